Context: an optimization exercise on an open-source flow, tuned for small area and a short achievable clock period. The choices shown serve that exercise and are no tape-out recipe.
Where RTL was checked, it was by simulation tests only, not by an equivalence proof against the original.
Order is by start time. A run may have started before the one above it ended, and the first run may already hold edits.
Some runs may be left out. An edit can pass the tests and still lose a function that they never use.
Only the layout flow was run in runs 3, 4, 8, 13, 14, 17, 19 to 21, 27 and 31; the RTL was not checked for function there.
Power and IR drop assume default switching activity.

### design/flow/run.sh
#!/bin/bash
# synth_recipe.tcl (not shown) runs the flow's synth.tcl, then flattens the netlist and writes it again
# the make line also repeats each setting of config.mk as NAME=value (left out here)
make -C /OpenROAD-flow-scripts/flow DESIGN_CONFIG=/design/flow/config.mk WORK_HOME=/design/flow/orfs CLKGATE_MAP_FILE= SYNTH_SCRIPT=/design/flow/synth_recipe.tcl finish
### design/flow/config.mk
export PLATFORM = sky130hd
export DESIGN_NAME = cpu
export DESIGN_NICKNAME = cpu
export VERILOG_FILES = /design/flow/design.v
export SDC_FILE = /design/flow/constraint.sdc
export NUM_CORES = 4
export LEC_CHECK = 0
export CAP_MARGIN = 20
export CORE_MARGIN = 2
export CORE_UTILIZATION = 40
export PLACE_DENSITY = 0.6
export SLEW_MARGIN = 20
### design/flow/constraint.sdc
create_clock -name core_clock -period 11.0 [get_ports {clk}]
set_input_delay 2.2000 -clock core_clock [delete_from_list [all_inputs] [get_ports {clk}]]
set_output_delay 2.2000 -clock core_clock [all_outputs]
set_load 0.01 [all_outputs]
### design/flow/design.v
parameter
    SYNC  = 6'd0,
    IMM0  = 6'd1,
    PHA0  = 6'd2,
    PLA0  = 6'd3,
    ZPG0  = 6'd4,
    DATA  = 6'd5,
    ABS0  = 6'd6,
    ABS1  = 6'd7,
    BRA0  = 6'd8,
    JSR0  = 6'd9,
    JSR1  = 6'd10,
    JSR2  = 6'd11,
    RTS0  = 6'd12,
    RTS1  = 6'd13,
    RTS2  = 6'd14,
    JMP0  = 6'd15,
    JMP1  = 6'd16,
    IDX0  = 6'd17,
    IDX1  = 6'd18,
    IDX2  = 6'd19,
    BRK0  = 6'd20,
    BRK1  = 6'd21,
    BRK2  = 6'd22,
    BRK3  = 6'd23,
    RTI0  = 6'd24,
    IND0  = 6'd25,
    IND1  = 6'd26,
    ZPW0  = 6'd27,
    ABW0  = 6'd28,
    ABW1  = 6'd29,
    RMW0  = 6'd30,
    RMW1  = 6'd31,
    BRK4  = 6'd32,
    JMPW  = 6'd33,
    INDW  = 6'd34,
    ABSW  = 6'd35,
    ABWW  = 6'd36,
    JSRW  = 6'd37,
    JSRH  = 6'd38,
    JSRL  = 6'd39,
    JSR3  = 6'd40,
    JSR4  = 6'd41,
    RTSW  = 6'd42,
    IMMR  = 6'd43,
    ABSR  = 6'd44,
    ZPGR  = 6'd45,
    IDXR  = 6'd46,
    PHAR  = 6'd47,
    PHAS  = 6'd48,
    PLAR  = 6'd49;
parameter
    NOP   = 2'b00,
    LDA   = 2'b01,
    STA   = 2'b10,
    RMW   = 2'b11;
parameter
    DST__ = 2'b00,
    DST_X = 2'b01,
    DST_Y = 2'b10,
    DST_A = 2'b11;
parameter
    SRC__ = 2'b00,
    SRC_Z = 2'b00,
    SRC_X = 2'b01,
    SRC_Y = 2'b10,
    SRC_A = 2'b11;
parameter
    SEL_Z = 2'b00,
    SEL_X = 2'b01,
    SEL_Y = 2'b10,
    SEL_A = 2'b11;
parameter
    FLAG____ = 2'b00,
    FLAG_ADD = 2'b01,
    FLAG_CMP = 2'b10,
    FLAG_BIT = 2'b11;
parameter
    IZ = SEL_Z,
    IX = SEL_X,
    IY = SEL_Y;
parameter
    IDX___ = 2'b00,      
    IDX_X_ = 2'b01,      
    IDX__Y = 2'b10,      
    IDX_XY = 2'b11;      
parameter  
    ALU_____ = 9'b00_000_00_00,
    ALU_REG  = 9'b00_000_00_00,  
    ALU_INCA = 9'b00_000_00_01,  
    ALU_DECA = 9'b00_000_10_00,  
    ALU_LDA  = 9'b00_001_00_00,  
    ALU_INCM = 9'b00_001_00_01,  
    ALU_DECM = 9'b00_001_10_00,  
    ALU_ADC  = 9'b00_000_01_10,  
    ALU_CMP  = 9'b00_000_11_01,  
    ALU_SBC  = 9'b00_000_11_10,  
    ALU_ORA  = 9'b00_100_00_00,  
    ALU_AND  = 9'b00_101_00_00,  
    ALU_EOR  = 9'b00_110_00_00,  
    ALU_TSX  = 9'b00_111_00_00,  
    ALU_PLA  = 9'b01_000_00_00,  
    ALU_ASLA = 9'b10_000_00_00,  
    ALU_ROLA = 9'b10_000_00_11,  
    ALU_LSRA = 9'b11_000_00_00,  
    ALU_RORA = 9'b11_000_00_11,  
    ALU_ASLM = 9'b10_001_00_00,  
    ALU_ROLM = 9'b10_001_00_11,  
    ALU_LSRM = 9'b11_001_00_00,  
    ALU_RORM = 9'b11_001_00_11;  
parameter
    AB_ZPGX = 11'b00_1_00_100_11_0,   
    AB_ABSX = 11'b10_1_00_010_01_0,   
    AB_PUSH = 11'b01_0_00_000_00_0,   
    AB_PULL = 11'b01_0_00_000_00_1,   
    AB_HOLD = 11'b10_0_00_011_00_0,   
    AB_NEXT = 11'b10_0_00_011_00_1,   
    AB_INCR = 11'b10_1_00_011_00_1,   
    AB_OPER = 11'b00_0_01_001_00_0,   
    AB_FWRD = 11'b10_0_01_001_10_0,   
    AB_JMP1 = 11'b10_0_01_010_00_1,   
    AB_JMP0 = 11'b10_0_01_010_01_0,   
    AB_BACK = 11'b11_0_01_001_10_0,   
    AB_NMIV = 11'b01_0_10_000_00_0,   
    AB_IRQV = 11'b01_0_11_000_00_0;   
parameter
    WE___ = 2'b00,                   
    WE_1_ = 2'b01,                   
    WE_ST = 2'b10;                   
parameter
    DR___ = 1'b0,                    
    DR_DI = 1'b1;                    
parameter
    DO____ = 3'b000,
    DO_ALU = 3'b000,
    DO_PCL = 3'b001,
    DO_PCH = 3'b010,
    DO_PHP = 3'b011,
    DO_PC3 = 3'b100;
parameter
    S____  = 2'b00,
    S_INC  = 2'b01,
    S_DEC  = 2'b10;
parameter
    AB_16  = 2'b00,
    AB_24  = 2'b01,
    AB_32  = 2'b10,
    AB_48  = 2'b11;
parameter
    R_08  = 2'b00,
    R_16  = 2'b01,
    R_24  = 2'b10,
    R_32  = 2'b11;
module alu(
    input [8:0] alu_op,              
    input [23:0] R,
    input [15:0] S,
    input [7:0] DI,
    input [7:0] DR,
    input [7:0] D3,
    input [7:0] D4,
    input C,
    input [1:0] RWDTH,
    output reg [23:0] alu_out,
    output reg alu_C,
    output alu_Z,
    output reg alu_N,
    output reg alu_V );
 parameter
    SYNC  = 6'd0,
    IMM0  = 6'd1,
    PHA0  = 6'd2,
    PLA0  = 6'd3,
    ZPG0  = 6'd4,
    DATA  = 6'd5,
    ABS0  = 6'd6,
    ABS1  = 6'd7,
    BRA0  = 6'd8,
    JSR0  = 6'd9,
    JSR1  = 6'd10,
    JSR2  = 6'd11,
    RTS0  = 6'd12,
    RTS1  = 6'd13,
    RTS2  = 6'd14,
    JMP0  = 6'd15,
    JMP1  = 6'd16,
    IDX0  = 6'd17,
    IDX1  = 6'd18,
    IDX2  = 6'd19,
    BRK0  = 6'd20,
    BRK1  = 6'd21,
    BRK2  = 6'd22,
    BRK3  = 6'd23,
    RTI0  = 6'd24,
    IND0  = 6'd25,
    IND1  = 6'd26,
    ZPW0  = 6'd27,
    ABW0  = 6'd28,
    ABW1  = 6'd29,
    RMW0  = 6'd30,
    RMW1  = 6'd31,
    BRK4  = 6'd32,
    JMPW  = 6'd33,
    INDW  = 6'd34,
    ABSW  = 6'd35,
    ABWW  = 6'd36,
    JSRW  = 6'd37,
    JSRH  = 6'd38,
    JSRL  = 6'd39,
    JSR3  = 6'd40,
    JSR4  = 6'd41,
    RTSW  = 6'd42,
    IMMR  = 6'd43,
    ABSR  = 6'd44,
    ZPGR  = 6'd45,
    IDXR  = 6'd46,
    PHAR  = 6'd47,
    PHAS  = 6'd48,
    PLAR  = 6'd49;
parameter
    NOP   = 2'b00,
    LDA   = 2'b01,
    STA   = 2'b10,
    RMW   = 2'b11;
parameter
    DST__ = 2'b00,
    DST_X = 2'b01,
    DST_Y = 2'b10,
    DST_A = 2'b11;
parameter
    SRC__ = 2'b00,
    SRC_Z = 2'b00,
    SRC_X = 2'b01,
    SRC_Y = 2'b10,
    SRC_A = 2'b11;
parameter
    SEL_Z = 2'b00,
    SEL_X = 2'b01,
    SEL_Y = 2'b10,
    SEL_A = 2'b11;
parameter
    FLAG____ = 2'b00,
    FLAG_ADD = 2'b01,
    FLAG_CMP = 2'b10,
    FLAG_BIT = 2'b11;
parameter
    IZ = SEL_Z,
    IX = SEL_X,
    IY = SEL_Y;
parameter
    IDX___ = 2'b00,      
    IDX_X_ = 2'b01,      
    IDX__Y = 2'b10,      
    IDX_XY = 2'b11;      
parameter  
    ALU_____ = 9'b00_000_00_00,
    ALU_REG  = 9'b00_000_00_00,  
    ALU_INCA = 9'b00_000_00_01,  
    ALU_DECA = 9'b00_000_10_00,  
    ALU_LDA  = 9'b00_001_00_00,  
    ALU_INCM = 9'b00_001_00_01,  
    ALU_DECM = 9'b00_001_10_00,  
    ALU_ADC  = 9'b00_000_01_10,  
    ALU_CMP  = 9'b00_000_11_01,  
    ALU_SBC  = 9'b00_000_11_10,  
    ALU_ORA  = 9'b00_100_00_00,  
    ALU_AND  = 9'b00_101_00_00,  
    ALU_EOR  = 9'b00_110_00_00,  
    ALU_TSX  = 9'b00_111_00_00,  
    ALU_PLA  = 9'b01_000_00_00,  
    ALU_ASLA = 9'b10_000_00_00,  
    ALU_ROLA = 9'b10_000_00_11,  
    ALU_LSRA = 9'b11_000_00_00,  
    ALU_RORA = 9'b11_000_00_11,  
    ALU_ASLM = 9'b10_001_00_00,  
    ALU_ROLM = 9'b10_001_00_11,  
    ALU_LSRM = 9'b11_001_00_00,  
    ALU_RORM = 9'b11_001_00_11;  
parameter
    AB_ZPGX = 11'b00_1_00_100_11_0,   
    AB_ABSX = 11'b10_1_00_010_01_0,   
    AB_PUSH = 11'b01_0_00_000_00_0,   
    AB_PULL = 11'b01_0_00_000_00_1,   
    AB_HOLD = 11'b10_0_00_011_00_0,   
    AB_NEXT = 11'b10_0_00_011_00_1,   
    AB_INCR = 11'b10_1_00_011_00_1,   
    AB_OPER = 11'b00_0_01_001_00_0,   
    AB_FWRD = 11'b10_0_01_001_10_0,   
    AB_JMP1 = 11'b10_0_01_010_00_1,   
    AB_JMP0 = 11'b10_0_01_010_01_0,   
    AB_BACK = 11'b11_0_01_001_10_0,   
    AB_NMIV = 11'b01_0_10_000_00_0,   
    AB_IRQV = 11'b01_0_11_000_00_0;   
parameter
    WE___ = 2'b00,                   
    WE_1_ = 2'b01,                   
    WE_ST = 2'b10;                   
parameter
    DR___ = 1'b0,                    
    DR_DI = 1'b1;                    
parameter
    DO____ = 3'b000,
    DO_ALU = 3'b000,
    DO_PCL = 3'b001,
    DO_PCH = 3'b010,
    DO_PHP = 3'b011,
    DO_PC3 = 3'b100;
parameter
    S____  = 2'b00,
    S_INC  = 2'b01,
    S_DEC  = 2'b10;
parameter
    AB_16  = 2'b00,
    AB_24  = 2'b01,
    AB_32  = 2'b10,
    AB_48  = 2'b11;
parameter
    R_08  = 2'b00,
    R_16  = 2'b01,
    R_24  = 2'b10,
    R_32  = 2'b11;
wire shift = alu_op[8];              
wire right = alu_op[7];              
reg [23:0] alu_ai;
reg [23:0] alu_bi;
reg alu_ci;
reg alu_si;
assign alu_Z = (alu_out == 8'b00);
reg [23:0] MEM;                      
reg [23:0] R_IN;                     
always @* begin
    case( RWDTH )
        R_08: R_IN = { 16'h0000, R[7:0] };
        R_16: R_IN = { 8'h00, R[15:0] };
        default: R_IN = R;
    endcase
    case( RWDTH )
        R_24: MEM = { DR, D3, D4 };
        R_16: MEM = { 8'h00, DR, D3 };
        default: MEM = { 8'h00, 8'h00, DR };
    endcase
    casez( alu_op[6:4] )                 
        3'b0?0: alu_ai = R_IN;           
        3'b0?1: alu_ai = MEM;            
        3'b100: alu_ai = R_IN | MEM;     
        3'b101: alu_ai = R_IN & MEM;     
        3'b110: alu_ai = R_IN ^ MEM;     
        3'b111: alu_ai = S;              
    endcase
    casez( alu_op[3:2] )             
        2'b00: alu_bi = 0;           
        2'b01: alu_bi = MEM;         
        2'b10: alu_bi = ~0;          
        2'b11: alu_bi = ~MEM;        
    endcase
    casez( alu_op[1:0] )             
        2'b00: alu_ci = 0;           
        2'b01: alu_ci = 1;           
        2'b10: alu_ci = C;           
        2'b11: alu_ci = 0;           
    endcase
    {alu_C, alu_out} = alu_ai + alu_bi + alu_ci;
    alu_si = C & alu_op[0];          
    if( shift )
        if( right )
            {alu_out, alu_C} = {alu_si, alu_out};
        else
            {alu_C, alu_out} = {alu_out, alu_si};
    else if( right )
        alu_out = DI;
    alu_N = (RWDTH == R_24) ? alu_out[23] : (RWDTH == R_16) ? alu_out[15] : alu_out[7];
    alu_V = (RWDTH == R_24) ? (alu_ai[23] ^  alu_bi[23] ^ alu_C ^ alu_N) :
             (RWDTH == R_16) ? (alu_ai[15] ^  alu_bi[15] ^ alu_C ^ alu_N) :
              (alu_ai[7] ^  alu_bi[7] ^ alu_C ^ alu_N); 
end
endmodule
module ab(
    input clk,
    input RST,
    input [10:0] ab_op,              
    input [15:0] S,
    input [7:0] DI,
    input [7:0] DR,
    input [7:0] D3,
    input [23:0] XY,
    input ABWDTH,                    
    output [23:0] AB,
    output reg [23:0] PC );
reg [7:0] AB3;
reg [7:0] ABH;
reg [7:0] ABL;
assign AB = { AB3, ABH, ABL };
reg [23:0] ab_hold;
always @(posedge clk)
    if( ab_op[8] )                   
        ab_hold <= AB;
always @(posedge clk)
    if( RST )
        PC <= 24'hfffffa;
    else case( ab_op[7:6] )          
        2'b01: PC <= AB + 1'b1;
        2'b10: PC <= 24'hfffff7;
        2'b11: PC <= 24'hfffffd;
      default:;  
    endcase
reg [23:0] base;
always @* begin
    if (ab_op[5]) base = 16'h0000;
    else case( ab_op[4:3] )          
       2'b00: base = {8'h00, S};
       2'b01: base = PC;
       2'b10: if (ABWDTH == 1'b1) base = { DI, DR, D3 };
              else base = { 8'h00, DI, DR };
       2'b11: base = ab_hold;
    endcase
end
wire abl_ci = ab_op[0];      
reg abl_co;                  
reg abh_co;                  
always @* begin
    case( ab_op[2:1] )               
        2'b00: {abl_co, ABL} = base[7:0] + 00 + abl_ci;
        2'b01: {abl_co, ABL} = base[7:0] + XY + abl_ci;
        2'b10: {abl_co, ABL} = base[7:0] + DI + abl_ci;
        2'b11: {abl_co, ABL} = XY        + DI + abl_ci;
    endcase
end
wire abh_ci = ab_op[10] & abl_co;     
always @* begin
    case( ab_op[10:9] )               
        2'b00: {abh_co, ABH} = base[15:8] + 8'h00 + abh_ci;                 
        2'b01: {abh_co, ABH} = base[15:8] + 8'h01 + abh_ci;    
        2'b10: {abh_co, ABH} = base[15:8] + 8'h00 + abh_ci;    
        2'b11: {abh_co, ABH} = base[15:8] + 8'hff + abh_ci;    
    endcase
end
always @* begin
    case( ab_op[10:9] )               
        2'b11: AB3 = base[23:16] + 8'hff + abh_co;   
        default: AB3 = base[23:16] + abh_co;         
    endcase    
end
endmodule
module regfile(
    input clk,
    input reg_we,
    input [1:0] reg_src,
    input [1:0] reg_dst,
    input [1:0] reg_idx,
    output [23:0] src,
    output [23:0] idx,
    input [23:0] dst,
    output reg [15:0] S,
    input txs,
    input push,
    input pull,
    input variation );
 parameter
    SYNC  = 6'd0,
    IMM0  = 6'd1,
    PHA0  = 6'd2,
    PLA0  = 6'd3,
    ZPG0  = 6'd4,
    DATA  = 6'd5,
    ABS0  = 6'd6,
    ABS1  = 6'd7,
    BRA0  = 6'd8,
    JSR0  = 6'd9,
    JSR1  = 6'd10,
    JSR2  = 6'd11,
    RTS0  = 6'd12,
    RTS1  = 6'd13,
    RTS2  = 6'd14,
    JMP0  = 6'd15,
    JMP1  = 6'd16,
    IDX0  = 6'd17,
    IDX1  = 6'd18,
    IDX2  = 6'd19,
    BRK0  = 6'd20,
    BRK1  = 6'd21,
    BRK2  = 6'd22,
    BRK3  = 6'd23,
    RTI0  = 6'd24,
    IND0  = 6'd25,
    IND1  = 6'd26,
    ZPW0  = 6'd27,
    ABW0  = 6'd28,
    ABW1  = 6'd29,
    RMW0  = 6'd30,
    RMW1  = 6'd31,
    BRK4  = 6'd32,
    JMPW  = 6'd33,
    INDW  = 6'd34,
    ABSW  = 6'd35,
    ABWW  = 6'd36,
    JSRW  = 6'd37,
    JSRH  = 6'd38,
    JSRL  = 6'd39,
    JSR3  = 6'd40,
    JSR4  = 6'd41,
    RTSW  = 6'd42,
    IMMR  = 6'd43,
    ABSR  = 6'd44,
    ZPGR  = 6'd45,
    IDXR  = 6'd46,
    PHAR  = 6'd47,
    PHAS  = 6'd48,
    PLAR  = 6'd49;
parameter
    NOP   = 2'b00,
    LDA   = 2'b01,
    STA   = 2'b10,
    RMW   = 2'b11;
parameter
    DST__ = 2'b00,
    DST_X = 2'b01,
    DST_Y = 2'b10,
    DST_A = 2'b11;
parameter
    SRC__ = 2'b00,
    SRC_Z = 2'b00,
    SRC_X = 2'b01,
    SRC_Y = 2'b10,
    SRC_A = 2'b11;
parameter
    SEL_Z = 2'b00,
    SEL_X = 2'b01,
    SEL_Y = 2'b10,
    SEL_A = 2'b11;
parameter
    FLAG____ = 2'b00,
    FLAG_ADD = 2'b01,
    FLAG_CMP = 2'b10,
    FLAG_BIT = 2'b11;
parameter
    IZ = SEL_Z,
    IX = SEL_X,
    IY = SEL_Y;
parameter
    IDX___ = 2'b00,      
    IDX_X_ = 2'b01,      
    IDX__Y = 2'b10,      
    IDX_XY = 2'b11;      
parameter  
    ALU_____ = 9'b00_000_00_00,
    ALU_REG  = 9'b00_000_00_00,  
    ALU_INCA = 9'b00_000_00_01,  
    ALU_DECA = 9'b00_000_10_00,  
    ALU_LDA  = 9'b00_001_00_00,  
    ALU_INCM = 9'b00_001_00_01,  
    ALU_DECM = 9'b00_001_10_00,  
    ALU_ADC  = 9'b00_000_01_10,  
    ALU_CMP  = 9'b00_000_11_01,  
    ALU_SBC  = 9'b00_000_11_10,  
    ALU_ORA  = 9'b00_100_00_00,  
    ALU_AND  = 9'b00_101_00_00,  
    ALU_EOR  = 9'b00_110_00_00,  
    ALU_TSX  = 9'b00_111_00_00,  
    ALU_PLA  = 9'b01_000_00_00,  
    ALU_ASLA = 9'b10_000_00_00,  
    ALU_ROLA = 9'b10_000_00_11,  
    ALU_LSRA = 9'b11_000_00_00,  
    ALU_RORA = 9'b11_000_00_11,  
    ALU_ASLM = 9'b10_001_00_00,  
    ALU_ROLM = 9'b10_001_00_11,  
    ALU_LSRM = 9'b11_001_00_00,  
    ALU_RORM = 9'b11_001_00_11;  
parameter
    AB_ZPGX = 11'b00_1_00_100_11_0,   
    AB_ABSX = 11'b10_1_00_010_01_0,   
    AB_PUSH = 11'b01_0_00_000_00_0,   
    AB_PULL = 11'b01_0_00_000_00_1,   
    AB_HOLD = 11'b10_0_00_011_00_0,   
    AB_NEXT = 11'b10_0_00_011_00_1,   
    AB_INCR = 11'b10_1_00_011_00_1,   
    AB_OPER = 11'b00_0_01_001_00_0,   
    AB_FWRD = 11'b10_0_01_001_10_0,   
    AB_JMP1 = 11'b10_0_01_010_00_1,   
    AB_JMP0 = 11'b10_0_01_010_01_0,   
    AB_BACK = 11'b11_0_01_001_10_0,   
    AB_NMIV = 11'b01_0_10_000_00_0,   
    AB_IRQV = 11'b01_0_11_000_00_0;   
parameter
    WE___ = 2'b00,                   
    WE_1_ = 2'b01,                   
    WE_ST = 2'b10;                   
parameter
    DR___ = 1'b0,                    
    DR_DI = 1'b1;                    
parameter
    DO____ = 3'b000,
    DO_ALU = 3'b000,
    DO_PCL = 3'b001,
    DO_PCH = 3'b010,
    DO_PHP = 3'b011,
    DO_PC3 = 3'b100;
parameter
    S____  = 2'b00,
    S_INC  = 2'b01,
    S_DEC  = 2'b10;
parameter
    AB_16  = 2'b00,
    AB_24  = 2'b01,
    AB_32  = 2'b10,
    AB_48  = 2'b11;
parameter
    R_08  = 2'b00,
    R_16  = 2'b01,
    R_24  = 2'b10,
    R_32  = 2'b11;
reg [23:0] regs[3:1];                     
assign src = (reg_src == SEL_Z) ? 24'h000000 : regs[reg_src];
assign idx = (reg_idx == SEL_Z) ? 24'h000000 : regs[reg_idx];
always @(posedge clk)
    if( reg_we && reg_dst != SEL_Z )
        regs[reg_dst] <= dst;
    else if( variation )
        regs[SEL_A] <= {16'h6502, R_16, AB_24, 4'h0};     
always @(posedge clk)
    if( txs )       S <= src[15:0];
    else if( push ) S <= S - 1;
    else if( pull ) S <= S + 1;
endmodule
module cpu( 
    input clk,                           
    input RST,                           
    output [23:0] AB,                    
    output sync,                         
    input [7:0] DI,                      
    output reg [7:0] DO,                 
    output WE,                           
    input IRQ,                           
    input NMI,                           
    input RDY,                           
    input debug );                       
 parameter
    SYNC  = 6'd0,
    IMM0  = 6'd1,
    PHA0  = 6'd2,
    PLA0  = 6'd3,
    ZPG0  = 6'd4,
    DATA  = 6'd5,
    ABS0  = 6'd6,
    ABS1  = 6'd7,
    BRA0  = 6'd8,
    JSR0  = 6'd9,
    JSR1  = 6'd10,
    JSR2  = 6'd11,
    RTS0  = 6'd12,
    RTS1  = 6'd13,
    RTS2  = 6'd14,
    JMP0  = 6'd15,
    JMP1  = 6'd16,
    IDX0  = 6'd17,
    IDX1  = 6'd18,
    IDX2  = 6'd19,
    BRK0  = 6'd20,
    BRK1  = 6'd21,
    BRK2  = 6'd22,
    BRK3  = 6'd23,
    RTI0  = 6'd24,
    IND0  = 6'd25,
    IND1  = 6'd26,
    ZPW0  = 6'd27,
    ABW0  = 6'd28,
    ABW1  = 6'd29,
    RMW0  = 6'd30,
    RMW1  = 6'd31,
    BRK4  = 6'd32,
    JMPW  = 6'd33,
    INDW  = 6'd34,
    ABSW  = 6'd35,
    ABWW  = 6'd36,
    JSRW  = 6'd37,
    JSRH  = 6'd38,
    JSRL  = 6'd39,
    JSR3  = 6'd40,
    JSR4  = 6'd41,
    RTSW  = 6'd42,
    IMMR  = 6'd43,
    ABSR  = 6'd44,
    ZPGR  = 6'd45,
    IDXR  = 6'd46,
    PHAR  = 6'd47,
    PHAS  = 6'd48,
    PLAR  = 6'd49;
parameter
    NOP   = 2'b00,
    LDA   = 2'b01,
    STA   = 2'b10,
    RMW   = 2'b11;
parameter
    DST__ = 2'b00,
    DST_X = 2'b01,
    DST_Y = 2'b10,
    DST_A = 2'b11;
parameter
    SRC__ = 2'b00,
    SRC_Z = 2'b00,
    SRC_X = 2'b01,
    SRC_Y = 2'b10,
    SRC_A = 2'b11;
parameter
    SEL_Z = 2'b00,
    SEL_X = 2'b01,
    SEL_Y = 2'b10,
    SEL_A = 2'b11;
parameter
    FLAG____ = 2'b00,
    FLAG_ADD = 2'b01,
    FLAG_CMP = 2'b10,
    FLAG_BIT = 2'b11;
parameter
    IZ = SEL_Z,
    IX = SEL_X,
    IY = SEL_Y;
parameter
    IDX___ = 2'b00,      
    IDX_X_ = 2'b01,      
    IDX__Y = 2'b10,      
    IDX_XY = 2'b11;      
parameter  
    ALU_____ = 9'b00_000_00_00,
    ALU_REG  = 9'b00_000_00_00,  
    ALU_INCA = 9'b00_000_00_01,  
    ALU_DECA = 9'b00_000_10_00,  
    ALU_LDA  = 9'b00_001_00_00,  
    ALU_INCM = 9'b00_001_00_01,  
    ALU_DECM = 9'b00_001_10_00,  
    ALU_ADC  = 9'b00_000_01_10,  
    ALU_CMP  = 9'b00_000_11_01,  
    ALU_SBC  = 9'b00_000_11_10,  
    ALU_ORA  = 9'b00_100_00_00,  
    ALU_AND  = 9'b00_101_00_00,  
    ALU_EOR  = 9'b00_110_00_00,  
    ALU_TSX  = 9'b00_111_00_00,  
    ALU_PLA  = 9'b01_000_00_00,  
    ALU_ASLA = 9'b10_000_00_00,  
    ALU_ROLA = 9'b10_000_00_11,  
    ALU_LSRA = 9'b11_000_00_00,  
    ALU_RORA = 9'b11_000_00_11,  
    ALU_ASLM = 9'b10_001_00_00,  
    ALU_ROLM = 9'b10_001_00_11,  
    ALU_LSRM = 9'b11_001_00_00,  
    ALU_RORM = 9'b11_001_00_11;  
parameter
    AB_ZPGX = 11'b00_1_00_100_11_0,   
    AB_ABSX = 11'b10_1_00_010_01_0,   
    AB_PUSH = 11'b01_0_00_000_00_0,   
    AB_PULL = 11'b01_0_00_000_00_1,   
    AB_HOLD = 11'b10_0_00_011_00_0,   
    AB_NEXT = 11'b10_0_00_011_00_1,   
    AB_INCR = 11'b10_1_00_011_00_1,   
    AB_OPER = 11'b00_0_01_001_00_0,   
    AB_FWRD = 11'b10_0_01_001_10_0,   
    AB_JMP1 = 11'b10_0_01_010_00_1,   
    AB_JMP0 = 11'b10_0_01_010_01_0,   
    AB_BACK = 11'b11_0_01_001_10_0,   
    AB_NMIV = 11'b01_0_10_000_00_0,   
    AB_IRQV = 11'b01_0_11_000_00_0;   
parameter
    WE___ = 2'b00,                   
    WE_1_ = 2'b01,                   
    WE_ST = 2'b10;                   
parameter
    DR___ = 1'b0,                    
    DR_DI = 1'b1;                    
parameter
    DO____ = 3'b000,
    DO_ALU = 3'b000,
    DO_PCL = 3'b001,
    DO_PCH = 3'b010,
    DO_PHP = 3'b011,
    DO_PC3 = 3'b100;
parameter
    S____  = 2'b00,
    S_INC  = 2'b01,
    S_DEC  = 2'b10;
parameter
    AB_16  = 2'b00,
    AB_24  = 2'b01,
    AB_32  = 2'b10,
    AB_48  = 2'b11;
parameter
    R_08  = 2'b00,
    R_16  = 2'b01,
    R_24  = 2'b10,
    R_32  = 2'b11;
wire [23:0] PC;                          
reg [7:0] D4;                            
reg [7:0] D3;                            
reg [7:0] DR;                            
wire [7:0] IR;                           
reg [2:0] PREFIX;                        
reg ABWDTH;                              
reg [1:0] RWDTH;                         
reg [1:0] RBYTES;                        
wire B = 1;
reg N, V, D, I, Z, C;                    
wire [7:0] P = { N, V, 1'b1, B, D, I, Z, C };
wire alu_C, alu_Z, alu_V, alu_N;
wire [23:0] alu_out;
reg [5:0] state;
wire [5:0] init_state;
assign sync = (state == SYNC);
reg [18:0] control;
wire [1:0] ins_type = control[18:17];
wire adc_sbc = (ins_type == FLAG_ADD);
wire cmp     = (ins_type == FLAG_CMP);
wire bit_isn = (ins_type == FLAG_BIT);
reg clc, sec, cld, sed, cli, sei, clv, plp, php, rti, txs, variation;
wire store = control[16];
wire load = control[15];
wire [8:0] alu_op = control[10:2];
wire shift = alu_op[8];
reg [3:0] cond_code;
reg cond;
reg [21:0] bus_op;
wire [10:0] ab_op = bus_op[10:0];
wire [1:0] we_op = bus_op[12:11];
wire dr_di = bus_op[13];
wire [2:0] do_op = bus_op[16:14];
wire pull = bus_op[19];
wire push = bus_op[20];
wire [15:0] S;                         
wire [23:0] R;                         
wire [23:0] XY;                        
regfile regfile( 
    .clk(clk),
    .reg_idx(control[1:0] & bus_op[18:17]),    
    .reg_src(control[14:13]),                  
    .reg_dst(control[12:11]),                  
    .reg_we(load & ~store & sync),             
    .src(R),
    .idx(XY),
    .dst(alu_out),
    .S(S),
    .txs(txs),
    .push(push),
    .pull(pull),
    .variation(variation) );
alu alu(
    .alu_op(alu_op),         
    .R(R),
    .S(S),
    .D4(D4),
    .D3(D3),
    .DR(DR),
    .DI(DI),
    .C(C),
    .RWDTH(RWDTH),
    .alu_out(alu_out),
    .alu_C(alu_C), 
    .alu_Z(alu_Z), 
    .alu_N(alu_N), 
    .alu_V(alu_V) );
ab ab(
    .clk(clk),
    .RST(RST),
    .ab_op(ab_op),           
    .S(S),
    .DI(DI),
    .DR(DR),
    .D3(D3),
    .XY(XY),
    .ABWDTH(ABWDTH),
    .AB(AB),
    .PC(PC) );
assign WE = we_op[0] | (we_op[1] & store);   
always @(posedge clk)
    if( dr_di ) begin
        D4 <= D3;
        D3 <= DR;
        DR <= DI;
    end
always @*
    case( do_op )
        DO_ALU: if (~store || (RWDTH == R_08)) DO = alu_out;
                else if (RWDTH == R_16) begin
                    if (RBYTES == 1) DO = alu_out[7:0];
                    else DO = alu_out[15:8];
                end
                else begin  
                    if (RBYTES == 2) DO = alu_out[7:0];
                    else if (RBYTES == 1) DO = alu_out[15:8];
                    else DO = alu_out[23:16];
                end
        DO_PHP: if (php) DO = P;
                else if (RWDTH == R_08) DO = alu_out[7:0];
                else if (RWDTH == R_16) begin
                    if (RBYTES == 1) DO = alu_out[7:0];
                    else DO = alu_out[15:8];
                end
                else begin  
                    if (RBYTES == 2) DO = alu_out[7:0];
                    else if (RBYTES == 1) DO = alu_out[15:8];
                    else DO = alu_out[23:16];
                end
        DO_PCL: DO = { 8'h00, PC[7:0] };
        DO_PCH: DO = { 8'h00, PC[15:8] };
        DO_PC3: DO = { 8'h00, PC[23:16] };
        default: DO = alu_out[7:0];
    endcase
always @(posedge clk)
    case( state )
        RTS0: if( rti )                         N <= DI[7];
        SYNC: if( plp )                         N <= DI[7];
              else if( bit_isn )                N <= DI[7];
              else if( load | cmp )             N <= alu_N;
     default:;  
    endcase
always @(posedge clk)
    case( state )
        RTS0: if( rti )                         V <= DI[6];
        SYNC: if( plp )                         V <= DI[6];
              else if( clv )                    V <= 0;
              else if( bit_isn )                V <= DI[6];
              else if( adc_sbc )                V <= alu_V;
     default:;  
    endcase
always @(posedge clk)
    case( state )
        RTS0: if( rti )                         D <= DI[3];
        SYNC: if( plp )                         D <= DI[3];
              else if( cld )                    D <= 0;
              else if( sed )                    D <= 1;
     default:;  
    endcase
always @(posedge clk)
    case( state )
        BRK4:                                   I <= 1;
        RTS0: if( rti )                         I <= DI[2];
        SYNC: if( plp )                         I <= DI[2]; 
              else if( cli )                    I <= 0;
              else if( sei )                    I <= 1;
     default:;  
    endcase
always @(posedge clk)
    case( state )
        RTS0: if( rti )                         Z <= DI[1];
        SYNC: if( plp )                         Z <= DI[1]; 
              else if( load | cmp | bit_isn )   Z <= alu_Z;
     default:;  
    endcase
always @(posedge clk) begin
    case( state )
        RTS0: if( rti )                         C <= DI[0];
        SYNC: if( plp )                         C <= DI[0];
              else if( clc )                    C <= 0;
              else if( sec )                    C <= 1;
              else if( cmp | shift | adc_sbc )  C <= alu_C;
     default:;  
    endcase
end
reg [8:0] DIHOLD;
always @(posedge clk)
    case( state )
        PLA0: DIHOLD <= {1'b1, DI[7:0]};
        PHA0: DIHOLD <= {1'b1, DI[7:0]};
        RMW1: DIHOLD <= {1'b1, DI[7:0]};
     default: DIHOLD <= {1'b0, DI[7:0]};
    endcase
assign IR = DIHOLD[8] ? DIHOLD[7:0] : DI[7:0];
always @(posedge clk) 
    cond_code <= IR[7:4];
always @*
    casez( cond_code )
        4'b000?: cond = ~N;
        4'b001?: cond =  N;
        4'b010?: cond = ~V;
        4'b011?: cond =  V;
        4'b1000: cond =  1;
        4'b1001: cond = ~C;
        4'b101?: cond =  C;
        4'b110?: cond = ~Z;
        4'b111?: cond =  Z;
    endcase
always @(posedge clk)
    if( RST ) begin
        ABWDTH <= 1'b1;                
        RWDTH <= R_08;                 
        RBYTES <= R_08;
        PREFIX <= { R_08, 1'b1 };
        state <= BRK4;
    end
    else begin
    if( sync ) begin
        ABWDTH <= PREFIX[0];                 
        RWDTH <= PREFIX[2:1];                
        RBYTES <= PREFIX[2:1];               
        if (IR[3:0] == 4'hF)                 
            PREFIX <= { IR[7:6], IR[4] };    
        else if (IR == 8'h40) begin          
            ABWDTH <= 1'b1;
            RWDTH <= R_08;
            PREFIX <= { R_08, 1'b1 };
        end
        else                                 
            PREFIX <= { R_08, 1'b0 };
    end
    case( state )
        SYNC:  state <= init_state;
        ABSW:  state <= ABS0;
        ABS0:  state <= ABS1;
        ABS1:  if (RBYTES == 0) state <= DATA;
               else begin
                   RBYTES <= RBYTES - 1'b1;
                   state <= ABSR;
               end
        ABSR:  if (RBYTES == 0) state <= DATA;
               else RBYTES <= RBYTES - 1'b1;
        ABWW:  state <= ABWW;
        ABW0:  state <= ABW1;
        ABW1:  state <= RMW0;
        BRA0:  state <= SYNC;
        BRK0:  state <= BRK1;
        BRK1:  state <= BRK2;
        BRK2:  state <= BRK3;
        BRK3:  state <= JMP0;
        BRK4:  state <= BRK3;
        DATA:  state <= SYNC;
        IDX0:  state <= IDX1;
        IDX1:  state <= IDX2;
        IDX2:  if (RBYTES == 0) state <= DATA;
               else begin
                   RBYTES <= RBYTES - 1'b1;
                   state <= IDXR;
               end
        IDXR:  if (RBYTES == 0) state <= DATA;
               else RBYTES <= RBYTES - 1'b1;
        IMM0:  if (RBYTES == 0) state <= SYNC;
               else begin
                   RBYTES <= RBYTES - 1'b1;
                   state <= IMMR;
               end
        IMMR:  if (RBYTES == 0) state <= SYNC;
               else RBYTES <= RBYTES - 1'b1;
        INDW:  state <= IND0;
        IND0:  state <= IND1;
        IND1:  state <= (ABWDTH == 1'b0) ? JMP0 : JMPW;
        JMPW:  state <= JMP0;
        JMP0:  state <= JMP1;
        JMP1:  state <= SYNC;
        JSRW:  state <= JSRH;
        JSRH:  state <= JSR3;
        JSR3:  state <= JSRL;
        JSRL:  state <= JSR4;
        JSR4:  state <= JMP1;
        JSR0:  state <= JSR1;
        JSR1:  state <= JSR2;
        JSR2:  state <= JMP1;
        PHA0:  if (RBYTES == 0) state <= SYNC;
               else begin
                   RBYTES <= RBYTES - 1'b1;
                   state <= PHAR;
               end
        PHAR:  if (RBYTES == 0) state <= PHAS;
               else RBYTES <= RBYTES - 1'b1;
        PHAS:  state <= SYNC;
        PLA0:  if (RBYTES == 0) state <= SYNC;
               else begin
                   RBYTES <= RBYTES - 1'b1;
                   state <= PLAR;
               end
        PLAR:  if (RBYTES == 0) state <= SYNC;
               else RBYTES <= RBYTES - 1'b1;
        RMW0:  state <= RMW1;
        RMW1:  state <= SYNC;
        RTI0:  state <= RTS0;
        RTS0:  state <= (ABWDTH == 1'b0) ? RTS1 : RTSW;
        RTSW:  state <= RTS1;
        RTS1:  state <= RTS2;
        RTS2:  state <= SYNC;
        ZPG0:  if (RBYTES == 0) state <= DATA;
               else begin
                   RBYTES <= RBYTES - 1'b1;
                   state <= ZPGR;
               end
        ZPGR:  if (RBYTES == 0) state <= DATA;
               else RBYTES <= RBYTES - 1'b1;
        ZPW0:  state <= RMW0;
        default:  state <= SYNC;
    endcase
    end
reg [24:0] decode;
assign init_state = decode[5:0];
always @* begin
    case( state )
       ABSW:                    bus_op = { S____, IDX___, DO____, DR_DI, WE___, AB_OPER };          
       ABS0:                    bus_op = { S____, IDX___, DO____, DR_DI, WE___, AB_OPER };          
       ABS1:                    bus_op = { S____, IDX_XY, DO_ALU, DR___, WE_ST, AB_ABSX };      
       ABSR:                    bus_op = { S____, IDX_XY, DO_ALU, DR_DI, WE_ST, AB_INCR };      
       ABWW:                    bus_op = { S____, IDX___, DO____, DR_DI, WE___, AB_OPER };          
       ABW0:                    bus_op = { S____, IDX___, DO____, DR_DI, WE___, AB_OPER };          
       ABW1:                    bus_op = { S____, IDX_XY, DO____, DR___, WE___, AB_ABSX };			
       BRA0: if( cond & DI[7] ) bus_op = { S____, IDX___, DO____, DR___, WE___, AB_BACK };
             else if( cond )    bus_op = { S____, IDX___, DO____, DR___, WE___, AB_FWRD };
             else               bus_op = { S____, IDX___, DO____, DR___, WE___, AB_OPER };
       BRK0:                    bus_op = { S_DEC, IDX___, DO_PCH, DR___, WE_1_, AB_PUSH };			
       BRK1:                    bus_op = { S_DEC, IDX___, DO_PCL, DR___, WE_1_, AB_PUSH };			
       BRK2:                    bus_op = { S_DEC, IDX___, DO_PHP, DR___, WE_1_, AB_IRQV };			
       BRK3:                    bus_op = { S____, IDX___, DO____, DR_DI, WE___, AB_OPER };          
       BRK4:                    bus_op = { S____, IDX___, DO____, DR___, WE___, AB_OPER };          
       DATA:                    bus_op = { S____, IDX___, DO____, DR_DI, WE___, AB_OPER };			
       IDX0:                    bus_op = { S____, IDX_X_, DO____, DR_DI, WE___, AB_ZPGX };			
       IDX1:                    bus_op = { S____, IDX___, DO____, DR_DI, WE___, AB_NEXT };			
       IDX2:                    bus_op = { S____, IDX__Y, DO_ALU, DR___, WE_ST, AB_ABSX };      
       IDXR:                    bus_op = { S____, IDX__Y, DO_ALU, DR_DI, WE_ST, AB_INCR };      
       IMM0:                    bus_op = { S____, IDX___, DO____, DR_DI, WE___, AB_OPER };          
       IMMR:                    bus_op = { S____, IDX___, DO____, DR_DI, WE___, AB_OPER };          
       INDW:                    bus_op = { S____, IDX___, DO____, DR_DI, WE___, AB_OPER };          
       IND0:                    bus_op = { S____, IDX___, DO____, DR_DI, WE___, AB_OPER };          
       IND1:                    bus_op = { S____, IDX_X_, DO____, DR___, WE___, AB_JMP0 };          
       JMPW:                    bus_op = { S____, IDX___, DO____, DR_DI, WE___, AB_OPER };          
       JMP0:                    bus_op = { S____, IDX___, DO____, DR_DI, WE___, AB_OPER };   
       JMP1:                    bus_op = { S____, IDX___, DO____, DR___, WE___, AB_JMP0 };          
       JSRW:                    bus_op = { S_DEC, IDX___, DO_PC3, DR_DI, WE_1_, AB_PUSH };          
       JSRH:                    bus_op = { S_DEC, IDX___, DO_PCH, DR___, WE_1_, AB_PUSH };          
       JSR3:                    bus_op = { S____, IDX___, DO____, DR___, WE___, AB_OPER };          
       JSR4:                    bus_op = { S____, IDX___, DO____, DR___, WE___, AB_OPER };          
       JSRL:                    bus_op = { S_DEC, IDX___, DO_PCL, DR_DI, WE_1_, AB_PUSH };          
       JSR0:                    bus_op = { S_DEC, IDX___, DO_PCH, DR_DI, WE_1_, AB_PUSH };          
       JSR1:                    bus_op = { S_DEC, IDX___, DO_PCL, DR___, WE_1_, AB_PUSH };			
       JSR2:                    bus_op = { S____, IDX___, DO____, DR___, WE___, AB_OPER };          
       PHA0:                    bus_op = { S_DEC, IDX___, DO_PHP, DR___, WE_1_, AB_PUSH };      
       PHAR:                    bus_op = { S_DEC, IDX___, DO_PHP, DR___, WE_1_, AB_PUSH };      
       PHAS:                    bus_op = { S____, IDX___, DO____, DR___, WE___, AB_OPER };  
       PLA0:                    bus_op = { S_INC, IDX___, DO____, DR_DI, WE___, AB_PULL };      
       PLAR:                    bus_op = { S_INC, IDX___, DO____, DR_DI, WE___, AB_PULL };      
       RMW0:                    bus_op = { S____, IDX___, DO____, DR_DI, WE___, AB_OPER };			
       RMW1:                    bus_op = { S____, IDX___, DO_ALU, DR___, WE_1_, AB_HOLD };			
       RTI0:                    bus_op = { S_INC, IDX___, DO____, DR___, WE___, AB_PULL };          
       RTS0:                    bus_op = { S_INC, IDX___, DO____, DR___, WE___, AB_PULL };          
       RTS1:                    bus_op = { S_INC, IDX___, DO____, DR_DI, WE___, AB_PULL };          
       RTSW:                    bus_op = { S_INC, IDX___, DO____, DR_DI, WE___, AB_PULL };          
       RTS2: if( rti )          bus_op = { S____, IDX___, DO____, DR___, WE___, AB_JMP0 };
             else               bus_op = { S____, IDX___, DO____, DR___, WE___, AB_JMP1 };
       SYNC:                    bus_op = { S____, IDX___, DO____, DR___, WE___, AB_OPER };	
       ZPG0:                    bus_op = { S____, IDX_XY, DO_ALU, DR___, WE_ST, AB_ZPGX };      
       ZPGR:                    bus_op = { S____, IDX_XY, DO_ALU, DR_DI, WE_ST, AB_INCR };      
       ZPW0:                    bus_op = { S____, IDX_XY, DO____, DR___, WE___, AB_ZPGX };			
       default:                 bus_op = { S____, IDX___, DO____, DR___, WE___, AB_OPER };           
    endcase
end
always @(posedge clk)
    if( sync ) begin
        control <= decode[24:6];
        clc <= (IR == 8'h18);
        sec <= (IR == 8'h38);
        cld <= (IR == 8'hD8);
        sed <= (IR == 8'hF8);
        cli <= (IR == 8'h58);
        sei <= (IR == 8'h78);
        rti <= (IR == 8'h40);
        clv <= (IR == 8'hB8);
        php <= (IR == 8'h08) || (IR == 8'h00);
        plp <= (IR == 8'h28);
        txs <= (IR == 8'h9A);
        variation <= (IR == 8'h0F);
    end
always @* begin
    case( IR )
         8'h6D: decode = { FLAG_ADD, LDA, SRC_A, DST_A, ALU_ADC , IZ, (PREFIX[0] == 1'b1) ? ABSW : ABS0 };  
         8'h7D: decode = { FLAG_ADD, LDA, SRC_A, DST_A, ALU_ADC , IX, (PREFIX[0] == 1'b1) ? ABSW : ABS0 };  
         8'h79: decode = { FLAG_ADD, LDA, SRC_A, DST_A, ALU_ADC , IY, (PREFIX[0] == 1'b1) ? ABSW : ABS0 };  
         8'h69: decode = { FLAG_ADD, LDA, SRC_A, DST_A, ALU_ADC , IZ, IMM0 };  
         8'h65: decode = { FLAG_ADD, LDA, SRC_A, DST_A, ALU_ADC , IZ, ZPG0 };  
         8'h72: decode = { FLAG_ADD, LDA, SRC_A, DST_A, ALU_ADC , IZ, IDX0 };  
         8'h61: decode = { FLAG_ADD, LDA, SRC_A, DST_A, ALU_ADC , IX, IDX0 };  
         8'h75: decode = { FLAG_ADD, LDA, SRC_A, DST_A, ALU_ADC , IX, ZPG0 };  
         8'h71: decode = { FLAG_ADD, LDA, SRC_A, DST_A, ALU_ADC , IY, IDX0 };  
         8'hED: decode = { FLAG_ADD, LDA, SRC_A, DST_A, ALU_SBC , IZ, (PREFIX[0] == 1'b1) ? ABSW : ABS0 };  
         8'hFD: decode = { FLAG_ADD, LDA, SRC_A, DST_A, ALU_SBC , IX, (PREFIX[0] == 1'b1) ? ABSW : ABS0 };  
         8'hF9: decode = { FLAG_ADD, LDA, SRC_A, DST_A, ALU_SBC , IY, (PREFIX[0] == 1'b1) ? ABSW : ABS0 };  
         8'hE9: decode = { FLAG_ADD, LDA, SRC_A, DST_A, ALU_SBC , IZ, IMM0 };  
         8'hE5: decode = { FLAG_ADD, LDA, SRC_A, DST_A, ALU_SBC , IZ, ZPG0 };  
         8'hF2: decode = { FLAG_ADD, LDA, SRC_A, DST_A, ALU_SBC , IZ, IDX0 };  
         8'hE1: decode = { FLAG_ADD, LDA, SRC_A, DST_A, ALU_SBC , IX, IDX0 };  
         8'hF5: decode = { FLAG_ADD, LDA, SRC_A, DST_A, ALU_SBC , IX, ZPG0 };  
         8'hF1: decode = { FLAG_ADD, LDA, SRC_A, DST_A, ALU_SBC , IY, IDX0 };  
         8'h2D: decode = { FLAG____, LDA, SRC_A, DST_A, ALU_AND , IZ, (PREFIX[0] == 1'b1) ? ABSW : ABS0 };  
         8'h3D: decode = { FLAG____, LDA, SRC_A, DST_A, ALU_AND , IX, (PREFIX[0] == 1'b1) ? ABSW : ABS0 };  
         8'h39: decode = { FLAG____, LDA, SRC_A, DST_A, ALU_AND , IY, (PREFIX[0] == 1'b1) ? ABSW : ABS0 };  
         8'h29: decode = { FLAG____, LDA, SRC_A, DST_A, ALU_AND , IZ, IMM0 };  
         8'h25: decode = { FLAG____, LDA, SRC_A, DST_A, ALU_AND , IZ, ZPG0 };  
         8'h32: decode = { FLAG____, LDA, SRC_A, DST_A, ALU_AND , IZ, IDX0 };  
         8'h21: decode = { FLAG____, LDA, SRC_A, DST_A, ALU_AND , IX, IDX0 };  
         8'h35: decode = { FLAG____, LDA, SRC_A, DST_A, ALU_AND , IX, ZPG0 };  
         8'h31: decode = { FLAG____, LDA, SRC_A, DST_A, ALU_AND , IY, IDX0 };  
         8'h0D: decode = { FLAG____, LDA, SRC_A, DST_A, ALU_ORA , IZ, (PREFIX[0] == 1'b1) ? ABSW : ABS0 };  
         8'h1D: decode = { FLAG____, LDA, SRC_A, DST_A, ALU_ORA , IX, (PREFIX[0] == 1'b1) ? ABSW : ABS0 };  
         8'h19: decode = { FLAG____, LDA, SRC_A, DST_A, ALU_ORA , IY, (PREFIX[0] == 1'b1) ? ABSW : ABS0 };  
         8'h09: decode = { FLAG____, LDA, SRC_A, DST_A, ALU_ORA , IZ, IMM0 };  
         8'h05: decode = { FLAG____, LDA, SRC_A, DST_A, ALU_ORA , IZ, ZPG0 };  
         8'h12: decode = { FLAG____, LDA, SRC_A, DST_A, ALU_ORA , IZ, IDX0 };  
         8'h01: decode = { FLAG____, LDA, SRC_A, DST_A, ALU_ORA , IX, IDX0 };  
         8'h15: decode = { FLAG____, LDA, SRC_A, DST_A, ALU_ORA , IX, ZPG0 };  
         8'h11: decode = { FLAG____, LDA, SRC_A, DST_A, ALU_ORA , IY, IDX0 };  
         8'hAD: decode = { FLAG____, LDA, SRC_A, DST_A, ALU_LDA , IZ, (PREFIX[0] == 1'b1) ? ABSW : ABS0 };  
         8'hBD: decode = { FLAG____, LDA, SRC_A, DST_A, ALU_LDA , IX, (PREFIX[0] == 1'b1) ? ABSW : ABS0 };  
         8'hB9: decode = { FLAG____, LDA, SRC_A, DST_A, ALU_LDA , IY, (PREFIX[0] == 1'b1) ? ABSW : ABS0 };  
         8'hA9: decode = { FLAG____, LDA, SRC_A, DST_A, ALU_LDA , IZ, IMM0 };  
         8'hA5: decode = { FLAG____, LDA, SRC_A, DST_A, ALU_LDA , IZ, ZPG0 };  
         8'hB2: decode = { FLAG____, LDA, SRC_A, DST_A, ALU_LDA , IZ, IDX0 };  
         8'hA1: decode = { FLAG____, LDA, SRC_A, DST_A, ALU_LDA , IX, IDX0 };  
         8'hB5: decode = { FLAG____, LDA, SRC_A, DST_A, ALU_LDA , IX, ZPG0 };  
         8'hB1: decode = { FLAG____, LDA, SRC_A, DST_A, ALU_LDA , IY, IDX0 };  
         8'hCD: decode = { FLAG_CMP, NOP, SRC_A, DST__, ALU_CMP , IZ, (PREFIX[0] == 1'b1) ? ABSW : ABS0 };  
         8'hDD: decode = { FLAG_CMP, NOP, SRC_A, DST__, ALU_CMP , IX, (PREFIX[0] == 1'b1) ? ABSW : ABS0 };  
         8'hD9: decode = { FLAG_CMP, NOP, SRC_A, DST__, ALU_CMP , IY, (PREFIX[0] == 1'b1) ? ABSW : ABS0 };  
         8'hC9: decode = { FLAG_CMP, NOP, SRC_A, DST__, ALU_CMP , IZ, IMM0 };  
         8'hC5: decode = { FLAG_CMP, NOP, SRC_A, DST__, ALU_CMP , IZ, ZPG0 };  
         8'hD2: decode = { FLAG_CMP, NOP, SRC_A, DST__, ALU_CMP , IZ, IDX0 };  
         8'hC1: decode = { FLAG_CMP, NOP, SRC_A, DST__, ALU_CMP , IX, IDX0 };  
         8'hD5: decode = { FLAG_CMP, NOP, SRC_A, DST__, ALU_CMP , IX, ZPG0 };  
         8'hD1: decode = { FLAG_CMP, NOP, SRC_A, DST__, ALU_CMP , IY, IDX0 };  
         8'h4D: decode = { FLAG____, LDA, SRC_A, DST_A, ALU_EOR , IZ, (PREFIX[0] == 1'b1) ? ABSW : ABS0 };  
         8'h5D: decode = { FLAG____, LDA, SRC_A, DST_A, ALU_EOR , IX, (PREFIX[0] == 1'b1) ? ABSW : ABS0 };  
         8'h59: decode = { FLAG____, LDA, SRC_A, DST_A, ALU_EOR , IY, (PREFIX[0] == 1'b1) ? ABSW : ABS0 };  
         8'h49: decode = { FLAG____, LDA, SRC_A, DST_A, ALU_EOR , IZ, IMM0 };  
         8'h45: decode = { FLAG____, LDA, SRC_A, DST_A, ALU_EOR , IZ, ZPG0 };  
         8'h52: decode = { FLAG____, LDA, SRC_A, DST_A, ALU_EOR , IZ, IDX0 };  
         8'h41: decode = { FLAG____, LDA, SRC_A, DST_A, ALU_EOR , IX, IDX0 };  
         8'h55: decode = { FLAG____, LDA, SRC_A, DST_A, ALU_EOR , IX, ZPG0 };  
         8'h51: decode = { FLAG____, LDA, SRC_A, DST_A, ALU_EOR , IY, IDX0 };  
         8'h8D: decode = { FLAG____, STA, SRC_A, DST__, ALU_REG , IZ, (PREFIX[0] == 1'b1) ? ABSW : ABS0 };  
         8'h9D: decode = { FLAG____, STA, SRC_A, DST__, ALU_REG , IX, (PREFIX[0] == 1'b1) ? ABSW : ABS0 };  
         8'h99: decode = { FLAG____, STA, SRC_A, DST__, ALU_REG , IY, (PREFIX[0] == 1'b1) ? ABSW : ABS0 };  
         8'h85: decode = { FLAG____, STA, SRC_A, DST__, ALU_REG , IZ, ZPG0 };  
         8'h92: decode = { FLAG____, STA, SRC_A, DST__, ALU_REG , IZ, IDX0 };  
         8'h81: decode = { FLAG____, STA, SRC_A, DST__, ALU_REG , IX, IDX0 };  
         8'h95: decode = { FLAG____, STA, SRC_A, DST__, ALU_REG , IX, ZPG0 };  
         8'h91: decode = { FLAG____, STA, SRC_A, DST__, ALU_REG , IY, IDX0 };  
         8'h0A: decode = { FLAG____, LDA, SRC_A, DST_A, ALU_ASLA, IZ, SYNC };  
         8'h4A: decode = { FLAG____, LDA, SRC_A, DST_A, ALU_LSRA, IZ, SYNC };  
         8'h2A: decode = { FLAG____, LDA, SRC_A, DST_A, ALU_ROLA, IZ, SYNC };  
         8'h6A: decode = { FLAG____, LDA, SRC_A, DST_A, ALU_RORA, IZ, SYNC };  
         8'h0E: decode = { FLAG____, RMW, SRC__, DST__, ALU_ASLM, IZ, (PREFIX[0] == 1'b1) ? ABWW : ABW0 };  
         8'h1E: decode = { FLAG____, RMW, SRC__, DST__, ALU_ASLM, IX, (PREFIX[0] == 1'b1) ? ABWW : ABW0 };  
         8'h06: decode = { FLAG____, RMW, SRC__, DST__, ALU_ASLM, IZ, ZPW0 };  
         8'h16: decode = { FLAG____, RMW, SRC__, DST__, ALU_ASLM, IX, ZPW0 };  
         8'h4E: decode = { FLAG____, RMW, SRC__, DST__, ALU_LSRM, IZ, (PREFIX[0] == 1'b1) ? ABWW : ABW0 };  
         8'h5E: decode = { FLAG____, RMW, SRC__, DST__, ALU_LSRM, IX, (PREFIX[0] == 1'b1) ? ABWW : ABW0 };  
         8'h46: decode = { FLAG____, RMW, SRC__, DST__, ALU_LSRM, IZ, ZPW0 };  
         8'h56: decode = { FLAG____, RMW, SRC__, DST__, ALU_LSRM, IX, ZPW0 };  
         8'h2E: decode = { FLAG____, RMW, SRC__, DST__, ALU_ROLM, IZ, (PREFIX[0] == 1'b1) ? ABWW : ABW0 };  
         8'h3E: decode = { FLAG____, RMW, SRC__, DST__, ALU_ROLM, IX, (PREFIX[0] == 1'b1) ? ABWW : ABW0 };  
         8'h26: decode = { FLAG____, RMW, SRC__, DST__, ALU_ROLM, IZ, ZPW0 };  
         8'h36: decode = { FLAG____, RMW, SRC__, DST__, ALU_ROLM, IX, ZPW0 };  
         8'h6E: decode = { FLAG____, RMW, SRC__, DST__, ALU_RORM, IZ, (PREFIX[0] == 1'b1) ? ABWW : ABW0 };  
         8'h7E: decode = { FLAG____, RMW, SRC__, DST__, ALU_RORM, IX, (PREFIX[0] == 1'b1) ? ABWW : ABW0 };  
         8'h66: decode = { FLAG____, RMW, SRC__, DST__, ALU_RORM, IZ, ZPW0 };  
         8'h76: decode = { FLAG____, RMW, SRC__, DST__, ALU_RORM, IX, ZPW0 };  
         8'h90: decode = { FLAG____, NOP, SRC__, DST__, ALU_____, IZ, BRA0 };  
         8'hB0: decode = { FLAG____, NOP, SRC__, DST__, ALU_____, IZ, BRA0 };  
         8'hF0: decode = { FLAG____, NOP, SRC__, DST__, ALU_____, IZ, BRA0 };  
         8'h30: decode = { FLAG____, NOP, SRC__, DST__, ALU_____, IZ, BRA0 };  
         8'hD0: decode = { FLAG____, NOP, SRC__, DST__, ALU_____, IZ, BRA0 };  
         8'h10: decode = { FLAG____, NOP, SRC__, DST__, ALU_____, IZ, BRA0 };  
         8'h80: decode = { FLAG____, NOP, SRC__, DST__, ALU_____, IZ, BRA0 };  
         8'h50: decode = { FLAG____, NOP, SRC__, DST__, ALU_____, IZ, BRA0 };  
         8'h70: decode = { FLAG____, NOP, SRC__, DST__, ALU_____, IZ, BRA0 };  
         8'h2C: decode = { FLAG_BIT, NOP, SRC_A, DST__, ALU_AND , IZ, (PREFIX[0] == 1'b1) ? ABSW : ABS0 };  
         8'h3C: decode = { FLAG_BIT, NOP, SRC_A, DST__, ALU_AND , IX, (PREFIX[0] == 1'b1) ? ABSW : ABS0 };  
         8'h89: decode = { FLAG_BIT, NOP, SRC_A, DST__, ALU_AND , IZ, IMM0 };  
         8'h24: decode = { FLAG_BIT, NOP, SRC_A, DST__, ALU_AND , IZ, ZPG0 };  
         8'h34: decode = { FLAG_BIT, NOP, SRC_A, DST__, ALU_AND , IX, ZPG0 };  
         8'h18: decode = { FLAG____, NOP, SRC__, DST__, ALU_____, IZ, SYNC };  
         8'hD8: decode = { FLAG____, NOP, SRC__, DST__, ALU_____, IZ, SYNC };  
         8'h58: decode = { FLAG____, NOP, SRC__, DST__, ALU_____, IZ, SYNC };  
         8'hB8: decode = { FLAG____, NOP, SRC__, DST__, ALU_____, IZ, SYNC };  
         8'h38: decode = { FLAG____, NOP, SRC__, DST__, ALU_____, IZ, SYNC };  
         8'hF8: decode = { FLAG____, NOP, SRC__, DST__, ALU_____, IZ, SYNC };  
         8'h78: decode = { FLAG____, NOP, SRC__, DST__, ALU_____, IZ, SYNC };  
         8'hEA: decode = { FLAG____, NOP, SRC__, DST__, ALU_____, IZ, SYNC };  
         8'hEC: decode = { FLAG_CMP, NOP, SRC_X, DST__, ALU_CMP , IZ, (PREFIX[0] == 1'b1) ? ABSW : ABS0 };  
         8'hE0: decode = { FLAG_CMP, NOP, SRC_X, DST__, ALU_CMP , IZ, IMM0 };  
         8'hE4: decode = { FLAG_CMP, NOP, SRC_X, DST__, ALU_CMP , IZ, ZPG0 };  
         8'hCC: decode = { FLAG_CMP, NOP, SRC_Y, DST__, ALU_CMP , IZ, (PREFIX[0] == 1'b1) ? ABSW : ABS0 };  
         8'hC0: decode = { FLAG_CMP, NOP, SRC_Y, DST__, ALU_CMP , IZ, IMM0 };  
         8'hC4: decode = { FLAG_CMP, NOP, SRC_Y, DST__, ALU_CMP , IZ, ZPG0 };  
         8'hCE: decode = { FLAG____, RMW, SRC__, DST__, ALU_DECM, IZ, (PREFIX[0] == 1'b1) ? ABWW : ABW0 };  
         8'hDE: decode = { FLAG____, RMW, SRC__, DST__, ALU_DECM, IX, (PREFIX[0] == 1'b1) ? ABWW : ABW0 };  
         8'hC6: decode = { FLAG____, RMW, SRC__, DST__, ALU_DECM, IZ, ZPW0 };  
         8'hD6: decode = { FLAG____, RMW, SRC__, DST__, ALU_DECM, IX, ZPW0 };  
         8'hEE: decode = { FLAG____, RMW, SRC__, DST__, ALU_INCM, IZ, (PREFIX[0] == 1'b1) ? ABWW : ABW0 };  
         8'hFE: decode = { FLAG____, RMW, SRC__, DST__, ALU_INCM, IX, (PREFIX[0] == 1'b1) ? ABWW : ABW0 };  
         8'hE6: decode = { FLAG____, RMW, SRC__, DST__, ALU_INCM, IZ, ZPW0 };  
         8'hF6: decode = { FLAG____, RMW, SRC__, DST__, ALU_INCM, IX, ZPW0 };  
         8'h3A: decode = { FLAG____, LDA, SRC_A, DST_A, ALU_DECA, IZ, SYNC };  
         8'hCA: decode = { FLAG____, LDA, SRC_X, DST_X, ALU_DECA, IZ, SYNC };  
         8'h88: decode = { FLAG____, LDA, SRC_Y, DST_Y, ALU_DECA, IZ, SYNC };  
         8'h1A: decode = { FLAG____, LDA, SRC_A, DST_A, ALU_INCA, IZ, SYNC };  
         8'hE8: decode = { FLAG____, LDA, SRC_X, DST_X, ALU_INCA, IZ, SYNC };  
         8'hC8: decode = { FLAG____, LDA, SRC_Y, DST_Y, ALU_INCA, IZ, SYNC };  
         8'hAA: decode = { FLAG____, LDA, SRC_A, DST_X, ALU_REG , IZ, SYNC };  
         8'hA8: decode = { FLAG____, LDA, SRC_A, DST_Y, ALU_REG , IZ, SYNC };  
         8'hBA: decode = { FLAG____, LDA, SRC__, DST_X, ALU_TSX , IZ, SYNC };  
         8'h8A: decode = { FLAG____, LDA, SRC_X, DST_A, ALU_REG , IZ, SYNC };  
         8'h9A: decode = { FLAG____, NOP, SRC_X, DST__, ALU_REG , IZ, SYNC };  
         8'h98: decode = { FLAG____, LDA, SRC_Y, DST_A, ALU_REG , IZ, SYNC };  
         8'h00: decode = { FLAG____, NOP, SRC__, DST__, ALU_____, IZ, BRK0 };  
         8'h4C: decode = { FLAG____, NOP, SRC__, DST__, ALU_____, IZ, (PREFIX[0] == 1'b1) ? JMPW : JMP0 };  
         8'h6C: decode = { FLAG____, NOP, SRC__, DST__, ALU_____, IZ, (PREFIX[0] == 1'b1) ? INDW : IND0 };  
         8'h7C: decode = { FLAG____, NOP, SRC__, DST__, ALU_____, IX, (PREFIX[0] == 1'b1) ? INDW : IND0 };  
         8'h20: decode = { FLAG____, NOP, SRC__, DST__, ALU_____, IZ, (PREFIX[0] == 1'b1) ? JSRW : JSR0 };  
         8'h40: decode = { FLAG____, NOP, SRC__, DST__, ALU_____, IZ, RTI0 };  
         8'h60: decode = { FLAG____, NOP, SRC__, DST__, ALU_____, IZ, RTS0 };  
         8'hAE: decode = { FLAG____, LDA, SRC__, DST_X, ALU_LDA , IZ, (PREFIX[0] == 1'b1) ? ABSW : ABS0 };  
         8'hBE: decode = { FLAG____, LDA, SRC__, DST_X, ALU_LDA , IY, (PREFIX[0] == 1'b1) ? ABSW : ABS0 };  
         8'hA2: decode = { FLAG____, LDA, SRC__, DST_X, ALU_LDA , IZ, IMM0 };  
         8'hA6: decode = { FLAG____, LDA, SRC__, DST_X, ALU_LDA , IZ, ZPG0 };  
         8'hB6: decode = { FLAG____, LDA, SRC__, DST_X, ALU_LDA , IY, ZPG0 };  
         8'hAC: decode = { FLAG____, LDA, SRC__, DST_Y, ALU_LDA , IZ, (PREFIX[0] == 1'b1) ? ABSW : ABS0 };  
         8'hBC: decode = { FLAG____, LDA, SRC__, DST_Y, ALU_LDA , IX, (PREFIX[0] == 1'b1) ? ABSW : ABS0 };  
         8'hA0: decode = { FLAG____, LDA, SRC__, DST_Y, ALU_LDA , IZ, IMM0 };  
         8'hA4: decode = { FLAG____, LDA, SRC__, DST_Y, ALU_LDA , IZ, ZPG0 };  
         8'hB4: decode = { FLAG____, LDA, SRC__, DST_Y, ALU_LDA , IX, ZPG0 };  
         8'h48: decode = { FLAG____, NOP, SRC_A, DST__, ALU_REG , IZ, PHA0 };  
         8'hDA: decode = { FLAG____, NOP, SRC_X, DST__, ALU_REG , IZ, PHA0 };  
         8'h5A: decode = { FLAG____, NOP, SRC_Y, DST__, ALU_REG , IZ, PHA0 };  
         8'h68: decode = { FLAG____, LDA, SRC__, DST_A, ALU_PLA , IZ, PLA0 };  
         8'hFA: decode = { FLAG____, LDA, SRC__, DST_X, ALU_PLA , IZ, PLA0 };  
         8'h7A: decode = { FLAG____, LDA, SRC__, DST_Y, ALU_PLA , IZ, PLA0 };  
         8'h08: decode = { FLAG____, NOP, SRC__, DST__, ALU_REG , IZ, PHA0 };  
         8'h28: decode = { FLAG____, NOP, SRC__, DST__, ALU_____, IZ, PLA0 };  
         8'h8E: decode = { FLAG____, STA, SRC_X, DST__, ALU_REG , IZ, (PREFIX[0] == 1'b1) ? ABSW : ABS0 };  
         8'h86: decode = { FLAG____, STA, SRC_X, DST__, ALU_REG , IZ, ZPG0 };  
         8'h96: decode = { FLAG____, STA, SRC_X, DST__, ALU_REG , IY, ZPG0 };  
         8'h8C: decode = { FLAG____, STA, SRC_Y, DST__, ALU_REG , IZ, (PREFIX[0] == 1'b1) ? ABSW : ABS0 };  
         8'h84: decode = { FLAG____, STA, SRC_Y, DST__, ALU_REG , IZ, ZPG0 };  
         8'h94: decode = { FLAG____, STA, SRC_Y, DST__, ALU_REG , IX, ZPG0 };  
         8'h9C: decode = { FLAG____, STA, SRC_Z, DST__, ALU_REG , IZ, (PREFIX[0] == 1'b1) ? ABSW : ABS0 };  
         8'h9E: decode = { FLAG____, STA, SRC_Z, DST__, ALU_REG , IX, (PREFIX[0] == 1'b1) ? ABSW : ABS0 };  
         8'h64: decode = { FLAG____, STA, SRC_Z, DST__, ALU_REG , IZ, ZPG0 };  
         8'h74: decode = { FLAG____, STA, SRC_Z, DST__, ALU_REG , IX, ZPG0 };  
         8'h0F: decode = { FLAG____, NOP, SRC__, DST__, ALU_____, IZ, SYNC };  
         8'h1F: decode = { FLAG____, NOP, SRC__, DST__, ALU_____, IZ, SYNC };  
         8'h4F: decode = { FLAG____, NOP, SRC__, DST__, ALU_____, IZ, SYNC };  
         8'h8F: decode = { FLAG____, NOP, SRC__, DST__, ALU_____, IZ, SYNC };  
         8'h5F: decode = { FLAG____, NOP, SRC__, DST__, ALU_____, IZ, SYNC };  
         8'h9F: decode = { FLAG____, NOP, SRC__, DST__, ALU_____, IZ, SYNC };  
         8'h1C: decode = { 21'b00_00_00_00_00_000000000_00, (PREFIX[0] == 1'b1) ? ABSW : ABS0 };  
         8'h14: decode = { 21'b00_00_00_00_00_000000000_00, ZPG0 };  
         8'h0C: decode = { 21'b00_00_00_00_00_000000000_00, (PREFIX[0] == 1'b1) ? ABSW : ABS0 };  
         8'h04: decode = { 21'b00_00_00_00_00_000000000_00, ZPG0 };  
       default: decode = { 21'b00_00_00_00_00_000000000_00, SYNC }; 
    endcase
end
endmodule
==> flow_metrics.tcl, run 1 <==
set metrics [dict create \
    vias 21973 \
    dieArea_um2 57100 \
    postSynthCellCount 2704 \
    cts_buffers 28 \
    drt-vias-per-instance 6.40 \
    hold_class "flop to flop" \
    start_util 0.402 \
    cap_violations 0 \
    grt_start_max_net_pins 55 \
    io_pins 48 \
    num_antenna_cells 0 \
    drive_gt1_frac 0.0970 \
    slowest_stage "clkdlybuf4s50_1" \
    worst_pin_slew_ns 1.21 \
    clock_sinks 226 \
    synth-edff-count 173 \
    io_buffer_count 43 \
    hold_depth 2 \
    rr_startpoint "state[5]" \
    syn_nets 2850 \
    fin_crit_sh 0.963 \
    crit_path_start "state[5]" \
    rrSetupSlack_ns 2.38 \
    clk_pin_slew_worst_paths_ns 0.06 \
    syn2layout_area_growth_pct 10.3 \
    fin_skew_ns 0.0403 \
    cpLargestDelayFamily "compound AO/OA/AOI/OAI gates" \
    finalHoldViolCount 0 \
    setup_viol 0 \
    synth_cell_types 120 \
    grt.overflow.total 0 \
    dp.cells 3377 \
    syn_area_per_cell_um2 8.17 \
    drtAntennaViolNets 0 \
    crit_path_start_kind "flop" \
    cpMostUsedCell "ha_1" \
    timing.final.crit_period_ns 10.59 \
    arrival_ns 8.39 \
    die_h_um 239 \
    cts_buffer_depth 3 \
    asyncSetResetFlopFracSynth 0 \
    maxSlewHeadroom 0.181 \
    fmax_ghz 0.0944 \
    rows 86 \
    slew_violations 0 \
    coreArea_um2 54900 \
    cts_tree "yes" \
    path_class "flop to output port" \
    path_depth 32 \
    grt_pass1_vias 20387 \
    synth_area_um2 22100 \
    die_x_um 239 \
    path_max_fanout 28 \
    root_buffer "clkbuf_16" \
    final_cells 3435 \
    cp_num_buf_inv 4 \
    track_usage 0.293 \
    r2r_end "ab.PC[23]" \
    fillCellCount 5493 \
    cts.htree.levels 1 \
    seq_area_frac_synth 0.283 \
    drcViolationCount 0 \
    dp_hpwl_um 64200 \
    grt_pass1_wl_um 128000 \
    drtIter0Drc 2563 \
    critical_path.max_stage_delay_ns 0.61 \
    cts_hold_buf 0 \
    finalWeightedCongestion 0.965 \
    firstDrtPassIters 8 \
    synth.ff_latch_count 226 \
    ys.flop_type "edfxtp_1" \
    r2r_cells 37 \
    grt_antenna_before_repair 1 \
    wl_per_cell_um 25.0 \
    status "complete, no violations" \
    yosys_warnings 4 \
    cp-end-kind "output port" \
    clk_latency_ns 0.60 \
    wirelength_um 85700 \
    cp-endpoint "AB[18]" \
    required_ns 8.80 \
    nNetsFinal 2855 \
]
==> per-stage QoR <==
| stage | util | cell area, µm² | TNS (ns) | setup WS [ns] | hold slack, ns |
|---|---|---|---|---|---|
| 2_1_floorplan | - | 22100 | 0 | 2.03 | 0.446 |
| 3_3_place_gp | 0.425 | 23300 | 0 | 0.568 | 0.461 |
| 3_5_place_dp | 0.425 | 23300 | 0 | 0.536 | 0.474 |
| 4_1_cts | 0.442 | 24300 | 0 | 0.0927 | 0.482 |
| 5_1_grt | 0.444 | 24400 | -0.00456 | -0.00456 | 0.515 |
| 6_report | 0.444 | 24400 | 0 | 0.410 | 0.481 |
==> cell usage after synthesis (all sizes together) (12+ instances only) <==
cell type | n | area share
nand2 | 313 | 0.054
nor2 | 267 | 0.046
a21oi | 216 | 0.050
o21ai | 180 | 0.041
edfxtp | 173 | 0.24
inv | 128 | 0.022
ha | 125 | 0.071
clkbuf | 102 | 0.017
xnor2 | 73 | 0.029
mux2i | 71 | 0.032
nand3 | 68 | 0.015
buf | 67 | 0.019
nor3 | 54 | 0.013
a211oi | 53 | 0.019
dfxtp | 53 | 0.048
xor2 | 46 | 0.019
o22ai | 45 | 0.013
nor2b | 44 | 0.012
a21o | 43 | 0.015
nand2b | 41 | 0.012
and2 | 34 | 0.0096
a22oi | 31 | 0.012
a31oi | 31 | 0.0088
o211ai | 28 | 0.0095
nand4 | 26 | 0.0087
and3 | 25 | 0.0071
nor4 | 22 | 0.0082
mux4 | 21 | 0.021
o21a | 19 | 0.0065
o31ai | 17 | 0.0066
or2 | 17 | 0.0048
o221ai | 15 | 0.0062
mux2 | 13 | 0.0066
nor3b | 13 | 0.0044
a21boi | 12 | 0.0041
a221oi | 12 | 0.0061
==> routing by layer <==
layer  vias up  part of all wire  routed length [µm]  GRT usage
met5         -           0.00058                  50          0
met4         2             0.044                3740      0.114
met3       214             0.082                7010     0.0455
met2      1056              0.45               38500      0.466
met1     10671              0.43               36400      0.400
li1      10030                 -                   -          -
==> sequential cells by signal, summed over array words and instances (netlist names), 4 cells and up, named ones only <==
register / flops
cond_code: 4
state: 6
DR: 8
control: 19
ab.PC: 24
D4: 8
regfile.S: 16
DIHOLD: 9
regfile.regs: 72
ab.ab_hold: 24
D3: 8
==> cells in the final DEF (no fill, tap or decap), drive strengths merged, types with 11 or more instances in the layout <==
cell type and count:
a211oi 53, a21boi 12, a21o 43, a21oi 216
a221oi 12, a22oi 31, a31oi 31, and2 34
and3 25, buf 101, clkbuf 39, clkdlybuf4s50 43
dfxtp 53, edfxtp 173, ha 125, inv 134
mux2 13, mux2i 71, mux4 21, nand2 313
nand2b 41, nand3 68, nand3b 11, nand4 26
nor2 267, nor2b 44, nor3 54, nor3b 13
nor4 22, o2111ai 11, o211ai 28, o21a 19
o21ai 180, o221ai 15, o22ai 45, o31a 11
o31ai 17, or2 17, xnor2 73, xor2 46
==> cell families after synthesis <==
family / share of synthesized area
and+or+nand+nor: 0.217
DFF: 0.283
adders and majority gates: 0.0772
xor gates and xnor gates: 0.0475
muxes: 0.0602
buffers and inverters: 0.0593
AOI/OAI and AO/OA: 0.256
==> worst register-to-register path: cells and delay by family (launching register included) <==
kind,cells,cell delay [ns]
mux,1,0.24
compound gates,15,3.47
buf+inv,3,0.51
simple gates,8,1.40
flops,1,0.47
fa+ha+maj,6,1.64
xor+xnor,4,0.76
==> worst min path at each step <==
stage | start | to
2_1_floorplan | PREFIX[1] | PREFIX[1]
3_3_place_gp | PREFIX[1] | PREFIX[1]
3_5_place_dp | PREFIX[2] | PREFIX[2]
4_1_cts | PREFIX[2] | PREFIX[2]
5_1_grt | PREFIX[1] | PREFIX[1]
6_report | PREFIX[2] | PREFIX[2]
==> layout make-up <==
type,count,area [µm²],share of cell area
Clock inverter,13,105,0.00431
Inverter,132,495,0.0203
Clock buffer,39,826,0.0339
Timing Repair Buffer,144,1190,0.0489
Tap cell,704,881,0.0362
Multi-Input combinational cell,2177,14600,0.599
Sequential cell,226,6270,0.257
==> what timing repair did <==
action | CTS | global route
gates resized for setup | 1 | 10
buffers inserted | 0 | 6
pin swaps | 0 | 2
gates cloned | 0 | 0
setup endpoints to repair | 2 | 8
Power of run 1 is not shown: the default activity estimate is doubtful for this run.
==> inputs of run 2 (changes only) <==
--- a/design/flow/config.mk
+++ b/design/flow/config.mk
@@ -5,8 +5,10 @@
 export SDC_FILE = /design/flow/constraint.sdc
 export NUM_CORES = 4
 export LEC_CHECK = 0
+export ABC_CLOCK_PERIOD_IN_PS = 6000
 export CAP_MARGIN = 20
 export CORE_MARGIN = 2
 export CORE_UTILIZATION = 40
 export PLACE_DENSITY = 0.6
+export SETUP_SLACK_MARGIN = 4
 export SLEW_MARGIN = 20
==> run 2 against run 1 <==
Still clean on timing, DRC and antenna. Flip-flop and latch count stayed put. Synthesized cell count stayed put. Setup slack better by 1.6 ns. Core utilization is 6.8 points higher. First-iteration DRC count is 7.1% higher. Wire length is 7.0% higher. Fmax is 17% higher. Cell area is 15% higher. Clock skew is 0.0090 ns lower. Sequential share of layout area is 3.3 points lower. Die area stayed put. Register-to-register slack better by 1.1 ns. Critical path type unchanged. Critical endpoint is now AB[23]. Largest cell class unchanged.
==> flow_metrics.tcl, run 2 <==
set metrics [dict create \
    drive_gt1_frac 0.251 \
    status "complete, no violations" \
    asyncSetResetFlopFracSynth 0 \
    rr_startpoint "state[3]" \
    io_buffer_count 43 \
    largest_register_ff_count 72 \
    rrSetupSlack_ns 3.52 \
    netlist.area_leader.share 0.235 \
    hold_depth 2 \
    dp_hpwl_um 64000 \
    cpMostUsedCell "a21o_1" \
    grt.overflow.total 0 \
    fin_skew_ns 0.0314 \
    cp_num_buf_inv 4 \
    start_util 0.402 \
    whs_ns 0.481 \
    grt_start_max_net_pins 54 \
    firstDrtPassIters 6 \
    wirelength_um 91800 \
    top_regs "regfile.regs (72), ab.PC (24), ab.ab_hold (24)" \
    setup_viol 0 \
    synth.ff_latch_count 226 \
    postSynthCellCount 2704 \
    ys.flop_type "edfxtp_1" \
    regMostFlops "regfile.regs" \
    r2r_end "ab.PC[23]" \
    final.setup.tns_ns 0 \
    fmax_ghz 0.111 \
    cts_buffer_depth 3 \
    dpl_worst_slack_ns 0.784 \
    drtAntennaViolNets 0 \
    layout_common_cells "298 x nand2_1, 259 x nor2_1, 258 x buf_4, 190 x a21oi_1, 173 x edfxtp_1" \
    coreArea_um2 54900 \
    io_pins 48 \
    cts.htree.levels 1 \
    drcViolationCount 0 \
    die_x_um 239 \
    timing.final.crit_period_ns 9.03 \
    cts_tree "yes" \
    arrival_ns 6.83 \
    cap_violations 0 \
    drt-vias-per-instance 6.35 \
    hold_class "flop to flop" \
    worst_slack_ns 1.97 \
    final_common_cell "nand2_1" \
    finalInstanceArea_um2 28100 \
    min-delay-start "PREFIX[1]" \
    wl_per_cell_um 25.0 \
    synth_common_cells "310 x nand2_1, 266 x nor2_1, 214 x a21oi_1" \
    required_ns 8.80 \
    slew_violations 0 \
    critical_path.max_stage_delay_ns 0.41 \
    synth.largest_area_cell "edfxtp_1" \
    track_usage 0.309 \
    dieArea_um2 57100 \
    fin_crit_sh 0.821 \
    slowest_stage "dfxtp_4" \
    yosysMostFrequentCell "nand2_1" \
    synth_area_um2 22100 \
    num_antenna_cells 0 \
    path_max_fanout 10 \
    fillCellCount 5077 \
    synth.area.top_cells "edfxtp_1 24%, ha_1 7.1%, nand2_1 5.3%" \
    synth_cell_types 120 \
    drtIter0Drc 2745 \
    clk_pin_slew_worst_paths_ns 0.06 \
    vias 23253 \
    yosys_warnings 4 \
    maxSlewHeadroom 0.241 \
    synth-edff-count 173 \
    finalHoldViolCount 0 \
    postPlaceCellArea_um2 23500 \
    grt_pass1_vias 22222 \
    cpLargestDelayFamily "compound AO/OA/AOI/OAI gates" \
    seq_area_frac_synth 0.283 \
    cp-end-kind "output port" \
    finalWeightedCongestion 1.02 \
    holdPathEnd "PREFIX[1]" \
    cts_buffers 28 \
    syn_nets 2850 \
    clock_sinks 226 \
    grt_antenna_before_repair 0 \
    nNetsFinal 3083 \
    r2r_cells 39 \
    crit_path_start "state[3]" \
    rows 86 \
    syn_area_per_cell_um2 8.17 \
    syn2layout_area_growth_pct 27.2 \
    root_buffer "clkbuf_16" \
    die_h_um 239 \
    path_class "flop to output port" \
    crit_path_start_kind "flop" \
    rsz0062_at_grt "true" \
    clk_latency_ns 0.58 \
    worst_pin_slew_ns 1.14 \
    grt_pass1_wl_um 136000 \
]
[run 2: layout make-up]
cell class                      instances  area [µm²]  area share
Multi-Input combinational cell       2177       16100       0.571
Inverter                              132         514      0.0183
Tap cell                              704         881      0.0314
Sequential cell                       226        6290       0.224
Clock buffer                           32         737      0.0262
Clock inverter                         20         211     0.00753
Timing Repair Buffer                  372        3400       0.121
[run 2: logic make-up (layout without fill, tap and decap cells)]
group,Yosys count,count (layout),share of synthesized area
AO/OA/AOI/OAI,840,840,0.256
XOR/XNOR,119,119,0.0475
adder cells (fa/ha/maj),132,132,0.0772
buffers and inverters,301,556,0.0593
flip-flops,226,226,0.283
multiplexers,105,105,0.0602
AND/OR/NAND/NOR,981,981,0.217
[run 2: layer usage]
layer	track usage	share of wire	up-vias
met5	0	0	-
met4	0.150	0.055	0
met3	0.0508	0.086	276
met2	0.494	0.45	1241
met1	0.407	0.41	11259
li1	-	-	10477
[run 2: how the worst max path moves through the flow]
stage,slack (ns),depth (start not counted),end
5_1_grt,1.68,32,AB[23]
2_1_floorplan,2.64,26,AB[22]
4_1_cts,2.08,33,AB[23]
6_report,1.97,32,AB[23]
3_3_place_gp,0.81,26,AB[18]
3_5_place_dp,0.78,27,AB[22]
[run 2: per-stage QoR]
step / cells / util
CTS: 3582 / 0.490
global route: 3663 / 0.512
detailed placement: 3361 / 0.429
floorplan: 2704 / -
finish: 3663 / 0.512
global placement: 3361 / 0.429
[run 2: worst reg2reg max path: cells and delay by family (launching register included)]
| family | cells | cell delay, ns |
|---|---|---|
| buf+inv | 5 | 0.57 |
| fa+ha+maj | 6 | 1.29 |
| mux | 1 | 0.16 |
| xor+xnor | 4 | 0.62 |
| simple gates | 8 | 1.34 |
| compound gates | 15 | 3.01 |
| flops | 1 | 0.41 |
[run 2: what timing repair did]
action,CTS,global route
endpoints found under the setup margin,49,44
endpoints found under the hold margin,0,0
setup buffers,166,79
pin swaps,117,125
gates resized for setup,370,122
gates cloned,3,2
hold buffers,0,0
Power of run 2 is not shown: the default activity estimate is doubtful for this run.
==> inputs of run 3 (changes only) <==
==> design/flow/design.v (replaced) <==
parameter
    SYNC  = 6'd0,
    IMM0  = 6'd1,
    PHA0  = 6'd2,
    PLA0  = 6'd3,
    ZPG0  = 6'd4,
    DATA  = 6'd5,
    ABS0  = 6'd6,
    ABS1  = 6'd7,
    BRA0  = 6'd8,
    JSR0  = 6'd9,
    JSR1  = 6'd10,
    JSR2  = 6'd11,
    RTS0  = 6'd12,
    RTS1  = 6'd13,
    RTS2  = 6'd14,
    JMP0  = 6'd15,
    JMP1  = 6'd16,
    IDX0  = 6'd17,
    IDX1  = 6'd18,
    IDX2  = 6'd19,
    BRK0  = 6'd20,
    BRK1  = 6'd21,
    BRK2  = 6'd22,
    BRK3  = 6'd23,
    RTI0  = 6'd24,
    IND0  = 6'd25,
    IND1  = 6'd26,
    ZPW0  = 6'd27,
    ABW0  = 6'd28,
    ABW1  = 6'd29,
    RMW0  = 6'd30,
    RMW1  = 6'd31,
    BRK4  = 6'd32,
    JMPW  = 6'd33,
    INDW  = 6'd34,
    ABSW  = 6'd35,
    ABWW  = 6'd36,
    JSRW  = 6'd37,
    JSRH  = 6'd38,
    JSRL  = 6'd39,
    JSR3  = 6'd40,
    JSR4  = 6'd41,
    RTSW  = 6'd42,
    IMMR  = 6'd43,
    ABSR  = 6'd44,
    ZPGR  = 6'd45,
    IDXR  = 6'd46,
    PHAR  = 6'd47,
    PHAS  = 6'd48,
    PLAR  = 6'd49;
parameter
    NOP   = 2'b00,
    LDA   = 2'b01,
    STA   = 2'b10,
    RMW   = 2'b11;
parameter
    DST__ = 2'b00,
    DST_X = 2'b01,
    DST_Y = 2'b10,
    DST_A = 2'b11;
parameter
    SRC__ = 2'b00,
    SRC_Z = 2'b00,
    SRC_X = 2'b01,
    SRC_Y = 2'b10,
    SRC_A = 2'b11;
parameter
    SEL_Z = 2'b00,
    SEL_X = 2'b01,
    SEL_Y = 2'b10,
    SEL_A = 2'b11;
parameter
    FLAG____ = 2'b00,
    FLAG_ADD = 2'b01,
    FLAG_CMP = 2'b10,
    FLAG_BIT = 2'b11;
parameter
    IZ = SEL_Z,
    IX = SEL_X,
    IY = SEL_Y;
parameter
    IDX___ = 2'b00,      
    IDX_X_ = 2'b01,      
    IDX__Y = 2'b10,      
    IDX_XY = 2'b11;      
parameter  
    ALU_____ = 9'b00_000_00_00,
    ALU_REG  = 9'b00_000_00_00,  
    ALU_INCA = 9'b00_000_00_01,  
    ALU_DECA = 9'b00_000_10_00,  
    ALU_LDA  = 9'b00_001_00_00,  
    ALU_INCM = 9'b00_001_00_01,  
    ALU_DECM = 9'b00_001_10_00,  
    ALU_ADC  = 9'b00_000_01_10,  
    ALU_CMP  = 9'b00_000_11_01,  
    ALU_SBC  = 9'b00_000_11_10,  
    ALU_ORA  = 9'b00_100_00_00,  
    ALU_AND  = 9'b00_101_00_00,  
    ALU_EOR  = 9'b00_110_00_00,  
    ALU_TSX  = 9'b00_111_00_00,  
    ALU_PLA  = 9'b01_000_00_00,  
    ALU_ASLA = 9'b10_000_00_00,  
    ALU_ROLA = 9'b10_000_00_11,  
    ALU_LSRA = 9'b11_000_00_00,  
    ALU_RORA = 9'b11_000_00_11,  
    ALU_ASLM = 9'b10_001_00_00,  
    ALU_ROLM = 9'b10_001_00_11,  
    ALU_LSRM = 9'b11_001_00_00,  
    ALU_RORM = 9'b11_001_00_11;  
parameter
    AB_ZPGX = 11'b00_1_00_100_11_0,   
    AB_ABSX = 11'b10_1_00_010_01_0,   
    AB_PUSH = 11'b01_0_00_000_00_0,   
    AB_PULL = 11'b01_0_00_000_00_1,   
    AB_HOLD = 11'b10_0_00_011_00_0,   
    AB_NEXT = 11'b10_0_00_011_00_1,   
    AB_INCR = 11'b10_1_00_011_00_1,   
    AB_OPER = 11'b00_0_01_001_00_0,   
    AB_FWRD = 11'b10_0_01_001_10_0,   
    AB_JMP1 = 11'b10_0_01_010_00_1,   
    AB_JMP0 = 11'b10_0_01_010_01_0,   
    AB_BACK = 11'b11_0_01_001_10_0,   
    AB_NMIV = 11'b01_0_10_000_00_0,   
    AB_IRQV = 11'b01_0_11_000_00_0;   
parameter
    WE___ = 2'b00,                   
    WE_1_ = 2'b01,                   
    WE_ST = 2'b10;                   
parameter
    DR___ = 1'b0,                    
    DR_DI = 1'b1;                    
parameter
    DO____ = 3'b000,
    DO_ALU = 3'b000,
    DO_PCL = 3'b001,
    DO_PCH = 3'b010,
    DO_PHP = 3'b011,
    DO_PC3 = 3'b100;
parameter
    S____  = 2'b00,
    S_INC  = 2'b01,
    S_DEC  = 2'b10;
parameter
    AB_16  = 2'b00,
    AB_24  = 2'b01,
    AB_32  = 2'b10,
    AB_48  = 2'b11;
parameter
    R_08  = 2'b00,
    R_16  = 2'b01,
    R_24  = 2'b10,
    R_32  = 2'b11;
module cpu( 
    input clk,                           
    input RST,                           
    output [23:0] AB,                    
    output sync,                         
    input [7:0] DI,                      
    output reg [7:0] DO,                 
    output WE,                           
    input IRQ,                           
    input NMI,                           
    input RDY,                           
    input debug );                       
 parameter
    SYNC  = 6'd0,
    IMM0  = 6'd1,
    PHA0  = 6'd2,
    PLA0  = 6'd3,
    ZPG0  = 6'd4,
    DATA  = 6'd5,
    ABS0  = 6'd6,
    ABS1  = 6'd7,
    BRA0  = 6'd8,
    JSR0  = 6'd9,
    JSR1  = 6'd10,
    JSR2  = 6'd11,
    RTS0  = 6'd12,
    RTS1  = 6'd13,
    RTS2  = 6'd14,
    JMP0  = 6'd15,
    JMP1  = 6'd16,
    IDX0  = 6'd17,
    IDX1  = 6'd18,
    IDX2  = 6'd19,
    BRK0  = 6'd20,
    BRK1  = 6'd21,
    BRK2  = 6'd22,
    BRK3  = 6'd23,
    RTI0  = 6'd24,
    IND0  = 6'd25,
    IND1  = 6'd26,
    ZPW0  = 6'd27,
    ABW0  = 6'd28,
    ABW1  = 6'd29,
    RMW0  = 6'd30,
    RMW1  = 6'd31,
    BRK4  = 6'd32,
    JMPW  = 6'd33,
    INDW  = 6'd34,
    ABSW  = 6'd35,
    ABWW  = 6'd36,
    JSRW  = 6'd37,
    JSRH  = 6'd38,
    JSRL  = 6'd39,
    JSR3  = 6'd40,
    JSR4  = 6'd41,
    RTSW  = 6'd42,
    IMMR  = 6'd43,
    ABSR  = 6'd44,
    ZPGR  = 6'd45,
    IDXR  = 6'd46,
    PHAR  = 6'd47,
    PHAS  = 6'd48,
    PLAR  = 6'd49;
parameter
    NOP   = 2'b00,
    LDA   = 2'b01,
    STA   = 2'b10,
    RMW   = 2'b11;
parameter
    DST__ = 2'b00,
    DST_X = 2'b01,
    DST_Y = 2'b10,
    DST_A = 2'b11;
parameter
    SRC__ = 2'b00,
    SRC_Z = 2'b00,
    SRC_X = 2'b01,
    SRC_Y = 2'b10,
    SRC_A = 2'b11;
parameter
    SEL_Z = 2'b00,
    SEL_X = 2'b01,
    SEL_Y = 2'b10,
    SEL_A = 2'b11;
parameter
    FLAG____ = 2'b00,
    FLAG_ADD = 2'b01,
    FLAG_CMP = 2'b10,
    FLAG_BIT = 2'b11;
parameter
    IZ = SEL_Z,
    IX = SEL_X,
    IY = SEL_Y;
parameter
    IDX___ = 2'b00,      
    IDX_X_ = 2'b01,      
    IDX__Y = 2'b10,      
    IDX_XY = 2'b11;      
parameter  
    ALU_____ = 9'b00_000_00_00,
    ALU_REG  = 9'b00_000_00_00,  
    ALU_INCA = 9'b00_000_00_01,  
    ALU_DECA = 9'b00_000_10_00,  
    ALU_LDA  = 9'b00_001_00_00,  
    ALU_INCM = 9'b00_001_00_01,  
    ALU_DECM = 9'b00_001_10_00,  
    ALU_ADC  = 9'b00_000_01_10,  
    ALU_CMP  = 9'b00_000_11_01,  
    ALU_SBC  = 9'b00_000_11_10,  
    ALU_ORA  = 9'b00_100_00_00,  
    ALU_AND  = 9'b00_101_00_00,  
    ALU_EOR  = 9'b00_110_00_00,  
    ALU_TSX  = 9'b00_111_00_00,  
    ALU_PLA  = 9'b01_000_00_00,  
    ALU_ASLA = 9'b10_000_00_00,  
    ALU_ROLA = 9'b10_000_00_11,  
    ALU_LSRA = 9'b11_000_00_00,  
    ALU_RORA = 9'b11_000_00_11,  
    ALU_ASLM = 9'b10_001_00_00,  
    ALU_ROLM = 9'b10_001_00_11,  
    ALU_LSRM = 9'b11_001_00_00,  
    ALU_RORM = 9'b11_001_00_11;  
parameter
    AB_ZPGX = 11'b00_1_00_100_11_0,   
    AB_ABSX = 11'b10_1_00_010_01_0,   
    AB_PUSH = 11'b01_0_00_000_00_0,   
    AB_PULL = 11'b01_0_00_000_00_1,   
    AB_HOLD = 11'b10_0_00_011_00_0,   
    AB_NEXT = 11'b10_0_00_011_00_1,   
    AB_INCR = 11'b10_1_00_011_00_1,   
    AB_OPER = 11'b00_0_01_001_00_0,   
    AB_FWRD = 11'b10_0_01_001_10_0,   
    AB_JMP1 = 11'b10_0_01_010_00_1,   
    AB_JMP0 = 11'b10_0_01_010_01_0,   
    AB_BACK = 11'b11_0_01_001_10_0,   
    AB_NMIV = 11'b01_0_10_000_00_0,   
    AB_IRQV = 11'b01_0_11_000_00_0;   
parameter
    WE___ = 2'b00,                   
    WE_1_ = 2'b01,                   
    WE_ST = 2'b10;                   
parameter
    DR___ = 1'b0,                    
    DR_DI = 1'b1;                    
parameter
    DO____ = 3'b000,
    DO_ALU = 3'b000,
    DO_PCL = 3'b001,
    DO_PCH = 3'b010,
    DO_PHP = 3'b011,
    DO_PC3 = 3'b100;
parameter
    S____  = 2'b00,
    S_INC  = 2'b01,
    S_DEC  = 2'b10;
parameter
    AB_16  = 2'b00,
    AB_24  = 2'b01,
    AB_32  = 2'b10,
    AB_48  = 2'b11;
parameter
    R_08  = 2'b00,
    R_16  = 2'b01,
    R_24  = 2'b10,
    R_32  = 2'b11;
function [24:0] dec;
    input [7:0] op;
    input p0;
    case( op )
         8'h6D: dec = { FLAG_ADD, LDA, SRC_A, DST_A, ALU_ADC , IZ, (p0) ? ABSW : ABS0 };  
         8'h7D: dec = { FLAG_ADD, LDA, SRC_A, DST_A, ALU_ADC , IX, (p0) ? ABSW : ABS0 };  
         8'h79: dec = { FLAG_ADD, LDA, SRC_A, DST_A, ALU_ADC , IY, (p0) ? ABSW : ABS0 };  
         8'h69: dec = { FLAG_ADD, LDA, SRC_A, DST_A, ALU_ADC , IZ, IMM0 };  
         8'h65: dec = { FLAG_ADD, LDA, SRC_A, DST_A, ALU_ADC , IZ, ZPG0 };  
         8'h72: dec = { FLAG_ADD, LDA, SRC_A, DST_A, ALU_ADC , IZ, IDX0 };  
         8'h61: dec = { FLAG_ADD, LDA, SRC_A, DST_A, ALU_ADC , IX, IDX0 };  
         8'h75: dec = { FLAG_ADD, LDA, SRC_A, DST_A, ALU_ADC , IX, ZPG0 };  
         8'h71: dec = { FLAG_ADD, LDA, SRC_A, DST_A, ALU_ADC , IY, IDX0 };  
         8'hED: dec = { FLAG_ADD, LDA, SRC_A, DST_A, ALU_SBC , IZ, (p0) ? ABSW : ABS0 };  
         8'hFD: dec = { FLAG_ADD, LDA, SRC_A, DST_A, ALU_SBC , IX, (p0) ? ABSW : ABS0 };  
         8'hF9: dec = { FLAG_ADD, LDA, SRC_A, DST_A, ALU_SBC , IY, (p0) ? ABSW : ABS0 };  
         8'hE9: dec = { FLAG_ADD, LDA, SRC_A, DST_A, ALU_SBC , IZ, IMM0 };  
         8'hE5: dec = { FLAG_ADD, LDA, SRC_A, DST_A, ALU_SBC , IZ, ZPG0 };  
         8'hF2: dec = { FLAG_ADD, LDA, SRC_A, DST_A, ALU_SBC , IZ, IDX0 };  
         8'hE1: dec = { FLAG_ADD, LDA, SRC_A, DST_A, ALU_SBC , IX, IDX0 };  
         8'hF5: dec = { FLAG_ADD, LDA, SRC_A, DST_A, ALU_SBC , IX, ZPG0 };  
         8'hF1: dec = { FLAG_ADD, LDA, SRC_A, DST_A, ALU_SBC , IY, IDX0 };  
         8'h2D: dec = { FLAG____, LDA, SRC_A, DST_A, ALU_AND , IZ, (p0) ? ABSW : ABS0 };  
         8'h3D: dec = { FLAG____, LDA, SRC_A, DST_A, ALU_AND , IX, (p0) ? ABSW : ABS0 };  
         8'h39: dec = { FLAG____, LDA, SRC_A, DST_A, ALU_AND , IY, (p0) ? ABSW : ABS0 };  
         8'h29: dec = { FLAG____, LDA, SRC_A, DST_A, ALU_AND , IZ, IMM0 };  
         8'h25: dec = { FLAG____, LDA, SRC_A, DST_A, ALU_AND , IZ, ZPG0 };  
         8'h32: dec = { FLAG____, LDA, SRC_A, DST_A, ALU_AND , IZ, IDX0 };  
         8'h21: dec = { FLAG____, LDA, SRC_A, DST_A, ALU_AND , IX, IDX0 };  
         8'h35: dec = { FLAG____, LDA, SRC_A, DST_A, ALU_AND , IX, ZPG0 };  
         8'h31: dec = { FLAG____, LDA, SRC_A, DST_A, ALU_AND , IY, IDX0 };  
         8'h0D: dec = { FLAG____, LDA, SRC_A, DST_A, ALU_ORA , IZ, (p0) ? ABSW : ABS0 };  
         8'h1D: dec = { FLAG____, LDA, SRC_A, DST_A, ALU_ORA , IX, (p0) ? ABSW : ABS0 };  
         8'h19: dec = { FLAG____, LDA, SRC_A, DST_A, ALU_ORA , IY, (p0) ? ABSW : ABS0 };  
         8'h09: dec = { FLAG____, LDA, SRC_A, DST_A, ALU_ORA , IZ, IMM0 };  
         8'h05: dec = { FLAG____, LDA, SRC_A, DST_A, ALU_ORA , IZ, ZPG0 };  
         8'h12: dec = { FLAG____, LDA, SRC_A, DST_A, ALU_ORA , IZ, IDX0 };  
         8'h01: dec = { FLAG____, LDA, SRC_A, DST_A, ALU_ORA , IX, IDX0 };  
         8'h15: dec = { FLAG____, LDA, SRC_A, DST_A, ALU_ORA , IX, ZPG0 };  
         8'h11: dec = { FLAG____, LDA, SRC_A, DST_A, ALU_ORA , IY, IDX0 };  
         8'hAD: dec = { FLAG____, LDA, SRC_A, DST_A, ALU_LDA , IZ, (p0) ? ABSW : ABS0 };  
         8'hBD: dec = { FLAG____, LDA, SRC_A, DST_A, ALU_LDA , IX, (p0) ? ABSW : ABS0 };  
         8'hB9: dec = { FLAG____, LDA, SRC_A, DST_A, ALU_LDA , IY, (p0) ? ABSW : ABS0 };  
         8'hA9: dec = { FLAG____, LDA, SRC_A, DST_A, ALU_LDA , IZ, IMM0 };  
         8'hA5: dec = { FLAG____, LDA, SRC_A, DST_A, ALU_LDA , IZ, ZPG0 };  
         8'hB2: dec = { FLAG____, LDA, SRC_A, DST_A, ALU_LDA , IZ, IDX0 };  
         8'hA1: dec = { FLAG____, LDA, SRC_A, DST_A, ALU_LDA , IX, IDX0 };  
         8'hB5: dec = { FLAG____, LDA, SRC_A, DST_A, ALU_LDA , IX, ZPG0 };  
         8'hB1: dec = { FLAG____, LDA, SRC_A, DST_A, ALU_LDA , IY, IDX0 };  
         8'hCD: dec = { FLAG_CMP, NOP, SRC_A, DST__, ALU_CMP , IZ, (p0) ? ABSW : ABS0 };  
         8'hDD: dec = { FLAG_CMP, NOP, SRC_A, DST__, ALU_CMP , IX, (p0) ? ABSW : ABS0 };  
         8'hD9: dec = { FLAG_CMP, NOP, SRC_A, DST__, ALU_CMP , IY, (p0) ? ABSW : ABS0 };  
         8'hC9: dec = { FLAG_CMP, NOP, SRC_A, DST__, ALU_CMP , IZ, IMM0 };  
         8'hC5: dec = { FLAG_CMP, NOP, SRC_A, DST__, ALU_CMP , IZ, ZPG0 };  
         8'hD2: dec = { FLAG_CMP, NOP, SRC_A, DST__, ALU_CMP , IZ, IDX0 };  
         8'hC1: dec = { FLAG_CMP, NOP, SRC_A, DST__, ALU_CMP , IX, IDX0 };  
         8'hD5: dec = { FLAG_CMP, NOP, SRC_A, DST__, ALU_CMP , IX, ZPG0 };  
         8'hD1: dec = { FLAG_CMP, NOP, SRC_A, DST__, ALU_CMP , IY, IDX0 };  
         8'h4D: dec = { FLAG____, LDA, SRC_A, DST_A, ALU_EOR , IZ, (p0) ? ABSW : ABS0 };  
         8'h5D: dec = { FLAG____, LDA, SRC_A, DST_A, ALU_EOR , IX, (p0) ? ABSW : ABS0 };  
         8'h59: dec = { FLAG____, LDA, SRC_A, DST_A, ALU_EOR , IY, (p0) ? ABSW : ABS0 };  
         8'h49: dec = { FLAG____, LDA, SRC_A, DST_A, ALU_EOR , IZ, IMM0 };  
         8'h45: dec = { FLAG____, LDA, SRC_A, DST_A, ALU_EOR , IZ, ZPG0 };  
         8'h52: dec = { FLAG____, LDA, SRC_A, DST_A, ALU_EOR , IZ, IDX0 };  
         8'h41: dec = { FLAG____, LDA, SRC_A, DST_A, ALU_EOR , IX, IDX0 };  
         8'h55: dec = { FLAG____, LDA, SRC_A, DST_A, ALU_EOR , IX, ZPG0 };  
         8'h51: dec = { FLAG____, LDA, SRC_A, DST_A, ALU_EOR , IY, IDX0 };  
         8'h8D: dec = { FLAG____, STA, SRC_A, DST__, ALU_REG , IZ, (p0) ? ABSW : ABS0 };  
         8'h9D: dec = { FLAG____, STA, SRC_A, DST__, ALU_REG , IX, (p0) ? ABSW : ABS0 };  
         8'h99: dec = { FLAG____, STA, SRC_A, DST__, ALU_REG , IY, (p0) ? ABSW : ABS0 };  
         8'h85: dec = { FLAG____, STA, SRC_A, DST__, ALU_REG , IZ, ZPG0 };  
         8'h92: dec = { FLAG____, STA, SRC_A, DST__, ALU_REG , IZ, IDX0 };  
         8'h81: dec = { FLAG____, STA, SRC_A, DST__, ALU_REG , IX, IDX0 };  
         8'h95: dec = { FLAG____, STA, SRC_A, DST__, ALU_REG , IX, ZPG0 };  
         8'h91: dec = { FLAG____, STA, SRC_A, DST__, ALU_REG , IY, IDX0 };  
         8'h0A: dec = { FLAG____, LDA, SRC_A, DST_A, ALU_ASLA, IZ, SYNC };  
         8'h4A: dec = { FLAG____, LDA, SRC_A, DST_A, ALU_LSRA, IZ, SYNC };  
         8'h2A: dec = { FLAG____, LDA, SRC_A, DST_A, ALU_ROLA, IZ, SYNC };  
         8'h6A: dec = { FLAG____, LDA, SRC_A, DST_A, ALU_RORA, IZ, SYNC };  
         8'h0E: dec = { FLAG____, RMW, SRC__, DST__, ALU_ASLM, IZ, (p0) ? ABWW : ABW0 };  
         8'h1E: dec = { FLAG____, RMW, SRC__, DST__, ALU_ASLM, IX, (p0) ? ABWW : ABW0 };  
         8'h06: dec = { FLAG____, RMW, SRC__, DST__, ALU_ASLM, IZ, ZPW0 };  
         8'h16: dec = { FLAG____, RMW, SRC__, DST__, ALU_ASLM, IX, ZPW0 };  
         8'h4E: dec = { FLAG____, RMW, SRC__, DST__, ALU_LSRM, IZ, (p0) ? ABWW : ABW0 };  
         8'h5E: dec = { FLAG____, RMW, SRC__, DST__, ALU_LSRM, IX, (p0) ? ABWW : ABW0 };  
         8'h46: dec = { FLAG____, RMW, SRC__, DST__, ALU_LSRM, IZ, ZPW0 };  
         8'h56: dec = { FLAG____, RMW, SRC__, DST__, ALU_LSRM, IX, ZPW0 };  
         8'h2E: dec = { FLAG____, RMW, SRC__, DST__, ALU_ROLM, IZ, (p0) ? ABWW : ABW0 };  
         8'h3E: dec = { FLAG____, RMW, SRC__, DST__, ALU_ROLM, IX, (p0) ? ABWW : ABW0 };  
         8'h26: dec = { FLAG____, RMW, SRC__, DST__, ALU_ROLM, IZ, ZPW0 };  
         8'h36: dec = { FLAG____, RMW, SRC__, DST__, ALU_ROLM, IX, ZPW0 };  
         8'h6E: dec = { FLAG____, RMW, SRC__, DST__, ALU_RORM, IZ, (p0) ? ABWW : ABW0 };  
         8'h7E: dec = { FLAG____, RMW, SRC__, DST__, ALU_RORM, IX, (p0) ? ABWW : ABW0 };  
         8'h66: dec = { FLAG____, RMW, SRC__, DST__, ALU_RORM, IZ, ZPW0 };  
         8'h76: dec = { FLAG____, RMW, SRC__, DST__, ALU_RORM, IX, ZPW0 };  
         8'h90: dec = { FLAG____, NOP, SRC__, DST__, ALU_____, IZ, BRA0 };  
         8'hB0: dec = { FLAG____, NOP, SRC__, DST__, ALU_____, IZ, BRA0 };  
         8'hF0: dec = { FLAG____, NOP, SRC__, DST__, ALU_____, IZ, BRA0 };  
         8'h30: dec = { FLAG____, NOP, SRC__, DST__, ALU_____, IZ, BRA0 };  
         8'hD0: dec = { FLAG____, NOP, SRC__, DST__, ALU_____, IZ, BRA0 };  
         8'h10: dec = { FLAG____, NOP, SRC__, DST__, ALU_____, IZ, BRA0 };  
         8'h80: dec = { FLAG____, NOP, SRC__, DST__, ALU_____, IZ, BRA0 };  
         8'h50: dec = { FLAG____, NOP, SRC__, DST__, ALU_____, IZ, BRA0 };  
         8'h70: dec = { FLAG____, NOP, SRC__, DST__, ALU_____, IZ, BRA0 };  
         8'h2C: dec = { FLAG_BIT, NOP, SRC_A, DST__, ALU_AND , IZ, (p0) ? ABSW : ABS0 };  
         8'h3C: dec = { FLAG_BIT, NOP, SRC_A, DST__, ALU_AND , IX, (p0) ? ABSW : ABS0 };  
         8'h89: dec = { FLAG_BIT, NOP, SRC_A, DST__, ALU_AND , IZ, IMM0 };  
         8'h24: dec = { FLAG_BIT, NOP, SRC_A, DST__, ALU_AND , IZ, ZPG0 };  
         8'h34: dec = { FLAG_BIT, NOP, SRC_A, DST__, ALU_AND , IX, ZPG0 };  
         8'h18: dec = { FLAG____, NOP, SRC__, DST__, ALU_____, IZ, SYNC };  
         8'hD8: dec = { FLAG____, NOP, SRC__, DST__, ALU_____, IZ, SYNC };  
         8'h58: dec = { FLAG____, NOP, SRC__, DST__, ALU_____, IZ, SYNC };  
         8'hB8: dec = { FLAG____, NOP, SRC__, DST__, ALU_____, IZ, SYNC };  
         8'h38: dec = { FLAG____, NOP, SRC__, DST__, ALU_____, IZ, SYNC };  
         8'hF8: dec = { FLAG____, NOP, SRC__, DST__, ALU_____, IZ, SYNC };  
         8'h78: dec = { FLAG____, NOP, SRC__, DST__, ALU_____, IZ, SYNC };  
         8'hEA: dec = { FLAG____, NOP, SRC__, DST__, ALU_____, IZ, SYNC };  
         8'hEC: dec = { FLAG_CMP, NOP, SRC_X, DST__, ALU_CMP , IZ, (p0) ? ABSW : ABS0 };  
         8'hE0: dec = { FLAG_CMP, NOP, SRC_X, DST__, ALU_CMP , IZ, IMM0 };  
         8'hE4: dec = { FLAG_CMP, NOP, SRC_X, DST__, ALU_CMP , IZ, ZPG0 };  
         8'hCC: dec = { FLAG_CMP, NOP, SRC_Y, DST__, ALU_CMP , IZ, (p0) ? ABSW : ABS0 };  
         8'hC0: dec = { FLAG_CMP, NOP, SRC_Y, DST__, ALU_CMP , IZ, IMM0 };  
         8'hC4: dec = { FLAG_CMP, NOP, SRC_Y, DST__, ALU_CMP , IZ, ZPG0 };  
         8'hCE: dec = { FLAG____, RMW, SRC__, DST__, ALU_DECM, IZ, (p0) ? ABWW : ABW0 };  
         8'hDE: dec = { FLAG____, RMW, SRC__, DST__, ALU_DECM, IX, (p0) ? ABWW : ABW0 };  
         8'hC6: dec = { FLAG____, RMW, SRC__, DST__, ALU_DECM, IZ, ZPW0 };  
         8'hD6: dec = { FLAG____, RMW, SRC__, DST__, ALU_DECM, IX, ZPW0 };  
         8'hEE: dec = { FLAG____, RMW, SRC__, DST__, ALU_INCM, IZ, (p0) ? ABWW : ABW0 };  
         8'hFE: dec = { FLAG____, RMW, SRC__, DST__, ALU_INCM, IX, (p0) ? ABWW : ABW0 };  
         8'hE6: dec = { FLAG____, RMW, SRC__, DST__, ALU_INCM, IZ, ZPW0 };  
         8'hF6: dec = { FLAG____, RMW, SRC__, DST__, ALU_INCM, IX, ZPW0 };  
         8'h3A: dec = { FLAG____, LDA, SRC_A, DST_A, ALU_DECA, IZ, SYNC };  
         8'hCA: dec = { FLAG____, LDA, SRC_X, DST_X, ALU_DECA, IZ, SYNC };  
         8'h88: dec = { FLAG____, LDA, SRC_Y, DST_Y, ALU_DECA, IZ, SYNC };  
         8'h1A: dec = { FLAG____, LDA, SRC_A, DST_A, ALU_INCA, IZ, SYNC };  
         8'hE8: dec = { FLAG____, LDA, SRC_X, DST_X, ALU_INCA, IZ, SYNC };  
         8'hC8: dec = { FLAG____, LDA, SRC_Y, DST_Y, ALU_INCA, IZ, SYNC };  
         8'hAA: dec = { FLAG____, LDA, SRC_A, DST_X, ALU_REG , IZ, SYNC };  
         8'hA8: dec = { FLAG____, LDA, SRC_A, DST_Y, ALU_REG , IZ, SYNC };  
         8'hBA: dec = { FLAG____, LDA, SRC__, DST_X, ALU_TSX , IZ, SYNC };  
         8'h8A: dec = { FLAG____, LDA, SRC_X, DST_A, ALU_REG , IZ, SYNC };  
         8'h9A: dec = { FLAG____, NOP, SRC_X, DST__, ALU_REG , IZ, SYNC };  
         8'h98: dec = { FLAG____, LDA, SRC_Y, DST_A, ALU_REG , IZ, SYNC };  
         8'h00: dec = { FLAG____, NOP, SRC__, DST__, ALU_____, IZ, BRK0 };  
         8'h4C: dec = { FLAG____, NOP, SRC__, DST__, ALU_____, IZ, (p0) ? JMPW : JMP0 };  
         8'h6C: dec = { FLAG____, NOP, SRC__, DST__, ALU_____, IZ, (p0) ? INDW : IND0 };  
         8'h7C: dec = { FLAG____, NOP, SRC__, DST__, ALU_____, IX, (p0) ? INDW : IND0 };  
         8'h20: dec = { FLAG____, NOP, SRC__, DST__, ALU_____, IZ, (p0) ? JSRW : JSR0 };  
         8'h40: dec = { FLAG____, NOP, SRC__, DST__, ALU_____, IZ, RTI0 };  
         8'h60: dec = { FLAG____, NOP, SRC__, DST__, ALU_____, IZ, RTS0 };  
         8'hAE: dec = { FLAG____, LDA, SRC__, DST_X, ALU_LDA , IZ, (p0) ? ABSW : ABS0 };  
         8'hBE: dec = { FLAG____, LDA, SRC__, DST_X, ALU_LDA , IY, (p0) ? ABSW : ABS0 };  
         8'hA2: dec = { FLAG____, LDA, SRC__, DST_X, ALU_LDA , IZ, IMM0 };  
         8'hA6: dec = { FLAG____, LDA, SRC__, DST_X, ALU_LDA , IZ, ZPG0 };  
         8'hB6: dec = { FLAG____, LDA, SRC__, DST_X, ALU_LDA , IY, ZPG0 };  
         8'hAC: dec = { FLAG____, LDA, SRC__, DST_Y, ALU_LDA , IZ, (p0) ? ABSW : ABS0 };  
         8'hBC: dec = { FLAG____, LDA, SRC__, DST_Y, ALU_LDA , IX, (p0) ? ABSW : ABS0 };  
         8'hA0: dec = { FLAG____, LDA, SRC__, DST_Y, ALU_LDA , IZ, IMM0 };  
         8'hA4: dec = { FLAG____, LDA, SRC__, DST_Y, ALU_LDA , IZ, ZPG0 };  
         8'hB4: dec = { FLAG____, LDA, SRC__, DST_Y, ALU_LDA , IX, ZPG0 };  
         8'h48: dec = { FLAG____, NOP, SRC_A, DST__, ALU_REG , IZ, PHA0 };  
         8'hDA: dec = { FLAG____, NOP, SRC_X, DST__, ALU_REG , IZ, PHA0 };  
         8'h5A: dec = { FLAG____, NOP, SRC_Y, DST__, ALU_REG , IZ, PHA0 };  
         8'h68: dec = { FLAG____, LDA, SRC__, DST_A, ALU_PLA , IZ, PLA0 };  
         8'hFA: dec = { FLAG____, LDA, SRC__, DST_X, ALU_PLA , IZ, PLA0 };  
         8'h7A: dec = { FLAG____, LDA, SRC__, DST_Y, ALU_PLA , IZ, PLA0 };  
         8'h08: dec = { FLAG____, NOP, SRC__, DST__, ALU_REG , IZ, PHA0 };  
         8'h28: dec = { FLAG____, NOP, SRC__, DST__, ALU_____, IZ, PLA0 };  
         8'h8E: dec = { FLAG____, STA, SRC_X, DST__, ALU_REG , IZ, (p0) ? ABSW : ABS0 };  
         8'h86: dec = { FLAG____, STA, SRC_X, DST__, ALU_REG , IZ, ZPG0 };  
         8'h96: dec = { FLAG____, STA, SRC_X, DST__, ALU_REG , IY, ZPG0 };  
         8'h8C: dec = { FLAG____, STA, SRC_Y, DST__, ALU_REG , IZ, (p0) ? ABSW : ABS0 };  
         8'h84: dec = { FLAG____, STA, SRC_Y, DST__, ALU_REG , IZ, ZPG0 };  
         8'h94: dec = { FLAG____, STA, SRC_Y, DST__, ALU_REG , IX, ZPG0 };  
         8'h9C: dec = { FLAG____, STA, SRC_Z, DST__, ALU_REG , IZ, (p0) ? ABSW : ABS0 };  
         8'h9E: dec = { FLAG____, STA, SRC_Z, DST__, ALU_REG , IX, (p0) ? ABSW : ABS0 };  
         8'h64: dec = { FLAG____, STA, SRC_Z, DST__, ALU_REG , IZ, ZPG0 };  
         8'h74: dec = { FLAG____, STA, SRC_Z, DST__, ALU_REG , IX, ZPG0 };  
         8'h0F: dec = { FLAG____, NOP, SRC__, DST__, ALU_____, IZ, SYNC };  
         8'h1F: dec = { FLAG____, NOP, SRC__, DST__, ALU_____, IZ, SYNC };  
         8'h4F: dec = { FLAG____, NOP, SRC__, DST__, ALU_____, IZ, SYNC };  
         8'h8F: dec = { FLAG____, NOP, SRC__, DST__, ALU_____, IZ, SYNC };  
         8'h5F: dec = { FLAG____, NOP, SRC__, DST__, ALU_____, IZ, SYNC };  
         8'h9F: dec = { FLAG____, NOP, SRC__, DST__, ALU_____, IZ, SYNC };  
         8'h1C: dec = { 21'b00_00_00_00_00_000000000_00, (p0) ? ABSW : ABS0 };  
         8'h14: dec = { 21'b00_00_00_00_00_000000000_00, ZPG0 };  
         8'h0C: dec = { 21'b00_00_00_00_00_000000000_00, (p0) ? ABSW : ABS0 };  
         8'h04: dec = { 21'b00_00_00_00_00_000000000_00, ZPG0 };  
       default: dec = { 19'b0, IZ, SYNC };
    endcase
endfunction
function [24:0] padd24;                  
    input [23:0] a;
    input [23:0] b;
    input c;
    reg [24:0] G, P, Gn, Pn;
    integer i, l;
    begin
        G = { a & b, c };
        P = { a ^ b, 1'b0 };
        for( l = 1; l < 25; l = l * 2 ) begin
            Gn = G;
            Pn = P;
            for( i = l; i < 25; i = i + 1 ) begin
                Gn[i] = G[i] | (P[i] & G[i - l]);
                Pn[i] = P[i] & P[i - l];
            end
            G = Gn;
            P = Pn;
        end
        padd24 = { G[24], (a ^ b) ^ G[23:0] };
    end
endfunction
function [8:0] padd8;                    
    input [7:0] a;
    input [7:0] b;
    input c;
    reg [8:0] G, P, Gn, Pn;
    integer i, l;
    begin
        G = { a & b, c };
        P = { a ^ b, 1'b0 };
        for( l = 1; l < 9; l = l * 2 ) begin
            Gn = G;
            Pn = P;
            for( i = l; i < 9; i = i + 1 ) begin
                Gn[i] = G[i] | (P[i] & G[i - l]);
                Pn[i] = P[i] & P[i - l];
            end
            G = Gn;
            P = Pn;
        end
        padd8 = { G[8], (a ^ b) ^ G[7:0] };
    end
endfunction
function [23:0] allones;                 
    input [23:0] x;
    reg [23:0] P, Pn;
    integer i, l;
    begin
        P = { x[22:0], 1'b1 };
        for( l = 1; l < 24; l = l * 2 ) begin
            Pn = P;
            for( i = l; i < 24; i = i + 1 )
                Pn[i] = P[i] & P[i - l];
            P = Pn;
        end
        allones = P;
    end
endfunction
reg [23:0] PC;                           
reg [23:0] ab_hold;                      
reg [7:0] D4;                            
reg [7:0] D3;                            
reg [7:0] DR;                            
wire [7:0] IR;                           
reg [7:0] OP;                            
reg [2:0] PREFIX;                        
reg ABWDTH;                              
reg [1:0] RWDTH;                         
reg [1:0] RBYTES;                        
reg N, V, D, I, Z, C;                    
wire [7:0] P = { N, V, 1'b1, 1'b1, D, I, Z, C };
reg [23:0] XR, YR, AR;                   
reg [15:0] S;                            
reg [5:0] state;
assign sync = (state == SYNC);
wire [24:0] op_dec = dec( OP, PREFIX[0] );      
wire [18:0] control = op_dec[24:6];
wire [1:0] ins_type = control[18:17];
wire adc_sbc = (ins_type == FLAG_ADD);
wire cmp     = (ins_type == FLAG_CMP);
wire bit_isn = (ins_type == FLAG_BIT);
wire store = control[16];
wire load = control[15];
wire [1:0] reg_src = control[14:13];
wire [1:0] reg_dst = control[12:11];
wire [8:0] alu_op = control[10:2];
wire shift = alu_op[8];
wire clc = (OP == 8'h18);
wire sec = (OP == 8'h38);
wire cld = (OP == 8'hD8);
wire sed = (OP == 8'hF8);
wire cli = (OP == 8'h58);
wire sei = (OP == 8'h78);
wire rti = (OP == 8'h40);
wire clv = (OP == 8'hB8);
wire php = (OP == 8'h08) || (OP == 8'h00);
wire plp = (OP == 8'h28);
wire txs = (OP == 8'h9A);
wire variation = (OP == 8'h0F);
reg [21:0] bus_op;
wire [10:0] ab_op = bus_op[10:0];
wire [1:0] we_op = bus_op[12:11];
wire dr_di = bus_op[13];
wire [2:0] do_op = bus_op[16:14];
wire pull = bus_op[19];
wire push = bus_op[20];
reg [23:0] R;                            
always @*
    case( reg_src )
        SEL_X: R = XR;
        SEL_Y: R = YR;
        SEL_A: R = AR;
        default: R = 24'h000000;
    endcase
wire [1:0] reg_idx = control[1:0] & bus_op[18:17];
wire [23:0] XY = ({24{reg_idx == SEL_X}} & XR) | ({24{reg_idx == SEL_Y}} & YR) | ({24{reg_idx == SEL_A}} & AR);
reg [23:0] R_IN;
reg [23:0] MEM;
reg [23:0] alu_ai;
reg [23:0] alu_bi;
reg alu_ci;
reg alu_si;
reg [23:0] alu_out;
reg alu_C, alu_N, alu_V;
wire alu_Z = (alu_out == 24'h000000);
always @* begin
    case( RWDTH )
        R_08: R_IN = { 16'h0000, R[7:0] };
        R_16: R_IN = { 8'h00, R[15:0] };
        default: R_IN = R;
    endcase
    case( RWDTH )
        R_24: MEM = { DR, D3, D4 };
        R_16: MEM = { 8'h00, DR, D3 };
        default: MEM = { 8'h00, 8'h00, DR };
    endcase
    casez( alu_op[6:4] )
        3'b0?0: alu_ai = R_IN;
        3'b0?1: alu_ai = MEM;
        3'b100: alu_ai = R_IN | MEM;
        3'b101: alu_ai = R_IN & MEM;
        3'b110: alu_ai = R_IN ^ MEM;
        3'b111: alu_ai = { 8'h00, S };
    endcase
    case( alu_op[3:2] )
        2'b00: alu_bi = 24'h000000;
        2'b01: alu_bi = MEM;
        2'b10: alu_bi = 24'hffffff;
        2'b11: alu_bi = ~MEM;
    endcase
    case( alu_op[1:0] )
        2'b01: alu_ci = 1'b1;
        2'b10: alu_ci = C;
        default: alu_ci = 1'b0;
    endcase
    {alu_C, alu_out} = padd24( alu_ai, alu_bi, alu_ci );
    alu_si = C & alu_op[0];
    if( alu_op[8] )
        if( alu_op[7] )
            {alu_out, alu_C} = {alu_si, alu_out};
        else
            {alu_C, alu_out} = {alu_out, alu_si};
    else if( alu_op[7] )
        alu_out = { 16'h0000, DI };
    alu_N = (RWDTH == R_24) ? alu_out[23] : (RWDTH == R_16) ? alu_out[15] : alu_out[7];
    alu_V = (RWDTH == R_24) ? (alu_ai[23] ^ alu_bi[23] ^ alu_C ^ alu_N) :
            (RWDTH == R_16) ? (alu_ai[15] ^ alu_bi[15] ^ alu_C ^ alu_N) :
                              (alu_ai[7]  ^ alu_bi[7]  ^ alu_C ^ alu_N);
end
wire reg_we = load & ~store & sync;
always @(posedge clk)
    if( reg_we && reg_dst == SEL_X )
        XR <= alu_out;
always @(posedge clk)
    if( reg_we && reg_dst == SEL_Y )
        YR <= alu_out;
always @(posedge clk)
    if( reg_we && reg_dst == SEL_A )
        AR <= alu_out;
    else if( variation && !(reg_we && reg_dst != SEL_Z) )
        AR <= {16'h6502, R_16, AB_24, 4'h0};
always @(posedge clk)
    if( txs )       S <= R[15:0];
    else if( push ) S <= S - 1'b1;
    else if( pull ) S <= S + 1'b1;
reg [23:0] base;
always @* begin
    if( ab_op[5] ) base = 24'h000000;
    else case( ab_op[4:3] )
       2'b00: base = { 8'h00, S };
       2'b01: base = PC;
       2'b10: base = ABWDTH ? { DI, DR, D3 } : { 8'h00, DI, DR };
       2'b11: base = ab_hold;
    endcase
end
wire [7:0] abl_a = (ab_op[2:1] == 2'b11) ? XY[7:0] : base[7:0];
wire [7:0] abl_b = ((ab_op[2:1] == 2'b01) ? XY[7:0] : 8'h00) | (ab_op[2] ? DI : 8'h00);
wire [8:0] abl_sum = padd8( abl_a, abl_b, ab_op[0] );
wire abl_co = abl_sum[8] ^ (ab_op[1] & XY[8]);
wire [15:0] abh_base = base[23:8];
wire [23:0] abh_ones = allones( { 8'h00, abh_base } );
wire [23:0] abh_zeros = allones( { 8'h00, ~abh_base } );
wire [15:0] abh_p1 = abh_base ^ abh_ones[15:0];
wire [15:0] abh_m1 = abh_base ^ abh_zeros[15:0];
wire [15:0] abh_c0 = (ab_op[10:9] == 2'b01) ? abh_p1 : (ab_op[10:9] == 2'b11) ? abh_m1 : abh_base;
wire [15:0] abh_c1 = ab_op[10] ^ ab_op[9] ? abh_p1 : abh_base;
wire [15:0] abh = abl_co ? abh_c1 : abh_c0;
assign AB = { abh, abl_sum[7:0] };
always @(posedge clk)
    if( ab_op[8] )
        ab_hold <= AB;
always @(posedge clk)
    if( RST )
        PC <= 24'hfffffa;
    else case( ab_op[7:6] )
        2'b01: PC <= AB ^ allones( AB );
        2'b10: PC <= 24'hfffff7;
        2'b11: PC <= 24'hfffffd;
      default:;
    endcase
assign WE = we_op[0] | (we_op[1] & store);
always @(posedge clk)
    if( dr_di ) begin
        D4 <= D3;
        D3 <= DR;
        DR <= DI;
    end
function [7:0] bytesel;
    input [23:0] x;
    input [1:0] w;
    input [1:0] n;
    if( w == R_08 ) bytesel = x[7:0];
    else if( w == R_16 ) bytesel = (n == 2'd1) ? x[7:0] : x[15:8];
    else bytesel = (n == 2'd2) ? x[7:0] : (n == 2'd1) ? x[15:8] : x[23:16];
endfunction
reg [8:0] rmw_in;
always @*
    case( RWDTH )
        R_16: rmw_in = { DR[0], D3 };
        R_24: rmw_in = { D3[0], D4 };
        default: rmw_in = { 1'b0, DR };
    endcase
wire rmw_si = C & alu_op[0];
wire [7:0] rmw_sum = rmw_in[7:0] + ((alu_op[3:2] == 2'b10) ? 8'hff : 8'h00) + (alu_op[1:0] == 2'b01);
reg [7:0] rmw_lo;                        
reg [7:0] rmw_hi;                        
always @* begin
    if( alu_op[8] ) begin
        rmw_lo = alu_op[7] ? rmw_in[8:1] : { rmw_in[6:0], rmw_si };
        rmw_hi = alu_op[7] ? { rmw_si, 7'h00 } : 8'h00;
    end
    else begin
        rmw_lo = rmw_sum;
        rmw_hi = ((alu_op[3:2] == 2'b10) && (alu_op[1:0] != 2'b01) && (DR == 8'h00)) ? 8'hff : 8'h00;
    end
end
wire [7:0] do_reg = bytesel( R, RWDTH, RBYTES );
wire [7:0] do_rmw = (RWDTH == R_32) ? rmw_hi : rmw_lo;
always @*
    case( do_op )
        DO_PCL: DO = PC[7:0];
        DO_PCH: DO = PC[15:8];
        DO_PC3: DO = PC[23:16];
        DO_PHP: DO = php ? P : do_reg;
        default: DO = (state == RMW1) ? do_rmw : do_reg;
    endcase
always @(posedge clk)
    case( state )
        RTS0: if( rti )                         N <= DI[7];
        SYNC: if( plp )                         N <= DI[7];
              else if( bit_isn )                N <= DI[7];
              else if( load | cmp )             N <= alu_N;
     default:;
    endcase
always @(posedge clk)
    case( state )
        RTS0: if( rti )                         V <= DI[6];
        SYNC: if( plp )                         V <= DI[6];
              else if( clv )                    V <= 0;
              else if( bit_isn )                V <= DI[6];
              else if( adc_sbc )                V <= alu_V;
     default:;
    endcase
always @(posedge clk)
    case( state )
        RTS0: if( rti )                         D <= DI[3];
        SYNC: if( plp )                         D <= DI[3];
              else if( cld )                    D <= 0;
              else if( sed )                    D <= 1;
     default:;
    endcase
always @(posedge clk)
    case( state )
        BRK4:                                   I <= 1;
        RTS0: if( rti )                         I <= DI[2];
        SYNC: if( plp )                         I <= DI[2]; 
              else if( cli )                    I <= 0;
              else if( sei )                    I <= 1;
     default:;
    endcase
always @(posedge clk)
    case( state )
        RTS0: if( rti )                         Z <= DI[1];
        SYNC: if( plp )                         Z <= DI[1]; 
              else if( load | cmp | bit_isn )   Z <= alu_Z;
     default:;
    endcase
always @(posedge clk)
    case( state )
        RTS0: if( rti )                         C <= DI[0];
        SYNC: if( plp )                         C <= DI[0];
              else if( clc )                    C <= 0;
              else if( sec )                    C <= 1;
              else if( cmp | shift | adc_sbc )  C <= alu_C;
     default:;
    endcase
reg [8:0] DIHOLD;
always @(posedge clk)
    case( state )
        PLA0: DIHOLD <= {1'b1, DI[7:0]};
        PHA0: DIHOLD <= {1'b1, DI[7:0]};
        RMW1: DIHOLD <= {1'b1, DI[7:0]};
     default: DIHOLD <= {1'b0, DI[7:0]};
    endcase
assign IR = DIHOLD[8] ? DIHOLD[7:0] : DI[7:0];
reg cond;
always @*
    casez( OP[7:4] )
        4'b000?: cond = ~N;
        4'b001?: cond =  N;
        4'b010?: cond = ~V;
        4'b011?: cond =  V;
        4'b1000: cond =  1;
        4'b1001: cond = ~C;
        4'b101?: cond =  C;
        4'b110?: cond = ~Z;
        4'b111?: cond =  Z;
    endcase
wire [24:0] ir_dec = dec( IR, PREFIX[0] );
wire [5:0] init_state = ir_dec[5:0];
always @(posedge clk)
    if( sync )
        OP <= IR;
always @(posedge clk)
    if( RST ) begin
        ABWDTH <= 1'b1;
        RWDTH <= R_08;
        RBYTES <= R_08;
        PREFIX <= { R_08, 1'b1 };
        state <= BRK4;
    end
    else begin
    if( sync ) begin
        ABWDTH <= PREFIX[0];
        RWDTH <= PREFIX[2:1];
        RBYTES <= PREFIX[2:1];
        if (IR[3:0] == 4'hF)
            PREFIX <= { IR[7:6], IR[4] };
        else if (IR == 8'h40) begin
            ABWDTH <= 1'b1;
            RWDTH <= R_08;
            PREFIX <= { R_08, 1'b1 };
        end
        else
            PREFIX <= { R_08, 1'b0 };
    end
    case( state )
        SYNC:  state <= init_state;
        ABSW:  state <= ABS0;
        ABS0:  state <= ABS1;
        ABS1:  if (RBYTES == 0) state <= DATA;
               else begin
                   RBYTES <= RBYTES - 1'b1;
                   state <= ABSR;
               end
        ABSR:  if (RBYTES == 0) state <= DATA;
               else RBYTES <= RBYTES - 1'b1;
        ABWW:  state <= ABWW;
        ABW0:  state <= ABW1;
        ABW1:  state <= RMW0;
        BRA0:  state <= SYNC;
        BRK0:  state <= BRK1;
        BRK1:  state <= BRK2;
        BRK2:  state <= BRK3;
        BRK3:  state <= JMP0;
        BRK4:  state <= BRK3;
        DATA:  state <= SYNC;
        IDX0:  state <= IDX1;
        IDX1:  state <= IDX2;
        IDX2:  if (RBYTES == 0) state <= DATA;
               else begin
                   RBYTES <= RBYTES - 1'b1;
                   state <= IDXR;
               end
        IDXR:  if (RBYTES == 0) state <= DATA;
               else RBYTES <= RBYTES - 1'b1;
        IMM0:  if (RBYTES == 0) state <= SYNC;
               else begin
                   RBYTES <= RBYTES - 1'b1;
                   state <= IMMR;
               end
        IMMR:  if (RBYTES == 0) state <= SYNC;
               else RBYTES <= RBYTES - 1'b1;
        INDW:  state <= IND0;
        IND0:  state <= IND1;
        IND1:  state <= (ABWDTH == 1'b0) ? JMP0 : JMPW;
        JMPW:  state <= JMP0;
        JMP0:  state <= JMP1;
        JMP1:  state <= SYNC;
        JSRW:  state <= JSRH;
        JSRH:  state <= JSR3;
        JSR3:  state <= JSRL;
        JSRL:  state <= JSR4;
        JSR4:  state <= JMP1;
        JSR0:  state <= JSR1;
        JSR1:  state <= JSR2;
        JSR2:  state <= JMP1;
        PHA0:  if (RBYTES == 0) state <= SYNC;
               else begin
                   RBYTES <= RBYTES - 1'b1;
                   state <= PHAR;
               end
        PHAR:  if (RBYTES == 0) state <= PHAS;
               else RBYTES <= RBYTES - 1'b1;
        PHAS:  state <= SYNC;
        PLA0:  if (RBYTES == 0) state <= SYNC;
               else begin
                   RBYTES <= RBYTES - 1'b1;
                   state <= PLAR;
               end
        PLAR:  if (RBYTES == 0) state <= SYNC;
               else RBYTES <= RBYTES - 1'b1;
        RMW0:  state <= RMW1;
        RMW1:  state <= SYNC;
        RTI0:  state <= RTS0;
        RTS0:  state <= (ABWDTH == 1'b0) ? RTS1 : RTSW;
        RTSW:  state <= RTS1;
        RTS1:  state <= RTS2;
        RTS2:  state <= SYNC;
        ZPG0:  if (RBYTES == 0) state <= DATA;
               else begin
                   RBYTES <= RBYTES - 1'b1;
                   state <= ZPGR;
               end
        ZPGR:  if (RBYTES == 0) state <= DATA;
               else RBYTES <= RBYTES - 1'b1;
        ZPW0:  state <= RMW0;
        default:  state <= SYNC;
    endcase
    end
always @* begin
    case( state )
       ABSW:                    bus_op = { S____, IDX___, DO____, DR_DI, WE___, AB_OPER };          
       ABS0:                    bus_op = { S____, IDX___, DO____, DR_DI, WE___, AB_OPER };          
       ABS1:                    bus_op = { S____, IDX_XY, DO_ALU, DR___, WE_ST, AB_ABSX };      
       ABSR:                    bus_op = { S____, IDX_XY, DO_ALU, DR_DI, WE_ST, AB_INCR };      
       ABWW:                    bus_op = { S____, IDX___, DO____, DR_DI, WE___, AB_OPER };          
       ABW0:                    bus_op = { S____, IDX___, DO____, DR_DI, WE___, AB_OPER };          
       ABW1:                    bus_op = { S____, IDX_XY, DO____, DR___, WE___, AB_ABSX };			
       BRA0: if( cond & DI[7] ) bus_op = { S____, IDX___, DO____, DR___, WE___, AB_BACK };
             else if( cond )    bus_op = { S____, IDX___, DO____, DR___, WE___, AB_FWRD };
             else               bus_op = { S____, IDX___, DO____, DR___, WE___, AB_OPER };
       BRK0:                    bus_op = { S_DEC, IDX___, DO_PCH, DR___, WE_1_, AB_PUSH };			
       BRK1:                    bus_op = { S_DEC, IDX___, DO_PCL, DR___, WE_1_, AB_PUSH };			
       BRK2:                    bus_op = { S_DEC, IDX___, DO_PHP, DR___, WE_1_, AB_IRQV };			
       BRK3:                    bus_op = { S____, IDX___, DO____, DR_DI, WE___, AB_OPER };          
       BRK4:                    bus_op = { S____, IDX___, DO____, DR___, WE___, AB_OPER };          
       DATA:                    bus_op = { S____, IDX___, DO____, DR_DI, WE___, AB_OPER };			
       IDX0:                    bus_op = { S____, IDX_X_, DO____, DR_DI, WE___, AB_ZPGX };			
       IDX1:                    bus_op = { S____, IDX___, DO____, DR_DI, WE___, AB_NEXT };			
       IDX2:                    bus_op = { S____, IDX__Y, DO_ALU, DR___, WE_ST, AB_ABSX };      
       IDXR:                    bus_op = { S____, IDX__Y, DO_ALU, DR_DI, WE_ST, AB_INCR };      
       IMM0:                    bus_op = { S____, IDX___, DO____, DR_DI, WE___, AB_OPER };          
       IMMR:                    bus_op = { S____, IDX___, DO____, DR_DI, WE___, AB_OPER };          
       INDW:                    bus_op = { S____, IDX___, DO____, DR_DI, WE___, AB_OPER };          
       IND0:                    bus_op = { S____, IDX___, DO____, DR_DI, WE___, AB_OPER };          
       IND1:                    bus_op = { S____, IDX_X_, DO____, DR___, WE___, AB_JMP0 };          
       JMPW:                    bus_op = { S____, IDX___, DO____, DR_DI, WE___, AB_OPER };          
       JMP0:                    bus_op = { S____, IDX___, DO____, DR_DI, WE___, AB_OPER };   
       JMP1:                    bus_op = { S____, IDX___, DO____, DR___, WE___, AB_JMP0 };          
       JSRW:                    bus_op = { S_DEC, IDX___, DO_PC3, DR_DI, WE_1_, AB_PUSH };          
       JSRH:                    bus_op = { S_DEC, IDX___, DO_PCH, DR___, WE_1_, AB_PUSH };          
       JSR3:                    bus_op = { S____, IDX___, DO____, DR___, WE___, AB_OPER };          
       JSR4:                    bus_op = { S____, IDX___, DO____, DR___, WE___, AB_OPER };          
       JSRL:                    bus_op = { S_DEC, IDX___, DO_PCL, DR_DI, WE_1_, AB_PUSH };          
       JSR0:                    bus_op = { S_DEC, IDX___, DO_PCH, DR_DI, WE_1_, AB_PUSH };          
       JSR1:                    bus_op = { S_DEC, IDX___, DO_PCL, DR___, WE_1_, AB_PUSH };			
       JSR2:                    bus_op = { S____, IDX___, DO____, DR___, WE___, AB_OPER };          
       PHA0:                    bus_op = { S_DEC, IDX___, DO_PHP, DR___, WE_1_, AB_PUSH };      
       PHAR:                    bus_op = { S_DEC, IDX___, DO_PHP, DR___, WE_1_, AB_PUSH };      
       PHAS:                    bus_op = { S____, IDX___, DO____, DR___, WE___, AB_OPER };  
       PLA0:                    bus_op = { S_INC, IDX___, DO____, DR_DI, WE___, AB_PULL };      
       PLAR:                    bus_op = { S_INC, IDX___, DO____, DR_DI, WE___, AB_PULL };      
       RMW0:                    bus_op = { S____, IDX___, DO____, DR_DI, WE___, AB_OPER };			
       RMW1:                    bus_op = { S____, IDX___, DO_ALU, DR___, WE_1_, AB_HOLD };			
       RTI0:                    bus_op = { S_INC, IDX___, DO____, DR___, WE___, AB_PULL };          
       RTS0:                    bus_op = { S_INC, IDX___, DO____, DR___, WE___, AB_PULL };          
       RTS1:                    bus_op = { S_INC, IDX___, DO____, DR_DI, WE___, AB_PULL };          
       RTSW:                    bus_op = { S_INC, IDX___, DO____, DR_DI, WE___, AB_PULL };          
       RTS2: if( rti )          bus_op = { S____, IDX___, DO____, DR___, WE___, AB_JMP0 };
             else               bus_op = { S____, IDX___, DO____, DR___, WE___, AB_JMP1 };
       SYNC:                    bus_op = { S____, IDX___, DO____, DR___, WE___, AB_OPER };	
       ZPG0:                    bus_op = { S____, IDX_XY, DO_ALU, DR___, WE_ST, AB_ZPGX };      
       ZPGR:                    bus_op = { S____, IDX_XY, DO_ALU, DR_DI, WE_ST, AB_INCR };      
       ZPW0:                    bus_op = { S____, IDX_XY, DO____, DR___, WE___, AB_ZPGX };			
       default:                 bus_op = { S____, IDX___, DO____, DR___, WE___, AB_OPER };           
    endcase
end
endmodule
==> design/flow/config.mk (replaced) <==
export PLATFORM = sky130hd
export DESIGN_NAME = cpu
export DESIGN_NICKNAME = cpu
export VERILOG_FILES = /design/flow/design.v
export SDC_FILE = /design/flow/constraint.sdc
export NUM_CORES = 4
export LEC_CHECK = 0
export CAP_MARGIN = 20
export CORE_MARGIN = 2
export CORE_UTILIZATION = 40
export PLACE_DENSITY = 0.6
export SETUP_SLACK_MARGIN = 3
export SLEW_MARGIN = 20
==> run 3 against run 2 <==
Still clean on timing, DRC and antenna. Synthesized cell count decreased by 7.6%. Clock-buffer cell count decreased by 15. Cell area decreased by 19%. Flip-flop and latch count decreased by 29. Global-route usage increased by 0.059 points. Synthesized area decreased by 10%. Via count decreased by 9.4%. Non-clock buffer count decreased by 174.
==> flow_metrics.tcl, run 3 <==
set metrics [dict create \
    status "complete, no violations" \
    rows 81 \
    worst_pin_slew_ns 1.10 \
    yosys_warnings 1 \
    ys.flop_type "edfxtp_1" \
    wirelength_um 80300 \
    final.setup.tns_ns 0 \
    crit_path_start_kind "flop" \
    grt_start_max_net_pins 63 \
    syn2layout_area_growth_pct 15.3 \
    grt_pass1_wl_um 121000 \
    synth.area.top_cells "edfxtp_1 23%, ha_1 7.0%, nor2_1 5.2%" \
    fin_skew_ns 0.0157 \
    vias 21076 \
    clk_latency_ns 0.48 \
    synth_common_cells "275 x nor2_1, 218 x nand2_1, 186 x a21oi_1" \
    timing.final.crit_period_ns 8.03 \
    cts.htree.levels 4 \
    synth.ff_latch_count 197 \
    maxSlewHeadroom 0.263 \
    hold_class "flop to flop" \
    yosysMostFrequentCell "nor2_1" \
    fin_crit_sh 0.730 \
    finalWeightedCongestion 0.972 \
    layout_common_cells "271 x nor2_1, 216 x nand2_1, 174 x a21oi_1, 151 x o21ai_0, 150 x edfxtp_1" \
    cts_buffers 17 \
    final_common_cell "nor2_1" \
    synth_cell_types 112 \
    synth_area_um2 19800 \
    start_util 0.405 \
    setup_viol 0 \
    grt_pass1_vias 19540 \
    root_buffer "clkbuf_16" \
    synth.largest_area_cell "edfxtp_1" \
    drt-vias-per-instance 6.55 \
    rsz0062_at_grt "true" \
    slew_violations 0 \
    drtIter0Drc 2897 \
    dp_hpwl_um 58100 \
    syn_area_per_cell_um2 7.94 \
    cts_tree "yes" \
    cap_violations 0 \
    drcViolationCount 0 \
    coreArea_um2 49000 \
    firstDrtPassIters 9 \
    drive_gt1_frac 0.140 \
    netlist.area_leader.share 0.227 \
    cp-end-kind "output port" \
    min-delay-start "PREFIX[1]" \
    io_buffer_count 43 \
    rr_startpoint "OP[0]" \
    fmax_ghz 0.125 \
    num_antenna_cells 0 \
    cts_hold_buf 0 \
    cts_buffer_depth 2 \
    path_max_fanout 16 \
    drtAntennaViolNets 0 \
    path_class "flop to output port" \
    syn_nets 2629 \
    finalHoldViolCount 0 \
    rrSetupSlack_ns 3.15 \
    wl_per_cell_um 25.0 \
    r2r_cells 31 \
    clk_pin_slew_worst_paths_ns 0.08 \
    track_usage 0.310 \
    die_h_um 227 \
    dieArea_um2 51400 \
    grt.overflow.total 0 \
    nNetsFinal 2671 \
    holdPathEnd "PREFIX[1]" \
    io_pins 48 \
    clock_sinks 197 \
    asyncSetResetFlopFracSynth 0 \
    synth-edff-count 150 \
    die_x_um 227 \
    r2r_end "Z" \
    seq_area_frac_synth 0.275 \
    postSynthCellCount 2499 \
    hold_depth 2 \
    required_ns 8.80 \
    grt_antenna_before_repair 3 \
    arrival_ns 5.83 \
]
[run 3: cells by family after synthesis]
family	synth area share
flops	0.275
buf+inv	0.0602
xor+xnor	0.0468
simple gates	0.223
compound gates	0.281
fa+ha+maj	0.0756
mux	0.0392
[run 3: per-stage QoR]
stage	util	hold WS [ns]	cells	setup WS (ns)	area, µm²
global placement	0.428	0.474	3104	1.77	20900
global route	0.467	0.508	3218	2.79	22900
detailed placement	0.428	0.473	3104	1.63	20900
floorplan	-	0.446	2499	3.40	19800
finish	0.467	0.488	3218	2.97	22900
CTS	0.459	0.486	3203	3.02	22500
[run 3: cell type report]
cell class	instances	area (µm²)
Clock inverter	15	174
Multi-Input combinational cell	2010	13800
Inverter	117	450
Timing Repair Buffer	198	1730
Fill cell	4850	26100
Tap cell	664	831
Sequential cell	197	5470
Clock buffer	17	425
[run 3: metal layers]
metal / routed length [µm] / share of wire / vias up / global-route usage
li1: - / - / 9461 / -
met5: 10 / 0.00012 / - / 0
met1: 33100 / 0.41 / 10186 / 0.422
met3: 7740 / 0.096 / 231 / 0.0494
met4: 4140 / 0.052 / 2 / 0.140
met2: 35300 / 0.44 / 1196 / 0.482
[run 3: critical path, stage by stage, from the launching register on]
cell and delay [ns]:
edfxtp_1 0.38, buf_4 0.23, nor2b_2 0.41, nand4_1 0.33, o32ai_1 0.36, nand2b_1 0.50, a22o_1 0.26, ha_4 0.22
a21o_1 0.17, a21o_1 0.17, a21o_1 0.18, a21o_1 0.19, a21oi_2 0.18, o21ai_4 0.18, mux2_4 0.36, buf_4 0.16
buf_4 0.14, o41ai_4 0.40, xnor2_1 0.20, inv_1 0.08, clkdlybuf4s15_2 0.23
[run 3: repair_timing]
| item | 4_1_cts | 5_1_grt |
|---|---|---|
| buffers inserted | 65 | 15 |
| cloned | 2 | 0 |
| gates resized for setup | 120 | 77 |
| pin swaps | 17 | 15 |
| endpoints found under the setup margin | 65 | 39 |
[run 3: worst max path at each step]
stage	cells past startpoint	to	start	slack (ns)
floorplan	25	AB[21]	state[5]	3.40
global placement	19	AB[21]	OP[1]	1.77
detailed placement	19	AB[21]	OP[1]	1.63
CTS	22	AB[23]	OP[7]	3.02
global route	31	Z	OP[0]	2.79
finish	20	AB[20]	OP[6]	2.97
Power of run 3 is not shown: the default activity estimate is doubtful for this run.
==> inputs of run 4 (changes only) <==
--- a/design/flow/design.v
+++ b/design/flow/design.v
@@ -507,6 +507,68 @@
        default: dec = { 19'b0, IZ, SYNC };
     endcase
 endfunction
+function [20:0] busop;
+    input [5:0] st;
+    input r;                             
+    input c;                             
+    input d7;                            
+    case( st )
+        ABSW:                    busop = { S____, IDX___, DO____, DR_DI, WE___, AB_OPER };
+        ABS0:                    busop = { S____, IDX___, DO____, DR_DI, WE___, AB_OPER };
+        ABS1:                    busop = { S____, IDX_XY, DO_ALU, DR___, WE_ST, AB_ABSX };
+        ABSR:                    busop = { S____, IDX_XY, DO_ALU, DR_DI, WE_ST, AB_INCR };
+        ABWW:                    busop = { S____, IDX___, DO____, DR_DI, WE___, AB_OPER };
+        ABW0:                    busop = { S____, IDX___, DO____, DR_DI, WE___, AB_OPER };
+        ABW1:                    busop = { S____, IDX_XY, DO____, DR___, WE___, AB_ABSX };
+        BRA0: if( c & d7 ) busop = { S____, IDX___, DO____, DR___, WE___, AB_BACK };
+             else if( c )    busop = { S____, IDX___, DO____, DR___, WE___, AB_FWRD };
+             else               busop = { S____, IDX___, DO____, DR___, WE___, AB_OPER };
+        BRK0:                    busop = { S_DEC, IDX___, DO_PCH, DR___, WE_1_, AB_PUSH };
+        BRK1:                    busop = { S_DEC, IDX___, DO_PCL, DR___, WE_1_, AB_PUSH };
+        BRK2:                    busop = { S_DEC, IDX___, DO_PHP, DR___, WE_1_, AB_IRQV };
+        BRK3:                    busop = { S____, IDX___, DO____, DR_DI, WE___, AB_OPER };
+        BRK4:                    busop = { S____, IDX___, DO____, DR___, WE___, AB_OPER };
+        DATA:                    busop = { S____, IDX___, DO____, DR_DI, WE___, AB_OPER };
+        IDX0:                    busop = { S____, IDX_X_, DO____, DR_DI, WE___, AB_ZPGX };
+        IDX1:                    busop = { S____, IDX___, DO____, DR_DI, WE___, AB_NEXT };
+        IDX2:                    busop = { S____, IDX__Y, DO_ALU, DR___, WE_ST, AB_ABSX };
+        IDXR:                    busop = { S____, IDX__Y, DO_ALU, DR_DI, WE_ST, AB_INCR };
+        IMM0:                    busop = { S____, IDX___, DO____, DR_DI, WE___, AB_OPER };
+        IMMR:                    busop = { S____, IDX___, DO____, DR_DI, WE___, AB_OPER };
+        INDW:                    busop = { S____, IDX___, DO____, DR_DI, WE___, AB_OPER };
+        IND0:                    busop = { S____, IDX___, DO____, DR_DI, WE___, AB_OPER };
+        IND1:                    busop = { S____, IDX_X_, DO____, DR___, WE___, AB_JMP0 };
+        JMPW:                    busop = { S____, IDX___, DO____, DR_DI, WE___, AB_OPER };
+        JMP0:                    busop = { S____, IDX___, DO____, DR_DI, WE___, AB_OPER };
+        JMP1:                    busop = { S____, IDX___, DO____, DR___, WE___, AB_JMP0 };
+        JSRW:                    busop = { S_DEC, IDX___, DO_PC3, DR_DI, WE_1_, AB_PUSH };
+        JSRH:                    busop = { S_DEC, IDX___, DO_PCH, DR___, WE_1_, AB_PUSH };
+        JSR3:                    busop = { S____, IDX___, DO____, DR___, WE___, AB_OPER };
+        JSR4:                    busop = { S____, IDX___, DO____, DR___, WE___, AB_OPER };
+        JSRL:                    busop = { S_DEC, IDX___, DO_PCL, DR_DI, WE_1_, AB_PUSH };
+        JSR0:                    busop = { S_DEC, IDX___, DO_PCH, DR_DI, WE_1_, AB_PUSH };
+        JSR1:                    busop = { S_DEC, IDX___, DO_PCL, DR___, WE_1_, AB_PUSH };
+        JSR2:                    busop = { S____, IDX___, DO____, DR___, WE___, AB_OPER };
+        PHA0:                    busop = { S_DEC, IDX___, DO_PHP, DR___, WE_1_, AB_PUSH };
+        PHAR:                    busop = { S_DEC, IDX___, DO_PHP, DR___, WE_1_, AB_PUSH };
+        PHAS:                    busop = { S____, IDX___, DO____, DR___, WE___, AB_OPER };
+        PLA0:                    busop = { S_INC, IDX___, DO____, DR_DI, WE___, AB_PULL };
+        PLAR:                    busop = { S_INC, IDX___, DO____, DR_DI, WE___, AB_PULL };
+        RMW0:                    busop = { S____, IDX___, DO____, DR_DI, WE___, AB_OPER };
+        RMW1:                    busop = { S____, IDX___, DO_ALU, DR___, WE_1_, AB_HOLD };
+        RTI0:                    busop = { S_INC, IDX___, DO____, DR___, WE___, AB_PULL };
+        RTS0:                    busop = { S_INC, IDX___, DO____, DR___, WE___, AB_PULL };
+        RTS1:                    busop = { S_INC, IDX___, DO____, DR_DI, WE___, AB_PULL };
+        RTSW:                    busop = { S_INC, IDX___, DO____, DR_DI, WE___, AB_PULL };
+        RTS2: if( r )          busop = { S____, IDX___, DO____, DR___, WE___, AB_JMP0 };
+             else               busop = { S____, IDX___, DO____, DR___, WE___, AB_JMP1 };
+        SYNC:                    busop = { S____, IDX___, DO____, DR___, WE___, AB_OPER };
+        ZPG0:                    busop = { S____, IDX_XY, DO_ALU, DR___, WE_ST, AB_ZPGX };
+        ZPGR:                    busop = { S____, IDX_XY, DO_ALU, DR_DI, WE_ST, AB_INCR };
+        ZPW0:                    busop = { S____, IDX_XY, DO____, DR___, WE___, AB_ZPGX };
+       default:                 busop = { S____, IDX___, DO____, DR___, WE___, AB_OPER };           
+    endcase
+endfunction
 function [24:0] padd24;                  
     input [23:0] a;
     input [23:0] b;
@@ -582,7 +644,20 @@
 reg [23:0] XR, YR, AR;                   
 reg [15:0] S;                            
 reg [5:0] state;
+reg [5:0] next_state;
 assign sync = (state == SYNC);
+reg [8:0] DIHOLD;
+always @(posedge clk)
+    case( state )
+        PLA0: DIHOLD <= {1'b1, DI[7:0]};
+        PHA0: DIHOLD <= {1'b1, DI[7:0]};
+        RMW1: DIHOLD <= {1'b1, DI[7:0]};
+     default: DIHOLD <= {1'b0, DI[7:0]};
+    endcase
+assign IR = DIHOLD[8] ? DIHOLD[7:0] : DI[7:0];
+wire [7:0] OP_next = sync ? IR : OP;
+always @(posedge clk)
+    OP <= OP_next;
 wire [24:0] op_dec = dec( OP, PREFIX[0] );      
 wire [18:0] control = op_dec[24:6];
 wire [1:0] ins_type = control[18:17];
@@ -591,7 +666,6 @@
 wire bit_isn = (ins_type == FLAG_BIT);
 wire store = control[16];
 wire load = control[15];
-wire [1:0] reg_src = control[14:13];
 wire [1:0] reg_dst = control[12:11];
 wire [8:0] alu_op = control[10:2];
 wire shift = alu_op[8];
@@ -607,23 +681,156 @@
 wire plp = (OP == 8'h28);
 wire txs = (OP == 8'h9A);
 wire variation = (OP == 8'h0F);
-reg [21:0] bus_op;
+reg cond;
+always @*
+    casez( OP[7:4] )
+        4'b000?: cond = ~N;
+        4'b001?: cond =  N;
+        4'b010?: cond = ~V;
+        4'b011?: cond =  V;
+        4'b1000: cond =  1;
+        4'b1001: cond = ~C;
+        4'b101?: cond =  C;
+        4'b110?: cond = ~Z;
+        4'b111?: cond =  Z;
+    endcase
+wire [20:0] bus_op = busop( state, rti, cond, DI[7] );
 wire [10:0] ab_op = bus_op[10:0];
 wire [1:0] we_op = bus_op[12:11];
 wire dr_di = bus_op[13];
 wire [2:0] do_op = bus_op[16:14];
 wire pull = bus_op[19];
 wire push = bus_op[20];
-reg [23:0] R;                            
+wire [24:0] ir_dec = dec( IR, PREFIX[0] );
+wire [5:0] init_state = ir_dec[5:0];
+always @* begin
+    next_state = state;
+    if( RST )
+        next_state = BRK4;
+    else case( state )
+        SYNC:  next_state = init_state;
+        ABSW:  next_state = ABS0;
+        ABS0:  next_state = ABS1;
+        ABS1:  if (RBYTES == 0) next_state = DATA;
+               else next_state = ABSR;
+        ABSR:  if (RBYTES == 0) next_state = DATA;
+        ABWW:  next_state = ABWW;
+        ABW0:  next_state = ABW1;
+        ABW1:  next_state = RMW0;
+        BRA0:  next_state = SYNC;
+        BRK0:  next_state = BRK1;
+        BRK1:  next_state = BRK2;
+        BRK2:  next_state = BRK3;
+        BRK3:  next_state = JMP0;
+        BRK4:  next_state = BRK3;
+        DATA:  next_state = SYNC;
+        IDX0:  next_state = IDX1;
+        IDX1:  next_state = IDX2;
+        IDX2:  if (RBYTES == 0) next_state = DATA;
+               else next_state = IDXR;
+        IDXR:  if (RBYTES == 0) next_state = DATA;
+        IMM0:  if (RBYTES == 0) next_state = SYNC;
+               else next_state = IMMR;
+        IMMR:  if (RBYTES == 0) next_state = SYNC;
+        INDW:  next_state = IND0;
+        IND0:  next_state = IND1;
+        IND1:  next_state = (ABWDTH == 1'b0) ? JMP0 : JMPW;
+        JMPW:  next_state = JMP0;
+        JMP0:  next_state = JMP1;
+        JMP1:  next_state = SYNC;
+        JSRW:  next_state = JSRH;
+        JSRH:  next_state = JSR3;
+        JSR3:  next_state = JSRL;
+        JSRL:  next_state = JSR4;
+        JSR4:  next_state = JMP1;
+        JSR0:  next_state = JSR1;
+        JSR1:  next_state = JSR2;
+        JSR2:  next_state = JMP1;
+        PHA0:  if (RBYTES == 0) next_state = SYNC;
+               else next_state = PHAR;
+        PHAR:  if (RBYTES == 0) next_state = PHAS;
+        PHAS:  next_state = SYNC;
+        PLA0:  if (RBYTES == 0) next_state = SYNC;
+               else next_state = PLAR;
+        PLAR:  if (RBYTES == 0) next_state = SYNC;
+        RMW0:  next_state = RMW1;
+        RMW1:  next_state = SYNC;
+        RTI0:  next_state = RTS0;
+        RTS0:  next_state = (ABWDTH == 1'b0) ? RTS1 : RTSW;
+        RTSW:  next_state = RTS1;
+        RTS1:  next_state = RTS2;
+        RTS2:  next_state = SYNC;
+        ZPG0:  if (RBYTES == 0) next_state = DATA;
+               else next_state = ZPGR;
+        ZPGR:  if (RBYTES == 0) next_state = DATA;
+        ZPW0:  next_state = RMW0;
+        default:  next_state = SYNC;
+    endcase
+end
+reg count;
 always @*
-    case( reg_src )
-        SEL_X: R = XR;
-        SEL_Y: R = YR;
-        SEL_A: R = AR;
-        default: R = 24'h000000;
+    case( state )
+        ABS1, ABSR, IDX2, IDXR, IMM0, IMMR, PHA0, PHAR, PLA0, PLAR, ZPG0, ZPGR:
+            count = 1'b1;
+        default:
+            count = 1'b0;
     endcase
-wire [1:0] reg_idx = control[1:0] & bus_op[18:17];
-wire [23:0] XY = ({24{reg_idx == SEL_X}} & XR) | ({24{reg_idx == SEL_Y}} & YR) | ({24{reg_idx == SEL_A}} & AR);
+always @(posedge clk)
+    state <= next_state;
+always @(posedge clk)
+    if( RST ) begin
+        ABWDTH <= 1'b1;
+        RWDTH <= R_08;
+        RBYTES <= R_08;
+        PREFIX <= { R_08, 1'b1 };
+    end
+    else begin
+        if( sync ) begin
+            ABWDTH <= PREFIX[0];
+            RWDTH <= PREFIX[2:1];
+            RBYTES <= PREFIX[2:1];
+            if (IR[3:0] == 4'hF)
+                PREFIX <= { IR[7:6], IR[4] };
+            else if (IR == 8'h40) begin
+                ABWDTH <= 1'b1;
+                RWDTH <= R_08;
+                PREFIX <= { R_08, 1'b1 };
+            end
+            else
+                PREFIX <= { R_08, 1'b0 };
+        end
+        if( count && RBYTES != 0 )
+            RBYTES <= RBYTES - 1'b1;
+    end
+wire [24:0] nop_dec = dec( OP_next, PREFIX[0] );
+wire [20:0] nbus_op = busop( next_state, OP_next == 8'h40, 1'b0, 1'b0 );
+wire nABWDTH = RST ? 1'b1 : (sync ? ((IR == 8'h40) ? 1'b1 : PREFIX[0]) : ABWDTH);
+wire [1:0] nidx = nop_dec[7:6] & nbus_op[18:17];
+reg bs_S, bs_PC, bs_D24, bs_D16, bs_H;   
+reg [1:0] ab_x;                          
+reg [1:0] ab_h;                          
+reg ab_ci;
+reg ab_bra;                              
+reg ix_X, ix_Y;                          
+reg src_X, src_Y, src_A;                 
+always @(posedge clk) begin
+    bs_S   <= ~nbus_op[5] & (nbus_op[4:3] == 2'b00);
+    bs_PC  <= ~nbus_op[5] & (nbus_op[4:3] == 2'b01);
+    bs_D24 <= ~nbus_op[5] & (nbus_op[4:3] == 2'b10) & nABWDTH;
+    bs_D16 <= ~nbus_op[5] & (nbus_op[4:3] == 2'b10) & ~nABWDTH;
+    bs_H   <= ~nbus_op[5] & (nbus_op[4:3] == 2'b11);
+    ab_x   <= nbus_op[2:1];
+    ab_h   <= nbus_op[10:9];
+    ab_ci  <= nbus_op[0];
+    ab_bra <= (next_state == BRA0);
+    ix_X   <= (nidx == SEL_X);
+    ix_Y   <= (nidx == SEL_Y);
+    src_X  <= (nop_dec[20:19] == SEL_X);
+    src_Y  <= (nop_dec[20:19] == SEL_Y);
+    src_A  <= (nop_dec[20:19] == SEL_A);
+end
+wire [23:0] R = ({24{src_X}} & XR) | ({24{src_Y}} & YR) | ({24{src_A}} & AR);
+wire [8:0] XY = ({9{ix_X}} & XR[8:0]) | ({9{ix_Y}} & YR[8:0]);
 reg [23:0] R_IN;
 reg [23:0] MEM;
 reg [23:0] alu_ai;
@@ -687,33 +894,30 @@
 always @(posedge clk)
     if( reg_we && reg_dst == SEL_A )
         AR <= alu_out;
-    else if( variation && !(reg_we && reg_dst != SEL_Z) )
+    else if( variation )                 
         AR <= {16'h6502, R_16, AB_24, 4'h0};
 always @(posedge clk)
     if( txs )       S <= R[15:0];
     else if( push ) S <= S - 1'b1;
     else if( pull ) S <= S + 1'b1;
-reg [23:0] base;
-always @* begin
-    if( ab_op[5] ) base = 24'h000000;
-    else case( ab_op[4:3] )
-       2'b00: base = { 8'h00, S };
-       2'b01: base = PC;
-       2'b10: base = ABWDTH ? { DI, DR, D3 } : { 8'h00, DI, DR };
-       2'b11: base = ab_hold;
-    endcase
-end
-wire [7:0] abl_a = (ab_op[2:1] == 2'b11) ? XY[7:0] : base[7:0];
-wire [7:0] abl_b = ((ab_op[2:1] == 2'b01) ? XY[7:0] : 8'h00) | (ab_op[2] ? DI : 8'h00);
-wire [8:0] abl_sum = padd8( abl_a, abl_b, ab_op[0] );
-wire abl_co = abl_sum[8] ^ (ab_op[1] & XY[8]);
+wire [23:0] base = ({24{bs_S}} & { 8'h00, S })
+                 | ({24{bs_PC}} & PC)
+                 | ({24{bs_D24}} & { DI, DR, D3 })
+                 | ({24{bs_D16}} & { 8'h00, DI, DR })
+                 | ({24{bs_H}} & ab_hold);
+wire [1:0] x_op = ab_bra ? { cond, 1'b0 } : ab_x;
+wire [1:0] h_op = ab_bra ? { cond, cond & DI[7] } : ab_h;
+wire [7:0] abl_a = (x_op == 2'b11) ? XY[7:0] : base[7:0];
+wire [7:0] abl_b = ((x_op == 2'b01) ? XY[7:0] : 8'h00) | (x_op[1] ? DI : 8'h00);
+wire [8:0] abl_sum = padd8( abl_a, abl_b, ab_ci );
+wire abl_co = abl_sum[8] ^ (x_op[0] & XY[8]);
 wire [15:0] abh_base = base[23:8];
 wire [23:0] abh_ones = allones( { 8'h00, abh_base } );
 wire [23:0] abh_zeros = allones( { 8'h00, ~abh_base } );
 wire [15:0] abh_p1 = abh_base ^ abh_ones[15:0];
 wire [15:0] abh_m1 = abh_base ^ abh_zeros[15:0];
-wire [15:0] abh_c0 = (ab_op[10:9] == 2'b01) ? abh_p1 : (ab_op[10:9] == 2'b11) ? abh_m1 : abh_base;
-wire [15:0] abh_c1 = ab_op[10] ^ ab_op[9] ? abh_p1 : abh_base;
+wire [15:0] abh_c0 = (h_op == 2'b01) ? abh_p1 : (h_op == 2'b11) ? abh_m1 : abh_base;
+wire [15:0] abh_c1 = (h_op[1] ^ h_op[0]) ? abh_p1 : abh_base;
 wire [15:0] abh = abl_co ? abh_c1 : abh_c0;
 assign AB = { abh, abl_sum[7:0] };
 always @(posedge clk)
@@ -824,196 +1028,4 @@
               else if( cmp | shift | adc_sbc )  C <= alu_C;
      default:;
     endcase
-reg [8:0] DIHOLD;
-always @(posedge clk)
-    case( state )
-        PLA0: DIHOLD <= {1'b1, DI[7:0]};
-        PHA0: DIHOLD <= {1'b1, DI[7:0]};
-        RMW1: DIHOLD <= {1'b1, DI[7:0]};
-     default: DIHOLD <= {1'b0, DI[7:0]};
-    endcase
-assign IR = DIHOLD[8] ? DIHOLD[7:0] : DI[7:0];
-reg cond;
-always @*
-    casez( OP[7:4] )
-        4'b000?: cond = ~N;
-        4'b001?: cond =  N;
-        4'b010?: cond = ~V;
-        4'b011?: cond =  V;
-        4'b1000: cond =  1;
-        4'b1001: cond = ~C;
-        4'b101?: cond =  C;
-        4'b110?: cond = ~Z;
-        4'b111?: cond =  Z;
-    endcase
-wire [24:0] ir_dec = dec( IR, PREFIX[0] );
-wire [5:0] init_state = ir_dec[5:0];
-always @(posedge clk)
-    if( sync )
-        OP <= IR;
-always @(posedge clk)
-    if( RST ) begin
-        ABWDTH <= 1'b1;
-        RWDTH <= R_08;
-        RBYTES <= R_08;
-        PREFIX <= { R_08, 1'b1 };
-        state <= BRK4;
-    end
-    else begin
-    if( sync ) begin
-        ABWDTH <= PREFIX[0];
-        RWDTH <= PREFIX[2:1];
-        RBYTES <= PREFIX[2:1];
-        if (IR[3:0] == 4'hF)
-            PREFIX <= { IR[7:6], IR[4] };
-        else if (IR == 8'h40) begin
-            ABWDTH <= 1'b1;
-            RWDTH <= R_08;
-            PREFIX <= { R_08, 1'b1 };
-        end
-        else
-            PREFIX <= { R_08, 1'b0 };
-    end
-    case( state )
-        SYNC:  state <= init_state;
-        ABSW:  state <= ABS0;
-        ABS0:  state <= ABS1;
-        ABS1:  if (RBYTES == 0) state <= DATA;
-               else begin
-                   RBYTES <= RBYTES - 1'b1;
-                   state <= ABSR;
-               end
-        ABSR:  if (RBYTES == 0) state <= DATA;
-               else RBYTES <= RBYTES - 1'b1;
-        ABWW:  state <= ABWW;
-        ABW0:  state <= ABW1;
-        ABW1:  state <= RMW0;
-        BRA0:  state <= SYNC;
-        BRK0:  state <= BRK1;
-        BRK1:  state <= BRK2;
-        BRK2:  state <= BRK3;
-        BRK3:  state <= JMP0;
-        BRK4:  state <= BRK3;
-        DATA:  state <= SYNC;
-        IDX0:  state <= IDX1;
-        IDX1:  state <= IDX2;
-        IDX2:  if (RBYTES == 0) state <= DATA;
-               else begin
-                   RBYTES <= RBYTES - 1'b1;
-                   state <= IDXR;
-               end
-        IDXR:  if (RBYTES == 0) state <= DATA;
-               else RBYTES <= RBYTES - 1'b1;
-        IMM0:  if (RBYTES == 0) state <= SYNC;
-               else begin
-                   RBYTES <= RBYTES - 1'b1;
-                   state <= IMMR;
-               end
-        IMMR:  if (RBYTES == 0) state <= SYNC;
-               else RBYTES <= RBYTES - 1'b1;
-        INDW:  state <= IND0;
-        IND0:  state <= IND1;
-        IND1:  state <= (ABWDTH == 1'b0) ? JMP0 : JMPW;
-        JMPW:  state <= JMP0;
-        JMP0:  state <= JMP1;
-        JMP1:  state <= SYNC;
-        JSRW:  state <= JSRH;
-        JSRH:  state <= JSR3;
-        JSR3:  state <= JSRL;
-        JSRL:  state <= JSR4;
-        JSR4:  state <= JMP1;
-        JSR0:  state <= JSR1;
-        JSR1:  state <= JSR2;
-        JSR2:  state <= JMP1;
-        PHA0:  if (RBYTES == 0) state <= SYNC;
-               else begin
-                   RBYTES <= RBYTES - 1'b1;
-                   state <= PHAR;
-               end
-        PHAR:  if (RBYTES == 0) state <= PHAS;
-               else RBYTES <= RBYTES - 1'b1;
-        PHAS:  state <= SYNC;
-        PLA0:  if (RBYTES == 0) state <= SYNC;
-               else begin
-                   RBYTES <= RBYTES - 1'b1;
-                   state <= PLAR;
-               end
-        PLAR:  if (RBYTES == 0) state <= SYNC;
-               else RBYTES <= RBYTES - 1'b1;
-        RMW0:  state <= RMW1;
-        RMW1:  state <= SYNC;
-        RTI0:  state <= RTS0;
-        RTS0:  state <= (ABWDTH == 1'b0) ? RTS1 : RTSW;
-        RTSW:  state <= RTS1;
-        RTS1:  state <= RTS2;
-        RTS2:  state <= SYNC;
-        ZPG0:  if (RBYTES == 0) state <= DATA;
-               else begin
-                   RBYTES <= RBYTES - 1'b1;
-                   state <= ZPGR;
-               end
-        ZPGR:  if (RBYTES == 0) state <= DATA;
-               else RBYTES <= RBYTES - 1'b1;
-        ZPW0:  state <= RMW0;
-        default:  state <= SYNC;
-    endcase
-    end
-always @* begin
-    case( state )
-       ABSW:                    bus_op = { S____, IDX___, DO____, DR_DI, WE___, AB_OPER };          
-       ABS0:                    bus_op = { S____, IDX___, DO____, DR_DI, WE___, AB_OPER };          
-       ABS1:                    bus_op = { S____, IDX_XY, DO_ALU, DR___, WE_ST, AB_ABSX };      
-       ABSR:                    bus_op = { S____, IDX_XY, DO_ALU, DR_DI, WE_ST, AB_INCR };      
-       ABWW:                    bus_op = { S____, IDX___, DO____, DR_DI, WE___, AB_OPER };          
-       ABW0:                    bus_op = { S____, IDX___, DO____, DR_DI, WE___, AB_OPER };          
-       ABW1:                    bus_op = { S____, IDX_XY, DO____, DR___, WE___, AB_ABSX };			
-       BRA0: if( cond & DI[7] ) bus_op = { S____, IDX___, DO____, DR___, WE___, AB_BACK };
-             else if( cond )    bus_op = { S____, IDX___, DO____, DR___, WE___, AB_FWRD };
-             else               bus_op = { S____, IDX___, DO____, DR___, WE___, AB_OPER };
-       BRK0:                    bus_op = { S_DEC, IDX___, DO_PCH, DR___, WE_1_, AB_PUSH };			
-       BRK1:                    bus_op = { S_DEC, IDX___, DO_PCL, DR___, WE_1_, AB_PUSH };			
-       BRK2:                    bus_op = { S_DEC, IDX___, DO_PHP, DR___, WE_1_, AB_IRQV };			
-       BRK3:                    bus_op = { S____, IDX___, DO____, DR_DI, WE___, AB_OPER };          
-       BRK4:                    bus_op = { S____, IDX___, DO____, DR___, WE___, AB_OPER };          
-       DATA:                    bus_op = { S____, IDX___, DO____, DR_DI, WE___, AB_OPER };			
-       IDX0:                    bus_op = { S____, IDX_X_, DO____, DR_DI, WE___, AB_ZPGX };			
-       IDX1:                    bus_op = { S____, IDX___, DO____, DR_DI, WE___, AB_NEXT };			
-       IDX2:                    bus_op = { S____, IDX__Y, DO_ALU, DR___, WE_ST, AB_ABSX };      
-       IDXR:                    bus_op = { S____, IDX__Y, DO_ALU, DR_DI, WE_ST, AB_INCR };      
-       IMM0:                    bus_op = { S____, IDX___, DO____, DR_DI, WE___, AB_OPER };          
-       IMMR:                    bus_op = { S____, IDX___, DO____, DR_DI, WE___, AB_OPER };          
-       INDW:                    bus_op = { S____, IDX___, DO____, DR_DI, WE___, AB_OPER };          
-       IND0:                    bus_op = { S____, IDX___, DO____, DR_DI, WE___, AB_OPER };          
-       IND1:                    bus_op = { S____, IDX_X_, DO____, DR___, WE___, AB_JMP0 };          
-       JMPW:                    bus_op = { S____, IDX___, DO____, DR_DI, WE___, AB_OPER };          
-       JMP0:                    bus_op = { S____, IDX___, DO____, DR_DI, WE___, AB_OPER };   
-       JMP1:                    bus_op = { S____, IDX___, DO____, DR___, WE___, AB_JMP0 };          
-       JSRW:                    bus_op = { S_DEC, IDX___, DO_PC3, DR_DI, WE_1_, AB_PUSH };          
-       JSRH:                    bus_op = { S_DEC, IDX___, DO_PCH, DR___, WE_1_, AB_PUSH };          
-       JSR3:                    bus_op = { S____, IDX___, DO____, DR___, WE___, AB_OPER };          
-       JSR4:                    bus_op = { S____, IDX___, DO____, DR___, WE___, AB_OPER };          
-       JSRL:                    bus_op = { S_DEC, IDX___, DO_PCL, DR_DI, WE_1_, AB_PUSH };          
-       JSR0:                    bus_op = { S_DEC, IDX___, DO_PCH, DR_DI, WE_1_, AB_PUSH };          
-       JSR1:                    bus_op = { S_DEC, IDX___, DO_PCL, DR___, WE_1_, AB_PUSH };			
-       JSR2:                    bus_op = { S____, IDX___, DO____, DR___, WE___, AB_OPER };          
-       PHA0:                    bus_op = { S_DEC, IDX___, DO_PHP, DR___, WE_1_, AB_PUSH };      
-       PHAR:                    bus_op = { S_DEC, IDX___, DO_PHP, DR___, WE_1_, AB_PUSH };      
-       PHAS:                    bus_op = { S____, IDX___, DO____, DR___, WE___, AB_OPER };  
-       PLA0:                    bus_op = { S_INC, IDX___, DO____, DR_DI, WE___, AB_PULL };      
-       PLAR:                    bus_op = { S_INC, IDX___, DO____, DR_DI, WE___, AB_PULL };      
-       RMW0:                    bus_op = { S____, IDX___, DO____, DR_DI, WE___, AB_OPER };			
-       RMW1:                    bus_op = { S____, IDX___, DO_ALU, DR___, WE_1_, AB_HOLD };			
-       RTI0:                    bus_op = { S_INC, IDX___, DO____, DR___, WE___, AB_PULL };          
-       RTS0:                    bus_op = { S_INC, IDX___, DO____, DR___, WE___, AB_PULL };          
-       RTS1:                    bus_op = { S_INC, IDX___, DO____, DR_DI, WE___, AB_PULL };          
-       RTSW:                    bus_op = { S_INC, IDX___, DO____, DR_DI, WE___, AB_PULL };          
-       RTS2: if( rti )          bus_op = { S____, IDX___, DO____, DR___, WE___, AB_JMP0 };
-             else               bus_op = { S____, IDX___, DO____, DR___, WE___, AB_JMP1 };
-       SYNC:                    bus_op = { S____, IDX___, DO____, DR___, WE___, AB_OPER };	
-       ZPG0:                    bus_op = { S____, IDX_XY, DO_ALU, DR___, WE_ST, AB_ZPGX };      
-       ZPGR:                    bus_op = { S____, IDX_XY, DO_ALU, DR_DI, WE_ST, AB_INCR };      
-       ZPW0:                    bus_op = { S____, IDX_XY, DO____, DR___, WE___, AB_ZPGX };			
-       default:                 bus_op = { S____, IDX___, DO____, DR___, WE___, AB_OPER };           
-    endcase
-end
 endmodule
--- a/design/flow/config.mk
+++ b/design/flow/config.mk
@@ -9,5 +9,5 @@
 export CORE_MARGIN = 2
 export CORE_UTILIZATION = 40
 export PLACE_DENSITY = 0.6
-export SETUP_SLACK_MARGIN = 3
+export SETUP_SLACK_MARGIN = 4
 export SLEW_MARGIN = 20
==> run 4 against run 3 <==
Still clean on timing, DRC and antenna. Non-clock buffer count up 62. Setup slack better by 0.71 ns. Critical path depth down 4. Flip-flop and latch count up 16. Die area up 4.5%. Cell count up 7.9%. Register-to-register slack better by 0.77 ns.
==> flow_metrics.tcl, run 4 <==
set metrics [dict create \
    status "complete, no violations" \
    coreArea_um2 51300 \
    track_usage 0.305 \
    dpl_worst_slack_ns 2.26 \
    cp-end-kind "output port" \
    timing.final.crit_period_ns 7.31 \
    finalHoldViolCount 0 \
    path_max_fanout 3 \
    grt_pass1_vias 20630 \
    cts_tree "yes" \
    cp_num_buf_inv 6 \
    io_buffer_count 43 \
    cap_violations 0 \
    syn2layout_area_growth_pct 19.8 \
    cpLargestDelayFamily "compound AO/OA/AOI/OAI gates" \
    wirelength_um 86200 \
    seq_area_frac_synth 0.274 \
    clock_sinks 213 \
    dp_hpwl_um 59700 \
    final.setup.tns_ns 0 \
    r2r_cells 40 \
    drive_gt1_frac 0.174 \
    grt_antenna_before_repair 1 \
    path_class "input pin to output port" \
    multiInputGateArea_um2 14600 \
    arrival_ns 5.11 \
    rsz0062_at_grt "true" \
    rows 83 \
    path_depth 16 \
    crit_chain "buf_6, buf_6, nand2_4, o21ai_2, ha_1, and2_4, buf_6, a22oi_2, and3b_2, o31a_1, buf_4, a2111oi_4, a311oi_2, a311oi_2, inv_1, buf_2" \
    postSynthCellCount 2660 \
    dieArea_um2 53700 \
    fillCellCount 4940 \
    drtIter0Drc 3190 \
    grt_pass1_wl_um 127000 \
    worst_slack_ns 3.69 \
    final_cells 3471 \
    dp.cells 3266 \
    layout_common_cells "292 x nand2_1, 258 x nor2_1, 181 x a21oi_1, 148 x buf_4, 142 x edfxtp_1" \
    die_x_um 232 \
    synth-edff-count 142 \
    fin_crit_sh 0.665 \
    cts_hold_buf 0 \
    syn_area_per_cell_um2 7.80 \
    cts.htree.levels 1 \
    drt-vias-per-instance 6.58 \
    cts_buffers 25 \
    setup_viol 0 \
    postPlaceCellArea_um2 21800 \
    synth_area_um2 20700 \
    finalWeightedCongestion 0.996 \
    die_h_um 232 \
    num_antenna_cells 0 \
    io_pins 48 \
    yosys_warnings 1 \
    critical_path.max_stage_delay_ns 0.42 \
    ys.flop_type "edfxtp_1" \
    slowest_stage "a311oi_2" \
    syn_nets 2793 \
    fmax_ghz 0.137 \
    nNetsFinal 2905 \
    clk_pin_slew_worst_paths_ns 0.07 \
    grt_start_max_net_pins 54 \
    wl_per_cell_um 24.8 \
    synth_common_cells "299 x nand2_1, 268 x nor2_1, 188 x a21oi_1" \
    hold_depth 2 \
    final_common_cell "nand2_1" \
    hold_class "flop to flop" \
    start_util 0.404 \
    netlist.area_leader.share 0.206 \
    asyncSetResetFlopFracSynth 0 \
    worst_pin_slew_ns 1.05 \
    drtAntennaViolNets 0 \
    synth.ff_latch_count 213 \
    fin_skew_ns 0.0258 \
    clk_latency_ns 0.56 \
    drcViolationCount 0 \
    slew_violations 0 \
    crit_path_start_kind "input pin" \
    maxSlewHeadroom 0.301 \
    grt.overflow.total 0 \
    yosysMostFrequentCell "nand2_1" \
    synth.area.top_cells "edfxtp_1 21%, ha_1 6.9%, dfxtp_1 6.9%" \
    vias 22828 \
    synth.largest_area_cell "edfxtp_1" \
    cts_buffer_depth 3 \
    synth_cell_types 113 \
    root_buffer "clkbuf_16" \
    required_ns 8.80 \
    seq_area_um2 5710 \
    finalInstanceArea_um2 24900 \
    firstDrtPassIters 7 \
    cpMostUsedCell "buf_6" \
]
==> run 4: through the flow <==
step,utilization,hold slack [ns]
2_1_floorplan,-,0.445
3_3_place_gp,0.424,0.464
3_5_place_dp,0.424,0.476
4_1_cts,0.468,0.486
5_1_grt,0.484,0.502
6_report,0.484,0.489
==> run 4: final timing paths <==
check | slack (ns) | start | to
worst min register to register | 0.49 | PREFIX[2] | PREFIX[2]
worst max-delay path | 3.69 | DI[2] | AB[10]
worst max register to register | 3.92 | OP[5] | PC[20]
worst min-delay path | 0.49 | PREFIX[2] | PREFIX[2]
==> run 4: area by class of cell <==
cell class | instances | area share
Tap cell | 680 | 0.0342
Clock inverter | 11 | 0.00398
Multi-Input combinational cell | 2138 | 0.587
Sequential cell | 213 | 0.230
Inverter | 134 | 0.0204
Clock buffer | 35 | 0.0288
Timing Repair Buffer | 260 | 0.0956
==> run 4: cell families (layout without fill, tap and decap cells) <==
family / Yosys count / count (layout) / share of synthesized area
AND/OR/NAND/NOR: 1025 / 1025 / 0.240
AO/OA/AOI/OAI: 874 / 874 / 0.297
buffers and inverters: 309 / 440 / 0.0607
flip-flops: 213 / 213 / 0.274
adder cells (fa/ha/maj): 119 / 119 / 0.0736
XOR/XNOR: 83 / 83 / 0.0350
multiplexers: 37 / 37 / 0.0199
==> run 4: repair_timing <==
item                                    4_1_cts  5_1_grt
cloned                                        4        0
pin swaps                                    50       51
gates resized for setup                     223      124
endpoints found under the setup margin       45       37
setup buffers                               107       48
==> run 4: worst reg2reg max path, delay by kind of cell (launching register included) <==
| family | cells | cell delay [ns] |
|---|---|---|
| buf+inv | 22 | 2.63 |
| compound gates | 7 | 1.93 |
| simple gates | 8 | 1.33 |
| fa+ha+maj | 1 | 0.36 |
| flops | 1 | 0.29 |
| mux | 1 | 0.23 |
| xor+xnor | 1 | 0.23 |
==> run 4: layer usage <==
metal,vias to the layer above,global-route usage,share of wire
met2,1347,0.491,0.45
met3,209,0.0542,0.10
met1,11001,0.409,0.40
li1,10269,-,-
met5,-,0.00643,0.00052
met4,2,0.112,0.045
Power of run 4 is not shown: the default activity estimate is doubtful for this run.
==> inputs of run 5 (changes only) <==
--- a/design/flow/design.v
+++ b/design/flow/design.v
@@ -569,28 +569,6 @@
        default:                 busop = { S____, IDX___, DO____, DR___, WE___, AB_OPER };           
     endcase
 endfunction
-function [24:0] padd24;                  
-    input [23:0] a;
-    input [23:0] b;
-    input c;
-    reg [24:0] G, P, Gn, Pn;
-    integer i, l;
-    begin
-        G = { a & b, c };
-        P = { a ^ b, 1'b0 };
-        for( l = 1; l < 25; l = l * 2 ) begin
-            Gn = G;
-            Pn = P;
-            for( i = l; i < 25; i = i + 1 ) begin
-                Gn[i] = G[i] | (P[i] & G[i - l]);
-                Pn[i] = P[i] & P[i - l];
-            end
-            G = Gn;
-            P = Pn;
-        end
-        padd24 = { G[24], (a ^ b) ^ G[23:0] };
-    end
-endfunction
 function [8:0] padd8;                    
     input [7:0] a;
     input [7:0] b;
@@ -870,7 +848,7 @@
         2'b10: alu_ci = C;
         default: alu_ci = 1'b0;
     endcase
-    {alu_C, alu_out} = padd24( alu_ai, alu_bi, alu_ci );
+    {alu_C, alu_out} = alu_ai + alu_bi + alu_ci;
     alu_si = C & alu_op[0];
     if( alu_op[8] )
         if( alu_op[7] )
@@ -912,13 +890,10 @@
 wire [8:0] abl_sum = padd8( abl_a, abl_b, ab_ci );
 wire abl_co = abl_sum[8] ^ (x_op[0] & XY[8]);
 wire [15:0] abh_base = base[23:8];
-wire [23:0] abh_ones = allones( { 8'h00, abh_base } );
-wire [23:0] abh_zeros = allones( { 8'h00, ~abh_base } );
-wire [15:0] abh_p1 = abh_base ^ abh_ones[15:0];
-wire [15:0] abh_m1 = abh_base ^ abh_zeros[15:0];
-wire [15:0] abh_c0 = (h_op == 2'b01) ? abh_p1 : (h_op == 2'b11) ? abh_m1 : abh_base;
-wire [15:0] abh_c1 = (h_op[1] ^ h_op[0]) ? abh_p1 : abh_base;
-wire [15:0] abh = abl_co ? abh_c1 : abh_c0;
+wire abh_down = (h_op == 2'b11);
+wire [23:0] abh_run = allones( { 8'h00, abh_base ^ {16{abh_down}} } );
+wire abh_flip = h_op[0] ^ (h_op[1] & abl_co);
+wire [15:0] abh = abh_base ^ ({16{abh_flip}} & abh_run[15:0]);
 assign AB = { abh, abl_sum[7:0] };
 always @(posedge clk)
     if( ab_op[8] )
@@ -927,7 +902,7 @@
     if( RST )
         PC <= 24'hfffffa;
     else case( ab_op[7:6] )
-        2'b01: PC <= AB ^ allones( AB );
+        2'b01: PC <= AB + 1'b1;
         2'b10: PC <= 24'hfffff7;
         2'b11: PC <= 24'hfffffd;
       default:;
--- a/design/flow/config.mk
+++ b/design/flow/config.mk
@@ -9,5 +9,5 @@
 export CORE_MARGIN = 2
 export CORE_UTILIZATION = 40
 export PLACE_DENSITY = 0.6
-export SETUP_SLACK_MARGIN = 4
+export SETUP_SLACK_MARGIN = 2.5
 export SLEW_MARGIN = 20
==> run 5 against run 4 <==
Clock-buffer cell count is 3 lower. Cell count is 9.2% lower. Synthesized area is 4.2% lower. Synthesized cell count is 6.4% lower. Worst hold slack better by 0.026 ns. Fmax is 12% lower. Register-to-register slack worse by 0.66 ns. Highest routed layer is now met4.
==> flow_metrics.tcl, run 5 <==
set metrics [dict create \
    status "complete, no violations" \
    grt_pass1_vias 18860 \
    clk_pin_slew_worst_paths_ns 0.07 \
    postSynthCellCount 2490 \
    cts_buffers 26 \
    syn_nets 2619 \
    grt.overflow.total 0 \
    critical_path.max_stage_delay_ns 0.59 \
    multiInputGateArea_um2 13300 \
    crit_chain "clkdlybuf4s50_1, buf_4, nand2_1, o21ai_0, ha_1, nand2_1, o31a_1, a21oi_1, o211ai_1, buf_4, a211oi_4, nor3_1, buf_4, nand4_1, nor2b_2, clkdlybuf4s50_1" \
    arrival_ns 6.11 \
    required_ns 8.80 \
    drtIter0Drc 2739 \
    path_max_fanout 13 \
    cts.htree.levels 1 \
    rsz0062_at_grt "true" \
    hold_class "flop to flop" \
    drtAntennaViolNets 0 \
    synth.ff_latch_count 213 \
    synth.area.top_cells "edfxtp_1 21%, dfxtp_1 7.2%, ha_1 6.9%" \
    dp_hpwl_um 55500 \
    cp-end-kind "output port" \
    start_util 0.406 \
    syn_area_per_cell_um2 7.98 \
    track_usage 0.288 \
    wl_per_cell_um 24.2 \
    worst_pin_slew_ns 1.27 \
    cpMostUsedCell "buf_4" \
    finalInstanceArea_um2 22100 \
    asyncSetResetFlopFracSynth 0 \
    synth_cell_types 98 \
    fin_crit_sh 0.755 \
    clk_latency_ns 0.56 \
    fin_skew_ns 0.0169 \
    vias 20736 \
    cts_tree "yes" \
    cts_hold_buf 0 \
    crit_path_start_kind "input pin" \
    num_antenna_cells 0 \
    fin_util 0.452 \
    final.setup.tns_ns 0 \
    io_buffer_count 43 \
    nNetsFinal 2599 \
    synth.largest_area_cell "edfxtp_1" \
    yosysMostFrequentCell "nor2_1" \
    dpl_worst_slack_ns 2.27 \
    path_class "input pin to output port" \
    grt_pass1_wl_um 115000 \
    root_buffer "clkbuf_16" \
    fmax_ghz 0.120 \
    syn2layout_area_growth_pct 11.3 \
    synth-edff-count 142 \
    die_x_um 227 \
    rows 81 \
    seq_area_um2 5690 \
    io_pins 48 \
    timing.final.crit_period_ns 8.31 \
    finalHoldViolCount 0 \
    synth_common_cells "267 x nor2_1, 264 x nand2_1, 151 x a21oi_1" \
    finalWeightedCongestion 0.942 \
    firstDrtPassIters 8 \
    grt_start_max_net_pins 49 \
    setup_viol 0 \
    slowest_stage "clkdlybuf4s50_1" \
    postPlaceCellArea_um2 21000 \
    yosys_warnings 1 \
    coreArea_um2 49000 \
    netlist.area_leader.share 0.215 \
    synth_area_um2 19900 \
    maxSlewHeadroom 0.154 \
    fillCellCount 4911 \
    drt-vias-per-instance 6.58 \
    seq_area_frac_synth 0.286 \
    worst_slack_ns 2.69 \
    grt_antenna_before_repair 0 \
    die_h_um 227 \
    cap_violations 0 \
    layout_common_cells "264 x nor2_1, 264 x nand2_1, 149 x a21oi_1, 145 x o21ai_0, 142 x edfxtp_1" \
    drcViolationCount 0 \
    ys.flop_type "edfxtp_1" \
    slew_violations 0 \
    wirelength_um 76300 \
    cts_buffer_depth 3 \
    dieArea_um2 51500 \
    clock_sinks 213 \
    drive_gt1_frac 0.0840 \
]
## run 5: critical path: cells and delay by family
kind	cells	cell delay (ns)
simple gates	5	0.64
buf+inv	5	1.58
fa+ha+maj	1	0.38
compound gates	5	1.28
## run 5: logic make-up after synthesis
kind of cell,after synthesis,share of synthesized area
simple gates,919,0.227
compound gates,813,0.288
buf+inv,287,0.0560
flops,213,0.286
fa+ha+maj,115,0.0747
xor+xnor,102,0.0450
mux,41,0.0239
## run 5: metrics by stage
| stage | cells | hold WS [ns] |
|---|---|---|
| after CTS | 3146 | 0.512 |
| after floorplan | 2490 | 0.469 |
| after global routing | 3153 | 0.537 |
| after global placement | 3095 | 0.491 |
| after detailed placement | 3096 | 0.496 |
| final | 3153 | 0.515 |
## run 5: layer usage
metal / vias to the layer above / wire [µm] / global-route usage
li1: 9382 / - / -
met1: 10033 / 31100 / 0.390
met2: 1114 / 34500 / 0.462
met3: 207 / 6770 / 0.0369
met4: 0 / 3920 / 0.122
met5: - / 0 / 0
## run 5: what timing repair did
action / CTS / global route
gates cloned: 0 / 0
buffers inserted: 3 / 6
endpoints found under the hold margin: 0 / 0
pin swaps: 3 / 6
resized for setup: 4 / 16
endpoints found under the setup margin: 9 / 16
## run 5: layout make-up
| type | instances | share of cell area |
|---|---|---|
| Sequential cell | 213 | 0.257 |
| Multi-Input combinational cell | 1990 | 0.599 |
| Tap cell | 664 | 0.0375 |
| Clock buffer | 32 | 0.0314 |
| Clock inverter | 15 | 0.00990 |
| Timing Repair Buffer | 116 | 0.0444 |
| Inverter | 123 | 0.0209 |
## run 5: worst paths after layout
| check | startpoint | to | slack (ns) | depth (start not counted) |
|---|---|---|---|---|
| max | DI[3] | AB[13] | 2.69 | 16 |
| min | PREFIX[1] | PREFIX[1] | 0.52 | 2 |
| max reg2reg | OP[4] | V | 3.26 | 21 |
| min reg2reg | PREFIX[1] | PREFIX[1] | 0.52 | 2 |
Power of run 5 is not shown: the default activity estimate is doubtful for this run.
==> inputs of run 6 (changes only) <==
--- a/design/flow/config.mk
+++ b/design/flow/config.mk
@@ -9,5 +9,5 @@
 export CORE_MARGIN = 2
 export CORE_UTILIZATION = 40
 export PLACE_DENSITY = 0.6
-export SETUP_SLACK_MARGIN = 2.5
+export SETUP_SLACK_MARGIN = 4
 export SLEW_MARGIN = 20
==> run 6 against run 5 <==
Core utilization grew 2.2 points. Fmax grew 15%. Flip-flop and latch count unchanged. Register-to-register slack better by 0.85 ns. Die area unchanged. Cell count up 2.3%. Synthesized area unchanged. Synthesized cell count unchanged. First-iteration DRC count decreased by 1.2%. Worst hold slack improved by 0.0036 ns. Sequential share of layout area shrank 1.1 points.
==> flow_metrics.tcl, run 6 <==
set metrics [dict create \
    cts_tree "yes" \
    asyncSetResetFlopFracSynth 0 \
    cp-end-kind "output port" \
    io_pins 48 \
    cts_hold_buf 0 \
    clock_sinks 213 \
    finalHoldViolCount 0 \
    rsz0062_at_grt "true" \
    grt_start_max_net_pins 53 \
    worst_pin_slew_ns 1.14 \
    path_class "input pin to output port" \
    cpLargestDelayFamily "buffers and inverters" \
    syn2layout_area_growth_pct 16.8 \
    yosys_warnings 1 \
    critical_path.max_stage_delay_ns 0.38 \
    die_x_um 227 \
    cp_num_buf_inv 5 \
    maxSlewHeadroom 0.228 \
    io_buffer_count 43 \
    drtIter0Drc 2705 \
    grt_antenna_before_repair 0 \
    clk_pin_slew_worst_paths_ns 0.06 \
    root_buffer "clkbuf_16" \
    synth_area_um2 19900 \
    fin_skew_ns 0.0163 \
    dp_hpwl_um 55800 \
    cap_violations 0 \
    crit_path_start_kind "input pin" \
    start_util 0.406 \
    synth-edff-count 142 \
    fmax_ghz 0.139 \
    synth.area.top_cells "edfxtp_1 21%, dfxtp_1 7.2%, ha_1 6.9%" \
    track_usage 0.297 \
    whs_ns 0.519 \
    cts_buffer_depth 3 \
    cts.htree.levels 1 \
    path_max_fanout 10 \
    hold_class "flop to flop" \
    synth_common_cells "267 x nor2_1, 264 x nand2_1, 151 x a21oi_1" \
    vias 21133 \
    coreArea_um2 49000 \
    finalWeightedCongestion 0.953 \
    status "complete, no violations" \
    dieArea_um2 51500 \
    fin_crit_sh 0.655 \
    synth.ff_latch_count 213 \
    nNetsFinal 2669 \
    slowest_stage "clkdlybuf4s15_2" \
    final.setup.tns_ns 0 \
    drt-vias-per-instance 6.55 \
    layout_common_cells "259 x nor2_1, 256 x nand2_1, 145 x a21oi_1, 142 x edfxtp_1, 136 x o21ai_0" \
    required_ns 8.80 \
    arrival_ns 5.01 \
    synth.largest_area_cell "edfxtp_1" \
    crit_chain "clkdlybuf4s15_2, nand2_1, o21ai_0, ha_1, o21a_1, nor2_2, a211o_1, o211ai_1, buf_4, and2_4, nor4_4, buf_4, and2_4, xor2_4, inv_2, buf_6" \
    yosysMostFrequentCell "nor2_1" \
    drive_gt1_frac 0.142 \
    syn_area_per_cell_um2 7.98 \
    die_h_um 227 \
    cts_buffers 27 \
    syn_nets 2619 \
    ys.flop_type "edfxtp_1" \
    grt.overflow.total 0 \
    final_common_cell "nor2_1" \
    setup_viol 0 \
    synth_cell_types 98 \
    rows 81 \
    firstDrtPassIters 7 \
    wirelength_um 79000 \
    clk_latency_ns 0.57 \
    slew_violations 0 \
    drcViolationCount 0 \
    grt_pass1_wl_um 118000 \
    drtAntennaViolNets 0 \
    postSynthCellCount 2490 \
    seq_area_frac_synth 0.286 \
    grt_pass1_vias 19226 \
    wl_per_cell_um 24.5 \
    timing.final.crit_period_ns 7.21 \
    netlist.area_leader.share 0.215 \
]
[run 6: cell counts after synthesis]
No cell type changed its count.
[run 6: cells by family after synthesis]
logic type	Yosys count	share of synthesized area
adders and majority gates	115	0.0747
DFF	213	0.286
and+or+nand+nor	919	0.227
muxes	41	0.0239
buffers and inverters	287	0.0560
xor gates and xnor gates	102	0.0450
AOI/OAI and AO/OA	813	0.288
[run 6: layer usage]
| layer | global-route usage | vias to the layer above | wire (µm) |
|---|---|---|---|
| met5 | 0 | - | 0 |
| met4 | 0.125 | 0 | 3560 |
| met1 | 0.394 | 10206 | 31700 |
| li1 | - | 9546 | - |
| met2 | 0.483 | 1196 | 36600 |
| met3 | 0.0413 | 185 | 7010 |
[run 6: worst min-delay path, cell delays in order, from the launching register on]
cell and delay, ns:
dfxtp_1 0.33, nor2_1 0.10, a31oi_1 0.04
[run 6: path summary, 6_finish.rpt]
kind	startpoint	endpoint	slack, ns	cells past startpoint
worst min register to register	PC[12]	PC[12]	0.52	2
worst min-delay path	PC[12]	PC[12]	0.52	2
worst max-delay path	DI[5]	AB[16]	3.79	16
worst max register to register	OP[7]	V	4.11	24
[run 6: area by class of cell]
class	count	area, µm²
clock inverter	16	148
multi-input combinational	1991	13700
inverter	123	463
antenna	1	2.50
fill	4750	25700
sequential	213	5700
tap	664	831
timing repair buffer	184	1590
clock buffer	34	744
[run 6: metrics by stage]
stage / area [µm²] / setup WS, ns / instances / utilization
floorplan: 19900 / 4.01 / 2490 / -
global placement: 21000 / 2.12 / 3093 / 0.430
detailed placement: 21000 / 2.04 / 3095 / 0.430
CTS: 22800 / 3.75 / 3198 / 0.466
global route: 23200 / 3.74 / 3225 / 0.474
finish: 23200 / 3.79 / 3226 / 0.474
[run 6: what timing repair did]
item,4_1_cts,5_1_grt
pin swaps,32,33
resized for setup,211,53
gates cloned,1,0
buffers inserted,52,25
setup endpoints to repair,34,29
Power of run 6 is not shown: the default activity estimate is doubtful for this run.
==> inputs of run 7 (changes only) <==
==> design/flow/flow/run.sh (new file) <==
#!/bin/bash
# The standard ORFS layout, but with gate resizing free to change a cell's
# footprint (the sky130hd platform default limits it to the same footprint).
set -euo pipefail
bash standard.sh MATCH_CELL_FOOTPRINT=0 finish > make_finish.log 2>&1
==> design/flow/standard.sh (new file) <==
#!/bin/bash
# synth_recipe.tcl (not shown) runs the flow's synth.tcl, then flattens the netlist and writes it again
# the make line also repeats each setting of config.mk as NAME=value (left out here)
make -C /OpenROAD-flow-scripts/flow DESIGN_CONFIG=/design/flow/config.mk WORK_HOME=/design/flow/orfs CLKGATE_MAP_FILE= SYNTH_SCRIPT=/design/flow/synth_recipe.tcl "${@:-finish}"
removed: design/flow/run.sh
==> run 7 against run 6 <==
Cell count is essentially flat. Fmax is essentially flat. Core utilization is essentially flat.
==> flow_metrics.tcl, run 7 <==
set metrics [dict create \
    status "complete, no violations" \
    cts.htree.levels 1 \
    drtIter0Drc 2668 \
    yosys_warnings 1 \
    dpl_worst_slack_ns 2.03 \
    synth-edff-count 142 \
    dieArea_um2 51500 \
    clock_sinks 213 \
    clk_latency_ns 0.56 \
    clk_pin_slew_worst_paths_ns 0.06 \
    final_cells 3225 \
    fin_skew_ns 0.0116 \
    final_common_cell "nor2_1" \
    fillCellCount 4721 \
    seq_area_frac_synth 0.286 \
    vias 21035 \
    grt_pass1_vias 19276 \
    use_met2 0.478 \
    grt_start_max_net_pins 53 \
    min-delay-start "RBYTES[1]" \
    hold_class "flop to flop" \
    finalHoldViolCount 0 \
    syn2layout_area_growth_pct 16.9 \
    firstDrtPassIters 7 \
    cap_violations 0 \
    asyncSetResetFlopFracSynth 0 \
    slew_violations 0 \
    synth.ff_latch_count 213 \
    multiInputGateArea_um2 13700 \
    fmax_ghz 0.139 \
    slowest_stage "ha_1" \
    drcViolationCount 0 \
    layout_common_cells "260 x nor2_1, 258 x nand2_1, 144 x a21oi_1, 142 x edfxtp_1, 139 x o21ai_0" \
    postPlaceCellArea_um2 21000 \
    wl_per_cell_um 24.5 \
    start_util 0.406 \
    rows 81 \
    io_buffer_count 43 \
    cpLargestDelayFamily "buffers and inverters" \
    nNetsFinal 2669 \
    die_h_um 227 \
    path_max_fanout 4 \
    final.setup.tns_ns 0 \
    use_met3 0.0391 \
    grt.overflow.total 0 \
    finalWeightedCongestion 0.953 \
    num_antenna_cells 0 \
    track_usage 0.297 \
    crit_path_start_kind "input pin" \
    wirelength_um 78900 \
    seq_area_um2 5700 \
    cts_buffer_depth 3 \
    yosysMostFrequentCell "nor2_1" \
    hold_depth 2 \
    grt_pass1_wl_um 118000 \
    netlist.area_leader.share 0.215 \
    root_buffer "clkbuf_16" \
    worst_pin_slew_ns 1.30 \
    drt-vias-per-instance 6.52 \
    cts_buffers 27 \
    synth.largest_area_cell "edfxtp_1" \
    busiest_layer "met2" \
    synth_cell_types 98 \
    dp.cells 3095 \
    ys.flop_type "edfxtp_1" \
    setup_viol 0 \
    synth_area_um2 19900 \
    rsz0062_at_grt "true" \
    synth_common_cells "267 x nor2_1, 264 x nand2_1, 151 x a21oi_1" \
    fin_crit_sh 0.655 \
    postSynthCellCount 2490 \
    timing.final.crit_period_ns 7.20 \
    cp_num_buf_inv 8 \
    grt_antenna_before_repair 0 \
    holdPathEnd "RBYTES[1]" \
    cts_tree "yes" \
    syn_area_per_cell_um2 7.98 \
    crit_chain "buf_6, buf_6, nand2_2, o21ai_2, ha_1, a211oi_2, o31a_1, a211o_1, o211ai_1, buf_4, a211oi_4, buf_12, nor3_4, buf_4, buf_6, buf_4, xor2_4, buf_6" \
    dp_hpwl_um 55900 \
    worst_slack_ns 3.80 \
    cp-end-kind "output port" \
    drtAntennaViolNets 0 \
    coreArea_um2 49000 \
    r2r_end "V" \
    syn_nets 2619 \
    io_pins 48 \
    path_class "input pin to output port" \
    arrival_ns 5.00 \
    cpMostUsedCell "buf_6" \
    rrSetupSlack_ns 4.22 \
    critical_path.max_stage_delay_ns 0.34 \
    use_met1 0.399 \
    finalInstanceArea_um2 23200 \
    drive_gt1_frac 0.141 \
    r2r_cells 24 \
    maxSlewHeadroom 0.132 \
    die_x_um 227 \
    rr_startpoint "OP[7]" \
    synth.area.top_cells "edfxtp_1 21%, dfxtp_1 7.2%, ha_1 6.9%" \
    required_ns 8.80 \
]
## run 7: layout make-up
type	instances	area share
multi-input cells	1990	0.590
flip-flops and latches	213	0.246
repair buffers	185	0.0680
well taps	664	0.0358
clock buffers	36	0.0328
inverters	123	0.0200
clock inverters	14	0.00776
## run 7: timing repair
action                                  in CTS  in global routing
cloned                                       0                  0
pin swaps                                   29                 26
hold buffers                                 0                  0
setup buffers                               51                 28
resized for setup                          169                 63
endpoints found under the setup margin      34                 31
## run 7: per-layer routing
| layer | wire length, µm | share of wire |
|---|---|---|
| met5 | 0 | 0 |
| met4 | 3830 | 0.049 |
| met3 | 6670 | 0.084 |
| met2 | 36200 | 0.46 |
| met1 | 32200 | 0.41 |
## run 7: worst max-delay path by stage
stage / slack, ns / start / depth (start not counted) / end
finish: 3.80 / DI[0] / 18 / AB[10]
CTS: 3.79 / DI[2] / 18 / AB[23]
global placement: 2.12 / DI[3] / 13 / AB[13]
global route: 3.71 / DI[0] / 18 / AB[13]
floorplan: 4.01 / DI[0] / 13 / AB[14]
detailed placement: 2.03 / DI[3] / 13 / AB[13]
## run 7: through the flow
| step | utilization | hold slack [ns] |
|---|---|---|
| final | 0.474 | 0.515 |
| after global routing | 0.474 | 0.533 |
| after CTS | 0.465 | 0.508 |
| after detailed placement | 0.430 | 0.500 |
| after global placement | 0.430 | 0.486 |
| after floorplan | - | 0.469 |
## run 7: kinds of logic (layout without fill, tap and decap cells)
kind of cell	after synthesis	in the layout	share of synthesized area
simple gates	919	919	0.227
compound gates	813	813	0.288
fa+ha+maj	115	115	0.0747
xor+xnor	102	102	0.0450
mux	41	41	0.0239
buf+inv	287	358	0.0560
flops	213	213	0.286
## run 7: worst min-delay path, stage by stage (launching register included)
cell and delay [ns]:
dfxtp_1 0.32, nand2_1 0.06, a311oi_1 0.09
Power of run 7 is not shown: the default activity estimate is doubtful for this run.
==> inputs of run 8 (changes only) <==
--- a/design/flow/design.v
+++ b/design/flow/design.v
@@ -151,6 +151,130 @@
     R_16  = 2'b01,
     R_24  = 2'b10,
     R_32  = 2'b11;
+module ab(
+    input bs_S,                      
+    input bs_PC,                     
+    input bs_D24,                    
+    input bs_D16,                    
+    input bs_H,                      
+    input [1:0] ab_x,                
+    input [1:0] ab_h,                
+    input ab_ci,                     
+    input ab_bra,                    
+    input cond,                      
+    input [15:0] S,
+    input [23:0] PC,
+    input [23:0] ab_hold,
+    input [7:0] DI,
+    input [7:0] DR,
+    input [7:0] D3,
+    input [8:0] XY,                  
+    output [23:0] AB,
+    output [23:0] AB_inc );
+function [23:0] allones;                 
+    input [23:0] x;
+    reg [23:0] P, Pn;
+    integer i, l;
+    begin
+        P = { x[22:0], 1'b1 };
+        for( l = 1; l < 24; l = l * 2 ) begin
+            Pn = P;
+            for( i = l; i < 24; i = i + 1 )
+                Pn[i] = P[i] & P[i - l];
+            P = Pn;
+        end
+        allones = P;
+    end
+endfunction
+wire [23:0] rbase = ({24{bs_S}} & { 8'h00, S })
+                  | ({24{bs_PC}} & PC)
+                  | ({24{bs_H}} & ab_hold);
+wire [7:0] base_lo = rbase[7:0] | ({8{bs_D24}} & D3) | ({8{bs_D16}} & DR);
+wire bs_D = bs_D24 | bs_D16;
+wire [1:0] x_op = ab_bra ? { cond, 1'b0 } : ab_x;
+wire [7:0] abl_a = (x_op == 2'b11) ? XY[7:0] : base_lo;
+wire [7:0] abl_b = ((x_op == 2'b01) ? XY[7:0] : 8'h00) | (x_op[1] ? DI : 8'h00);
+wire [7:0] abl_sum;
+wire abl_co;
+ab_add8 ab_add8(
+    .a(abl_a),
+    .b(abl_b),
+    .ci(ab_ci),
+    .x(x_op[0] & XY[8]),
+    .s(abl_sum),
+    .co(abl_co) );
+wire [15:0] abh_base = rbase[23:8];
+wire [23:0] abh_ones = allones( { 8'h00, abh_base } );
+wire [23:0] abh_zeros = allones( { 8'h00, ~abh_base } );
+wire [15:0] abh_p1 = abh_base ^ abh_ones[15:0];
+wire [15:0] abh_m1 = abh_base ^ abh_zeros[15:0];
+reg [15:0] abh_c0, abh_c1;               
+always @*
+    case( ab_h )
+        2'b01: begin abh_c0 = abh_p1; abh_c1 = abh_p1; end
+        2'b10: begin abh_c0 = abh_base; abh_c1 = abh_p1; end
+        2'b11: begin abh_c0 = abh_m1; abh_c1 = abh_base; end
+      default: begin abh_c0 = abh_base; abh_c1 = abh_base; end
+    endcase
+wire [15:0] abh_bc0 = DI[7] ? abh_m1 : abh_base;
+wire [15:0] abh_bc1 = DI[7] ? abh_base : abh_p1;
+wire bra_taken = ab_bra & cond;
+wire [7:0] di_inc = DI ^ allones( { 16'h0000, DI } );
+wire di_ones = (DI == 8'hff);
+wire dr_ones = (DR == 8'hff);
+wire [15:0] abh_d0 = bs_D24 ? { DI, DR } : { 8'h00, DI };
+wire [15:0] abh_d1 = bs_D24 ? (dr_ones ? { di_inc, 8'h00 } : { DI, DR + 8'h01 }) : { 7'h00, di_ones, di_inc };
+wire [15:0] abh_s1 = bs_D ? abh_d1 : bra_taken ? abh_bc1 : abh_c1;
+wire [15:0] abh_s0 = bs_D ? abh_d0 : bra_taken ? abh_bc0 : abh_c0;
+wire [15:0] abh;
+ab_sel16 ab_sel16(
+    .s(abl_co),
+    .a(abh_s1),
+    .b(abh_s0),
+    .y(abh) );
+assign AB = { abh, abl_sum };
+assign AB_inc = AB ^ allones( AB );
+endmodule
+module ab_add8(
+    input [7:0] a,
+    input [7:0] b,
+    input ci,
+    input x,
+    output [7:0] s,
+    output co );
+function [8:0] padd8;                    
+    input [7:0] a;
+    input [7:0] b;
+    input c;
+    reg [8:0] G, P, Gn, Pn;
+    integer i, l;
+    begin
+        G = { a & b, c };
+        P = { a ^ b, 1'b0 };
+        for( l = 1; l < 9; l = l * 2 ) begin
+            Gn = G;
+            Pn = P;
+            for( i = l; i < 9; i = i + 1 ) begin
+                Gn[i] = G[i] | (P[i] & G[i - l]);
+                Pn[i] = P[i] & P[i - l];
+            end
+            G = Gn;
+            P = Pn;
+        end
+        padd8 = { G[8], (a ^ b) ^ G[7:0] };
+    end
+endfunction
+wire [8:0] sum = padd8( a, b, ci );
+assign s = sum[7:0];
+assign co = sum[8] ^ x;
+endmodule
+module ab_sel16(
+    input s,
+    input [15:0] a,
+    input [15:0] b,
+    output [15:0] y );
+assign y = s ? a : b;
+endmodule
 module cpu( 
     input clk,                           
     input RST,                           
@@ -569,43 +693,6 @@
        default:                 busop = { S____, IDX___, DO____, DR___, WE___, AB_OPER };           
     endcase
 endfunction
-function [8:0] padd8;                    
-    input [7:0] a;
-    input [7:0] b;
-    input c;
-    reg [8:0] G, P, Gn, Pn;
-    integer i, l;
-    begin
-        G = { a & b, c };
-        P = { a ^ b, 1'b0 };
-        for( l = 1; l < 9; l = l * 2 ) begin
-            Gn = G;
-            Pn = P;
-            for( i = l; i < 9; i = i + 1 ) begin
-                Gn[i] = G[i] | (P[i] & G[i - l]);
-                Pn[i] = P[i] & P[i - l];
-            end
-            G = Gn;
-            P = Pn;
-        end
-        padd8 = { G[8], (a ^ b) ^ G[7:0] };
-    end
-endfunction
-function [23:0] allones;                 
-    input [23:0] x;
-    reg [23:0] P, Pn;
-    integer i, l;
-    begin
-        P = { x[22:0], 1'b1 };
-        for( l = 1; l < 24; l = l * 2 ) begin
-            Pn = P;
-            for( i = l; i < 24; i = i + 1 )
-                Pn[i] = P[i] & P[i - l];
-            P = Pn;
-        end
-        allones = P;
-    end
-endfunction
 reg [23:0] PC;                           
 reg [23:0] ab_hold;                      
 reg [7:0] D4;                            
@@ -659,19 +746,15 @@
 wire plp = (OP == 8'h28);
 wire txs = (OP == 8'h9A);
 wire variation = (OP == 8'h0F);
-reg cond;
-always @*
-    casez( OP[7:4] )
-        4'b000?: cond = ~N;
-        4'b001?: cond =  N;
-        4'b010?: cond = ~V;
-        4'b011?: cond =  V;
-        4'b1000: cond =  1;
-        4'b1001: cond = ~C;
-        4'b101?: cond =  C;
-        4'b110?: cond = ~Z;
-        4'b111?: cond =  Z;
-    endcase
+reg bc_N, bc_V, bc_C, bc_Z, bc_inv;
+always @(posedge clk) begin
+    bc_N   <= (OP_next[7:6] == 2'b00);
+    bc_V   <= (OP_next[7:6] == 2'b01);
+    bc_C   <= (OP_next[7:5] == 3'b101) | (OP_next[7:4] == 4'b1001);
+    bc_Z   <= (OP_next[7:6] == 2'b11);
+    bc_inv <= ~OP_next[5];
+end
+wire cond = bc_inv ^ ((bc_N & N) | (bc_V & V) | (bc_C & C) | (bc_Z & Z));
 wire [20:0] bus_op = busop( state, rti, cond, DI[7] );
 wire [10:0] ab_op = bus_op[10:0];
 wire [1:0] we_op = bus_op[12:11];
@@ -878,23 +961,27 @@
     if( txs )       S <= R[15:0];
     else if( push ) S <= S - 1'b1;
     else if( pull ) S <= S + 1'b1;
-wire [23:0] base = ({24{bs_S}} & { 8'h00, S })
-                 | ({24{bs_PC}} & PC)
-                 | ({24{bs_D24}} & { DI, DR, D3 })
-                 | ({24{bs_D16}} & { 8'h00, DI, DR })
-                 | ({24{bs_H}} & ab_hold);
-wire [1:0] x_op = ab_bra ? { cond, 1'b0 } : ab_x;
-wire [1:0] h_op = ab_bra ? { cond, cond & DI[7] } : ab_h;
-wire [7:0] abl_a = (x_op == 2'b11) ? XY[7:0] : base[7:0];
-wire [7:0] abl_b = ((x_op == 2'b01) ? XY[7:0] : 8'h00) | (x_op[1] ? DI : 8'h00);
-wire [8:0] abl_sum = padd8( abl_a, abl_b, ab_ci );
-wire abl_co = abl_sum[8] ^ (x_op[0] & XY[8]);
-wire [15:0] abh_base = base[23:8];
-wire abh_down = (h_op == 2'b11);
-wire [23:0] abh_run = allones( { 8'h00, abh_base ^ {16{abh_down}} } );
-wire abh_flip = h_op[0] ^ (h_op[1] & abl_co);
-wire [15:0] abh = abh_base ^ ({16{abh_flip}} & abh_run[15:0]);
-assign AB = { abh, abl_sum[7:0] };
+wire [23:0] AB_inc;                      
+ab ab(
+    .bs_S(bs_S),
+    .bs_PC(bs_PC),
+    .bs_D24(bs_D24),
+    .bs_D16(bs_D16),
+    .bs_H(bs_H),
+    .ab_x(ab_x),
+    .ab_h(ab_h),
+    .ab_ci(ab_ci),
+    .ab_bra(ab_bra),
+    .cond(cond),
+    .S(S),
+    .PC(PC),
+    .ab_hold(ab_hold),
+    .DI(DI),
+    .DR(DR),
+    .D3(D3),
+    .XY(XY),
+    .AB(AB),
+    .AB_inc(AB_inc) );
 always @(posedge clk)
     if( ab_op[8] )
         ab_hold <= AB;
@@ -902,7 +989,7 @@
     if( RST )
         PC <= 24'hfffffa;
     else case( ab_op[7:6] )
-        2'b01: PC <= AB + 1'b1;
+        2'b01: PC <= AB_inc;
         2'b10: PC <= 24'hfffff7;
         2'b11: PC <= 24'hfffffd;
       default:;
==> design/flow/run.sh (new file) <==
#!/bin/bash
# synth_recipe.tcl (not shown) runs the flow's synth.tcl, then flattens the netlist and writes it again
# the make line also repeats each setting of config.mk as NAME=value (left out here)
make -C /OpenROAD-flow-scripts/flow DESIGN_CONFIG=/design/flow/config.mk WORK_HOME=/design/flow/orfs CLKGATE_MAP_FILE= SYNTH_SCRIPT=/design/flow/synth_recipe.tcl finish
--- a/design/flow/config.mk
+++ b/design/flow/config.mk
@@ -11,3 +11,4 @@
 export PLACE_DENSITY = 0.6
 export SETUP_SLACK_MARGIN = 4
 export SLEW_MARGIN = 20
+export SYNTH_HIERARCHICAL = 1
removed: design/flow/flow/run.sh
removed: design/flow/standard.sh
==> run 8 against run 7 <==
Die area increased by 9.6%. Critical endpoint is now AB[14]. Synthesized area increased by 9.8%. Critical path type unchanged. Cell area increased by 7.1%. Via count increased by 9.9%. Flip-flop and latch count increased by 5. Critical path depth decreased by 2. Global-route usage decreased by 0.21 points.
==> flow_metrics.tcl, run 8 <==
set metrics [dict create \
    hold_class "flop to flop" \
    postPlaceCellArea_um2 22800 \
    finalInstanceArea_um2 24900 \
    cts_buffer_depth 3 \
    syn_nets 2872 \
    cp-end-kind "output port" \
    drcViolationCount 0 \
    setup_viol 0 \
    fin_crit_sh 0.647 \
    synth_compound_area_frac 0.294 \
    crit_path_start "DI[0]" \
    r2r_cells 24 \
    required_ns 8.80 \
    path_class "input pin to output port" \
    final_cells 3470 \
    seq_area_frac_synth 0.265 \
    timing.final.crit_period_ns 7.12 \
    drtIter0Drc 3242 \
    cp-endpoint "AB[14]" \
    path_max_fanout 4 \
    finalWeightedCongestion 0.960 \
    ys.flop_type "edfxtp_1" \
    synth_top_family_by_area "compound AO/OA/AOI/OAI gates" \
    rrSetupSlack_ns 4.21 \
    yosysMostFrequentCell "nand2_1" \
    yosys_warnings 9 \
    synthMuxAreaShare 0.0275 \
    final.setup.tns_ns 0 \
    firstDrtPassIters 6 \
    dp_hpwl_um 60600 \
    dieArea_um2 56400 \
    crit_path_start_kind "input pin" \
    netlist.area_leader.share 0.195 \
    worst_pin_slew_ns 1.21 \
    wirelength_um 86500 \
    grt_antenna_before_repair 0 \
    cts_buffers 28 \
    io_pins 48 \
    postSynthCellCount 2737 \
    yosys.area_share.simple 0.225 \
    synth.largest_area_cell "edfxtp_1" \
    yosys.area_share.xor_xnor 0.0514 \
    nNetsFinal 2886 \
    final_common_cell "nand2_1" \
    die_h_um 238 \
    fin_skew_ns 0.0295 \
    cts_tree "yes" \
    slew_violations 0 \
    grt_start_max_net_pins 54 \
    grt_pass1_vias 21337 \
    syn_area_per_cell_um2 7.97 \
    cts_hold_buf 0 \
    synth_area_um2 21800 \
    arrival_ns 4.92 \
    wl_per_cell_um 24.9 \
    die_x_um 238 \
    synth_cell_types 120 \
    r2r_end "V" \
    fmax_ghz 0.140 \
    layout_common_cells "297 x nand2_1, 237 x nor2_1, 146 x a21oi_1, 142 x edfxtp_1, 126 x inv_1" \
    rsz0062_at_grt "true" \
    drtAntennaViolNets 0 \
    status "complete, no violations" \
    vias 23123 \
    drive_gt1_frac 0.132 \
    grt_pass1_wl_um 130000 \
    coreArea_um2 53900 \
    synth.ff_latch_count 218 \
    maxSlewHeadroom 0.187 \
    rows 85 \
    drt-vias-per-instance 6.66 \
    cts.htree.levels 1 \
    synth.area.top_cells "edfxtp_1 20%, dfxtp_1 7.0%, ha_1 6.6%" \
    synth-adder-area-share 0.0714 \
    start_util 0.405 \
    syn2layout_area_growth_pct 14.0 \
    finalHoldViolCount 0 \
    clock_sinks 218 \
    asyncSetResetFlopFracSynth 0 \
    clk_latency_ns 0.62 \
    io_buffer_count 43 \
    dp.cells 3347 \
    root_buffer "clkbuf_16" \
    track_usage 0.295 \
    clk_pin_slew_worst_paths_ns 0.06 \
    synth_common_cells "298 x nand2_1, 237 x nor2_1, 150 x a21oi_1" \
    cap_violations 0 \
    rr_startpoint "OP[4]" \
    synth-edff-count 142 \
    grt.overflow.total 0 \
]
## run 8: how the worst min path moves through the flow
stage / startpoint / to / slack, ns / depth (start not counted)
after global routing: PREFIX[1] / PREFIX[1] / 0.52 / 2
final: PREFIX[1] / PREFIX[1] / 0.49 / 2
after CTS: PREFIX[1] / PREFIX[1] / 0.49 / 2
after global placement: PREFIX[1] / PREFIX[1] / 0.47 / 2
after floorplan: PREFIX[1] / PREFIX[1] / 0.45 / 2
after detailed placement: PREFIX[1] / PREFIX[1] / 0.48 / 2
## run 8: layer usage
layer,up-vias,part of all wire,track usage
met3,213,0.12,0.0622
met1,11063,0.42,0.416
li1,10415,-,-
met2,1432,0.42,0.435
met5,-,0,0
met4,0,0.043,0.124
## run 8: through the flow
step | util | hold WS, ns | setup WS, ns
after floorplan | - | 0.450 | 4.14
after global placement | 0.423 | 0.468 | 2.49
after detailed placement | 0.423 | 0.477 | 2.56
after CTS | 0.455 | 0.487 | 3.90
after global routing | 0.461 | 0.517 | 3.79
final | 0.461 | 0.486 | 3.88
## run 8: cell families (layout without fill, tap and decap cells)
group | Yosys count | count (layout)
other cells | 0 | 1
mux | 53 | 53
simple gates | 990 | 990
compound gates | 890 | 890
buf+inv | 337 | 373
flops | 218 | 218
fa+ha+maj | 121 | 121
xor+xnor | 128 | 128
## run 8: critical path: stages
cell       delay (ns)
buf_6            0.10
buf_12           0.12
a22oi_2          0.16
o21ai_2          0.09
ha_1             0.29
a21o_1           0.22
a2111oi_4        0.42
o21ai_2          0.11
a21oi_2          0.18
xnor2_2          0.13
buf_6            0.13
buf_12           0.10
buf_16           0.11
buf_8            0.11
mux2_4           0.31
buf_6            0.12
## run 8: cell type report
type | count | area [µm²]
diodes | 1 | 2.50
clock buffers | 32 | 747
clock inverters | 20 | 215
fillers | 5263 | 29100
inverters | 135 | 518
multi-input cells | 2182 | 14900
flip-flops and latches | 218 | 5820
well taps | 696 | 871
repair buffers | 186 | 1780
## run 8: what timing repair did
action | 4_1_cts | 5_1_grt
pin swaps | 22 | 14
setup endpoints to repair | 35 | 27
gates resized for setup | 196 | 36
cloned | 5 | 1
setup buffers | 43 | 20
## run 8: per-module statistics from Yosys, one instance, submodules excluded
module	flip-flops and latches	copies in the design	cell area (µm²)
cpu	218	1	17900
ab_add8	0	1	385
ab	0	1	3330
ab_sel16	0	1	249
Power of run 8 is not shown: the default activity estimate is doubtful for this run.
==> inputs of run 9 (changes only) <==
==> design/flow/design.v: back to that of run 5 <==
--- a/design/flow/config.mk
+++ b/design/flow/config.mk
@@ -8,7 +8,7 @@
 export CAP_MARGIN = 20
 export CORE_MARGIN = 2
 export CORE_UTILIZATION = 40
+export CTS_BUF_LIST = sky130_fd_sc_hd__clkbuf_8
 export PLACE_DENSITY = 0.6
 export SETUP_SLACK_MARGIN = 4
 export SLEW_MARGIN = 20
-export SYNTH_HIERARCHICAL = 1
==> run 9 against run 8 <==
Clock-buffer cell count is 11 higher. Synthesized cell count shrank 9.0%. Die area down 8.8%. Critical path depth increased by 1. Setup slack worse by 0.033 ns. Global-route usage is 0.49 points higher. Non-clock buffer count fell by 14. Still clean. Worst hold slack gained 0.032 ns.
==> flow_metrics.tcl, run 9 <==
set metrics [dict create \
    status "complete, no violations" \
    cpMostUsedCell "buf_6" \
    path_max_fanout 5 \
    worst_pin_slew_ns 1.13 \
    rows 81 \
    drtAntennaViolNets 0 \
    slew_violations 0 \
    netlist.area_leader.share 0.215 \
    fillCellCount 4796 \
    track_usage 0.300 \
    crit_path_start_kind "input pin" \
    root_buffer "clkbuf_8" \
    yosysMostFrequentCell "nor2_1" \
    finalWeightedCongestion 0.953 \
    vias 21252 \
    fmax_ghz 0.140 \
    grt_start_max_net_pins 53 \
    hold_class "flop to flop" \
    layout_common_cells "259 x nor2_1, 256 x nand2_1, 145 x a21oi_1, 142 x edfxtp_1, 136 x o21ai_0" \
    min-delay-start "PC[12]" \
    fin_skew_ns 0.0291 \
    clk_latency_ns 0.63 \
    synth_cell_types 98 \
    syn_nets 2619 \
    grt_pass1_vias 19400 \
    asyncSetResetFlopFracSynth 0 \
    syn2layout_area_growth_pct 15.6 \
    arrival_ns 4.95 \
    r2r_end "V" \
    io_buffer_count 43 \
    clock_sinks 213 \
    grt.overflow.total 0 \
    wirelength_um 79600 \
    drcViolationCount 0 \
    die_h_um 227 \
    fin_crit_sh 0.650 \
    synth-edff-count 142 \
    drive_gt1_frac 0.143 \
    required_ns 8.80 \
    io_pins 48 \
    rr_startpoint "OP[2]" \
    syn_area_per_cell_um2 7.98 \
    multiInputGateArea_um2 13700 \
    synth_area_um2 19900 \
    maxSlewHeadroom 0.249 \
    final_common_cell "nor2_1" \
    hold_depth 2 \
    path_class "input pin to output port" \
    grt_pass1_wl_um 118000 \
    cts.htree.levels 2 \
    crit_chain "buf_6, buf_8, nand2_4, o21ai_2, ha_1, a211oi_2, o31a_1, a211o_1, o211ai_1, buf_4, and2_4, nor4_4, buf_6, nand2_8, a21oi_4, xnor2_2, buf_2" \
    finalHoldViolCount 0 \
    final.setup.tns_ns 0 \
    postSynthCellCount 2490 \
    clk_pin_slew_worst_paths_ns 0.06 \
    critical_path.max_stage_delay_ns 0.33 \
    drt-vias-per-instance 6.57 \
    start_util 0.406 \
    drtIter0Drc 2849 \
    yosys_warnings 1 \
    synth.ff_latch_count 213 \
    cp-end-kind "output port" \
    die_x_um 227 \
    synth.largest_area_cell "edfxtp_1" \
    setup_viol 0 \
    timing.final.crit_period_ns 7.15 \
    cts_tree "yes" \
    synth_common_cells "267 x nor2_1, 264 x nand2_1, 151 x a21oi_1" \
    cts_buffer_depth 3 \
    slowest_stage "ha_1" \
    seq_area_frac_synth 0.286 \
    dieArea_um2 51500 \
    seq_area_um2 5700 \
    rsz0062_at_grt "true" \
    coreArea_um2 49000 \
    grt_antenna_before_repair 0 \
    rrSetupSlack_ns 4.23 \
    nNetsFinal 2670 \
    dp_hpwl_um 55800 \
    ys.flop_type "edfxtp_1" \
    cap_violations 0 \
    synth.area.top_cells "edfxtp_1 21%, dfxtp_1 7.2%, ha_1 6.9%" \
    wl_per_cell_um 24.6 \
    holdPathEnd "PC[12]" \
    firstDrtPassIters 7 \
    r2r_cells 23 \
    cts_buffers 40 \
]
run 9: cell types whose count changed after synthesis, moves of 12 or more:
cell / previous run / this run
nand3_1: 99 / 58
o22ai_1: 78 / 38
nand2_1: 298 / 264
nor2_1: 237 / 267
a31oi_1: 65 / 40
o21ai_0: 123 / 148
a222oi_1: 65 / 45
a221oi_1: 11 / 29
xor2_1: 47 / 29
a32oi_1: 9 / 25
a22o_1: 28 / 14
buf_2: 36 / 22
inv_1: 130 / 118
run 9: critical path: cells and delay by family:
kind            cells  cell delay (ns)
xor+xnor            1             0.13
buf+inv             5             0.73
simple gates        4             0.58
fa+ha+maj           1             0.33
compound gates      6             0.94
run 9: metal layers:
| layer | up-vias | track usage | wire [µm] |
|---|---|---|---|
| met3 | 190 | 0.0441 | 6660 |
| li1 | 9554 | - | - |
| met1 | 10362 | 0.395 | 32500 |
| met2 | 1146 | 0.481 | 36600 |
| met5 | - | 0 | 0 |
| met4 | 0 | 0.146 | 3860 |
run 9: stage by stage:
stage,instances,setup WS (ns),utilization,instance area (µm²),hold WS [ns]
finish,3237,3.85,0.469,23000,0.518
detailed placement,3095,2.04,0.430,21000,0.501
global route,3236,3.74,0.469,23000,0.534
floorplan,2490,4.01,-,19900,0.469
CTS,3219,3.79,0.462,22600,0.510
global placement,3093,2.12,0.430,21000,0.486
run 9: kinds of logic (layout without fill, tap and decap cells):
family	after synthesis	after routing	synth area share
buffers and inverters	287	368	0.0560
adder cells (fa/ha/maj)	115	115	0.0747
AND/OR/NAND/NOR	919	920	0.227
AO/OA/AOI/OAI	813	813	0.288
other	0	1	0
multiplexers	41	41	0.0239
XOR/XNOR	102	102	0.0450
flip-flops	213	213	0.286
run 9: what timing repair did:
| item | 4_1_cts | 5_1_grt |
|---|---|---|
| setup buffers | 50 | 15 |
| resized for setup | 209 | 54 |
| hold buffers | 0 | 0 |
| pin swaps | 33 | 31 |
| hold endpoints to repair | 0 | 0 |
| endpoints found under the setup margin | 34 | 30 |
| cloned | 1 | 1 |
run 9: worst max path at each step:
stage,from,end,slack (ns),cells past startpoint
4_1_cts,DI[1],AB[23],3.79,18
5_1_grt,DI[0],AB[23],3.74,17
3_5_place_dp,DI[3],AB[13],2.04,13
3_3_place_gp,DI[3],AB[13],2.12,13
2_1_floorplan,DI[0],AB[14],4.01,13
6_report,DI[0],AB[23],3.85,17
run 9: cell type report:
type / instances / share of cell area
Multi-Input combinational cell: 1991 / 0.596
Clock inverter: 30 / 0.00882
Timing Repair Buffer: 172 / 0.0646
Tap cell: 664 / 0.0361
Clock buffer: 43 / 0.0258
Sequential cell: 213 / 0.248
Inverter: 123 / 0.0201
Antenna cell: 1 / 0.000109
Power of run 9 is not shown: the default activity estimate is doubtful for this run.
==> inputs of run 10 (changes only) <==
--- a/design/flow/config.mk
+++ b/design/flow/config.mk
@@ -7,8 +7,7 @@
 export LEC_CHECK = 0
 export CAP_MARGIN = 20
 export CORE_MARGIN = 2
-export CORE_UTILIZATION = 40
-export CTS_BUF_LIST = sky130_fd_sc_hd__clkbuf_8
-export PLACE_DENSITY = 0.6
+export CORE_UTILIZATION = 65
+export PLACE_DENSITY = 0.75
 export SETUP_SLACK_MARGIN = 4
 export SLEW_MARGIN = 20
==> run 10 against run 9 <==
Still clean. Critical path depth shrank 2. Clock skew is 0.0057 ns lower. Setup slack worse by 0.17 ns.
==> flow_metrics.tcl, run 10 <==
set metrics [dict create \
    status "complete, no violations" \
    rsz0062_at_grt "true" \
    fmax_ghz 0.137 \
    final.setup.tns_ns 0 \
    setup_viol 0 \
    path_depth 15 \
    clock_sinks 213 \
    syn_nets 2619 \
    rr_startpoint "OP[7]" \
    fillCellCount 2137 \
    netlist.area_leader.share 0.215 \
    start_util 0.655 \
    clk_latency_ns 0.55 \
    synth-edff-count 142 \
    multiInputGateArea_um2 13700 \
    slowest_stage "o211ai_1" \
    cts_tree "yes" \
    yosysMostFrequentCell "nor2_1" \
    synth.area.top_cells "edfxtp_1 21%, dfxtp_1 7.2%, ha_1 6.9%" \
    rrSetupSlack_ns 4.24 \
    cap_violations 0 \
    firstDrtPassIters 10 \
    critical_path.max_stage_delay_ns 0.42 \
    path_max_fanout 6 \
    postSynthCellCount 2490 \
    ys.flop_type "edfxtp_1" \
    die_h_um 179 \
    fin_skew_ns 0.0233 \
    arrival_ns 5.12 \
    finalHoldViolCount 0 \
    vias 22340 \
    wirelength_um 78000 \
    required_ns 8.80 \
    seq_area_um2 5710 \
    r2r_end "V" \
    synth.ff_latch_count 213 \
    synth_area_um2 19900 \
    grt_start_max_net_pins 53 \
    nNetsFinal 2671 \
    rows 64 \
    grt_antenna_before_repair 1 \
    cts_buffers 25 \
    worst_pin_slew_ns 1.21 \
    grt_pass1_vias 19824 \
    syn_area_per_cell_um2 7.98 \
    dp_hpwl_um 52300 \
    path_class "input pin to output port" \
    drive_gt1_frac 0.148 \
    drtIter0Drc 4289 \
    clk_pin_slew_worst_paths_ns 0.07 \
    cp_num_buf_inv 3 \
    root_buffer "clkbuf_16" \
    seq_area_frac_synth 0.286 \
    cts.htree.levels 1 \
    whs_ns 0.514 \
    cts_hold_buf 0 \
    wl_per_cell_um 26.4 \
    synth.largest_area_cell "edfxtp_1" \
    drtAntennaViolNets 0 \
    min-delay-start "OP[1]" \
    track_usage 0.456 \
    asyncSetResetFlopFracSynth 0 \
    cp-end-kind "output port" \
    io_buffer_count 43 \
    crit_path_start "DI[0]" \
    yosys_warnings 1 \
    use_met2 0.711 \
    io_pins 48 \
    grt_pass1_wl_um 113000 \
    coreArea_um2 30300 \
    timing.final.crit_period_ns 7.32 \
    fin_crit_sh 0.666 \
    cts_buffer_depth 3 \
    maxSlewHeadroom 0.190 \
    use_met3 0.0939 \
    slew_violations 0 \
    r2r_cells 22 \
    syn2layout_area_growth_pct 15.0 \
    drcViolationCount 0 \
    synth_cell_types 98 \
    crit_chain "buf_12, nand2_4, o21ai_2, ha_1, a211oi_2, o31a_1, a21oi_2, o211ai_1, a211oi_4, nor4_4, buf_6, nand2_8, a21oi_4, xnor2_2, buf_2" \
    hold_class "flop to flop" \
    crit_path_start_kind "input pin" \
    fin_util 0.753 \
    synth_common_cells "267 x nor2_1, 264 x nand2_1, 151 x a21oi_1" \
    use_met1 0.578 \
    busiest_layer "met2" \
    die_x_um 179 \
    finalWeightedCongestion 1.03 \
    grt.overflow.total 0 \
    drt-vias-per-instance 7.55 \
    final_common_cell "nor2_1" \
    dieArea_um2 32000 \
    cpLargestDelayFamily "compound AO/OA/AOI/OAI gates" \
    cp-endpoint "AB[23]" \
    layout_common_cells "261 x nor2_1, 251 x nand2_1, 144 x a21oi_1, 142 x edfxtp_1, 136 x o21ai_0" \
]
-- run 10: metal layers --
metal,up-vias,share of wire
met5,-,0
met4,0,0.088
met1,10387,0.35
li1,9532,-
met2,1912,0.43
met3,509,0.13
-- run 10: how the worst min path moves through the flow --
stage / slack (ns) / endpoint / cells after the start
after floorplan: 0.47 / RBYTES[0] / 2
after global placement: 0.49 / RBYTES[1] / 2
after detailed placement: 0.50 / PREFIX[2] / 2
after CTS: 0.51 / OP[1] / 2
after global routing: 0.54 / OP[1] / 2
final: 0.51 / OP[1] / 2
-- run 10: repair_timing --
item                       4_1_cts  5_1_grt
setup buffers                   54       35
gates resized for setup        201       88
setup endpoints to repair       43       31
cloned                           1        2
pin swaps                       33       32
-- run 10: through the flow --
stage               setup slack [ns]  instance area (µm²)  instances
CTS                             3.86                22200       2919
global route                    3.63                22800       2957
finish                          3.68                22900       2958
detailed placement              2.20                20600       2818
floorplan                       4.01                19900       2490
global placement                2.31                20600       2818
-- run 10: area by class of cell --
class	instances	share of cell area
inverters	123	0.0203
clock inverters	9	0.00367
multi-input cells	1991	0.602
diodes	1	0.000110
repair buffers	188	0.0708
flip-flops and latches	213	0.250
well taps	396	0.0217
clock buffers	37	0.0320
-- run 10: worst min-delay path: stages, from the launching register on --
cell     delay (ns)
dfxtp_2        0.35
nand2_1        0.06
o21ai_0        0.06
-- run 10: logic make-up (layout without fill, tap and decap cells) --
kind of cell               Yosys count  in the layout  synth area share
AOI/OAI and AO/OA                  813            813             0.288
buffers and inverters              287            357            0.0560
muxes                               41             41            0.0239
xor gates and xnor gates           102            102            0.0450
DFF                                213            213             0.286
other                                0              1                 0
adders and majority gates          115            115            0.0747
and+or+nand+nor                    919            920             0.227
Power of run 10 is not shown: the default activity estimate is doubtful for this run.
==> inputs of run 11 (changes only) <==
==> design/flow/flow/run.sh (new file) <==
#!/bin/bash
# The standard ORFS layout, with the data pins placed together on one edge.
set -euo pipefail
bash standard.sh IO_CONSTRAINTS="$PWD/flow/io.tcl" finish > make_finish.log 2>&1
==> design/flow/flow/io.tcl (new file) <==
# keep the data pins together on the bottom edge, next to the address logic
set_io_pin_constraint -region bottom:* -pin_names {AB[0] AB[1] AB[2] AB[3] AB[4] AB[5] AB[6] AB[7] AB[8] AB[9] AB[10] AB[11] AB[12] AB[13] AB[14] AB[15] AB[16] AB[17] AB[18] AB[19] AB[20] AB[21] AB[22] AB[23] DI[0] DI[1] DI[2] DI[3] DI[4] DI[5] DI[6] DI[7] DO[0] DO[1] DO[2] DO[3] DO[4] DO[5] DO[6] DO[7] WE sync}
==> design/flow/standard.sh (new file) <==
#!/bin/bash
# synth_recipe.tcl (not shown) runs the flow's synth.tcl, then flattens the netlist and writes it again
# the make line also repeats each setting of config.mk as NAME=value (left out here)
make -C /OpenROAD-flow-scripts/flow DESIGN_CONFIG=/design/flow/config.mk WORK_HOME=/design/flow/orfs CLKGATE_MAP_FILE= SYNTH_SCRIPT=/design/flow/synth_recipe.tcl "${@:-finish}"
--- a/design/flow/config.mk
+++ b/design/flow/config.mk
@@ -7,7 +7,7 @@
 export LEC_CHECK = 0
 export CAP_MARGIN = 20
 export CORE_MARGIN = 2
-export CORE_UTILIZATION = 65
-export PLACE_DENSITY = 0.75
+export CORE_UTILIZATION = 40
+export PLACE_DENSITY = 0.6
 export SETUP_SLACK_MARGIN = 4
 export SLEW_MARGIN = 20
removed: design/flow/run.sh
==> run 11 against run 10 <==
Synthesized cell count did not move. First-iteration DRC count fell by 36%. Highest routed layer unchanged. Cell area is 2.4% higher. Setup slack better by 0.058 ns. Sequential share of layout area fell by 0.59 points. Register-to-register slack gained 0.03 ns. Flip-flop and latch count did not move. Core utilization down 28 points. Clock skew grew 0.0093 ns.
==> flow_metrics.tcl, run 11 <==
set metrics [dict create \
    rr_startpoint "OP[7]" \
    wl_per_cell_um 24.5 \
    layout_common_cells "261 x nor2_1, 256 x nand2_1, 142 x edfxtp_1, 142 x a21oi_1, 135 x o21ai_0" \
    final_cells 3238 \
    maxSlewHeadroom 0.154 \
    start_util 0.406 \
    drtAntennaViolNets 0 \
    rsz0062_at_grt "true" \
    dieArea_um2 51500 \
    min-delay-start "RBYTES[1]" \
    seq_area_frac_synth 0.286 \
    synth_common_cells "267 x nor2_1, 264 x nand2_1, 151 x a21oi_1" \
    critical_path.max_stage_delay_ns 0.37 \
    rows 81 \
    syn_area_per_cell_um2 7.98 \
    cpLargestDelayFamily "compound AO/OA/AOI/OAI gates" \
    holdPathEnd "RBYTES[1]" \
    coreArea_um2 49000 \
    synth_cell_types 98 \
    rrSetupSlack_ns 4.27 \
    firstDrtPassIters 8 \
    crit_chain "buf_6, buf_6, nand2_4, o21ai_2, ha_1, nand2_1, o31a_1, a211o_1, o211ai_1, buf_4, a211oi_4, buf_6, buf_6, nor4_4, a21boi_4, xnor2_2, buf_2" \
    path_class "input pin to output port" \
    r2r_end "Z" \
    netlist.area_leader.share 0.215 \
    die_x_um 227 \
    r2r_cells 23 \
    vias 21167 \
    dp.cells 3098 \
    clk_latency_ns 0.58 \
    cpMostUsedCell "buf_6" \
    grt_antenna_before_repair 2 \
    cp-end-kind "output port" \
    grt_pass1_wl_um 118000 \
    cap_violations 0 \
    hold_class "flop to flop" \
    clk_pin_slew_worst_paths_ns 0.06 \
    setup_viol 0 \
    wl_met2_um 36000 \
    wl_met3_um 6730 \
    fmax_ghz 0.138 \
    status "complete, no violations" \
    drcViolationCount 0 \
    fin_crit_sh 0.661 \
    timing.final.crit_period_ns 7.27 \
    syn_nets 2619 \
    cts_buffers 26 \
    cts.htree.levels 1 \
    dp_hpwl_um 56400 \
    yosysMostFrequentCell "nor2_1" \
    wl_met1_um 32000 \
    die_h_um 227 \
    crit_path_start_kind "input pin" \
    finalWeightedCongestion 0.993 \
    arrival_ns 5.07 \
    worst_pin_slew_ns 1.27 \
    slowest_stage "nor4_4" \
    finalHoldViolCount 0 \
    drive_gt1_frac 0.151 \
    asyncSetResetFlopFracSynth 0 \
    io_buffer_count 43 \
    postSynthCellCount 2490 \
    cts_tree "yes" \
    cts_buffer_depth 3 \
    wirelength_um 79500 \
    path_max_fanout 5 \
    track_usage 0.299 \
    clock_sinks 213 \
    top_layer "met4" \
    hold_depth 2 \
    yosys_warnings 1 \
    synth.area.top_cells "edfxtp_1 21%, dfxtp_1 7.2%, ha_1 6.9%" \
    num_antenna_cells 0 \
    slew_violations 0 \
    syn2layout_area_growth_pct 17.7 \
    fin_skew_ns 0.0326 \
    synth.ff_latch_count 213 \
    ys.flop_type "edfxtp_1" \
    grt.overflow.total 0 \
    grt_pass1_vias 19285 \
    fillCellCount 4730 \
    final.setup.tns_ns 0 \
    root_buffer "clkbuf_16" \
    synth-edff-count 142 \
    cp_num_buf_inv 6 \
    nNetsFinal 2683 \
    drt-vias-per-instance 6.54 \
    required_ns 8.80 \
    final_common_cell "nor2_1" \
    synth.largest_area_cell "edfxtp_1" \
    grt_start_max_net_pins 53 \
    drtIter0Drc 2739 \
    io_pins 48 \
    synth_area_um2 19900 \
]
-- run 11: cell type report --
type                       instances  area, µm²  area share
clock inverter                    16        236      0.0101
sequential                       213       5700       0.244
tap                              664        831      0.0355
clock buffer                      32        673      0.0288
inverter                         123        464      0.0198
timing repair buffer             200       1740      0.0745
multi-input combinational       1990      13700       0.587
-- run 11: worst max path at each step --
stage | start | endpoint | slack [ns] | cells after the start
global placement | DI[1] | AB[13] | 2.16 | 13
global route | DI[3] | AB[17] | 3.65 | 17
finish | DI[3] | AB[17] | 3.73 | 17
CTS | DI[3] | AB[23] | 3.81 | 18
floorplan | DI[0] | AB[14] | 4.01 | 13
detailed placement | DI[1] | AB[13] | 2.17 | 13
-- run 11: tightest hold or removal path: stages (launching register included) --
cell      delay, ns
dfxtp_1        0.32
nand2_1        0.06
a311oi_1       0.08
-- run 11: logic make-up after synthesis --
family / share of synthesized area
AOI/OAI and AO/OA: 0.288
xor gates and xnor gates: 0.0450
and+or+nand+nor: 0.227
muxes: 0.0239
adders and majority gates: 0.0747
buffers and inverters: 0.0560
DFF: 0.286
-- run 11: repair_timing --
action                                  CTS  global route
endpoints found under the setup margin   37            30
buffers inserted                         57            34
hold buffers                              0             0
gates resized for setup                 201            80
cloned                                    1             0
pin swaps                                33            37
hold endpoints to repair                  0             0
-- run 11: metrics by stage --
stage,hold WS [ns],utilization,instance area [µm²],worst slack [ns]
3_5_place_dp,0.496,0.430,21100,2.17
2_1_floorplan,0.469,-,19900,4.01
6_report,0.512,0.478,23400,3.73
5_1_grt,0.532,0.478,23400,3.65
3_3_place_gp,0.487,0.430,21100,2.16
4_1_cts,0.510,0.466,22800,3.81
-- run 11: metal layers --
| layer | GRT usage | vias to the layer above |
|---|---|---|
| li1 | - | 9559 |
| met1 | 0.392 | 10248 |
| met2 | 0.474 | 1120 |
| met3 | 0.0531 | 240 |
| met4 | 0.152 | 0 |
| met5 | 0 | - |
Power of run 11 is not shown: the default activity estimate is doubtful for this run.
==> inputs of run 12 (changes only) <==
==> design/flow/run.sh (new file) <==
#!/bin/bash
# synth_recipe.tcl (not shown) runs the flow's synth.tcl, then flattens the netlist and writes it again
# the make line also repeats each setting of config.mk as NAME=value (left out here)
make -C /OpenROAD-flow-scripts/flow DESIGN_CONFIG=/design/flow/config.mk WORK_HOME=/design/flow/orfs CLKGATE_MAP_FILE= SYNTH_SCRIPT=/design/flow/synth_recipe.tcl finish
--- a/design/flow/config.mk
+++ b/design/flow/config.mk
@@ -5,9 +5,11 @@
 export SDC_FILE = /design/flow/constraint.sdc
 export NUM_CORES = 4
 export LEC_CHECK = 0
+export ABC_AREA = 1
 export CAP_MARGIN = 20
 export CORE_MARGIN = 2
 export CORE_UTILIZATION = 40
+export CTS_BUF_LIST = sky130_fd_sc_hd__clkbuf_8
 export PLACE_DENSITY = 0.6
 export SETUP_SLACK_MARGIN = 4
 export SLEW_MARGIN = 20
removed: design/flow/flow/run.sh
removed: design/flow/flow/io.tcl
removed: design/flow/standard.sh
==> run 12 against run 11 <==
Still clean on timing, DRC and antenna. Global-route usage grew 1.5 points. Fmax rose by 3.7%. Setup slack improved by 0.26 ns. Flip-flop and latch count unchanged. Core utilization down 1.4 points. Register-to-register slack gained 0.05 ns. Synthesized area up 2.6%. Sequential share of layout area up 0.12 points.
==> flow_metrics.tcl, run 12 <==
set metrics [dict create \
    syn_nets 3291 \
    path_class "input pin to output port" \
    cts.htree.levels 2 \
    postSynthCellCount 3162 \
    status "complete, no violations" \
    dieArea_um2 52800 \
    dp_hpwl_um 65700 \
    finalHoldViolCount 0 \
    cp-end-kind "output port" \
    netlist.area_leader.share 0.209 \
    arrival_ns 4.81 \
    holdPathEnd "PC[8]" \
    yosys_warnings 1 \
    synth_common_cells "868 x nand2_1, 412 x inv_1, 310 x nor2_1" \
    seq_area_um2 5710 \
    critical_path.max_stage_delay_ns 0.32 \
    io_pins 48 \
    r2r_end "Z" \
    die_h_um 230 \
    multiInputGateArea_um2 13200 \
    rr_startpoint "OP[5]" \
    rows 82 \
    syn_area_per_cell_um2 6.45 \
    fin_crit_sh 0.637 \
    ys.flop_type "edfxtp_1" \
    hold_depth 2 \
    vias 23034 \
    nNetsFinal 3370 \
    num_antenna_cells 0 \
    slew_violations 0 \
    synth.ff_latch_count 213 \
    cts_buffers 41 \
    start_util 0.405 \
    io_buffer_count 43 \
    drcViolationCount 0 \
    track_usage 0.314 \
    synth.largest_area_cell "edfxtp_1" \
    clk_latency_ns 0.64 \
    clk_pin_slew_worst_paths_ns 0.06 \
    cp_num_buf_inv 5 \
    required_ns 8.80 \
    grt_pass1_vias 21113 \
    wl_per_cell_um 21.7 \
    drtAntennaViolNets 0 \
    drive_gt1_frac 0.114 \
    cpLargestDelayFamily "simple AND/OR/NAND/NOR gates" \
    clock_sinks 213 \
    synth-edff-count 142 \
    grt_start_max_net_pins 43 \
    asyncSetResetFlopFracSynth 0 \
    hold_class "flop to flop" \
    drtIter0Drc 2680 \
    path_max_fanout 5 \
    yosysMostFrequentCell "nand2_1" \
    wirelength_um 85700 \
    final.setup.tns_ns 0 \
    r2r_cells 31 \
    maxSlewHeadroom 0.296 \
    grt_pass1_wl_um 128000 \
    layout_common_cells "833 x nand2_1, 390 x inv_1, 287 x nor2_1, 236 x o21ai_0, 235 x nand3_1" \
    crit_chain "buf_2, inv_2, o21ai_1, ha_1, inv_2, o21ai_2, a21boi_2, nand3_1, nand2_1, nand2_2, nand3_2, nand2_2, nand2_2, nand2_4, nor2_4, nand3_2, or2_4, xor2_4, inv_2, buf_6" \
    timing.final.crit_period_ns 7.01 \
    finalWeightedCongestion 0.962 \
    synth_cell_types 69 \
    min-delay-start "PC[8]" \
    coreArea_um2 50300 \
    grt.overflow.total 0 \
    drt-vias-per-instance 5.84 \
    firstDrtPassIters 6 \
    root_buffer "clkbuf_8" \
    die_x_um 230 \
    crit_path_start_kind "input pin" \
    final_common_cell "nand2_1" \
    fillCellCount 5328 \
    worst_pin_slew_ns 1.05 \
    slowest_stage "ha_1" \
    synth.area.top_cells "edfxtp_1 21%, nand2_1 16%, inv_1 7.6%" \
    cts_hold_buf 0 \
    syn2layout_area_growth_pct 14.3 \
    rsz0062_at_grt "true" \
    rrSetupSlack_ns 4.32 \
    fin_skew_ns 0.0530 \
    synth_area_um2 20400 \
    cts_tree "yes" \
    fmax_ghz 0.143 \
    grt_antenna_before_repair 2 \
    seq_area_frac_synth 0.279 \
    cap_violations 0 \
    cts_buffer_depth 3 \
    setup_viol 0 \
]
run 12: changes by cell type after synthesis, moves of 43 or more:
| cell | change |
|---|---|
| nand2_1 | +604 |
| inv_1 | +294 |
| nand3_1 | +182 |
| o21ai_0 | +102 |
| a22oi_1 | -60 |
| xnor2_1 | -57 |
| clkbuf_1 | -51 |
| a222oi_1 | -45 |
| nor2_1 | +43 |
run 12: cell families (layout without fill, tap and decap cells):
group / count (synthesis) / after routing / share of synthesized area
xor gates and xnor gates: 53 / 53 / 0.0228
muxes: 3 / 3 / 0.00147
and+or+nand+nor: 1604 / 1604 / 0.334
buffers and inverters: 522 / 633 / 0.101
adders and majority gates: 115 / 115 / 0.0728
DFF: 213 / 213 / 0.279
AOI/OAI and AO/OA: 652 / 652 / 0.189
run 12: how the worst max path moves through the flow:
stage / from / endpoint / slack [ns] / cells after the start
after floorplan: DI[5] / AB[23] / 4.34 / 19
after detailed placement: DI[6] / AB[23] / 2.33 / 20
after global placement: DI[6] / AB[23] / 2.35 / 20
after CTS: DI[7] / AB[23] / 4.00 / 20
final: DI[5] / AB[23] / 3.99 / 20
after global routing: DI[7] / AB[23] / 3.92 / 20
run 12: layout make-up:
type	count	area share
multi-input cells	2427	0.569
clock inverters	32	0.00876
repair buffers	132	0.0455
inverters	426	0.0704
clock buffers	43	0.0254
well taps	672	0.0361
flip-flops and latches	213	0.245
run 12: repair_timing:
| item | CTS | global route |
|---|---|---|
| setup endpoints to repair | 52 | 28 |
| gates cloned | 2 | 0 |
| pin swaps | 29 | 41 |
| setup buffers | 29 | 28 |
| endpoints found under the hold margin | 0 | 0 |
| resized for setup | 192 | 104 |
run 12: per-stage QoR:
stage                     hold WS (ns)  cells  worst slack, ns   util  instance area, µm²
after global routing             0.519   3945             3.92  0.463               23300
after detailed placement         0.477   3811             2.33  0.427               21400
after floorplan                  0.446   3162             4.34      -               20400
after CTS                        0.491   3917             4.00  0.455               22900
final                            0.492   3945             3.99  0.463               23300
after global placement           0.464   3811             2.35  0.427               21400
run 12: per-layer routing:
| layer | track usage | vias to the layer above | part of all wire | wire (µm) |
|---|---|---|---|---|
| li1 | - | 10833 | - | - |
| met5 | 0 | - | 0.00019 | 16 |
| met4 | 0.127 | 4 | 0.040 | 3470 |
| met2 | 0.499 | 1193 | 0.45 | 38400 |
| met3 | 0.0448 | 191 | 0.085 | 7290 |
| met1 | 0.429 | 10813 | 0.43 | 36500 |
run 12: worst register-to-register path, delay by kind of cell, from the launching register on:
family | cells | cell delay (ns)
and+or+nand+nor | 17 | 2.30
buffers and inverters | 5 | 1.11
xor gates and xnor gates | 1 | 0.17
adders and majority gates | 2 | 0.96
DFF | 1 | 0.40
AOI/OAI and AO/OA | 6 | 1.63
Power of run 12 is not shown: the default activity estimate is doubtful for this run.
==> inputs of run 13 (changes only) <==
--- a/design/flow/design.v
+++ b/design/flow/design.v
@@ -151,6 +151,137 @@
     R_16  = 2'b01,
     R_24  = 2'b10,
     R_32  = 2'b11;
+module ab(
+    input bs_S,                      
+    input bs_PC,                     
+    input bs_D24,                    
+    input bs_D16,                    
+    input bs_H,                      
+    input [1:0] ab_x,                
+    input [1:0] ab_h,                
+    input ab_ci,                     
+    input ab_bra,                    
+    input cond,                      
+    input [15:0] S,
+    input [23:0] PC,
+    input [23:0] ab_hold,
+    input [7:0] DI,
+    input [7:0] DR,
+    input [7:0] D3,
+    input [8:0] XY,                  
+    output [23:0] AB,
+    output [23:0] AB_inc );
+function [23:0] allones;                 
+    input [23:0] x;
+    reg [23:0] P;
+    integer i, d;
+    begin
+        P = { x[22:0], 1'b1 };
+        for( d = 1; d < 24; d = d * 2 )
+            for( i = 2 * d - 1; i < 24; i = i + 2 * d )
+                P[i] = P[i] & P[i - d];
+        for( d = 8; d >= 1; d = d / 2 )
+            for( i = 3 * d - 1; i < 24; i = i + 2 * d )
+                P[i] = P[i] & P[i - d];
+        allones = P;
+    end
+endfunction
+wire [23:0] rbase = ({24{bs_S}} & { 8'h00, S })
+                  | ({24{bs_PC}} & PC)
+                  | ({24{bs_H}} & ab_hold);
+wire [7:0] base_lo = rbase[7:0] | ({8{bs_D24}} & D3) | ({8{bs_D16}} & DR);
+wire bs_D = bs_D24 | bs_D16;
+wire [1:0] x_op = ab_bra ? { cond, 1'b0 } : ab_x;
+wire [7:0] abl_a = x_op[0] ? XY[7:0] : base_lo;
+wire [7:0] abl_di;                       
+wire abl_di_co;
+ab_add8 ab_add8(
+    .a(abl_a),
+    .b(DI),
+    .ci(ab_ci),
+    .s(abl_di),
+    .co(abl_di_co) );
+wire [8:0] abl_reg = base_lo + (x_op[0] ? XY[7:0] : 8'h00) + ab_ci;
+wire [7:0] abl_sum = x_op[1] ? abl_di : abl_reg[7:0];
+wire [15:0] abh_base = rbase[23:8];
+wire [23:0] abh_ones = allones( { 8'h00, abh_base } );
+wire [23:0] abh_zeros = allones( { 8'h00, ~abh_base } );
+wire [15:0] abh_p1 = abh_base ^ abh_ones[15:0];
+wire [15:0] abh_m1 = abh_base ^ abh_zeros[15:0];
+reg [15:0] abh_c0, abh_c1;               
+always @*
+    case( ab_h )
+        2'b01: begin abh_c0 = abh_p1; abh_c1 = abh_p1; end
+        2'b10: begin abh_c0 = abh_base; abh_c1 = abh_p1; end
+        2'b11: begin abh_c0 = abh_m1; abh_c1 = abh_base; end
+      default: begin abh_c0 = abh_base; abh_c1 = abh_base; end
+    endcase
+wire [15:0] abh_bc0 = DI[7] ? abh_m1 : abh_base;
+wire [15:0] abh_bc1 = DI[7] ? abh_base : abh_p1;
+wire bra_taken = ab_bra & cond;
+wire [7:0] di_inc = DI ^ allones( { 16'h0000, DI } );
+wire di_ones = (DI == 8'hff);
+wire dr_ones = (DR == 8'hff);
+wire [15:0] abh_d0 = bs_D24 ? { DI, DR } : { 8'h00, DI };
+wire [15:0] abh_d1 = bs_D24 ? (dr_ones ? { di_inc, 8'h00 } : { DI, DR + 8'h01 }) : { 7'h00, di_ones, di_inc };
+wire [15:0] abh_s1 = bra_taken ? abh_bc1 : abh_c1;
+wire [15:0] abh_s0 = bra_taken ? abh_bc0 : abh_c0;
+wire abl_swap = x_op[0] & XY[8];
+wire abl_reg_co = abl_reg[8] ^ abl_swap;
+wire [15:0] abh_t1 = abl_swap ? abh_s0 : abh_s1;
+wire [15:0] abh_t0 = abl_swap ? abh_s1 : abh_s0;
+wire [15:0] abh_r = abl_reg_co ? abh_s1 : abh_s0;
+wire [15:0] abh_d = abl_reg_co ? abh_d1 : abh_d0;
+wire [15:0] abh_u1 = bs_D ? abh_d : x_op[1] ? abh_t1 : abh_r;
+wire [15:0] abh_u0 = bs_D ? abh_d : x_op[1] ? abh_t0 : abh_r;
+wire [15:0] abh;
+ab_sel16 ab_sel16(
+    .s(abl_di_co),
+    .a(abh_u1),
+    .b(abh_u0),
+    .y(abh) );
+assign AB = { abh, abl_sum };
+assign AB_inc = AB ^ allones( AB );
+endmodule
+module ab_add8(
+    input [7:0] a,
+    input [7:0] b,
+    input ci,
+    output [7:0] s,
+    output co );
+function [8:0] padd8;                    
+    input [7:0] a;
+    input [7:0] b;
+    input c;
+    reg [8:0] G, P, Gn, Pn;
+    integer i, l;
+    begin
+        G = { a & b, c };
+        P = { a | b, 1'b0 };
+        for( l = 1; l < 9; l = l * 2 ) begin
+            Gn = G;
+            Pn = P;
+            for( i = l; i < 9; i = i + 1 ) begin
+                Gn[i] = G[i] | (P[i] & G[i - l]);
+                Pn[i] = P[i] & P[i - l];
+            end
+            G = Gn;
+            P = Pn;
+        end
+        padd8 = { G[8], (a ^ b) ^ G[7:0] };
+    end
+endfunction
+wire [8:0] sum = padd8( a, b, ci );
+assign s = sum[7:0];
+assign co = sum[8];
+endmodule
+module ab_sel16(
+    input s,
+    input [15:0] a,
+    input [15:0] b,
+    output [15:0] y );
+assign y = s ? a : b;
+endmodule
 module cpu( 
     input clk,                           
     input RST,                           
@@ -569,43 +700,6 @@
        default:                 busop = { S____, IDX___, DO____, DR___, WE___, AB_OPER };           
     endcase
 endfunction
-function [8:0] padd8;                    
-    input [7:0] a;
-    input [7:0] b;
-    input c;
-    reg [8:0] G, P, Gn, Pn;
-    integer i, l;
-    begin
-        G = { a & b, c };
-        P = { a ^ b, 1'b0 };
-        for( l = 1; l < 9; l = l * 2 ) begin
-            Gn = G;
-            Pn = P;
-            for( i = l; i < 9; i = i + 1 ) begin
-                Gn[i] = G[i] | (P[i] & G[i - l]);
-                Pn[i] = P[i] & P[i - l];
-            end
-            G = Gn;
-            P = Pn;
-        end
-        padd8 = { G[8], (a ^ b) ^ G[7:0] };
-    end
-endfunction
-function [23:0] allones;                 
-    input [23:0] x;
-    reg [23:0] P, Pn;
-    integer i, l;
-    begin
-        P = { x[22:0], 1'b1 };
-        for( l = 1; l < 24; l = l * 2 ) begin
-            Pn = P;
-            for( i = l; i < 24; i = i + 1 )
-                Pn[i] = P[i] & P[i - l];
-            P = Pn;
-        end
-        allones = P;
-    end
-endfunction
 reg [23:0] PC;                           
 reg [23:0] ab_hold;                      
 reg [7:0] D4;                            
@@ -659,19 +753,15 @@
 wire plp = (OP == 8'h28);
 wire txs = (OP == 8'h9A);
 wire variation = (OP == 8'h0F);
-reg cond;
-always @*
-    casez( OP[7:4] )
-        4'b000?: cond = ~N;
-        4'b001?: cond =  N;
-        4'b010?: cond = ~V;
-        4'b011?: cond =  V;
-        4'b1000: cond =  1;
-        4'b1001: cond = ~C;
-        4'b101?: cond =  C;
-        4'b110?: cond = ~Z;
-        4'b111?: cond =  Z;
-    endcase
+reg bc_N, bc_V, bc_C, bc_Z, bc_inv;
+always @(posedge clk) begin
+    bc_N   <= (OP_next[7:6] == 2'b00);
+    bc_V   <= (OP_next[7:6] == 2'b01);
+    bc_C   <= (OP_next[7:5] == 3'b101) | (OP_next[7:4] == 4'b1001);
+    bc_Z   <= (OP_next[7:6] == 2'b11);
+    bc_inv <= ~OP_next[5];
+end
+wire cond = bc_inv ^ ((bc_N & N) | (bc_V & V) | (bc_C & C) | (bc_Z & Z));
 wire [20:0] bus_op = busop( state, rti, cond, DI[7] );
 wire [10:0] ab_op = bus_op[10:0];
 wire [1:0] we_op = bus_op[12:11];
@@ -874,27 +964,37 @@
         AR <= alu_out;
     else if( variation )                 
         AR <= {16'h6502, R_16, AB_24, 4'h0};
+reg [15:0] s_run;
+integer si;
+always @* begin
+    s_run[0] = 1'b1;
+    for( si = 1; si < 16; si = si + 1 )
+        s_run[si] = s_run[si - 1] & (S[si - 1] ^ push);
+end
 always @(posedge clk)
-    if( txs )       S <= R[15:0];
-    else if( push ) S <= S - 1'b1;
-    else if( pull ) S <= S + 1'b1;
-wire [23:0] base = ({24{bs_S}} & { 8'h00, S })
-                 | ({24{bs_PC}} & PC)
-                 | ({24{bs_D24}} & { DI, DR, D3 })
-                 | ({24{bs_D16}} & { 8'h00, DI, DR })
-                 | ({24{bs_H}} & ab_hold);
-wire [1:0] x_op = ab_bra ? { cond, 1'b0 } : ab_x;
-wire [1:0] h_op = ab_bra ? { cond, cond & DI[7] } : ab_h;
-wire [7:0] abl_a = (x_op == 2'b11) ? XY[7:0] : base[7:0];
-wire [7:0] abl_b = ((x_op == 2'b01) ? XY[7:0] : 8'h00) | (x_op[1] ? DI : 8'h00);
-wire [8:0] abl_sum = padd8( abl_a, abl_b, ab_ci );
-wire abl_co = abl_sum[8] ^ (x_op[0] & XY[8]);
-wire [15:0] abh_base = base[23:8];
-wire abh_down = (h_op == 2'b11);
-wire [23:0] abh_run = allones( { 8'h00, abh_base ^ {16{abh_down}} } );
-wire abh_flip = h_op[0] ^ (h_op[1] & abl_co);
-wire [15:0] abh = abh_base ^ ({16{abh_flip}} & abh_run[15:0]);
-assign AB = { abh, abl_sum[7:0] };
+    if( txs )              S <= R[15:0];
+    else if( push | pull ) S <= S ^ s_run;
+wire [23:0] AB_inc;                      
+ab ab(
+    .bs_S(bs_S),
+    .bs_PC(bs_PC),
+    .bs_D24(bs_D24),
+    .bs_D16(bs_D16),
+    .bs_H(bs_H),
+    .ab_x(ab_x),
+    .ab_h(ab_h),
+    .ab_ci(ab_ci),
+    .ab_bra(ab_bra),
+    .cond(cond),
+    .S(S),
+    .PC(PC),
+    .ab_hold(ab_hold),
+    .DI(DI),
+    .DR(DR),
+    .D3(D3),
+    .XY(XY),
+    .AB(AB),
+    .AB_inc(AB_inc) );
 always @(posedge clk)
     if( ab_op[8] )
         ab_hold <= AB;
@@ -902,7 +1002,7 @@
     if( RST )
         PC <= 24'hfffffa;
     else case( ab_op[7:6] )
-        2'b01: PC <= AB + 1'b1;
+        2'b01: PC <= AB_inc;
         2'b10: PC <= 24'hfffff7;
         2'b11: PC <= 24'hfffffd;
       default:;
@@ -929,20 +1029,19 @@
         R_24: rmw_in = { D3[0], D4 };
         default: rmw_in = { 1'b0, DR };
     endcase
-wire rmw_si = C & alu_op[0];
-wire [7:0] rmw_sum = rmw_in[7:0] + ((alu_op[3:2] == 2'b10) ? 8'hff : 8'h00) + (alu_op[1:0] == 2'b01);
+wire [7:0] rmw_inc = rmw_in[7:0] + 8'h01;
+wire [7:0] rmw_dec = rmw_in[7:0] - 8'h01;
 reg [7:0] rmw_lo;                        
 reg [7:0] rmw_hi;                        
-always @* begin
-    if( alu_op[8] ) begin
-        rmw_lo = alu_op[7] ? rmw_in[8:1] : { rmw_in[6:0], rmw_si };
-        rmw_hi = alu_op[7] ? { rmw_si, 7'h00 } : 8'h00;
-    end
-    else begin
-        rmw_lo = rmw_sum;
-        rmw_hi = ((alu_op[3:2] == 2'b10) && (alu_op[1:0] != 2'b01) && (DR == 8'h00)) ? 8'hff : 8'h00;
-    end
-end
+always @*
+    case( OP[7:5] )
+        3'b000:  begin rmw_lo = { rmw_in[6:0], 1'b0 }; rmw_hi = 8'h00; end      
+        3'b001:  begin rmw_lo = { rmw_in[6:0], C };    rmw_hi = 8'h00; end      
+        3'b010:  begin rmw_lo = rmw_in[8:1];           rmw_hi = 8'h00; end      
+        3'b011:  begin rmw_lo = rmw_in[8:1];           rmw_hi = { C, 7'h00 }; end   
+        3'b110:  begin rmw_lo = rmw_dec;               rmw_hi = (DR == 8'h00) ? 8'hff : 8'h00; end   
+        default: begin rmw_lo = rmw_inc;               rmw_hi = 8'h00; end      
+    endcase
 wire [7:0] do_reg = bytesel( R, RWDTH, RBYTES );
 wire [7:0] do_rmw = (RWDTH == R_32) ? rmw_hi : rmw_lo;
 always @*
==> run 13 against run 12 <==
Synthesized area up 11%. Core utilization fell by 0.62 points. Clock skew is 0.013 ns higher. Worst hold slack worse by 0.029 ns. Fmax up 0.55%. Register-to-register slack better by 0.12 ns. Cell area increased by 10%.
==> flow_metrics.tcl, run 13 <==
set metrics [dict create \
    use_met2 0.476 \
    syn_nets 3694 \
    synth_compound_area_frac 0.190 \
    cts_buffer_depth 3 \
    synth.largest_area_cell "edfxtp_1" \
    rrSetupSlack_ns 4.44 \
    vias 25042 \
    path_class "input pin to output port" \
    wirelength_um 89900 \
    final.setup.tns_ns 0 \
    use_met3 0.0352 \
    io_buffer_count 43 \
    crit_path_start "DI[1]" \
    drive_gt1_frac 0.117 \
    maxSlewHeadroom 0.379 \
    synth_cell_types 76 \
    grt_pass1_wl_um 137000 \
    die_x_um 242 \
    required_ns 8.80 \
    setup_viol 0 \
    synth.area.top_cells "edfxtp_1 19%, nand2_1 17%, ha_1 7.8%" \
    hold_class "flop to flop" \
    synth_common_cells "999 x nand2_1, 403 x inv_1, 349 x nor2_1" \
    grt_antenna_before_repair 4 \
    syn_area_per_cell_um2 6.40 \
    min-delay-start "D3[1]" \
    clk_pin_slew_worst_paths_ns 0.05 \
    cap_violations 0 \
    synth.ff_latch_count 218 \
    drcViolationCount 0 \
    final_common_cell "nand2_1" \
    synth_top_family_by_area "simple AND/OR/NAND/NOR gates" \
    timing.final.crit_period_ns 6.97 \
    root_buffer "clkbuf_8" \
    cts.htree.levels 2 \
    syn2layout_area_growth_pct 13.5 \
    busiest_layer "met2" \
    rows 87 \
    layout_common_cells "974 x nand2_1, 395 x inv_1, 343 x nor2_1, 253 x nand3_1, 235 x o21ai_0" \
    seq_area_frac_synth 0.256 \
    clk_latency_ns 0.65 \
    dp_hpwl_um 68300 \
    synth-edff-count 142 \
    drtIter0Drc 2583 \
    status "complete, no violations" \
    rsz0062_at_grt "true" \
    yosysMostFrequentCell "nand2_1" \
    ys.flop_type "edfxtp_1" \
    synth-adder-area-share 0.0833 \
    fmax_ghz 0.144 \
    grt.overflow.total 0 \
    cp-end-kind "output port" \
    yosys.area_share.simple 0.344 \
    coreArea_um2 56200 \
    firstDrtPassIters 6 \
    asyncSetResetFlopFracSynth 0 \
    grt_start_max_net_pins 45 \
    netlist.area_leader.share 0.189 \
    crit_path_start_kind "input pin" \
    postSynthCellCount 3533 \
    fin_skew_ns 0.0665 \
    yosys_warnings 3 \
    io_pins 48 \
    cts_buffers 42 \
    worst_pin_slew_ns 0.922 \
    synth_area_um2 22600 \
    finalWeightedCongestion 0.985 \
    drtAntennaViolNets 0 \
    use_met1 0.399 \
    grt_pass1_vias 22738 \
    cts_tree "yes" \
    rr_startpoint "OP[5]" \
    drt-vias-per-instance 5.69 \
    wl_per_cell_um 20.4 \
    track_usage 0.298 \
    die_h_um 242 \
    path_max_fanout 5 \
    synthMuxAreaShare 0.00398 \
    finalHoldViolCount 0 \
    nNetsFinal 3774 \
    fin_crit_sh 0.633 \
    arrival_ns 4.77 \
    dieArea_um2 58500 \
    slew_violations 0 \
    clock_sinks 218 \
    start_util 0.403 \
    yosys.area_share.xor_xnor 0.0240 \
]
[run 13: cell count changes after synthesis, sizes merged, moves of 12 or more]
cell / before / now
nand2: 880 / 1028
nor2: 335 / 376
inv: 420 / 458
ha: 109 / 141
buf: 22 / 49
nand3: 246 / 263
o211ai: 37 / 54
clkbuf: 73 / 61
o22ai: 35 / 47
xor2: 37 / 49
[run 13: what timing repair did]
action                                  CTS  global route
endpoints found under the setup margin   59            34
resized for setup                       128            79
gates cloned                              1             0
setup buffers                            32            36
pin swaps                                17            22
hold buffers                              0             0
endpoints found under the hold margin     0             0
[run 13: area by class of cell]
class	count	area [µm²]
repair buffers	146	1300
flip-flops and latches	218	5790
multi-input cells	2742	15000
diodes	1	2.50
clock inverters	29	229
clock buffers	47	647
fillers	6038	30500
inverters	463	1790
well taps	756	946
[run 13: worst max-delay path, stage by stage]
cell and delay, ns:
clkdlybuf4s50_1 0.48, buf_6 0.15, clkinvlp_4 0.16, ha_2 0.22
nor2_1 0.15, nand2_1 0.07, nand2_1 0.12, xnor2_1 0.08
mux2i_2 0.48, clkdlybuf4s50_1 0.65
[run 13: cell families (layout without fill, tap and decap cells)]
kind of cell,Yosys count,count (layout)
and+or+nand+nor,1821,1821
AOI/OAI and AO/OA,703,703
buffers and inverters,573,685
DFF,218,218
adders and majority gates,147,147
xor gates and xnor gates,62,62
muxes,9,9
other,0,1
[run 13: final timing paths]
path	to	cells past startpoint
min	D4[1]	0
max reg2reg	Z	33
min reg2reg	D4[1]	0
max	AB[2]	10
[run 13: metal layers]
metal	routed length, µm	vias up
met4	4890	2
met5	13	-
met2	40000	1196
li1	-	12041
met1	37800	11554
met3	7130	249
[run 13: per-stage QoR]
stage	instance area, µm²	setup WS [ns]	hold WS, ns	utilization	instances
CTS	25200	3.93	0.460	0.449	4364
global route	25700	3.94	0.486	0.457	4401
global placement	23800	2.33	0.430	0.423	4255
floorplan	22600	4.27	0.426	-	3533
detailed placement	23800	2.31	0.445	0.423	4255
finish	25700	4.03	0.464	0.457	4402
Power of run 13 is not shown: the default activity estimate is doubtful for this run.
==> inputs of run 14 (changes only) <==
--- a/design/flow/config.mk
+++ b/design/flow/config.mk
@@ -13,3 +13,4 @@
 export PLACE_DENSITY = 0.6
 export SETUP_SLACK_MARGIN = 4
 export SLEW_MARGIN = 20
+export SYNTH_HIERARCHICAL = 1
==> run 14 against run 13 <==
Non-clock buffer count decreased by 50. First-iteration DRC count increased by 5.4%. Synthesized cell count increased by 5.6%. Synthesized area increased by 4.9%. Register-to-register slack got worse by 0.06 ns. Largest cell class unchanged. Highest routed layer is now met4.
==> flow_metrics.tcl, run 14 <==
set metrics [dict create \
    coreArea_um2 58800 \
    postSynthCellCount 3731 \
    grt.overflow.total 0 \
    ys.flop_type "edfxtp_1" \
    dieArea_um2 61300 \
    firstDrtPassIters 6 \
    synth.largest_area_cell "edfxtp_1" \
    maxSlewHeadroom 0.288 \
    grt_antenna_before_repair 1 \
    cp-end-kind "output port" \
    fmax_ghz 0.146 \
    worst_pin_slew_ns 1.07 \
    clk_pin_slew_worst_paths_ns 0.06 \
    cts_buffer_depth 3 \
    cts.htree.levels 2 \
    clock_sinks 218 \
    die_h_um 248 \
    drtIter0Drc 2722 \
    syn_nets 3891 \
    arrival_ns 4.65 \
    synth_area_um2 23700 \
    setup_viol 0 \
    asyncSetResetFlopFracSynth 0 \
    io_pins 48 \
    path_class "input pin to output port" \
    finalWeightedCongestion 0.970 \
    yosys_warnings 9 \
    finalHoldViolCount 0 \
    drive_gt1_frac 0.0970 \
    grt_pass1_vias 23233 \
    io_buffer_count 43 \
    fin_crit_sh 0.623 \
    final_common_cell "nand2_1" \
    seq_area_frac_synth 0.244 \
    required_ns 8.80 \
    grt_pass1_wl_um 138000 \
    status "complete, no violations" \
    netlist.area_leader.share 0.180 \
    path_max_fanout 10 \
    synth-edff-count 142 \
    die_x_um 248 \
    nNetsFinal 3893 \
    yosysMostFrequentCell "nand2_1" \
    cts_tree "yes" \
    cts_buffers 40 \
    rows 89 \
    fin_skew_ns 0.0484 \
    slew_violations 0 \
    synth_common_cells "1040 x nand2_1, 418 x inv_1, 377 x nor2_1" \
    drt-vias-per-instance 5.68 \
    synth.ff_latch_count 218 \
    clk_latency_ns 0.63 \
    final.setup.tns_ns 0 \
    dp_hpwl_um 67800 \
    track_usage 0.292 \
    wl_per_cell_um 20.1 \
    vias 25764 \
    drcViolationCount 0 \
    rsz0062_at_grt "true" \
    syn2layout_area_growth_pct 10.0 \
    synth.area.top_cells "edfxtp_1 18%, nand2_1 16%, ha_1 7.4%" \
    timing.final.crit_period_ns 6.85 \
    syn_area_per_cell_um2 6.36 \
    grt_start_max_net_pins 43 \
    synth_cell_types 85 \
    wirelength_um 91000 \
    start_util 0.404 \
    cap_violations 0 \
    drtAntennaViolNets 0 \
    crit_path_start_kind "input pin" \
    root_buffer "clkbuf_8" \
    layout_common_cells "1021 x nand2_1, 426 x inv_1, 372 x nor2_1, 294 x o21ai_0, 207 x nand3_1" \
    hold_class "flop to flop" \
]
==> run 14: path summary, 6_finish.rpt <==
check	cells after the start	slack, ns	endpoint	from
worst max-delay path	15	4.15	AB[9]	DI[3]
worst min-delay path	2	0.47	PREFIX[1]	PREFIX[1]
worst max register to register	31	4.38	Z	OP[4]
worst min register to register	2	0.47	PREFIX[1]	PREFIX[1]
==> run 14: cell families after synthesis <==
family	synth area share
fa+ha+maj	0.0789
xor+xnor	0.0273
simple gates	0.344
flops	0.244
mux	0.000422
compound gates	0.200
buf+inv	0.105
==> run 14: worst max-delay path: stages <==
cell             delay (ns)
clkdlybuf4s50_1        0.45
buf_4                  0.22
inv_1                  0.06
ha_1                   0.18
inv_2                  0.06
nand2_1                0.04
nand2_1                0.12
inv_1                  0.08
nand2_2                0.08
nand2_1                0.08
nand2_4                0.15
buf_12                 0.15
nand2_1                0.06
nand2_2                0.14
clkdlybuf4s50_1        0.56
==> run 14: timing repair <==
action	CTS	global route
resized for setup	80	61
gates cloned	5	0
setup buffers	8	9
pin swaps	3	5
hold buffers	0	0
endpoints found under the setup margin	34	53
==> run 14: final cells by class <==
type | count | area (µm²)
Fill cell | 6342 | 32700
Multi-Input combinational cell | 2901 | 15700
Sequential cell | 218 | 5810
Inverter | 473 | 1810
Timing Repair Buffer | 96 | 997
Tap cell | 773 | 967
Clock buffer | 48 | 661
Clock inverter | 23 | 154
Timing Repair inverter | 3 | 22.5
Antenna cell | 2 | 5.00
==> run 14: through the flow <==
stage | area, µm² | util | hold WS (ns) | cells | worst slack (ns)
global route | 26100 | 0.444 | 0.496 | 4536 | 3.87
detailed placement | 24700 | 0.420 | 0.464 | 4442 | 2.97
floorplan | 23700 | - | 0.445 | 3731 | 5.14
global placement | 24700 | 0.420 | 0.458 | 4441 | 2.99
CTS | 25900 | 0.440 | 0.474 | 4526 | 3.93
finish | 26100 | 0.444 | 0.473 | 4537 | 4.15
==> run 14: metal layers <==
layer	GRT usage	part of all wire	vias up
met1	0.410	0.44	11872
met3	0.0403	0.088	191
met2	0.449	0.43	1209
met4	0.123	0.043	0
met5	0	0	-
li1	-	-	12492
==> run 14: modules after synthesis (local to each module, per instance) <==
module / area (µm²) / cells
ab: 4930 / 937
ab_add8: 677 / 110
ab_sel16: 244 / 52
cpu: 17900 / 2632
Power of run 14 is not shown: the default activity estimate is doubtful for this run.
==> inputs of run 15 (changes only) <==
==> design/flow/design.v: back to that of run 5 <==
--- a/design/flow/config.mk
+++ b/design/flow/config.mk
@@ -6,11 +6,10 @@
 export NUM_CORES = 4
 export LEC_CHECK = 0
 export ABC_AREA = 1
-export CAP_MARGIN = 20
+export CAP_MARGIN = 5
 export CORE_MARGIN = 2
 export CORE_UTILIZATION = 40
 export CTS_BUF_LIST = sky130_fd_sc_hd__clkbuf_8
 export PLACE_DENSITY = 0.6
 export SETUP_SLACK_MARGIN = 4
-export SLEW_MARGIN = 20
-export SYNTH_HIERARCHICAL = 1
+export SLEW_MARGIN = 5
==> run 15 against run 14 <==
Worst hold slack improved by 0.020 ns. Synthesized cell count fell by 15%. Die area down 14%. First-iteration DRC count decreased by 1.1%. Cell area is 11% lower. Critical path depth is 5 higher. Clock-buffer cell count down 5. Via count shrank 10%. Still clean.
==> flow_metrics.tcl, run 15 <==
set metrics [dict create \
    slew_violations 0 \
    ys.flop_type "edfxtp_1" \
    hold_class "flop to flop" \
    grt_pass1_wl_um 128000 \
    wl_per_cell_um 21.7 \
    postSynthCellCount 3162 \
    rr_startpoint "OP[5]" \
    setup_viol 0 \
    clk_latency_ns 0.64 \
    fmax_ghz 0.143 \
    required_ns 8.80 \
    num_antenna_cells 0 \
    path_max_fanout 5 \
    die_x_um 230 \
    use_met3 0.0448 \
    clock_sinks 213 \
    finalWeightedCongestion 0.962 \
    maxSlewHeadroom 0.252 \
    crit_path_start_kind "input pin" \
    grt_start_max_net_pins 43 \
    synth-edff-count 142 \
    status "complete, no violations" \
    cp-end-kind "output port" \
    finalHoldViolCount 0 \
    cts_buffer_depth 3 \
    cts_tree "yes" \
    synth.ff_latch_count 213 \
    io_pins 48 \
    nNetsFinal 3370 \
    syn2layout_area_growth_pct 14.3 \
    netlist.area_leader.share 0.209 \
    firstDrtPassIters 6 \
    coreArea_um2 50300 \
    layout_common_cells "833 x nand2_1, 390 x inv_1, 287 x nor2_1, 236 x o21ai_0, 235 x nand3_1" \
    r2r_cells 31 \
    synth_cell_types 69 \
    fin_crit_sh 0.637 \
    cts_buffers 41 \
    grt_antenna_before_repair 2 \
    synth.largest_area_cell "edfxtp_1" \
    io_buffer_count 43 \
    dp_hpwl_um 65700 \
    busiest_layer "met2" \
    use_met2 0.499 \
    seq_area_frac_synth 0.279 \
    worst_pin_slew_ns 1.12 \
    drtAntennaViolNets 0 \
    synth_common_cells "868 x nand2_1, 412 x inv_1, 310 x nor2_1" \
    synth_area_um2 20400 \
    grt.overflow.total 0 \
    final_common_cell "nand2_1" \
    hold_depth 2 \
    final.setup.tns_ns 0 \
    drcViolationCount 0 \
    use_met1 0.429 \
    wirelength_um 85700 \
    crit_path_start "DI[5]" \
    cts.htree.levels 2 \
    yosys_warnings 1 \
    synth.area.top_cells "edfxtp_1 21%, nand2_1 16%, inv_1 7.6%" \
    vias 23064 \
    start_util 0.405 \
    rsz0062_at_grt "true" \
    grt_pass1_vias 21113 \
    min-delay-start "PC[8]" \
    rows 82 \
    asyncSetResetFlopFracSynth 0 \
    drt-vias-per-instance 5.85 \
    clk_pin_slew_worst_paths_ns 0.06 \
    drive_gt1_frac 0.114 \
    syn_area_per_cell_um2 6.45 \
    path_class "input pin to output port" \
    timing.final.crit_period_ns 7.00 \
    track_usage 0.314 \
    drtIter0Drc 2691 \
    die_h_um 230 \
    dieArea_um2 52800 \
    yosysMostFrequentCell "nand2_1" \
    fin_skew_ns 0.0506 \
    syn_nets 3291 \
    fillCellCount 5327 \
    arrival_ns 4.80 \
    root_buffer "clkbuf_8" \
    cap_violations 0 \
]
-- run 15: cell types whose count changed in the layout (fill, tap and decap cells not counted), sizes merged, moves of 14 or more --
cell	before	now
nand2	1086	880
o21ai	370	265
nor2	405	335
inv	479	427
buf	53	98
ha	140	109
a21oi	195	176
o211ai	56	37
o22ai	18	35
dlymetal6s2s	16	1
nand3	231	246
nor3	62	48
-- run 15: through the flow --
step / util / cells / cell area (µm²) / setup WS [ns] / hold slack, ns
after CTS: 0.455 / 3917 / 22900 / 4.00 / 0.491
after floorplan: - / 3162 / 20400 / 4.34 / 0.446
after detailed placement: 0.427 / 3811 / 21400 / 2.33 / 0.477
final: 0.463 / 3945 / 23300 / 4.00 / 0.492
after global routing: 0.463 / 3945 / 23300 / 3.92 / 0.519
after global placement: 0.427 / 3811 / 21400 / 2.35 / 0.464
-- run 15: path summary, 6_finish.rpt --
check,endpoint,slack (ns)
worst max-delay path,AB[23],4.00
worst min-delay path,PC[8],0.49
worst min register to register,PC[8],0.49
worst max register to register,Z,4.30
-- run 15: area by class of cell --
cell class                      count  area, µm²  area share
Inverter                          426       1640      0.0704
Sequential cell                   213       5710       0.245
Timing Repair Buffer              132       1060      0.0455
Clock buffer                       43        592      0.0254
Multi-Input combinational cell   2427      13200       0.569
Clock inverter                     32        204     0.00876
Tap cell                          672        841      0.0361
-- run 15: routing by layer --
metal	part of all wire	vias to the layer above
li1	-	10831
met1	0.43	10827
met2	0.45	1215
met3	0.085	187
met4	0.040	4
met5	0.00019	-
-- run 15: cells by family (layout without fill, tap and decap cells) --
group | count (synthesis) | count (layout) | share of synthesized area
AND/OR/NAND/NOR | 1604 | 1604 | 0.334
AO/OA/AOI/OAI | 652 | 652 | 0.189
buffers and inverters | 522 | 633 | 0.101
flip-flops | 213 | 213 | 0.279
adder cells (fa/ha/maj) | 115 | 115 | 0.0728
XOR/XNOR | 53 | 53 | 0.0228
multiplexers | 3 | 3 | 0.00147
-- run 15: worst max-delay path, cell delays in order --
cell and delay (ns):
buf_2 0.18, inv_2 0.08, o21ai_1 0.20, ha_1 0.32
inv_2 0.10, o21ai_2 0.07, a21boi_2 0.14, nand3_1 0.08
nand2_1 0.07, nand2_2 0.09, nand3_2 0.09, nand2_2 0.06
nand2_2 0.11, nand2_4 0.08, nor2_4 0.16, nand3_2 0.10
or2_4 0.27, xor2_4 0.16, inv_2 0.12, buf_6 0.11
-- run 15: timing repair --
item | 4_1_cts | 5_1_grt
hold buffers | 0 | 0
gates cloned | 2 | 0
gates resized for setup | 192 | 104
buffers inserted | 29 | 28
setup endpoints to repair | 52 | 28
pin swaps | 29 | 41
endpoints found under the hold margin | 0 | 0
Power of run 15 is not shown: the default activity estimate is doubtful for this run.
==> inputs of run 16 (changes only) <==
--- a/design/flow/config.mk
+++ b/design/flow/config.mk
@@ -6,10 +6,10 @@
 export NUM_CORES = 4
 export LEC_CHECK = 0
 export ABC_AREA = 1
-export CAP_MARGIN = 5
+export CAP_MARGIN = 20
 export CORE_MARGIN = 2
 export CORE_UTILIZATION = 40
 export CTS_BUF_LIST = sky130_fd_sc_hd__clkbuf_8
 export PLACE_DENSITY = 0.6
-export SETUP_SLACK_MARGIN = 4
-export SLEW_MARGIN = 5
+export SETUP_SLACK_MARGIN = 5
+export SLEW_MARGIN = 20
==> run 16 against run 15 <==
Still clean. Wire length grew 0.99%. Critical path depth is 2 lower. Via count increased by 2.9%. Fmax up 2.6%. Register-to-register slack improved by 0.73 ns. Synthesized area stayed put. Flip-flop and latch count unchanged. Die area stayed put. Non-clock buffer count up 86. Worst hold slack worse by 0.0049 ns.
==> flow_metrics.tcl, run 16 <==
set metrics [dict create \
    path_max_fanout 5 \
    root_buffer "clkbuf_8" \
    vias 23722 \
    synth.largest_area_cell "edfxtp_1" \
    rrSetupSlack_ns 5.03 \
    synth.area.top_cells "edfxtp_1 21%, nand2_1 16%, inv_1 7.6%" \
    firstDrtPassIters 7 \
    synth_cell_types 69 \
    grt.overflow.total 0 \
    nNetsFinal 3458 \
    grt_pass1_wl_um 129000 \
    grt_pass1_vias 21836 \
    required_ns 8.80 \
    cts_tree "yes" \
    path_class "input pin to output port" \
    cts_hold_buf 0 \
    status "complete, no violations" \
    drt-vias-per-instance 5.88 \
    wl_per_cell_um 21.5 \
    cp-end-kind "output port" \
    syn_area_per_cell_um2 6.45 \
    drive_gt1_frac 0.169 \
    yosysMostFrequentCell "nand2_1" \
    fmax_ghz 0.147 \
    synth_area_um2 20400 \
    synth-edff-count 142 \
    hold_class "flop to flop" \
    drtIter0Drc 2592 \
    critical_path.max_stage_delay_ns 0.31 \
    slew_violations 0 \
    fin_crit_sh 0.620 \
    dp_hpwl_um 63500 \
    grt_start_max_net_pins 43 \
    yosys_warnings 1 \
    arrival_ns 4.62 \
    die_h_um 230 \
    track_usage 0.314 \
    final_common_cell "nand2_1" \
    layout_common_cells "812 x nand2_1, 381 x inv_1, 281 x nor2_1, 224 x nand3_1, 214 x o21ai_0" \
    postSynthCellCount 3162 \
    crit_path_start_kind "input pin" \
    crit_chain "clkbuf_4, inv_2, o21ai_4, ha_2, nand2_1, nor2_1, nand3_1, nand4_1, nand2_2, nand3_2, nand2_4, nand2_4, nor2_4, nand3_2, or2_4, xor2_2, inv_2, buf_6" \
    clock_sinks 213 \
    synth.ff_latch_count 213 \
    cts_buffer_depth 3 \
    cts.htree.levels 2 \
    die_x_um 230 \
    synth_common_cells "868 x nand2_1, 412 x inv_1, 310 x nor2_1" \
    coreArea_um2 50300 \
    cts_buffers 42 \
    io_pins 48 \
    timing.final.crit_period_ns 6.82 \
    start_util 0.405 \
    asyncSetResetFlopFracSynth 0 \
    worst_pin_slew_ns 1.10 \
    setup_viol 0 \
    cap_violations 0 \
    wirelength_um 86600 \
    maxSlewHeadroom 0.260 \
    io_buffer_count 43 \
    netlist.area_leader.share 0.209 \
    clk_pin_slew_worst_paths_ns 0.06 \
    syn_nets 3291 \
    clk_latency_ns 0.63 \
    finalWeightedCongestion 0.978 \
    finalHoldViolCount 0 \
    drcViolationCount 0 \
    syn2layout_area_growth_pct 22.3 \
    seq_area_frac_synth 0.279 \
    drtAntennaViolNets 0 \
    ys.flop_type "edfxtp_1" \
    dieArea_um2 52800 \
    rows 82 \
    rsz0062_at_grt "true" \
    slowest_stage "ha_2" \
    final.setup.tns_ns 0 \
    grt_antenna_before_repair 1 \
    fin_skew_ns 0.0383 \
]
run 16: critical path: cells and delay by family:
kind / cells / cell delay [ns]
compound gates: 1 / 0.19
fa+ha+maj: 1 / 0.31
xor+xnor: 1 / 0.16
simple gates: 11 / 1.30
buf+inv: 4 / 0.44
run 16: worst paths after layout:
kind               start     end  cells past startpoint
setup / recovery   DI[0]  AB[23]                     18
hold / removal    PC[12]  PC[12]                      2
setup reg to reg   OP[0]       V                     31
hold reg to reg   PC[12]  PC[12]                      2
run 16: layout make-up:
cell class / instances / area, µm²
Sequential cell: 213 / 5720
Tap cell: 672 / 841
Clock inverter: 26 / 204
Multi-Input combinational cell: 2427 / 13800
Clock buffer: 48 / 661
Antenna cell: 1 / 2.50
Timing Repair inverter: 1 / 5.00
Fill cell: 5139 / 25300
Inverter: 426 / 1740
Timing Repair Buffer: 218 / 1940
run 16: per-stage QoR:
stage,cell area [µm²],hold slack (ns),utilization,cells,worst slack (ns)
2_1_floorplan,20600,0.446,-,3162,4.66
3_3_place_gp,21700,0.464,0.431,3810,2.76
3_5_place_dp,21700,0.476,0.431,3810,2.73
4_1_cts,24000,0.492,0.478,3979,4.18
5_1_grt,24900,0.514,0.496,4031,4.04
6_report,24900,0.487,0.496,4032,4.18
run 16: what timing repair did:
action	4_1_cts	5_1_grt
setup endpoints to repair	100	58
pin swaps	67	83
resized for setup	383	135
gates cloned	3	0
setup buffers	92	52
run 16: cell families (layout without fill, tap and decap cells):
group | Yosys count | after routing | share of synthesized area
AND/OR/NAND/NOR | 1604 | 1604 | 0.334
AO/OA/AOI/OAI | 652 | 652 | 0.189
buffers and inverters | 522 | 719 | 0.101
flip-flops | 213 | 213 | 0.279
adder cells (fa/ha/maj) | 115 | 115 | 0.0728
XOR/XNOR | 53 | 53 | 0.0228
multiplexers | 3 | 3 | 0.00147
other | 0 | 1 | 0
run 16: per-layer routing:
layer	part of all wire	up-vias	wire (µm)	global-route usage
met5	0	-	0	0
met2	0.45	1349	39200	0.508
met1	0.40	11135	34900	0.411
li1	-	10994	-	-
met4	0.050	0	4350	0.138
met3	0.093	244	8060	0.0547
Power of run 16 is not shown: the default activity estimate is doubtful for this run.
==> inputs of run 17 (changes only) <==
--- a/design/flow/design.v
+++ b/design/flow/design.v
@@ -874,10 +874,16 @@
         AR <= alu_out;
     else if( variation )                 
         AR <= {16'h6502, R_16, AB_24, 4'h0};
+reg [15:0] s_run;
+integer si;
+always @* begin
+    s_run[0] = 1'b1;
+    for( si = 1; si < 16; si = si + 1 )
+        s_run[si] = s_run[si - 1] & (S[si - 1] ^ push);
+end
 always @(posedge clk)
-    if( txs )       S <= R[15:0];
-    else if( push ) S <= S - 1'b1;
-    else if( pull ) S <= S + 1'b1;
+    if( txs )              S <= R[15:0];
+    else if( push | pull ) S <= S ^ s_run;
 wire [23:0] base = ({24{bs_S}} & { 8'h00, S })
                  | ({24{bs_PC}} & PC)
                  | ({24{bs_D24}} & { DI, DR, D3 })
@@ -929,20 +935,19 @@
         R_24: rmw_in = { D3[0], D4 };
         default: rmw_in = { 1'b0, DR };
     endcase
-wire rmw_si = C & alu_op[0];
-wire [7:0] rmw_sum = rmw_in[7:0] + ((alu_op[3:2] == 2'b10) ? 8'hff : 8'h00) + (alu_op[1:0] == 2'b01);
+wire [7:0] rmw_inc = rmw_in[7:0] + 8'h01;
+wire [7:0] rmw_dec = rmw_in[7:0] - 8'h01;
 reg [7:0] rmw_lo;                        
 reg [7:0] rmw_hi;                        
-always @* begin
-    if( alu_op[8] ) begin
-        rmw_lo = alu_op[7] ? rmw_in[8:1] : { rmw_in[6:0], rmw_si };
-        rmw_hi = alu_op[7] ? { rmw_si, 7'h00 } : 8'h00;
-    end
-    else begin
-        rmw_lo = rmw_sum;
-        rmw_hi = ((alu_op[3:2] == 2'b10) && (alu_op[1:0] != 2'b01) && (DR == 8'h00)) ? 8'hff : 8'h00;
-    end
-end
+always @*
+    case( OP[7:5] )
+        3'b000:  begin rmw_lo = { rmw_in[6:0], 1'b0 }; rmw_hi = 8'h00; end      
+        3'b001:  begin rmw_lo = { rmw_in[6:0], C };    rmw_hi = 8'h00; end      
+        3'b010:  begin rmw_lo = rmw_in[8:1];           rmw_hi = 8'h00; end      
+        3'b011:  begin rmw_lo = rmw_in[8:1];           rmw_hi = { C, 7'h00 }; end   
+        3'b110:  begin rmw_lo = rmw_dec;               rmw_hi = (DR == 8'h00) ? 8'hff : 8'h00; end   
+        default: begin rmw_lo = rmw_inc;               rmw_hi = 8'h00; end      
+    endcase
 wire [7:0] do_reg = bytesel( R, RWDTH, RBYTES );
 wire [7:0] do_rmw = (RWDTH == R_32) ? rmw_hi : rmw_lo;
 always @*
--- a/design/flow/config.mk
+++ b/design/flow/config.mk
@@ -11,5 +11,5 @@
 export CORE_UTILIZATION = 40
 export CTS_BUF_LIST = sky130_fd_sc_hd__clkbuf_8
 export PLACE_DENSITY = 0.6
-export SETUP_SLACK_MARGIN = 5
+export SETUP_SLACK_MARGIN = 4
 export SLEW_MARGIN = 20
==> run 17 against run 16 <==
Still clean on timing, DRC and antenna. Sequential share of layout area up 1.6 points. Cell count shrank 3.1%. Synthesized area is 1.7% lower. Fmax down 2.7%. Register-to-register slack got worse by 0.93 ns. Via count shrank 5.2%. Setup slack got worse by 0.19 ns. Critical path depth is 26 higher. Wire length fell by 4.4%. Critical path type is now input pin to flop.
==> flow_metrics.tcl, run 17 <==
set metrics [dict create \
    drcViolationCount 0 \
    rows 82 \
    cts_buffers 41 \
    timing.final.crit_period_ns 7.01 \
    synth_common_cells "818 x nand2_1, 397 x inv_1, 320 x nor2_1" \
    maxSlewHeadroom 0.377 \
    track_usage 0.305 \
    arrival_ns 7.51 \
    vias 22482 \
    io_buffer_count 43 \
    crit_path_start_kind "input pin" \
    drt-vias-per-instance 5.76 \
    dp_hpwl_um 62900 \
    grt_pass1_wl_um 124000 \
    required_ns 11.50 \
    wirelength_um 82800 \
    yosys_warnings 1 \
    synth.ff_latch_count 213 \
    syn_nets 3196 \
    clk_pin_slew_worst_paths_ns 0.06 \
    fin_crit_sh 0.637 \
    grt_pass1_vias 20854 \
    io_pins 48 \
    status "complete, no violations" \
    drtAntennaViolNets 0 \
    synth.area.top_cells "edfxtp_1 21%, nand2_1 15%, inv_1 7.4%" \
    path_class "input pin to flop" \
    grt_antenna_before_repair 1 \
    wl_per_cell_um 21.2 \
    cpMostUsedCell "buf_4" \
    die_h_um 228 \
    asyncSetResetFlopFracSynth 0 \
    seq_area_frac_synth 0.284 \
    synth-edff-count 142 \
    cpLargestDelayFamily "buffers and inverters" \
    slowest_stage "ha_4" \
    postSynthCellCount 3083 \
    setup_viol 0 \
    start_util 0.403 \
    synth_cell_types 71 \
    firstDrtPassIters 6 \
    cts_hold_buf 0 \
    fmax_ghz 0.143 \
    final_common_cell "nand2_1" \
    cts_tree "yes" \
    netlist.area_leader.share 0.213 \
    dieArea_um2 51900 \
    final.setup.tns_ns 0 \
    synth_area_um2 20000 \
    coreArea_um2 49800 \
    hold_class "flop to flop" \
    rsz0062_at_grt "true" \
    syn_area_per_cell_um2 6.50 \
    clock_sinks 213 \
    drive_gt1_frac 0.122 \
    synth.largest_area_cell "edfxtp_1" \
    layout_common_cells "799 x nand2_1, 397 x inv_1, 312 x nor2_1, 234 x nand3_1, 194 x o21ai_0" \
    grt.overflow.total 0 \
    grt_start_max_net_pins 39 \
    cp_num_buf_inv 26 \
    path_max_fanout 5 \
    finalHoldViolCount 0 \
    drtIter0Drc 2505 \
    die_x_um 228 \
    fillCellCount 5199 \
    yosysMostFrequentCell "nand2_1" \
    critical_path.max_stage_delay_ns 0.23 \
    ys.flop_type "edfxtp_1" \
    cap_violations 0 \
    clk_latency_ns 0.63 \
    fin_skew_ns 0.0369 \
    root_buffer "clkbuf_8" \
    worst_pin_slew_ns 0.931 \
    syn2layout_area_growth_pct 15.9 \
    cp-end-kind "flop" \
    nNetsFinal 3313 \
    finalWeightedCongestion 0.985 \
    cts.htree.levels 2 \
    cts_buffer_depth 3 \
    slew_violations 0 \
]
[run 17: logic make-up after synthesis]
logic type,synth area share
compound gates,0.178
flops,0.284
xor+xnor,0.0250
mux,0.000999
buf+inv,0.103
fa+ha+maj,0.0633
simple gates,0.345
[run 17: worst paths after layout]
path,from,to,slack [ns],depth (start not counted)
worst min register to register,PC[15],PC[15],0.49,2
worst max register to register,OP[7],PC[23],4.10,51
worst min-delay path,PC[15],PC[15],0.49,2
worst max-delay path,DI[5],PC[23],3.99,44
[run 17: through the flow]
stage	std cells	util	worst slack, ns	hold WS (ns)	instance area (µm²)
final	3906	0.467	3.99	0.486	23200
after global routing	3906	0.467	3.78	0.509	23200
after CTS	3870	0.454	3.95	0.481	22600
after detailed placement	3733	0.424	1.97	0.462	21100
after global placement	3733	0.424	2.01	0.460	21100
after floorplan	3083	-	4.41	0.442	20000
[run 17: repair_timing]
| action | 4_1_cts | 5_1_grt |
|---|---|---|
| cloned | 3 | 1 |
| pin swaps | 20 | 34 |
| setup endpoints to repair | 68 | 35 |
| gates resized for setup | 131 | 104 |
| setup buffers | 58 | 34 |
[run 17: final cells by class]
class	count	area, µm²	share of cell area
diodes	1	2.50	0.000108
repair inverters	1	5.00	0.000216
multi-input cells	2347	12800	0.549
repair buffers	161	1390	0.0597
clock buffers	46	633	0.0273
flip-flops and latches	213	5700	0.246
clock inverters	30	191	0.00824
inverters	435	1700	0.0733
well taps	672	841	0.0362
[run 17: worst min-delay path, cell delays in order, from the launching register on]
cell	delay, ns
dfxtp_1	0.33
nand2_1	0.05
nand3_1	0.07
[run 17: routing by layer]
layer  track usage  vias to the layer above  share of wire
met5             0                        -              0
met1         0.412                    10602           0.43
met4         0.145                        0          0.051
li1              -                    10598              -
met3        0.0515                      214          0.084
met2         0.475                     1068           0.44
Power of run 17 is not shown: the default activity estimate is doubtful for this run.
==> inputs of run 18 (changes only) <==
--- a/design/flow/design.v
+++ b/design/flow/design.v
@@ -645,7 +645,7 @@
 wire store = control[16];
 wire load = control[15];
 wire [1:0] reg_dst = control[12:11];
-wire [8:0] alu_op = control[10:2];
+reg [8:0] alu_op;                        
 wire shift = alu_op[8];
 wire clc = (OP == 8'h18);
 wire sec = (OP == 8'h38);
@@ -806,6 +806,7 @@
     src_X  <= (nop_dec[20:19] == SEL_X);
     src_Y  <= (nop_dec[20:19] == SEL_Y);
     src_A  <= (nop_dec[20:19] == SEL_A);
+    alu_op <= nop_dec[16:8];
 end
 wire [23:0] R = ({24{src_X}} & XR) | ({24{src_Y}} & YR) | ({24{src_A}} & AR);
 wire [8:0] XY = ({9{ix_X}} & XR[8:0]) | ({9{ix_Y}} & YR[8:0]);
==> run 18 against run 17 <==
Setup slack gained 0.14 ns. Sequential share of layout area up 0.70 points. Cell area rose by 0.14%. Clock-buffer cell count did not move. Critical path depth down 21. Die area grew 2.1%.
==> flow_metrics.tcl, run 18 <==
set metrics [dict create \
    maxSlewHeadroom 0.284 \
    cp_num_buf_inv 6 \
    yosys_warnings 1 \
    vias 22671 \
    rows 82 \
    cts_buffer_depth 3 \
    leakage_nw 10.5 \
    final_common_cell "nand2_1" \
    ys.flop_type "edfxtp_1" \
    status "complete, no violations" \
    slew_violations 0 \
    drtIter0Drc 2617 \
    seq_area_frac_synth 0.287 \
    rrSetupSlack_ns 4.61 \
    coreArea_um2 50400 \
    required_ns 8.80 \
    setup_viol 0 \
    cts_buffers 45 \
    grt_start_max_net_pins 34 \
    crit_chain "buf_2, inv_4, o21ai_1, ha_1, nand2_2, inv_1, nand2_1, nand3_2, nand2_2, nand3_1, nand2_1, nand2_2, nand3_2, nand2_4, nand2_8, nand3_4, nor2_8, buf_6, buf_4, nand2_2, nand2_2, nand2_2, buf_6" \
    cts.htree.levels 2 \
    finalHoldViolCount 0 \
    synth_cell_types 79 \
    yosys.area_share.simple 0.342 \
    synth_common_cells "814 x nand2_1, 401 x inv_1, 347 x nor2_1" \
    yosys.area_share.xor_xnor 0.0205 \
    cp-end-kind "output port" \
    cts_hold_buf 0 \
    synth.largest_area_cell "edfxtp_1" \
    critical_path.max_stage_delay_ns 0.30 \
    power_mw 7.31 \
    wl_per_cell_um 21.0 \
    wirelength_um 81900 \
    seqPwrFrac 0.214 \
    syn2layout_area_growth_pct 13.6 \
    seq_area_um2 5870 \
    grt_pass1_vias 20891 \
    finalWeightedCongestion 0.981 \
    fmax_ghz 0.146 \
    synthMuxAreaShare 0.000978 \
    io_pins 48 \
    cpMostUsedCell "nand2_2" \
    path_class "input pin to output port" \
    firstDrtPassIters 6 \
    syn_nets 3212 \
    synth-edff-count 142 \
    fillCellCount 5292 \
    die_x_um 230 \
    track_usage 0.301 \
    synth.area.top_cells "edfxtp_1 21%, nand2_1 15%, dfxtp_1 7.8%" \
    synth.ff_latch_count 222 \
    root_buffer "clkbuf_8" \
    cap_violations 0 \
    cpLargestDelayFamily "simple AND/OR/NAND/NOR gates" \
    final.setup.tns_ns 0 \
    drtAntennaViolNets 0 \
    worst_slack_ns 4.13 \
    switching_power_mw 3.99 \
    fin_skew_ns 0.0453 \
    path_max_fanout 5 \
    io_buffer_count 43 \
    hold_class "flop to flop" \
    synth_area_um2 20500 \
    grt.overflow.total 0 \
    netlist.area_leader.share 0.208 \
    ir_worst_vdd_mv 0.170 \
    die_h_um 230 \
    worst_pin_slew_ns 1.07 \
    slowest_stage "ha_1" \
    yosysMostFrequentCell "nand2_1" \
    dpl_worst_slack_ns 2.66 \
    synth-adder-area-share 0.0620 \
    p_per_area_nw_per_um2 314 \
    rsz0062_at_grt "true" \
    clkPwrFrac 0.137 \
    asyncSetResetFlopFracSynth 0 \
    layout_common_cells "801 x nand2_1, 398 x inv_1, 341 x nor2_1, 225 x nand3_1, 171 x o21ai_0" \
    postSynthCellCount 3099 \
    fin_crit_sh 0.625 \
    p_int_mw 3.32 \
    dieArea_um2 53000 \
    grt_pass1_wl_um 124000 \
    clk_latency_ns 0.65 \
    synth_top_family_by_area "simple AND/OR/NAND/NOR gates" \
    arrival_ns 4.67 \
    syn_area_per_cell_um2 6.60 \
    grt_antenna_before_repair 2 \
    nNetsFinal 3293 \
    synth_compound_area_frac 0.183 \
    timing.final.crit_period_ns 6.87 \
    multiInputGateArea_um2 12800 \
    dp_hpwl_um 62200 \
    crit_path_start_kind "input pin" \
    drcViolationCount 0 \
    drive_gt1_frac 0.111 \
    clk_pin_slew_worst_paths_ns 0.05 \
    start_util 0.406 \
    fin_util 0.462 \
    clock_sinks 222 \
    drt-vias-per-instance 5.83 \
    combPwrFrac 0.649 \
    swShare 0.545 \
    cts_tree "yes" \
]
run 18: worst min-delay path, stage by stage (launching register included):
cell,delay (ns)
dfxtp_1,0.31
nand2_1,0.06
a21oi_1,0.05
run 18: worst paths after layout:
check / start / end / cells past startpoint
setup / recovery: DI[3] / AB[16] / 23
hold / removal: PREFIX[2] / PREFIX[2] / 2
setup reg to reg: RWDTH[1] / Z / 30
hold reg to reg: PREFIX[2] / PREFIX[2] / 2
run 18: metrics by stage:
step	cell area [µm²]	cells	hold WS (ns)
floorplan	20500	3099	0.445
global placement	21500	3752	0.455
detailed placement	21500	3752	0.457
CTS	23100	3881	0.466
global route	23300	3890	0.488
finish	23300	3890	0.463
run 18: repair_timing:
item	4_1_cts	5_1_grt
pin swaps	32	16
setup endpoints to repair	28	22
gates resized for setup	129	30
cloned	2	0
setup buffers	43	8
run 18: kinds of logic (layout without fill, tap and decap cells):
logic type,after synthesis,in the layout
compound gates,596,596
mux,2,2
other cells,0,1
fa+ha+maj,99,99
xor+xnor,48,48
flops,222,222
buf+inv,536,652
simple gates,1596,1598
run 18: per-layer routing:
layer	GRT usage	vias up	routed length, µm
li1	-	10595	-
met1	0.404	10683	34500
met2	0.467	1181	35800
met3	0.0604	212	7700
met4	0.132	0	3870
met5	0	-	0
run 18: power groups by stage:
stage	Clock [mW]	Combinational, mW	Sequential, mW
3_5_place_dp	0	4.45	1.57
5_1_grt	1.05	5.18	1.59
3_3_place_gp	0	4.43	1.57
4_1_cts	1.01	4.61	1.56
2_1_floorplan	0	3.13	1.40
6_report	1.00	4.75	1.57
run 18: layout make-up:
| type | count | share of cell area |
|---|---|---|
| repair buffers | 122 | 0.0443 |
| inverters | 446 | 0.0736 |
| flip-flops and latches | 222 | 0.253 |
| multi-input cells | 2343 | 0.549 |
| clock inverters | 38 | 0.0169 |
| clock buffers | 46 | 0.0272 |
| diodes | 1 | 0.000108 |
| well taps | 672 | 0.0362 |
==> inputs of run 19 (changes only) <==
--- a/design/flow/design.v
+++ b/design/flow/design.v
@@ -577,7 +577,7 @@
     integer i, l;
     begin
         G = { a & b, c };
-        P = { a ^ b, 1'b0 };
+        P = { a | b, 1'b0 };             
         for( l = 1; l < 9; l = l * 2 ) begin
             Gn = G;
             Pn = P;
@@ -895,11 +895,10 @@
 wire [7:0] abl_a = (x_op == 2'b11) ? XY[7:0] : base[7:0];
 wire [7:0] abl_b = ((x_op == 2'b01) ? XY[7:0] : 8'h00) | (x_op[1] ? DI : 8'h00);
 wire [8:0] abl_sum = padd8( abl_a, abl_b, ab_ci );
-wire abl_co = abl_sum[8] ^ (x_op[0] & XY[8]);
 wire [15:0] abh_base = base[23:8];
 wire abh_down = (h_op == 2'b11);
 wire [23:0] abh_run = allones( { 8'h00, abh_base ^ {16{abh_down}} } );
-wire abh_flip = h_op[0] ^ (h_op[1] & abl_co);
+wire abh_flip = (h_op[0] ^ (h_op[1] & x_op[0] & XY[8])) ^ (h_op[1] & abl_sum[8]);    
 wire [15:0] abh = abh_base ^ ({16{abh_flip}} & abh_run[15:0]);
 assign AB = { abh, abl_sum[7:0] };
 always @(posedge clk)
==> run 19 against run 18 <==
Fmax down 2.3%. Power down 6.6%. Critical path type unchanged. Still clean. Non-clock buffer count down 26. Register-to-register slack improved by 0.08 ns. Sequential share of layout area grew 0.21 points. Wire length fell by 0.18%. Clock power down 9.5%. Largest power group unchanged. Flip-flop and latch count unchanged. Via count rose by 0.57%. Worst hold slack lost 0.012 ns. Cell area is 0.79% lower.
==> flow_metrics.tcl, run 19 <==
set metrics [dict create \
    dp_hpwl_um 63100 \
    yosysMostFrequentCell "nand2_1" \
    dp.cells 3805 \
    hold_class "flop to flop" \
    io_buffer_count 43 \
    cap_violations 0 \
    root_buffer "clkbuf_8" \
    final_common_cell "nand2_1" \
    wirelength_um 81700 \
    ys.flop_type "edfxtp_1" \
    clk_latency_ns 0.63 \
    setup_viol 0 \
    synth.ff_latch_count 222 \
    finalWeightedCongestion 1.00 \
    dieArea_um2 53300 \
    firstDrtPassIters 7 \
    p_per_area_nw_per_um2 296 \
    clk_pin_slew_worst_paths_ns 0.06 \
    asyncSetResetFlopFracSynth 0 \
    required_ns 8.80 \
    slew_violations 0 \
    rows 83 \
    track_usage 0.297 \
    finalHoldViolCount 0 \
    path_class "input pin to output port" \
    synth_area_um2 20600 \
    synth-edff-count 142 \
    coreArea_um2 51100 \
    leakage_nw 10.6 \
    synth.area.top_cells "edfxtp_1 21%, nand2_1 14%, inv_1 8.0%" \
    drive_gt1_frac 0.101 \
    nNetsFinal 3323 \
    syn2layout_area_growth_pct 12.1 \
    netlist.area_leader.share 0.207 \
    start_util 0.403 \
    synth_common_cells "779 x nand2_1, 437 x inv_1, 341 x nor2_1" \
    grt_antenna_before_repair 1 \
    drtAntennaViolNets 0 \
    crit_path_start_kind "input pin" \
    drcViolationCount 0 \
    worst_pin_slew_ns 1.09 \
    cts.htree.levels 2 \
    cts_hold_buf 0 \
    drtIter0Drc 2891 \
    fin_skew_ns 0.0292 \
    yosys_warnings 1 \
    arrival_ns 4.83 \
    final_cells 3917 \
    maxSlewHeadroom 0.270 \
    rsz0062_at_grt "true" \
    power_mw 6.83 \
    io_pins 48 \
    postSynthCellCount 3151 \
    synth.largest_area_cell "edfxtp_1" \
    clock_sinks 222 \
    layout_common_cells "771 x nand2_1, 438 x inv_1, 336 x nor2_1, 254 x nand3_1, 206 x o21ai_0" \
    syn_nets 3272 \
    synth_cell_types 66 \
    final.setup.tns_ns 0 \
    fmax_ghz 0.142 \
    die_h_um 231 \
    vias 22801 \
    fin_crit_sh 0.639 \
    cts_tree "yes" \
    status "complete, no violations" \
    drt-vias-per-instance 5.82 \
    grt_pass1_wl_um 123000 \
    seq_area_frac_synth 0.285 \
    grt_start_max_net_pins 35 \
    grt_pass1_vias 20904 \
    cts_buffers 43 \
    syn_area_per_cell_um2 6.53 \
    ir_worst_vdd_mv 0.133 \
    timing.final.crit_period_ns 7.03 \
    path_max_fanout 5 \
    grt.overflow.total 0 \
    wl_per_cell_um 20.9 \
    cts_buffer_depth 3 \
    die_x_um 231 \
    cp-end-kind "output port" \
]
[run 19: changes by cell type after synthesis, sizes merged, moves of 8 or more]
cell    before  now
a21oi      141  125
ha          95  103
nand2      840  811
or2          7   15
inv        428  464
nand3      239  266
o21ai      206  245
clkinv      18    8
[run 19: path summary, 6_finish.rpt]
check / startpoint / end / slack (ns) / cells after the start
setup / recovery: DI[7] / AB[23] / 3.97 / 19
setup reg to reg: RWDTH[1] / Z / 4.69 / 31
hold / removal: D3[7] / D4[7] / 0.45 / 0
hold reg to reg: D3[7] / D4[7] / 0.45 / 0
[run 19: worst max-delay path, cell delays in order]
cell	delay [ns]
buf_6	0.14
clkinvlp_4	0.16
o22ai_4	0.21
inv_1	0.07
ha_1	0.22
nor2_2	0.13
nand2_1	0.08
nor3_2	0.23
nor2_1	0.09
a21oi_2	0.16
nand3_2	0.12
nand2_4	0.11
nor2_8	0.05
nand2_2	0.10
nor2_4	0.05
nand4_1	0.10
xor2_1	0.23
inv_1	0.08
dlygate4sd2_1	0.29
[run 19: cell families (layout without fill, tap and decap cells)]
logic type	Yosys count	count (layout)	synth area share
and+or+nand+nor	1603	1603	0.343
AOI/OAI and AO/OA	612	612	0.181
buffers and inverters	563	647	0.106
DFF	222	222	0.285
adders and majority gates	107	107	0.0665
xor gates and xnor gates	44	44	0.0191
other	0	2	0
[run 19: power breakdown]
group          switching, mW  leakage, nW  internal [mW]
logic                   3.08         8.13           1.32
clock network          0.398        0.528          0.507
registers              0.268         1.95           1.26
[run 19: area by class of cell]
type | count | area (µm²)
fillers | 5427 | 28000
multi-input cells | 2366 | 12800
flip-flops and latches | 222 | 5880
inverters | 472 | 1790
well taps | 680 | 851
repair buffers | 96 | 822
clock buffers | 53 | 729
clock inverters | 25 | 199
repair inverters | 1 | 5.00
diodes | 2 | 5.00
[run 19: through the flow]
| stage | worst slack, ns | utilization | hold WS (ns) | instance area (µm²) |
|---|---|---|---|---|
| finish | 3.97 | 0.452 | 0.451 | 23100 |
| global route | 3.79 | 0.451 | 0.458 | 23100 |
| CTS | 3.77 | 0.446 | 0.450 | 22800 |
| detailed placement | 2.39 | 0.424 | 0.437 | 21700 |
| global placement | 2.43 | 0.424 | 0.430 | 21700 |
| floorplan | 4.54 | - | 0.426 | 20600 |
[run 19: repair_timing]
action / 4_1_cts / 5_1_grt
hold endpoints to repair: 0 / 0
buffers inserted: 8 / 23
endpoints found under the setup margin: 30 / 23
gates cloned: 1 / 0
pin swaps: 4 / 14
gates resized for setup: 95 / 53
[run 19: routing by layer]
layer | routed length (µm) | vias up | share of wire | track usage
met5 | 0 | - | 0 | 0
met4 | 3320 | 0 | 0.041 | 0.114
met3 | 8360 | 180 | 0.10 | 0.0516
met2 | 34700 | 1242 | 0.42 | 0.444
met1 | 35300 | 10700 | 0.43 | 0.424
li1 | - | 10679 | - | -
==> inputs of run 20 (changes only) <==
--- a/design/flow/design.v
+++ b/design/flow/design.v
@@ -577,7 +577,7 @@
     integer i, l;
     begin
         G = { a & b, c };
-        P = { a | b, 1'b0 };             
+        P = { a ^ b, 1'b0 };
         for( l = 1; l < 9; l = l * 2 ) begin
             Gn = G;
             Pn = P;
@@ -895,10 +895,11 @@
 wire [7:0] abl_a = (x_op == 2'b11) ? XY[7:0] : base[7:0];
 wire [7:0] abl_b = ((x_op == 2'b01) ? XY[7:0] : 8'h00) | (x_op[1] ? DI : 8'h00);
 wire [8:0] abl_sum = padd8( abl_a, abl_b, ab_ci );
+wire abl_co = abl_sum[8] ^ (x_op[0] & XY[8]);
 wire [15:0] abh_base = base[23:8];
 wire abh_down = (h_op == 2'b11);
 wire [23:0] abh_run = allones( { 8'h00, abh_base ^ {16{abh_down}} } );
-wire abh_flip = (h_op[0] ^ (h_op[1] & x_op[0] & XY[8])) ^ (h_op[1] & abl_sum[8]);    
+wire abh_flip = h_op[0] ^ (h_op[1] & abl_co);
 wire [15:0] abh = abh_base ^ ({16{abh_flip}} & abh_run[15:0]);
 assign AB = { abh, abl_sum[7:0] };
 always @(posedge clk)
@@ -935,8 +936,10 @@
         R_24: rmw_in = { D3[0], D4 };
         default: rmw_in = { 1'b0, DR };
     endcase
-wire [7:0] rmw_inc = rmw_in[7:0] + 8'h01;
-wire [7:0] rmw_dec = rmw_in[7:0] - 8'h01;
+wire [23:0] rmw_ones = allones( { 16'h0000, rmw_in[7:0] } );
+wire [23:0] rmw_zeros = allones( { 16'h0000, ~rmw_in[7:0] } );
+wire [7:0] rmw_inc = rmw_in[7:0] ^ rmw_ones[7:0];
+wire [7:0] rmw_dec = rmw_in[7:0] ^ rmw_zeros[7:0];
 reg [7:0] rmw_lo;                        
 reg [7:0] rmw_hi;                        
 always @*
==> run 20 against run 19 <==
Still clean. Worst hold slack better by 0.045 ns. Global-route usage is 0.48 points higher. Fmax is 1.6% higher. Flip-flop and latch count stayed put. First-iteration DRC count is 13% lower. Power is 5.7% higher. Clock power is 5.6% higher. Largest cell class unchanged.
==> flow_metrics.tcl, run 20 <==
set metrics [dict create \
    worst_slack_ns 4.08 \
    clk_pin_slew_worst_paths_ns 0.06 \
    drtIter0Drc 2520 \
    synth.largest_area_cell "edfxtp_1" \
    nNetsFinal 3320 \
    clkPwrFrac 0.132 \
    synth.area.top_cells "edfxtp_1 21%, nand2_1 15%, dfxtp_1 7.8%" \
    dp_hpwl_um 62500 \
    rows 82 \
    timing.final.crit_period_ns 6.92 \
    use_met1 0.413 \
    syn_area_per_cell_um2 6.47 \
    postSynthCellCount 3160 \
    fin_crit_sh 0.629 \
    swShare 0.550 \
    rsz0062_at_grt "false" \
    yosys_warnings 1 \
    finalWeightedCongestion 0.974 \
    die_h_um 230 \
    final_cells 3919 \
    dpl_worst_slack_ns 2.64 \
    clock_sinks 222 \
    combPwrFrac 0.654 \
    grt_pass1_vias 20902 \
    worst_pin_slew_ns 1.22 \
    grt_antenna_before_repair 1 \
    use_met2 0.483 \
    status "complete, no violations" \
    cts_tree "yes" \
    cts.htree.levels 2 \
    clk_latency_ns 0.67 \
    use_met3 0.0430 \
    synth_common_cells "793 x nand2_1, 415 x inv_1, 352 x nor2_1" \
    coreArea_um2 50300 \
    synth_cell_types 67 \
    dp.cells 3805 \
    dieArea_um2 52900 \
    drtAntennaViolNets 0 \
    arrival_ns 4.72 \
    cts_buffer_depth 3 \
    seq_area_frac_synth 0.287 \
    final.setup.tns_ns 0 \
    busiest_layer "met2" \
    cp-end-kind "output port" \
    cp-endpoint "AB[18]" \
    slew_violations 0 \
    asyncSetResetFlopFracSynth 0 \
    syn2layout_area_growth_pct 13.1 \
    path_class "input pin to output port" \
    grt_pass1_wl_um 124000 \
    required_ns 8.80 \
    crit_path_start "DI[3]" \
    rrSetupSlack_ns 4.38 \
    fillCellCount 5301 \
    hold_class "flop to flop" \
    die_x_um 230 \
    cap_violations 0 \
    synth-edff-count 142 \
    crit_path_start_kind "input pin" \
    r2r_cells 30 \
    drive_gt1_frac 0.105 \
    wl_per_cell_um 21.1 \
    track_usage 0.302 \
    seqPwrFrac 0.214 \
    fin_skew_ns 0.0751 \
    final_common_cell "nand2_1" \
    netlist.area_leader.share 0.209 \
    cts_buffers 43 \
    ir_worst_vdd_mv 0.170 \
    maxSlewHeadroom 0.177 \
    yosysMostFrequentCell "nand2_1" \
    ys.flop_type "edfxtp_1" \
    leakage_nw 10.5 \
    rr_startpoint "RWDTH[1]" \
    syn_nets 3266 \
    grt.overflow.total 0 \
    setup_viol 0 \
    wirelength_um 82600 \
    fmax_ghz 0.145 \
    root_buffer "clkbuf_8" \
    layout_common_cells "772 x nand2_1, 406 x inv_1, 346 x nor2_1, 264 x nand3_1, 203 x o21ai_0" \
    synth_area_um2 20400 \
    p_per_area_nw_per_um2 312 \
    firstDrtPassIters 8 \
    io_pins 48 \
    r2r_end "V" \
    drt-vias-per-instance 5.86 \
    grt_start_max_net_pins 39 \
    drcViolationCount 0 \
    path_max_fanout 5 \
    vias 22981 \
    start_util 0.407 \
    synth.ff_latch_count 222 \
    p_int_mw 3.25 \
    finalHoldViolCount 0 \
    switching_power_mw 3.97 \
    io_buffer_count 43 \
]
## run 20: layout make-up
type	instances	area, µm²	area share
antenna	1	2.50	0.000108
clock buffer	44	606	0.0262
clock inverter	33	363	0.0157
inverter	455	1740	0.0755
multi-input combinational	2383	12800	0.553
sequential	222	5870	0.254
tap	672	841	0.0364
timing repair buffer	108	895	0.0387
timing repair inverter	1	5.00	0.000217
## run 20: how the worst min path moves through the flow
| stage | startpoint | endpoint | slack (ns) | depth (start not counted) |
|---|---|---|---|---|
| 6_report | PREFIX[1] | PREFIX[1] | 0.50 | 2 |
| 4_1_cts | PREFIX[1] | PREFIX[1] | 0.49 | 2 |
| 3_5_place_dp | PC[9] | PC[9] | 0.47 | 2 |
| 5_1_grt | PREFIX[1] | RWDTH[0] | 0.52 | 2 |
| 2_1_floorplan | PC[9] | PC[9] | 0.45 | 2 |
| 3_3_place_gp | PC[9] | PC[9] | 0.46 | 2 |
## run 20: worst max-delay path, cell delays in order
cell,delay [ns]
clkbuf_2,0.09
buf_6,0.14
clkinvlp_4,0.12
o21ai_4,0.18
ha_4,0.25
a21oi_4,0.15
nand2_2,0.09
nand2_2,0.09
nand4_1,0.09
nand2_2,0.15
nand3_2,0.09
nand2_2,0.09
nand2_4,0.10
nor2_4,0.19
nand3_4,0.12
nor2_4,0.17
nand4_1,0.12
nand2_2,0.11
inv_2,0.05
buf_6,0.11
## run 20: routing by layer
layer  vias up  wire (µm)
li1      10772          -
met1     10901      35300
met2      1151      37200
met3       157       6950
met4         0       3150
met5         -          0
## run 20: what timing repair did
action / in CTS / in global routing
resized for setup: 121 / 59
cloned: 1 / 0
buffers inserted: 26 / 9
pin swaps: 34 / 25
hold buffers: 0 / 0
endpoints found under the setup margin: 27 / 25
## run 20: through the flow
step                      power, mW  area, µm²  utilization  hold WS (ns)
after global routing           7.73      23100        0.460         0.521
after CTS                      7.02      22900        0.456         0.490
after detailed placement       5.92      21500        0.428         0.470
after global placement         5.91      21500        0.428         0.464
after floorplan                4.43      20400            -         0.446
final                          7.22      23100        0.460         0.496
## run 20: logic make-up after synthesis
group / Yosys count / share of synthesized area
simple gates: 1616 / 0.343
compound gates: 626 / 0.186
buf+inv: 555 / 0.105
flops: 222 / 0.287
fa+ha+maj: 92 / 0.0574
xor+xnor: 45 / 0.0193
mux: 4 / 0.00196
## run 20: power by group through the flow
stage | combinational [mW] | sequential [mW] | clock [mW]
after floorplan | 3.03 | 1.40 | 0
after global placement | 4.37 | 1.54 | 0
after detailed placement | 4.38 | 1.55 | 0
after CTS | 4.52 | 1.53 | 0.972
after global routing | 5.16 | 1.56 | 1.01
final | 4.72 | 1.54 | 0.956
==> inputs of run 21 (changes only) <==
--- a/design/flow/design.v
+++ b/design/flow/design.v
@@ -659,19 +659,15 @@
 wire plp = (OP == 8'h28);
 wire txs = (OP == 8'h9A);
 wire variation = (OP == 8'h0F);
-reg cond;
-always @*
-    casez( OP[7:4] )
-        4'b000?: cond = ~N;
-        4'b001?: cond =  N;
-        4'b010?: cond = ~V;
-        4'b011?: cond =  V;
-        4'b1000: cond =  1;
-        4'b1001: cond = ~C;
-        4'b101?: cond =  C;
-        4'b110?: cond = ~Z;
-        4'b111?: cond =  Z;
-    endcase
+reg bc_N, bc_V, bc_C, bc_Z, bc_inv;
+always @(posedge clk) begin
+    bc_N   <= (OP_next[7:6] == 2'b00);
+    bc_V   <= (OP_next[7:6] == 2'b01);
+    bc_C   <= (OP_next[7:5] == 3'b101) | (OP_next[7:4] == 4'b1001);
+    bc_Z   <= (OP_next[7:6] == 2'b11);
+    bc_inv <= ~OP_next[5];
+end
+wire cond = bc_inv ^ ((bc_N & N) | (bc_V & V) | (bc_C & C) | (bc_Z & Z));
 wire [20:0] bus_op = busop( state, rti, cond, DI[7] );
 wire [10:0] ab_op = bus_op[10:0];
 wire [1:0] we_op = bus_op[12:11];
@@ -936,10 +932,8 @@
         R_24: rmw_in = { D3[0], D4 };
         default: rmw_in = { 1'b0, DR };
     endcase
-wire [23:0] rmw_ones = allones( { 16'h0000, rmw_in[7:0] } );
-wire [23:0] rmw_zeros = allones( { 16'h0000, ~rmw_in[7:0] } );
-wire [7:0] rmw_inc = rmw_in[7:0] ^ rmw_ones[7:0];
-wire [7:0] rmw_dec = rmw_in[7:0] ^ rmw_zeros[7:0];
+wire [7:0] rmw_inc = rmw_in[7:0] + 8'h01;
+wire [7:0] rmw_dec = rmw_in[7:0] - 8'h01;
 reg [7:0] rmw_lo;                        
 reg [7:0] rmw_hi;                        
 always @*
==> run 21 against run 20 <==
Sequential share of layout area fell by 0.34 points. First-iteration DRC count is 11% higher. Register-to-register slack gained 0.19 ns. Critical endpoint is now AB[9]. Largest power group unchanged.
==> flow_metrics.tcl, run 21 <==
set metrics [dict create \
    status "complete, no violations" \
    crit_path_start_kind "input pin" \
    nNetsFinal 3396 \
    cts_tree "yes" \
    clock_sinks 227 \
    start_util 0.405 \
    ir_worst_vdd_mv 0.144 \
    syn2layout_area_growth_pct 14.7 \
    synthMuxAreaShare 0 \
    yosys.area_share.simple 0.356 \
    wirelength_um 84300 \
    rrSetupSlack_ns 4.57 \
    hold_class "flop to flop" \
    wl_per_cell_um 21.1 \
    arrival_ns 4.73 \
    cts_buffers 44 \
    postPlaceCellArea_um2 21800 \
    yosys.area_share.xor_xnor 0.0213 \
    synth_common_cells "877 x nand2_1, 422 x inv_1, 354 x nor2_1" \
    io_buffer_count 43 \
    setup_viol 0 \
    vias 23366 \
    die_h_um 232 \
    fin_crit_sh 0.630 \
    asyncSetResetFlopFracSynth 0 \
    grt_start_max_net_pins 39 \
    slew_violations 0 \
    rsz0062_at_grt "true" \
    path_class "input pin to output port" \
    finalHoldViolCount 0 \
    hold_depth 2 \
    grt.overflow.total 0 \
    maxSlewHeadroom 0.210 \
    io_pins 48 \
    rr_startpoint "RWDTH[1]" \
    r2r_cells 26 \
    grt_antenna_before_repair 3 \
    worst_pin_slew_ns 1.18 \
    cp-endpoint "AB[9]" \
    synth.ff_latch_count 227 \
    yosys_warnings 1 \
    crit_path_start "DI[6]" \
    fmax_ghz 0.144 \
    synth_compound_area_frac 0.172 \
    netlist.area_leader.share 0.205 \
    final_common_cell "nand2_1" \
    cp-end-kind "output port" \
    fin_skew_ns 0.0447 \
    clk_latency_ns 0.64 \
    dp_hpwl_um 63200 \
    cts_buffer_depth 3 \
    drive_gt1_frac 0.113 \
    coreArea_um2 51300 \
    drtAntennaViolNets 0 \
    p_per_area_nw_per_um2 311 \
    track_usage 0.305 \
    syn_area_per_cell_um2 6.48 \
    synth_area_um2 20800 \
    r2r_end "Z" \
    ys.flop_type "edfxtp_1" \
    synth.area.top_cells "edfxtp_1 21%, nand2_1 16%, dfxtp_1 8.2%" \
    finalWeightedCongestion 1.01 \
    drcViolationCount 0 \
    grt_pass1_wl_um 126000 \
    finalInstanceArea_um2 23800 \
    drtIter0Drc 2800 \
    leakage_nw 11.2 \
    synth_cell_types 69 \
    required_ns 8.80 \
    seq_area_frac_synth 0.287 \
    root_buffer "clkbuf_8" \
    synth-edff-count 142 \
    firstDrtPassIters 6 \
    die_x_um 232 \
    cts.htree.levels 2 \
    layout_common_cells "854 x nand2_1, 418 x inv_1, 347 x nor2_1, 261 x nand3_1, 184 x o21ai_0" \
    path_max_fanout 4 \
    timing.final.crit_period_ns 6.93 \
    synth.largest_area_cell "edfxtp_1" \
    cap_violations 0 \
    postSynthCellCount 3203 \
    rows 83 \
    syn_nets 3316 \
    final.setup.tns_ns 0 \
    clk_pin_slew_worst_paths_ns 0.05 \
    synth_top_family_by_area "simple AND/OR/NAND/NOR gates" \
    synth-adder-area-share 0.0611 \
    yosysMostFrequentCell "nand2_1" \
    dieArea_um2 53700 \
    grt_pass1_vias 21237 \
    drt-vias-per-instance 5.85 \
]
==> run 21: cell types whose count changed in the layout (fill, tap and decap cells not counted), moves of 8 or more <==
| cell | delta |
|---|---|
| nand3b_1 | +10 |
| clkbuf_8 | +10 |
| a21oi_1 | -35 |
| nand2_1 | +82 |
| nand4_1 | -16 |
| inv_2 | -9 |
| inv_1 | +12 |
| a31oi_1 | +8 |
| a211oi_1 | -8 |
| buf_4 | +15 |
| o21ai_0 | -19 |
==> run 21: timing repair <==
item / in CTS / in global routing
gates cloned: 2 / 0
endpoints found under the setup margin: 30 / 24
setup buffers: 45 / 15
pin swaps: 27 / 34
hold buffers: 0 / 0
gates resized for setup: 122 / 73
==> run 21: per-stage QoR <==
stage	hold WS, ns	util	worst slack [ns]	instances	power, mW
after floorplan	0.446	-	4.55	3203	4.53
after global placement	0.465	0.426	2.53	3855	6.02
after detailed placement	0.470	0.426	2.51	3855	6.06
after CTS	0.479	0.457	4.00	3981	7.15
after global routing	0.502	0.464	3.95	3997	7.89
final	0.482	0.464	4.07	3997	7.40
==> run 21: cell type report <==
cell class              count  area, µm²
diodes                      1       2.50
repair buffers            128       1080
well taps                 680        851
multi-input cells        2427      13200
fillers                  5410      27500
flip-flops and latches    227       5970
clock buffers              54        743
clock inverters            25        205
inverters                 454       1750
repair inverters            1       5.00
==> run 21: kinds of logic after synthesis <==
kind of cell,Yosys count
buffers and inverters,550
adder cells (fa/ha/maj),99
XOR/XNOR,48
flip-flops,227
AO/OA/AOI/OAI,573
AND/OR/NAND/NOR,1706
==> run 21: worst max-delay path, stage by stage <==
cell and delay (ns):
clkdlybuf4s15_1 0.18, buf_8 0.15, inv_8 0.06, o22ai_4 0.07
ha_4 0.32, nand2_4 0.06, nor2_4 0.14, nand3_2 0.12
nand3_2 0.10, nand2_2 0.06, nand2_4 0.07, nand2_2 0.05
nand2_2 0.09, nand2_4 0.09, buf_4 0.16, buf_4 0.16
nor2_2 0.13, xor2_2 0.21, dlygate4sd2_1 0.30
==> run 21: worst min-delay path by stage <==
stage,from,to,slack [ns]
6_report,PREFIX[2],PREFIX[2],0.48
5_1_grt,PC[10],PC[10],0.50
4_1_cts,PREFIX[2],PREFIX[2],0.48
3_5_place_dp,PREFIX[2],PREFIX[2],0.47
3_3_place_gp,PC[10],PC[10],0.47
2_1_floorplan,PC[10],PC[10],0.45
==> run 21: where the power goes <==
part | switching (mW) | internal [mW] | total [mW]
combinational | 3.41 | 1.48 | 4.89
clock | 0.407 | 0.517 | 0.924
sequential | 0.275 | 1.31 | 1.58
==> run 21: metal layers <==
metal | part of all wire | global-route usage | vias up
met1 | 0.44 | 0.431 | 11097
met3 | 0.092 | 0.0500 | 202
li1 | - | - | 10875
met4 | 0.039 | 0.114 | 2
met2 | 0.43 | 0.465 | 1190
met5 | 0.00015 | 0 | -
==> inputs of run 22 (changes only) <==
--- a/design/flow/design.v
+++ b/design/flow/design.v
@@ -659,15 +659,19 @@
 wire plp = (OP == 8'h28);
 wire txs = (OP == 8'h9A);
 wire variation = (OP == 8'h0F);
-reg bc_N, bc_V, bc_C, bc_Z, bc_inv;
-always @(posedge clk) begin
-    bc_N   <= (OP_next[7:6] == 2'b00);
-    bc_V   <= (OP_next[7:6] == 2'b01);
-    bc_C   <= (OP_next[7:5] == 3'b101) | (OP_next[7:4] == 4'b1001);
-    bc_Z   <= (OP_next[7:6] == 2'b11);
-    bc_inv <= ~OP_next[5];
-end
-wire cond = bc_inv ^ ((bc_N & N) | (bc_V & V) | (bc_C & C) | (bc_Z & Z));
+reg cond;
+always @*
+    casez( OP[7:4] )
+        4'b000?: cond = ~N;
+        4'b001?: cond =  N;
+        4'b010?: cond = ~V;
+        4'b011?: cond =  V;
+        4'b1000: cond =  1;
+        4'b1001: cond = ~C;
+        4'b101?: cond =  C;
+        4'b110?: cond = ~Z;
+        4'b111?: cond =  Z;
+    endcase
 wire [20:0] bus_op = busop( state, rti, cond, DI[7] );
 wire [10:0] ab_op = bus_op[10:0];
 wire [1:0] we_op = bus_op[12:11];
--- a/design/flow/config.mk
+++ b/design/flow/config.mk
@@ -5,7 +5,7 @@
 export SDC_FILE = /design/flow/constraint.sdc
 export NUM_CORES = 4
 export LEC_CHECK = 0
-export ABC_AREA = 1
+export ABC_AREA = 0
 export CAP_MARGIN = 20
 export CORE_MARGIN = 2
 export CORE_UTILIZATION = 40
==> run 22 against run 21 <==
Setup slack got worse by 0.18 ns. Flip-flop and latch count decreased by 5. Global-route usage shrank 2.6 points. Critical path type unchanged. Critical endpoint is now AB[23]. Largest cell class unchanged.
==> flow_metrics.tcl, run 22 <==
set metrics [dict create \
    cap_violations 0 \
    grt_pass1_wl_um 114000 \
    p_per_area_nw_per_um2 311 \
    fin_crit_sh 0.647 \
    fmax_ghz 0.141 \
    dieArea_um2 52200 \
    drtAntennaViolNets 0 \
    syn_area_per_cell_um2 8.23 \
    seq_area_frac_synth 0.291 \
    synth_area_um2 20200 \
    yosysMostFrequentCell "nand2_1" \
    firstDrtPassIters 7 \
    leakage_nw 8.77 \
    cts_buffer_depth 3 \
    yosys_warnings 1 \
    dp_hpwl_um 53600 \
    io_buffer_count 43 \
    hold_class "flop to flop" \
    wl_per_cell_um 23.5 \
    ir_worst_vdd_mv 0.166 \
    asyncSetResetFlopFracSynth 0 \
    wirelength_um 75600 \
    vias 20089 \
    status "complete, no violations" \
    clock_sinks 222 \
    clk_latency_ns 0.63 \
    cp-end-kind "output port" \
    cp_num_buf_inv 4 \
    critical_path.max_stage_delay_ns 0.33 \
    path_class "input pin to output port" \
    required_ns 8.80 \
    finalWeightedCongestion 0.922 \
    nNetsFinal 2619 \
    cpMostUsedCell "buf_6" \
    worst_pin_slew_ns 1.11 \
    syn_nets 2565 \
    postSynthCellCount 2452 \
    fin_skew_ns 0.0253 \
    grt_pass1_vias 18895 \
    die_x_um 229 \
    synth-edff-count 142 \
    root_buffer "clkbuf_8" \
    maxSlewHeadroom 0.252 \
    start_util 0.404 \
    netlist.area_leader.share 0.211 \
    crit_chain "buf_4, nand2_4, o21ai_2, ha_1, and2_4, a221oi_4, a21oi_2, a21o_4, o31ai_4, buf_6, nand4b_4, nor2_4, buf_6, o21ai_4, xor2_2, buf_2" \
    io_pins 48 \
    rsz0062_at_grt "true" \
    crit_path_start_kind "input pin" \
    clk_pin_slew_worst_paths_ns 0.06 \
    final.setup.tns_ns 0 \
    slew_violations 0 \
    setup_viol 0 \
    drt-vias-per-instance 6.25 \
    grt_antenna_before_repair 0 \
    path_max_fanout 6 \
    fin_util 0.463 \
    final_common_cell "nand2_1" \
    ys.flop_type "edfxtp_1" \
    drtIter0Drc 2218 \
    synth_common_cells "290 x nand2_1, 202 x nor2_1, 156 x a21oi_1" \
    syn2layout_area_growth_pct 14.6 \
    cts_buffers 43 \
    cts_tree "yes" \
    grt.overflow.total 0 \
    slowest_stage "ha_1" \
    drive_gt1_frac 0.151 \
    die_h_um 229 \
    arrival_ns 4.91 \
    cpLargestDelayFamily "compound AO/OA/AOI/OAI gates" \
    layout_common_cells "284 x nand2_1, 194 x nor2_1, 147 x a21oi_1, 142 x edfxtp_1, 137 x o21ai_0" \
    coreArea_um2 50000 \
    synth_cell_types 115 \
    rows 82 \
    drcViolationCount 0 \
    timing.final.crit_period_ns 7.11 \
    cts.htree.levels 2 \
    synth.largest_area_cell "edfxtp_1" \
    synth.area.top_cells "edfxtp_1 21%, dfxtp_1 7.9%, ha_1 5.9%" \
    finalHoldViolCount 0 \
    track_usage 0.279 \
    grt_start_max_net_pins 56 \
    synth.ff_latch_count 222 \
]
## run 22: cell count changes after synthesis, moves of 32 or more
cell	change
a21oi_1	+41
mux2i_1	+42
clkbuf_1	+39
nor2_1	-152
o21ai_0	-44
nand2b_1	+39
xnor2_1	+86
or3_1	+32
nor2b_1	+48
nand3_1	-213
nand2_1	-587
a222oi_1	+42
inv_1	-305
a22oi_1	+65
## run 22: kinds of logic after synthesis
group                      synth area share
and+or+nand+nor                       0.221
AOI/OAI and AO/OA                     0.255
buffers and inverters                0.0575
DFF                                   0.291
xor gates and xnor gates             0.0540
adders and majority gates            0.0629
muxes                                0.0586
## run 22: area by class of cell
type	count	area, µm²
Fill cell	4898	26800
Multi-Input combinational cell	1948	13700
Timing Repair Buffer	168	1410
Antenna cell	1	2.50
Clock inverter	31	206
Inverter	123	462
Clock buffer	48	661
Tap cell	672	841
Sequential cell	222	5880
## run 22: what timing repair did
action	CTS	global route
endpoints found under the hold margin	0	0
resized for setup	174	38
cloned	0	1
hold buffers	0	0
buffers inserted	50	14
setup endpoints to repair	25	25
pin swaps	40	29
## run 22: tightest hold or removal path, cell delays in order (launching register included)
cell and delay, ns:
dfxtp_1 0.34, nand3_1 0.08, a21oi_1 0.06
## run 22: final timing paths
path	end	slack, ns	cells past startpoint	from
worst max register to register	Z	4.37	20	RWDTH[1]
worst min-delay path	RWDTH[0]	0.52	2	PREFIX[1]
worst max-delay path	AB[23]	3.89	16	DI[6]
worst min register to register	RWDTH[0]	0.52	2	PREFIX[1]
## run 22: power breakdown
part           internal [mW]  leakage (nW)  switching, mW
clock network          0.453         0.507          0.402
registers               1.28          2.01          0.322
logic                   1.82          6.26           2.91
## run 22: per-stage QoR
step	hold WS, ns	power, mW	instances	cell area, µm²	setup WS, ns
after global placement	0.501	5.84	3066	21200	2.38
after floorplan	0.462	4.51	2452	20200	4.05
after detailed placement	0.508	5.89	3066	21200	2.29
after global routing	0.538	7.63	3212	23100	3.82
after CTS	0.518	7.00	3195	22800	3.92
final	0.523	7.19	3213	23100	3.89
## run 22: layer usage
metal,vias to the layer above,GRT usage,share of wire
met2,948,0.451,0.46
met3,177,0.0543,0.084
li1,9267,-,-
met5,-,0,0
met1,9697,0.362,0.41
met4,0,0.118,0.048
==> inputs of run 23 (changes only) <==
==> design/flow/config.mk (replaced) <==
export PLATFORM = sky130hd
export DESIGN_NAME = cpu
export DESIGN_NICKNAME = cpu
export VERILOG_FILES = /design/flow/design.v
export SDC_FILE = /design/flow/constraint.sdc
export NUM_CORES = 4
export LEC_CHECK = 0
export ABC_AREA = 1
export CAP_MARGIN = 20
export CORE_MARGIN = 2
export CORE_UTILIZATION = 40
export CTS_BUF_LIST = sky130_fd_sc_hd__clkbuf_8
export PLACE_DENSITY = 0.7
export SETUP_SLACK_MARGIN = 4
export SLEW_MARGIN = 20
==> run 23 against run 22 <==
Still clean on timing, DRC and antenna. Via count grew 11%. Setup slack better by 0.13 ns. Worst hold slack worse by 0.052 ns. Non-clock buffer count decreased by 72. Wire length is 1.4% higher. Die area increased by 1.4%. Synthesized area is 1.4% higher. Cell count rose by 20%. Register-to-register slack improved by 0.34 ns. Critical path depth increased by 3. Critical path type unchanged. Critical endpoint is now AB[16].
==> flow_metrics.tcl, run 23 <==
set metrics [dict create \
    fmax_ghz 0.143 \
    drive_gt1_frac 0.103 \
    die_h_um 230 \
    cts_buffer_depth 3 \
    slowest_stage "ha_1" \
    wirelength_um 76700 \
    clk_pin_slew_worst_paths_ns 0.06 \
    rsz0062_at_grt "true" \
    synth.area.top_cells "edfxtp_1 21%, nand2_1 15%, dfxtp_1 7.8%" \
    slew_violations 0 \
    coreArea_um2 50400 \
    drt-vias-per-instance 5.80 \
    wl_met1_um 31800 \
    cts_buffers 41 \
    cp-end-kind "output port" \
    root_buffer "clkbuf_8" \
    finalHoldViolCount 0 \
    p_int_mw 3.20 \
    leakage_nw 10.4 \
    wl_per_cell_um 19.9 \
    synth.ff_latch_count 222 \
    dpl_worst_slack_ns 2.68 \
    grt_pass1_vias 19985 \
    grt_pass1_wl_um 116000 \
    ir_worst_vdd_mv 0.149 \
    critical_path.max_stage_delay_ns 0.42 \
    path_max_fanout 7 \
    cap_violations 0 \
    finalWeightedCongestion 1.00 \
    firstDrtPassIters 7 \
    drtAntennaViolNets 0 \
    top_layer "met4" \
    timing.final.crit_period_ns 6.98 \
    fin_skew_ns 0.0543 \
    switching_power_mw 3.93 \
    postSynthCellCount 3099 \
    path_class "input pin to output port" \
    yosys_warnings 1 \
    dieArea_um2 53000 \
    syn_area_per_cell_um2 6.60 \
    synth_common_cells "814 x nand2_1, 401 x inv_1, 347 x nor2_1" \
    netlist.area_leader.share 0.208 \
    rows 82 \
    syn_nets 3212 \
    vias 22364 \
    io_buffer_count 43 \
    wl_met2_um 33800 \
    fin_crit_sh 0.635 \
    grt_start_max_net_pins 34 \
    setup_viol 0 \
    crit_chain "buf_4, inv_2, o21ai_1, ha_1, nand2_1, nor2_2, nand3_2, nand4_1, nand2_2, nand3_2, nand2_4, nand2_8, nand2_4, nor2_4, nand2_4, nor2_4, nand2_1, nand2_2, clkdlybuf4s15_1" \
    worst_pin_slew_ns 1.13 \
    grt.overflow.total 0 \
    hold_class "flop to flop" \
    final.setup.tns_ns 0 \
    io_pins 48 \
    syn2layout_area_growth_pct 11.7 \
    yosysMostFrequentCell "nand2_1" \
    synth_cell_types 79 \
    asyncSetResetFlopFracSynth 0 \
    layout_common_cells "803 x nand2_1, 398 x inv_1, 341 x nor2_1, 222 x nand3_1, 172 x o21ai_0" \
    synth-edff-count 142 \
    synth.largest_area_cell "edfxtp_1" \
    cpMostUsedCell "nand2_4" \
    track_usage 0.280 \
    maxSlewHeadroom 0.244 \
    clkPwrFrac 0.127 \
    cts_hold_buf 0 \
    final_common_cell "nand2_1" \
    synth_area_um2 20500 \
    status "complete, no violations" \
    die_x_um 230 \
    grt_antenna_before_repair 1 \
    seq_area_frac_synth 0.287 \
    clk_latency_ns 0.65 \
    seqPwrFrac 0.219 \
    cts_tree "yes" \
    required_ns 8.80 \
    fillCellCount 5246 \
    arrival_ns 4.78 \
    cts.htree.levels 2 \
    wl_met3_um 7670 \
    ys.flop_type "edfxtp_1" \
    start_util 0.406 \
    combPwrFrac 0.654 \
    clock_sinks 222 \
    nNetsFinal 3263 \
    p_per_area_nw_per_um2 312 \
    drtIter0Drc 2851 \
    drcViolationCount 0 \
    worst_slack_ns 4.02 \
    dp_hpwl_um 58100 \
    crit_path_start_kind "input pin" \
    swShare 0.551 \
]
run 23: cell types whose count changed after synthesis, moves of 31 or more:
cell,before,now
or3_1,32,1
nand2_1,290,814
nor2_1,202,347
clkbuf_1,104,55
a222oi_1,42,0
xnor2_1,93,16
nand4_1,14,45
a22oi_1,71,11
nand3_1,53,228
inv_1,117,401
nand2b_1,39,0
mux2i_1,42,2
nor2b_1,48,0
run 23: worst paths after layout:
check / from / to / slack, ns / cells after the start
hold / removal: PREFIX[1] / PREFIX[1] / 0.47 / 2
hold reg to reg: PREFIX[1] / PREFIX[1] / 0.47 / 2
setup reg to reg: alu_op[3] / Z / 4.71 / 25
setup / recovery: DI[7] / AB[16] / 4.02 / 19
run 23: power groups by stage:
stage / Combinational [mW] / Clock (mW) / Sequential, mW
2_1_floorplan: 3.13 / 0 / 1.40
3_3_place_gp: 4.40 / 0 / 1.56
3_5_place_dp: 4.39 / 0 / 1.56
4_1_cts: 4.46 / 0.919 / 1.55
5_1_grt: 5.08 / 0.951 / 1.58
6_report: 4.67 / 0.907 / 1.56
run 23: routing by layer:
| layer | vias up | track usage |
|---|---|---|
| li1 | 10551 | - |
| met1 | 10388 | 0.381 |
| met2 | 1222 | 0.439 |
| met3 | 203 | 0.0456 |
| met4 | 0 | 0.116 |
| met5 | - | 0 |
run 23: critical path, delay by kind of cell:
family / cells / cell delay [ns]
and+or+nand+nor: 14 / 1.49
buffers and inverters: 3 / 0.54
adders and majority gates: 1 / 0.42
AOI/OAI and AO/OA: 1 / 0.10
run 23: what timing repair did:
item	4_1_cts	5_1_grt
resized for setup	104	64
buffers inserted	15	19
endpoints found under the setup margin	28	22
gates cloned	2	0
pin swaps	12	25
endpoints found under the hold margin	0	0
run 23: kinds of logic after synthesis:
group / count (synthesis) / share of synthesized area
fa+ha+maj: 99 / 0.0620
simple gates: 1596 / 0.342
compound gates: 596 / 0.183
mux: 2 / 0.000978
xor+xnor: 48 / 0.0205
flops: 222 / 0.287
buf+inv: 536 / 0.105
run 23: through the flow:
| stage | utilization | total power [mW] | hold WS (ns) | instance area, µm² | cells |
|---|---|---|---|---|---|
| floorplan | - | 4.53 | 0.445 | 20500 | 3099 |
| global placement | 0.425 | 5.95 | 0.454 | 21400 | 3743 |
| detailed placement | 0.425 | 5.95 | 0.456 | 21400 | 3743 |
| CTS | 0.448 | 6.93 | 0.465 | 22600 | 3834 |
| global route | 0.454 | 7.61 | 0.509 | 22900 | 3854 |
| finish | 0.454 | 7.14 | 0.471 | 22900 | 3854 |
run 23: area by class of cell:
cell class | count | area (µm²) | share of cell area
well taps | 672 | 841 | 0.0368
diodes | 1 | 2.50 | 0.000109
clock inverters | 29 | 282 | 0.0123
flip-flops and latches | 222 | 5870 | 0.257
inverters | 446 | 1710 | 0.0746
clock buffers | 45 | 619 | 0.0271
multi-input cells | 2343 | 12700 | 0.557
repair buffers | 96 | 803 | 0.0351
==> inputs of run 24 (changes only) <==
--- a/design/flow/config.mk
+++ b/design/flow/config.mk
@@ -10,6 +10,8 @@
 export CORE_MARGIN = 2
 export CORE_UTILIZATION = 40
 export CTS_BUF_LIST = sky130_fd_sc_hd__clkbuf_8
-export PLACE_DENSITY = 0.7
+export CTS_CLUSTER_DIAMETER = 70
+export CTS_CLUSTER_SIZE = 16
+export PLACE_DENSITY = 0.6
 export SETUP_SLACK_MARGIN = 4
 export SLEW_MARGIN = 20
==> run 24 against run 23 <==
Sequential power hardly changed. Synthesized cell count did not move. Combinational power grew 2%. Critical path depth increased by 4. Synthesized area stayed put. Cell area about the same. Clock power down 23%. Flip-flop and latch count stayed put. Wire length is 6.7% higher. Clock skew increased by 0.017 ns.
==> flow_metrics.tcl, run 24 <==
set metrics [dict create \
    status "complete, no violations" \
    netlist.area_leader.share 0.208 \
    cpMostUsedCell "nand2_2" \
    grt.overflow.total 0 \
    clock_sinks 222 \
    required_ns 8.80 \
    whs_ns 0.470 \
    clkPwrFrac 0.099 \
    leakage_nw 10.3 \
    die_h_um 230 \
    p_per_area_nw_per_um2 307 \
    grt_pass1_vias 20754 \
    postSynthCellCount 3099 \
    dieArea_um2 53000 \
    wirelength_um 81800 \
    swShare 0.568 \
    worst_pin_slew_ns 1.05 \
    start_util 0.406 \
    crit_path_start_kind "input pin" \
    critical_path.max_stage_delay_ns 0.29 \
    path_class "input pin to output port" \
    cp_num_buf_inv 6 \
    ir_worst_vdd_mv 0.182 \
    fin_crit_sh 0.626 \
    p_int_mw 3.03 \
    cts_buffer_depth 3 \
    cts_buffers 27 \
    final.setup.tns_ns 0 \
    track_usage 0.299 \
    synth_area_um2 20500 \
    slowest_stage "ha_1" \
    wl_per_cell_um 21.2 \
    finalWeightedCongestion 0.981 \
    drtAntennaViolNets 0 \
    nNetsFinal 3275 \
    drt-vias-per-instance 5.86 \
    arrival_ns 4.69 \
    drcViolationCount 0 \
    asyncSetResetFlopFracSynth 0 \
    syn2layout_area_growth_pct 11.7 \
    syn_area_per_cell_um2 6.60 \
    setup_viol 0 \
    io_buffer_count 43 \
    yosysMostFrequentCell "nand2_1" \
    cap_violations 0 \
    dp_hpwl_um 62200 \
    grt_pass1_wl_um 124000 \
    synth-edff-count 142 \
    die_x_um 230 \
    seq_area_frac_synth 0.287 \
    drive_gt1_frac 0.107 \
    coreArea_um2 50400 \
    synth_common_cells "814 x nand2_1, 401 x inv_1, 347 x nor2_1" \
    cp-end-kind "output port" \
    drtIter0Drc 2609 \
    cts_tree "yes" \
    finalHoldViolCount 0 \
    rows 82 \
    switching_power_mw 3.99 \
    yosys_warnings 1 \
    seqPwrFrac 0.223 \
    ys.flop_type "edfxtp_1" \
    hold_class "flop to flop" \
    slew_violations 0 \
    fmax_ghz 0.145 \
    grt_antenna_before_repair 2 \
    layout_common_cells "801 x nand2_1, 394 x inv_1, 341 x nor2_1, 225 x nand3_1, 171 x o21ai_0" \
    clk_pin_slew_worst_paths_ns 0.10 \
    cpLargestDelayFamily "simple AND/OR/NAND/NOR gates" \
    synth.area.top_cells "edfxtp_1 21%, nand2_1 15%, dfxtp_1 7.8%" \
    path_max_fanout 5 \
    final_common_cell "nand2_1" \
    cts.htree.levels 1 \
    synth.largest_area_cell "edfxtp_1" \
    timing.final.crit_period_ns 6.89 \
    crit_chain "buf_2, inv_4, o21ai_1, ha_1, nand2_2, inv_1, nand2_1, nand3_2, nand2_2, nand3_1, nand2_1, nand2_2, nand3_2, nand2_4, nand2_8, nand3_4, nor2_8, buf_6, buf_4, nand2_2, nand2_2, nand2_2, buf_6" \
    rsz0062_at_grt "false" \
    clk_latency_ns 0.66 \
    fin_skew_ns 0.0714 \
    syn_nets 3212 \
    synth_cell_types 79 \
    firstDrtPassIters 7 \
    root_buffer "clkbuf_8" \
    synth.ff_latch_count 222 \
    io_pins 48 \
    combPwrFrac 0.678 \
    vias 22607 \
    maxSlewHeadroom 0.296 \
    grt_start_max_net_pins 34 \
]
[run 24: cell types whose count changed in the layout (fill, tap and decap cells not counted), moves of 5 or more]
| cell | previous run | this run |
|---|---|---|
| buf_6 | 2 | 8 |
| buf_4 | 54 | 70 |
| buf_2 | 1 | 7 |
| clkinv_2 | 12 | 4 |
| clkbuf_2 | 6 | 1 |
| clkbuf_8 | 45 | 27 |
| inv_8 | 0 | 5 |
[run 24: path summary, 6_finish.rpt]
check,startpoint,to,slack (ns),cells past startpoint
worst min register to register,PREFIX[2],PREFIX[2],0.47,2
worst max register to register,RWDTH[1],Z,4.53,30
worst min-delay path,PREFIX[2],PREFIX[2],0.47,2
worst max-delay path,DI[3],AB[16],4.11,23
[run 24: power by group through the flow]
stage	Clock, mW	Sequential [mW]	Combinational, mW
global route	0.734	1.59	5.19
floorplan	0	1.40	3.13
CTS	0.705	1.55	4.61
finish	0.696	1.57	4.76
detailed placement	0	1.57	4.45
global placement	0	1.57	4.43
[run 24: cells by family after synthesis]
| kind of cell | after synthesis | share of synthesized area |
|---|---|---|
| xor gates and xnor gates | 48 | 0.0205 |
| buffers and inverters | 536 | 0.105 |
| and+or+nand+nor | 1596 | 0.342 |
| muxes | 2 | 0.000978 |
| DFF | 222 | 0.287 |
| adders and majority gates | 99 | 0.0620 |
| AOI/OAI and AO/OA | 596 | 0.183 |
[run 24: metal layers]
layer	vias to the layer above	global-route usage	wire length, µm
li1	10537	-	-
met1	10694	0.406	34100
met2	1158	0.468	35900
met3	218	0.0517	7930
met4	0	0.123	3880
met5	-	0	0
[run 24: stage by stage]
stage | utilization | std cells | setup WS [ns] | area, µm² | total power, mW
2_1_floorplan | - | 3099 | 4.53 | 20500 | 4.53
3_3_place_gp | 0.427 | 3752 | 2.68 | 21500 | 5.99
3_5_place_dp | 0.427 | 3752 | 2.66 | 21500 | 6.02
4_1_cts | 0.451 | 3847 | 4.04 | 22700 | 6.87
5_1_grt | 0.454 | 3856 | 3.99 | 22900 | 7.51
6_report | 0.454 | 3856 | 4.11 | 22900 | 7.02
[run 24: tightest hold or removal path: stages, from the launching register on]
cell	delay, ns
dfxtp_1	0.32
nand2_1	0.06
a21oi_1	0.05
[run 24: area by class of cell]
cell class,instances,area (µm²)
antenna,1,2.50
tap,672,841
inverter,446,1710
timing repair buffer,122,1020
multi-input combinational,2343,12800
sequential,222,5880
clock inverter,23,251
fill,5327,27500
clock buffer,27,372
[run 24: what timing repair did]
item | in CTS | in global routing
setup endpoints to repair | 28 | 22
pin swaps | 32 | 15
cloned | 2 | 0
buffers inserted | 43 | 8
hold buffers | 0 | 0
gates resized for setup | 131 | 31
==> inputs of run 25 (changes only) <==
--- a/design/flow/config.mk
+++ b/design/flow/config.mk
@@ -10,8 +10,8 @@
 export CORE_MARGIN = 2
 export CORE_UTILIZATION = 40
 export CTS_BUF_LIST = sky130_fd_sc_hd__clkbuf_8
-export CTS_CLUSTER_DIAMETER = 70
-export CTS_CLUSTER_SIZE = 16
+export CTS_CLUSTER_DIAMETER = 60
+export CTS_CLUSTER_SIZE = 14
 export PLACE_DENSITY = 0.6
-export SETUP_SLACK_MARGIN = 4
+export SETUP_SLACK_MARGIN = 3.8
 export SLEW_MARGIN = 20
==> run 25 against run 24 <==
Still clean on timing, DRC and antenna. Clock skew is 0.014 ns lower. Cell count hardly changed. Global-route usage is 0.51 points lower. Core utilization hardly changed. Synthesized cell count stayed put. Combinational power hardly changed. Via count hardly changed. Fmax is 2.3% lower. Sequential power hardly changed. Critical path type unchanged. Largest power group unchanged. Highest routed layer unchanged.
==> flow_metrics.tcl, run 25 <==
set metrics [dict create \
    status "complete, no violations" \
    switching_power_mw 3.97 \
    path_class "input pin to output port" \
    io_buffer_count 43 \
    clock_sinks 222 \
    coreArea_um2 50400 \
    path_max_fanout 5 \
    grt_pass1_wl_um 122000 \
    timing.final.crit_period_ns 7.05 \
    use_met1 0.403 \
    start_util 0.406 \
    yosysMostFrequentCell "nand2_1" \
    ir_worst_vdd_mv 0.157 \
    fmax_ghz 0.142 \
    fillCellCount 5329 \
    synth.area.top_cells "edfxtp_1 21%, nand2_1 15%, dfxtp_1 7.8%" \
    final.setup.tns_ns 0 \
    slowest_stage "ha_1" \
    die_h_um 230 \
    wirelength_um 81000 \
    synth_area_um2 20500 \
    whs_ns 0.468 \
    p_int_mw 3.06 \
    root_buffer "clkbuf_8" \
    grt_antenna_before_repair 1 \
    dp_hpwl_um 62200 \
    ys.flop_type "edfxtp_1" \
    seq_area_frac_synth 0.287 \
    netlist.area_leader.share 0.208 \
    synth_cell_types 79 \
    dieArea_um2 53000 \
    clk_latency_ns 0.67 \
    drive_gt1_frac 0.104 \
    track_usage 0.294 \
    cpMostUsedCell "nand2_1" \
    power_mw 7.04 \
    nNetsFinal 3275 \
    rr_startpoint "RWDTH[1]" \
    vias 22598 \
    wl_per_cell_um 21.0 \
    cts_buffer_depth 3 \
    crit_chain "buf_2, inv_4, o21ai_0, ha_1, nand2_1, inv_1, nand2_1, nand3_2, nand2_2, nand3_1, nand2_1, nand2_2, nand3_2, nand2_4, nand2_8, nand3_4, nor2_8, buf_4, buf_4, nand3_1, nand2_1, nand2_2, inv_4, buf_6" \
    swShare 0.564 \
    grt.overflow.total 0 \
    firstDrtPassIters 6 \
    layout_common_cells "804 x nand2_1, 394 x inv_1, 342 x nor2_1, 225 x nand3_1, 172 x o21ai_0" \
    fin_skew_ns 0.0579 \
    crit_path_start "DI[3]" \
    drt-vias-per-instance 5.86 \
    busiest_layer "met2" \
    worst_pin_slew_ns 1.06 \
    hold_class "flop to flop" \
    cts_hold_buf 0 \
    cts_tree "yes" \
    final_cells 3859 \
    p_per_area_nw_per_um2 308 \
    setup_viol 0 \
    multiInputGateArea_um2 12800 \
    slew_violations 0 \
    maxSlewHeadroom 0.292 \
    rsz0062_at_grt "false" \
    drtIter0Drc 2556 \
    asyncSetResetFlopFracSynth 0 \
    cp_num_buf_inv 7 \
    cap_violations 0 \
    yosys_warnings 1 \
    postSynthCellCount 3099 \
    clkPwrFrac 0.106 \
    fin_crit_sh 0.641 \
    clk_pin_slew_worst_paths_ns 0.08 \
    io_pins 48 \
    dp.cells 3752 \
    synth_common_cells "814 x nand2_1, 401 x inv_1, 347 x nor2_1" \
    die_x_um 230 \
    rows 82 \
    finalHoldViolCount 0 \
    final_common_cell "nand2_1" \
    required_ns 8.80 \
    finalWeightedCongestion 0.981 \
    cts_buffers 30 \
    syn_area_per_cell_um2 6.60 \
    leakage_nw 10.3 \
    grt_pass1_vias 20527 \
    grt_start_max_net_pins 34 \
    use_met3 0.0413 \
    crit_path_start_kind "input pin" \
    synth.largest_area_cell "edfxtp_1" \
    synth.ff_latch_count 222 \
    synth-edff-count 142 \
    drtAntennaViolNets 0 \
    syn2layout_area_growth_pct 11.8 \
    critical_path.max_stage_delay_ns 0.31 \
    cpLargestDelayFamily "simple AND/OR/NAND/NOR gates" \
    drcViolationCount 0 \
    arrival_ns 4.85 \
    cts.htree.levels 1 \
    min-delay-start "PREFIX[2]" \
    use_met2 0.466 \
    seq_area_um2 5880 \
    combPwrFrac 0.672 \
    syn_nets 3212 \
    seqPwrFrac 0.222 \
    cp-end-kind "output port" \
]
-- run 25: cells by family (layout without fill, tap and decap cells) --
group,count (synthesis),after routing,share of synthesized area
AND/OR/NAND/NOR,1596,1598,0.342
AO/OA/AOI/OAI,596,596,0.183
buffers and inverters,536,621,0.105
flip-flops,222,222,0.287
adder cells (fa/ha/maj),99,99,0.0620
XOR/XNOR,48,48,0.0205
multiplexers,2,2,0.000978
other,0,1,0
-- run 25: layer usage --
layer,up-vias,share of wire
met5,-,0
met4,0,0.043
met3,208,0.087
met2,1102,0.44
met1,10734,0.42
li1,10554,-
-- run 25: what timing repair did --
action / 4_1_cts / 5_1_grt
pin swaps: 16 / 28
setup buffers: 34 / 14
endpoints found under the setup margin: 26 / 24
cloned: 1 / 1
resized for setup: 85 / 53
-- run 25: cell type report --
| cell class | instances | area share |
|---|---|---|
| clock buffers | 30 | 0.0181 |
| diodes | 1 | 0.000109 |
| flip-flops and latches | 222 | 0.257 |
| multi-input cells | 2343 | 0.558 |
| clock inverters | 26 | 0.0123 |
| inverters | 446 | 0.0746 |
| repair buffers | 119 | 0.0437 |
| well taps | 672 | 0.0368 |
-- run 25: power groups by stage --
stage	logic [mW]	clock network (mW)	registers, mW
after floorplan	3.13	0	1.40
after global placement	4.43	0	1.57
after detailed placement	4.45	0	1.57
after CTS	4.55	0.754	1.55
after global routing	5.16	0.780	1.59
final	4.73	0.743	1.56
-- run 25: metrics by stage --
stage	worst slack (ns)	area, µm²	utilization
after floorplan	4.53	20500	-
after global placement	2.68	21500	0.427
after detailed placement	2.66	21500	0.427
after CTS	3.63	22600	0.448
after global routing	3.80	22900	0.454
final	3.95	22900	0.454
-- run 25: worst reg2reg max path, delay by kind of cell, from the launching register on --
| kind | cells | cell delay (ns) |
|---|---|---|
| and+or+nand+nor | 12 | 1.40 |
| buffers and inverters | 5 | 0.81 |
| xor gates and xnor gates | 1 | 0.26 |
| adders and majority gates | 4 | 1.18 |
| AOI/OAI and AO/OA | 8 | 2.25 |
| DFF | 1 | 0.37 |
-- run 25: final timing paths --
kind                    end  slack (ns)  cells after the start
setup / recovery     AB[20]        3.95                     24
hold / removal    PREFIX[2]        0.47                      2
setup reg to reg          Z        4.62                     30
hold reg to reg   PREFIX[2]        0.47                      2
==> inputs of run 26 (changes only) <==
--- a/design/flow/config.mk
+++ b/design/flow/config.mk
@@ -13,5 +13,5 @@
 export CTS_CLUSTER_DIAMETER = 60
 export CTS_CLUSTER_SIZE = 14
 export PLACE_DENSITY = 0.6
-export SETUP_SLACK_MARGIN = 3.8
+export SETUP_SLACK_MARGIN = 4
 export SLEW_MARGIN = 20
==> run 26 against run 25 <==
Fmax increased by 2.6%. Core utilization is 0.13 points higher. Synthesized area is the same. Sequential power about the same. Register-to-register slack gained 0.05 ns. Critical path depth shrank 3.
==> flow_metrics.tcl, run 26 <==
set metrics [dict create \
    status "complete, no violations" \
    slowest_stage "ha_1" \
    yosysMostFrequentCell "nand2_1" \
    dieArea_um2 53000 \
    clock_sinks 222 \
    io_pins 48 \
    syn2layout_area_growth_pct 12.1 \
    asyncSetResetFlopFracSynth 0 \
    synth_common_cells "814 x nand2_1, 401 x inv_1, 347 x nor2_1" \
    final_common_cell "nand2_1" \
    maxSlewHeadroom 0.291 \
    finalHoldViolCount 0 \
    syn_area_per_cell_um2 6.60 \
    synth.area.top_cells "edfxtp_1 21%, nand2_1 15%, dfxtp_1 7.8%" \
    rr_startpoint "RWDTH[1]" \
    rsz0062_at_grt "true" \
    postSynthCellCount 3099 \
    setup_viol 0 \
    rows 82 \
    netlist.area_leader.share 0.208 \
    slew_violations 0 \
    r2r_cells 29 \
    drt-vias-per-instance 5.86 \
    worst_slack_ns 4.13 \
    finalInstanceArea_um2 22900 \
    rrSetupSlack_ns 4.67 \
    cts_tree "yes" \
    synth.largest_area_cell "edfxtp_1" \
    root_buffer "clkbuf_8" \
    synth_area_um2 20500 \
    cts_buffers 30 \
    postPlaceCellArea_um2 21500 \
    drive_gt1_frac 0.108 \
    synth.ff_latch_count 222 \
    cts.htree.levels 1 \
    arrival_ns 4.67 \
    path_max_fanout 5 \
    whs_ns 0.467 \
    cpMostUsedCell "nand2_2" \
    synth-edff-count 142 \
    die_h_um 230 \
    clk_pin_slew_worst_paths_ns 0.08 \
    dpl_worst_slack_ns 2.66 \
    grt_pass1_wl_um 122000 \
    hold_class "flop to flop" \
    fin_skew_ns 0.0614 \
    synth_cell_types 79 \
    fin_crit_sh 0.625 \
    timing.final.crit_period_ns 6.87 \
    coreArea_um2 50400 \
    wirelength_um 81300 \
    cts_hold_buf 0 \
    drcViolationCount 0 \
    r2r_end "Z" \
    worst_pin_slew_ns 1.06 \
    min-delay-start "PREFIX[2]" \
    ir_worst_vdd_mv 0.158 \
    cap_violations 0 \
    firstDrtPassIters 7 \
    grt_start_max_net_pins 34 \
    final.setup.tns_ns 0 \
    fillCellCount 5320 \
    holdPathEnd "PREFIX[2]" \
    grt.overflow.total 0 \
    nNetsFinal 3275 \
    hold_depth 2 \
    drtIter0Drc 2613 \
    yosys_warnings 1 \
    crit_chain "dlygate4sd2_1, buf_8, inv_4, o22ai_2, ha_1, nand2_1, nor2_2, nand3_2, nand4_1, nand2_2, nand3_2, nand2_4, nand2_8, nand3_4, nor2_8, buf_6, buf_4, nand2_2, nand2_2, nand2_2, buf_6" \
    die_x_um 230 \
    critical_path.max_stage_delay_ns 0.30 \
    dp_hpwl_um 62200 \
    finalWeightedCongestion 0.981 \
    crit_path_start_kind "input pin" \
    fmax_ghz 0.146 \
    layout_common_cells "800 x nand2_1, 393 x inv_1, 340 x nor2_1, 225 x nand3_1, 171 x o21ai_0" \
    p_per_area_nw_per_um2 308 \
    required_ns 8.80 \
    cts_buffer_depth 3 \
    io_buffer_count 43 \
    cp-end-kind "output port" \
    ys.flop_type "edfxtp_1" \
    clk_latency_ns 0.67 \
    grt_antenna_before_repair 2 \
    start_util 0.406 \
    path_class "input pin to output port" \
    syn_nets 3212 \
    track_usage 0.296 \
    vias 22604 \
    wl_per_cell_um 21.1 \
    leakage_nw 10.3 \
    drtAntennaViolNets 0 \
    grt_pass1_vias 20711 \
    seq_area_frac_synth 0.287 \
]
==> run 26: metal layers <==
| layer | up-vias | part of all wire | track usage |
|---|---|---|---|
| li1 | 10551 | - | - |
| met1 | 10665 | 0.42 | 0.403 |
| met2 | 1179 | 0.44 | 0.466 |
| met3 | 209 | 0.093 | 0.0465 |
| met4 | 0 | 0.046 | 0.123 |
| met5 | - | 0 | 0 |
==> run 26: final cells by class <==
cell class                 instances  area, µm²  area share
tap                              672        841      0.0367
antenna                            1       2.50    0.000109
inverter                         446       1710      0.0746
timing repair buffer             119       1000      0.0438
sequential                       222       5880       0.256
clock buffer                      30        413      0.0180
clock inverter                    26        280      0.0122
multi-input combinational       2343      12800       0.558
==> run 26: where the power goes <==
group / switching (mW) / internal, mW / total, mW
registers: 0.286 / 1.28 / 1.57
logic: 3.29 / 1.46 / 4.76
clock network: 0.411 / 0.333 / 0.744
total: 3.99 / 3.08 / 7.07
==> run 26: how the worst max path moves through the flow <==
stage | endpoint | slack (ns) | cells past startpoint | from
floorplan | AB[17] | 4.53 | 22 | DI[3]
global placement | AB[17] | 2.68 | 22 | DI[3]
global route | AB[23] | 3.96 | 16 | DI[7]
detailed placement | AB[17] | 2.66 | 23 | DI[3]
finish | AB[16] | 4.13 | 21 | DI[0]
CTS | DO[7] | 4.04 | 22 | RWDTH[1]
==> run 26: stage by stage <==
| step | instances | utilization | total power [mW] |
|---|---|---|---|
| 2_1_floorplan | 3099 | - | 4.53 |
| 3_3_place_gp | 3752 | 0.427 | 5.99 |
| 3_5_place_dp | 3752 | 0.427 | 6.02 |
| 4_1_cts | 3852 | 0.452 | 6.91 |
| 5_1_grt | 3859 | 0.455 | 7.56 |
| 6_report | 3859 | 0.455 | 7.07 |
==> run 26: worst max-delay path: cells and delay by family <==
kind	cells	cell delay (ns)
compound gates	1	0.08
fa+ha+maj	1	0.30
buf+inv	6	0.82
simple gates	13	1.25
==> run 26: what timing repair did <==
action | 4_1_cts | 5_1_grt
cloned | 2 | 0
pin swaps | 30 | 16
endpoints found under the setup margin | 29 | 21
setup buffers | 42 | 6
gates resized for setup | 132 | 39
endpoints found under the hold margin | 0 | 0
==> run 26: cells by family (layout without fill, tap and decap cells) <==
logic type	count (synthesis)	after routing	synth area share
muxes	2	2	0.000978
adders and majority gates	99	99	0.0620
xor gates and xnor gates	48	48	0.0205
AOI/OAI and AO/OA	596	596	0.183
and+or+nand+nor	1596	1598	0.342
buffers and inverters	536	621	0.105
other	0	1	0
DFF	222	222	0.287
==> inputs of run 27 (changes only) <==
--- a/design/flow/design.v
+++ b/design/flow/design.v
@@ -892,9 +892,10 @@
                  | ({24{bs_H}} & ab_hold);
 wire [1:0] x_op = ab_bra ? { cond, 1'b0 } : ab_x;
 wire [1:0] h_op = ab_bra ? { cond, cond & DI[7] } : ab_h;
-wire [7:0] abl_a = (x_op == 2'b11) ? XY[7:0] : base[7:0];
-wire [7:0] abl_b = ((x_op == 2'b01) ? XY[7:0] : 8'h00) | (x_op[1] ? DI : 8'h00);
-wire [8:0] abl_sum = padd8( abl_a, abl_b, ab_ci );
+wire [7:0] abl_a = x_op[0] ? XY[7:0] : base[7:0];
+wire [8:0] abl_di = padd8( abl_a, DI, ab_ci );                              
+wire [8:0] abl_reg = base[7:0] + (x_op[0] ? XY[7:0] : 8'h00) + ab_ci;       
+wire [8:0] abl_sum = x_op[1] ? abl_di : abl_reg;
 wire abl_co = abl_sum[8] ^ (x_op[0] & XY[8]);
 wire [15:0] abh_base = base[23:8];
 wire abh_down = (h_op == 2'b11);
==> run 27 against run 26 <==
First-iteration DRC count is 6.4% higher. Register-to-register slack worse by 0.32 ns. Clock-buffer cell count grew 1. Sequential share of layout area down 0.39 points. Synthesized area up 2.0%. Largest cell class unchanged. Wire length increased by 0.79%. Setup slack got worse by 0.038 ns. Combinational power hardly changed. Critical path type is now flop to output port. Flip-flop and latch count unchanged. Non-clock buffer count is 10 higher.
==> flow_metrics.tcl, run 27 <==
set metrics [dict create \
    status "complete, no violations" \
    nNetsFinal 3357 \
    syn_nets 3297 \
    required_ns 8.80 \
    seq_area_frac_synth 0.281 \
    fin_crit_sh 0.628 \
    synth_cell_types 75 \
    p_per_area_nw_per_um2 298 \
    io_pins 48 \
    syn2layout_area_growth_pct 11.7 \
    ir_worst_vdd_mv 0.125 \
    synth_area_um2 20900 \
    path_class "flop to output port" \
    io_buffer_count 43 \
    track_usage 0.297 \
    final.setup.tns_ns 0 \
    asyncSetResetFlopFracSynth 0 \
    arrival_ns 4.71 \
    syn_area_per_cell_um2 6.57 \
    timing.final.crit_period_ns 6.91 \
    fillCellCount 5356 \
    crit_path_start_kind "flop" \
    finalHoldViolCount 0 \
    dieArea_um2 54000 \
    yosysMostFrequentCell "nand2_1" \
    die_h_um 232 \
    synth-edff-count 142 \
    rows 83 \
    cts.htree.levels 1 \
    clock_sinks 222 \
    grt_pass1_vias 21096 \
    grt_start_max_net_pins 38 \
    wirelength_um 81900 \
    postSynthCellCount 3175 \
    cap_violations 0 \
    rsz0062_at_grt "true" \
    layout_common_cells "810 x nand2_1, 416 x inv_1, 342 x nor2_1, 244 x nand3_1, 161 x o21ai_0" \
    synth.ff_latch_count 222 \
    coreArea_um2 51400 \
    synth_common_cells "826 x nand2_1, 425 x inv_1, 346 x nor2_1" \
    drt-vias-per-instance 5.83 \
    hold_class "flop to flop" \
    finalWeightedCongestion 0.952 \
    final_common_cell "nand2_1" \
    dpl_worst_slack_ns 2.85 \
    fin_skew_ns 0.0266 \
    synth.largest_area_cell "edfxtp_1" \
    cts_buffer_depth 3 \
    drtAntennaViolNets 0 \
    grt.overflow.total 0 \
    dp_hpwl_um 63000 \
    worst_slack_ns 4.09 \
    firstDrtPassIters 9 \
    slew_violations 0 \
    leakage_nw 10.6 \
    yosys_warnings 1 \
    path_max_fanout 10 \
    start_util 0.406 \
    drive_gt1_frac 0.104 \
    ys.flop_type "edfxtp_1" \
    final_cells 3938 \
    dp.cells 3826 \
    cts_buffers 28 \
    vias 22944 \
    cp-end-kind "output port" \
    worst_pin_slew_ns 1.05 \
    netlist.area_leader.share 0.204 \
    drcViolationCount 0 \
    clk_pin_slew_worst_paths_ns 0.09 \
    die_x_um 232 \
    maxSlewHeadroom 0.297 \
    drtIter0Drc 2779 \
    root_buffer "clkbuf_8" \
    fmax_ghz 0.145 \
    grt_antenna_before_repair 2 \
    setup_viol 0 \
    synth.area.top_cells "edfxtp_1 20%, nand2_1 15%, dfxtp_1 7.7%" \
    whs_ns 0.493 \
    grt_pass1_wl_um 124000 \
    cts_tree "yes" \
    clk_latency_ns 0.64 \
    wl_per_cell_um 20.8 \
]
## run 27: per-layer routing
layer	wire, µm	track usage	share of wire
met3	6450	0.0320	0.079
met2	36000	0.464	0.44
met4	3410	0.120	0.042
met1	36000	0.418	0.44
met5	0	0	0
## run 27: cell families (layout without fill, tap and decap cells)
logic type | count (synthesis) | in the layout | share of synthesized area
AO/OA/AOI/OAI | 574 | 574 | 0.173
XOR/XNOR | 75 | 75 | 0.0315
adder cells (fa/ha/maj) | 108 | 108 | 0.0669
buffers and inverters | 559 | 640 | 0.106
flip-flops | 222 | 222 | 0.281
other | 0 | 1 | 0
AND/OR/NAND/NOR | 1637 | 1638 | 0.341
## run 27: area by class of cell
type,count,area (µm²),share of cell area
Antenna cell,1,2.50,0.000107
Clock buffer,31,427,0.0183
Clock inverter,21,196,0.00843
Inverter,459,1740,0.0748
Multi-Input combinational cell,2395,13100,0.564
Sequential cell,222,5880,0.252
Tap cell,680,851,0.0365
Timing Repair Buffer,129,1060,0.0454
## run 27: what timing repair did
action,in CTS,in global routing
resized for setup,116,51
buffers inserted,42,16
pin swaps,14,15
gates cloned,0,1
hold buffers,0,0
endpoints found under the setup margin,33,26
## run 27: per-stage QoR
step           instance area, µm²  utilization  power, mW
2_1_floorplan               20900            -       4.51
3_3_place_gp                21900        0.426       5.95
3_5_place_dp                21900        0.426       5.99
4_1_cts                     23100        0.449       6.78
5_1_grt                     23300        0.453       7.48
6_report                    23300        0.453       6.95
## run 27: where the power goes
part	internal (mW)	total [mW]	switching (mW)
registers	1.29	1.53	0.244
logic	1.42	4.73	3.31
clock network	0.306	0.691	0.385
## run 27: final timing paths
check        depth (start not counted)  endpoint  slack [ns]     start
max                                 20     DO[7]        4.09  RWDTH[1]
min                                  0     D4[6]        0.49     D3[6]
max reg2reg                         45    PC[22]        4.35     bs_PC
min reg2reg                          0     D4[6]        0.49     D3[6]
## run 27: worst max-delay path: stages, from the launching register on
cell             delay, ns
dfxtp_4               0.42
inv_1                 0.12
ha_4                  0.32
buf_4                 0.17
o21ai_1               0.63
inv_1                 0.23
ha_1                  0.36
inv_1                 0.05
o21ai_1               0.16
inv_1                 0.06
nor2_1                0.14
nor2_1                0.06
o21bai_1              0.18
a21oi_1               0.09
o21ai_0               0.09
nand4_1               0.11
o21ai_0               0.10
nand2_1               0.07
nand3_1               0.11
nand2_1               0.12
clkdlybuf4s50_1       0.50
==> inputs of run 28 (changes only) <==
--- a/design/flow/design.v
+++ b/design/flow/design.v
@@ -892,10 +892,9 @@
                  | ({24{bs_H}} & ab_hold);
 wire [1:0] x_op = ab_bra ? { cond, 1'b0 } : ab_x;
 wire [1:0] h_op = ab_bra ? { cond, cond & DI[7] } : ab_h;
-wire [7:0] abl_a = x_op[0] ? XY[7:0] : base[7:0];
-wire [8:0] abl_di = padd8( abl_a, DI, ab_ci );                              
-wire [8:0] abl_reg = base[7:0] + (x_op[0] ? XY[7:0] : 8'h00) + ab_ci;       
-wire [8:0] abl_sum = x_op[1] ? abl_di : abl_reg;
+wire [7:0] abl_a = (x_op == 2'b11) ? XY[7:0] : base[7:0];
+wire [7:0] abl_b = ((x_op == 2'b01) ? XY[7:0] : 8'h00) | (x_op[1] ? DI : 8'h00);
+wire [8:0] abl_sum = padd8( abl_a, abl_b, ab_ci );
 wire abl_co = abl_sum[8] ^ (x_op[0] & XY[8]);
 wire [15:0] abh_base = base[23:8];
 wire abh_down = (h_op == 2'b11);
--- a/design/flow/config.mk
+++ b/design/flow/config.mk
@@ -12,6 +12,7 @@
 export CTS_BUF_LIST = sky130_fd_sc_hd__clkbuf_8
 export CTS_CLUSTER_DIAMETER = 60
 export CTS_CLUSTER_SIZE = 14
+export GPL_ROUTABILITY_DRIVEN = 0
 export PLACE_DENSITY = 0.6
 export SETUP_SLACK_MARGIN = 4
 export SLEW_MARGIN = 20
==> run 28 against run 27 <==
Still clean on timing, DRC and antenna. Power up 1.5%. Clock-buffer cell count is 3 lower. Global-route usage down 1.8 points. Die area is 1.9% lower. Synthesized area decreased by 1.9%. Clock skew up 0.023 ns. Core utilization up 0.46 points. Highest routed layer is now met5.
==> flow_metrics.tcl, run 28 <==
set metrics [dict create \
    die_h_um 230 \
    rows 82 \
    hold_class "flop to flop" \
    clk_latency_ns 0.66 \
    dieArea_um2 53000 \
    ys.flop_type "edfxtp_1" \
    power_mw 7.06 \
    fillCellCount 5233 \
    fin_crit_sh 0.625 \
    syn_nets 3212 \
    rrSetupSlack_ns 4.91 \
    worst_slack_ns 4.13 \
    finalInstanceArea_um2 23100 \
    worst_pin_slew_ns 0.994 \
    drt-vias-per-instance 5.90 \
    maxSlewHeadroom 0.333 \
    drtIter0Drc 2661 \
    final_common_cell "nand2_1" \
    fin_skew_ns 0.0493 \
    timing.final.crit_period_ns 6.87 \
    grt_antenna_before_repair 2 \
    layout_common_cells "794 x nand2_1, 396 x inv_1, 343 x nor2_1, 224 x nand3_1, 172 x o21ai_0" \
    r2r_cells 26 \
    slew_violations 0 \
    io_pins 48 \
    drive_gt1_frac 0.112 \
    synth-edff-count 142 \
    yosysMostFrequentCell "nand2_1" \
    postPlaceCellArea_um2 21500 \
    io_buffer_count 43 \
    syn2layout_area_growth_pct 12.7 \
    required_ns 8.80 \
    hold_depth 2 \
    postSynthCellCount 3099 \
    root_buffer "clkbuf_8" \
    grt_pass1_wl_um 117000 \
    dpl_worst_slack_ns 2.77 \
    yosys_warnings 1 \
    r2r_end "Z" \
    grt.overflow.total 0 \
    cts.htree.levels 1 \
    wirelength_um 77300 \
    final.setup.tns_ns 0 \
    track_usage 0.280 \
    synth_cell_types 79 \
    finalHoldViolCount 0 \
    cts_buffers 28 \
    firstDrtPassIters 9 \
    fmax_ghz 0.145 \
    cts_tree "yes" \
    synth_area_um2 20500 \
    coreArea_um2 50400 \
    path_class "input pin to output port" \
    die_x_um 230 \
    p_per_area_nw_per_um2 306 \
    grt_pass1_vias 20720 \
    dp.cells 3749 \
    cts_hold_buf 0 \
    path_max_fanout 4 \
    wl_per_cell_um 20.0 \
    synth.largest_area_cell "edfxtp_1" \
    holdPathEnd "PREFIX[1]" \
    rsz0062_at_grt "false" \
    final_cells 3866 \
    clock_sinks 222 \
    arrival_ns 4.67 \
    syn_area_per_cell_um2 6.60 \
    clk_pin_slew_worst_paths_ns 0.07 \
    drtAntennaViolNets 0 \
    rr_startpoint "alu_op[3]" \
    status "complete, no violations" \
    start_util 0.406 \
    seq_area_frac_synth 0.287 \
    ir_worst_vdd_mv 0.124 \
    fin_util 0.458 \
    cp-end-kind "output port" \
    cap_violations 0 \
    asyncSetResetFlopFracSynth 0 \
    cts_buffer_depth 3 \
    whs_ns 0.467 \
    min-delay-start "PREFIX[1]" \
    drcViolationCount 0 \
    synth.area.top_cells "edfxtp_1 21%, nand2_1 15%, dfxtp_1 7.8%" \
    nNetsFinal 3283 \
    netlist.area_leader.share 0.208 \
    leakage_nw 10.4 \
    vias 22796 \
    synth_common_cells "814 x nand2_1, 401 x inv_1, 347 x nor2_1" \
    dp_hpwl_um 58600 \
    setup_viol 0 \
    crit_path_start_kind "input pin" \
    grt_start_max_net_pins 34 \
    synth.ff_latch_count 222 \
]
[run 28: critical path: stages]
cell	delay [ns]
clkdlybuf4s15_1	0.18
buf_6	0.13
clkinvlp_4	0.13
o21ai_4	0.19
ha_4	0.24
nand2_4	0.07
a21oi_1	0.05
nor2_2	0.11
nand4_1	0.14
nand2_4	0.14
nand3_4	0.10
nand2_8	0.10
nand2_8	0.08
buf_12	0.13
buf_4	0.13
buf_4	0.12
nand4_1	0.14
xnor2_2	0.13
buf_2	0.15
[run 28: worst max-delay path by stage]
stage                  end  slack, ns   from
CTS                 AB[20]       3.87  OP[7]
finish              AB[23]       4.13  DI[6]
global placement    AB[17]       2.80  DI[3]
detailed placement  AB[17]       2.77  DI[3]
floorplan           AB[17]       4.53  DI[3]
global route         AB[5]       3.96  DI[0]
[run 28: cell type report]
cell class / instances / area [µm²] / area share
Antenna cell: 2 / 5.00 / 0.000217
Clock buffer: 28 / 385 / 0.0167
Multi-Input combinational cell: 2342 / 12900 / 0.559
Sequential cell: 222 / 5880 / 0.255
Tap cell: 672 / 841 / 0.0364
Timing Repair Buffer: 130 / 1070 / 0.0464
Inverter: 446 / 1720 / 0.0744
Clock inverter: 24 / 288 / 0.0125
[run 28: power breakdown]
| part | total, mW | leakage [nW] | switching [mW] | internal (mW) |
|---|---|---|---|---|
| Sequential | 1.55 | 1.98 | 0.270 | 1.28 |
| Combinational | 4.79 | 8.07 | 3.30 | 1.49 |
| Clock | 0.718 | 0.358 | 0.384 | 0.334 |
| Total | 7.06 | 10.4 | 3.95 | 3.11 |
[run 28: what timing repair did]
action | 4_1_cts | 5_1_grt
pin swaps | 31 | 33
resized for setup | 121 | 68
endpoints found under the setup margin | 27 | 23
endpoints found under the hold margin | 0 | 0
gates cloned | 1 | 0
buffers inserted | 39 | 23
[run 28: cells by family after synthesis]
family / Yosys count / share of synthesized area
AND/OR/NAND/NOR: 1596 / 0.342
AO/OA/AOI/OAI: 596 / 0.183
buffers and inverters: 536 / 0.105
flip-flops: 222 / 0.287
adder cells (fa/ha/maj): 99 / 0.0620
XOR/XNOR: 48 / 0.0205
multiplexers: 2 / 0.000978
[run 28: per-layer routing]
layer | vias up | part of all wire | wire [µm] | global-route usage
met5 | - | 0.0014 | 106 | 0
met4 | 2 | 0.053 | 4110 | 0.134
met1 | 10627 | 0.42 | 32200 | 0.379
met2 | 1344 | 0.43 | 33000 | 0.429
li1 | 10575 | - | - | -
met3 | 248 | 0.10 | 7870 | 0.0510
==> inputs of run 29 (changes only) <==
--- a/design/flow/config.mk
+++ b/design/flow/config.mk
@@ -12,7 +12,7 @@
 export CTS_BUF_LIST = sky130_fd_sc_hd__clkbuf_8
 export CTS_CLUSTER_DIAMETER = 60
 export CTS_CLUSTER_SIZE = 14
-export GPL_ROUTABILITY_DRIVEN = 0
 export PLACE_DENSITY = 0.6
 export SETUP_SLACK_MARGIN = 4
 export SLEW_MARGIN = 20
+export TNS_END_PERCENT = 0
==> run 29 against run 28 <==
Non-clock buffer count shrank 11. Core utilization shrank 0.41 points. Via count shrank 1.1%. Wire length grew 5.0%. Worst hold slack gained 0.0017 ns. Clock skew grew 0.014 ns. Fmax shrank 1.0%. Setup slack lost 0.069 ns. Clock power grew 3.3%. Synthesized cell count is the same. Synthesized area is the same. Flip-flop and latch count is the same.
==> flow_metrics.tcl, run 29 <==
set metrics [dict create \
    maxSlewHeadroom 0.285 \
    drt-vias-per-instance 5.84 \
    grt_start_max_net_pins 34 \
    finalWeightedCongestion 0.981 \
    layout_common_cells "800 x nand2_1, 394 x inv_1, 341 x nor2_1, 225 x nand3_1, 171 x o21ai_0" \
    fin_util 0.454 \
    rrSetupSlack_ns 4.33 \
    grt_pass1_vias 20657 \
    asyncSetResetFlopFracSynth 0 \
    syn_area_per_cell_um2 6.60 \
    setup_viol 0 \
    wirelength_um 81100 \
    arrival_ns 4.74 \
    coreArea_um2 50400 \
    dp_hpwl_um 62200 \
    synth.area.top_cells "edfxtp_1 21%, nand2_1 15%, dfxtp_1 7.8%" \
    critical_path.max_stage_delay_ns 0.23 \
    cts.htree.levels 1 \
    drive_gt1_frac 0.106 \
    io_buffer_count 43 \
    grt.overflow.total 0 \
    synth-edff-count 142 \
    drtAntennaViolNets 0 \
    wl_per_cell_um 21.0 \
    seq_area_frac_synth 0.287 \
    required_ns 8.80 \
    vias 22549 \
    finalInstanceArea_um2 22900 \
    path_max_fanout 5 \
    syn_nets 3212 \
    fin_crit_sh 0.631 \
    final.setup.tns_ns 0 \
    leakage_nw 10.3 \
    fin_skew_ns 0.0633 \
    postPlaceCellArea_um2 21500 \
    slowest_stage "ha_4" \
    synth.largest_area_cell "edfxtp_1" \
    final_common_cell "nand2_1" \
    status "complete, no violations" \
    path_class "input pin to output port" \
    hold_depth 2 \
    slew_violations 0 \
    cts_hold_buf 0 \
    ir_worst_vdd_mv 0.158 \
    rows 82 \
    dpl_worst_slack_ns 2.66 \
    fmax_ghz 0.144 \
    cts_buffer_depth 3 \
    clk_pin_slew_worst_paths_ns 0.08 \
    clock_sinks 222 \
    postSynthCellCount 3099 \
    finalHoldViolCount 0 \
    worst_pin_slew_ns 1.07 \
    synth_area_um2 20500 \
    synth.ff_latch_count 222 \
    yosys_warnings 1 \
    root_buffer "clkbuf_8" \
    nNetsFinal 3275 \
    synth_cell_types 79 \
    netlist.area_leader.share 0.208 \
    drtIter0Drc 2578 \
    cpMostUsedCell "nand2_2" \
    ys.flop_type "edfxtp_1" \
    rsz0062_at_grt "true" \
    cp-end-kind "output port" \
    path_depth 24 \
    die_x_um 230 \
    p_per_area_nw_per_um2 308 \
    firstDrtPassIters 6 \
    dieArea_um2 53000 \
    cp_num_buf_inv 7 \
    start_util 0.406 \
    hold_class "flop to flop" \
    cap_violations 0 \
    cts_buffers 30 \
    drcViolationCount 0 \
    syn2layout_area_growth_pct 11.7 \
    crit_chain "dlygate4sd2_1, buf_6, clkinvlp_4, o21ai_2, ha_4, nand2_2, inv_1, nand2_2, nand3_2, nand2_2, nand3_1, nand2_1, nand2_2, nand3_2, nand2_4, nand2_8, nand3_4, nor2_8, buf_6, buf_4, nand2_2, nand2_2, nand2_2, buf_6" \
    timing.final.crit_period_ns 6.94 \
    worst_slack_ns 4.06 \
    power_mw 7.03 \
    crit_path_start_kind "input pin" \
    io_pins 48 \
    grt_pass1_wl_um 122000 \
    yosysMostFrequentCell "nand2_1" \
    cts_tree "yes" \
    cpLargestDelayFamily "simple AND/OR/NAND/NOR gates" \
    synth_common_cells "814 x nand2_1, 401 x inv_1, 347 x nor2_1" \
    grt_antenna_before_repair 2 \
    die_h_um 230 \
    clk_latency_ns 0.68 \
    r2r_cells 29 \
    track_usage 0.296 \
]
run 29: area by class of cell:
class / instances / area, µm²
Fill cell: 5327 / 27500
Inverter: 446 / 1700
Antenna cell: 1 / 2.50
Tap cell: 672 / 841
Timing Repair Buffer: 119 / 1000
Sequential cell: 222 / 5880
Clock inverter: 26 / 280
Clock buffer: 30 / 413
Multi-Input combinational cell: 2343 / 12700
run 29: cell families after synthesis:
| logic type | Yosys count | synth area share |
|---|---|---|
| buf+inv | 536 | 0.105 |
| simple gates | 1596 | 0.342 |
| fa+ha+maj | 99 | 0.0620 |
| mux | 2 | 0.000978 |
| compound gates | 596 | 0.183 |
| flops | 222 | 0.287 |
| xor+xnor | 48 | 0.0205 |
run 29: timing repair:
item                       CTS  global route
cloned                       2             0
gates resized for setup    115            33
pin swaps                   27            23
setup endpoints to repair   29            26
setup buffers               42             6
run 29: worst paths after layout:
path,start,endpoint
setup / recovery,DI[2],AB[16]
hold / removal,PREFIX[2],PREFIX[2]
setup reg to reg,RWDTH[1],Z
hold reg to reg,PREFIX[2],PREFIX[2]
run 29: worst min-delay path, delay by kind of cell, from the launching register on:
kind	cells	cell delay [ns]
AO/OA/AOI/OAI	1	0.05
flip-flops	1	0.32
AND/OR/NAND/NOR	1	0.06
run 29: where the power goes:
part           internal [mW]  switching (mW)  total, mW
Combinational           1.44            3.28       4.72
Clock                  0.333           0.408      0.742
Sequential              1.28           0.284       1.56
Total                   3.06            3.97       7.03
run 29: per-layer routing:
layer / vias to the layer above / global-route usage / routed length, µm
li1: 10549 / - / -
met4: 0 / 0.120 / 3880
met1: 10635 / 0.406 / 34100
met2: 1152 / 0.467 / 35600
met5: - / 0 / 0
met3: 213 / 0.0432 / 7440
run 29: per-stage QoR:
stage | hold slack (ns) | instances
after CTS | 0.471 | 3852
final | 0.469 | 3859
after floorplan | 0.445 | 3099
after global placement | 0.455 | 3752
after global routing | 0.494 | 3859
after detailed placement | 0.457 | 3752
==> inputs of run 30 (changes only) <==
--- a/design/flow/config.mk
+++ b/design/flow/config.mk
@@ -13,6 +13,5 @@
 export CTS_CLUSTER_DIAMETER = 60
 export CTS_CLUSTER_SIZE = 14
 export PLACE_DENSITY = 0.6
-export SETUP_SLACK_MARGIN = 4
+export SETUP_SLACK_MARGIN = 4.3
 export SLEW_MARGIN = 20
-export TNS_END_PERCENT = 0
==> run 30 against run 29 <==
Worst hold slack lost 0.0019 ns. Register-to-register slack gained 0.45 ns. Wire length grew 0.87%. Combinational power grew 4.7%. Sequential share of layout area shrank 0.53 points. Power grew 3.0%. Flip-flop and latch count is the same.
==> flow_metrics.tcl, run 30 <==
set metrics [dict create \
    status "complete, no violations" \
    cts_buffers 30 \
    maxSlewHeadroom 0.277 \
    synth_common_cells "814 x nand2_1, 401 x inv_1, 347 x nor2_1" \
    p_per_area_nw_per_um2 310 \
    finalWeightedCongestion 0.981 \
    fmax_ghz 0.148 \
    seq_area_frac_synth 0.287 \
    crit_chain "buf_6, inv_6, o21ai_1, ha_1, nand2_4, inv_2, nand2_2, nand3_2, nand2_2, nand4_1, nand2_4, nand3_4, nand2_8, nand3_4, nor2_8, buf_6, buf_6, nand2_4, nand2_2, nand2_2, buf_6" \
    grt_pass1_wl_um 123000 \
    slowest_stage "ha_1" \
    final.setup.tns_ns 0 \
    rows 82 \
    yosys_warnings 1 \
    top_layer "met4" \
    setup_viol 0 \
    grt_start_max_net_pins 34 \
    wl_met3_um 7340 \
    drtAntennaViolNets 0 \
    asyncSetResetFlopFracSynth 0 \
    cts.htree.levels 1 \
    coreArea_um2 50400 \
    drt-vias-per-instance 5.86 \
    vias 22773 \
    syn2layout_area_growth_pct 14.1 \
    die_h_um 230 \
    cts_tree "yes" \
    swShare 0.561 \
    cp-end-kind "output port" \
    clk_latency_ns 0.67 \
    synth_cell_types 79 \
    cap_violations 0 \
    start_util 0.406 \
    arrival_ns 4.58 \
    rrSetupSlack_ns 4.78 \
    wl_per_cell_um 21.0 \
    combPwrFrac 0.682 \
    track_usage 0.296 \
    dp_hpwl_um 62200 \
    path_class "input pin to output port" \
    drive_gt1_frac 0.127 \
    drcViolationCount 0 \
    final_common_cell "nand2_1" \
    dpl_worst_slack_ns 2.66 \
    hold_class "flop to flop" \
    io_pins 48 \
    clkPwrFrac 0.102 \
    timing.final.crit_period_ns 6.78 \
    fin_crit_sh 0.616 \
    grt_pass1_vias 20726 \
    switching_power_mw 4.06 \
    io_buffer_count 43 \
    rsz0062_at_grt "true" \
    p_int_mw 3.18 \
    grt.overflow.total 0 \
    seqPwrFrac 0.216 \
    netlist.area_leader.share 0.208 \
    grt_antenna_before_repair 2 \
    worst_slack_ns 4.22 \
    root_buffer "clkbuf_8" \
    dieArea_um2 53000 \
    leakage_nw 10.6 \
    critical_path.max_stage_delay_ns 0.31 \
    synth.area.top_cells "edfxtp_1 21%, nand2_1 15%, dfxtp_1 7.8%" \
    die_x_um 230 \
    synth_area_um2 20500 \
    synth.largest_area_cell "edfxtp_1" \
    whs_ns 0.467 \
    clk_pin_slew_worst_paths_ns 0.08 \
    drtIter0Drc 2637 \
    required_ns 8.80 \
    wirelength_um 81800 \
    postSynthCellCount 3099 \
    nNetsFinal 3304 \
    clock_sinks 222 \
    fillCellCount 5293 \
    yosysMostFrequentCell "nand2_1" \
    synth-edff-count 142 \
    finalHoldViolCount 0 \
    wl_met2_um 36000 \
    syn_nets 3212 \
    crit_path_start_kind "input pin" \
    ys.flop_type "edfxtp_1" \
    slew_violations 0 \
    wl_met1_um 34600 \
    cts_buffer_depth 3 \
    worst_pin_slew_ns 1.08 \
    path_max_fanout 5 \
    ir_worst_vdd_mv 0.156 \
    layout_common_cells "789 x nand2_1, 393 x inv_1, 341 x nor2_1, 218 x nand3_1, 170 x o21ai_0" \
    syn_area_per_cell_um2 6.60 \
    fin_skew_ns 0.0598 \
    firstDrtPassIters 6 \
    synth.ff_latch_count 222 \
]
run 30: kinds of logic after synthesis:
group / count (synthesis) / synth area share
xor gates and xnor gates: 48 / 0.0205
muxes: 2 / 0.000978
DFF: 222 / 0.287
AOI/OAI and AO/OA: 596 / 0.183
and+or+nand+nor: 1596 / 0.342
buffers and inverters: 536 / 0.105
adders and majority gates: 99 / 0.0620
run 30: final timing paths:
kind | cells after the start | endpoint | from
setup / recovery | 21 | AB[16] | DI[3]
hold / removal | 2 | PREFIX[2] | PREFIX[2]
setup reg to reg | 30 | Z | RWDTH[1]
hold reg to reg | 2 | PREFIX[2] | PREFIX[2]
run 30: final cells by class:
type                            instances  area, µm²  area share
Antenna cell                            1       2.50    0.000107
Clock buffer                           30        413      0.0177
Clock inverter                         26        280      0.0120
Inverter                              446       1720      0.0738
Multi-Input combinational cell       2343      13000       0.555
Sequential cell                       222       5880       0.252
Tap cell                              672        841      0.0360
Timing Repair Buffer                  148       1260      0.0538
run 30: timing repair:
item / in CTS / in global routing
setup buffers: 51 / 26
endpoints found under the setup margin: 33 / 26
hold buffers: 0 / 0
pin swaps: 42 / 27
gates resized for setup: 194 / 69
gates cloned: 2 / 0
run 30: per-layer routing:
layer,vias to the layer above,global-route usage
li1,10608,-
met1,10757,0.403
met2,1189,0.468
met3,219,0.0459
met4,0,0.121
met5,-,0
run 30: power groups by stage:
stage | Sequential (mW) | Clock (mW) | Combinational [mW]
CTS | 1.56 | 0.754 | 4.67
global route | 1.59 | 0.780 | 5.36
detailed placement | 1.57 | 0 | 4.45
floorplan | 1.40 | 0 | 3.13
finish | 1.56 | 0.742 | 4.94
global placement | 1.57 | 0 | 4.43
run 30: metrics by stage:
stage	instance area [µm²]	instances	utilization	total power, mW
6_report	23300	3888	0.463	7.24
5_1_grt	23300	3888	0.463	7.73
4_1_cts	22900	3861	0.455	6.98
3_5_place_dp	21500	3752	0.427	6.02
3_3_place_gp	21500	3752	0.427	5.99
2_1_floorplan	20500	3099	-	4.53
run 30: critical path: cells and delay by family:
family | cells | cell delay [ns]
and+or+nand+nor | 13 | 1.28
buffers and inverters | 6 | 0.59
adders and majority gates | 1 | 0.31
AOI/OAI and AO/OA | 1 | 0.18
==> inputs of run 31 (changes only) <==
--- a/design/flow/design.v
+++ b/design/flow/design.v
@@ -672,13 +672,13 @@
         4'b110?: cond = ~Z;
         4'b111?: cond =  Z;
     endcase
-wire [20:0] bus_op = busop( state, rti, cond, DI[7] );
-wire [10:0] ab_op = bus_op[10:0];
-wire [1:0] we_op = bus_op[12:11];
-wire dr_di = bus_op[13];
-wire [2:0] do_op = bus_op[16:14];
-wire pull = bus_op[19];
-wire push = bus_op[20];
+reg [1:0] we_op;                         
+reg dr_di;
+reg [2:0] do_op;
+reg pull, push;
+reg hold_ld;                             
+reg [1:0] pc_op;                         
+reg rmw1;                                
 wire [24:0] ir_dec = dec( IR, PREFIX[0] );
 wire [5:0] init_state = ir_dec[5:0];
 always @* begin
@@ -800,6 +800,14 @@
     ab_x   <= nbus_op[2:1];
     ab_h   <= nbus_op[10:9];
     ab_ci  <= nbus_op[0];
+    hold_ld <= nbus_op[8];
+    pc_op  <= nbus_op[7:6];
+    we_op  <= nbus_op[12:11];
+    dr_di  <= nbus_op[13];
+    do_op  <= nbus_op[16:14];
+    pull   <= nbus_op[19];
+    push   <= nbus_op[20];
+    rmw1   <= (next_state == RMW1);
     ab_bra <= (next_state == BRA0);
     ix_X   <= (nidx == SEL_X);
     ix_Y   <= (nidx == SEL_Y);
@@ -903,12 +911,12 @@
 wire [15:0] abh = abh_base ^ ({16{abh_flip}} & abh_run[15:0]);
 assign AB = { abh, abl_sum[7:0] };
 always @(posedge clk)
-    if( ab_op[8] )
+    if( hold_ld )
         ab_hold <= AB;
 always @(posedge clk)
     if( RST )
         PC <= 24'hfffffa;
-    else case( ab_op[7:6] )
+    else case( pc_op )
         2'b01: PC <= AB + 1'b1;
         2'b10: PC <= 24'hfffff7;
         2'b11: PC <= 24'hfffffd;
@@ -957,7 +965,7 @@
         DO_PCH: DO = PC[15:8];
         DO_PC3: DO = PC[23:16];
         DO_PHP: DO = php ? P : do_reg;
-        default: DO = (state == RMW1) ? do_rmw : do_reg;
+        default: DO = rmw1 ? do_rmw : do_reg;
     endcase
 always @(posedge clk)
     case( state )
--- a/design/flow/config.mk
+++ b/design/flow/config.mk
@@ -13,5 +13,5 @@
 export CTS_CLUSTER_DIAMETER = 60
 export CTS_CLUSTER_SIZE = 14
 export PLACE_DENSITY = 0.6
-export SETUP_SLACK_MARGIN = 4.3
+export SETUP_SLACK_MARGIN = 4
 export SLEW_MARGIN = 20
==> run 31 against run 30 <==
Flip-flop and latch count grew 12. Clock power grew 3.1%. Sequential power is essentially flat. Register-to-register slack lost 0.30 ns. Setup slack lost 0.28 ns. Fmax shrank 4.0%. Critical path depth shrank 1. Cell count grew 0.28%. Worst hold slack gained 0.015 ns. Critical endpoint is now AB[18]. Largest cell class unchanged. Highest routed layer unchanged.
==> flow_metrics.tcl, run 31 <==
set metrics [dict create \
    syn2layout_area_growth_pct 12.4 \
    fin_util 0.453 \
    die_x_um 231 \
    dp_hpwl_um 62500 \
    cts_buffers 30 \
    start_util 0.403 \
    firstDrtPassIters 6 \
    crit_path_start "DI[7]" \
    drive_gt1_frac 0.102 \
    cts_tree "yes" \
    hold_class "flop to flop" \
    r2r_end "Z" \
    cts_buffer_depth 3 \
    synth_common_cells "837 x nand2_1, 434 x inv_1, 328 x nor2_1" \
    dieArea_um2 53300 \
    synth_compound_area_frac 0.176 \
    timing.final.crit_period_ns 7.06 \
    wl_per_cell_um 21.0 \
    grt_antenna_before_repair 3 \
    crit_path_start_kind "input pin" \
    path_class "input pin to output port" \
    synth-adder-area-share 0.0616 \
    final_common_cell "nand2_1" \
    fin_skew_ns 0.0526 \
    clk_latency_ns 0.68 \
    ir_worst_vdd_mv 0.159 \
    postPlaceCellArea_um2 21700 \
    io_pins 48 \
    drt-vias-per-instance 5.82 \
    asyncSetResetFlopFracSynth 0 \
    yosys_warnings 1 \
    ys.flop_type "edfxtp_1" \
    finalHoldViolCount 0 \
    grt_start_max_net_pins 39 \
    rr_startpoint "RWDTH[0]" \
    synth.ff_latch_count 234 \
    wirelength_um 81900 \
    worst_pin_slew_ns 1.13 \
    clock_sinks 234 \
    postSynthCellCount 3138 \
    cts.htree.levels 1 \
    yosysMostFrequentCell "nand2_1" \
    syn_area_per_cell_um2 6.56 \
    clk_pin_slew_worst_paths_ns 0.09 \
    finalInstanceArea_um2 23100 \
    p_per_area_nw_per_um2 289 \
    final.setup.tns_ns 0 \
    final_cells 3899 \
    drtIter0Drc 2536 \
    fmax_ghz 0.142 \
    leakage_nw 10.8 \
    r2r_cells 32 \
    synth.largest_area_cell "edfxtp_1" \
    fin_crit_sh 0.642 \
    nNetsFinal 3306 \
    setup_viol 0 \
    fillCellCount 5352 \
    cap_violations 0 \
    grt_pass1_vias 20909 \
    dp.cells 3791 \
    vias 22698 \
    netlist.area_leader.share 0.207 \
    maxSlewHeadroom 0.248 \
    synth-edff-count 142 \
    seq_area_frac_synth 0.297 \
    io_buffer_count 43 \
    status "complete, no violations" \
    yosys.area_share.simple 0.340 \
    cp-endpoint "AB[18]" \
    synth_top_family_by_area "simple AND/OR/NAND/NOR gates" \
    synth.area.top_cells "edfxtp_1 21%, nand2_1 15%, dfxtp_1 8.9%" \
    rrSetupSlack_ns 4.48 \
    track_usage 0.297 \
    required_ns 8.80 \
    cp-end-kind "output port" \
    rows 83 \
    grt.overflow.total 0 \
    layout_common_cells "818 x nand2_1, 420 x inv_1, 323 x nor2_1, 235 x nand3_1, 159 x o21ai_0" \
    hold_depth 2 \
    yosys.area_share.xor_xnor 0.0234 \
    synthMuxAreaShare 0 \
    rsz0062_at_grt "true" \
    synth_cell_types 72 \
    grt_pass1_wl_um 123000 \
    drtAntennaViolNets 0 \
    synth_area_um2 20600 \
    drcViolationCount 0 \
    path_max_fanout 5 \
    root_buffer "clkbuf_8" \
    arrival_ns 4.86 \
    syn_nets 3251 \
    finalWeightedCongestion 1.02 \
    coreArea_um2 51100 \
    die_h_um 231 \
    slew_violations 0 \
]
[run 31: how the worst min path moves through the flow]
stage	from	end	slack (ns)
after global placement	PC[8]	PC[8]	0.46
final	PC[9]	PC[9]	0.48
after floorplan	PC[6]	PC[6]	0.44
after CTS	PC[9]	PC[9]	0.48
after detailed placement	PC[9]	PC[9]	0.46
after global routing	PC[8]	PC[8]	0.51
[run 31: final cells by class]
cell class	instances	area (µm²)	share of cell area
multi-input combinational	2359	12800	0.553
clock buffer	31	427	0.0184
timing repair buffer	110	930	0.0402
timing repair inverter	1	5.00	0.000216
antenna	2	5.00	0.000216
sequential	234	6120	0.264
clock inverter	25	278	0.0120
inverter	457	1740	0.0753
tap	680	851	0.0368
[run 31: critical path, stage by stage]
cell	delay [ns]
buf_6	0.07
buf_6	0.12
clkinvlp_4	0.09
o21ai_2	0.19
ha_4	0.24
a21oi_2	0.14
a21boi_2	0.20
nand4_1	0.16
nand2_4	0.13
nand3_2	0.07
nand2_2	0.10
nand2_4	0.07
nor2_4	0.22
nand2_4	0.14
nor2_8	0.18
buf_4	0.13
nand3_2	0.06
nand2_2	0.13
clkinv_4	0.08
buf_6	0.12
[run 31: per-layer routing]
layer  track usage  wire length [µm]  vias up
met2         0.476             36700     1079
met5             0                 0        -
met1         0.405             35300    10784
met4         0.106              3310        0
li1              -                 -    10640
met3        0.0466              6630      195
[run 31: logic make-up after synthesis]
group / count (synthesis)
AO/OA/AOI/OAI: 585
XOR/XNOR: 55
adder cells (fa/ha/maj): 99
buffers and inverters: 547
flip-flops: 234
AND/OR/NAND/NOR: 1618
[run 31: repair_timing]
action                     in CTS  in global routing
hold buffers                    0                  0
gates resized for setup       127                 83
buffers inserted               25                 22
pin swaps                      39                 39
gates cloned                    3                  0
setup endpoints to repair      29                 24
[run 31: report_power, final]
| group | internal (mW) | switching (mW) |
|---|---|---|
| combinational | 1.35 | 3.03 |
| clock | 0.357 | 0.408 |
| sequential | 1.27 | 0.273 |
[run 31: metrics by stage]
stage	setup slack [ns]	hold slack (ns)	power [mW]
6_report	3.94	0.482	6.68
5_1_grt	3.79	0.512	7.16
4_1_cts	3.94	0.484	6.48
3_5_place_dp	2.47	0.463	5.60
3_3_place_gp	2.55	0.460	5.58
2_1_floorplan	4.50	0.437	4.17
==> inputs of run 32 (changes only) <==
--- a/design/flow/design.v
+++ b/design/flow/design.v
@@ -672,13 +672,13 @@
         4'b110?: cond = ~Z;
         4'b111?: cond =  Z;
     endcase
-reg [1:0] we_op;                         
-reg dr_di;
-reg [2:0] do_op;
-reg pull, push;
-reg hold_ld;                             
-reg [1:0] pc_op;                         
-reg rmw1;                                
+wire [20:0] bus_op = busop( state, rti, cond, DI[7] );
+wire [10:0] ab_op = bus_op[10:0];
+wire [1:0] we_op = bus_op[12:11];
+wire dr_di = bus_op[13];
+wire [2:0] do_op = bus_op[16:14];
+wire pull = bus_op[19];
+wire push = bus_op[20];
 wire [24:0] ir_dec = dec( IR, PREFIX[0] );
 wire [5:0] init_state = ir_dec[5:0];
 always @* begin
@@ -800,14 +800,6 @@
     ab_x   <= nbus_op[2:1];
     ab_h   <= nbus_op[10:9];
     ab_ci  <= nbus_op[0];
-    hold_ld <= nbus_op[8];
-    pc_op  <= nbus_op[7:6];
-    we_op  <= nbus_op[12:11];
-    dr_di  <= nbus_op[13];
-    do_op  <= nbus_op[16:14];
-    pull   <= nbus_op[19];
-    push   <= nbus_op[20];
-    rmw1   <= (next_state == RMW1);
     ab_bra <= (next_state == BRA0);
     ix_X   <= (nidx == SEL_X);
     ix_Y   <= (nidx == SEL_Y);
@@ -911,12 +903,12 @@
 wire [15:0] abh = abh_base ^ ({16{abh_flip}} & abh_run[15:0]);
 assign AB = { abh, abl_sum[7:0] };
 always @(posedge clk)
-    if( hold_ld )
+    if( ab_op[8] )
         ab_hold <= AB;
 always @(posedge clk)
     if( RST )
         PC <= 24'hfffffa;
-    else case( pc_op )
+    else case( ab_op[7:6] )
         2'b01: PC <= AB + 1'b1;
         2'b10: PC <= 24'hfffff7;
         2'b11: PC <= 24'hfffffd;
@@ -965,7 +957,7 @@
         DO_PCH: DO = PC[15:8];
         DO_PC3: DO = PC[23:16];
         DO_PHP: DO = php ? P : do_reg;
-        default: DO = rmw1 ? do_rmw : do_reg;
+        default: DO = (state == RMW1) ? do_rmw : do_reg;
     endcase
 always @(posedge clk)
     case( state )
--- a/design/flow/config.mk
+++ b/design/flow/config.mk
@@ -6,6 +6,7 @@
 export NUM_CORES = 4
 export LEC_CHECK = 0
 export ABC_AREA = 1
+export ABC_CLOCK_PERIOD_IN_PS = 8500
 export CAP_MARGIN = 20
 export CORE_MARGIN = 2
 export CORE_UTILIZATION = 40
==> run 32 against run 31 <==
Critical path depth grew 1. Clock skew grew 0.0089 ns. Highest routed layer unchanged. Core utilization grew 0.25 points. Cell count shrank 1.0%. Clock power shrank 2.7%. Via count shrank 0.41%. Global-route usage shrank 0.11 points. Critical path type unchanged. Non-clock buffer count grew 9.
==> flow_metrics.tcl, run 32 <==
set metrics [dict create \
    cts_buffers 30 \
    syn_area_per_cell_um2 6.60 \
    rows 82 \
    final_cells 3859 \
    grt_pass1_wl_um 122000 \
    start_util 0.406 \
    leakage_nw 10.3 \
    grt_start_max_net_pins 34 \
    dp_hpwl_um 62200 \
    drtAntennaViolNets 0 \
    arrival_ns 4.67 \
    ir_worst_vdd_mv 0.158 \
    path_max_fanout 5 \
    setup_viol 0 \
    status "complete, no violations" \
    cts_buffer_depth 3 \
    cpMostUsedCell "nand2_2" \
    cp_num_buf_inv 6 \
    seq_area_frac_synth 0.287 \
    final.setup.tns_ns 0 \
    synth_area_um2 20500 \
    synth.largest_area_cell "edfxtp_1" \
    swShare 0.565 \
    dieArea_um2 53000 \
    fin_skew_ns 0.0614 \
    hold_depth 2 \
    drive_gt1_frac 0.108 \
    rsz0062_at_grt "true" \
    crit_chain "dlygate4sd2_1, buf_8, inv_4, o22ai_2, ha_1, nand2_1, nor2_2, nand3_2, nand4_1, nand2_2, nand3_2, nand2_4, nand2_8, nand3_4, nor2_8, buf_6, buf_4, nand2_2, nand2_2, nand2_2, buf_6" \
    nNetsFinal 3275 \
    yosys_warnings 1 \
    finalWeightedCongestion 0.981 \
    worst_pin_slew_ns 1.06 \
    dp.cells 3752 \
    p_per_area_nw_per_um2 308 \
    asyncSetResetFlopFracSynth 0 \
    vias 22604 \
    clk_pin_slew_worst_paths_ns 0.08 \
    power_mw 7.07 \
    netlist.area_leader.share 0.208 \
    holdPathEnd "PREFIX[2]" \
    drcViolationCount 0 \
    wirelength_um 81300 \
    cts.htree.levels 1 \
    clkPwrFrac 0.105 \
    root_buffer "clkbuf_8" \
    cts_tree "yes" \
    p_int_mw 3.08 \
    track_usage 0.296 \
    final_common_cell "nand2_1" \
    synth_common_cells "814 x nand2_1, 401 x inv_1, 347 x nor2_1" \
    whs_ns 0.467 \
    die_h_um 230 \
    switching_power_mw 3.99 \
    grt_antenna_before_repair 2 \
    timing.final.crit_period_ns 6.87 \
    hold_class "flop to flop" \
    fin_util 0.455 \
    fmax_ghz 0.146 \
    yosysMostFrequentCell "nand2_1" \
    synth.area.top_cells "edfxtp_1 21%, nand2_1 15%, dfxtp_1 7.8%" \
    cts_hold_buf 0 \
    firstDrtPassIters 7 \
    r2r_cells 29 \
    grt_pass1_vias 20711 \
    synth_cell_types 79 \
    syn2layout_area_growth_pct 12.1 \
    crit_path_start_kind "input pin" \
    fin_crit_sh 0.625 \
    combPwrFrac 0.673 \
    clk_latency_ns 0.67 \
    multiInputGateArea_um2 12800 \
    synth.ff_latch_count 222 \
    io_buffer_count 43 \
    critical_path.max_stage_delay_ns 0.30 \
    r2r_end "Z" \
    required_ns 8.80 \
    postSynthCellCount 3099 \
    drtIter0Drc 2613 \
    drt-vias-per-instance 5.86 \
    min-delay-start "PREFIX[2]" \
    clock_sinks 222 \
    wl_per_cell_um 21.1 \
    coreArea_um2 50400 \
    layout_common_cells "800 x nand2_1, 393 x inv_1, 340 x nor2_1, 225 x nand3_1, 171 x o21ai_0" \
    io_pins 48 \
    cp-end-kind "output port" \
    grt.overflow.total 0 \
    fillCellCount 5320 \
    maxSlewHeadroom 0.291 \
    cpLargestDelayFamily "simple AND/OR/NAND/NOR gates" \
    seq_area_um2 5880 \
    synth-edff-count 142 \
    seqPwrFrac 0.222 \
    slew_violations 0 \
    ys.flop_type "edfxtp_1" \
    rr_startpoint "RWDTH[1]" \
    cap_violations 0 \
    slowest_stage "ha_1" \
    path_class "input pin to output port" \
    die_x_um 230 \
    syn_nets 3212 \
    finalHoldViolCount 0 \
    rrSetupSlack_ns 4.67 \
]
## run 32: changes by cell type after synthesis, sizes merged, moves of 12 or more
cell    change
xor2       -15
o21ai      +17
nor2       +28
inv        -21
dfxtp      -12
a21oi      -14
nand2      -24
o221ai     -14
o22ai      +12
## run 32: cell type report
| type | instances | share of cell area |
|---|---|---|
| inverters | 446 | 0.0746 |
| diodes | 1 | 0.000109 |
| multi-input cells | 2343 | 0.558 |
| repair buffers | 119 | 0.0438 |
| clock inverters | 26 | 0.0122 |
| flip-flops and latches | 222 | 0.256 |
| clock buffers | 30 | 0.0180 |
| well taps | 672 | 0.0367 |
## run 32: worst max path at each step
stage | to | cells past startpoint | startpoint
after global routing | AB[23] | 16 | DI[7]
after floorplan | AB[17] | 22 | DI[3]
after detailed placement | AB[17] | 23 | DI[3]
final | AB[16] | 21 | DI[0]
after global placement | AB[17] | 22 | DI[3]
after CTS | DO[7] | 22 | RWDTH[1]
## run 32: logic make-up (layout without fill, tap and decap cells)
| logic type | Yosys count | count (layout) | synth area share |
|---|---|---|---|
| adder cells (fa/ha/maj) | 99 | 99 | 0.0620 |
| AO/OA/AOI/OAI | 596 | 596 | 0.183 |
| XOR/XNOR | 48 | 48 | 0.0205 |
| flip-flops | 222 | 222 | 0.287 |
| multiplexers | 2 | 2 | 0.000978 |
| buffers and inverters | 536 | 621 | 0.105 |
| other | 0 | 1 | 0 |
| AND/OR/NAND/NOR | 1596 | 1598 | 0.342 |
## run 32: worst reg2reg max path: cells and delay by family (launching register included)
| family | cells | cell delay (ns) |
|---|---|---|
| compound gates | 8 | 2.43 |
| simple gates | 13 | 1.46 |
| fa+ha+maj | 4 | 1.21 |
| buf+inv | 3 | 0.44 |
| flops | 1 | 0.40 |
| xor+xnor | 1 | 0.26 |
## run 32: metal layers
metal	wire length, µm	GRT usage
met1	34100	0.403
met2	35900	0.466
met4	3740	0.123
met5	0	0
met3	7530	0.0465
## run 32: power by group through the flow
stage                     sequential [mW]  clock, mW  combinational, mW
after detailed placement             1.57          0               4.45
after global routing                 1.59      0.780               5.20
after global placement               1.57          0               4.43
after CTS                            1.55      0.754               4.60
final                                1.57      0.744               4.76
after floorplan                      1.40          0               3.13
## run 32: per-stage QoR
step | instance area, µm² | setup WS [ns]
after floorplan | 20500 | 4.53
after global placement | 21500 | 2.68
after detailed placement | 21500 | 2.66
after CTS | 22800 | 4.04
after global routing | 22900 | 3.96
final | 22900 | 4.13
## run 32: repair_timing
action	CTS	global route
gates cloned	2	0
endpoints found under the setup margin	29	21
gates resized for setup	132	39
setup buffers	42	6
pin swaps	30	16
==> inputs of run 33 (changes only) <==
--- a/design/flow/config.mk
+++ b/design/flow/config.mk
@@ -6,7 +6,7 @@
 export NUM_CORES = 4
 export LEC_CHECK = 0
 export ABC_AREA = 1
-export ABC_CLOCK_PERIOD_IN_PS = 8500
+export ABC_CLOCK_PERIOD_IN_PS = 6000
 export CAP_MARGIN = 20
 export CORE_MARGIN = 2
 export CORE_UTILIZATION = 40
==> run 33 against run 32 <==
Still clean on timing, DRC and antenna. Critical path type unchanged. Core utilization did not move. Wire length unchanged. Fmax unchanged. Critical endpoint unchanged. Synthesized cell count did not move. Synthesized area stayed put.
==> flow_metrics.tcl, run 33 <==
set metrics [dict create \
    fillCellCount 5320 \
    postSynthCellCount 3099 \
    whs_ns 0.467 \
    crit_chain "dlygate4sd2_1, buf_8, inv_4, o22ai_2, ha_1, nand2_1, nor2_2, nand3_2, nand4_1, nand2_2, nand3_2, nand2_4, nand2_8, nand3_4, nor2_8, buf_6, buf_4, nand2_2, nand2_2, nand2_2, buf_6" \
    synthMuxAreaShare 0.000978 \
    cpLargestDelayFamily "simple AND/OR/NAND/NOR gates" \
    vias 22604 \
    synth_top_family_by_area "simple AND/OR/NAND/NOR gates" \
    ir_worst_vdd_mv 0.158 \
    leakage_nw 10.3 \
    netlist.area_leader.share 0.208 \
    drtAntennaViolNets 0 \
    cts_buffers 30 \
    yosys.area_share.xor_xnor 0.0205 \
    clk_pin_slew_worst_paths_ns 0.08 \
    status "complete, no violations" \
    synth-adder-area-share 0.0620 \
    syn2layout_area_growth_pct 12.1 \
    timing.final.crit_period_ns 6.87 \
    synth.largest_area_cell "edfxtp_1" \
    syn_area_per_cell_um2 6.60 \
    die_x_um 230 \
    required_ns 8.80 \
    start_util 0.406 \
    grt.overflow.total 0 \
    p_int_mw 3.08 \
    firstDrtPassIters 7 \
    dpl_worst_slack_ns 2.66 \
    track_usage 0.296 \
    grt_pass1_vias 20711 \
    syn_nets 3212 \
    synth.ff_latch_count 222 \
    slew_violations 0 \
    wl_per_cell_um 21.1 \
    cts_tree "yes" \
    path_max_fanout 5 \
    arrival_ns 4.67 \
    setup_viol 0 \
    switching_power_mw 3.99 \
    drive_gt1_frac 0.108 \
    rsz0062_at_grt "true" \
    dp_hpwl_um 62200 \
    final.setup.tns_ns 0 \
    drt-vias-per-instance 5.86 \
    cp-end-kind "output port" \
    power_mw 7.07 \
    critical_path.max_stage_delay_ns 0.30 \
    slowest_stage "ha_1" \
    fin_util 0.455 \
    grt_start_max_net_pins 34 \
    dp.cells 3752 \
    grt_antenna_before_repair 2 \
    finalWeightedCongestion 0.981 \
    maxSlewHeadroom 0.291 \
    clkPwrFrac 0.105 \
    die_h_um 230 \
    final_common_cell "nand2_1" \
    ys.flop_type "edfxtp_1" \
    drtIter0Drc 2613 \
    final_cells 3859 \
    worst_pin_slew_ns 1.06 \
    hold_class "flop to flop" \
    seq_area_frac_synth 0.287 \
    combPwrFrac 0.673 \
    layout_common_cells "800 x nand2_1, 393 x inv_1, 340 x nor2_1, 225 x nand3_1, 171 x o21ai_0" \
    fin_skew_ns 0.0614 \
    coreArea_um2 50400 \
    synth-edff-count 142 \
    rows 82 \
    seqPwrFrac 0.222 \
    drcViolationCount 0 \
    cp_num_buf_inv 6 \
    yosys.area_share.simple 0.342 \
    yosys_warnings 1 \
    cpMostUsedCell "nand2_2" \
    clk_latency_ns 0.67 \
    swShare 0.565 \
    p_per_area_nw_per_um2 308 \
    path_class "input pin to output port" \
    nNetsFinal 3275 \
    root_buffer "clkbuf_8" \
    worst_slack_ns 4.13 \
    fin_crit_sh 0.625 \
    cts.htree.levels 1 \
    postPlaceCellArea_um2 21500 \
    clock_sinks 222 \
    yosysMostFrequentCell "nand2_1" \
    crit_path_start_kind "input pin" \
    cts_buffer_depth 3 \
    dieArea_um2 53000 \
    io_pins 48 \
    io_buffer_count 43 \
    finalInstanceArea_um2 22900 \
    synth_compound_area_frac 0.183 \
    wirelength_um 81300 \
    finalHoldViolCount 0 \
    synth_area_um2 20500 \
    synth_cell_types 79 \
    grt_pass1_wl_um 122000 \
    synth.area.top_cells "edfxtp_1 21%, nand2_1 15%, dfxtp_1 7.8%" \
    asyncSetResetFlopFracSynth 0 \
    cap_violations 0 \
    synth_common_cells "814 x nand2_1, 401 x inv_1, 347 x nor2_1" \
    fmax_ghz 0.146 \
]
[run 33: power groups by stage]
stage / Combinational (mW) / Clock, mW / Sequential (mW)
2_1_floorplan: 3.13 / 0 / 1.40
3_3_place_gp: 4.43 / 0 / 1.57
3_5_place_dp: 4.45 / 0 / 1.57
4_1_cts: 4.60 / 0.754 / 1.55
5_1_grt: 5.20 / 0.780 / 1.59
6_report: 4.76 / 0.744 / 1.57
[run 33: path summary, 6_finish.rpt]
check	start	slack [ns]	endpoint	depth (start not counted)
worst max-delay path	DI[0]	4.13	AB[16]	21
worst min-delay path	PREFIX[2]	0.47	PREFIX[2]	2
worst max register to register	RWDTH[1]	4.67	Z	29
worst min register to register	PREFIX[2]	0.47	PREFIX[2]	2
[run 33: routing by layer]
layer	vias to the layer above	global-route usage	part of all wire
li1	10551	-	-
met1	10665	0.403	0.42
met2	1179	0.466	0.44
met3	209	0.0465	0.093
met4	0	0.123	0.046
met5	-	0	0
[run 33: kinds of logic (layout without fill, tap and decap cells)]
group,Yosys count,count (layout)
AO/OA/AOI/OAI,596,596
XOR/XNOR,48,48
adder cells (fa/ha/maj),99,99
buffers and inverters,536,621
flip-flops,222,222
multiplexers,2,2
other,0,1
AND/OR/NAND/NOR,1596,1598
[run 33: area by class of cell]
type	instances	area, µm²	share of cell area
clock inverters	26	280	0.0122
clock buffers	30	413	0.0180
flip-flops and latches	222	5880	0.256
repair buffers	119	1000	0.0438
multi-input cells	2343	12800	0.558
diodes	1	2.50	0.000109
well taps	672	841	0.0367
inverters	446	1710	0.0746
[run 33: worst register-to-register path: cells and delay by family (launching register included)]
family                     cells  cell delay, ns
buffers and inverters          3            0.44
and+or+nand+nor               13            1.46
xor gates and xnor gates       1            0.26
adders and majority gates      4            1.21
AOI/OAI and AO/OA              8            2.43
DFF                            1            0.40
[run 33: what timing repair did]
item                                    4_1_cts  5_1_grt
pin swaps                                    30       16
endpoints found under the setup margin       29       21
gates cloned                                  2        0
buffers inserted                             42        6
hold buffers                                  0        0
gates resized for setup                     132       39

afterwards: timing with drivers on the ports:
The results above use ideal ports. As a check the final layouts listed here were re-extracted and re-timed, cells and wires unchanged.
Step 1 sets driving cells, clkbuf_16 on the clock port and buf_2 on the other inputs (assumed; they add their load-dependent delay and slew).
Step 2 also shifts input and output timing later by t, the mid clock arrival at the registers, as if the neighbouring blocks saw the same clock.
Three values: ideal ports, drivers, drivers and shift; two values: the first two.
run | shift t [ns] | setup WS [ns] | hold WS [ns] | worst setup path at the end
run 1 | 0.641 | 0.410 / 0.353 / 0.473 | 0.481 / 0.481 / 0.481 | input to output
run 2 | 0.629 | 1.974 / 1.914 / 2.191 | 0.481 / 0.481 / 0.481 | input to output
run 3 | 0.524 | 2.972 / 2.917 / 2.954 | 0.488 / 0.488 / 0.488 | input to output
run 4 | 0.611 | 3.686 / 3.654 / 3.228 | 0.489 / 0.489 / 0.489 | input to register
run 5 | 0.619 | 2.692 / 2.671 / 2.671 | 0.515 / 0.515 / 0.515 | input to output
run 6 | 0.621 | 3.792 / 3.770 / 3.770 | 0.519 / 0.519 / 0.519 | input to output
run 7 | 0.615 | 3.796 / 3.764 / 3.764 | 0.515 / 0.515 / 0.515 | input to output
run 8 | 0.672 | 3.879 / 3.840 / 3.840 | 0.486 / 0.486 / 0.486 | input to output
run 9 | 0.679 | 3.846 / 3.815 / 3.815 | 0.518 / 0.518 / 0.518 | input to output
run 10 | 0.597 | 3.676 / 3.629 / 3.629 | 0.514 / 0.514 / 0.514 | input to output
run 11 | 0.625 | 3.734 / 3.703 / 3.703 | 0.512 / 0.512 / 0.512 | input to output
run 12 | 0.676 | 3.994 / 3.963 / 3.963 | 0.492 / 0.492 / 0.492 | input to output
run 13 | 0.675 | 4.032 / 4.006 / 4.006 | 0.464 / 0.464 / 0.464 | input to output
run 14 | 0.661 | 4.151 / 4.118 / 4.118 | 0.473 / 0.473 / 0.473 | input to output
run 15 | 0.674 | 3.997 / 3.965 / 3.965 | 0.492 / 0.492 / 0.492 | input to output
run 16 | 0.663 | 4.176 / 4.144 / 4.144 | 0.487 / 0.487 / 0.487 | input to output
run 17 | 0.655 | 3.988 / 3.969 / 3.313 | 0.486 / 0.486 / 0.486 | input to register
run 18 | 0.677 | 4.128 / 4.106 / 4.106 | 0.463 / 0.463 / 0.463 | input to output
run 19 | 0.667 | 3.969 / 3.927 / 3.927 | 0.451 / 0.451 / 0.451 | input to output
run 20 | 0.688 | 4.082 / 4.059 / 4.059 | 0.496 / 0.496 / 0.496 | input to output
run 21 | 0.668 | 4.070 / 4.048 / 4.048 | 0.482 / 0.482 / 0.482 | input to output
run 22 | 0.667 | 3.887 / 3.863 / 3.863 | 0.523 / 0.523 / 0.523 | input to output
run 23 | 0.682 | 4.015 / 3.987 / 3.987 | 0.471 / 0.471 / 0.471 | input to output
run 24 | 0.681 | 4.111 / 4.089 / 4.089 | 0.470 / 0.470 / 0.470 | input to output
run 25 | 0.699 | 3.951 / 3.930 / 3.930 | 0.468 / 0.468 / 0.468 | input to output
run 26 | 0.696 | 4.127 / 4.107 / 4.107 | 0.467 / 0.467 / 0.467 | input to output
run 27 | 0.676 | 4.089 / 4.039 / 3.567 | 0.493 / 0.493 / 0.493 | input to register
run 28 | 0.686 | 4.126 / 4.097 / 4.097 | 0.467 / 0.467 / 0.467 | input to output
run 29 | 0.700 | 4.056 / 4.030 / 4.030 | 0.469 / 0.469 / 0.469 | input to output
run 30 | 0.697 | 4.221 / 4.183 / 4.183 | 0.467 / 0.467 / 0.467 | input to output
run 31 | 0.701 | 3.941 / 3.901 / 3.901 | 0.482 / 0.482 / 0.482 | input to output
run 32 | 0.696 | 4.127 / 4.107 / 4.107 | 0.467 / 0.467 / 0.467 | input to output
run 33 | 0.696 | 4.127 / 4.107 / 4.107 | 0.467 / 0.467 / 0.467 | input to output
After both steps setup and hold are still met in every run listed. The setup slack of run 17, which loses most, moves by -0.019 ns with the drivers and by -0.675 ns with both steps.
